What follows belongs to an exercise in optimizing a design on an open flow for small area, a short achievable clock period and few clock cycles per item; a production flow would make more cautious choices. Where RTL was checked, it was by simulation tests only, not by an equivalence proof against the original. Order is by start time. A run may have started before the one above it ended, and the first run may already hold edits. The series may have gaps, and a smaller design here may also do less where the tests do not look. Only the layout flow was run in runs 3 to 6, 9 to 13, 18 and 23; the RTL was not checked for function there. Power figures rest on the tool's default switching activity, not on a simulated workload.

[design/flow/run.sh]
#!/bin/bash
# synth_recipe.tcl (not shown) runs the flow's synth.tcl, then flattens the netlist and writes it again
# the make line also repeats each setting of config.mk as NAME=value (left out here)
make -C /OpenROAD-flow-scripts/flow DESIGN_CONFIG=/design/flow/config.mk WORK_HOME=/design/flow/orfs CLKGATE_MAP_FILE= SYNTH_SCRIPT=/design/flow/synth_recipe.tcl finish
[design/flow/config.mk]
export PLATFORM = sky130hd
export DESIGN_NAME = Final
export DESIGN_NICKNAME = Final
export VERILOG_FILES = /design/flow/design.v
export SDC_FILE = /design/flow/constraint.sdc
export NUM_CORES = 4
export LEC_CHECK = 0
export CAP_MARGIN = 20
export CORE_MARGIN = 2
export CORE_UTILIZATION = 40
export SLEW_MARGIN = 20
[design/flow/design.v]
module Final(
    rst_n,
    clk,
    in_valid,
    weight_valid,
    I,
    W,
	out_valid,
	OUT
);
    input rst_n;
    input clk;
    input in_valid;
    input weight_valid;
    input [127:0] I;
    input [127:0] W;
    output reg  out_valid;
    output reg [12:0] OUT;
    wire clk_gate_invalid;
  reg [9:0] cnt;
  reg [3:0] inputs [0:31];
  reg [3:0] weight [0:31];
   reg [7:0] mul_ans [0:3];
   reg [7:0] mul_ans1 [0:3];
   reg [7:0] mul_ans2 [0:3];
   reg [7:0] mul_ans3 [0:3];
   reg [7:0] mul_ans4 [0:3];
   reg [7:0] mul_ans5 [0:3];
   reg [7:0] mul_ans6 [0:3];
   reg [7:0] mul_ans7 [0:3];
   reg [8:0] add_ans1 [0:3];
   reg [8:0] add_ans2 [0:3];
   reg [8:0] add_ans3 [0:3];
   reg [8:0] add_ans4 [0:3];
   reg [9:0] add_ans5 [0:7];
   reg [10:0] add_ans6 [0:3];
   reg [11:0] add_ans7 [0:1];
   wire enable;
   reg flag;
always @(posedge clk or negedge rst_n) 
begin
  if(~rst_n)
    flag <= 0;
  else if(in_valid)
   flag <= 1;
  else if(out_valid)
   flag <= 0;
  else 
   flag <= flag; 
end
always @(posedge clk or negedge rst_n)  
  begin
    if(~rst_n)
      cnt <= 0;
    else if(in_valid)
      cnt <= 1;  
    else if (flag)
     cnt  <= cnt + 1;   
    else if(out_valid)
     cnt <= 0; 
    else 
     cnt <= cnt;
  end
  integer i,j;
  always @(posedge clk or negedge rst_n)  
  begin
    if (~rst_n)
    begin
     for ( i=0 ;i<32 ;i=i+1 ) 
      begin
        inputs [i] <= 0;  
      end
    end 
   else if (in_valid)
    begin
      inputs[0] <= I[127:124] ;  
      inputs[1] <= I[123:120] ;  
      inputs[2] <= I[119:116] ;  
      inputs[3] <= I[115:112] ;  
      inputs[4] <= I[111:108] ;  
      inputs[5] <= I[107:104] ;  
      inputs[6] <= I[103:100] ;  
      inputs[7] <= I[99:96] ;  
      inputs[8] <= I[95:92] ;  
      inputs[9] <= I[91:88] ;  
      inputs[10] <= I[87:84];  
      inputs[11] <= I[83:80];  
      inputs[12] <= I[79:76];  
      inputs[13] <= I[75:72];  
      inputs[14] <= I[71:68];  
      inputs[15] <= I[67:64];  
      inputs[16] <= I[63:60];  
      inputs[17] <= I[59:56];  
      inputs[18] <= I[55:52];  
      inputs[19] <= I[51:48];  
      inputs[20] <= I[47:44];  
      inputs[21] <= I[43:40];  
      inputs[22] <= I[39:36];  
      inputs[23] <= I[35:32];  
      inputs[24] <= I[31:28];  
      inputs[25] <= I[27:24];  
      inputs[26] <= I[23:20];  
      inputs[27] <= I[19:16];  
      inputs[28] <= I[15:12];  
      inputs[29] <= I[11:8];  
      inputs[30] <= I[7:4];  
      inputs[31] <= I[3:0];  
    end 
   else if (out_valid)
    begin
      for ( i=0 ;i<32 ;i=i+1 ) 
      begin
        inputs[i] <= 0;  
      end
    end 
   else 
   begin
    for ( i=0 ;i<32 ;i=i+1 ) 
    begin
      inputs[i] <= inputs[i] ; 
    end 
  end
   end
  always @(posedge clk or negedge rst_n)  
  begin
    if (~rst_n)
    begin
     for ( j=0 ;j<32 ;j=j+1 ) 
      begin
        weight[j] <= 0;  
      end
    end 
   else if(weight_valid)
    begin
      weight[0] <= W[127:124] ;  
      weight[1] <= W[123:120] ;  
      weight[2] <= W[119:116] ;  
      weight[3] <= W[115:112] ;  
      weight[4] <= W[111:108] ;  
      weight[5] <= W[107:104] ;  
      weight[6] <= W[103:100] ;  
      weight[7] <= W[99:96] ;  
      weight[8] <= W[95:92] ;  
      weight[9] <= W[91:88] ;  
      weight[10] <= W[87:84];  
      weight[11] <= W[83:80];  
      weight[12] <= W[79:76];  
      weight[13] <= W[75:72];  
      weight[14] <= W[71:68];  
      weight[15] <= W[67:64];  
      weight[16] <= W[63:60];  
      weight[17] <= W[59:56];  
      weight[18] <= W[55:52];  
      weight[19] <= W[51:48];  
      weight[20] <= W[47:44];  
      weight[21] <= W[43:40];  
      weight[22] <= W[39:36];  
      weight[23] <= W[35:32];  
      weight[24] <= W[31:28];  
      weight[25] <= W[27:24];  
      weight[26] <= W[23:20];  
      weight[27] <= W[19:16];  
      weight[28] <= W[15:12];  
      weight[29] <= W[11:8];  
      weight[30] <= W[7:4];  
      weight[31] <= W[3:0];  
    end 
  end
 always @(posedge clk or negedge rst_n) 
 begin
 if (~rst_n) 
  begin
  for ( i=0 ;i<3 ; i=i+1) 
   begin
      add_ans1[i]<=0;
      add_ans2[i]<=0;
      add_ans3[i]<=0;
      add_ans4[i]<=0;
   end
  end 
 else if (cnt==1) begin
  add_ans1[0] <= (inputs[0] *weight[0]) + (inputs[4] *weight[4]) ;
  add_ans1[1] <= (inputs[1] *weight[1]) + (inputs[5] *weight[5]) ;
  add_ans1[2] <= (inputs[2] *weight[2]) + (inputs[6] *weight[6]) ;
  add_ans1[3] <= (inputs[3] *weight[3]) + (inputs[7] *weight[7]) ;
  add_ans2[0] <= (inputs[8] *weight[8] ) + (inputs[12]*weight[12]) ;
  add_ans2[1] <= (inputs[9] *weight[9] ) + (inputs[13]*weight[13]) ;
  add_ans2[2] <= (inputs[10]*weight[10]) + (inputs[14]*weight[14]) ;
  add_ans2[3] <= (inputs[11]*weight[11]) + (inputs[15]*weight[15]) ;
  add_ans3[0] <= (inputs[16]*weight[16]) + (inputs[20]*weight[20]) ;
  add_ans3[1] <= (inputs[17]*weight[17]) + (inputs[21]*weight[21]) ;
  add_ans3[2] <= (inputs[18]*weight[18]) + (inputs[22]*weight[22]) ;
  add_ans3[3] <= (inputs[19]*weight[19]) + (inputs[23]*weight[23]) ;
  add_ans4[0] <= (inputs[24]*weight[24]) + (inputs[28]*weight[28]) ;
  add_ans4[1] <= (inputs[25]*weight[25]) + (inputs[29]*weight[29]) ;
  add_ans4[2] <= (inputs[26]*weight[26]) + (inputs[30]*weight[30]) ;
  add_ans4[3] <= (inputs[27]*weight[27]) + (inputs[31]*weight[31]) ;
  end
  else 
  begin
    for ( i=0 ;i<3 ;i=i+1 ) 
    begin
      add_ans1[i] <= add_ans1[i];
      add_ans2[i] <= add_ans2[i];
      add_ans3[i] <= add_ans3[i];
      add_ans4[i] <= add_ans4[i];
    end
  end
end
always @(posedge clk or negedge rst_n)  
 begin
  if (~rst_n) 
    begin
    for ( i=0 ;i<7 ; i=i+1) 
     begin
      add_ans5[i] <= 0;
     end
    end 
    else if (cnt==2) begin
      add_ans5[0] <= add_ans1[0] + add_ans2[0] ;
      add_ans5[1] <= add_ans1[1] + add_ans2[1] ;
      add_ans5[2] <= add_ans1[2] + add_ans2[2] ;
      add_ans5[3] <= add_ans1[3] + add_ans2[3] ;
      add_ans5[4] <= add_ans3[0] + add_ans4[0] ;
      add_ans5[5] <= add_ans3[1] + add_ans4[1] ;
      add_ans5[6] <= add_ans3[2] + add_ans4[2] ;
      add_ans5[7] <= add_ans3[3] + add_ans4[3] ;
    end
  else 
  begin
   for ( i=0 ;i<7 ;i=i+1 ) 
   begin
      add_ans5[i] <= add_ans5[i];
   end 
  end
 end
always @(posedge clk or negedge rst_n)  
 begin
  if (~rst_n) 
    begin
    for ( i=0 ;i<3 ; i=i+1) 
     begin
      add_ans6[i]<=0;
     end
    end 
   else if (cnt==3) begin
      add_ans6[0] <= add_ans5[0] + add_ans5[2] ;
      add_ans6[1] <= add_ans5[1] + add_ans5[3] ;
      add_ans6[2] <= add_ans5[4] + add_ans5[6] ;
      add_ans6[3] <= add_ans5[5] + add_ans5[7] ;
    end
 else 
  begin
   for ( i=0 ;i<3 ;i=i+1 ) 
   begin
      add_ans6[i]  <= add_ans6[i] ;
   end
  end
 end
always @(posedge clk or negedge rst_n)  
 begin
  if (~rst_n) 
    begin
    for ( i=0 ;i<2 ; i=i+1) 
     begin
      add_ans7[i]<=0;
     end
    end 
   else if (cnt==4) begin
      add_ans7[0] <= add_ans6[0] + add_ans6[1] ;
      add_ans7[1] <= add_ans6[2] + add_ans6[3] ;
    end
 else 
  begin
   for ( i=0 ;i<2 ;i=i+1 ) 
   begin
      add_ans7[i]  <= 0 ;
   end
  end
 end
  always @(posedge clk or negedge rst_n)
  begin
    if (~rst_n)
      out_valid <= 0;
    else if (cnt==5) 
      out_valid <=1;
    else
         out_valid <= 0;
  end
always @(posedge clk or negedge rst_n)
  begin
    if (~rst_n)
      OUT <= 0;
    else if(cnt==5)
       OUT <= add_ans7[0] + add_ans7[1]; 
    else 
        OUT <= 0;
  end
endmodule
[design/flow/constraint.sdc]
create_clock -name core_clock -period 10.0 [get_ports {clk}]
set_input_delay 2.0000 -clock core_clock [delete_from_list [all_inputs] [get_ports {clk}]]
set_output_delay 2.0000 -clock core_clock [all_outputs]
set_load 0.01 [all_outputs]
==> results of run 1 <==
[per-stage QoR]
stage	power, mW	std cells
finish	12.2	6013
global route	13.4	6013
CTS	12.4	6012
detailed placement	9.58	5883
global placement	9.48	5883
floorplan	7.91	4299
[registers in the layout, summed over array words and instances, names as in the netlist, 10 cells and up]
name and cells:
add_ans5 80, add_ans3 36, OUT 13, add_ans2 36, add_ans6 44, add_ans7 24, add_ans1 36, weight 128
cnt 10, inputs 128, add_ans4 36
[cell families after synthesis]
group | after synthesis | synth area share, %
AOI/OAI and AO/OA | 692 | 9.24
xor gates and xnor gates | 161 | 3.26
muxes | 181 | 5.06
buffers and inverters | 687 | 6.09
DFF | 573 | 33.9
adders and majority gates | 789 | 28.1
and+or+nand+nor | 1216 | 14.4
[layer usage]
layer	vias up	global-route usage, %	wire [um]
met3	102	2.30	3420
met2	378	29.7	45300
met5	-	0	0
met1	14158	26.1	48200
li1	14502	-	-
met4	0	4.48	1870
[worst max-delay path, stage by stage (launching register included)]
cell,delay [ns]
dfrtp_1,0.42
and2_1,0.19
fa_1,0.55
inv_1,0.05
fa_1,0.47
inv_1,0.05
fa_1,0.53
inv_1,0.06
fa_1,0.53
inv_1,0.07
fa_1,0.45
a21o_1,0.17
a21oi_1,0.22
o21bai_1,0.09
a21oi_1,0.17
xor2_1,0.15
o21ai_0,0.08
[cell usage after synthesis (3+ instances only)]
cell      number  area share [%]
buf_2          8           0.093
dfrtp_1      516              30
o21bai_1      41            0.71
a211oi_1      22            0.38
a21boi_0       6            0.10
mux2_4        40             1.4
clkbuf_1      86            0.75
nand2b_1     154             2.2
xor2_1        75             1.5
o31ai_1       13            0.23
a21o_1        47            0.82
o21ai_1       35            0.41
nand3_1       13            0.15
o22ai_1        4           0.058
a31o_2         3           0.061
or2_2          3           0.043
nor3_1        31            0.36
edfxtp_1      57             4.0
nand4_1        5           0.072
and3_1         3           0.043
o21ai_0      340             3.9
a21oi_1      114             1.3
xnor2_1       86             1.7
inv_1        583             5.1
a31oi_1       12            0.17
mux2_2       140             3.6
buf_6          5            0.13
and2_1       405             5.9
buf_1          4           0.035
a41oi_1        4           0.081
o31a_1        10            0.20
fa_1         303              14
nand2_1      442             3.8
or3_1          4           0.058
nor2b_1       39            0.56
o21a_1        26            0.45
ha_1         486              14
nor2_1       107            0.93
[power groups by stage]
stage | clock network (mW) | registers [mW] | logic, mW
floorplan | 0 | 3.31 | 4.60
global placement | 0 | 3.55 | 5.93
detailed placement | 0 | 3.56 | 6.02
CTS | 2.79 | 3.52 | 6.09
global route | 2.88 | 3.60 | 6.92
finish | 2.71 | 3.52 | 6.00
[final cells by class]
cell class | instances | area, um2 | area share [%]
diodes | 1 | 2.50 | 0.00502
clock buffers | 94 | 1990 | 3.99
clock inverters | 35 | 450 | 0.903
inverters | 583 | 2190 | 4.39
multi-input cells | 3039 | 26000 | 52.1
flip-flops and latches | 573 | 14600 | 29.3
well taps | 1403 | 1760 | 3.52
repair buffers | 285 | 2870 | 5.75
[worst paths after layout]
kind,startpoint,to,slack (ns)
setup / recovery,inputs[22][3],add_ans3[2][8],5.63
hold / removal,add_ans5[6][2],add_ans5[6][2],0.48
setup reg to reg,inputs[22][3],add_ans3[2][8],5.63
hold reg to reg,add_ans5[6][2],add_ans5[6][2],0.48
max in group asynchronous,rst_n,add_ans2[1][6],6.40
min in group asynchronous,rst_n,weight[18][1],1.37
==> notes.md, run 1 <==
hold_ws a little under 0.5 ns; core area 107000 um2; P_int around 7.3 mW; post-cts sizing count 0; Hold/Removal Path Class register to register; Fmax 229 MHz; postcts setup bufs 0; setup repair after global routing missed its margin false; initial core utilization a little over 40%; worst-case reg-to-reg path depth 16; Final nets 5602; Comb pwr share around half; Area after DPL ~47000 um2; Remaining DRCs 0; Slew Limit Fails 0; final hold violation count 0; largest fanout on the critical path 5; pre-CTS setup slack 5.60 ns; Worst VDD drop 0.130 mV; total gr overflow 0; period utilization around 44%; Sw Share 39.9%; IO Pins 274; Layout fillers 10137; first-pass GRT wire length 162 mm; Mapped Area 43200 um2; WP data arrival 4.85 ns; PwrDens 245 nW/um2; Util after Layout a little under half; area grow syn2layout 15.4%; Detail Route Antenna Nets 0; commonest non-fill, non-tap cell in the layout inv_1; Final setup viols 0; commonest non-fill, non-tap cells in the layout inv_1, dfrtp_1, ha_1; sw power 4.88 mW; Clk pwr share approximately 22%; Core Rows 120; Die Ht 333 um; number of vias per cell 4.85; Crit. End Element register; status timing/DRC/antenna clean; max_slew headroom about a third; Max H-tree Level 3; sequential power share around 29%; Final Cell Area 49900 um2; largest net degree at the start of global routing 175; CTS tree yes; vias in the first global route 30131; final worst setup slack ~5.6 ns; min cycle time layout 4.37 ns; Leak Pwr 24.0 nW; routed vias 29140; Post-synth ARST share 90.1%; syn_area_per_cell around 10 um2; critical path launch point type register; WS Path Type register to register; CTS root buf clkbuf_16; Clock Tree Buf Depth 3; total track usage between 15 and 20%; Synth cell types 60; IO Port Bufs 273; Hold Path Stages 2; DP Wirelength 76.9 mm; dominant synthesized flop cell dfrtp_1; cts hold-fix bufs 0; Maximum Capacitance Violations 0; Synth Warn # 10; Post-Syn Instances roughly 4300; Fin Clk Skew 0.0191 ns; TNS Setup 0 ns; Synth Register Bits 573; die extent in x 333 um; worst-skew pair later-pin latency 0.62 ns; die area 111000 um2; Initial DRT Pass Iterations 7; TritonCTS Buffers 71; Seq/Total Area, Yosys 33.9%; EDFF count, synth 57; clock sinks 573; layout cell share with drive strength beyond 1 7.07%; DR iter-0 viols 1335; total wire length 98.8 mm; initial antenna violation count 5; Reg clk slew, reported paths 0.06 ns; per-cell routed wire length ~16 um; routability congestion estimate 0.847; Critical Path RT 10.48 ns; Worst Max-Slew Pin Slew 0.998 ns
Testbench counts, summed over its fixed seeds: cycles 19,200, items 3,200.
==> run 2: too many edits to list; what changed since run 1 <==
design/flow/design.v: 299 -> 2592 lines; modules unchanged: 0
  Final: edited, 299 -> 2592 lines, shown in part
==> module Final as of run 2, first 80 of 2592 lines <==
module Final(
    rst_n,
    clk,
    in_valid,
    weight_valid,
    I,
    W,
    out_valid,
    OUT
);
    input rst_n;
    input clk;
    input in_valid;
    input weight_valid;
    input [127:0] I;
    input [127:0] W;
    output reg out_valid;
    output [12:0] OUT;
  reg  [127:0] weight;
  wire [127:0] wn = weight_valid ? W : weight;
  always @(posedge clk or negedge rst_n)
    if (~rst_n) weight <= 128'd0;
    else        weight <= wn;
  always @(posedge clk or negedge rst_n)
    if (~rst_n) out_valid <= 1'b0;
    else        out_valid <= in_valid;
  wire [511:0] pp;
  reg [61:0] cs;
  wire s0;
  wire c1;
  wire s2;
  wire c3;
  wire s4;
  wire c5;
  wire s6;
  wire c7;
  wire s8;
  wire c9;
  wire s10;
  wire c11;
  wire s12;
  wire c13;
  wire s14;
  wire c15;
  wire s16;
  wire c17;
  wire s18;
  wire c19;
  wire s20;
  wire c21;
  wire s22;
  wire c23;
  wire s24;
  wire c25;
  wire s26;
  wire c27;
  wire s28;
  wire c29;
  wire s30;
  wire c31;
  wire s32;
  wire c33;
  wire s34;
  wire c35;
  wire s36;
  wire c37;
  wire s38;
  wire c39;
  wire s40;
  wire c41;
  wire s42;
  wire c43;
  wire s44;
  wire c45;
  wire s46;
  wire c47;
  wire s48;
  wire c49;
  wire s50;
  wire c51;
==> notes.md, run 2 <==
area grow syn2layout 19.5%; most frequent cell after synthesis inv_1; Fmax around 150 MHz; total gr overflow 0; Crit path largest cell delay 0.61 ns; EDFF count, synth 0; Mapped Area roughly 21000 um2; Final setup viols 0; period utilization 68.9%; Reg clk slew, reported paths approximately 0.08 ns; critical path's slowest cell buf_4; area of the multi-input gates 14500 um2; die extent in x 235 um; min cycle time layout a little under 7 ns; CTS root buf clkbuf_16; DP Wirelength 57.9 mm; vias in the first global route 15793; Synth Warn # 1; worst-skew pair later-pin latency around 0.52 ns; initial antenna violation count 0; layout cell share with drive strength beyond 1 6.53%; IO Port Bufs 273; final non-filler cell total 2972; hold_ws 0.541 ns; core area 52600 um2; Post-synth ARST share between 60% and 70%; area leader, netlist fa_1; total wire length 64.3 mm; WS Path Type input port to register; Initial DRT Pass Iterations 5; Synth cell types 36; worst-path cell chain buf_4 > buf_12 > mux2_2 > and2_1 > fa_1 > fa_1 > fa_1 > inv_1 > fa_1 > inv_1 > fa_1 > inv_1 > fa_1 > fa_1; Slew Limit Fails 0; status timing/DRC/antenna clean; Maximum Capacitance Violations 0; per-cell routed wire length 21.6 um; WP data arrival 7.28 ns; placed insts about 3000; Crit. End Element register; top flop regs weight x128, cs x62, out_valid x1; Max H-tree Level 4; largest fanout on the critical path 66; postcts setup bufs 0; Hold/Removal Path Class register to register; cts hold-fix bufs 0; largest net degree at the start of global routing 68; Die Ht 235 um; Core Rows 84; Remaining DRCs 0; TritonCTS Buffers 17; commonest non-fill, non-tap cells in the layout inv_1, fa_1, clkdlybuf4s50_1; post-cts sizing count 0; routed vias approximately 14000; setup repair after global routing missed its margin false; syn_area_per_cell 10.7 um2; dominant synthesized flop cell dfrtp_1; Critical Path RT between 10 and 15 ns; Seq/Total Area, Yosys 21.0%; Clock Tree Buf Depth 2; most frequent CP cell fa_1; largest reg by FF count weight; sequential cell area approximately 4500 um2; Worst R2R Setup Slack 5.40 ns; total track usage 25.0%; Largest register FFs 128; commonest non-fill, non-tap cell in the layout inv_1; Worst Max-Slew Pin Slew 0.896 ns; Layout fillers 4923; max_slew headroom approximately two fifths; Detail Route Antenna Nets 0; critical path launch point type input port; Final Cell Area 25400 um2; CTS tree yes; Synth Register Bits 191; first-pass GRT wire length approximately 100 mm; clock sinks 191; Area after DPL 24800 um2; final hold violation count 0; Fin Clk Skew 0.0212 ns; top cell type's share of synthesized area 46.0%; top cells by area, synth fa_1, dfrtp_1, inv_1; Post-synth top cells inv_1, fa_1, and2_1; IO Pins 274; number of vias per cell 4.65; initial core utilization 40.4%; Post-Syn Instances roughly 2000; DR iter-0 viols 863; die area 55000 um2; TNS Setup 0 ns; routability congestion estimate 0.934; Final nets between 3000 and 4000
run 2: critical path: cells and delay by family:
family / cells / cell delay [ns]
muxes: 1 / 0.43
adders and majority gates: 7 / 3.37
buffers and inverters: 5 / 1.18
and+or+nand+nor: 1 / 0.18
run 2: path summary, 6_finish.rpt:
| kind | start | to | depth (start not counted) |
|---|---|---|---|
| worst max-delay path | weight_valid | cs[47] | 14 |
| worst min-delay path | weight[52] | weight[52] | 1 |
| worst max register to register | weight[121] | cs[47] | 10 |
| worst min register to register | weight[52] | weight[52] | 1 |
| max in group asynchronous | rst_n | weight[30] | 2 |
| min in group asynchronous | rst_n | out_valid | 1 |
run 2: cell families (layout without fill, tap and decap cells):
group / after synthesis / in the layout / share of synthesized area (%)
fa+ha+maj: 509 / 509 / 47.2
simple gates: 533 / 533 / 13.3
buf+inv: 592 / 887 / 10.5
flops: 191 / 191 / 21.0
xor+xnor: 8 / 8 / 0.330
mux: 129 / 129 / 6.70
other cells: 0 / 1 / 0
compound gates: 26 / 26 / 0.930
run 2: metal layers:
metal | global-route usage, % | vias up | routed length [um]
met5 | 0 | - | 0
met4 | 7.57 | 0 | 1550
met3 | 3.82 | 64 | 3080
met2 | 42.0 | 371 | 31900
met1 | 33.5 | 7201 | 27700
li1 | - | 6181 | -
run 2: final cells by class:
cell class | count | share of cell area (%)
Multi-Input combinational cell | 1205 | 57.3
Sequential cell | 191 | 17.6
Timing Repair Buffer | 277 | 10.9
Inverter | 578 | 8.54
Tap cell | 688 | 3.39
Clock buffer | 19 | 1.87
Clock inverter | 13 | 0.443
Antenna cell | 1 | 0.00985
run 2: stage by stage:
| step | setup slack [ns] | util, % |
|---|---|---|
| global placement | 2.54 | 47.2 |
| finish | 3.11 | 48.3 |
| detailed placement | 2.52 | 47.2 |
| global route | 2.84 | 48.3 |
| floorplan | 3.47 | - |
| CTS | 3.09 | 48.3 |
Testbench counts for the RTL of run 2, summed over its fixed seeds: cycles 3,200, items 3,200.
Power of run 2 is not shown: the default activity estimate is doubtful for this run.
--- run 3: outline of the changes from run 2 ---
design/flow/design.v: 2592 -> 2138 lines; modules unchanged: 0
  Final: edited, 2592 -> 2130 lines, shown in part
  Final_fa: new, 4 lines
  Final_hai: new, 4 lines
==> module Final, changes in run 3, first 29 of 1674 lines <==
@@ -25,7 +25,7 @@
     if (~rst_n) out_valid <= 1'b0;
     else        out_valid <= in_valid;
   wire [511:0] pp;
-  reg [61:0] cs;
+  reg [86:0] cs;
   wire s0;
   wire c1;
   wire s2;
@@ -1018,6 +1018,12 @@
   wire c989;
   wire s990;
   wire c991;
+  wire s992;
+  wire c993;
+  wire s994;
+  wire c995;
+  wire s996;
+  wire c997;
   assign pp[0] = ~(I[0] & wn[0]);
   assign pp[1] = ~(I[0] & wn[1]);
   assign pp[2] = ~(I[0] & wn[2]);
@@ -1530,1063 +1536,595 @@
   assign pp[509] = ~(I[127] & wn[125]);
   assign pp[510] = ~(I[127] & wn[126]);
   assign pp[511] = ~(I[127] & wn[127]);
-  assign s0 = pp[0] ^ pp[112] ^ pp[128];
-  assign c1 = (pp[0] & pp[112]) | (pp[0] & pp[128]) | (pp[112] & pp[128]);
-  assign s2 = pp[144] ^ pp[160] ^ pp[16];
==> module Final_fa as of run 3 <==
module Final_fa(input a, input b, input c, output s, output co);
  assign s = a ^ b ^ c;
  assign co = (a & b) | (a & c) | (b & c);
endmodule
==> module Final_hai as of run 3 <==
module Final_hai(input a, input b, output s, output co);
  assign s = ~(a ^ b);
  assign co = a | b;
endmodule
--- a/design/flow/config.mk
+++ b/design/flow/config.mk
@@ -9,3 +9,4 @@
 export CORE_MARGIN = 2
 export CORE_UTILIZATION = 40
 export SLEW_MARGIN = 20
+export SYNTH_HIERARCHICAL = 1
==> notes.md, run 3 <==
cts hold-fix bufs 0; die area 49600 um2; Clock Tree Buf Depth 3; initial core utilization 40.3%; worst-skew pair later-pin latency 0.58 ns; critical path launch point type register; final hold violation count 0; CTS root buf clkbuf_16; TritonCTS Buffers 28; Core Rows 80; Maximum Capacitance Violations 0; dominant synthesized flop cell dfrtp_1; status timing/DRC/antenna clean; routability congestion estimate 0.969; placed insts 2389; initial antenna violation count 0; final non-filler cell total 2441; WS Path Type register to primary output; vias in the first global route 14643; Layout fillers roughly 4300; IO Port Bufs 273; total gr overflow 0; critical path's slowest cell clkdlybuf4s50_1; commonest non-fill, non-tap cell in the layout nand2_1; syn_area_per_cell between 10 and 15 um2; IO Pins approximately 270; Slew Limit Fails 0; Synth cell types 34; period utilization 68.5%; clock sinks around 220; critical path launch point cs[63]; Synth Warn # 7; area leader, netlist fa_1; area grow syn2layout 23.0%; routed vias around 13000; postcts setup bufs 0; setup repair after global routing missed its margin false; Critical Path RT 8.00 ns; commonest non-fill, non-tap cells in the layout nand2_1, fa_1, clkdlybuf4s50_1; per-cell routed wire length between 20 and 30 um; Fin Clk Skew 0.0163 ns; Final nets 2576; CTS tree yes; worst-path cell chain fa_1 > fa_1 > fa_1 > fa_1 > fa_1 > inv_1 > ha_1 > nand3_1 > o311ai_2 > xor2_1 > clkdlybuf4s50_1; DR iter-0 viols 1022; Mapped Area 19100 um2; Fmax 146 MHz; top cells by area, synth fa_1, dfrtp_1, nand2_1; Remaining DRCs 0; TNS Setup 0 ns; WP data arrival around 4.9 ns; Post-Syn Instances roughly 1500; die extent in x roughly 220 um; Util after Layout between 40 and 50%; most frequent CP cell fa_1; Crit. End Element primary output; ant diodes 0; max_slew headroom 47.7%; core area 47400 um2; first-pass GRT wire length 94.0 mm; Synth Register Bits 216; top cell type's share of synthesized area 51.1%; DP Wirelength roughly 56 mm; largest net degree at the start of global routing 78; Reg clk slew, reported paths 0.06 ns; Die Ht approximately 220 um; Detail Route Antenna Nets 0; R2R Path Start weight[3]; min cycle time layout 6.85 ns; largest reg by FF count weight; total wire length 63.4 mm; Final setup viols 0; Largest register FFs 128; hold_sp weight[64]; top flop regs weight x128, cs x87, out_valid x1; total track usage 26.6%; Max H-tree Level 1; post-cts sizing count 0; Post-synth top cells nand2_1, fa_1, dfrtp_1; Post-synth ARST share 59.7%; Initial DRT Pass Iterations 7; largest fanout on the critical path 5; most frequent cell after synthesis nand2_1; EDFF count, synth 0; Worst R2R Setup Slack 5.94 ns; Seq/Total Area, Yosys 26.0%; Crit path largest cell delay 0.57 ns; Worst Max-Slew Pin Slew between 0.7 and 0.8 ns; number of vias per cell 5.16; layout cell share with drive strength beyond 1 10.4%; Hold/Removal Path Class register to register
-- run 3: cell count changes after synthesis, sizes merged, moves of 3 or more --
cell,previous run,this run
inv,578,70
nand2,204,517
and2,224,0
nor2b,90,1
dfxtp,62,87
mux2i,23,0
mux2,106,128
nor2,5,11
o21ai,2,7
xnor2,8,4
nand3,0,3
xor2,0,3
-- run 3: cell type report --
cell class	count	area [um2]	area share, %
Multi-Input combinational cell	1212	13800	58.8
Inverter	70	263	1.12
Clock inverter	15	163	0.691
Timing Repair Buffer	276	2750	11.7
Clock buffer	37	796	3.38
Tap cell	615	769	3.27
Sequential cell	216	4970	21.1
-- run 3: critical path: cells and delay by family (launching register included) --
| family | cells | cell delay (ns) |
|---|---|---|
| compound gates | 1 | 0.33 |
| simple gates | 1 | 0.16 |
| flops | 1 | 0.35 |
| buf+inv | 2 | 0.62 |
| xor+xnor | 1 | 0.18 |
| fa+ha+maj | 6 | 2.65 |
-- run 3: final timing paths --
check,cells after the start,end
max reg2reg,8,cs[62]
min reg2reg,1,weight[64]
min in group asynchronous,1,weight[69]
max in group asynchronous,2,weight[3]
min,1,weight[64]
max,11,OUT[11]
-- run 3: metal layers --
layer  vias up  global-route usage, %  part of all wire [%]
met5         -                      0                     0
met4         0                   9.29                   4.1
met3       112                   5.90                   7.4
met2       573                   44.1                    49
met1      6640                   34.7                    40
li1       5274                      -                     -
-- run 3: per-module statistics from Yosys (local to each module, per instance) --
module / copies in the design / flops+latches / cells inside / area [um2]
Final_hai: 11 / 0 / 5 / 27.5
Final: 1 / 216 / 969 / 9070
Final_fa: 488 / 0 / 1 / 20.0
-- run 3: logic make-up (layout without fill, tap and decap cells) --
group | count (synthesis) | count (layout) | share of synthesized area (%)
xor+xnor | 7 | 7 | 0.320
mux | 128 | 128 | 7.53
flops | 216 | 216 | 26.0
simple gates | 538 | 538 | 10.8
compound gates | 27 | 27 | 0.974
fa+ha+maj | 512 | 512 | 52.6
buf+inv | 84 | 398 | 1.74
-- run 3: per-stage QoR --
stage | instance area [um2] | hold WS [ns] | setup slack (ns)
after floorplan | 19100 | 0.512 | 4.21
final | 23600 | 0.547 | 3.15
after global placement | 22600 | 0.527 | 3.23
after global routing | 23600 | 0.565 | 2.94
after detailed placement | 22600 | 0.534 | 3.16
after CTS | 23600 | 0.548 | 3.06
Power of run 3 is left out: the tool's default activity adds up to more than one toggle a clock period on the data nets, which glitch-free logic cannot reach.
==> run 4, diff against run 3 <==
==> design/flow/design.v (replaced) <==
module Final(
    rst_n,
    clk,
    in_valid,
    weight_valid,
    I,
    W,
    out_valid,
    OUT
);
    input rst_n;
    input clk;
    input in_valid;
    input weight_valid;
    input [127:0] I;
    input [127:0] W;
    output reg out_valid;
    output [12:0] OUT;
  reg  [127:0] weight;
  wire [127:0] wn = weight_valid ? W : weight;
  always @(posedge clk or negedge rst_n)
    if (~rst_n) weight <= 128'd0;
    else        weight <= wn;
  always @(posedge clk or negedge rst_n)
    if (~rst_n) out_valid <= 1'b0;
    else        out_valid <= in_valid;
  wire [511:0] pp;
  reg [61:0] cs;
  wire s0;
  wire c1;
  wire s2;
  wire c3;
  wire s4;
  wire c5;
  wire s6;
  wire c7;
  wire s8;
  wire c9;
  wire s10;
  wire c11;
  wire s12;
  wire c13;
  wire s14;
  wire c15;
  wire s16;
  wire c17;
  wire s18;
  wire c19;
  wire s20;
  wire c21;
  wire s22;
  wire c23;
  wire s24;
  wire c25;
  wire s26;
  wire c27;
  wire s28;
  wire c29;
  wire s30;
  wire c31;
  wire s32;
  wire c33;
  wire s34;
  wire c35;
  wire s36;
  wire c37;
  wire s38;
  wire c39;
  wire s40;
  wire c41;
  wire s42;
  wire c43;
  wire s44;
  wire c45;
  wire s46;
  wire c47;
  wire s48;
  wire c49;
  wire s50;
  wire c51;
  wire s52;
  wire c53;
  wire s54;
  wire c55;
  wire s56;
  wire c57;
  wire s58;
  wire c59;
  wire s60;
  wire c61;
  wire s62;
  wire c63;
  wire s64;
  wire c65;
  wire s66;
  wire c67;
  wire s68;
  wire c69;
  wire s70;
  wire c71;
  wire s72;
  wire c73;
  wire s74;
  wire c75;
  wire s76;
  wire c77;
  wire s78;
  wire c79;
  wire s80;
  wire c81;
  wire s82;
  wire c83;
  wire s84;
  wire c85;
  wire s86;
  wire c87;
  wire s88;
  wire c89;
  wire s90;
  wire c91;
  wire s92;
  wire c93;
  wire s94;
  wire c95;
  wire s96;
  wire c97;
  wire s98;
  wire c99;
  wire s100;
  wire c101;
  wire s102;
  wire c103;
  wire s104;
  wire c105;
  wire s106;
  wire c107;
  wire s108;
  wire c109;
  wire s110;
  wire c111;
  wire s112;
  wire c113;
  wire s114;
  wire c115;
  wire s116;
  wire c117;
  wire s118;
  wire c119;
  wire s120;
  wire c121;
  wire s122;
  wire c123;
  wire s124;
  wire c125;
  wire s126;
  wire c127;
  wire s128;
  wire c129;
  wire s130;
  wire c131;
  wire s132;
  wire c133;
  wire s134;
  wire c135;
  wire s136;
  wire c137;
  wire s138;
  wire c139;
  wire s140;
  wire c141;
  wire s142;
  wire c143;
  wire s144;
  wire c145;
  wire s146;
  wire c147;
  wire s148;
  wire c149;
  wire s150;
  wire c151;
  wire s152;
  wire c153;
  wire s154;
  wire c155;
  wire s156;
  wire c157;
  wire s158;
  wire c159;
  wire s160;
  wire c161;
  wire s162;
  wire c163;
  wire s164;
  wire c165;
  wire s166;
  wire c167;
  wire s168;
  wire c169;
  wire s170;
  wire c171;
  wire s172;
  wire c173;
  wire s174;
  wire c175;
  wire s176;
  wire c177;
  wire s178;
  wire c179;
  wire s180;
  wire c181;
  wire s182;
  wire c183;
  wire s184;
  wire c185;
  wire s186;
  wire c187;
  wire s188;
  wire c189;
  wire s190;
  wire c191;
  wire s192;
  wire c193;
  wire s194;
  wire c195;
  wire s196;
  wire c197;
  wire s198;
  wire c199;
  wire s200;
  wire c201;
  wire s202;
  wire c203;
  wire s204;
  wire c205;
  wire s206;
  wire c207;
  wire s208;
  wire c209;
  wire s210;
  wire c211;
  wire s212;
  wire c213;
  wire s214;
  wire c215;
  wire s216;
  wire c217;
  wire s218;
  wire c219;
  wire s220;
  wire c221;
  wire s222;
  wire c223;
  wire s224;
  wire c225;
  wire s226;
  wire c227;
  wire s228;
  wire c229;
  wire s230;
  wire c231;
  wire s232;
  wire c233;
  wire s234;
  wire c235;
  wire s236;
  wire c237;
  wire s238;
  wire c239;
  wire s240;
  wire c241;
  wire s242;
  wire c243;
  wire s244;
  wire c245;
  wire s246;
  wire c247;
  wire s248;
  wire c249;
  wire s250;
  wire c251;
  wire s252;
  wire c253;
  wire s254;
  wire c255;
  wire s256;
  wire c257;
  wire s258;
  wire c259;
  wire s260;
  wire c261;
  wire s262;
  wire c263;
  wire s264;
  wire c265;
  wire s266;
  wire c267;
  wire s268;
  wire c269;
  wire s270;
  wire c271;
  wire s272;
  wire c273;
  wire s274;
  wire c275;
  wire s276;
  wire c277;
  wire s278;
  wire c279;
  wire s280;
  wire c281;
  wire s282;
  wire c283;
  wire s284;
  wire c285;
  wire s286;
  wire c287;
  wire s288;
  wire c289;
  wire s290;
  wire c291;
  wire s292;
  wire c293;
  wire s294;
  wire c295;
  wire s296;
  wire c297;
  wire s298;
  wire c299;
  wire s300;
  wire c301;
  wire s302;
  wire c303;
  wire s304;
  wire c305;
  wire s306;
  wire c307;
  wire s308;
  wire c309;
  wire s310;
  wire c311;
  wire s312;
  wire c313;
  wire s314;
  wire c315;
  wire s316;
  wire c317;
  wire s318;
  wire c319;
  wire s320;
  wire c321;
  wire s322;
  wire c323;
  wire s324;
  wire c325;
  wire s326;
  wire c327;
  wire s328;
  wire c329;
  wire s330;
  wire c331;
  wire s332;
  wire c333;
  wire s334;
  wire c335;
  wire s336;
  wire c337;
  wire s338;
  wire c339;
  wire s340;
  wire c341;
  wire s342;
  wire c343;
  wire s344;
  wire c345;
  wire s346;
  wire c347;
  wire s348;
  wire c349;
  wire s350;
  wire c351;
  wire s352;
  wire c353;
  wire s354;
  wire c355;
  wire s356;
  wire c357;
  wire s358;
  wire c359;
  wire s360;
  wire c361;
  wire s362;
  wire c363;
  wire s364;
  wire c365;
  wire s366;
  wire c367;
  wire s368;
  wire c369;
  wire s370;
  wire c371;
  wire s372;
  wire c373;
  wire s374;
  wire c375;
  wire s376;
  wire c377;
  wire s378;
  wire c379;
  wire s380;
  wire c381;
  wire s382;
  wire c383;
  wire s384;
  wire c385;
  wire s386;
  wire c387;
  wire s388;
  wire c389;
  wire s390;
  wire c391;
  wire s392;
  wire c393;
  wire s394;
  wire c395;
  wire s396;
  wire c397;
  wire s398;
  wire c399;
  wire s400;
  wire c401;
  wire s402;
  wire c403;
  wire s404;
  wire c405;
  wire s406;
  wire c407;
  wire s408;
  wire c409;
  wire s410;
  wire c411;
  wire s412;
  wire c413;
  wire s414;
  wire c415;
  wire s416;
  wire c417;
  wire s418;
  wire c419;
  wire s420;
  wire c421;
  wire s422;
  wire c423;
  wire s424;
  wire c425;
  wire s426;
  wire c427;
  wire s428;
  wire c429;
  wire s430;
  wire c431;
  wire s432;
  wire c433;
  wire s434;
  wire c435;
  wire s436;
  wire c437;
  wire s438;
  wire c439;
  wire s440;
  wire c441;
  wire s442;
  wire c443;
  wire s444;
  wire c445;
  wire s446;
  wire c447;
  wire s448;
  wire c449;
  wire s450;
  wire c451;
  wire s452;
  wire c453;
  wire s454;
  wire c455;
  wire s456;
  wire c457;
  wire s458;
  wire c459;
  wire s460;
  wire c461;
  wire s462;
  wire c463;
  wire s464;
  wire c465;
  wire s466;
  wire c467;
  wire s468;
  wire c469;
  wire s470;
  wire c471;
  wire s472;
  wire c473;
  wire s474;
  wire c475;
  wire s476;
  wire c477;
  wire s478;
  wire c479;
  wire s480;
  wire c481;
  wire s482;
  wire c483;
  wire s484;
  wire c485;
  wire s486;
  wire c487;
  wire s488;
  wire c489;
  wire s490;
  wire c491;
  wire s492;
  wire c493;
  wire s494;
  wire c495;
  wire s496;
  wire c497;
  wire s498;
  wire c499;
  wire s500;
  wire c501;
  wire s502;
  wire c503;
  wire s504;
  wire c505;
  wire s506;
  wire c507;
  wire s508;
  wire c509;
  wire s510;
  wire c511;
  wire s512;
  wire c513;
  wire s514;
  wire c515;
  wire s516;
  wire c517;
  wire s518;
  wire c519;
  wire s520;
  wire c521;
  wire s522;
  wire c523;
  wire s524;
  wire c525;
  wire s526;
  wire c527;
  wire s528;
  wire c529;
  wire s530;
  wire c531;
  wire s532;
  wire c533;
  wire s534;
  wire c535;
  wire s536;
  wire c537;
  wire s538;
  wire c539;
  wire s540;
  wire c541;
  wire s542;
  wire c543;
  wire s544;
  wire c545;
  wire s546;
  wire c547;
  wire s548;
  wire c549;
  wire s550;
  wire c551;
  wire s552;
  wire c553;
  wire s554;
  wire c555;
  wire s556;
  wire c557;
  wire s558;
  wire c559;
  wire s560;
  wire c561;
  wire s562;
  wire c563;
  wire s564;
  wire c565;
  wire s566;
  wire c567;
  wire s568;
  wire c569;
  wire s570;
  wire c571;
  wire s572;
  wire c573;
  wire s574;
  wire c575;
  wire s576;
  wire c577;
  wire s578;
  wire c579;
  wire s580;
  wire c581;
  wire s582;
  wire c583;
  wire s584;
  wire c585;
  wire s586;
  wire c587;
  wire s588;
  wire c589;
  wire s590;
  wire c591;
  wire s592;
  wire c593;
  wire s594;
  wire c595;
  wire s596;
  wire c597;
  wire s598;
  wire c599;
  wire s600;
  wire c601;
  wire s602;
  wire c603;
  wire s604;
  wire c605;
  wire s606;
  wire c607;
  wire s608;
  wire c609;
  wire s610;
  wire c611;
  wire s612;
  wire c613;
  wire s614;
  wire c615;
  wire s616;
  wire c617;
  wire s618;
  wire c619;
  wire s620;
  wire c621;
  wire s622;
  wire c623;
  wire s624;
  wire c625;
  wire s626;
  wire c627;
  wire s628;
  wire c629;
  wire s630;
  wire c631;
  wire s632;
  wire c633;
  wire s634;
  wire c635;
  wire s636;
  wire c637;
  wire s638;
  wire c639;
  wire s640;
  wire c641;
  wire s642;
  wire c643;
  wire s644;
  wire c645;
  wire s646;
  wire c647;
  wire s648;
  wire c649;
  wire s650;
  wire c651;
  wire s652;
  wire c653;
  wire s654;
  wire c655;
  wire s656;
  wire c657;
  wire s658;
  wire c659;
  wire s660;
  wire c661;
  wire s662;
  wire c663;
  wire s664;
  wire c665;
  wire s666;
  wire c667;
  wire s668;
  wire c669;
  wire s670;
  wire c671;
  wire s672;
  wire c673;
  wire s674;
  wire c675;
  wire s676;
  wire c677;
  wire s678;
  wire c679;
  wire s680;
  wire c681;
  wire s682;
  wire c683;
  wire s684;
  wire c685;
  wire s686;
  wire c687;
  wire s688;
  wire c689;
  wire s690;
  wire c691;
  wire s692;
  wire c693;
  wire s694;
  wire c695;
  wire s696;
  wire c697;
  wire s698;
  wire c699;
  wire s700;
  wire c701;
  wire s702;
  wire c703;
  wire s704;
  wire c705;
  wire s706;
  wire c707;
  wire s708;
  wire c709;
  wire s710;
  wire c711;
  wire s712;
  wire c713;
  wire s714;
  wire c715;
  wire s716;
  wire c717;
  wire s718;
  wire c719;
  wire s720;
  wire c721;
  wire s722;
  wire c723;
  wire s724;
  wire c725;
  wire s726;
  wire c727;
  wire s728;
  wire c729;
  wire s730;
  wire c731;
  wire s732;
  wire c733;
  wire s734;
  wire c735;
  wire s736;
  wire c737;
  wire s738;
  wire c739;
  wire s740;
  wire c741;
  wire s742;
  wire c743;
  wire s744;
  wire c745;
  wire s746;
  wire c747;
  wire s748;
  wire c749;
  wire s750;
  wire c751;
  wire s752;
  wire c753;
  wire s754;
  wire c755;
  wire s756;
  wire c757;
  wire s758;
  wire c759;
  wire s760;
  wire c761;
  wire s762;
  wire c763;
  wire s764;
  wire c765;
  wire s766;
  wire c767;
  wire s768;
  wire c769;
  wire s770;
  wire c771;
  wire s772;
  wire c773;
  wire s774;
  wire c775;
  wire s776;
  wire c777;
  wire s778;
  wire c779;
  wire s780;
  wire c781;
  wire s782;
  wire c783;
  wire s784;
  wire c785;
  wire s786;
  wire c787;
  wire s788;
  wire c789;
  wire s790;
  wire c791;
  wire s792;
  wire c793;
  wire s794;
  wire c795;
  wire s796;
  wire c797;
  wire s798;
  wire c799;
  wire s800;
  wire c801;
  wire s802;
  wire c803;
  wire s804;
  wire c805;
  wire s806;
  wire c807;
  wire s808;
  wire c809;
  wire s810;
  wire c811;
  wire s812;
  wire c813;
  wire s814;
  wire c815;
  wire s816;
  wire c817;
  wire s818;
  wire c819;
  wire s820;
  wire c821;
  wire s822;
  wire c823;
  wire s824;
  wire c825;
  wire s826;
  wire c827;
  wire s828;
  wire c829;
  wire s830;
  wire c831;
  wire s832;
  wire c833;
  wire s834;
  wire c835;
  wire s836;
  wire c837;
  wire s838;
  wire c839;
  wire s840;
  wire c841;
  wire s842;
  wire c843;
  wire s844;
  wire c845;
  wire s846;
  wire c847;
  wire s848;
  wire c849;
  wire s850;
  wire c851;
  wire s852;
  wire c853;
  wire s854;
  wire c855;
  wire s856;
  wire c857;
  wire s858;
  wire c859;
  wire s860;
  wire c861;
  wire s862;
  wire c863;
  wire s864;
  wire c865;
  wire s866;
  wire c867;
  wire s868;
  wire c869;
  wire s870;
  wire c871;
  wire s872;
  wire c873;
  wire s874;
  wire c875;
  wire s876;
  wire c877;
  wire s878;
  wire c879;
  wire s880;
  wire c881;
  wire s882;
  wire c883;
  wire s884;
  wire c885;
  wire s886;
  wire c887;
  wire s888;
  wire c889;
  wire s890;
  wire c891;
  wire s892;
  wire c893;
  wire s894;
  wire c895;
  wire s896;
  wire c897;
  wire s898;
  wire c899;
  wire s900;
  wire c901;
  wire s902;
  wire c903;
  wire s904;
  wire c905;
  wire s906;
  wire c907;
  wire s908;
  wire c909;
  wire s910;
  wire c911;
  wire s912;
  wire c913;
  wire s914;
  wire c915;
  wire s916;
  wire c917;
  wire s918;
  wire c919;
  wire s920;
  wire c921;
  wire s922;
  wire c923;
  wire s924;
  wire c925;
  wire s926;
  wire c927;
  wire s928;
  wire c929;
  wire s930;
  wire c931;
  wire s932;
  wire c933;
  wire s934;
  wire c935;
  wire s936;
  wire c937;
  wire s938;
  wire c939;
  wire s940;
  wire c941;
  wire s942;
  wire c943;
  wire s944;
  wire c945;
  wire s946;
  wire c947;
  wire s948;
  wire c949;
  wire s950;
  wire c951;
  wire s952;
  wire c953;
  wire s954;
  wire c955;
  wire s956;
  wire c957;
  wire s958;
  wire c959;
  wire s960;
  wire c961;
  wire s962;
  wire c963;
  wire s964;
  wire c965;
  wire s966;
  wire c967;
  wire s968;
  wire c969;
  wire s970;
  wire c971;
  wire s972;
  wire c973;
  wire s974;
  wire c975;
  wire s976;
  wire c977;
  wire s978;
  wire c979;
  wire s980;
  wire c981;
  wire s982;
  wire c983;
  wire s984;
  wire c985;
  wire s986;
  wire c987;
  wire s988;
  wire c989;
  wire s990;
  wire c991;
  assign pp[0] = ~(I[0] & wn[0]);
  assign pp[1] = ~(I[0] & wn[1]);
  assign pp[2] = ~(I[0] & wn[2]);
  assign pp[3] = ~(I[0] & wn[3]);
  assign pp[4] = ~(I[1] & wn[0]);
  assign pp[5] = ~(I[1] & wn[1]);
  assign pp[6] = ~(I[1] & wn[2]);
  assign pp[7] = ~(I[1] & wn[3]);
  assign pp[8] = ~(I[2] & wn[0]);
  assign pp[9] = ~(I[2] & wn[1]);
  assign pp[10] = ~(I[2] & wn[2]);
  assign pp[11] = ~(I[2] & wn[3]);
  assign pp[12] = ~(I[3] & wn[0]);
  assign pp[13] = ~(I[3] & wn[1]);
  assign pp[14] = ~(I[3] & wn[2]);
  assign pp[15] = ~(I[3] & wn[3]);
  assign pp[16] = ~(I[4] & wn[4]);
  assign pp[17] = ~(I[4] & wn[5]);
  assign pp[18] = ~(I[4] & wn[6]);
  assign pp[19] = ~(I[4] & wn[7]);
  assign pp[20] = ~(I[5] & wn[4]);
  assign pp[21] = ~(I[5] & wn[5]);
  assign pp[22] = ~(I[5] & wn[6]);
  assign pp[23] = ~(I[5] & wn[7]);
  assign pp[24] = ~(I[6] & wn[4]);
  assign pp[25] = ~(I[6] & wn[5]);
  assign pp[26] = ~(I[6] & wn[6]);
  assign pp[27] = ~(I[6] & wn[7]);
  assign pp[28] = ~(I[7] & wn[4]);
  assign pp[29] = ~(I[7] & wn[5]);
  assign pp[30] = ~(I[7] & wn[6]);
  assign pp[31] = ~(I[7] & wn[7]);
  assign pp[32] = ~(I[8] & wn[8]);
  assign pp[33] = ~(I[8] & wn[9]);
  assign pp[34] = ~(I[8] & wn[10]);
  assign pp[35] = ~(I[8] & wn[11]);
  assign pp[36] = ~(I[9] & wn[8]);
  assign pp[37] = ~(I[9] & wn[9]);
  assign pp[38] = ~(I[9] & wn[10]);
  assign pp[39] = ~(I[9] & wn[11]);
  assign pp[40] = ~(I[10] & wn[8]);
  assign pp[41] = ~(I[10] & wn[9]);
  assign pp[42] = ~(I[10] & wn[10]);
  assign pp[43] = ~(I[10] & wn[11]);
  assign pp[44] = ~(I[11] & wn[8]);
  assign pp[45] = ~(I[11] & wn[9]);
  assign pp[46] = ~(I[11] & wn[10]);
  assign pp[47] = ~(I[11] & wn[11]);
  assign pp[48] = ~(I[12] & wn[12]);
  assign pp[49] = ~(I[12] & wn[13]);
  assign pp[50] = ~(I[12] & wn[14]);
  assign pp[51] = ~(I[12] & wn[15]);
  assign pp[52] = ~(I[13] & wn[12]);
  assign pp[53] = ~(I[13] & wn[13]);
  assign pp[54] = ~(I[13] & wn[14]);
  assign pp[55] = ~(I[13] & wn[15]);
  assign pp[56] = ~(I[14] & wn[12]);
  assign pp[57] = ~(I[14] & wn[13]);
  assign pp[58] = ~(I[14] & wn[14]);
  assign pp[59] = ~(I[14] & wn[15]);
  assign pp[60] = ~(I[15] & wn[12]);
  assign pp[61] = ~(I[15] & wn[13]);
  assign pp[62] = ~(I[15] & wn[14]);
  assign pp[63] = ~(I[15] & wn[15]);
  assign pp[64] = ~(I[16] & wn[16]);
  assign pp[65] = ~(I[16] & wn[17]);
  assign pp[66] = ~(I[16] & wn[18]);
  assign pp[67] = ~(I[16] & wn[19]);
  assign pp[68] = ~(I[17] & wn[16]);
  assign pp[69] = ~(I[17] & wn[17]);
  assign pp[70] = ~(I[17] & wn[18]);
  assign pp[71] = ~(I[17] & wn[19]);
  assign pp[72] = ~(I[18] & wn[16]);
  assign pp[73] = ~(I[18] & wn[17]);
  assign pp[74] = ~(I[18] & wn[18]);
  assign pp[75] = ~(I[18] & wn[19]);
  assign pp[76] = ~(I[19] & wn[16]);
  assign pp[77] = ~(I[19] & wn[17]);
  assign pp[78] = ~(I[19] & wn[18]);
  assign pp[79] = ~(I[19] & wn[19]);
  assign pp[80] = ~(I[20] & wn[20]);
  assign pp[81] = ~(I[20] & wn[21]);
  assign pp[82] = ~(I[20] & wn[22]);
  assign pp[83] = ~(I[20] & wn[23]);
  assign pp[84] = ~(I[21] & wn[20]);
  assign pp[85] = ~(I[21] & wn[21]);
  assign pp[86] = ~(I[21] & wn[22]);
  assign pp[87] = ~(I[21] & wn[23]);
  assign pp[88] = ~(I[22] & wn[20]);
  assign pp[89] = ~(I[22] & wn[21]);
  assign pp[90] = ~(I[22] & wn[22]);
  assign pp[91] = ~(I[22] & wn[23]);
  assign pp[92] = ~(I[23] & wn[20]);
  assign pp[93] = ~(I[23] & wn[21]);
  assign pp[94] = ~(I[23] & wn[22]);
  assign pp[95] = ~(I[23] & wn[23]);
  assign pp[96] = ~(I[24] & wn[24]);
  assign pp[97] = ~(I[24] & wn[25]);
  assign pp[98] = ~(I[24] & wn[26]);
  assign pp[99] = ~(I[24] & wn[27]);
  assign pp[100] = ~(I[25] & wn[24]);
  assign pp[101] = ~(I[25] & wn[25]);
  assign pp[102] = ~(I[25] & wn[26]);
  assign pp[103] = ~(I[25] & wn[27]);
  assign pp[104] = ~(I[26] & wn[24]);
  assign pp[105] = ~(I[26] & wn[25]);
  assign pp[106] = ~(I[26] & wn[26]);
  assign pp[107] = ~(I[26] & wn[27]);
  assign pp[108] = ~(I[27] & wn[24]);
  assign pp[109] = ~(I[27] & wn[25]);
  assign pp[110] = ~(I[27] & wn[26]);
  assign pp[111] = ~(I[27] & wn[27]);
  assign pp[112] = ~(I[28] & wn[28]);
  assign pp[113] = ~(I[28] & wn[29]);
  assign pp[114] = ~(I[28] & wn[30]);
  assign pp[115] = ~(I[28] & wn[31]);
  assign pp[116] = ~(I[29] & wn[28]);
  assign pp[117] = ~(I[29] & wn[29]);
  assign pp[118] = ~(I[29] & wn[30]);
  assign pp[119] = ~(I[29] & wn[31]);
  assign pp[120] = ~(I[30] & wn[28]);
  assign pp[121] = ~(I[30] & wn[29]);
  assign pp[122] = ~(I[30] & wn[30]);
  assign pp[123] = ~(I[30] & wn[31]);
  assign pp[124] = ~(I[31] & wn[28]);
  assign pp[125] = ~(I[31] & wn[29]);
  assign pp[126] = ~(I[31] & wn[30]);
  assign pp[127] = ~(I[31] & wn[31]);
  assign pp[128] = ~(I[32] & wn[32]);
  assign pp[129] = ~(I[32] & wn[33]);
  assign pp[130] = ~(I[32] & wn[34]);
  assign pp[131] = ~(I[32] & wn[35]);
  assign pp[132] = ~(I[33] & wn[32]);
  assign pp[133] = ~(I[33] & wn[33]);
  assign pp[134] = ~(I[33] & wn[34]);
  assign pp[135] = ~(I[33] & wn[35]);
  assign pp[136] = ~(I[34] & wn[32]);
  assign pp[137] = ~(I[34] & wn[33]);
  assign pp[138] = ~(I[34] & wn[34]);
  assign pp[139] = ~(I[34] & wn[35]);
  assign pp[140] = ~(I[35] & wn[32]);
  assign pp[141] = ~(I[35] & wn[33]);
  assign pp[142] = ~(I[35] & wn[34]);
  assign pp[143] = ~(I[35] & wn[35]);
  assign pp[144] = ~(I[36] & wn[36]);
  assign pp[145] = ~(I[36] & wn[37]);
  assign pp[146] = ~(I[36] & wn[38]);
  assign pp[147] = ~(I[36] & wn[39]);
  assign pp[148] = ~(I[37] & wn[36]);
  assign pp[149] = ~(I[37] & wn[37]);
  assign pp[150] = ~(I[37] & wn[38]);
  assign pp[151] = ~(I[37] & wn[39]);
  assign pp[152] = ~(I[38] & wn[36]);
  assign pp[153] = ~(I[38] & wn[37]);
  assign pp[154] = ~(I[38] & wn[38]);
  assign pp[155] = ~(I[38] & wn[39]);
  assign pp[156] = ~(I[39] & wn[36]);
  assign pp[157] = ~(I[39] & wn[37]);
  assign pp[158] = ~(I[39] & wn[38]);
  assign pp[159] = ~(I[39] & wn[39]);
  assign pp[160] = ~(I[40] & wn[40]);
  assign pp[161] = ~(I[40] & wn[41]);
  assign pp[162] = ~(I[40] & wn[42]);
  assign pp[163] = ~(I[40] & wn[43]);
  assign pp[164] = ~(I[41] & wn[40]);
  assign pp[165] = ~(I[41] & wn[41]);
  assign pp[166] = ~(I[41] & wn[42]);
  assign pp[167] = ~(I[41] & wn[43]);
  assign pp[168] = ~(I[42] & wn[40]);
  assign pp[169] = ~(I[42] & wn[41]);
  assign pp[170] = ~(I[42] & wn[42]);
  assign pp[171] = ~(I[42] & wn[43]);
  assign pp[172] = ~(I[43] & wn[40]);
  assign pp[173] = ~(I[43] & wn[41]);
  assign pp[174] = ~(I[43] & wn[42]);
  assign pp[175] = ~(I[43] & wn[43]);
  assign pp[176] = ~(I[44] & wn[44]);
  assign pp[177] = ~(I[44] & wn[45]);
  assign pp[178] = ~(I[44] & wn[46]);
  assign pp[179] = ~(I[44] & wn[47]);
  assign pp[180] = ~(I[45] & wn[44]);
  assign pp[181] = ~(I[45] & wn[45]);
  assign pp[182] = ~(I[45] & wn[46]);
  assign pp[183] = ~(I[45] & wn[47]);
  assign pp[184] = ~(I[46] & wn[44]);
  assign pp[185] = ~(I[46] & wn[45]);
  assign pp[186] = ~(I[46] & wn[46]);
  assign pp[187] = ~(I[46] & wn[47]);
  assign pp[188] = ~(I[47] & wn[44]);
  assign pp[189] = ~(I[47] & wn[45]);
  assign pp[190] = ~(I[47] & wn[46]);
  assign pp[191] = ~(I[47] & wn[47]);
  assign pp[192] = ~(I[48] & wn[48]);
  assign pp[193] = ~(I[48] & wn[49]);
  assign pp[194] = ~(I[48] & wn[50]);
  assign pp[195] = ~(I[48] & wn[51]);
  assign pp[196] = ~(I[49] & wn[48]);
  assign pp[197] = ~(I[49] & wn[49]);
  assign pp[198] = ~(I[49] & wn[50]);
  assign pp[199] = ~(I[49] & wn[51]);
  assign pp[200] = ~(I[50] & wn[48]);
  assign pp[201] = ~(I[50] & wn[49]);
  assign pp[202] = ~(I[50] & wn[50]);
  assign pp[203] = ~(I[50] & wn[51]);
  assign pp[204] = ~(I[51] & wn[48]);
  assign pp[205] = ~(I[51] & wn[49]);
  assign pp[206] = ~(I[51] & wn[50]);
  assign pp[207] = ~(I[51] & wn[51]);
  assign pp[208] = ~(I[52] & wn[52]);
  assign pp[209] = ~(I[52] & wn[53]);
  assign pp[210] = ~(I[52] & wn[54]);
  assign pp[211] = ~(I[52] & wn[55]);
  assign pp[212] = ~(I[53] & wn[52]);
  assign pp[213] = ~(I[53] & wn[53]);
  assign pp[214] = ~(I[53] & wn[54]);
  assign pp[215] = ~(I[53] & wn[55]);
  assign pp[216] = ~(I[54] & wn[52]);
  assign pp[217] = ~(I[54] & wn[53]);
  assign pp[218] = ~(I[54] & wn[54]);
  assign pp[219] = ~(I[54] & wn[55]);
  assign pp[220] = ~(I[55] & wn[52]);
  assign pp[221] = ~(I[55] & wn[53]);
  assign pp[222] = ~(I[55] & wn[54]);
  assign pp[223] = ~(I[55] & wn[55]);
  assign pp[224] = ~(I[56] & wn[56]);
  assign pp[225] = ~(I[56] & wn[57]);
  assign pp[226] = ~(I[56] & wn[58]);
  assign pp[227] = ~(I[56] & wn[59]);
  assign pp[228] = ~(I[57] & wn[56]);
  assign pp[229] = ~(I[57] & wn[57]);
  assign pp[230] = ~(I[57] & wn[58]);
  assign pp[231] = ~(I[57] & wn[59]);
  assign pp[232] = ~(I[58] & wn[56]);
  assign pp[233] = ~(I[58] & wn[57]);
  assign pp[234] = ~(I[58] & wn[58]);
  assign pp[235] = ~(I[58] & wn[59]);
  assign pp[236] = ~(I[59] & wn[56]);
  assign pp[237] = ~(I[59] & wn[57]);
  assign pp[238] = ~(I[59] & wn[58]);
  assign pp[239] = ~(I[59] & wn[59]);
  assign pp[240] = ~(I[60] & wn[60]);
  assign pp[241] = ~(I[60] & wn[61]);
  assign pp[242] = ~(I[60] & wn[62]);
  assign pp[243] = ~(I[60] & wn[63]);
  assign pp[244] = ~(I[61] & wn[60]);
  assign pp[245] = ~(I[61] & wn[61]);
  assign pp[246] = ~(I[61] & wn[62]);
  assign pp[247] = ~(I[61] & wn[63]);
  assign pp[248] = ~(I[62] & wn[60]);
  assign pp[249] = ~(I[62] & wn[61]);
  assign pp[250] = ~(I[62] & wn[62]);
  assign pp[251] = ~(I[62] & wn[63]);
  assign pp[252] = ~(I[63] & wn[60]);
  assign pp[253] = ~(I[63] & wn[61]);
  assign pp[254] = ~(I[63] & wn[62]);
  assign pp[255] = ~(I[63] & wn[63]);
  assign pp[256] = ~(I[64] & wn[64]);
  assign pp[257] = ~(I[64] & wn[65]);
  assign pp[258] = ~(I[64] & wn[66]);
  assign pp[259] = ~(I[64] & wn[67]);
  assign pp[260] = ~(I[65] & wn[64]);
  assign pp[261] = ~(I[65] & wn[65]);
  assign pp[262] = ~(I[65] & wn[66]);
  assign pp[263] = ~(I[65] & wn[67]);
  assign pp[264] = ~(I[66] & wn[64]);
  assign pp[265] = ~(I[66] & wn[65]);
  assign pp[266] = ~(I[66] & wn[66]);
  assign pp[267] = ~(I[66] & wn[67]);
  assign pp[268] = ~(I[67] & wn[64]);
  assign pp[269] = ~(I[67] & wn[65]);
  assign pp[270] = ~(I[67] & wn[66]);
  assign pp[271] = ~(I[67] & wn[67]);
  assign pp[272] = ~(I[68] & wn[68]);
  assign pp[273] = ~(I[68] & wn[69]);
  assign pp[274] = ~(I[68] & wn[70]);
  assign pp[275] = ~(I[68] & wn[71]);
  assign pp[276] = ~(I[69] & wn[68]);
  assign pp[277] = ~(I[69] & wn[69]);
  assign pp[278] = ~(I[69] & wn[70]);
  assign pp[279] = ~(I[69] & wn[71]);
  assign pp[280] = ~(I[70] & wn[68]);
  assign pp[281] = ~(I[70] & wn[69]);
  assign pp[282] = ~(I[70] & wn[70]);
  assign pp[283] = ~(I[70] & wn[71]);
  assign pp[284] = ~(I[71] & wn[68]);
  assign pp[285] = ~(I[71] & wn[69]);
  assign pp[286] = ~(I[71] & wn[70]);
  assign pp[287] = ~(I[71] & wn[71]);
  assign pp[288] = ~(I[72] & wn[72]);
  assign pp[289] = ~(I[72] & wn[73]);
  assign pp[290] = ~(I[72] & wn[74]);
  assign pp[291] = ~(I[72] & wn[75]);
  assign pp[292] = ~(I[73] & wn[72]);
  assign pp[293] = ~(I[73] & wn[73]);
  assign pp[294] = ~(I[73] & wn[74]);
  assign pp[295] = ~(I[73] & wn[75]);
  assign pp[296] = ~(I[74] & wn[72]);
  assign pp[297] = ~(I[74] & wn[73]);
  assign pp[298] = ~(I[74] & wn[74]);
  assign pp[299] = ~(I[74] & wn[75]);
  assign pp[300] = ~(I[75] & wn[72]);
  assign pp[301] = ~(I[75] & wn[73]);
  assign pp[302] = ~(I[75] & wn[74]);
  assign pp[303] = ~(I[75] & wn[75]);
  assign pp[304] = ~(I[76] & wn[76]);
  assign pp[305] = ~(I[76] & wn[77]);
  assign pp[306] = ~(I[76] & wn[78]);
  assign pp[307] = ~(I[76] & wn[79]);
  assign pp[308] = ~(I[77] & wn[76]);
  assign pp[309] = ~(I[77] & wn[77]);
  assign pp[310] = ~(I[77] & wn[78]);
  assign pp[311] = ~(I[77] & wn[79]);
  assign pp[312] = ~(I[78] & wn[76]);
  assign pp[313] = ~(I[78] & wn[77]);
  assign pp[314] = ~(I[78] & wn[78]);
  assign pp[315] = ~(I[78] & wn[79]);
  assign pp[316] = ~(I[79] & wn[76]);
  assign pp[317] = ~(I[79] & wn[77]);
  assign pp[318] = ~(I[79] & wn[78]);
  assign pp[319] = ~(I[79] & wn[79]);
  assign pp[320] = ~(I[80] & wn[80]);
  assign pp[321] = ~(I[80] & wn[81]);
  assign pp[322] = ~(I[80] & wn[82]);
  assign pp[323] = ~(I[80] & wn[83]);
  assign pp[324] = ~(I[81] & wn[80]);
  assign pp[325] = ~(I[81] & wn[81]);
  assign pp[326] = ~(I[81] & wn[82]);
  assign pp[327] = ~(I[81] & wn[83]);
  assign pp[328] = ~(I[82] & wn[80]);
  assign pp[329] = ~(I[82] & wn[81]);
  assign pp[330] = ~(I[82] & wn[82]);
  assign pp[331] = ~(I[82] & wn[83]);
  assign pp[332] = ~(I[83] & wn[80]);
  assign pp[333] = ~(I[83] & wn[81]);
  assign pp[334] = ~(I[83] & wn[82]);
  assign pp[335] = ~(I[83] & wn[83]);
  assign pp[336] = ~(I[84] & wn[84]);
  assign pp[337] = ~(I[84] & wn[85]);
  assign pp[338] = ~(I[84] & wn[86]);
  assign pp[339] = ~(I[84] & wn[87]);
  assign pp[340] = ~(I[85] & wn[84]);
  assign pp[341] = ~(I[85] & wn[85]);
  assign pp[342] = ~(I[85] & wn[86]);
  assign pp[343] = ~(I[85] & wn[87]);
  assign pp[344] = ~(I[86] & wn[84]);
  assign pp[345] = ~(I[86] & wn[85]);
  assign pp[346] = ~(I[86] & wn[86]);
  assign pp[347] = ~(I[86] & wn[87]);
  assign pp[348] = ~(I[87] & wn[84]);
  assign pp[349] = ~(I[87] & wn[85]);
  assign pp[350] = ~(I[87] & wn[86]);
  assign pp[351] = ~(I[87] & wn[87]);
  assign pp[352] = ~(I[88] & wn[88]);
  assign pp[353] = ~(I[88] & wn[89]);
  assign pp[354] = ~(I[88] & wn[90]);
  assign pp[355] = ~(I[88] & wn[91]);
  assign pp[356] = ~(I[89] & wn[88]);
  assign pp[357] = ~(I[89] & wn[89]);
  assign pp[358] = ~(I[89] & wn[90]);
  assign pp[359] = ~(I[89] & wn[91]);
  assign pp[360] = ~(I[90] & wn[88]);
  assign pp[361] = ~(I[90] & wn[89]);
  assign pp[362] = ~(I[90] & wn[90]);
  assign pp[363] = ~(I[90] & wn[91]);
  assign pp[364] = ~(I[91] & wn[88]);
  assign pp[365] = ~(I[91] & wn[89]);
  assign pp[366] = ~(I[91] & wn[90]);
  assign pp[367] = ~(I[91] & wn[91]);
  assign pp[368] = ~(I[92] & wn[92]);
  assign pp[369] = ~(I[92] & wn[93]);
  assign pp[370] = ~(I[92] & wn[94]);
  assign pp[371] = ~(I[92] & wn[95]);
  assign pp[372] = ~(I[93] & wn[92]);
  assign pp[373] = ~(I[93] & wn[93]);
  assign pp[374] = ~(I[93] & wn[94]);
  assign pp[375] = ~(I[93] & wn[95]);
  assign pp[376] = ~(I[94] & wn[92]);
  assign pp[377] = ~(I[94] & wn[93]);
  assign pp[378] = ~(I[94] & wn[94]);
  assign pp[379] = ~(I[94] & wn[95]);
  assign pp[380] = ~(I[95] & wn[92]);
  assign pp[381] = ~(I[95] & wn[93]);
  assign pp[382] = ~(I[95] & wn[94]);
  assign pp[383] = ~(I[95] & wn[95]);
  assign pp[384] = ~(I[96] & wn[96]);
  assign pp[385] = ~(I[96] & wn[97]);
  assign pp[386] = ~(I[96] & wn[98]);
  assign pp[387] = ~(I[96] & wn[99]);
  assign pp[388] = ~(I[97] & wn[96]);
  assign pp[389] = ~(I[97] & wn[97]);
  assign pp[390] = ~(I[97] & wn[98]);
  assign pp[391] = ~(I[97] & wn[99]);
  assign pp[392] = ~(I[98] & wn[96]);
  assign pp[393] = ~(I[98] & wn[97]);
  assign pp[394] = ~(I[98] & wn[98]);
  assign pp[395] = ~(I[98] & wn[99]);
  assign pp[396] = ~(I[99] & wn[96]);
  assign pp[397] = ~(I[99] & wn[97]);
  assign pp[398] = ~(I[99] & wn[98]);
  assign pp[399] = ~(I[99] & wn[99]);
  assign pp[400] = ~(I[100] & wn[100]);
  assign pp[401] = ~(I[100] & wn[101]);
  assign pp[402] = ~(I[100] & wn[102]);
  assign pp[403] = ~(I[100] & wn[103]);
  assign pp[404] = ~(I[101] & wn[100]);
  assign pp[405] = ~(I[101] & wn[101]);
  assign pp[406] = ~(I[101] & wn[102]);
  assign pp[407] = ~(I[101] & wn[103]);
  assign pp[408] = ~(I[102] & wn[100]);
  assign pp[409] = ~(I[102] & wn[101]);
  assign pp[410] = ~(I[102] & wn[102]);
  assign pp[411] = ~(I[102] & wn[103]);
  assign pp[412] = ~(I[103] & wn[100]);
  assign pp[413] = ~(I[103] & wn[101]);
  assign pp[414] = ~(I[103] & wn[102]);
  assign pp[415] = ~(I[103] & wn[103]);
  assign pp[416] = ~(I[104] & wn[104]);
  assign pp[417] = ~(I[104] & wn[105]);
  assign pp[418] = ~(I[104] & wn[106]);
  assign pp[419] = ~(I[104] & wn[107]);
  assign pp[420] = ~(I[105] & wn[104]);
  assign pp[421] = ~(I[105] & wn[105]);
  assign pp[422] = ~(I[105] & wn[106]);
  assign pp[423] = ~(I[105] & wn[107]);
  assign pp[424] = ~(I[106] & wn[104]);
  assign pp[425] = ~(I[106] & wn[105]);
  assign pp[426] = ~(I[106] & wn[106]);
  assign pp[427] = ~(I[106] & wn[107]);
  assign pp[428] = ~(I[107] & wn[104]);
  assign pp[429] = ~(I[107] & wn[105]);
  assign pp[430] = ~(I[107] & wn[106]);
  assign pp[431] = ~(I[107] & wn[107]);
  assign pp[432] = ~(I[108] & wn[108]);
  assign pp[433] = ~(I[108] & wn[109]);
  assign pp[434] = ~(I[108] & wn[110]);
  assign pp[435] = ~(I[108] & wn[111]);
  assign pp[436] = ~(I[109] & wn[108]);
  assign pp[437] = ~(I[109] & wn[109]);
  assign pp[438] = ~(I[109] & wn[110]);
  assign pp[439] = ~(I[109] & wn[111]);
  assign pp[440] = ~(I[110] & wn[108]);
  assign pp[441] = ~(I[110] & wn[109]);
  assign pp[442] = ~(I[110] & wn[110]);
  assign pp[443] = ~(I[110] & wn[111]);
  assign pp[444] = ~(I[111] & wn[108]);
  assign pp[445] = ~(I[111] & wn[109]);
  assign pp[446] = ~(I[111] & wn[110]);
  assign pp[447] = ~(I[111] & wn[111]);
  assign pp[448] = ~(I[112] & wn[112]);
  assign pp[449] = ~(I[112] & wn[113]);
  assign pp[450] = ~(I[112] & wn[114]);
  assign pp[451] = ~(I[112] & wn[115]);
  assign pp[452] = ~(I[113] & wn[112]);
  assign pp[453] = ~(I[113] & wn[113]);
  assign pp[454] = ~(I[113] & wn[114]);
  assign pp[455] = ~(I[113] & wn[115]);
  assign pp[456] = ~(I[114] & wn[112]);
  assign pp[457] = ~(I[114] & wn[113]);
  assign pp[458] = ~(I[114] & wn[114]);
  assign pp[459] = ~(I[114] & wn[115]);
  assign pp[460] = ~(I[115] & wn[112]);
  assign pp[461] = ~(I[115] & wn[113]);
  assign pp[462] = ~(I[115] & wn[114]);
  assign pp[463] = ~(I[115] & wn[115]);
  assign pp[464] = ~(I[116] & wn[116]);
  assign pp[465] = ~(I[116] & wn[117]);
  assign pp[466] = ~(I[116] & wn[118]);
  assign pp[467] = ~(I[116] & wn[119]);
  assign pp[468] = ~(I[117] & wn[116]);
  assign pp[469] = ~(I[117] & wn[117]);
  assign pp[470] = ~(I[117] & wn[118]);
  assign pp[471] = ~(I[117] & wn[119]);
  assign pp[472] = ~(I[118] & wn[116]);
  assign pp[473] = ~(I[118] & wn[117]);
  assign pp[474] = ~(I[118] & wn[118]);
  assign pp[475] = ~(I[118] & wn[119]);
  assign pp[476] = ~(I[119] & wn[116]);
  assign pp[477] = ~(I[119] & wn[117]);
  assign pp[478] = ~(I[119] & wn[118]);
  assign pp[479] = ~(I[119] & wn[119]);
  assign pp[480] = ~(I[120] & wn[120]);
  assign pp[481] = ~(I[120] & wn[121]);
  assign pp[482] = ~(I[120] & wn[122]);
  assign pp[483] = ~(I[120] & wn[123]);
  assign pp[484] = ~(I[121] & wn[120]);
  assign pp[485] = ~(I[121] & wn[121]);
  assign pp[486] = ~(I[121] & wn[122]);
  assign pp[487] = ~(I[121] & wn[123]);
  assign pp[488] = ~(I[122] & wn[120]);
  assign pp[489] = ~(I[122] & wn[121]);
  assign pp[490] = ~(I[122] & wn[122]);
  assign pp[491] = ~(I[122] & wn[123]);
  assign pp[492] = ~(I[123] & wn[120]);
  assign pp[493] = ~(I[123] & wn[121]);
  assign pp[494] = ~(I[123] & wn[122]);
  assign pp[495] = ~(I[123] & wn[123]);
  assign pp[496] = ~(I[124] & wn[124]);
  assign pp[497] = ~(I[124] & wn[125]);
  assign pp[498] = ~(I[124] & wn[126]);
  assign pp[499] = ~(I[124] & wn[127]);
  assign pp[500] = ~(I[125] & wn[124]);
  assign pp[501] = ~(I[125] & wn[125]);
  assign pp[502] = ~(I[125] & wn[126]);
  assign pp[503] = ~(I[125] & wn[127]);
  assign pp[504] = ~(I[126] & wn[124]);
  assign pp[505] = ~(I[126] & wn[125]);
  assign pp[506] = ~(I[126] & wn[126]);
  assign pp[507] = ~(I[126] & wn[127]);
  assign pp[508] = ~(I[127] & wn[124]);
  assign pp[509] = ~(I[127] & wn[125]);
  assign pp[510] = ~(I[127] & wn[126]);
  assign pp[511] = ~(I[127] & wn[127]);
  Final_fa us0 (.a(pp[0]), .b(pp[112]), .c(pp[128]), .s(s0), .co(c1));
  Final_fa us2 (.a(pp[144]), .b(pp[160]), .c(pp[16]), .s(s2), .co(c3));
  Final_fa us4 (.a(pp[176]), .b(pp[192]), .c(pp[208]), .s(s4), .co(c5));
  Final_fa us6 (.a(pp[224]), .b(pp[240]), .c(pp[256]), .s(s6), .co(c7));
  Final_fa us8 (.a(pp[272]), .b(pp[288]), .c(pp[304]), .s(s8), .co(c9));
  Final_fa us10 (.a(pp[320]), .b(pp[32]), .c(pp[336]), .s(s10), .co(c11));
  Final_fa us12 (.a(pp[352]), .b(pp[368]), .c(pp[384]), .s(s12), .co(c13));
  Final_fa us14 (.a(pp[400]), .b(pp[416]), .c(pp[432]), .s(s14), .co(c15));
  Final_fa us16 (.a(pp[448]), .b(pp[464]), .c(pp[480]), .s(s16), .co(c17));
  Final_fa us18 (.a(pp[48]), .b(pp[496]), .c(pp[64]), .s(s18), .co(c19));
  Final_fa us20 (.a(pp[80]), .b(pp[96]), .c(s0), .s(s20), .co(c21));
  Final_fa us22 (.a(s10), .b(s12), .c(s14), .s(s22), .co(c23));
  Final_fa us24 (.a(s16), .b(s18), .c(s2), .s(s24), .co(c25));
  Final_fa us26 (.a(pp[100]), .b(pp[113]), .c(pp[116]), .s(s26), .co(c27));
  Final_fa us28 (.a(pp[129]), .b(pp[132]), .c(pp[145]), .s(s28), .co(c29));
  Final_fa us30 (.a(pp[148]), .b(pp[161]), .c(pp[164]), .s(s30), .co(c31));
  Final_fa us32 (.a(pp[177]), .b(pp[17]), .c(pp[180]), .s(s32), .co(c33));
  Final_fa us34 (.a(pp[193]), .b(pp[196]), .c(pp[1]), .s(s34), .co(c35));
  Final_fa us36 (.a(pp[209]), .b(pp[20]), .c(pp[212]), .s(s36), .co(c37));
  Final_fa us38 (.a(pp[225]), .b(pp[228]), .c(pp[241]), .s(s38), .co(c39));
  Final_fa us40 (.a(pp[244]), .b(pp[257]), .c(pp[260]), .s(s40), .co(c41));
  Final_fa us42 (.a(pp[273]), .b(pp[276]), .c(pp[289]), .s(s42), .co(c43));
  Final_fa us44 (.a(pp[292]), .b(pp[305]), .c(pp[308]), .s(s44), .co(c45));
  Final_fa us46 (.a(pp[321]), .b(pp[324]), .c(pp[337]), .s(s46), .co(c47));
  Final_fa us48 (.a(pp[33]), .b(pp[340]), .c(pp[353]), .s(s48), .co(c49));
  Final_fa us50 (.a(pp[356]), .b(pp[369]), .c(pp[36]), .s(s50), .co(c51));
  Final_fa us52 (.a(pp[372]), .b(pp[385]), .c(pp[388]), .s(s52), .co(c53));
  Final_fa us54 (.a(pp[401]), .b(pp[404]), .c(pp[417]), .s(s54), .co(c55));
  Final_fa us56 (.a(pp[420]), .b(pp[433]), .c(pp[436]), .s(s56), .co(c57));
  Final_fa us58 (.a(pp[449]), .b(pp[452]), .c(pp[465]), .s(s58), .co(c59));
  Final_fa us60 (.a(pp[468]), .b(pp[481]), .c(pp[484]), .s(s60), .co(c61));
  Final_fa us62 (.a(pp[497]), .b(pp[49]), .c(pp[4]), .s(s62), .co(c63));
  Final_fa us64 (.a(pp[500]), .b(pp[52]), .c(pp[65]), .s(s64), .co(c65));
  Final_fa us66 (.a(pp[68]), .b(pp[81]), .c(pp[84]), .s(s66), .co(c67));
  Final_fa us68 (.a(pp[97]), .b(c1), .c(c11), .s(s68), .co(c69));
  Final_fa us70 (.a(c13), .b(c15), .c(c17), .s(s70), .co(c71));
  Final_fa us72 (.a(c19), .b(c3), .c(c5), .s(s72), .co(c73));
  Final_fa us74 (.a(c7), .b(c9), .c(s26), .s(s74), .co(c75));
  Final_fa us76 (.a(s28), .b(s30), .c(s32), .s(s76), .co(c77));
  Final_fa us78 (.a(s34), .b(s36), .c(s38), .s(s78), .co(c79));
  Final_fa us80 (.a(s40), .b(s42), .c(s44), .s(s80), .co(c81));
  Final_fa us82 (.a(s46), .b(s48), .c(s50), .s(s82), .co(c83));
  Final_fa us84 (.a(s52), .b(s54), .c(s56), .s(s84), .co(c85));
  Final_fa us86 (.a(s58), .b(s60), .c(s62), .s(s86), .co(c87));
  Final_fa us88 (.a(s64), .b(s66), .c(c21), .s(s88), .co(c89));
  Final_fa us90 (.a(c23), .b(c25), .c(s68), .s(s90), .co(c91));
  Final_fa us92 (.a(s70), .b(s72), .c(s74), .s(s92), .co(c93));
  Final_fa us94 (.a(s76), .b(s78), .c(s80), .s(s94), .co(c95));
  Final_hai us96 (.a(s82), .b(s84), .s(s96), .co(c97));
  Final_fa us98 (.a(pp[101]), .b(pp[104]), .c(pp[114]), .s(s98), .co(c99));
  Final_fa us100 (.a(pp[117]), .b(pp[120]), .c(pp[130]), .s(s100), .co(c101));
  Final_fa us102 (.a(pp[133]), .b(pp[136]), .c(pp[146]), .s(s102), .co(c103));
  Final_fa us104 (.a(pp[149]), .b(pp[152]), .c(pp[162]), .s(s104), .co(c105));
  Final_fa us106 (.a(pp[165]), .b(pp[168]), .c(pp[178]), .s(s106), .co(c107));
  Final_fa us108 (.a(pp[181]), .b(pp[184]), .c(pp[18]), .s(s108), .co(c109));
  Final_fa us110 (.a(pp[194]), .b(pp[197]), .c(pp[200]), .s(s110), .co(c111));
  Final_fa us112 (.a(pp[210]), .b(pp[213]), .c(pp[216]), .s(s112), .co(c113));
  Final_fa us114 (.a(pp[21]), .b(pp[226]), .c(pp[229]), .s(s114), .co(c115));
  Final_fa us116 (.a(pp[232]), .b(pp[242]), .c(pp[245]), .s(s116), .co(c117));
  Final_fa us118 (.a(pp[248]), .b(pp[24]), .c(pp[258]), .s(s118), .co(c119));
  Final_fa us120 (.a(pp[261]), .b(pp[264]), .c(pp[274]), .s(s120), .co(c121));
  Final_fa us122 (.a(pp[277]), .b(pp[280]), .c(pp[290]), .s(s122), .co(c123));
  Final_fa us124 (.a(pp[293]), .b(pp[296]), .c(pp[2]), .s(s124), .co(c125));
  Final_fa us126 (.a(pp[306]), .b(pp[309]), .c(pp[312]), .s(s126), .co(c127));
  Final_fa us128 (.a(pp[322]), .b(pp[325]), .c(pp[328]), .s(s128), .co(c129));
  Final_fa us130 (.a(pp[338]), .b(pp[341]), .c(pp[344]), .s(s130), .co(c131));
  Final_fa us132 (.a(pp[34]), .b(pp[354]), .c(pp[357]), .s(s132), .co(c133));
  Final_fa us134 (.a(pp[360]), .b(pp[370]), .c(pp[373]), .s(s134), .co(c135));
  Final_fa us136 (.a(pp[376]), .b(pp[37]), .c(pp[386]), .s(s136), .co(c137));
  Final_fa us138 (.a(pp[389]), .b(pp[392]), .c(pp[402]), .s(s138), .co(c139));
  Final_fa us140 (.a(pp[405]), .b(pp[408]), .c(pp[40]), .s(s140), .co(c141));
  Final_fa us142 (.a(pp[418]), .b(pp[421]), .c(pp[424]), .s(s142), .co(c143));
  Final_fa us144 (.a(pp[434]), .b(pp[437]), .c(pp[440]), .s(s144), .co(c145));
  Final_fa us146 (.a(pp[450]), .b(pp[453]), .c(pp[456]), .s(s146), .co(c147));
  Final_fa us148 (.a(pp[466]), .b(pp[469]), .c(pp[472]), .s(s148), .co(c149));
  Final_fa us150 (.a(pp[482]), .b(pp[485]), .c(pp[488]), .s(s150), .co(c151));
  Final_fa us152 (.a(pp[498]), .b(pp[501]), .c(pp[504]), .s(s152), .co(c153));
  Final_fa us154 (.a(pp[50]), .b(pp[53]), .c(pp[56]), .s(s154), .co(c155));
  Final_fa us156 (.a(pp[5]), .b(pp[66]), .c(pp[69]), .s(s156), .co(c157));
  Final_fa us158 (.a(pp[72]), .b(pp[82]), .c(pp[85]), .s(s158), .co(c159));
  Final_fa us160 (.a(pp[88]), .b(pp[8]), .c(pp[98]), .s(s160), .co(c161));
  Final_fa us162 (.a(c27), .b(c29), .c(c31), .s(s162), .co(c163));
  Final_fa us164 (.a(c33), .b(c35), .c(c37), .s(s164), .co(c165));
  Final_fa us166 (.a(c39), .b(c41), .c(c43), .s(s166), .co(c167));
  Final_fa us168 (.a(c45), .b(c47), .c(c49), .s(s168), .co(c169));
  Final_fa us170 (.a(c51), .b(c53), .c(c55), .s(s170), .co(c171));
  Final_fa us172 (.a(c57), .b(c59), .c(c61), .s(s172), .co(c173));
  Final_fa us174 (.a(c63), .b(c65), .c(c67), .s(s174), .co(c175));
  Final_fa us176 (.a(s100), .b(s102), .c(s104), .s(s176), .co(c177));
  Final_fa us178 (.a(s106), .b(s108), .c(s110), .s(s178), .co(c179));
  Final_fa us180 (.a(s112), .b(s114), .c(s116), .s(s180), .co(c181));
  Final_fa us182 (.a(s118), .b(s120), .c(s122), .s(s182), .co(c183));
  Final_fa us184 (.a(s124), .b(s126), .c(s128), .s(s184), .co(c185));
  Final_fa us186 (.a(s130), .b(s132), .c(s134), .s(s186), .co(c187));
  Final_fa us188 (.a(s136), .b(s138), .c(s140), .s(s188), .co(c189));
  Final_fa us190 (.a(s142), .b(s144), .c(s146), .s(s190), .co(c191));
  Final_fa us192 (.a(s148), .b(s150), .c(s152), .s(s192), .co(c193));
  Final_fa us194 (.a(s154), .b(s156), .c(s158), .s(s194), .co(c195));
  Final_fa us196 (.a(s160), .b(s98), .c(c69), .s(s196), .co(c197));
  Final_fa us198 (.a(c71), .b(c73), .c(c75), .s(s198), .co(c199));
  Final_fa us200 (.a(c77), .b(c79), .c(c81), .s(s200), .co(c201));
  Final_fa us202 (.a(c83), .b(c85), .c(c87), .s(s202), .co(c203));
  Final_fa us204 (.a(s162), .b(s164), .c(s166), .s(s204), .co(c205));
  Final_fa us206 (.a(s168), .b(s170), .c(s172), .s(s206), .co(c207));
  Final_fa us208 (.a(s174), .b(s176), .c(s178), .s(s208), .co(c209));
  Final_fa us210 (.a(s180), .b(s182), .c(s184), .s(s210), .co(c211));
  Final_fa us212 (.a(s186), .b(s188), .c(s190), .s(s212), .co(c213));
  Final_fa us214 (.a(s192), .b(s194), .c(c97), .s(s214), .co(c215));
  Final_fa us216 (.a(c89), .b(c91), .c(s196), .s(s216), .co(c217));
  Final_fa us218 (.a(c93), .b(c95), .c(s198), .s(s218), .co(c219));
  Final_fa us220 (.a(s200), .b(s202), .c(s204), .s(s220), .co(c221));
  Final_fa us222 (.a(s206), .b(s208), .c(s210), .s(s222), .co(c223));
  Final_fa us224 (.a(pp[102]), .b(pp[105]), .c(pp[108]), .s(s224), .co(c225));
  Final_fa us226 (.a(pp[115]), .b(pp[118]), .c(pp[121]), .s(s226), .co(c227));
  Final_fa us228 (.a(pp[124]), .b(pp[12]), .c(pp[131]), .s(s228), .co(c229));
  Final_fa us230 (.a(pp[134]), .b(pp[137]), .c(pp[140]), .s(s230), .co(c231));
  Final_fa us232 (.a(pp[147]), .b(pp[150]), .c(pp[153]), .s(s232), .co(c233));
  Final_fa us234 (.a(pp[156]), .b(pp[163]), .c(pp[166]), .s(s234), .co(c235));
  Final_fa us236 (.a(pp[169]), .b(pp[172]), .c(pp[179]), .s(s236), .co(c237));
  Final_fa us238 (.a(pp[182]), .b(pp[185]), .c(pp[188]), .s(s238), .co(c239));
  Final_fa us240 (.a(pp[195]), .b(pp[198]), .c(pp[19]), .s(s240), .co(c241));
  Final_fa us242 (.a(pp[201]), .b(pp[204]), .c(pp[211]), .s(s242), .co(c243));
  Final_fa us244 (.a(pp[214]), .b(pp[217]), .c(pp[220]), .s(s244), .co(c245));
  Final_fa us246 (.a(pp[227]), .b(pp[22]), .c(pp[230]), .s(s246), .co(c247));
  Final_fa us248 (.a(pp[233]), .b(pp[236]), .c(pp[243]), .s(s248), .co(c249));
  Final_fa us250 (.a(pp[246]), .b(pp[249]), .c(pp[252]), .s(s250), .co(c251));
  Final_fa us252 (.a(pp[259]), .b(pp[25]), .c(pp[262]), .s(s252), .co(c253));
  Final_fa us254 (.a(pp[265]), .b(pp[268]), .c(pp[275]), .s(s254), .co(c255));
  Final_fa us256 (.a(pp[278]), .b(pp[281]), .c(pp[284]), .s(s256), .co(c257));
  Final_fa us258 (.a(pp[28]), .b(pp[291]), .c(pp[294]), .s(s258), .co(c259));
  Final_fa us260 (.a(pp[297]), .b(pp[300]), .c(pp[307]), .s(s260), .co(c261));
  Final_fa us262 (.a(pp[310]), .b(pp[313]), .c(pp[316]), .s(s262), .co(c263));
  Final_fa us264 (.a(pp[323]), .b(pp[326]), .c(pp[329]), .s(s264), .co(c265));
  Final_fa us266 (.a(pp[332]), .b(pp[339]), .c(pp[342]), .s(s266), .co(c267));
  Final_fa us268 (.a(pp[345]), .b(pp[348]), .c(pp[355]), .s(s268), .co(c269));
  Final_fa us270 (.a(pp[358]), .b(pp[35]), .c(pp[361]), .s(s270), .co(c271));
  Final_fa us272 (.a(pp[364]), .b(pp[371]), .c(pp[374]), .s(s272), .co(c273));
  Final_fa us274 (.a(pp[377]), .b(pp[380]), .c(pp[387]), .s(s274), .co(c275));
  Final_fa us276 (.a(pp[38]), .b(pp[390]), .c(pp[393]), .s(s276), .co(c277));
  Final_fa us278 (.a(pp[396]), .b(pp[3]), .c(pp[403]), .s(s278), .co(c279));
  Final_fa us280 (.a(pp[406]), .b(pp[409]), .c(pp[412]), .s(s280), .co(c281));
  Final_fa us282 (.a(pp[419]), .b(pp[41]), .c(pp[422]), .s(s282), .co(c283));
  Final_fa us284 (.a(pp[425]), .b(pp[428]), .c(pp[435]), .s(s284), .co(c285));
  Final_fa us286 (.a(pp[438]), .b(pp[441]), .c(pp[444]), .s(s286), .co(c287));
  Final_fa us288 (.a(pp[44]), .b(pp[451]), .c(pp[454]), .s(s288), .co(c289));
  Final_fa us290 (.a(pp[457]), .b(pp[460]), .c(pp[467]), .s(s290), .co(c291));
  Final_fa us292 (.a(pp[470]), .b(pp[473]), .c(pp[476]), .s(s292), .co(c293));
  Final_fa us294 (.a(pp[483]), .b(pp[486]), .c(pp[489]), .s(s294), .co(c295));
  Final_fa us296 (.a(pp[492]), .b(pp[499]), .c(pp[502]), .s(s296), .co(c297));
  Final_fa us298 (.a(pp[505]), .b(pp[508]), .c(pp[51]), .s(s298), .co(c299));
  Final_fa us300 (.a(pp[54]), .b(pp[57]), .c(pp[60]), .s(s300), .co(c301));
  Final_fa us302 (.a(pp[67]), .b(pp[6]), .c(pp[70]), .s(s302), .co(c303));
  Final_fa us304 (.a(pp[73]), .b(pp[76]), .c(pp[83]), .s(s304), .co(c305));
  Final_fa us306 (.a(pp[86]), .b(pp[89]), .c(pp[92]), .s(s306), .co(c307));
  Final_fa us308 (.a(pp[99]), .b(pp[9]), .c(c101), .s(s308), .co(c309));
  Final_fa us310 (.a(c103), .b(c105), .c(c107), .s(s310), .co(c311));
  Final_fa us312 (.a(c109), .b(c111), .c(c113), .s(s312), .co(c313));
  Final_fa us314 (.a(c115), .b(c117), .c(c119), .s(s314), .co(c315));
  Final_fa us316 (.a(c121), .b(c123), .c(c125), .s(s316), .co(c317));
  Final_fa us318 (.a(c127), .b(c129), .c(c131), .s(s318), .co(c319));
  Final_fa us320 (.a(c133), .b(c135), .c(c137), .s(s320), .co(c321));
  Final_fa us322 (.a(c139), .b(c141), .c(c143), .s(s322), .co(c323));
  Final_fa us324 (.a(c145), .b(c147), .c(c149), .s(s324), .co(c325));
  Final_fa us326 (.a(c151), .b(c153), .c(c155), .s(s326), .co(c327));
  Final_fa us328 (.a(c157), .b(c159), .c(c161), .s(s328), .co(c329));
  Final_fa us330 (.a(c99), .b(s224), .c(s226), .s(s330), .co(c331));
  Final_fa us332 (.a(s228), .b(s230), .c(s232), .s(s332), .co(c333));
  Final_fa us334 (.a(s234), .b(s236), .c(s238), .s(s334), .co(c335));
  Final_fa us336 (.a(s240), .b(s242), .c(s244), .s(s336), .co(c337));
  Final_fa us338 (.a(s246), .b(s248), .c(s250), .s(s338), .co(c339));
  Final_fa us340 (.a(s252), .b(s254), .c(s256), .s(s340), .co(c341));
  Final_fa us342 (.a(s258), .b(s260), .c(s262), .s(s342), .co(c343));
  Final_fa us344 (.a(s264), .b(s266), .c(s268), .s(s344), .co(c345));
  Final_fa us346 (.a(s270), .b(s272), .c(s274), .s(s346), .co(c347));
  Final_fa us348 (.a(s276), .b(s278), .c(s280), .s(s348), .co(c349));
  Final_fa us350 (.a(s282), .b(s284), .c(s286), .s(s350), .co(c351));
  Final_fa us352 (.a(s288), .b(s290), .c(s292), .s(s352), .co(c353));
  Final_fa us354 (.a(s294), .b(s296), .c(s298), .s(s354), .co(c355));
  Final_fa us356 (.a(s300), .b(s302), .c(s304), .s(s356), .co(c357));
  Final_fa us358 (.a(s306), .b(c163), .c(c165), .s(s358), .co(c359));
  Final_fa us360 (.a(c167), .b(c169), .c(c171), .s(s360), .co(c361));
  Final_fa us362 (.a(c173), .b(c175), .c(c177), .s(s362), .co(c363));
  Final_fa us364 (.a(c179), .b(c181), .c(c183), .s(s364), .co(c365));
  Final_fa us366 (.a(c185), .b(c187), .c(c189), .s(s366), .co(c367));
  Final_fa us368 (.a(c191), .b(c193), .c(c195), .s(s368), .co(c369));
  Final_fa us370 (.a(s308), .b(s310), .c(s312), .s(s370), .co(c371));
  Final_fa us372 (.a(s314), .b(s316), .c(s318), .s(s372), .co(c373));
  Final_fa us374 (.a(s320), .b(s322), .c(s324), .s(s374), .co(c375));
  Final_fa us376 (.a(s326), .b(s328), .c(s330), .s(s376), .co(c377));
  Final_fa us378 (.a(s332), .b(s334), .c(s336), .s(s378), .co(c379));
  Final_fa us380 (.a(s338), .b(s340), .c(s342), .s(s380), .co(c381));
  Final_fa us382 (.a(s344), .b(s346), .c(s348), .s(s382), .co(c383));
  Final_fa us384 (.a(s350), .b(s352), .c(s354), .s(s384), .co(c385));
  Final_fa us386 (.a(s356), .b(c197), .c(c199), .s(s386), .co(c387));
  Final_fa us388 (.a(c201), .b(c203), .c(c205), .s(s388), .co(c389));
  Final_fa us390 (.a(c207), .b(s358), .c(s360), .s(s390), .co(c391));
  Final_fa us392 (.a(c209), .b(c211), .c(c213), .s(s392), .co(c393));
  Final_fa us394 (.a(s362), .b(s364), .c(s366), .s(s394), .co(c395));
  Final_fa us396 (.a(s368), .b(s370), .c(s372), .s(s396), .co(c397));
  Final_fa us398 (.a(s374), .b(s376), .c(s378), .s(s398), .co(c399));
  Final_fa us400 (.a(s380), .b(s382), .c(s384), .s(s400), .co(c401));
  Final_fa us402 (.a(c215), .b(c217), .c(c219), .s(s402), .co(c403));
  Final_fa us404 (.a(c221), .b(s386), .c(s388), .s(s404), .co(c405));
  Final_fa us406 (.a(s390), .b(c223), .c(s392), .s(s406), .co(c407));
  Final_hai us408 (.a(s394), .b(s396), .s(s408), .co(c409));
  Final_fa us410 (.a(pp[103]), .b(pp[106]), .c(pp[109]), .s(s410), .co(c411));
  Final_fa us412 (.a(pp[10]), .b(pp[119]), .c(pp[122]), .s(s412), .co(c413));
  Final_fa us414 (.a(pp[125]), .b(pp[135]), .c(pp[138]), .s(s414), .co(c415));
  Final_fa us416 (.a(pp[13]), .b(pp[141]), .c(pp[151]), .s(s416), .co(c417));
  Final_fa us418 (.a(pp[154]), .b(pp[157]), .c(pp[167]), .s(s418), .co(c419));
  Final_fa us420 (.a(pp[170]), .b(pp[173]), .c(pp[183]), .s(s420), .co(c421));
  Final_fa us422 (.a(pp[186]), .b(pp[189]), .c(pp[199]), .s(s422), .co(c423));
  Final_fa us424 (.a(pp[202]), .b(pp[205]), .c(pp[215]), .s(s424), .co(c425));
  Final_fa us426 (.a(pp[218]), .b(pp[221]), .c(pp[231]), .s(s426), .co(c427));
  Final_fa us428 (.a(pp[234]), .b(pp[237]), .c(pp[23]), .s(s428), .co(c429));
  Final_fa us430 (.a(pp[247]), .b(pp[250]), .c(pp[253]), .s(s430), .co(c431));
  Final_fa us432 (.a(pp[263]), .b(pp[266]), .c(pp[269]), .s(s432), .co(c433));
  Final_fa us434 (.a(pp[26]), .b(pp[279]), .c(pp[282]), .s(s434), .co(c435));
  Final_fa us436 (.a(pp[285]), .b(pp[295]), .c(pp[298]), .s(s436), .co(c437));
  Final_fa us438 (.a(pp[29]), .b(pp[301]), .c(pp[311]), .s(s438), .co(c439));
  Final_fa us440 (.a(pp[314]), .b(pp[317]), .c(pp[327]), .s(s440), .co(c441));
  Final_fa us442 (.a(pp[330]), .b(pp[333]), .c(pp[343]), .s(s442), .co(c443));
  Final_fa us444 (.a(pp[346]), .b(pp[349]), .c(pp[359]), .s(s444), .co(c445));
  Final_fa us446 (.a(pp[362]), .b(pp[365]), .c(pp[375]), .s(s446), .co(c447));
  Final_fa us448 (.a(pp[378]), .b(pp[381]), .c(pp[391]), .s(s448), .co(c449));
  Final_fa us450 (.a(pp[394]), .b(pp[397]), .c(pp[39]), .s(s450), .co(c451));
  Final_fa us452 (.a(pp[407]), .b(pp[410]), .c(pp[413]), .s(s452), .co(c453));
  Final_fa us454 (.a(pp[423]), .b(pp[426]), .c(pp[429]), .s(s454), .co(c455));
  Final_fa us456 (.a(pp[42]), .b(pp[439]), .c(pp[442]), .s(s456), .co(c457));
  Final_fa us458 (.a(pp[445]), .b(pp[455]), .c(pp[458]), .s(s458), .co(c459));
  Final_fa us460 (.a(pp[45]), .b(pp[461]), .c(pp[471]), .s(s460), .co(c461));
  Final_fa us462 (.a(pp[474]), .b(pp[477]), .c(pp[487]), .s(s462), .co(c463));
  Final_fa us464 (.a(pp[490]), .b(pp[493]), .c(pp[503]), .s(s464), .co(c465));
  Final_fa us466 (.a(pp[506]), .b(pp[509]), .c(pp[55]), .s(s466), .co(c467));
  Final_fa us468 (.a(pp[58]), .b(pp[61]), .c(pp[71]), .s(s468), .co(c469));
  Final_fa us470 (.a(pp[74]), .b(pp[77]), .c(pp[7]), .s(s470), .co(c471));
  Final_fa us472 (.a(pp[87]), .b(pp[90]), .c(pp[93]), .s(s472), .co(c473));
  Final_fa us474 (.a(c225), .b(c227), .c(c229), .s(s474), .co(c475));
  Final_fa us476 (.a(c231), .b(c233), .c(c235), .s(s476), .co(c477));
  Final_fa us478 (.a(c237), .b(c239), .c(c241), .s(s478), .co(c479));
  Final_fa us480 (.a(c243), .b(c245), .c(c247), .s(s480), .co(c481));
  Final_fa us482 (.a(c249), .b(c251), .c(c253), .s(s482), .co(c483));
  Final_fa us484 (.a(c255), .b(c257), .c(c259), .s(s484), .co(c485));
  Final_fa us486 (.a(c261), .b(c263), .c(c265), .s(s486), .co(c487));
  Final_fa us488 (.a(c267), .b(c269), .c(c271), .s(s488), .co(c489));
  Final_fa us490 (.a(c273), .b(c275), .c(c277), .s(s490), .co(c491));
  Final_fa us492 (.a(c279), .b(c281), .c(c283), .s(s492), .co(c493));
  Final_fa us494 (.a(c285), .b(c287), .c(c289), .s(s494), .co(c495));
  Final_fa us496 (.a(c291), .b(c293), .c(c295), .s(s496), .co(c497));
  Final_fa us498 (.a(c297), .b(c299), .c(c301), .s(s498), .co(c499));
  Final_fa us500 (.a(c303), .b(c305), .c(c307), .s(s500), .co(c501));
  Final_fa us502 (.a(s410), .b(s412), .c(s414), .s(s502), .co(c503));
  Final_fa us504 (.a(s416), .b(s418), .c(s420), .s(s504), .co(c505));
  Final_fa us506 (.a(s422), .b(s424), .c(s426), .s(s506), .co(c507));
  Final_fa us508 (.a(s428), .b(s430), .c(s432), .s(s508), .co(c509));
  Final_fa us510 (.a(s434), .b(s436), .c(s438), .s(s510), .co(c511));
  Final_fa us512 (.a(s440), .b(s442), .c(s444), .s(s512), .co(c513));
  Final_fa us514 (.a(s446), .b(s448), .c(s450), .s(s514), .co(c515));
  Final_fa us516 (.a(s452), .b(s454), .c(s456), .s(s516), .co(c517));
  Final_fa us518 (.a(s458), .b(s460), .c(s462), .s(s518), .co(c519));
  Final_fa us520 (.a(s464), .b(s466), .c(s468), .s(s520), .co(c521));
  Final_fa us522 (.a(s470), .b(s472), .c(c309), .s(s522), .co(c523));
  Final_fa us524 (.a(c311), .b(c313), .c(c315), .s(s524), .co(c525));
  Final_fa us526 (.a(c317), .b(c319), .c(c321), .s(s526), .co(c527));
  Final_fa us528 (.a(c323), .b(c325), .c(c327), .s(s528), .co(c529));
  Final_fa us530 (.a(c329), .b(c331), .c(c333), .s(s530), .co(c531));
  Final_fa us532 (.a(c335), .b(c337), .c(c339), .s(s532), .co(c533));
  Final_fa us534 (.a(c341), .b(c343), .c(c345), .s(s534), .co(c535));
  Final_fa us536 (.a(c347), .b(c349), .c(c351), .s(s536), .co(c537));
  Final_fa us538 (.a(c353), .b(c355), .c(c357), .s(s538), .co(c539));
  Final_fa us540 (.a(s474), .b(s476), .c(s478), .s(s540), .co(c541));
  Final_fa us542 (.a(s480), .b(s482), .c(s484), .s(s542), .co(c543));
  Final_fa us544 (.a(s486), .b(s488), .c(s490), .s(s544), .co(c545));
  Final_fa us546 (.a(s492), .b(s494), .c(s496), .s(s546), .co(c547));
  Final_fa us548 (.a(s498), .b(s500), .c(s502), .s(s548), .co(c549));
  Final_fa us550 (.a(s504), .b(s506), .c(s508), .s(s550), .co(c551));
  Final_fa us552 (.a(s510), .b(s512), .c(s514), .s(s552), .co(c553));
  Final_fa us554 (.a(s516), .b(s518), .c(s520), .s(s554), .co(c555));
  Final_fa us556 (.a(c359), .b(c361), .c(c363), .s(s556), .co(c557));
  Final_fa us558 (.a(c365), .b(c367), .c(c369), .s(s558), .co(c559));
  Final_fa us560 (.a(c371), .b(c373), .c(c375), .s(s560), .co(c561));
  Final_fa us562 (.a(s522), .b(s524), .c(s526), .s(s562), .co(c563));
  Final_fa us564 (.a(s528), .b(c377), .c(c379), .s(s564), .co(c565));
  Final_fa us566 (.a(c381), .b(c383), .c(c385), .s(s566), .co(c567));
  Final_fa us568 (.a(s530), .b(s532), .c(s534), .s(s568), .co(c569));
  Final_fa us570 (.a(s536), .b(s538), .c(s540), .s(s570), .co(c571));
  Final_fa us572 (.a(s542), .b(s544), .c(s546), .s(s572), .co(c573));
  Final_fa us574 (.a(s548), .b(s550), .c(s552), .s(s574), .co(c575));
  Final_fa us576 (.a(s554), .b(c387), .c(c389), .s(s576), .co(c577));
  Final_fa us578 (.a(c391), .b(c393), .c(c395), .s(s578), .co(c579));
  Final_fa us580 (.a(c397), .b(s556), .c(s558), .s(s580), .co(c581));
  Final_fa us582 (.a(s560), .b(s562), .c(c399), .s(s582), .co(c583));
  Final_fa us584 (.a(c401), .b(s564), .c(s566), .s(s584), .co(c585));
  Final_fa us586 (.a(s568), .b(s570), .c(s572), .s(s586), .co(c587));
  Final_fa us588 (.a(s574), .b(c409), .c(c403), .s(s588), .co(c589));
  Final_fa us590 (.a(c405), .b(s576), .c(c407), .s(s590), .co(c591));
  Final_hai us592 (.a(s578), .b(s580), .s(s592), .co(c593));
  Final_fa us594 (.a(pp[107]), .b(pp[110]), .c(pp[11]), .s(s594), .co(c595));
  Final_fa us596 (.a(pp[123]), .b(pp[126]), .c(pp[139]), .s(s596), .co(c597));
  Final_fa us598 (.a(pp[142]), .b(pp[14]), .c(pp[155]), .s(s598), .co(c599));
  Final_fa us600 (.a(pp[158]), .b(pp[171]), .c(pp[174]), .s(s600), .co(c601));
  Final_fa us602 (.a(pp[187]), .b(pp[190]), .c(pp[203]), .s(s602), .co(c603));
  Final_fa us604 (.a(pp[206]), .b(pp[219]), .c(pp[222]), .s(s604), .co(c605));
  Final_fa us606 (.a(pp[235]), .b(pp[238]), .c(pp[251]), .s(s606), .co(c607));
  Final_fa us608 (.a(pp[254]), .b(pp[267]), .c(pp[270]), .s(s608), .co(c609));
  Final_fa us610 (.a(pp[27]), .b(pp[283]), .c(pp[286]), .s(s610), .co(c611));
  Final_fa us612 (.a(pp[299]), .b(pp[302]), .c(pp[30]), .s(s612), .co(c613));
  Final_fa us614 (.a(pp[315]), .b(pp[318]), .c(pp[331]), .s(s614), .co(c615));
  Final_fa us616 (.a(pp[334]), .b(pp[347]), .c(pp[350]), .s(s616), .co(c617));
  Final_fa us618 (.a(pp[363]), .b(pp[366]), .c(pp[379]), .s(s618), .co(c619));
  Final_fa us620 (.a(pp[382]), .b(pp[395]), .c(pp[398]), .s(s620), .co(c621));
  Final_fa us622 (.a(pp[411]), .b(pp[414]), .c(pp[427]), .s(s622), .co(c623));
  Final_fa us624 (.a(pp[430]), .b(pp[43]), .c(pp[443]), .s(s624), .co(c625));
  Final_fa us626 (.a(pp[446]), .b(pp[459]), .c(pp[462]), .s(s626), .co(c627));
  Final_fa us628 (.a(pp[46]), .b(pp[475]), .c(pp[478]), .s(s628), .co(c629));
  Final_fa us630 (.a(pp[491]), .b(pp[494]), .c(pp[507]), .s(s630), .co(c631));
  Final_fa us632 (.a(pp[510]), .b(pp[59]), .c(pp[62]), .s(s632), .co(c633));
  Final_fa us634 (.a(pp[75]), .b(pp[78]), .c(pp[91]), .s(s634), .co(c635));
  Final_fa us636 (.a(pp[94]), .b(c411), .c(c413), .s(s636), .co(c637));
  Final_fa us638 (.a(c415), .b(c417), .c(c419), .s(s638), .co(c639));
  Final_fa us640 (.a(c421), .b(c423), .c(c425), .s(s640), .co(c641));
  Final_fa us642 (.a(c427), .b(c429), .c(c431), .s(s642), .co(c643));
  Final_fa us644 (.a(c433), .b(c435), .c(c437), .s(s644), .co(c645));
  Final_fa us646 (.a(c439), .b(c441), .c(c443), .s(s646), .co(c647));
  Final_fa us648 (.a(c445), .b(c447), .c(c449), .s(s648), .co(c649));
  Final_fa us650 (.a(c451), .b(c453), .c(c455), .s(s650), .co(c651));
  Final_fa us652 (.a(c457), .b(c459), .c(c461), .s(s652), .co(c653));
  Final_fa us654 (.a(c463), .b(c465), .c(c467), .s(s654), .co(c655));
  Final_fa us656 (.a(c469), .b(c471), .c(c473), .s(s656), .co(c657));
  Final_fa us658 (.a(s594), .b(s596), .c(s598), .s(s658), .co(c659));
  Final_fa us660 (.a(s600), .b(s602), .c(s604), .s(s660), .co(c661));
  Final_fa us662 (.a(s606), .b(s608), .c(s610), .s(s662), .co(c663));
  Final_fa us664 (.a(s612), .b(s614), .c(s616), .s(s664), .co(c665));
  Final_fa us666 (.a(s618), .b(s620), .c(s622), .s(s666), .co(c667));
  Final_fa us668 (.a(s624), .b(s626), .c(s628), .s(s668), .co(c669));
  Final_fa us670 (.a(s630), .b(s632), .c(s634), .s(s670), .co(c671));
  Final_fa us672 (.a(c475), .b(c477), .c(c479), .s(s672), .co(c673));
  Final_fa us674 (.a(c481), .b(c483), .c(c485), .s(s674), .co(c675));
  Final_fa us676 (.a(c487), .b(c489), .c(c491), .s(s676), .co(c677));
  Final_fa us678 (.a(c493), .b(c495), .c(c497), .s(s678), .co(c679));
  Final_fa us680 (.a(c499), .b(c501), .c(c503), .s(s680), .co(c681));
  Final_fa us682 (.a(c505), .b(c507), .c(c509), .s(s682), .co(c683));
  Final_fa us684 (.a(c511), .b(c513), .c(c515), .s(s684), .co(c685));
  Final_fa us686 (.a(c517), .b(c519), .c(c521), .s(s686), .co(c687));
  Final_fa us688 (.a(s636), .b(s638), .c(s640), .s(s688), .co(c689));
  Final_fa us690 (.a(s642), .b(s644), .c(s646), .s(s690), .co(c691));
  Final_fa us692 (.a(s648), .b(s650), .c(s652), .s(s692), .co(c693));
  Final_fa us694 (.a(s654), .b(s656), .c(s658), .s(s694), .co(c695));
  Final_fa us696 (.a(s660), .b(s662), .c(s664), .s(s696), .co(c697));
  Final_fa us698 (.a(s666), .b(s668), .c(s670), .s(s698), .co(c699));
  Final_fa us700 (.a(c523), .b(c525), .c(c527), .s(s700), .co(c701));
  Final_fa us702 (.a(c529), .b(c531), .c(c533), .s(s702), .co(c703));
  Final_fa us704 (.a(c535), .b(c537), .c(c539), .s(s704), .co(c705));
  Final_fa us706 (.a(c541), .b(c543), .c(c545), .s(s706), .co(c707));
  Final_fa us708 (.a(c547), .b(s672), .c(s674), .s(s708), .co(c709));
  Final_fa us710 (.a(s676), .b(s678), .c(c549), .s(s710), .co(c711));
  Final_fa us712 (.a(c551), .b(c553), .c(c555), .s(s712), .co(c713));
  Final_fa us714 (.a(s680), .b(s682), .c(s684), .s(s714), .co(c715));
  Final_fa us716 (.a(s686), .b(s688), .c(s690), .s(s716), .co(c717));
  Final_fa us718 (.a(s692), .b(s694), .c(s696), .s(s718), .co(c719));
  Final_fa us720 (.a(s698), .b(c557), .c(c559), .s(s720), .co(c721));
  Final_fa us722 (.a(c561), .b(c563), .c(s700), .s(s722), .co(c723));
  Final_fa us724 (.a(c565), .b(c567), .c(c569), .s(s724), .co(c725));
  Final_fa us726 (.a(c571), .b(c573), .c(s702), .s(s726), .co(c727));
  Final_fa us728 (.a(s704), .b(s706), .c(s708), .s(s728), .co(c729));
  Final_fa us730 (.a(c575), .b(s710), .c(s712), .s(s730), .co(c731));
  Final_fa us732 (.a(s714), .b(s716), .c(s718), .s(s732), .co(c733));
  Final_fa us734 (.a(c577), .b(c579), .c(c581), .s(s734), .co(c735));
  Final_fa us736 (.a(s720), .b(s722), .c(c583), .s(s736), .co(c737));
  Final_fa us738 (.a(c585), .b(c587), .c(s724), .s(s738), .co(c739));
  Final_fa us740 (.a(s726), .b(s728), .c(s730), .s(s740), .co(c741));
  Final_fa us742 (.a(s732), .b(c593), .c(c589), .s(s742), .co(c743));
  Final_fa us744 (.a(pp[111]), .b(pp[127]), .c(pp[143]), .s(s744), .co(c745));
  Final_fa us746 (.a(pp[159]), .b(pp[15]), .c(pp[175]), .s(s746), .co(c747));
  Final_fa us748 (.a(pp[191]), .b(pp[207]), .c(pp[223]), .s(s748), .co(c749));
  Final_fa us750 (.a(pp[239]), .b(pp[255]), .c(pp[271]), .s(s750), .co(c751));
  Final_fa us752 (.a(pp[287]), .b(pp[303]), .c(pp[319]), .s(s752), .co(c753));
  Final_fa us754 (.a(pp[31]), .b(pp[335]), .c(pp[351]), .s(s754), .co(c755));
  Final_fa us756 (.a(pp[367]), .b(pp[383]), .c(pp[399]), .s(s756), .co(c757));
  Final_fa us758 (.a(pp[415]), .b(pp[431]), .c(pp[447]), .s(s758), .co(c759));
  Final_fa us760 (.a(pp[463]), .b(pp[479]), .c(pp[47]), .s(s760), .co(c761));
  Final_fa us762 (.a(pp[495]), .b(pp[511]), .c(pp[63]), .s(s762), .co(c763));
  Final_fa us764 (.a(pp[79]), .b(pp[95]), .c(c595), .s(s764), .co(c765));
  Final_fa us766 (.a(c597), .b(c599), .c(c601), .s(s766), .co(c767));
  Final_fa us768 (.a(c603), .b(c605), .c(c607), .s(s768), .co(c769));
  Final_fa us770 (.a(c609), .b(c611), .c(c613), .s(s770), .co(c771));
  Final_fa us772 (.a(c615), .b(c617), .c(c619), .s(s772), .co(c773));
  Final_fa us774 (.a(c621), .b(c623), .c(c625), .s(s774), .co(c775));
  Final_fa us776 (.a(c627), .b(c629), .c(c631), .s(s776), .co(c777));
  Final_fa us778 (.a(c633), .b(c635), .c(s744), .s(s778), .co(c779));
  Final_fa us780 (.a(s746), .b(s748), .c(s750), .s(s780), .co(c781));
  Final_fa us782 (.a(s752), .b(s754), .c(s756), .s(s782), .co(c783));
  Final_fa us784 (.a(s758), .b(s760), .c(s762), .s(s784), .co(c785));
  Final_fa us786 (.a(c637), .b(c639), .c(c641), .s(s786), .co(c787));
  Final_fa us788 (.a(c643), .b(c645), .c(c647), .s(s788), .co(c789));
  Final_fa us790 (.a(c649), .b(c651), .c(c653), .s(s790), .co(c791));
  Final_fa us792 (.a(c655), .b(c657), .c(c659), .s(s792), .co(c793));
  Final_fa us794 (.a(c661), .b(c663), .c(c665), .s(s794), .co(c795));
  Final_fa us796 (.a(c667), .b(c669), .c(c671), .s(s796), .co(c797));
  Final_fa us798 (.a(s764), .b(s766), .c(s768), .s(s798), .co(c799));
  Final_fa us800 (.a(s770), .b(s772), .c(s774), .s(s800), .co(c801));
  Final_fa us802 (.a(s776), .b(s778), .c(s780), .s(s802), .co(c803));
  Final_fa us804 (.a(s782), .b(s784), .c(c673), .s(s804), .co(c805));
  Final_fa us806 (.a(c675), .b(c677), .c(c679), .s(s806), .co(c807));
  Final_fa us808 (.a(c681), .b(c683), .c(c685), .s(s808), .co(c809));
  Final_fa us810 (.a(c687), .b(c689), .c(c691), .s(s810), .co(c811));
  Final_fa us812 (.a(c693), .b(s786), .c(s788), .s(s812), .co(c813));
  Final_fa us814 (.a(s790), .b(c695), .c(c697), .s(s814), .co(c815));
  Final_fa us816 (.a(c699), .b(s792), .c(s794), .s(s816), .co(c817));
  Final_fa us818 (.a(s796), .b(s798), .c(s800), .s(s818), .co(c819));
  Final_fa us820 (.a(s802), .b(c701), .c(c703), .s(s820), .co(c821));
  Final_fa us822 (.a(c705), .b(c707), .c(c709), .s(s822), .co(c823));
  Final_fa us824 (.a(s804), .b(s806), .c(c711), .s(s824), .co(c825));
  Final_fa us826 (.a(c713), .b(c715), .c(c717), .s(s826), .co(c827));
  Final_fa us828 (.a(s808), .b(s810), .c(s812), .s(s828), .co(c829));
  Final_fa us830 (.a(c719), .b(s814), .c(s816), .s(s830), .co(c831));
  Final_fa us832 (.a(s818), .b(c721), .c(c723), .s(s832), .co(c833));
  Final_fa us834 (.a(c725), .b(c727), .c(c729), .s(s834), .co(c835));
  Final_fa us836 (.a(s820), .b(s822), .c(c731), .s(s836), .co(c837));
  Final_fa us838 (.a(s824), .b(s826), .c(s828), .s(s838), .co(c839));
  Final_fa us840 (.a(s830), .b(c733), .c(c735), .s(s840), .co(c841));
  Final_fa us842 (.a(s832), .b(c737), .c(c739), .s(s842), .co(c843));
  Final_hai us844 (.a(s834), .b(c741), .s(s844), .co(c845));
  Final_fa us846 (.a(c745), .b(c747), .c(c749), .s(s846), .co(c847));
  Final_fa us848 (.a(c751), .b(c753), .c(c755), .s(s848), .co(c849));
  Final_fa us850 (.a(c757), .b(c759), .c(c761), .s(s850), .co(c851));
  Final_fa us852 (.a(c763), .b(c765), .c(c767), .s(s852), .co(c853));
  Final_fa us854 (.a(c769), .b(c771), .c(c773), .s(s854), .co(c855));
  Final_fa us856 (.a(c775), .b(c777), .c(c779), .s(s856), .co(c857));
  Final_fa us858 (.a(c781), .b(c783), .c(c785), .s(s858), .co(c859));
  Final_fa us860 (.a(s846), .b(s848), .c(s850), .s(s860), .co(c861));
  Final_fa us862 (.a(c787), .b(c789), .c(c791), .s(s862), .co(c863));
  Final_fa us864 (.a(c793), .b(c795), .c(c797), .s(s864), .co(c865));
  Final_fa us866 (.a(c799), .b(c801), .c(s852), .s(s866), .co(c867));
  Final_fa us868 (.a(s854), .b(c803), .c(s856), .s(s868), .co(c869));
  Final_fa us870 (.a(s858), .b(s860), .c(c805), .s(s870), .co(c871));
  Final_fa us872 (.a(c807), .b(c809), .c(c811), .s(s872), .co(c873));
  Final_fa us874 (.a(c813), .b(s862), .c(c815), .s(s874), .co(c875));
  Final_fa us876 (.a(c817), .b(c819), .c(s864), .s(s876), .co(c877));
  Final_fa us878 (.a(s866), .b(s868), .c(c821), .s(s878), .co(c879));
  Final_fa us880 (.a(c823), .b(s870), .c(c825), .s(s880), .co(c881));
  Final_fa us882 (.a(c827), .b(c829), .c(s872), .s(s882), .co(c883));
  Final_fa us884 (.a(c831), .b(s874), .c(s876), .s(s884), .co(c885));
  Final_fa us886 (.a(c833), .b(s878), .c(c835), .s(s886), .co(c887));
  Final_fa us888 (.a(c837), .b(c839), .c(s880), .s(s888), .co(c889));
  Final_hai us890 (.a(s882), .b(s884), .s(s890), .co(c891));
  Final_fa us892 (.a(c847), .b(c849), .c(c851), .s(s892), .co(c893));
  Final_fa us894 (.a(c853), .b(c855), .c(c857), .s(s894), .co(c895));
  Final_fa us896 (.a(c859), .b(c861), .c(s892), .s(s896), .co(c897));
  Final_fa us898 (.a(c863), .b(c865), .c(c867), .s(s898), .co(c899));
  Final_fa us900 (.a(c869), .b(s894), .c(s896), .s(s900), .co(c901));
  Final_fa us902 (.a(c871), .b(c873), .c(c875), .s(s902), .co(c903));
  Final_fa us904 (.a(c877), .b(s898), .c(s900), .s(s904), .co(c905));
  Final_fa us906 (.a(c879), .b(c881), .c(c883), .s(s906), .co(c907));
  Final_hai us908 (.a(c885), .b(s902), .s(s908), .co(c909));
  Final_fa us910 (.a(c893), .b(c895), .c(c897), .s(s910), .co(c911));
  Final_hai us912 (.a(c899), .b(c901), .s(s912), .co(c913));
  Final_fa us914 (.a(cs[0]), .b(cs[1]), .c(cs[2]), .s(s914), .co(c915));
  Final_fa us916 (.a(cs[3]), .b(cs[4]), .c(cs[5]), .s(s916), .co(c917));
  Final_fa us918 (.a(cs[10]), .b(cs[11]), .c(cs[6]), .s(s918), .co(c919));
  Final_fa us920 (.a(cs[7]), .b(cs[8]), .c(cs[9]), .s(s920), .co(c921));
  Final_fa us922 (.a(c915), .b(c917), .c(s918), .s(s922), .co(c923));
  Final_fa us924 (.a(cs[12]), .b(cs[13]), .c(cs[14]), .s(s924), .co(c925));
  Final_fa us926 (.a(cs[15]), .b(cs[16]), .c(cs[17]), .s(s926), .co(c927));
  Final_fa us928 (.a(c919), .b(c921), .c(s924), .s(s928), .co(c929));
  Final_hai us930 (.a(s926), .b(c923), .s(s930), .co(c931));
  Final_fa us932 (.a(cs[18]), .b(cs[19]), .c(cs[20]), .s(s932), .co(c933));
  Final_fa us934 (.a(cs[21]), .b(cs[22]), .c(cs[23]), .s(s934), .co(c935));
  Final_fa us936 (.a(c925), .b(c927), .c(s932), .s(s936), .co(c937));
  Final_fa us938 (.a(s934), .b(c929), .c(s936), .s(s938), .co(c939));
  Final_fa us940 (.a(cs[24]), .b(cs[25]), .c(cs[26]), .s(s940), .co(c941));
  Final_fa us942 (.a(cs[27]), .b(cs[28]), .c(cs[29]), .s(s942), .co(c943));
  Final_fa us944 (.a(c933), .b(c935), .c(s940), .s(s944), .co(c945));
  Final_fa us946 (.a(s942), .b(c937), .c(s944), .s(s946), .co(c947));
  Final_fa us948 (.a(cs[30]), .b(cs[31]), .c(cs[32]), .s(s948), .co(c949));
  Final_fa us950 (.a(cs[33]), .b(cs[34]), .c(cs[35]), .s(s950), .co(c951));
  Final_fa us952 (.a(c941), .b(c943), .c(s948), .s(s952), .co(c953));
  Final_fa us954 (.a(s950), .b(c945), .c(s952), .s(s954), .co(c955));
  Final_fa us956 (.a(cs[36]), .b(cs[37]), .c(cs[38]), .s(s956), .co(c957));
  Final_fa us958 (.a(cs[39]), .b(cs[40]), .c(cs[41]), .s(s958), .co(c959));
  Final_fa us960 (.a(c949), .b(c951), .c(s956), .s(s960), .co(c961));
  Final_fa us962 (.a(s958), .b(c953), .c(s960), .s(s962), .co(c963));
  Final_fa us964 (.a(cs[42]), .b(cs[43]), .c(cs[44]), .s(s964), .co(c965));
  Final_fa us966 (.a(cs[45]), .b(cs[46]), .c(cs[47]), .s(s966), .co(c967));
  Final_fa us968 (.a(c957), .b(c959), .c(s964), .s(s968), .co(c969));
  Final_fa us970 (.a(s966), .b(c961), .c(s968), .s(s970), .co(c971));
  Final_fa us972 (.a(cs[48]), .b(cs[49]), .c(cs[50]), .s(s972), .co(c973));
  Final_fa us974 (.a(cs[51]), .b(cs[52]), .c(cs[53]), .s(s974), .co(c975));
  Final_fa us976 (.a(c965), .b(c967), .c(s972), .s(s976), .co(c977));
  Final_fa us978 (.a(s974), .b(c969), .c(s976), .s(s978), .co(c979));
  Final_fa us980 (.a(cs[54]), .b(cs[55]), .c(cs[56]), .s(s980), .co(c981));
  Final_fa us982 (.a(cs[57]), .b(cs[58]), .c(cs[59]), .s(s982), .co(c983));
  Final_fa us984 (.a(c973), .b(c975), .c(s980), .s(s984), .co(c985));
  Final_fa us986 (.a(s982), .b(c977), .c(s984), .s(s986), .co(c987));
  Final_fa us988 (.a(cs[60]), .b(cs[61]), .c(c981), .s(s988), .co(c989));
  Final_fa us990 (.a(c983), .b(c985), .c(s988), .s(s990), .co(c991));
  always @(posedge clk) begin
    cs[0] <= s4;
    cs[1] <= s6;
    cs[2] <= s8;
    cs[3] <= s20;
    cs[4] <= s22;
    cs[5] <= s24;
    cs[6] <= s86;
    cs[7] <= s96;
    cs[8] <= s88;
    cs[9] <= s90;
    cs[10] <= s92;
    cs[11] <= s94;
    cs[12] <= s212;
    cs[13] <= s214;
    cs[14] <= s216;
    cs[15] <= s218;
    cs[16] <= s220;
    cs[17] <= s222;
    cs[18] <= s398;
    cs[19] <= s400;
    cs[20] <= s408;
    cs[21] <= s402;
    cs[22] <= s404;
    cs[23] <= s406;
    cs[24] <= s582;
    cs[25] <= s584;
    cs[26] <= s586;
    cs[27] <= s592;
    cs[28] <= s588;
    cs[29] <= s590;
    cs[30] <= c591;
    cs[31] <= s734;
    cs[32] <= s736;
    cs[33] <= s738;
    cs[34] <= s740;
    cs[35] <= s742;
    cs[36] <= s836;
    cs[37] <= s838;
    cs[38] <= c743;
    cs[39] <= s844;
    cs[40] <= s840;
    cs[41] <= s842;
    cs[42] <= c845;
    cs[43] <= c841;
    cs[44] <= s890;
    cs[45] <= c843;
    cs[46] <= s886;
    cs[47] <= s888;
    cs[48] <= s904;
    cs[49] <= s908;
    cs[50] <= c891;
    cs[51] <= c887;
    cs[52] <= c889;
    cs[53] <= s906;
    cs[54] <= s910;
    cs[55] <= s912;
    cs[56] <= c903;
    cs[57] <= c905;
    cs[58] <= c909;
    cs[59] <= c907;
    cs[60] <= c911;
    cs[61] <= c913;
  end
  wire [12:0] ra = {1'b0, ~c989, ~c987, ~c979, ~c971, ~c963, ~c955, ~c947, ~c939, ~c931, ~s928, ~s920, ~s914};
  wire [12:0] rb = {1'b0, ~c991, ~s990, ~s986, ~s978, ~s970, ~s962, ~s954, ~s946, ~s938, ~s930, ~s922, ~s916};
  assign OUT = ra + rb;
endmodule
module Final_fa(input a, input b, input c, output s, output co);
  assign s = a ^ b ^ c;
  assign co = (a & b) | (a & c) | (b & c);
endmodule
module Final_hai(input a, input b, output s, output co);
  assign s = ~(a ^ b);
  assign co = a | b;
endmodule
==> notes.md, run 4 <==
status timing/DRC/antenna clean; critical path launch point type input port; Critical R2R Capture cs[41]; Remaining DRCs 0; commonest non-fill, non-tap cells in the layout nand2_1, fa_1, clkdlybuf4s50_1; die area 48100 um2; Crit. End Element register; TNS Setup 0 ns; final hold violation count 0; DP Wirelength 55.9 mm; postcts setup bufs 0; routability congestion estimate 0.964; cts hold-fix bufs 0; hold_ws 0.545 ns; die extent in x 219 um; Synth Register Bits 191; total gr overflow 0; syn_area_per_cell 12.6 um2; core area 45600 um2; R2R Path Start weight[2]; placed insts roughly 2300; Detail Route Antenna Nets 0; per-cell routed wire length approximately 26 um; commonest non-fill, non-tap cell in the layout nand2_1; Post-synth ARST share 67.5%; hold_sp weight[98]; most frequent cell after synthesis nand2_1; Clock Tree Buf Depth 2; largest fanout on the critical path 65; min cycle time layout about 6.7 ns; IO Pins 274; Slew Limit Fails 0; vias in the first global route around 14000; IO Port Bufs 273; period utilization 67.3%; total wire length 62.1 mm; Synth cell types 34; number of vias per cell 5.15; sequential cell area about 4500 um2; routed vias 12185; clock sinks approximately 190; Hold Path Stages 1; area grow syn2layout 21.7%; Seq/Total Area, Yosys 24.1%; Core Rows 78; Initial DRT Pass Iterations 5; hold endpoint weight[98]; Area after DPL between 20000 and 25000 um2; Layout fillers 4024; Fin Clk Skew 0.0145 ns; Final setup viols 0; largest reg by FF count weight; Final Cell Area 22600 um2; dominant synthesized flop cell dfrtp_1; DR iter-0 viols 1052; Die Ht 219 um; worst-skew pair later-pin latency 0.48 ns; worst-case reg-to-reg path depth 9; Largest register FFs roughly 130; Worst R2R Setup Slack 5.55 ns; initial antenna violation count 1; EDFF count, synth 0; first-pass GRT wire length between 90 and 100 mm; Max H-tree Level 4; Mapped Area around 19000 um2; Hold/Removal Path Class register to register; top flop regs weight x128, cs x62, out_valid x1; WS Path Type input port to register; layout cell share with drive strength beyond 1 about a tenth; setup repair after global routing missed its margin false; top cell type's share of synthesized area ~53%; Fmax 149 MHz; final non-filler cell total approximately 2400; post-cts sizing count 0; CTS tree yes; CTS root buf clkbuf_16; initial core utilization 40.7%; area leader, netlist fa_1; area of the multi-input gates 13800 um2; Critical Path RT 10.37 ns; WP data arrival 7.09 ns; Reg clk slew, reported paths about 0.08 ns; TritonCTS Buffers 17; Post-synth top cells nand2_1, fa_1, dfrtp_1; Maximum Capacitance Violations 0; max_slew headroom 38.7%; Synth Warn # 7; Final nets 2521; Post-Syn Instances 1472; largest net degree at the start of global routing 67; Worst Max-Slew Pin Slew 0.919 ns; top cells by area, synth fa_1, dfrtp_1, nand2_1; total track usage 27.7%
-- run 4: metrics by stage --
stage | util (%) | setup WS (ns)
after floorplan | - | 3.81
after global placement | 48.3 | 2.78
after detailed placement | 48.3 | 2.75
after CTS | 49.5 | 3.27
after global routing | 49.5 | 3.08
final | 49.5 | 3.27
-- run 4: final cells by class --
cell class,count,area share (%)
clock inverter,13,0.515
inverter,58,0.964
sequential,191,19.8
clock buffer,19,2.06
multi-input combinational,1209,61.1
antenna,1,0.0111
timing repair buffer,275,12.2
tap,600,3.33
-- run 4: critical path: stages --
cell     delay, ns
buf_4         0.63
buf_12        0.36
mux2_2        0.34
nand2_1       0.13
fa_1          0.47
fa_1          0.56
fa_1          0.60
fa_1          0.56
fa_1          0.42
fa_1          0.44
fa_1          0.46
-- run 4: cell families (layout without fill, tap and decap cells) --
kind of cell	after synthesis	in the layout	share of synthesized area (%)
DFF	191	191	24.1
buffers and inverters	72	365	1.55
adders and majority gates	509	509	54.1
xor gates and xnor gates	7	7	0.330
and+or+nand+nor	538	538	11.2
muxes	128	128	7.77
other	0	1	0
AOI/OAI and AO/OA	27	27	1.00
-- run 4: worst max-delay path by stage --
stage                  from  endpoint  slack, ns  cells after the start
2_1_floorplan  weight_valid    cs[47]       3.81                     11
5_1_grt        weight_valid    cs[47]       3.08                     11
3_3_place_gp   weight_valid    cs[44]       2.78                     13
3_5_place_dp   weight_valid    cs[47]       2.75                     11
6_report       weight_valid    cs[41]       3.27                     11
4_1_cts        weight_valid    cs[47]       3.27                     11
-- run 4: Yosys stat by module, one instance, submodules excluded --
module,cells,area (um2),times used,flip-flops and latches
Final,944,8570,1,191
Final_hai,5,27.5,8,0
Final_fa,1,20.0,488,0
-- run 4: layer usage --
| metal | vias to the layer above | global-route usage (%) | part of all wire (%) |
|---|---|---|---|
| met3 | 80 | 4.48 | 5.9 |
| met4 | 0 | 9.82 | 3.3 |
| met5 | - | 0 | 0 |
| li1 | 5138 | - | - |
| met1 | 6485 | 38.1 | 42 |
| met2 | 482 | 44.6 | 48 |
Power of run 4 is not shown: the default activity estimate is doubtful for this run.
==> run 5, diff against run 4 <==
--- a/design/flow/config.mk
+++ b/design/flow/config.mk
@@ -8,5 +8,6 @@
 export CAP_MARGIN = 20
 export CORE_MARGIN = 2
 export CORE_UTILIZATION = 40
+export SETUP_SLACK_MARGIN = 4
 export SLEW_MARGIN = 20
 export SYNTH_HIERARCHICAL = 1
==> notes.md, run 5 <==
R2R Path Start weight[2]; worst-case reg-to-reg path depth 9; max_slew headroom a little under two fifths; Post-synth ARST share 67.5%; Worst R2R Setup Slack 5.67 ns; Worst Max-Slew Pin Slew between 0.9 and 1 ns; Core Rows 78; Post-Syn Instances 1472; Final nets roughly 2500; status timing/DRC/antenna clean; Synth Register Bits 191; first-pass GRT wire length between 90 and 100 mm; Seq/Total Area, Yosys 24.1%; Hold Path Stages 1; pre-CTS setup slack 2.78 ns; hold endpoint weight[82]; final non-filler cell total 2377; initial core utilization between 40% and 50%; per-cell routed wire length 26.4 um; Synth Warn # 7; EDFF count, synth 0; largest net degree at the start of global routing 66; final hold violation count 0; Synth cell types 34; top flop regs weight x128, cs x62, out_valid x1; CTS root buf clkbuf_16; routability congestion estimate 0.978; most frequent cell after synthesis nand2_1; total track usage 27.7%; Hold/Removal Path Class register to register; Maximum Capacitance Violations 0; Fin Clk Skew between 0.01 and 0.015 ns; Detail Route Antenna Nets 0; period utilization 59.2%; Initial DRT Pass Iterations 8; syn_area_per_cell 12.6 um2; dominant synthesized flop cell dfrtp_1; Largest register FFs 128; DR iter-0 viols 1119; worst-skew pair later-pin latency 0.49 ns; ant diodes 0; top cell type's share of synthesized area 52.8%; CTS tree yes; largest reg by FF count weight; total wire length between 60 and 70 mm; Remaining DRCs 0; IO Port Bufs 273; final worst setup slack 4.08 ns; setup repair after global routing missed its margin true; Slew Limit Fails 0; largest fanout on the critical path 5; critical path's slowest cell fa_1; Critical Path RT slightly above 10 ns; initial antenna violation count 1; DP Wirelength 54.9 mm; core area 45600 um2; commonest non-fill, non-tap cell in the layout nand2_1; critical path launch point type input port; WP data arrival 6.28 ns; WS Path Type input port to register; Crit path largest cell delay 0.58 ns; Die Ht 219 um; placed insts between 2000 and 2500; Critical R2R Capture cs[41]; Max H-tree Level 4; vias in the first global route 14040; most frequent CP cell fa_1; hold_sp weight[82]; Reg clk slew, reported paths 0.07 ns; Clock Tree Buf Depth 2; TritonCTS Buffers 17; Mapped Area 18600 um2; Fmax about 170 MHz; die area 48100 um2; Crit. End Element register; number of vias per cell 5.17; top cells by area, synth fa_1, dfrtp_1, nand2_1; layout cell share with drive strength beyond 1 13.2%; clock sinks 191; commonest non-fill, non-tap cells in the layout nand2_1, fa_1, clkdlybuf4s50_1; die extent in x 219 um; Final setup viols 0; area grow syn2layout 23.9%; area leader, netlist fa_1; routed vias 12299; worst-path cell chain clkdlybuf4s50_1 > mux2_2 > nand2_1 > fa_1 > fa_1 > fa_1 > fa_1 > fa_1 > fa_1 > fa_1; total gr overflow 0; TNS Setup 0 ns; Post-synth top cells nand2_1, fa_1, dfrtp_1; IO Pins 274; min cycle time layout 5.92 ns; hold_ws 0.550 ns
## run 5: cell types whose count changed in the layout (fill, tap and decap cells not counted), sizes merged, moves of 2 or more
cell / before / now
clkinv: 4 / 6
buf: 4 / 14
clkdlybuf4s50: 271 / 267
dlymetal6s2s: 0 / 2
dlygate4sd2: 0 / 2
bufbuf: 0 / 2
## run 5: worst max-delay path, delay by kind of cell
| kind | cells | cell delay [ns] |
|---|---|---|
| fa+ha+maj | 7 | 3.51 |
| mux | 1 | 0.22 |
| buf+inv | 1 | 0.47 |
| simple gates | 1 | 0.09 |
## run 5: stage by stage
stage                     area [um2]  utilization [%]
after floorplan                18700                -
after global placement         22100             48.4
after detailed placement       22100             48.4
after CTS                      22800             50.1
after global routing           23000             50.5
final                          23000             50.5
## run 5: area by class of cell
type	count	area [um2]
Tap cell	600	751
Clock buffer	18	429
Fill cell	3949	22600
Multi-Input combinational cell	1209	14000
Clock inverter	14	168
Timing Repair Buffer	287	2980
Inverter	58	218
Sequential cell	191	4470
## run 5: cell families (layout without fill, tap and decap cells)
logic type,after synthesis,count (layout),synth area share [%]
adders and majority gates,509,509,54.1
muxes,128,128,7.77
buffers and inverters,72,377,1.55
and+or+nand+nor,538,538,11.2
AOI/OAI and AO/OA,27,27,1.00
DFF,191,191,24.1
xor gates and xnor gates,7,7,0.330
## run 5: per-module statistics from Yosys (local to each module, per instance)
module,area [um2],times used
Final_fa,20.0,488
Final,8570,1
Final_hai,27.5,8
## run 5: repair_timing
action / 4_1_cts / 5_1_grt
pin swaps: 1 / 2
resized for setup: 17 / 37
endpoints found under the setup margin: 35 / 15
gates cloned: 4 / 0
setup buffers: 0 / 6
hold buffers: 0 / 0
## run 5: worst max path at each step
stage / from / end / slack, ns / cells past startpoint
floorplan: weight_valid / cs[47] / 4.00 / 11
global placement: weight_valid / cs[44] / 2.86 / 14
detailed placement: weight_valid / cs[47] / 2.78 / 12
CTS: weight_valid / cs[47] / 3.99 / 11
global route: weight_valid / cs[47] / 3.99 / 11
finish: W[49] / cs[47] / 4.08 / 10
## run 5: metal layers
metal  vias up  routed length, um  global-route usage (%)
met1      6511              26300                    37.5
met5         -                  0                       0
met3        84               4500                    6.17
met2       551              29900                    44.1
li1       5153                  -                       -
met4         0               2090                    10.0
Power of run 5 is not shown: the default activity estimate is doubtful for this run.
--- run 6: outline of the changes from run 5 ---
design/flow/design.v: 2104 -> 2121 lines; modules unchanged: 2
  Final: edited, 2096 -> 2113 lines, shown in part
==> module Final as of run 6, first 62 of 2113 lines <==
module Final(
    rst_n,
    clk,
    in_valid,
    weight_valid,
    I,
    W,
    out_valid,
    OUT
);
    input rst_n;
    input clk;
    input in_valid;
    input weight_valid;
    input [127:0] I;
    input [127:0] W;
    output reg out_valid;
    output [12:0] OUT;
  reg  [127:0] weight;
  wire [127:0] wn = weight_valid ? W : weight;
  always @(posedge clk or negedge rst_n)
    if (~rst_n) weight <= 128'd0;
    else        weight <= wn;
  always @(posedge clk or negedge rst_n)
    if (~rst_n) out_valid <= 1'b0;
    else        out_valid <= in_valid;
  wire [511:0] pp;
  reg [78:0] cs;
  wire s0;
  wire c1;
  wire s2;
  wire c3;
  wire s4;
  wire c5;
  wire s6;
  wire c7;
  wire s8;
  wire c9;
  wire s10;
  wire c11;
  wire s12;
  wire c13;
  wire s14;
  wire c15;
  wire s16;
  wire c17;
  wire s18;
  wire c19;
  wire s20;
  wire c21;
  wire s22;
  wire c23;
  wire s24;
  wire c25;
  wire s26;
  wire c27;
  wire s28;
  wire c29;
  wire s30;
  wire c31;
  wire s32;
  wire c33;
--- a/design/flow/config.mk
+++ b/design/flow/config.mk
@@ -8,6 +8,5 @@
 export CAP_MARGIN = 20
 export CORE_MARGIN = 2
 export CORE_UTILIZATION = 40
-export SETUP_SLACK_MARGIN = 4
 export SLEW_MARGIN = 20
 export SYNTH_HIERARCHICAL = 1
==> notes.md, run 6 <==
max_slew headroom 39.2%; R2R Path Start weight[2]; die extent in x 221 um; routability congestion estimate 0.973; EDFF count, synth 0; Reg clk slew, reported paths around 0.060 ns; final hold violation count 0; DR iter-0 viols 975; area grow syn2layout 22.8%; Max H-tree Level 1; Mapped Area 18900 um2; top cell type's share of synthesized area between 50 and 60%; largest fanout on the critical path 5; hold_sp weight[65]; DP Wirelength 54.9 mm; Synth Register Bits 208; Worst R2R Setup Slack 5.83 ns; first-pass GRT wire length 92.1 mm; area leader, netlist fa_1; period utilization between 60% and 70%; Slew Limit Fails 0; critical path launch point type register; final worst setup slack a little over 3 ns; initial core utilization between 40% and 50%; commonest non-fill, non-tap cells in the layout nand2_1, fa_1, clkdlybuf4s50_1; Initial DRT Pass Iterations 5; Die Ht 221 um; CTS root buf clkbuf_16; total gr overflow 0; setup repair after global routing missed its margin false; largest reg by FF count weight; Hold/Removal Path Class register to register; cts hold-fix bufs 0; pre-CTS setup slack 3.06 ns; total wire length 62.0 mm; Post-synth top cells nand2_1, fa_1, dfrtp_1; largest net degree at the start of global routing 68; Post-Syn Instances 1489; Final Cell Area 23200 um2; Fin Clk Skew 0.0141 ns; Hold Path Stages 1; min cycle time layout ~6.9 ns; Remaining DRCs 0; post-cts sizing count 0; syn_area_per_cell 12.7 um2; Maximum Capacitance Violations 0; clock sinks 208; Crit. End Element primary output; initial antenna violation count 1; WS Path Type register to primary output; WP data arrival 4.88 ns; worst-case reg-to-reg path depth 11; dominant synthesized flop cell dfrtp_1; Final setup viols 0; commonest non-fill, non-tap cell in the layout nand2_1; Clock Tree Buf Depth 3; postcts setup bufs 0; vias in the first global route 14232; Seq/Total Area, Yosys 25.5%; top flop regs weight x128, cs x79, out_valid x1; core area approximately 47000 um2; die area 49000 um2; Critical R2R Capture cs[63]; IO Pins 274; TritonCTS Buffers 27; Post-synth ARST share about 62%; worst-skew pair later-pin latency 0.56 ns; per-cell routed wire length between 20 and 30 um; Final nets 2548; total track usage 26.1%; Largest register FFs 128; IO Port Bufs 273; CTS tree yes; Fmax 145 MHz; Worst Max-Slew Pin Slew approximately 0.91 ns; layout cell share with drive strength beyond 1 10.2%; Critical Path RT approximately 8 ns; hold endpoint weight[65]; routed vias between 10000 and 15000; Area after DPL 22300 um2; Core Rows 79; Synth cell types 34; status timing/DRC/antenna clean; Detail Route Antenna Nets 0; TNS Setup 0 ns; most frequent cell after synthesis nand2_1; top cells by area, synth fa_1, dfrtp_1, nand2_1; number of vias per cell about 5; Synth Warn # 7
==> run 6: cell types whose count changed in the layout (fill, tap and decap cells not counted), sizes merged, moves of 4 or more <==
cell	previous run	this run
clkbuf	18	35
dfxtp	62	79
buf	14	4
inv	66	59
clkdlybuf4s50	267	271
clkinv	6	10
==> run 6: cell families (layout without fill, tap and decap cells) <==
logic type | count (synthesis) | count (layout) | synth area share, %
other | 0 | 1 | 0
buffers and inverters | 72 | 382 | 1.52
AO/OA/AOI/OAI | 27 | 27 | 0.987
multiplexers | 128 | 128 | 7.63
adder cells (fa/ha/maj) | 509 | 509 | 53.1
flip-flops | 208 | 208 | 25.5
XOR/XNOR | 7 | 7 | 0.324
AND/OR/NAND/NOR | 538 | 538 | 11.0
==> run 6: critical path, cell delays in order (launching register included) <==
cell and delay (ns):
dfxtp_1 0.31, fa_1 0.47, fa_1 0.46, fa_1 0.46, fa_1 0.39, fa_1 0.58
inv_1 0.08, ha_1 0.36, nand3_1 0.14, o311ai_2 0.32, xor2_1 0.20, clkdlybuf4s50_1 0.57
==> run 6: per-stage QoR <==
stage	cells	hold WS (ns)	utilization (%)
3_5_place_dp	2357	0.532	48.0
6_report	2407	0.544	49.8
4_1_cts	2406	0.545	49.8
2_1_floorplan	1489	0.512	-
5_1_grt	2407	0.552	49.8
3_3_place_gp	2357	0.525	48.0
==> run 6: cell type report <==
cell class	count	area, um2
Tap cell	607	759
Inverter	58	218
Timing Repair Buffer	275	2760
Antenna cell	1	2.50
Multi-Input combinational cell	1209	13800
Clock buffer	35	736
Sequential cell	208	4810
Fill cell	4139	23400
Clock inverter	14	123
==> run 6: Yosys stat by module (local to each module, per instance) <==
module,flops+latches,cells
Final_fa,0,1
Final,208,961
Final_hai,0,5
==> run 6: routing by layer <==
| layer | vias up | GRT usage [%] | share of wire [%] |
|---|---|---|---|
| met1 | 6456 | 34.8 | 41 |
| met4 | 0 | 8.38 | 3.4 |
| li1 | 5202 | - | - |
| met5 | - | 0 | 0 |
| met2 | 453 | 43.5 | 49 |
| met3 | 86 | 4.89 | 6.4 |
==> run 6: worst max-delay path by stage <==
stage / end / slack (ns) / cells past startpoint / startpoint
floorplan: cs[63] / 4.11 / 15 / weight_valid
global placement: cs[63] / 3.10 / 15 / weight_valid
detailed placement: cs[63] / 3.06 / 15 / weight_valid
CTS: OUT[11] / 3.12 / 11 / cs[48]
global route: OUT[11] / 2.97 / 13 / cs[48]
finish: OUT[11] / 3.12 / 11 / cs[48]
Power of run 6 is not shown: default switching activity piles up to over one toggle a cycle in this logic, so the estimate is an artifact.
==> run 7: too many edits to list; what changed since run 6 <==
design/flow/design.v: 2121 -> 2100 lines; modules unchanged: 1
  Final: edited, 2113 -> 2096 lines, shown in part
  removed: Final_hai
==> module Final as of run 7, first 62 of 2096 lines <==
module Final(
    rst_n,
    clk,
    in_valid,
    weight_valid,
    I,
    W,
    out_valid,
    OUT
);
    input rst_n;
    input clk;
    input in_valid;
    input weight_valid;
    input [127:0] I;
    input [127:0] W;
    output reg out_valid;
    output [12:0] OUT;
  reg  [127:0] weight;
  wire [127:0] wn = weight_valid ? W : weight;
  always @(posedge clk or negedge rst_n)
    if (~rst_n) weight <= 128'd0;
    else        weight <= wn;
  always @(posedge clk or negedge rst_n)
    if (~rst_n) out_valid <= 1'b0;
    else        out_valid <= in_valid;
  wire [511:0] pp;
  reg [61:0] cs;
  wire s0;
  wire c1;
  wire s2;
  wire c3;
  wire s4;
  wire c5;
  wire s6;
  wire c7;
  wire s8;
  wire c9;
  wire s10;
  wire c11;
  wire s12;
  wire c13;
  wire s14;
  wire c15;
  wire s16;
  wire c17;
  wire s18;
  wire c19;
  wire s20;
  wire c21;
  wire s22;
  wire c23;
  wire s24;
  wire c25;
  wire s26;
  wire c27;
  wire s28;
  wire c29;
  wire s30;
  wire c31;
  wire s32;
  wire c33;
--- a/design/flow/config.mk
+++ b/design/flow/config.mk
@@ -8,5 +8,6 @@
 export CAP_MARGIN = 20
 export CORE_MARGIN = 2
 export CORE_UTILIZATION = 40
+export SETUP_SLACK_MARGIN = 5
 export SLEW_MARGIN = 20
 export SYNTH_HIERARCHICAL = 1
==> notes.md, run 7 <==
area leader, netlist fa_1; total wire length 65.7 mm; initial antenna violation count 1; ant diodes 0; Crit. End Element register; status timing/DRC/antenna clean; CTS root buf clkbuf_16; Hold/Removal Path Class register to register; commonest non-fill, non-tap cell in the layout nand2_1; CTS tree yes; commonest non-fill, non-tap cells in the layout nand2_1, fa_2, clkdlybuf4s50_1; Core Rows 78; sequential cell area 4480 um2; TNS Setup 0 ns; total track usage 28.6%; Mapped Area about 19000 um2; area of the multi-input gates 15800 um2; EDFF count, synth 0; top cell type's share of synthesized area a little over half; top cells by area, synth fa_1, dfrtp_1, nand2_1; syn_area_per_cell 12.8 um2; WP data arrival 6.15 ns; period utilization 57.9%; number of vias per cell 5.16; TritonCTS Buffers 17; Clock Tree Buf Depth 2; Initial DRT Pass Iterations 7; Synth Register Bits around 190; total gr overflow 0; Remaining DRCs 0; initial core utilization roughly 40%; routability congestion estimate 0.970; Seq/Total Area, Yosys 24.2%; largest net degree at the start of global routing 60; largest fanout on the critical path 7; setup repair after global routing missed its margin true; Fmax 173 MHz; Largest register FFs 128; Final nets 2561; WS Path Type input port to register; largest reg by FF count weight; DR iter-0 viols between 900 and 1000; die area 48000 um2; layout cell share with drive strength beyond 1 between 40 and 50%; Die Ht 219 um; max_slew headroom 44.0%; Slew Limit Fails 0; most frequent cell after synthesis nand2_1; Post-synth top cells nand2_1, fa_1, dfrtp_1; IO Port Bufs 273; Fin Clk Skew 0.0163 ns; Maximum Capacitance Violations 0; final hold violation count 0; clock sinks 191; critical path launch point type input port; die extent in x about 220 um; DP Wirelength 54.5 mm; dominant synthesized flop cell dfrtp_1; Layout fillers 3747; Max H-tree Level 4; hold_ws 0.532 ns; top flop regs weight x128, cs x62, out_valid x1; Post-Syn Instances about 1400; routed vias 12403; Synth cell types 35; per-cell routed wire length 27.3 um; Synth Warn # 7; IO Pins roughly 270; Reg clk slew, reported paths approximately 0.080 ns; min cycle time layout roughly 5.8 ns; area grow syn2layout 36.7%; first-pass GRT wire length 95.4 mm; Detail Route Antenna Nets 0; Post-synth ARST share 67.5%; core area 45500 um2; Final setup viols 0; vias in the first global route roughly 14000; worst-skew pair later-pin latency 0.48 ns; Critical Path RT between 10 and 15 ns; Worst Max-Slew Pin Slew 0.840 ns
run 7: changes by cell type after synthesis:
| cell | before | now |
|---|---|---|
| conb_1 | 0 | 1 |
| inv_1 | 58 | 26 |
| ha_1 | 20 | 12 |
| dfxtp_1 | 79 | 62 |
| fa_1 | 489 | 497 |
run 7: worst max-delay path: stages:
cell and delay (ns):
buf_16 0.14, buf_12 0.13, buf_16 0.15, mux2_4 0.36
nand2_4 0.08, fa_2 0.46, fa_2 0.39, fa_2 0.43
fa_2 0.56, fa_2 0.45, fa_2 0.58, fa_2 0.42
run 7: stage by stage:
| stage | area, um2 | instances | util, % | worst slack, ns |
|---|---|---|---|---|
| 3_5_place_dp | 23200 | 2311 | 50.9 | 2.87 |
| 5_1_grt | 25300 | 2405 | 55.6 | 4.14 |
| 2_1_floorplan | 19900 | 1448 | - | 4.08 |
| 6_report | 25300 | 2405 | 55.6 | 4.21 |
| 3_3_place_gp | 23200 | 2311 | 50.9 | 2.90 |
| 4_1_cts | 24600 | 2381 | 54.1 | 4.15 |
run 7: final timing paths:
check / end / depth (start not counted) / start / slack, ns
setup / recovery: cs[44] / 12 / weight_valid / 4.21
hold / removal: weight[117] / 1 / weight[117] / 0.53
setup reg to reg: cs[44] / 9 / weight[78] / 5.78
hold reg to reg: weight[117] / 1 / weight[117] / 0.53
max in group asynchronous: weight[20] / 2 / rst_n / 7.55
min in group asynchronous: out_valid / 1 / rst_n / 1.35
run 7: cells by family after synthesis:
| logic type | after synthesis | synth area share [%] |
|---|---|---|
| compound gates | 27 | 1.01 |
| xor+xnor | 7 | 0.331 |
| fa+ha+maj | 509 | 54.6 |
| buf+inv | 40 | 0.906 |
| flops | 191 | 24.2 |
| mux | 128 | 7.79 |
| other cells | 1 | 0.0203 |
| simple gates | 538 | 11.2 |
run 7: repair_timing:
action                     4_1_cts  5_1_grt
setup buffers                   29       21
cloned                           9        3
setup endpoints to repair       60       50
pin swaps                       41      152
hold buffers                     0        0
resized for setup              160      159
run 7: final cells by class:
class / instances / area share, %
Clock inverter: 7 / 0.218
Tap cell: 600 / 2.97
Inverter: 26 / 0.386
Multi-Input combinational cell: 1217 / 62.3
Clock buffer: 25 / 2.34
Sequential cell: 191 / 17.7
Timing Repair Buffer: 339 / 14.1
run 7: modules after synthesis, one instance, submodules excluded:
| module | cells inside | times used | flops+latches |
|---|---|---|---|
| Final | 945 | 1 | 191 |
| Final_fa | 1 | 496 | 0 |
run 7: metal layers:
metal | vias up | share of wire [%] | global-route usage (%)
li1 | 5198 | - | -
met2 | 438 | 49 | 47.6
met5 | - | 0.017 | 0
met4 | 2 | 3.2 | 7.86
met3 | 94 | 5.6 | 4.67
met1 | 6671 | 42 | 39.0
Testbench counts for the RTL of run 7, summed over its fixed seeds: cycles 3,200, items 3,200.
Power of run 7 is not shown: the default activity estimate is doubtful for this run.
==> run 8, diff against run 7 <==
==> design/flow/flow/run.sh (new file) <==
#!/bin/bash
# Own layout flow: the standard flow (standard.sh, unchanged synthesis and
# steps) with the port buffers made from the small sky130_fd_sc_hd__buf_1
# instead of the default delay buffer. Each tool's output goes to a log here.
set -euo pipefail
export BUFFER_PORTS_ARGS="-buffer_cell sky130_fd_sc_hd__buf_1"
bash standard.sh > standard_flow.log 2>&1
==> design/flow/standard.sh (new file) <==
#!/bin/bash
# synth_recipe.tcl (not shown) runs the flow's synth.tcl, then flattens the netlist and writes it again
# the make line also repeats each setting of config.mk as NAME=value (left out here)
make -C /OpenROAD-flow-scripts/flow DESIGN_CONFIG=/design/flow/config.mk WORK_HOME=/design/flow/orfs CLKGATE_MAP_FILE= SYNTH_SCRIPT=/design/flow/synth_recipe.tcl "${@:-finish}"
--- a/design/flow/config.mk
+++ b/design/flow/config.mk
@@ -8,6 +8,6 @@
 export CAP_MARGIN = 20
 export CORE_MARGIN = 2
 export CORE_UTILIZATION = 40
-export SETUP_SLACK_MARGIN = 5
+export SETUP_SLACK_MARGIN = 4
 export SLEW_MARGIN = 20
 export SYNTH_HIERARCHICAL = 1
removed: design/flow/run.sh
==> notes.md, run 8 <==
status timing/DRC/antenna clean; dominant synthesized flop cell dfrtp_1; Post-Syn Instances 1441; largest fanout on the critical path 11; worst-case reg-to-reg path depth 9; top layer in use met4; Hold/Removal Path Class register to register; area of the multi-input gates 14100 um2; DR iter-0 viols around 950; Remaining DRCs 0; CP bufs+invs 2; Layout fillers 4258; Die Ht 219 um; area grow syn2layout 15.3%; largest net degree at the start of global routing 62; WS Path Type input port to register; worst-skew pair later-pin latency 0.49 ns; Seq/Total Area, Yosys between 20 and 25%; Slew Limit Fails 0; total track usage around 27%; area leader, netlist fa_1; Synth Warn # 7; total gr overflow 0; CTS root buf clkbuf_16; commonest non-fill, non-tap cell in the layout nand2_1; max_slew headroom ~44%; initial antenna violation count 3; final hold violation count 0; Detail Route Antenna Nets 0; min cycle time layout 5.94 ns; IO Port Bufs approximately 270; Maximum Capacitance Violations 0; EDFF count, synth 0; Largest register FFs 128; sequential cell area 4470 um2; most frequent cell after synthesis nand2_1; IO Pins 274; met1 WL 24.9 mm; Mapped Area ~19000 um2; die area 48000 um2; TNS Setup 0 ns; Post-synth top cells nand2_1, fa_1, dfrtp_1; worst-path cell chain clkbuf_16 > clkbuf_16 > mux2_2 > nand2_1 > fa_1 > fa_1 > fa_2 > fa_1 > fa_1 > fa_1 > fa_1; CP top delay family adder cells; Synth cell types 35; WP data arrival 6.30 ns; most frequent CP cell fa_1; commonest non-fill, non-tap cells in the layout nand2_1, fa_1, buf_1; core area around 45000 um2; Core Rows 78; Initial DRT Pass Iterations 5; per-cell routed wire length about 26 um; critical path's slowest cell fa_2; Fmax about 170 MHz; Worst Max-Slew Pin Slew 0.833 ns; die extent in x approximately 220 um; routed vias 12372; Fin Clk Skew 0.0172 ns; Crit. End Element register; first-pass GRT wire length 90.5 mm; largest reg by FF count weight; Hold Path Stages 1; Clock Tree Buf Depth 2; CTS tree yes; Post-synth ARST share 67.5%; setup repair after global routing missed its margin false; Critical Path RT 10.36 ns; DP Wirelength 53.3 mm; initial core utilization around two fifths; total wire length 61.7 mm; period utilization 59.4%; syn_area_per_cell between 10 and 15 um2; top cells by area, synth fa_1, dfrtp_1, nand2_1; Reg clk slew, reported paths 0.08 ns; Crit path largest cell delay slightly above 0.6 ns; number of vias per cell ~5.3; critical path launch point type input port; routability congestion estimate 0.940; top cell type's share of synthesized area between 50% and 60%; top flop regs weight x128, cs x62, out_valid x1; layout cell share with drive strength beyond 1 14.1%; Final nets 2508; met2 WL 30.1 mm; Levels on crit path 11; TritonCTS Buffers 17; vias in the first global route 14048; cts hold-fix bufs 0; Synth Register Bits about 190; clock sinks 191; metal3 WL 4.61 mm; Max H-tree Level 4; Final setup viols 0
run 8: cell counts after synthesis:
No cell type changed its count.
run 8: cell type report:
type                    instances  share of cell area [%]
well taps                     600                    3.52
flip-flops and latches        191                    20.9
clock buffers                  17                    1.99
multi-input cells            1217                    66.1
diodes                          3                  0.0352
inverters                      26                   0.457
clock inverters                15                   0.886
repair buffers                286                    6.06
run 8: final timing paths:
kind                          endpoint  slack (ns)         start
max in group asynchronous   weight[49]        7.52         rst_n
min                        weight[114]        0.54   weight[114]
min reg2reg                weight[114]        0.54   weight[114]
max reg2reg                     cs[44]        5.72    weight[10]
max                             cs[35]        4.06  weight_valid
min in group asynchronous    out_valid        1.39         rst_n
run 8: kinds of logic after synthesis:
family	Yosys count	share of synthesized area [%]
muxes	128	7.79
xor gates and xnor gates	7	0.331
adders and majority gates	509	54.6
DFF	191	24.2
and+or+nand+nor	538	11.2
other	1	0.0203
buffers and inverters	40	0.906
AOI/OAI and AO/OA	27	1.01
run 8: Yosys stat by module (local to each module, per instance):
module,flops+latches,cell area (um2),times used
Final_fa,0,20.0,496
Final,191,8570,1
run 8: worst register-to-register path: stages, from the launching register on:
cell and delay, ns:
dfrtp_1 0.36, mux2_2 0.34, nand2_1 0.17, fa_1 0.44, fa_1 0.53, fa_2 0.43
fa_2 0.41, fa_1 0.59, fa_1 0.45, fa_1 0.46
run 8: through the flow:
step	instances	setup WS [ns]	cell area, um2	utilization, %	hold slack [ns]
after floorplan	1448	3.98	18800	-	0.492
after global placement	2312	2.97	20500	45.0	0.514
after detailed placement	2312	2.89	20500	45.0	0.515
after CTS	2348	4.01	21200	46.6	0.537
after global routing	2355	4.01	21300	46.9	0.550
final	2355	4.06	21300	46.9	0.539
run 8: what timing repair did:
| item | in CTS | in global routing |
|---|---|---|
| gates resized for setup | 10 | 14 |
| cloned | 4 | 4 |
| endpoints found under the setup margin | 30 | 8 |
| buffers inserted | 0 | 0 |
| hold endpoints to repair | 0 | 0 |
| pin swaps | 1 | 1 |
run 8: routing by layer:
metal / global-route usage [%] / vias to the layer above
li1: - / 5100
met1: 35.7 / 6609
met2: 43.8 / 569
met3: 5.16 / 94
met4: 10.2 / 0
met5: 0 / -
Power of run 8 is not shown: the default activity estimate is doubtful for this run.
==> run 9, diff against run 8 <==
--- a/design/flow/design.v
+++ b/design/flow/design.v
@@ -16,11 +16,14 @@
     input [127:0] W;
     output reg out_valid;
     output [12:0] OUT;
+  reg          wz;
   reg  [127:0] weight;
-  wire [127:0] wn = weight_valid ? W : weight;
+  wire [127:0] wn = ({128{weight_valid}} & W) | ({128{~weight_valid & ~wz}} & weight);
   always @(posedge clk or negedge rst_n)
-    if (~rst_n) weight <= 128'd0;
-    else        weight <= wn;
+    if (~rst_n)            wz <= 1'b1;
+    else if (weight_valid) wz <= 1'b0;
+  always @(posedge clk)
+    weight <= wn;
   always @(posedge clk or negedge rst_n)
     if (~rst_n) out_valid <= 1'b0;
     else        out_valid <= in_valid;
@@ -1638,8 +1641,8 @@
   Final_fa us210 (.a(s180), .b(s182), .c(s184), .s(s210), .co(c211));
   Final_fa us212 (.a(s186), .b(s188), .c(s190), .s(s212), .co(c213));
   Final_fa us214 (.a(s192), .b(s194), .c(c97), .s(s214), .co(c215));
-  Final_fa us216 (.a(c89), .b(c91), .c(s196), .s(s216), .co(c217));
-  Final_fa us218 (.a(c93), .b(c95), .c(s198), .s(s218), .co(c219));
+  Final_fa us216 (.a(s196), .b(c89), .c(c91), .s(s216), .co(c217));
+  Final_fa us218 (.a(c93), .b(s198), .c(c95), .s(s218), .co(c219));
   Final_fa us220 (.a(s200), .b(s202), .c(s204), .s(s220), .co(c221));
   Final_fa us222 (.a(s206), .b(s208), .c(s210), .s(s222), .co(c223));
   Final_fa us224 (.a(pp[102]), .b(pp[105]), .c(pp[108]), .s(s224), .co(c225));
@@ -1711,11 +1714,11 @@
   Final_fa us356 (.a(s300), .b(s302), .c(s304), .s(s356), .co(c357));
   Final_fa us358 (.a(s306), .b(c163), .c(c165), .s(s358), .co(c359));
   Final_fa us360 (.a(c167), .b(c169), .c(c171), .s(s360), .co(c361));
-  Final_fa us362 (.a(c173), .b(c175), .c(c177), .s(s362), .co(c363));
-  Final_fa us364 (.a(c179), .b(c181), .c(c183), .s(s364), .co(c365));
-  Final_fa us366 (.a(c185), .b(c187), .c(c189), .s(s366), .co(c367));
-  Final_fa us368 (.a(c191), .b(c193), .c(c195), .s(s368), .co(c369));
-  Final_fa us370 (.a(s308), .b(s310), .c(s312), .s(s370), .co(c371));
+  Final_fa us362 (.a(c173), .b(c175), .c(s308), .s(s362), .co(c363));
+  Final_fa us364 (.a(c177), .b(c179), .c(c181), .s(s364), .co(c365));
+  Final_fa us366 (.a(c183), .b(c185), .c(c187), .s(s366), .co(c367));
+  Final_fa us368 (.a(c189), .b(c191), .c(c193), .s(s368), .co(c369));
+  Final_fa us370 (.a(c195), .b(s310), .c(s312), .s(s370), .co(c371));
   Final_fa us372 (.a(s314), .b(s316), .c(s318), .s(s372), .co(c373));
   Final_fa us374 (.a(s320), .b(s322), .c(s324), .s(s374), .co(c375));
   Final_fa us376 (.a(s326), .b(s328), .c(s330), .s(s376), .co(c377));
@@ -1726,13 +1729,13 @@
   Final_fa us386 (.a(s356), .b(c197), .c(c199), .s(s386), .co(c387));
   Final_fa us388 (.a(c201), .b(c203), .c(c205), .s(s388), .co(c389));
   Final_fa us390 (.a(c207), .b(s358), .c(s360), .s(s390), .co(c391));
-  Final_fa us392 (.a(c209), .b(c211), .c(c213), .s(s392), .co(c393));
-  Final_fa us394 (.a(s362), .b(s364), .c(s366), .s(s394), .co(c395));
+  Final_fa us392 (.a(s362), .b(c209), .c(c211), .s(s392), .co(c393));
+  Final_fa us394 (.a(c213), .b(s364), .c(s366), .s(s394), .co(c395));
   Final_fa us396 (.a(s368), .b(s370), .c(s372), .s(s396), .co(c397));
   Final_fa us398 (.a(s374), .b(s376), .c(s378), .s(s398), .co(c399));
   Final_fa us400 (.a(s380), .b(s382), .c(s384), .s(s400), .co(c401));
-  Final_fa us402 (.a(c215), .b(c217), .c(c219), .s(s402), .co(c403));
-  Final_fa us404 (.a(c221), .b(s386), .c(s388), .s(s404), .co(c405));
+  Final_fa us402 (.a(c215), .b(c217), .c(s386), .s(s402), .co(c403));
+  Final_fa us404 (.a(c219), .b(c221), .c(s388), .s(s404), .co(c405));
   Final_fa us406 (.a(s390), .b(c223), .c(s392), .s(s406), .co(c407));
   Final_fa us408 (.a(s394), .b(s396), .c(1'b1), .s(s408), .co(c409));
   Final_fa us410 (.a(pp[103]), .b(pp[106]), .c(pp[109]), .s(s410), .co(c411));
@@ -1808,10 +1811,10 @@
   Final_fa us550 (.a(s504), .b(s506), .c(s508), .s(s550), .co(c551));
   Final_fa us552 (.a(s510), .b(s512), .c(s514), .s(s552), .co(c553));
   Final_fa us554 (.a(s516), .b(s518), .c(s520), .s(s554), .co(c555));
-  Final_fa us556 (.a(c359), .b(c361), .c(c363), .s(s556), .co(c557));
-  Final_fa us558 (.a(c365), .b(c367), .c(c369), .s(s558), .co(c559));
-  Final_fa us560 (.a(c371), .b(c373), .c(c375), .s(s560), .co(c561));
-  Final_fa us562 (.a(s522), .b(s524), .c(s526), .s(s562), .co(c563));
+  Final_fa us556 (.a(s522), .b(c359), .c(c361), .s(s556), .co(c557));
+  Final_fa us558 (.a(c363), .b(c365), .c(c367), .s(s558), .co(c559));
+  Final_fa us560 (.a(c369), .b(c371), .c(c373), .s(s560), .co(c561));
+  Final_fa us562 (.a(c375), .b(s524), .c(s526), .s(s562), .co(c563));
   Final_fa us564 (.a(s528), .b(c377), .c(c379), .s(s564), .co(c565));
   Final_fa us566 (.a(c381), .b(c383), .c(c385), .s(s566), .co(c567));
   Final_fa us568 (.a(s530), .b(s532), .c(s534), .s(s568), .co(c569));
@@ -1819,14 +1822,14 @@
   Final_fa us572 (.a(s542), .b(s544), .c(s546), .s(s572), .co(c573));
   Final_fa us574 (.a(s548), .b(s550), .c(s552), .s(s574), .co(c575));
   Final_fa us576 (.a(s554), .b(c387), .c(c389), .s(s576), .co(c577));
-  Final_fa us578 (.a(c391), .b(c393), .c(c395), .s(s578), .co(c579));
-  Final_fa us580 (.a(c397), .b(s556), .c(s558), .s(s580), .co(c581));
+  Final_fa us578 (.a(s556), .b(c391), .c(c393), .s(s578), .co(c579));
+  Final_fa us580 (.a(c395), .b(c397), .c(s558), .s(s580), .co(c581));
   Final_fa us582 (.a(s560), .b(s562), .c(c399), .s(s582), .co(c583));
-  Final_fa us584 (.a(c401), .b(s564), .c(s566), .s(s584), .co(c585));
+  Final_fa us584 (.a(s564), .b(c401), .c(s566), .s(s584), .co(c585));
   Final_fa us586 (.a(s568), .b(s570), .c(s572), .s(s586), .co(c587));
-  Final_fa us588 (.a(s574), .b(c409), .c(c403), .s(s588), .co(c589));
-  Final_fa us590 (.a(c405), .b(s576), .c(c407), .s(s590), .co(c591));
-  Final_fa us592 (.a(s578), .b(s580), .c(1'b1), .s(s592), .co(c593));
+  Final_fa us588 (.a(s574), .b(c403), .c(c409), .s(s588), .co(c589));
+  Final_fa us590 (.a(s576), .b(c405), .c(s578), .s(s590), .co(c591));
+  Final_fa us592 (.a(c407), .b(s580), .c(1'b1), .s(s592), .co(c593));
   Final_fa us594 (.a(pp[107]), .b(pp[110]), .c(pp[11]), .s(s594), .co(c595));
   Final_fa us596 (.a(pp[123]), .b(pp[126]), .c(pp[139]), .s(s596), .co(c597));
   Final_fa us598 (.a(pp[142]), .b(pp[14]), .c(pp[155]), .s(s598), .co(c599));
@@ -1885,23 +1888,23 @@
   Final_fa us704 (.a(c535), .b(c537), .c(c539), .s(s704), .co(c705));
   Final_fa us706 (.a(c541), .b(c543), .c(c545), .s(s706), .co(c707));
   Final_fa us708 (.a(c547), .b(s672), .c(s674), .s(s708), .co(c709));
-  Final_fa us710 (.a(s676), .b(s678), .c(c549), .s(s710), .co(c711));
-  Final_fa us712 (.a(c551), .b(c553), .c(c555), .s(s712), .co(c713));
-  Final_fa us714 (.a(s680), .b(s682), .c(s684), .s(s714), .co(c715));
+  Final_fa us710 (.a(s676), .b(s678), .c(s680), .s(s710), .co(c711));
+  Final_fa us712 (.a(c549), .b(c551), .c(c553), .s(s712), .co(c713));
+  Final_fa us714 (.a(c555), .b(s682), .c(s684), .s(s714), .co(c715));
   Final_fa us716 (.a(s686), .b(s688), .c(s690), .s(s716), .co(c717));
   Final_fa us718 (.a(s692), .b(s694), .c(s696), .s(s718), .co(c719));
   Final_fa us720 (.a(s698), .b(c557), .c(c559), .s(s720), .co(c721));
-  Final_fa us722 (.a(c561), .b(c563), .c(s700), .s(s722), .co(c723));
+  Final_fa us722 (.a(c561), .b(s700), .c(c563), .s(s722), .co(c723));
   Final_fa us724 (.a(c565), .b(c567), .c(c569), .s(s724), .co(c725));
   Final_fa us726 (.a(c571), .b(c573), .c(s702), .s(s726), .co(c727));
   Final_fa us728 (.a(s704), .b(s706), .c(s708), .s(s728), .co(c729));
-  Final_fa us730 (.a(c575), .b(s710), .c(s712), .s(s730), .co(c731));
+  Final_fa us730 (.a(s710), .b(c575), .c(s712), .s(s730), .co(c731));
   Final_fa us732 (.a(s714), .b(s716), .c(s718), .s(s732), .co(c733));
-  Final_fa us734 (.a(c577), .b(c579), .c(c581), .s(s734), .co(c735));
-  Final_fa us736 (.a(s720), .b(s722), .c(c583), .s(s736), .co(c737));
+  Final_fa us734 (.a(c577), .b(s720), .c(c579), .s(s734), .co(c735));
+  Final_fa us736 (.a(c581), .b(s722), .c(c583), .s(s736), .co(c737));
   Final_fa us738 (.a(c585), .b(c587), .c(s724), .s(s738), .co(c739));
   Final_fa us740 (.a(s726), .b(s728), .c(s730), .s(s740), .co(c741));
-  Final_fa us742 (.a(s732), .b(c593), .c(c589), .s(s742), .co(c743));
+  Final_fa us742 (.a(s732), .b(c589), .c(c593), .s(s742), .co(c743));
   Final_fa us744 (.a(pp[111]), .b(pp[127]), .c(pp[143]), .s(s744), .co(c745));
   Final_fa us746 (.a(pp[159]), .b(pp[15]), .c(pp[175]), .s(s746), .co(c747));
   Final_fa us748 (.a(pp[191]), .b(pp[207]), .c(pp[223]), .s(s748), .co(c749));
@@ -1926,10 +1929,10 @@
   Final_fa us786 (.a(c637), .b(c639), .c(c641), .s(s786), .co(c787));
   Final_fa us788 (.a(c643), .b(c645), .c(c647), .s(s788), .co(c789));
   Final_fa us790 (.a(c649), .b(c651), .c(c653), .s(s790), .co(c791));
-  Final_fa us792 (.a(c655), .b(c657), .c(c659), .s(s792), .co(c793));
-  Final_fa us794 (.a(c661), .b(c663), .c(c665), .s(s794), .co(c795));
-  Final_fa us796 (.a(c667), .b(c669), .c(c671), .s(s796), .co(c797));
-  Final_fa us798 (.a(s764), .b(s766), .c(s768), .s(s798), .co(c799));
+  Final_fa us792 (.a(c655), .b(c657), .c(s764), .s(s792), .co(c793));
+  Final_fa us794 (.a(c659), .b(c661), .c(c663), .s(s794), .co(c795));
+  Final_fa us796 (.a(c665), .b(c667), .c(c669), .s(s796), .co(c797));
+  Final_fa us798 (.a(c671), .b(s766), .c(s768), .s(s798), .co(c799));
   Final_fa us800 (.a(s770), .b(s772), .c(s774), .s(s800), .co(c801));
   Final_fa us802 (.a(s776), .b(s778), .c(s780), .s(s802), .co(c803));
   Final_fa us804 (.a(s782), .b(s784), .c(c673), .s(s804), .co(c805));
@@ -1937,22 +1940,22 @@
   Final_fa us808 (.a(c681), .b(c683), .c(c685), .s(s808), .co(c809));
   Final_fa us810 (.a(c687), .b(c689), .c(c691), .s(s810), .co(c811));
   Final_fa us812 (.a(c693), .b(s786), .c(s788), .s(s812), .co(c813));
-  Final_fa us814 (.a(s790), .b(c695), .c(c697), .s(s814), .co(c815));
-  Final_fa us816 (.a(c699), .b(s792), .c(s794), .s(s816), .co(c817));
+  Final_fa us814 (.a(s790), .b(s792), .c(c695), .s(s814), .co(c815));
+  Final_fa us816 (.a(c697), .b(c699), .c(s794), .s(s816), .co(c817));
   Final_fa us818 (.a(s796), .b(s798), .c(s800), .s(s818), .co(c819));
-  Final_fa us820 (.a(s802), .b(c701), .c(c703), .s(s820), .co(c821));
-  Final_fa us822 (.a(c705), .b(c707), .c(c709), .s(s822), .co(c823));
-  Final_fa us824 (.a(s804), .b(s806), .c(c711), .s(s824), .co(c825));
+  Final_fa us820 (.a(s802), .b(c701), .c(s804), .s(s820), .co(c821));
+  Final_fa us822 (.a(c703), .b(c705), .c(c707), .s(s822), .co(c823));
+  Final_fa us824 (.a(s806), .b(c709), .c(c711), .s(s824), .co(c825));
   Final_fa us826 (.a(c713), .b(c715), .c(c717), .s(s826), .co(c827));
   Final_fa us828 (.a(s808), .b(s810), .c(s812), .s(s828), .co(c829));
-  Final_fa us830 (.a(c719), .b(s814), .c(s816), .s(s830), .co(c831));
+  Final_fa us830 (.a(s814), .b(c719), .c(s816), .s(s830), .co(c831));
   Final_fa us832 (.a(s818), .b(c721), .c(c723), .s(s832), .co(c833));
-  Final_fa us834 (.a(c725), .b(c727), .c(c729), .s(s834), .co(c835));
-  Final_fa us836 (.a(s820), .b(s822), .c(c731), .s(s836), .co(c837));
-  Final_fa us838 (.a(s824), .b(s826), .c(s828), .s(s838), .co(c839));
-  Final_fa us840 (.a(s830), .b(c733), .c(c735), .s(s840), .co(c841));
+  Final_fa us834 (.a(s820), .b(c725), .c(c727), .s(s834), .co(c835));
+  Final_fa us836 (.a(c729), .b(s822), .c(s824), .s(s836), .co(c837));
+  Final_fa us838 (.a(c731), .b(c733), .c(s826), .s(s838), .co(c839));
+  Final_fa us840 (.a(s828), .b(s830), .c(c735), .s(s840), .co(c841));
   Final_fa us842 (.a(s832), .b(c737), .c(c739), .s(s842), .co(c843));
-  Final_fa us844 (.a(s834), .b(c741), .c(1'b1), .s(s844), .co(c845));
+  Final_fa us844 (.a(s834), .b(s836), .c(1'b1), .s(s844), .co(c845));
   Final_fa us846 (.a(c745), .b(c747), .c(c749), .s(s846), .co(c847));
   Final_fa us848 (.a(c751), .b(c753), .c(c755), .s(s848), .co(c849));
   Final_fa us850 (.a(c757), .b(c759), .c(c761), .s(s850), .co(c851));
@@ -1962,31 +1965,31 @@
   Final_fa us858 (.a(c781), .b(c783), .c(c785), .s(s858), .co(c859));
   Final_fa us860 (.a(s846), .b(s848), .c(s850), .s(s860), .co(c861));
   Final_fa us862 (.a(c787), .b(c789), .c(c791), .s(s862), .co(c863));
-  Final_fa us864 (.a(c793), .b(c795), .c(c797), .s(s864), .co(c865));
-  Final_fa us866 (.a(c799), .b(c801), .c(s852), .s(s866), .co(c867));
-  Final_fa us868 (.a(s854), .b(c803), .c(s856), .s(s868), .co(c869));
+  Final_fa us864 (.a(c793), .b(s852), .c(c795), .s(s864), .co(c865));
+  Final_fa us866 (.a(c797), .b(c799), .c(c801), .s(s866), .co(c867));
+  Final_fa us868 (.a(s854), .b(s856), .c(c803), .s(s868), .co(c869));
   Final_fa us870 (.a(s858), .b(s860), .c(c805), .s(s870), .co(c871));
   Final_fa us872 (.a(c807), .b(c809), .c(c811), .s(s872), .co(c873));
-  Final_fa us874 (.a(c813), .b(s862), .c(c815), .s(s874), .co(c875));
-  Final_fa us876 (.a(c817), .b(c819), .c(s864), .s(s876), .co(c877));
-  Final_fa us878 (.a(s866), .b(s868), .c(c821), .s(s878), .co(c879));
-  Final_fa us880 (.a(c823), .b(s870), .c(c825), .s(s880), .co(c881));
+  Final_fa us874 (.a(s862), .b(c813), .c(c815), .s(s874), .co(c875));
+  Final_fa us876 (.a(s864), .b(c817), .c(c819), .s(s876), .co(c877));
+  Final_fa us878 (.a(s866), .b(s868), .c(s870), .s(s878), .co(c879));
+  Final_fa us880 (.a(c821), .b(c823), .c(c825), .s(s880), .co(c881));
   Final_fa us882 (.a(c827), .b(c829), .c(s872), .s(s882), .co(c883));
-  Final_fa us884 (.a(c831), .b(s874), .c(s876), .s(s884), .co(c885));
-  Final_fa us886 (.a(c833), .b(s878), .c(c835), .s(s886), .co(c887));
-  Final_fa us888 (.a(c837), .b(c839), .c(s880), .s(s888), .co(c889));
+  Final_fa us884 (.a(s874), .b(c831), .c(s876), .s(s884), .co(c885));
+  Final_fa us886 (.a(s878), .b(c833), .c(c835), .s(s886), .co(c887));
+  Final_fa us888 (.a(c837), .b(s880), .c(c839), .s(s888), .co(c889));
   Final_fa us890 (.a(s882), .b(s884), .c(1'b1), .s(s890), .co(c891));
   Final_fa us892 (.a(c847), .b(c849), .c(c851), .s(s892), .co(c893));
   Final_fa us894 (.a(c853), .b(c855), .c(c857), .s(s894), .co(c895));
   Final_fa us896 (.a(c859), .b(c861), .c(s892), .s(s896), .co(c897));
   Final_fa us898 (.a(c863), .b(c865), .c(c867), .s(s898), .co(c899));
-  Final_fa us900 (.a(c869), .b(s894), .c(s896), .s(s900), .co(c901));
+  Final_fa us900 (.a(s894), .b(c869), .c(s896), .s(s900), .co(c901));
   Final_fa us902 (.a(c871), .b(c873), .c(c875), .s(s902), .co(c903));
-  Final_fa us904 (.a(c877), .b(s898), .c(s900), .s(s904), .co(c905));
+  Final_fa us904 (.a(s898), .b(c877), .c(s900), .s(s904), .co(c905));
   Final_fa us906 (.a(c879), .b(c881), .c(c883), .s(s906), .co(c907));
-  Final_fa us908 (.a(c885), .b(s902), .c(1'b1), .s(s908), .co(c909));
+  Final_fa us908 (.a(s902), .b(c885), .c(1'b1), .s(s908), .co(c909));
   Final_fa us910 (.a(c893), .b(c895), .c(c897), .s(s910), .co(c911));
-  Final_fa us912 (.a(c899), .b(c901), .c(1'b1), .s(s912), .co(c913));
+  Final_fa us912 (.a(c899), .b(s910), .c(1'b1), .s(s912), .co(c913));
   Final_fa us914 (.a(cs[0]), .b(cs[1]), .c(cs[2]), .s(s914), .co(c915));
   Final_fa us916 (.a(cs[3]), .b(cs[4]), .c(cs[5]), .s(s916), .co(c917));
   Final_fa us918 (.a(cs[10]), .b(cs[11]), .c(cs[6]), .s(s918), .co(c919));
@@ -2025,7 +2028,7 @@
   Final_fa us984 (.a(c973), .b(c975), .c(s980), .s(s984), .co(c985));
   Final_fa us986 (.a(s982), .b(c977), .c(s984), .s(s986), .co(c987));
   Final_fa us988 (.a(cs[60]), .b(cs[61]), .c(c981), .s(s988), .co(c989));
-  Final_fa us990 (.a(c983), .b(c985), .c(s988), .s(s990), .co(c991));
+  Final_fa us990 (.a(c983), .b(s988), .c(c985), .s(s990), .co(c991));
   always @(posedge clk) begin
     cs[0] <= s4;
     cs[1] <= s6;
@@ -2063,25 +2066,25 @@
     cs[33] <= s738;
     cs[34] <= s740;
     cs[35] <= s742;
-    cs[36] <= s836;
+    cs[36] <= c741;
     cs[37] <= s838;
     cs[38] <= c743;
-    cs[39] <= s844;
-    cs[40] <= s840;
+    cs[39] <= s840;
+    cs[40] <= s844;
     cs[41] <= s842;
-    cs[42] <= c845;
-    cs[43] <= c841;
-    cs[44] <= s890;
-    cs[45] <= c843;
-    cs[46] <= s886;
+    cs[42] <= c841;
+    cs[43] <= c845;
+    cs[44] <= s886;
+    cs[45] <= s890;
+    cs[46] <= c843;
     cs[47] <= s888;
     cs[48] <= s904;
     cs[49] <= s908;
-    cs[50] <= c891;
-    cs[51] <= c887;
-    cs[52] <= c889;
-    cs[53] <= s906;
-    cs[54] <= s910;
+    cs[50] <= c887;
+    cs[51] <= c891;
+    cs[52] <= s906;
+    cs[53] <= c889;
+    cs[54] <= c901;
     cs[55] <= s912;
     cs[56] <= c903;
     cs[57] <= c905;
--- a/design/flow/config.mk
+++ b/design/flow/config.mk
@@ -8,6 +8,6 @@
 export CAP_MARGIN = 20
 export CORE_MARGIN = 2
 export CORE_UTILIZATION = 40
-export SETUP_SLACK_MARGIN = 4
+export SETUP_SLACK_MARGIN = 4.5
 export SLEW_MARGIN = 20
 export SYNTH_HIERARCHICAL = 1
==> notes.md, run 9 <==
initial core utilization 40.8%; Post-Syn Instances 1458; commonest non-fill, non-tap cells in the layout nand2_1, fa_2, buf_1; CP top delay family adder cells; DP Wirelength 53.4 mm; largest net degree at the start of global routing 49; Synth Warn # 7; worst-case reg-to-reg path depth 14; CTS tree yes; top layer in use met4; per-cell routed wire length about 29 um; Critical R2R Capture cs[40]; Initial DRT Pass Iterations 5; syn_area_per_cell 12.1 um2; met2 WL about 33 mm; most frequent cell after synthesis nand2_1; critical path launch point weight_valid; Post-synth ARST share under 10%; die extent in x ~210 um; WP data arrival roughly 6.4 ns; crit path to cs[40]; top cells by area, synth fa_1, dfxtp_1, nand2_1; Remaining DRCs 0; area leader, netlist fa_1; initial antenna violation count 2; TritonCTS Buffers 17; TNS Setup 0 ns; Area after DPL slightly below 20000 um2; dominant synthesized flop cell dfxtp_1; worst-path cell chain clkbuf_16 > nor2_4 > buf_12 > buf_16 > buf_16 > buf_4 > a22o_4 > nand2_1 > fa_2 > fa_2 > fa_2 > fa_1 > fa_2 > fa_2 > fa_2; Seq/Total Area, Yosys 21.8%; total wire length 68.2 mm; Worst R2R Setup Slack 5.03 ns; EDFF count, synth 0; Util after Layout 52.7%; Largest register FFs 128; Post-synth top cells nand2_1, fa_1, dfxtp_1; vias in the first global route around 14000; worst-skew pair later-pin latency about 0.48 ns; Levels on crit path 15; largest fanout on the critical path 8; IO Port Bufs 273; Fin Clk Skew 0.0169 ns; routability congestion estimate between 0.9 and 1; R2R Path Start wz; sequential cell area 3860 um2; Clock Tree Buf Depth 2; status timing/DRC/antenna clean; CTS root buf clkbuf_16; Final nets 2542; CP bufs+invs 5; layout cell share with drive strength beyond 1 about a third; critical path launch point type input port; largest reg by FF count weight; Die Ht 214 um; DR iter-0 viols about 1200; die area 45800 um2; final hold violation count 0; Synth Register Bits 192; Reg clk slew, reported paths about 0.07 ns; Mapped Area 17600 um2; Crit path largest cell delay about 0.58 ns; Hold/Removal Path Class register to register; metal3 WL about 5.6 mm; top cell type's share of synthesized area 56.4%; critical path's slowest cell fa_2; Detail Route Antenna Nets 0; most frequent CP cell fa_2; Core Rows 76; Layout fillers 3805; area grow syn2layout 29.3%; top flop regs weight x128, cs x62; Slew Limit Fails 0; routed vias 12893; first-pass GRT wire length 98.6 mm; IO Pins roughly 270; core area between 40000 and 50000 um2; Synth cell types 37; met1 WL 27.1 mm; number of vias per cell 5.44; Max H-tree Level 4; Maximum Capacitance Violations 0; Crit. End Element register; Final setup viols 0; min cycle time layout 6.08 ns; area of the multi-input gates approximately 16000 um2; commonest non-fill, non-tap cell in the layout nand2_1; setup repair after global routing missed its margin true; Critical Path RT around 10 ns; cts hold-fix bufs 0; period utilization 60.8%; Final Cell Area ~23000 um2; clock sinks 192; total track usage 30.5%; Fmax 165 MHz; total gr overflow 0; WS Path Type input port to register
## run 9: cell types whose count changed after synthesis
cell,delta
a22o_1,+128
buf_2,+12
clkbuf_1,+2
dfrtp_1,-128
dfstp_2,+1
dfxtp_1,+128
mux2_2,-128
nor2_1,+1
nor2b_1,+1
o21ai_0,+1
o21ai_1,-1
## run 9: logic make-up (layout without fill, tap and decap cells)
kind of cell               Yosys count  after routing  synth area share, %
xor gates and xnor gates             7              7                0.347
other                                1             10               0.0213
adders and majority gates          509            509                 57.2
and+or+nand+nor                    540            540                 11.8
buffers and inverters               54            374                 1.33
DFF                                192            192                 21.8
AOI/OAI and AO/OA                  155            155                 7.41
## run 9: layout make-up
| class | count | area share (%) |
|---|---|---|
| Multi-Input combinational cell | 1219 | 69.1 |
| Sequential cell | 192 | 16.9 |
| Timing Repair Buffer | 317 | 7.86 |
| Tap cell | 585 | 3.21 |
| Clock buffer | 21 | 2.02 |
| Inverter | 26 | 0.428 |
| Clock inverter | 10 | 0.389 |
| Antenna cell | 2 | 0.0219 |
## run 9: routing by layer
layer	vias up	track usage (%)
met5	-	0
li1	5302	-
met1	6773	40.6
met4	0	11.1
met2	703	49.6
met3	115	6.18
## run 9: metrics by stage
step	hold slack [ns]	worst slack (ns)	cells
after floorplan	0.485	4.04	1465
after global placement	0.497	2.83	2298
after detailed placement	0.496	2.76	2298
after CTS	0.485	3.96	2358
after global routing	0.504	3.87	2371
final	0.492	3.92	2372
## run 9: worst min path at each step
stage / start / to / cells past startpoint
6_report: weight[74] / weight[74] / 1
5_1_grt: weight[121] / weight[121] / 1
4_1_cts: weight[84] / weight[84] / 1
3_5_place_dp: wz / wz / 1
3_3_place_gp: wz / wz / 1
2_1_floorplan: wz / wz / 1
## run 9: modules after synthesis, one instance, submodules excluded
module | times used | cells | area (um2) | flops+latches
Final | 1 | 962 | 7710 | 192
Final_fa | 496 | 1 | 20.0 | 0
## run 9: repair_timing
| item | 4_1_cts | 5_1_grt |
|---|---|---|
| endpoints found under the hold margin | 0 | 0 |
| pin swaps | 168 | 113 |
| setup endpoints to repair | 51 | 38 |
| cloned | 13 | 2 |
| buffers inserted | 16 | 10 |
| resized for setup | 288 | 75 |
Power of run 9 is not shown: the default activity estimate is doubtful for this run.
==> run 10, diff against run 9 <==
--- a/design/flow/config.mk
+++ b/design/flow/config.mk
@@ -8,6 +8,6 @@
 export CAP_MARGIN = 20
 export CORE_MARGIN = 2
 export CORE_UTILIZATION = 40
-export SETUP_SLACK_MARGIN = 4.5
+export SETUP_SLACK_MARGIN = 4
 export SLEW_MARGIN = 20
 export SYNTH_HIERARCHICAL = 1
==> notes.md, run 10 <==
IO Pins 274; DP Wirelength between 50 and 60 mm; WP data arrival between 6 and 7 ns; Crit path largest cell delay 0.60 ns; Levels on crit path 14; DR iter-0 viols 1105; Critical R2R Capture cs[45]; dominant synthesized flop cell dfxtp_1; commonest non-fill, non-tap cell in the layout nand2_1; Max H-tree Level 4; cts hold-fix bufs 0; most frequent cell after synthesis nand2_1; Worst Max-Slew Pin Slew 0.511 ns; number of vias per cell 5.29; area grow syn2layout 24.3%; clock sinks around 190; critical path launch point type input port; Core Rows 76; Seq/Total Area, Yosys 21.8%; worst-path cell chain clkbuf_16 > nor2_4 > buf_12 > buf_12 > buf_16 > a22o_4 > nand2_1 > fa_1 > fa_2 > fa_2 > fa_2 > fa_2 > fa_2 > fa_1; worst-case reg-to-reg path depth 13; EDFF count, synth 0; status timing/DRC/antenna clean; Post-synth ARST share under 10%; pre-CTS setup slack 2.81 ns; TritonCTS Buffers 17; most frequent CP cell fa_2; area leader, netlist fa_1; die area 45800 um2; CP bufs+invs 4; Largest register FFs 128; largest reg by FF count weight; Crit. End Element register; Critical Path RT approximately 10 ns; Synth Warn # 7; core area roughly 43000 um2; Remaining DRCs 0; per-cell routed wire length 27.5 um; top cells by area, synth fa_1, dfxtp_1, nand2_1; largest fanout on the critical path 8; routability congestion estimate 0.983; Final setup viols 0; top cell type's share of synthesized area 56.4%; critical path launch point weight_valid; R2R Path Start wz; top flop regs weight x128, cs x62; Synth Register Bits 192; final hold violation count 0; syn_area_per_cell 12.1 um2; max_slew headroom approximately 66%; Post-synth top cells nand2_1, fa_1, dfxtp_1; CTS root buf clkbuf_16; Layout fillers 3850; vias in the first global route 13952; critical path's slowest cell fa_2; Reg clk slew, reported paths 0.08 ns; first-pass GRT wire length 92.6 mm; setup repair after global routing missed its margin true; die extent in x 214 um; Fmax 166 MHz; initial core utilization about two fifths; Post-Syn Instances 1458; total track usage 28.4%; CTS tree yes; worst-skew pair later-pin latency ~0.5 ns; period utilization 60.2%; total wire length 64.9 mm; IO Port Bufs 273; Fin Clk Skew 0.0125 ns; Detail Route Antenna Nets 0; Worst R2R Setup Slack just over 5 ns; WS Path Type input port to register; Synth cell types 37; final worst setup slack 3.98 ns; Mapped Area 17600 um2; Clock Tree Buf Depth 2; commonest non-fill, non-tap cells in the layout nand2_1, fa_1, buf_1; Hold/Removal Path Class register to register; min cycle time layout 6.02 ns; Initial DRT Pass Iterations 5; total gr overflow 0; Maximum Capacitance Violations 0; crit path to cs[45]; Slew Limit Fails 0; Final nets between 2000 and 3000; routed vias approximately 12000; largest net degree at the start of global routing 74; Die Ht 214 um; initial antenna violation count 1; TNS Setup 0 ns; CP top delay family adder cells; layout cell share with drive strength beyond 1 19.9%
-- run 10: cell counts after synthesis --
No cell type changed its count.
-- run 10: cell type report --
class	instances	area (um2)	share of cell area (%)
Tap cell	585	732	3.34
Multi-Input combinational cell	1219	14900	68.2
Inverter	26	97.6	0.445
Sequential cell	192	3850	17.6
Antenna cell	1	2.50	0.0114
Timing Repair Buffer	301	1650	7.51
Clock inverter	11	175	0.799
Clock buffer	21	470	2.15
-- run 10: per-stage QoR --
step | util, % | area (um2) | hold WS [ns] | cells
after CTS | 49.5 | 21400 | 0.487 | 2344
after floorplan | - | 18000 | 0.485 | 1465
after global placement | 45.2 | 19500 | 0.499 | 2299
final | 50.7 | 21900 | 0.489 | 2356
after global routing | 50.7 | 21900 | 0.503 | 2356
after detailed placement | 45.2 | 19500 | 0.497 | 2299
-- run 10: worst min path at each step --
stage                    start    endpoint  slack [ns]  cells past startpoint
global route        weight[76]  weight[76]        0.50                      1
finish              weight[95]  weight[95]        0.49                      1
detailed placement          wz          wz        0.50                      1
floorplan                   wz          wz        0.49                      1
CTS                 weight[99]  weight[99]        0.49                      1
global placement            wz          wz        0.50                      1
-- run 10: timing repair --
item,4_1_cts,5_1_grt
setup endpoints to repair,32,18
hold endpoints to repair,0,0
pin swaps,31,21
buffers inserted,7,3
cloned,6,8
gates resized for setup,165,77
-- run 10: per-module statistics from Yosys, one instance, submodules excluded --
module    cells inside  flops+latches
Final              962            192
Final_fa             1              0
-- run 10: metal layers --
layer	routed length [um]	part of all wire, %	vias up	GRT usage, %
li1	-	-	5274	-
met1	27500	42	6576	38.9
met2	30900	48	516	46.1
met3	4470	6.9	90	5.04
met4	1980	3.1	0	9.02
met5	0	0	-	0
-- run 10: cell families after synthesis --
logic type / share of synthesized area [%]
compound gates: 7.41
xor+xnor: 0.347
fa+ha+maj: 57.2
buf+inv: 1.33
flops: 21.8
other cells: 0.0213
simple gates: 11.8
Power of run 10 is not shown: the default activity estimate is doubtful for this run.
==> run 11, diff against run 10 <==
--- a/design/flow/config.mk
+++ b/design/flow/config.mk
@@ -8,6 +8,6 @@
 export CAP_MARGIN = 20
 export CORE_MARGIN = 2
 export CORE_UTILIZATION = 40
-export SETUP_SLACK_MARGIN = 4
+export SETUP_SLACK_MARGIN = 3.5
 export SLEW_MARGIN = 20
 export SYNTH_HIERARCHICAL = 1
==> notes.md, run 11 <==
status timing/DRC/antenna clean; total wire length 60.1 mm; Util after Layout a little under half; Slew Limit Fails 0; Final Cell Area 20100 um2; core area 43300 um2; DR iter-0 viols 994; routability congestion estimate roughly 0.96; min cycle time layout 6.34 ns; Final nets 2509; Post-Syn Instances 1458; EDFF count, synth 0; Post-synth ARST share 1.04%; Reg clk slew, reported paths around 0.080 ns; Crit. End Element register; Seq/Total Area, Yosys 21.8%; placed insts 2300; Core Rows 76; Worst Max-Slew Pin Slew 0.567 ns; Synth cell types 37; Fmax 158 MHz; area grow syn2layout 13.9%; critical path launch point type input port; Remaining DRCs 0; worst-skew pair later-pin latency 0.47 ns; TNS Setup 0 ns; initial antenna violation count 1; Area after DPL 19300 um2; period utilization 63.4%; Final setup viols 0; DP Wirelength ~53 mm; setup repair after global routing missed its margin true; CTS tree yes; die extent in x 214 um; layout cell share with drive strength beyond 1 4.56%; CTS root buf clkbuf_16; IO Pins 274; Layout fillers 4022; Detail Route Antenna Nets 0; Largest register FFs 128; top cells by area, synth fa_1, dfxtp_1, nand2_1; top flop regs weight x128, cs x62; total track usage a little over a quarter; largest net degree at the start of global routing between 70 and 80; largest fanout on the critical path 60; number of vias per cell 5.16; Synth Register Bits 192; per-cell routed wire length ~26 um; Initial DRT Pass Iterations 5; first-pass GRT wire length 88.6 mm; area of the multi-input gates roughly 14000 um2; sequential cell area 3850 um2; TritonCTS Buffers 17; dominant synthesized flop cell dfxtp_1; Maximum Capacitance Violations 0; area leader, netlist fa_1; Fin Clk Skew roughly 0.014 ns; vias in the first global route ~14000; Synth Warn # 7; top cell type's share of synthesized area 56.4%; Critical Path RT 10.36 ns; Hold/Removal Path Class register to register; R2R Path Start wz; IO Port Bufs 273; ant diodes 0; commonest non-fill, non-tap cells in the layout nand2_1, fa_1, buf_1; Post-synth top cells nand2_1, fa_1, dfxtp_1; clock sinks 192; initial core utilization 40.8%; final non-filler cell total between 2000 and 2500; max_slew headroom approximately 62%; critical path launch point weight_valid; commonest non-fill, non-tap cell in the layout nand2_1; Die Ht 214 um; die area around 46000 um2; largest reg by FF count weight; Max H-tree Level 4; final hold violation count 0; routed vias 12059; WS Path Type input port to register; syn_area_per_cell 12.1 um2; hold_sp weight[91]; Mapped Area roughly 18000 um2; most frequent cell after synthesis nand2_1; cts hold-fix bufs 0; total gr overflow 0; WP data arrival 6.70 ns; Clock Tree Buf Depth 2
[run 11: cell types whose count changed in the layout (fill, tap and decap cells not counted), moves of 6 or more]
cell | before | now
a22o_4 | 107 | 5
buf_16 | 9 | 1
clkbuf_16 | 25 | 19
fa_1 | 337 | 492
a22o_1 | 10 | 106
fa_2 | 160 | 5
a22o_2 | 11 | 17
[run 11: worst paths after layout]
| check | cells past startpoint | slack, ns | to |
|---|---|---|---|
| max in group asynchronous | 1 | 8.49 | wz |
| min reg2reg | 1 | 0.49 | weight[91] |
| max reg2reg | 13 | 4.95 | cs[35] |
| max | 14 | 3.66 | cs[45] |
| min in group asynchronous | 1 | 1.30 | out_valid |
| min | 1 | 0.49 | weight[91] |
[run 11: per-stage QoR]
stage                     hold WS, ns  worst slack [ns]
after global placement          0.495              1.97
after CTS                       0.546              3.54
final                           0.486              3.66
after detailed placement        0.493              1.92
after floorplan                 0.466              3.80
after global routing            0.502              3.50
[run 11: layer usage]
metal	track usage, %	wire [um]
met1	34.9	24300
met5	0	0
met2	44.0	29100
met3	6.37	4250
met4	11.8	2450
[run 11: worst max-delay path: stages]
cell and delay (ns):
clkbuf_16 0.23, nor2_4 0.13, buf_4 0.19, buf_4 0.17, buf_4 0.19, a22o_1 0.25
nand2_1 0.11, fa_1 0.48, fa_1 0.48, fa_1 0.50, fa_1 0.53, fa_1 0.46
fa_1 0.52, fa_1 0.48
[run 11: cell type report]
| type | instances | share of cell area [%] |
|---|---|---|
| tap | 585 | 3.64 |
| inverter | 26 | 0.486 |
| clock buffer | 20 | 2.22 |
| sequential | 192 | 19.2 |
| timing repair buffer | 283 | 5.88 |
| clock inverter | 12 | 0.548 |
| multi-input combinational | 1220 | 68.0 |
[run 11: kinds of logic after synthesis]
family,count (synthesis),share of synthesized area (%)
adders and majority gates,509,57.2
buffers and inverters,54,1.33
AOI/OAI and AO/OA,155,7.41
xor gates and xnor gates,7,0.347
other,1,0.0213
DFF,192,21.8
and+or+nand+nor,540,11.8
[run 11: repair_timing]
| item | in CTS | in global routing |
|---|---|---|
| endpoints found under the setup margin | 39 | 13 |
| setup buffers | 4 | 0 |
| gates cloned | 1 | 1 |
| pin swaps | 1 | 0 |
| gates resized for setup | 9 | 31 |
[run 11: per-module statistics from Yosys (local to each module, per instance)]
module | cells inside | copies in the design | flip-flops and latches | area [um2]
Final_fa | 1 | 496 | 0 | 20.0
Final | 962 | 1 | 192 | 7710
Power of run 11 is not shown: the default activity estimate is doubtful for this run.
==> run 12: too many edits to list; what changed since run 11 <==
design/flow/design.v: 2103 -> 2115 lines; modules unchanged: 1
  Final: edited, 2099 -> 2111 lines, shown in part
==> module Final, changes in run 12, first 31 of 1075 lines <==
@@ -28,7 +28,7 @@
     if (~rst_n) out_valid <= 1'b0;
     else        out_valid <= in_valid;
   wire [511:0] pp;
-  reg [61:0] cs;
+  reg [70:0] cs;
   wire s0;
   wire c1;
   wire s2;
@@ -1021,6 +1021,8 @@
   wire c989;
   wire s990;
   wire c991;
+  wire s992;
+  wire c993;
   assign pp[0] = ~(I[0] & wn[0]);
   assign pp[1] = ~(I[0] & wn[1]);
   assign pp[2] = ~(I[0] & wn[2]);
@@ -1545,7 +1547,7 @@
   Final_fa us18 (.a(pp[48]), .b(pp[496]), .c(pp[64]), .s(s18), .co(c19));
   Final_fa us20 (.a(pp[80]), .b(pp[96]), .c(s0), .s(s20), .co(c21));
   Final_fa us22 (.a(s10), .b(s12), .c(s14), .s(s22), .co(c23));
-  Final_fa us24 (.a(s16), .b(s18), .c(s2), .s(s24), .co(c25));
+  Final_fa us24 (.a(s16), .b(s18), .c(1'b1), .s(s24), .co(c25));
   Final_fa us26 (.a(pp[100]), .b(pp[113]), .c(pp[116]), .s(s26), .co(c27));
   Final_fa us28 (.a(pp[129]), .b(pp[132]), .c(pp[145]), .s(s28), .co(c29));
   Final_fa us30 (.a(pp[148]), .b(pp[161]), .c(pp[164]), .s(s30), .co(c31));
@@ -1577,523 +1579,533 @@
   Final_fa us82 (.a(s46), .b(s48), .c(s50), .s(s82), .co(c83));
   Final_fa us84 (.a(s52), .b(s54), .c(s56), .s(s84), .co(c85));
   Final_fa us86 (.a(s58), .b(s60), .c(s62), .s(s86), .co(c87));
==> notes.md, run 12 <==
status timing/DRC/antenna clean; dominant synthesized flop cell dfxtp_1; Remaining DRCs 0; Post-Syn Instances 1468; EDFF count, synth 0; Final nets between 2000 and 3000; Layout fillers 4207; Synth cell types 37; Reg clk slew, reported paths about 0.07 ns; IO Port Bufs ~270; Slew Limit Fails 0; Fmax roughly 160 MHz; Post-synth top cells nand2_1, fa_1, dfxtp_1; top flop regs weight x128, cs x71; clock sinks 201; total wire length 61.6 mm; TNS Setup 0 ns; layout cell share with drive strength beyond 1 4.00%; vias in the first global route 13811; Hold Path Stages 1; setup repair after global routing missed its margin false; area leader, netlist fa_1; TritonCTS Buffers 26; syn_area_per_cell 12.2 um2; Seq/Total Area, Yosys a little under a quarter; Fin Clk Skew 0.0150 ns; min cycle time layout 6.36 ns; Detail Route Antenna Nets 0; cts hold-fix bufs 0; Mapped Area between 15000 and 20000 um2; WS Path Type register to primary output; area grow syn2layout 15.4%; sequential cell area approximately 4000 um2; worst-skew pair later-pin latency roughly 0.58 ns; Largest register FFs 128; core area 44100 um2; IO Pins 274; most frequent cell after synthesis nand2_1; Die Ht 215 um; critical path launch point type register; WP data arrival 4.36 ns; Maximum Capacitance Violations 0; final hold violation count 0; DR iter-0 viols a little under 1000; total gr overflow 0; largest net degree at the start of global routing 65; number of vias per cell 5.22; Hold/Removal Path Class register to register; die extent in x about 220 um; Initial DRT Pass Iterations 5; Post-synth ARST share 0.995%; top cell type's share of synthesized area 55.9%; commonest non-fill, non-tap cells in the layout nand2_1, fa_1, buf_1; largest reg by FF count weight; top cells by area, synth fa_1, dfxtp_1, nand2_1; area of the multi-input gates 13600 um2; Final Cell Area 20600 um2; period utilization 63.6%; largest fanout on the critical path 6; Max H-tree Level 1; first-pass GRT wire length 89.7 mm; commonest non-fill, non-tap cell in the layout nand2_1; die area 46300 um2; Area after DPL 19500 um2; routed vias 12376; Clock Tree Buf Depth 3; DP Wirelength approximately 53 mm; Crit. End Element primary output; routability congestion estimate 0.967; Critical Path RT approximately 8.0 ns; Util after Layout between 40% and 50%; total track usage 26.8%; Synth Register Bits 201; worst-case reg-to-reg path depth 12; CTS tree yes; Core Rows 77; Synth Warn # 7; hold_ws 0.505 ns; Final setup viols 0; per-cell routed wire length ~26 um; initial core utilization 40.4%; initial antenna violation count 2; CTS root buf clkbuf_16
run 12: changes by cell type in the layout (fill, tap and decap cells not counted), sizes merged:
cell | previous run | this run
clkinv | 5 | 6
clkinvlp | 3 | 4
diode | 0 | 2
conb | 8 | 9
buf | 281 | 279
nor2 | 13 | 12
dfxtp | 190 | 199
fa | 497 | 498
inv | 29 | 26
bufinv | 1 | 3
clkbuf | 22 | 35
run 12: cell type report:
cell class | instances | share of cell area [%]
Multi-Input combinational cell | 1221 | 66.2
Sequential cell | 201 | 19.6
Timing Repair Buffer | 281 | 5.79
Tap cell | 592 | 3.60
Clock buffer | 33 | 3.59
Clock inverter | 13 | 0.748
Inverter | 26 | 0.474
Antenna cell | 2 | 0.0243
run 12: metal layers:
layer  up-vias  part of all wire [%]  global-route usage (%)
met5         -                 0.018                       0
met4         2                   3.3                    8.76
met3        86                   7.8                    5.10
met2       565                    48                    43.9
met1      6453                    41                    36.0
li1       5270                     -                       -
run 12: kinds of logic after synthesis:
group / count (synthesis) / synth area share [%]
AOI/OAI and AO/OA: 155 / 7.33
adders and majority gates: 510 / 56.7
xor gates and xnor gates: 7 / 0.344
buffers and inverters: 54 / 1.32
and+or+nand+nor: 540 / 11.7
other: 1 / 0.0210
DFF: 201 / 22.6
run 12: worst paths after layout:
path,startpoint,endpoint,slack [ns]
max in group asynchronous,rst_n,wz,8.60
max,cs[35],OUT[11],3.64
min in group asynchronous,rst_n,out_valid,1.20
min,wz,wz,0.50
min reg2reg,wz,wz,0.50
max reg2reg,wz,cs[53],5.07
run 12: stage by stage:
| stage | instances | worst slack (ns) |
|---|---|---|
| floorplan | 1476 | 3.82 |
| global placement | 2316 | 2.85 |
| detailed placement | 2316 | 2.81 |
| CTS | 2364 | 3.54 |
| global route | 2367 | 3.52 |
| finish | 2369 | 3.64 |
run 12: per-module statistics from Yosys, one instance, submodules excluded:
module    area (um2)  flops+latches  cells inside
Final_fa        20.0              0             1
Final           7900            201           971
run 12: timing repair:
action | CTS | global route
pin swaps | 1 | 1
endpoints found under the setup margin | 4 | 5
gates resized for setup | 4 | 14
cloned | 1 | 2
hold endpoints to repair | 0 | 0
buffers inserted | 1 | 1
run 12: critical path: stages (launching register included):
cell and delay (ns):
dfxtp_1 0.35, fa_1 0.47, fa_1 0.43, fa_1 0.51, fa_1 0.54, inv_1 0.05
ha_1 0.40, a21oi_2 0.09, nand2b_4 0.14, a211o_1 0.27, o311ai_2 0.09, xor2_1 0.25
buf_1 0.18
Power of run 12 is not shown: the default activity estimate is doubtful for this run.
--- run 13: outline of the changes from run 12 ---
design/flow/design.v: 2115 -> 2120 lines; modules unchanged: 1
  Final: edited, 2111 -> 2116 lines, shown in part
==> module Final as of run 13, first 74 of 2116 lines <==
module Final(
    rst_n,
    clk,
    in_valid,
    weight_valid,
    I,
    W,
    out_valid,
    OUT
);
    input rst_n;
    input clk;
    input in_valid;
    input weight_valid;
    input [127:0] I;
    input [127:0] W;
    output reg out_valid;
    output [12:0] OUT;
  reg          wz;
  reg  [127:0] weight;
  wire [127:0] wn = ({128{weight_valid}} & W) | ({128{~weight_valid & ~wz}} & weight);
  always @(posedge clk or negedge rst_n)
    if (~rst_n)            wz <= 1'b1;
    else if (weight_valid) wz <= 1'b0;
  always @(posedge clk)
    weight <= wn;
  always @(posedge clk or negedge rst_n)
    if (~rst_n) out_valid <= 1'b0;
    else        out_valid <= in_valid;
  wire [511:0] pp;
  reg [78:0] cs;
  wire s0;
  wire c1;
  wire s2;
  wire c3;
  wire s4;
  wire c5;
  wire s6;
  wire c7;
  wire s8;
  wire c9;
  wire s10;
  wire c11;
  wire s12;
  wire c13;
  wire s14;
  wire c15;
  wire s16;
  wire c17;
  wire s18;
  wire c19;
  wire s20;
  wire c21;
  wire s22;
  wire c23;
  wire s24;
  wire c25;
  wire s26;
  wire c27;
  wire s28;
  wire c29;
  wire s30;
  wire c31;
  wire s32;
  wire c33;
  wire s34;
  wire c35;
  wire s36;
  wire c37;
  wire s38;
  wire c39;
  wire s40;
  wire c41;
  wire s42;
==> notes.md, run 13 <==
most frequent cell after synthesis nand2_1; worst-skew pair later-pin latency 0.55 ns; initial antenna violation count 1; WP data arrival 4.44 ns; CP top delay family adder cells; worst-path cell chain fa_1 > fa_1 > fa_1 > fa_2 > fa_1 > inv_1 > ha_4 > nor2_1 > a211o_1 > o311ai_4 > xor2_1 > buf_2; Synth Area in Simple Gates around 12%; top layer in use met4; commonest non-fill, non-tap cells in the layout nand2_1, fa_1, buf_1; IO Port Bufs 273; critical path's slowest cell fa_1; CP bufs+invs 2; met1 WL 25.2 mm; CTS root buf clkbuf_16; die area ~47000 um2; core area 44300 um2; die extent in x 216 um; top cells by area, synth fa_1, dfxtp_1, nand2_1; Fmax 155 MHz; metal3 WL 4.41 mm; post-synthesis mux area share 0%; min cycle time layout 6.44 ns; max_slew headroom between 50% and 60%; met2 WL 30.5 mm; Post-Syn Instances 1475; commonest non-fill, non-tap cell in the layout nand2_1; Synth Warn # 7; area leader, netlist fa_1; top flop regs weight x128, cs x79; IO Pins 274; status timing/DRC/antenna clean; Remaining DRCs 0; dominant synthesized flop cell dfxtp_1; critical path launch point type register; Synth cell types 37; DP Wirelength 53.7 mm; Final setup viols 0; total wire length 61.9 mm; Synth Register Bits 209; largest family of logic cells by synthesized area adder cells; area of the multi-input gates 13700 um2; Core Rows 77; CTS tree yes; Slew Limit Fails 0; top cell type's share of synthesized area 55.3%; most frequent CP cell fa_1; Synth Area in Compound Gates 7.27%; syn_area_per_cell 12.2 um2; Reg clk slew, reported paths 0.06 ns; routability congestion estimate 0.952; ant diodes 0; Layout fillers roughly 4200; Hold/Removal Path Class register to register; Initial DRT Pass Iterations 5; final hold violation count 0; Maximum Capacitance Violations 0; period utilization 64.4%; Post-synth top cells nand2_1, fa_1, dfxtp_1; xor and xnor area share after synthesis less than 1%; Mapped Area 18000 um2; TritonCTS Buffers 26; total gr overflow 0; sequential cell area between 4000 and 5000 um2; Crit path largest cell delay ~0.53 ns; TNS Setup 0 ns; Largest register FFs 128; DR iter-0 viols between 1000 and 1500; WS Path Type register to primary output; Crit. End Element primary output; Seq/Total Area, Yosys 23.3%; routed vias around 12000; Post-synth ARST share less than 1%; per-cell routed wire length approximately 26 um; Fin Clk Skew 0.0108 ns; largest reg by FF count weight; Worst Max-Slew Pin Slew 0.664 ns; setup repair after global routing missed its margin true; cts hold-fix bufs 0; area grow syn2layout 15.0%; Clock Tree Buf Depth 3; Critical Path RT 8.00 ns; largest net degree at the start of global routing 129; Detail Route Antenna Nets 0; Die Ht 216 um; layout cell share with drive strength beyond 1 3.99%; Max H-tree Level 1; initial core utilization 40.6%; Worst R2R Setup Slack 4.96 ns; first-pass GRT wire length ~90 mm; EDFF count, synth 0; number of vias per cell about 5.2; Final nets 2530; Adder-Cell Fraction of Synth Area 56.2%; vias in the first global route approximately 14000; clock sinks between 200 and 250; total track usage 26.9%; largest fanout on the critical path 6
==> run 13: changes by cell type in the layout (fill, tap and decap cells not counted), moves of 5 or more <==
cell,delta
a22o_1,+6
fa_1,-7
dfxtp_1,+7
a22o_2,-6
clkinv_2,-5
fa_2,+6
clkbuf_8,+6
==> run 13: per-layer routing <==
metal  up-vias  GRT usage (%)
met5         -              0
met1      6542           36.8
met4         0           7.15
met2       545           45.3
li1       5277              -
met3        82           3.57
==> run 13: logic make-up (layout without fill, tap and decap cells) <==
kind of cell    Yosys count  count (layout)
xor+xnor                  7               7
compound gates          155             155
other cells               1               8
flops                   209             209
buf+inv                  54             351
simple gates            540             540
fa+ha+maj               509             509
==> run 13: per-stage QoR <==
stage          std cells  worst slack (ns)  utilization [%]  cell area, um2  hold WS (ns)
3_5_place_dp        2322              3.07             44.4           19700         0.507
3_3_place_gp        2322              3.14             44.4           19700         0.507
6_report            2371              3.56             46.7           20700         0.508
5_1_grt             2371              3.44             46.7           20700         0.516
2_1_floorplan       1482              3.98                -           18000         0.466
4_1_cts             2368              3.52             46.5           20600         0.515
==> run 13: what timing repair did <==
item	4_1_cts	5_1_grt
hold endpoints to repair	0	0
endpoints found under the setup margin	7	2
gates resized for setup	9	11
setup buffers	0	2
pin swaps	5	11
gates cloned	0	1
==> run 13: worst paths after layout <==
path,startpoint,endpoint,cells after the start
min in group asynchronous,rst_n,out_valid,1
setup / recovery,cs[56],OUT[11],12
hold / removal,wz,wz,1
setup reg to reg,wz,cs[46],11
max in group asynchronous,rst_n,wz,1
hold reg to reg,wz,wz,1
==> run 13: worst reg2reg max path, cell delays in order (launching register included) <==
cell and delay, ns:
dfstp_2 0.38, nor2_4 0.19, buf_6 0.56, a22o_1 0.36
nand2_1 0.10, fa_1 0.54, fa_1 0.49, fa_1 0.55
fa_1 0.43, fa_1 0.46, fa_1 0.42, fa_1 0.44
==> run 13: area by class of cell <==
type | instances | area share [%]
Clock buffer | 42 | 4.02
Timing Repair Buffer | 279 | 5.34
Clock inverter | 4 | 0.254
Tap cell | 592 | 3.58
Inverter | 26 | 0.472
Sequential cell | 209 | 20.3
Multi-Input combinational cell | 1219 | 66.0
==> run 13: per-module statistics from Yosys (local to each module, per instance) <==
module,area [um2],flops+latches
Final,8060,209
Final_fa,20.0,0
Power of run 13 is not shown: default switching activity piles up to over one toggle a cycle in this logic, so the estimate is an artifact.
==> run 14, diff against run 13 <==
==> design/flow/design.v: back to that of run 7 <==
==> notes.md, run 14 <==
crit path to cs[35]; top cells by area, synth fa_1, dfrtp_1, nand2_1; WP data arrival 6.72 ns; total wire length 60.4 mm; dominant synthesized flop cell dfrtp_1; most frequent cell after synthesis nand2_1; syn_area_per_cell 12.8 um2; area leader, netlist fa_1; Initial DRT Pass Iterations 5; Synth Warn # 7; status timing/DRC/antenna clean; initial antenna violation count 1; core area 45500 um2; largest reg by FF count weight; Synth cell types 35; routability congestion estimate 0.968; critical path launch point weight_valid; Fmax between 150 and 200 MHz; CTS tree yes; TritonCTS Buffers 17; initial core utilization 40.7%; most frequent CP cell fa_1; first-pass GRT wire length between 80 and 90 mm; Synth Register Bits 191; period utilization ~64%; Fin Clk Skew 0.0173 ns; Crit path largest cell delay 0.54 ns; Final setup viols 0; max_slew headroom 34.0%; Maximum Capacitance Violations 0; Mapped Area 18500 um2; Layout fillers 4296; CP bufs+invs 2; die extent in x ~220 um; Detail Route Antenna Nets 0; EDFF count, synth 0; clock sinks 191; critical path launch point type input port; Levels on crit path 11; routed vias 12047; layout cell share with drive strength beyond 1 9.87%; commonest non-fill, non-tap cell in the layout nand2_1; final hold violation count 0; Largest register FFs 128; Final nets 2498; CP top delay family adder cells; per-cell routed wire length 25.8 um; Remaining DRCs 0; cts hold-fix bufs 0; vias in the first global route about 14000; Critical R2R Capture cs[44]; Max H-tree Level 4; Die Ht 219 um; DR iter-0 viols around 860; Reg clk slew, reported paths 0.07 ns; post-cts sizing count 3; worst-case reg-to-reg path depth 9; sequential cell area 4470 um2; WS Path Type input port to register; area of the multi-input gates 13900 um2; top cell type's share of synthesized area 53.8%; die area around 48000 um2; total track usage between 20% and 30%; top flop regs weight x128, cs x62, out_valid x1; Crit. End Element register; IO Port Bufs 273; Clock Tree Buf Depth 2; Seq/Total Area, Yosys about a quarter; worst-path cell chain clkbuf_16 > bufbuf_16 > mux2_2 > nand2_1 > fa_1 > fa_1 > fa_1 > fa_1 > fa_1 > fa_1 > fa_1; Post-Syn Instances 1441; R2R Path Start weight[43]; IO Pins approximately 270; Hold/Removal Path Class register to register; area grow syn2layout 13.0%; min cycle time layout 6.36 ns; number of vias per cell roughly 5.1; largest net degree at the start of global routing 68; Post-synth ARST share about two thirds; Worst Max-Slew Pin Slew just under 1 ns; TNS Setup 0 ns; critical path's slowest cell fa_1; Critical Path RT 10.35 ns; Core Rows 78; CTS root buf clkbuf_16; postcts setup bufs 0; Worst R2R Setup Slack 5.55 ns; Post-synth top cells nand2_1, fa_1, dfrtp_1; setup repair after global routing missed its margin false; commonest non-fill, non-tap cells in the layout nand2_1, fa_1, buf_1; largest fanout on the critical path 57; worst-skew pair later-pin latency about 0.48 ns; Slew Limit Fails 0; DP Wirelength 54.1 mm; total gr overflow 0; hold_ws between 0.5 and 0.6 ns
run 14: cell count changes after synthesis:
cell	before	now
buf_2	26	14
clkbuf_1	2	0
nor2b_1	2	1
nor2_1	12	11
a22o_1	128	0
o21ai_1	3	4
o21ai_0	3	2
dfrtp_1	1	129
dfxtp_1	207	62
dfstp_2	1	0
mux2_2	0	128
run 14: worst min path at each step:
| stage | start | end | slack (ns) | cells past startpoint |
|---|---|---|---|---|
| floorplan | weight[0] | weight[0] | 0.51 | 1 |
| detailed placement | weight[41] | weight[41] | 0.53 | 1 |
| finish | weight[80] | weight[80] | 0.54 | 1 |
| CTS | weight[80] | weight[80] | 0.55 | 1 |
| global route | weight[41] | weight[41] | 0.57 | 1 |
| global placement | weight[117] | weight[117] | 0.52 | 1 |
run 14: kinds of logic (layout without fill, tap and decap cells):
family	after synthesis	count (layout)	synth area share, %
compound gates	27	27	1.01
xor+xnor	7	7	0.331
fa+ha+maj	509	509	54.6
buf+inv	40	334	0.906
flops	191	191	24.2
mux	128	128	7.79
other cells	1	9	0.0203
simple gates	538	538	11.2
run 14: stage by stage:
step	cells	cell area (um2)	utilization, %	setup slack (ns)
5_1_grt	2343	20900	46.0	3.53
3_3_place_gp	2309	20300	44.6	2.71
4_1_cts	2342	20900	46.0	3.65
6_report	2343	20900	46.0	3.64
3_5_place_dp	2309	20300	44.6	2.65
2_1_floorplan	1448	18500	-	3.75
run 14: area by class of cell:
type                    count  area share [%]
diodes                      1          0.0120
clock buffers              18            2.05
multi-input cells        1217            66.4
clock inverters            14           0.742
well taps                 600            3.59
inverters                  26           0.467
repair buffers            276            5.34
flip-flops and latches    191            21.4
run 14: modules after synthesis, one instance, submodules excluded:
| module | cells | cell area (um2) | copies in the design |
|---|---|---|---|
| Final | 945 | 8570 | 1 |
| Final_fa | 1 | 20.0 | 496 |
run 14: routing by layer:
| layer | track usage (%) | up-vias | share of wire (%) |
|---|---|---|---|
| met2 | 43.7 | 464 | 49 |
| met4 | 11.3 | 0 | 4.2 |
| li1 | - | 5076 | - |
| met3 | 4.95 | 96 | 6.2 |
| met5 | 0 | - | 0 |
| met1 | 35.0 | 6411 | 41 |
Testbench counts for the RTL of run 14, summed over its fixed seeds: cycles 3,200, items 3,200.
Power of run 14 is not shown: the default activity estimate is doubtful for this run.
==> run 15, diff against run 14 <==
--- a/design/flow/config.mk
+++ b/design/flow/config.mk
@@ -8,6 +8,6 @@
 export CAP_MARGIN = 20
 export CORE_MARGIN = 2
 export CORE_UTILIZATION = 40
-export SETUP_SLACK_MARGIN = 3.5
+export SETUP_SLACK_MARGIN = 3.0
 export SLEW_MARGIN = 20
 export SYNTH_HIERARCHICAL = 1
==> notes.md, run 15 <==
status timing/DRC/antenna clean; xor and xnor area share after synthesis 0.331%; die area 48000 um2; Synth Area in Simple Gates between 10% and 20%; top flop regs weight x128, cs x62, out_valid x1; DR iter-0 viols 915; Detail Route Antenna Nets 0; commonest non-fill, non-tap cell in the layout nand2_1; Adder-Cell Fraction of Synth Area 54.6%; largest fanout on the critical path 73; clock sinks roughly 190; core area 45500 um2; Critical R2R Capture cs[44]; Reg clk slew, reported paths about 0.07 ns; Synth Register Bits 191; critical path's slowest cell clkbuf_4; final non-filler cell total 2342; initial antenna violation count 1; CTS tree yes; die extent in x ~220 um; top cell type's share of synthesized area 53.8%; worst-skew pair later-pin latency 0.48 ns; Initial DRT Pass Iterations 5; Post-synth ARST share 67.5%; most frequent CP cell fa_1; Synth cell types 35; commonest non-fill, non-tap cells in the layout nand2_1, fa_1, buf_1; Post-Syn Instances between 1000 and 1500; Crit. End Element register; total gr overflow 0; number of vias per cell about 5.2; top cells by area, synth fa_1, dfrtp_1, nand2_1; total wire length 59.8 mm; max_slew headroom 34.0%; hold endpoint weight[80]; Final setup viols 0; Post-synth top cells nand2_1, fa_1, dfrtp_1; postcts setup bufs 0; Remaining DRCs 0; hold_sp weight[80]; Hold Path Stages 1; routed vias approximately 12000; routability congestion estimate 0.968; WS Path Type input port to register; area grow syn2layout 12.7%; CTS root buf clkbuf_16; Mapped Area 18500 um2; Worst R2R Setup Slack 5.53 ns; cts hold-fix bufs 0; Largest register FFs 128; R2R Path Start weight[43]; Final nets between 2000 and 2500; Worst Max-Slew Pin Slew 0.990 ns; IO Port Bufs roughly 270; WP data arrival 7.12 ns; Slew Limit Fails 0; first-pass GRT wire length 89.0 mm; Clock Tree Buf Depth 2; post-synthesis mux area share slightly below 8%; TritonCTS Buffers 17; Synth Area in Compound Gates roughly 1%; worst-path cell chain clkbuf_4 > buf_12 > mux2_2 > nand2_1 > fa_1 > fa_1 > fa_1 > fa_1 > fa_1 > fa_1 > fa_1; critical path launch point type input port; Fin Clk Skew 0.0139 ns; min cycle time layout 6.76 ns; TNS Setup 0 ns; IO Pins 274; Crit path largest cell delay 0.60 ns; worst-case reg-to-reg path depth 9; Maximum Capacitance Violations 0; setup repair after global routing missed its margin false; final hold violation count 0; area leader, netlist fa_1; Hold/Removal Path Class register to register; Synth Warn # 7; Critical Path RT between 10 and 15 ns; layout cell share with drive strength beyond 1 9.82%; largest family of logic cells by synthesized area adder cells; post-cts sizing count 0; per-cell routed wire length roughly 26 um; Max H-tree Level 4; Core Rows 78; syn_area_per_cell 12.8 um2; initial core utilization 40.7%; DP Wirelength 54.1 mm; most frequent cell after synthesis nand2_1; Seq/Total Area, Yosys 24.2%; largest reg by FF count weight; dominant synthesized flop cell dfrtp_1; total track usage 26.5%; Fmax 148 MHz; vias in the first global route 13616; largest net degree at the start of global routing 74; EDFF count, synth 0; Die Ht approximately 220 um; placed insts 2309; period utilization 67.6%
==> run 15: cell counts after synthesis <==
No cell type changed its count.
==> run 15: worst max path at each step <==
stage               depth (start not counted)          from      to
finish                                     11  weight_valid  cs[35]
global route                               11  weight_valid  cs[44]
detailed placement                         11  weight_valid  cs[44]
global placement                           11  weight_valid  cs[44]
floorplan                                  11  weight_valid  cs[44]
CTS                                        11  weight_valid  cs[44]
==> run 15: per-stage QoR <==
step	setup WS, ns	hold WS [ns]	cell area (um2)	utilization [%]
after CTS	3.17	0.550	20900	45.9
after detailed placement	2.65	0.533	20300	44.6
after global routing	3.04	0.572	20900	45.9
final	3.24	0.548	20900	45.9
after global placement	2.71	0.525	20300	44.6
after floorplan	3.75	0.512	18500	-
==> run 15: per-module statistics from Yosys (local to each module, per instance) <==
module / cells / flip-flops and latches / cell area [um2]
Final_fa: 1 / 0 / 20.0
Final: 945 / 191 / 8570
==> run 15: routing by layer <==
layer  GRT usage [%]  vias to the layer above  wire [um]
met5               0                        -          0
met4            11.3                        0       2480
met3            4.91                      106       3880
met2            43.4                      513      29300
met1            34.8                     6382      24200
li1                -                     5076          -
==> run 15: cell families (layout without fill, tap and decap cells) <==
| family | after synthesis | count (layout) |
|---|---|---|
| other | 1 | 9 |
| AOI/OAI and AO/OA | 27 | 27 |
| adders and majority gates | 509 | 509 |
| buffers and inverters | 40 | 333 |
| DFF | 191 | 191 |
| xor gates and xnor gates | 7 | 7 |
| muxes | 128 | 128 |
| and+or+nand+nor | 538 | 538 |
==> run 15: worst max-delay path, delay by kind of cell <==
kind	cells	cell delay, ns
mux	1	0.44
buf+inv	2	1.00
simple gates	1	0.11
fa+ha+maj	7	3.45
==> run 15: cell type report <==
type                       count  area [um2]
multi-input combinational   1217       13900
sequential                   191        4470
clock buffer                  18         429
clock inverter                14         155
fill                        4298       24600
inverter                      26        97.6
antenna                        1        2.50
timing repair buffer         275        1060
tap                          600         751
Power of run 15 is not shown: the default activity estimate is doubtful for this run.
==> run 16, diff against run 15 <==
--- a/design/flow/config.mk
+++ b/design/flow/config.mk
@@ -8,6 +8,6 @@
 export CAP_MARGIN = 20
 export CORE_MARGIN = 2
 export CORE_UTILIZATION = 40
-export SETUP_SLACK_MARGIN = 3.0
+export SETUP_SLACK_MARGIN = 4.5
 export SLEW_MARGIN = 20
 export SYNTH_HIERARCHICAL = 1
==> notes.md, run 16 <==
Maximum Capacitance Violations 0; top cell type's share of synthesized area 53.8%; Crit. End Element register; worst-skew pair later-pin latency 0.51 ns; Synth Area in Simple Gates 11.2%; Util after Layout 50.6%; max_slew headroom around 43%; largest fanout on the critical path 7; largest family of logic cells by synthesized area adder cells; critical path launch point type input port; initial core utilization 40.7%; clock sinks between 150 and 200; Seq/Total Area, Yosys about a quarter; xor and xnor area share after synthesis 0.331%; per-cell routed wire length between 20 and 30 um; initial antenna violation count 1; WS Path Type input port to register; first-pass GRT wire length 96.6 mm; total track usage 29.2%; total gr overflow 0; layout cell share with drive strength beyond 1 33.7%; IO Port Bufs 273; final non-filler cell total 2371; core area 45500 um2; commonest non-fill, non-tap cell in the layout nand2_1; number of vias per cell 5.17; CTS tree yes; DR iter-0 viols 1039; Adder-Cell Fraction of Synth Area 54.6%; Clock Tree Buf Depth 2; routed vias 12268; syn_area_per_cell 12.8 um2; ant diodes 0; Final nets 2527; total wire length 65.0 mm; Reg clk slew, reported paths 0.09 ns; Initial DRT Pass Iterations 5; commonest non-fill, non-tap cells in the layout nand2_1, fa_2, buf_1; routability congestion estimate a little over 0.9; Max H-tree Level 4; post-synthesis mux area share roughly 7.8%; Post-Syn Instances between 1000 and 1500; hold_ws 0.532 ns; status timing/DRC/antenna clean; Detail Route Antenna Nets 0; Largest register FFs approximately 130; Fin Clk Skew 0.0144 ns; Core Rows 78; Worst Max-Slew Pin Slew 0.857 ns; min cycle time layout 5.83 ns; DP Wirelength 54.7 mm; die extent in x 219 um; Mapped Area 18500 um2; die area between 40000 and 50000 um2; TNS Setup 0 ns; area grow syn2layout 24.4%; Post-synth top cells nand2_1, fa_1, dfrtp_1; largest net degree at the start of global routing 64; IO Pins 274; top flop regs weight x128, cs x62, out_valid x1; Hold/Removal Path Class register to register; Synth Register Bits roughly 190; CTS root buf clkbuf_16; most frequent cell after synthesis nand2_1; Post-synth ARST share 67.5%; Synth cell types 35; area leader, netlist fa_1; Fmax ~170 MHz; top cells by area, synth fa_1, dfrtp_1, nand2_1; Final setup viols 0; Synth Warn # 7; period utilization 58.3%; WP data arrival 6.23 ns; setup repair after global routing missed its margin true; EDFF count, synth 0; dominant synthesized flop cell dfrtp_1; TritonCTS Buffers 17; largest reg by FF count weight; Synth Area in Compound Gates around 1%; Slew Limit Fails 0; final hold violation count 0; Remaining DRCs 0; Die Ht about 220 um; placed insts roughly 2300; vias in the first global route 14389; Critical Path RT between 10 and 15 ns
## run 16: path summary, 6_finish.rpt
kind	from	endpoint	slack (ns)	cells after the start
setup / recovery	weight_valid	cs[44]	4.17	12
hold / removal	weight[64]	weight[64]	0.53	1
setup reg to reg	weight[2]	cs[35]	5.72	9
hold reg to reg	weight[64]	weight[64]	0.53	1
max in group asynchronous	rst_n	weight[64]	7.56	2
min in group asynchronous	rst_n	weight[126]	1.34	1
## run 16: routing by layer
metal | share of wire, % | up-vias | track usage (%)
met3 | 5.5 | 86 | 4.77
met2 | 50 | 441 | 48.6
met4 | 3.1 | 0 | 9.73
met1 | 42 | 6591 | 39.3
li1 | - | 5150 | -
met5 | 0 | - | 0
## run 16: Yosys stat by module (local to each module, per instance)
module	cell area [um2]	copies in the design	cells	flops+latches
Final_fa	20.0	496	1	0
Final	8570	1	945	191
## run 16: cell families after synthesis
logic type      after synthesis
compound gates               27
xor+xnor                      7
fa+ha+maj                   509
buf+inv                      40
flops                       191
mux                         128
other cells                   1
simple gates                538
## run 16: cell type report
| type | instances | area [um2] |
|---|---|---|
| Clock buffer | 17 | 425 |
| Clock inverter | 15 | 209 |
| Fill cell | 4039 | 22500 |
| Inverter | 26 | 97.6 |
| Multi-Input combinational cell | 1217 | 15400 |
| Sequential cell | 191 | 4480 |
| Tap cell | 600 | 751 |
| Timing Repair Buffer | 305 | 1610 |
## run 16: through the flow
step	area, um2	setup slack (ns)
floorplan	19700	4.08
global placement	21300	2.64
detailed placement	21300	2.60
CTS	22800	4.21
global route	23000	4.17
finish	23000	4.17
## run 16: worst max-delay path, stage by stage
cell and delay [ns]:
clkbuf_16 0.16, buf_12 0.16, buf_16 0.15, mux2_4 0.25, nand2_2 0.07, fa_2 0.61, fa_2 0.51, fa_2 0.44
fa_2 0.49, fa_2 0.40, fa_2 0.55, fa_2 0.42
## run 16: what timing repair did
action	4_1_cts	5_1_grt
pin swaps	102	67
endpoints found under the setup margin	53	26
buffers inserted	17	0
cloned	11	0
resized for setup	150	53
hold buffers	0	0
Power of run 16 is left out: the tool's default activity adds up to more than one toggle a clock period on the data nets, which glitch-free logic cannot reach.
==> run 17, diff against run 16 <==
==> design/flow/flow/run.sh (replaced) <==
#!/bin/bash
# Own layout flow: the standard flow (standard.sh, unchanged synthesis and
# steps) with
#  - port buffers made from the small sky130_fd_sc_hd__buf_1 instead of the
#    default delay buffer;
#  - clock tree synthesis without dummy loads and with smaller clock buffers.
# The make output goes to standard_flow.log here; ORFS keeps each step's log
# under orfs/logs.
set -euo pipefail
export BUFFER_PORTS_ARGS="-buffer_cell sky130_fd_sc_hd__buf_1"
export CTS_ARGS="-sink_clustering_enable -sink_clustering_size 14 -repair_clock_nets -dont_use_dummy_load -buf_list {sky130_fd_sc_hd__clkbuf_4 sky130_fd_sc_hd__clkbuf_8} -root_buf sky130_fd_sc_hd__clkbuf_8"
bash standard.sh > standard_flow.log 2>&1
--- a/design/flow/config.mk
+++ b/design/flow/config.mk
@@ -8,6 +8,6 @@
 export CAP_MARGIN = 20
 export CORE_MARGIN = 2
 export CORE_UTILIZATION = 40
-export SETUP_SLACK_MARGIN = 4.5
+export SETUP_SLACK_MARGIN = 4
 export SLEW_MARGIN = 20
 export SYNTH_HIERARCHICAL = 1
==> notes.md, run 17 <==
Crit path largest cell delay 0.64 ns; DP Wirelength 53.3 mm; Layout fillers 4314; Detail Route Antenna Nets 0; largest net degree at the start of global routing 62; total wire length 60.7 mm; max_slew headroom 44.6%; routability congestion estimate 0.940; pre-CTS setup slack between 2 and 3 ns; GR Util met3 5.05%; min cycle time layout 5.96 ns; commonest non-fill, non-tap cells in the layout nand2_1, fa_1, buf_1; IO Pins 274; GR Util met2 42.9%; WS Path Type input port to register; IO Port Bufs between 200 and 300; number of vias per cell 5.22; routed vias 12194; final non-filler cell total 2335; setup repair after global routing missed its margin true; total track usage about a quarter; largest reg by FF count weight; Fmax 168 MHz; Final setup viols 0; critical path launch point type input port; die area 48000 um2; postcts setup bufs 0; TNS Setup 0 ns; Clock Tree Buf Depth 2; per-cell routed wire length 26.0 um; layout cell share with drive strength beyond 1 roughly an eighth; critical path's slowest cell fa_2; dominant synthesized flop cell dfrtp_1; Critical Path RT 10.43 ns; CTS tree yes; Initial DRT Pass Iterations 5; first-pass GRT wire length 89.2 mm; placed insts approximately 2300; EDFF count, synth 0; most frequent CP cell fa_1; largest fanout on the critical path 21; most frequent cell after synthesis nand2_1; Post-Syn Instances 1441; sequential cell area 4470 um2; Post-synth top cells nand2_1, fa_1, dfrtp_1; die extent in x 219 um; top flop regs weight x128, cs x62, out_valid x1; initial core utilization 40.7%; Core Rows 78; Maximum Capacitance Violations 0; status timing/DRC/antenna clean; area grow syn2layout 12.6%; M1 GR Usage 35.6%; Fin Clk Skew approximately 0.040 ns; final hold violation count 0; CP bufs+invs 2; Largest register FFs 128; Die Ht 219 um; Hold/Removal Path Class register to register; top cell type's share of synthesized area a little over half; Mapped Area roughly 19000 um2; Crit. End Element register; area of the multi-input gates 14100 um2; Remaining DRCs 0; total gr overflow 0; TritonCTS Buffers 17; final worst setup slack between 4 and 5 ns; Reg clk slew, reported paths 0.11 ns; worst-path cell chain clkbuf_16 > buf_16 > mux2_2 > nand2_1 > fa_1 > fa_1 > fa_2 > fa_1 > fa_1 > fa_1 > fa_1; CP top delay family adder cells; top cells by area, synth fa_1, dfrtp_1, nand2_1; cts hold-fix bufs 0; area leader, netlist fa_1; vias in the first global route 13868; core area 45500 um2; clock sinks 191; WP data arrival 6.38 ns; Synth Register Bits about 190; CTS root buf clkbuf_8; initial antenna violation count 4; commonest non-fill, non-tap cell in the layout nand2_1; Post-synth ARST share 67.5%; Slew Limit Fails 0; DR iter-0 viols roughly 980; Synth cell types 35; period utilization 59.6%; Synth Warn # 7; Most Used Layer, Global Route met2; syn_area_per_cell 12.8 um2; Seq/Total Area, Yosys between 20% and 30%; Max H-tree Level 4; Final nets about 2500; worst-skew pair later-pin latency 0.54 ns; Worst Max-Slew Pin Slew 0.830 ns
-- run 17: cell counts after synthesis --
Identical to the previous run, type by type.
-- run 17: cell families after synthesis --
| group | share of synthesized area (%) |
|---|---|
| mux | 7.79 |
| compound gates | 1.01 |
| xor+xnor | 0.331 |
| other cells | 0.0203 |
| flops | 24.2 |
| buf+inv | 0.906 |
| simple gates | 11.2 |
| fa+ha+maj | 54.6 |
-- run 17: path summary, 6_finish.rpt --
path                         startpoint     endpoint  slack, ns  cells past startpoint
max in group asynchronous         rst_n   weight[48]       7.55                      2
hold reg to reg             weight[114]  weight[114]       0.54                      1
setup reg to reg              weight[0]       cs[39]       5.67                      9
min in group asynchronous         rst_n    out_valid       1.35                      1
hold / removal              weight[114]  weight[114]       0.54                      1
setup / recovery           weight_valid       cs[35]       4.04                     11
-- run 17: worst register-to-register path: cells and delay by family (launching register included) --
| kind | cells | cell delay [ns] |
|---|---|---|
| fa+ha+maj | 7 | 3.44 |
| flops | 1 | 0.38 |
| mux | 1 | 0.32 |
| simple gates | 1 | 0.13 |
-- run 17: timing repair --
action,CTS,global route
setup endpoints to repair,29,20
resized for setup,6,6
gates cloned,2,2
-- run 17: Yosys stat by module (local to each module, per instance) --
module	cells inside	area (um2)	flip-flops and latches	copies in the design
Final	945	8570	191	1
Final_fa	1	20.0	0	496
-- run 17: metrics by stage --
stage	util (%)	hold slack [ns]	area [um2]
after floorplan	-	0.492	18800
after global placement	45.0	0.514	20500
after detailed placement	45.0	0.515	20500
after CTS	45.7	0.541	20800
after global routing	45.8	0.551	20800
final	45.8	0.537	20800
-- run 17: cell type report --
class / count / area share, %
antenna: 2 / 0.0240
clock buffer: 17 / 1.12
inverter: 26 / 0.469
multi-input combinational: 1217 / 67.6
sequential: 191 / 21.5
tap: 600 / 3.60
timing repair buffer: 282 / 5.76
-- run 17: layer usage --
metal / part of all wire [%] / up-vias
met4: 3.7 / 2
met3: 7.2 / 92
li1: - / 5059
met5: 0.020 / -
met2: 48 / 527
met1: 41 / 6514
Power of run 17 is not shown: the default activity estimate is doubtful for this run.
==> run 18, diff against run 17 <==
==> design/flow/design.v: back to that of run 9 <==
==> notes.md, run 18 <==
status timing/DRC/antenna clean; period utilization 60.0%; Initial DRT Pass Iterations 5; Post-Syn Instances roughly 1500; Synth Warn # 7; total wire length 63.6 mm; Worst R2R Setup Slack 5.10 ns; routed vias about 12000; total track usage between 20% and 30%; Final nets 2518; area leader, netlist fa_1; Crit. End Element register; CTS root buf clkbuf_8; IO Port Bufs 273; Die Ht ~210 um; Crit path largest cell delay 0.62 ns; die area roughly 46000 um2; syn_area_per_cell 12.1 um2; final hold violation count 0; Fin Clk Skew 0.0314 ns; clock sinks around 190; Final setup viols 0; Critical Path RT 10.46 ns; sequential cell area 3850 um2; number of vias per cell 5.30; most frequent CP cell fa_1; largest reg by FF count weight; initial antenna violation count 0; Seq/Total Area, Yosys 21.8%; WS Path Type input port to register; top cells by area, synth fa_1, dfxtp_1, nand2_1; layout cell share with drive strength beyond 1 between 10 and 15%; Mapped Area 17600 um2; ant diodes 0; Util after Layout 48.5%; TritonCTS Buffers 17; Most Used Layer, Global Route met2; largest fanout on the critical path 21; Area after DPL about 20000 um2; most frequent cell after synthesis nand2_1; dominant synthesized flop cell dfxtp_1; TNS Setup 0 ns; commonest non-fill, non-tap cell in the layout nand2_1; critical path launch point type input port; Detail Route Antenna Nets 0; Layout fillers 3956; core area 43300 um2; top flop regs weight x128, cs x62; CP bufs+invs 4; critical path's slowest cell fa_1; die extent in x 214 um; per-cell routed wire length about 27 um; final worst setup slack 4.00 ns; Core Rows 76; Clock Tree Buf Depth 2; Reg clk slew, reported paths approximately 0.10 ns; DR iter-0 viols 1126; cts hold-fix bufs 0; commonest non-fill, non-tap cells in the layout nand2_1, fa_1, buf_1; M1 GR Usage 39.0%; vias in the first global route around 14000; Post-synth top cells nand2_1, fa_1, dfxtp_1; Post-synth ARST share 1.04%; CP top delay family adder cells; initial core utilization 40.8%; Maximum Capacitance Violations 0; total gr overflow 0; Remaining DRCs 0; WP data arrival 6.46 ns; setup repair after global routing missed its margin true; Slew Limit Fails 0; first-pass GRT wire length 91.7 mm; IO Pins 274; largest net degree at the start of global routing 74; min cycle time layout roughly 6 ns; GR Util met2 between 40% and 50%; worst-skew pair later-pin latency 0.58 ns; routability congestion estimate 0.983; EDFF count, synth 0; pre-CTS setup slack 2.81 ns; DP Wirelength 53.3 mm; area of the multi-input gates approximately 15000 um2; Synth cell types 37; Max H-tree Level 4; GR Util met3 roughly 4.8%; Largest register FFs ~130; Fmax between 150 and 200 MHz; worst-path cell chain buf_12 > nor2_4 > buf_12 > buf_12 > buf_16 > a22o_4 > nand2_1 > fa_1 > fa_1 > fa_1 > fa_1 > fa_2 > fa_1 > fa_1; area grow syn2layout 18.9%; top cell type's share of synthesized area 56.4%; Final Cell Area roughly 21000 um2; Hold/Removal Path Class register to register; Synth Register Bits 192; CTS tree yes
## run 18: cell types whose count changed in the layout (fill, tap and decap cells not counted), sizes merged
cell | before | now
nor2 | 11 | 12
buf | 278 | 288
a22o | 0 | 128
mux2 | 128 | 0
dfstp | 0 | 1
clkbuf | 21 | 22
nor2b | 1 | 2
dfxtp | 62 | 190
dfrtp | 129 | 1
diode | 2 | 0
## run 18: routing by layer
layer  routed length [um]  up-vias
met2                30500      554
met5                    0        -
met3                 4380       69
met1                27100     6511
met4                 1580        0
li1                     -     5228
## run 18: final cells by class
class / instances / share of cell area (%)
Multi-Input combinational cell: 1219 / 69.4
Sequential cell: 192 / 18.4
Timing Repair Buffer: 293 / 7.11
Tap cell: 585 / 3.49
Clock buffer: 17 / 1.12
Inverter: 26 / 0.465
## run 18: worst paths after layout
kind | startpoint | end | cells after the start
setup / recovery | weight_valid | cs[35] | 14
hold / removal | weight[95] | weight[95] | 1
setup reg to reg | wz | cs[45] | 13
hold reg to reg | weight[95] | weight[95] | 1
max in group asynchronous | rst_n | wz | 1
min in group asynchronous | rst_n | out_valid | 1
## run 18: metrics by stage
| stage | hold slack (ns) | std cells |
|---|---|---|
| floorplan | 0.485 | 1465 |
| global placement | 0.499 | 2299 |
| detailed placement | 0.497 | 2299 |
| CTS | 0.489 | 2326 |
| global route | 0.512 | 2332 |
| finish | 0.493 | 2332 |
## run 18: cells by family (layout without fill, tap and decap cells)
family,after synthesis,after routing,synth area share (%)
and+or+nand+nor,540,540,11.8
adders and majority gates,509,509,57.2
DFF,192,192,21.8
AOI/OAI and AO/OA,155,155,7.41
buffers and inverters,54,336,1.33
xor gates and xnor gates,7,7,0.347
other,1,8,0.0213
## run 18: modules after synthesis, one instance, submodules excluded
module	times used	cells inside	flops+latches
Final_fa	496	1	0
Final	1	962	192
## run 18: timing repair
item,in CTS,in global routing
pin swaps,10,21
endpoints found under the setup margin,30,19
gates resized for setup,116,46
cloned,5,5
buffers inserted,5,1
Power of run 18 is not shown: the default activity estimate is doubtful for this run.
==> run 19, diff against run 18 <==
==> design/flow/design.v: back to that of run 7 <==
--- a/design/flow/flow/run.sh
+++ b/design/flow/flow/run.sh
@@ -8,5 +8,5 @@
 # under orfs/logs.
 set -euo pipefail
 export BUFFER_PORTS_ARGS="-buffer_cell sky130_fd_sc_hd__buf_1"
-export CTS_ARGS="-sink_clustering_enable -sink_clustering_size 14 -repair_clock_nets -dont_use_dummy_load -buf_list {sky130_fd_sc_hd__clkbuf_4 sky130_fd_sc_hd__clkbuf_8} -root_buf sky130_fd_sc_hd__clkbuf_8"
+export CTS_ARGS="-sink_clustering_enable -repair_clock_nets -dont_use_dummy_load -buf_list {sky130_fd_sc_hd__clkbuf_4 sky130_fd_sc_hd__clkbuf_8} -root_buf sky130_fd_sc_hd__clkbuf_8"
 bash standard.sh > standard_flow.log 2>&1
==> notes.md, run 19 <==
Layout fillers 4314; Synth cell types 35; Reg clk slew, reported paths 0.11 ns; Worst Max-Slew Pin Slew 0.830 ns; top flop regs weight x128, cs x62, out_valid x1; Clock Tree Buf Depth 2; Fin Clk Skew 0.0399 ns; Mapped Area 18500 um2; crit path to cs[35]; total gr overflow 0; min cycle time layout 5.96 ns; Post-synth ARST share 67.5%; Area after DPL around 20000 um2; IO Port Bufs 273; number of vias per cell 5.22; Hold/Removal Path Class register to register; Detail Route Antenna Nets 0; TritonCTS Buffers 17; DP Wirelength roughly 53 mm; largest net degree at the start of global routing a little over 60; worst-case reg-to-reg path depth 9; largest fanout on the critical path 21; top cells by area, synth fa_1, dfrtp_1, nand2_1; CTS tree yes; largest reg by FF count weight; Critical R2R Capture cs[39]; Synth Warn # 7; critical path launch point weight_valid; final hold violation count 0; commonest non-fill, non-tap cell in the layout nand2_1; die area 48000 um2; total track usage 26.5%; routability congestion estimate roughly 0.94; WS Path Type input port to register; Fmax 168 MHz; Initial DRT Pass Iterations 5; layout cell share with drive strength beyond 1 roughly an eighth; syn_area_per_cell 12.8 um2; area grow syn2layout 12.6%; Post-Syn Instances 1441; critical path launch point type input port; Die Ht ~220 um; first-pass GRT wire length 89.2 mm; area leader, netlist fa_1; commonest non-fill, non-tap cells in the layout nand2_1, fa_1, buf_1; Critical Path RT 10.43 ns; max_slew headroom 44.6%; per-cell routed wire length approximately 26 um; Final nets 2504; Crit. End Element register; dominant synthesized flop cell dfrtp_1; Max H-tree Level 4; IO Pins 274; Post-synth top cells nand2_1, fa_1, dfrtp_1; Final Cell Area 20800 um2; DR iter-0 viols 981; clock sinks 191; Core Rows a little under 80; core area 45500 um2; Maximum Capacitance Violations 0; Slew Limit Fails 0; die extent in x between 200 and 250 um; R2R Path Start weight[0]; Final setup viols 0; setup repair after global routing missed its margin true; routed vias 12194; period utilization 59.6%; Seq/Total Area, Yosys between 20% and 30%; status timing/DRC/antenna clean; TNS Setup 0 ns; Largest register FFs 128; Worst R2R Setup Slack 5.67 ns; worst-skew pair later-pin latency 0.54 ns; top cell type's share of synthesized area 53.8%; initial antenna violation count 4; CTS root buf clkbuf_8; Util after Layout a little under half; EDFF count, synth 0; total wire length 60.7 mm; Synth Register Bits about 190; initial core utilization 40.7%; vias in the first global route 13868; WP data arrival 6.38 ns; Remaining DRCs 0; most frequent cell after synthesis nand2_1
## run 19: how the worst min path moves through the flow
stage / from / endpoint / slack, ns / cells past startpoint
after floorplan: weight[107] / weight[107] / 0.49 / 1
after global placement: weight[63] / weight[63] / 0.51 / 1
after detailed placement: weight[107] / weight[107] / 0.52 / 1
after CTS: weight[114] / weight[114] / 0.54 / 1
after global routing: weight[63] / weight[63] / 0.55 / 1
final: weight[114] / weight[114] / 0.54 / 1
## run 19: per-module statistics from Yosys, one instance, submodules excluded
| module | flops+latches | cells inside | copies in the design | area (um2) |
|---|---|---|---|---|
| Final_fa | 0 | 1 | 496 | 20.0 |
| Final | 191 | 945 | 1 | 8570 |
## run 19: metrics by stage
stage | worst slack, ns | hold slack (ns) | instances
after floorplan | 3.98 | 0.492 | 1448
after global placement | 2.97 | 0.514 | 2312
after detailed placement | 2.89 | 0.515 | 2312
after CTS | 3.99 | 0.541 | 2331
after global routing | 3.99 | 0.551 | 2335
final | 4.04 | 0.537 | 2335
## run 19: cells by family (layout without fill, tap and decap cells)
| family | after synthesis | in the layout | synth area share, % |
|---|---|---|---|
| xor gates and xnor gates | 7 | 7 | 0.331 |
| buffers and inverters | 40 | 325 | 0.906 |
| and+or+nand+nor | 538 | 538 | 11.2 |
| muxes | 128 | 128 | 7.79 |
| other | 1 | 10 | 0.0203 |
| DFF | 191 | 191 | 24.2 |
| AOI/OAI and AO/OA | 27 | 27 | 1.01 |
| adders and majority gates | 509 | 509 | 54.6 |
## run 19: per-layer routing
metal / part of all wire [%] / routed length [um] / track usage [%] / vias to the layer above
met5: 0.020 / 12 / 0 / -
met4: 3.7 / 2220 / 10.1 / 2
met3: 7.2 / 4400 / 5.05 / 92
met2: 48 / 29200 / 42.9 / 527
met1: 41 / 24800 / 35.6 / 6514
li1: - / - / - / 5059
## run 19: timing repair
action                                  4_1_cts  5_1_grt
endpoints found under the hold margin         0        0
gates resized for setup                       6        6
endpoints found under the setup margin       29       20
hold buffers                                  0        0
gates cloned                                  2        2
setup buffers                                 0        0
## run 19: cell type report
class	count	area [um2]	area share [%]
flip-flops and latches	191	4470	21.5
diodes	2	5.00	0.0240
repair buffers	282	1200	5.76
inverters	26	97.6	0.469
multi-input cells	1217	14100	67.6
well taps	600	751	3.60
clock buffers	17	234	1.12
## run 19: worst max-delay path, stage by stage
cell       delay, ns
clkbuf_16       0.21
buf_16          0.21
mux2_2          0.43
nand2_1         0.11
fa_1            0.46
fa_1            0.51
fa_2            0.64
fa_1            0.47
fa_1            0.45
fa_1            0.42
fa_1            0.44
Testbench counts for the RTL of run 19, summed over its fixed seeds: cycles 3,200, items 3,200.
Power of run 19 is not shown: the default activity estimate is doubtful for this run.
==> run 20, diff against run 19 <==
--- a/design/flow/flow/run.sh
+++ b/design/flow/flow/run.sh
@@ -8,5 +8,5 @@
 # under orfs/logs.
 set -euo pipefail
 export BUFFER_PORTS_ARGS="-buffer_cell sky130_fd_sc_hd__buf_1"
-export CTS_ARGS="-sink_clustering_enable -repair_clock_nets -dont_use_dummy_load -buf_list {sky130_fd_sc_hd__clkbuf_4 sky130_fd_sc_hd__clkbuf_8} -root_buf sky130_fd_sc_hd__clkbuf_8"
+export CTS_ARGS="-sink_clustering_enable -repair_clock_nets -dont_use_dummy_load -buf_list {sky130_fd_sc_hd__clkbuf_8 sky130_fd_sc_hd__clkbuf_16} -root_buf sky130_fd_sc_hd__clkbuf_16"
 bash standard.sh > standard_flow.log 2>&1
==> notes.md, run 20 <==
Initial DRT Pass Iterations 5; Synth cell types 35; Final nets 2509; Seq/Total Area, Yosys approximately 24%; area leader, netlist fa_1; Remaining DRCs 0; top flop regs weight x128, cs x62, out_valid x1; Synth Warn # 7; TNS Setup 0 ns; status timing/DRC/antenna clean; top cells by area, synth fa_1, dfrtp_1, nand2_1; Max H-tree Level 4; Crit path largest cell delay 0.59 ns; largest fanout on the critical path 12; Fin Clk Skew about 0.026 ns; per-cell routed wire length ~26 um; syn_area_per_cell about 13 um2; max_slew headroom 43.9%; CP top delay family adder cells; die area 48000 um2; CP bufs+invs 2; top cell type's share of synthesized area between 50% and 60%; Slew Limit Fails 0; layout cell share with drive strength beyond 1 about an eighth; critical path launch point type input port; routability congestion estimate 0.940; total track usage 26.7%; EDFF count, synth 0; Mapped Area 18500 um2; Post-Syn Instances 1441; Crit. End Element register; Post-synth top cells nand2_1, fa_1, dfrtp_1; first-pass GRT wire length 90.1 mm; Layout fillers roughly 4300; Die Ht approximately 220 um; worst-skew pair later-pin latency 0.48 ns; CTS tree yes; sequential cell area about 4500 um2; setup repair after global routing missed its margin true; total wire length 61.8 mm; dominant synthesized flop cell dfrtp_1; Largest register FFs 128; Critical Path RT around 10 ns; DR iter-0 viols ~950; most frequent CP cell fa_1; GR Util met2 roughly 43%; area of the multi-input gates between 10000 and 15000 um2; IO Pins 274; Worst Max-Slew Pin Slew 0.842 ns; total gr overflow 0; Core Rows between 70 and 80; commonest non-fill, non-tap cell in the layout nand2_1; Hold/Removal Path Class register to register; Final setup viols 0; most frequent cell after synthesis nand2_1; M1 GR Usage 35.9%; routed vias 12362; WP data arrival 6.32 ns; GR Util met3 4.80%; period utilization between 50% and 60%; Detail Route Antenna Nets 0; min cycle time layout 5.96 ns; Clock Tree Buf Depth 2; initial core utilization ~41%; Fmax 168 MHz; largest reg by FF count weight; cts hold-fix bufs 0; vias in the first global route between 10000 and 15000; area grow syn2layout 14.4%; number of vias per cell 5.28; WS Path Type input port to register; core area 45500 um2; initial antenna violation count 3; final hold violation count 0; Synth Register Bits 191; Maximum Capacitance Violations 0; critical path's slowest cell fa_1; die extent in x 219 um; Post-synth ARST share between 60% and 70%; largest net degree at the start of global routing 62; DP Wirelength 53.3 mm; IO Port Bufs 273; worst-path cell chain clkbuf_16 > clkbuf_16 > mux2_2 > nand2_1 > fa_1 > fa_1 > fa_1 > fa_1 > fa_1 > fa_1 > fa_1; CTS root buf clkbuf_16; Reg clk slew, reported paths 0.08 ns; TritonCTS Buffers 17; Most Used Layer, Global Route met2; clock sinks 191; commonest non-fill, non-tap cells in the layout nand2_1, fa_1, buf_1
[run 20: path summary, 6_finish.rpt]
kind / startpoint / to / slack [ns] / cells past startpoint
setup / recovery: weight_valid / cs[35] / 4.04 / 11
hold / removal: weight[114] / weight[114] / 0.53 / 1
setup reg to reg: weight[107] / cs[44] / 5.70 / 9
hold reg to reg: weight[114] / weight[114] / 0.53 / 1
max in group asynchronous: rst_n / weight[49] / 7.48 / 2
min in group asynchronous: rst_n / out_valid / 1.41 / 1
[run 20: modules after synthesis, one instance, submodules excluded]
module    cell area [um2]  cells  times used  flip-flops and latches
Final_fa             20.0      1         496                       0
Final                8570    945           1                     191
[run 20: layer usage]
layer  part of all wire, %  wire (um)
met1                    41      25400
met2                    48      29800
met3                   6.9       4280
met5                 0.019         12
met4                   3.8       2350
[run 20: stage by stage]
stage	util [%]	hold WS, ns	setup slack, ns	std cells	instance area [um2]
finish	46.5	0.534	4.04	2340	21200
global route	46.5	0.544	3.99	2340	21200
CTS	46.2	0.535	4.01	2333	21000
detailed placement	45.0	0.515	2.89	2312	20500
global placement	45.0	0.514	2.97	2312	20500
floorplan	-	0.492	3.98	1448	18800
[run 20: area by class of cell]
cell class,count,share of cell area (%)
Multi-Input combinational cell,1217,66.6
Sequential cell,191,21.1
Timing Repair Buffer,287,6.23
Tap cell,600,3.55
Clock buffer,17,2.01
Inverter,26,0.461
Antenna cell,2,0.0236
[run 20: cells by family after synthesis]
logic type,after synthesis,share of synthesized area [%]
AO/OA/AOI/OAI,27,1.01
adder cells (fa/ha/maj),509,54.6
multiplexers,128,7.79
flip-flops,191,24.2
AND/OR/NAND/NOR,538,11.2
other,1,0.0203
buffers and inverters,40,0.906
XOR/XNOR,7,0.331
[run 20: timing repair]
item	4_1_cts	5_1_grt
setup endpoints to repair	31	13
setup buffers	0	0
gates resized for setup	8	16
gates cloned	4	5
pin swaps	1	3
endpoints found under the hold margin	0	0
Power of run 20 is not shown: the default activity estimate is doubtful for this run.
==> run 21, diff against run 20 <==
--- a/design/flow/config.mk
+++ b/design/flow/config.mk
@@ -5,6 +5,7 @@
 export SDC_FILE = /design/flow/constraint.sdc
 export NUM_CORES = 4
 export LEC_CHECK = 0
+export ABC_CLOCK_PERIOD_IN_PS = 2000
 export CAP_MARGIN = 20
 export CORE_MARGIN = 2
 export CORE_UTILIZATION = 40
==> notes.md, run 21 <==
top flop regs weight x128, cs x62, out_valid x1; total wire length 61.8 mm; Post-synth top cells nand2_1, fa_1, dfrtp_1; Critical R2R Capture cs[44]; total gr overflow 0; Fin Clk Skew 0.0264 ns; Worst R2R Setup Slack 5.70 ns; top cells by area, synth fa_1, dfrtp_1, nand2_1; WS Path Type input port to register; status timing/DRC/antenna clean; Seq/Total Area, Yosys between 20 and 25%; DR iter-0 viols 953; IO Pins 274; commonest non-fill, non-tap cell in the layout nand2_1; routed vias 12362; Remaining DRCs 0; Initial DRT Pass Iterations 5; largest fanout on the critical path 12; syn_area_per_cell 12.8 um2; Maximum Capacitance Violations 0; Reg clk slew, reported paths roughly 0.080 ns; Worst Max-Slew Pin Slew between 0.8 and 0.9 ns; EDFF count, synth 0; Slew Limit Fails 0; Detail Route Antenna Nets 0; period utilization 59.6%; placed insts 2312; crit path to cs[35]; core area 45500 um2; max_slew headroom between 40% and 50%; postcts setup bufs 0; worst-case reg-to-reg path depth 9; Hold/Removal Path Class register to register; CTS root buf clkbuf_16; vias in the first global route around 14000; Clock Tree Buf Depth 2; Mapped Area approximately 19000 um2; Crit. End Element register; final hold violation count 0; initial antenna violation count 3; first-pass GRT wire length about 90 mm; Final setup viols 0; dominant synthesized flop cell dfrtp_1; critical path launch point type input port; setup repair after global routing missed its margin true; largest reg by FF count weight; IO Port Bufs ~270; clock sinks 191; commonest non-fill, non-tap cells in the layout nand2_1, fa_1, buf_1; Fmax 168 MHz; Util after Layout ~47%; final non-filler cell total about 2300; total track usage 26.7%; critical path launch point weight_valid; area grow syn2layout 14.4%; per-cell routed wire length 26.4 um; die extent in x 219 um; Post-synth ARST share 67.5%; largest net degree at the start of global routing 62; Final nets 2509; CTS tree yes; top cell type's share of synthesized area 53.8%; worst-skew pair later-pin latency 0.48 ns; Synth Warn # 7; DP Wirelength 53.3 mm; TNS Setup 0 ns; TritonCTS Buffers 17; initial core utilization 40.7%; Critical Path RT 10.35 ns; area leader, netlist fa_1; min cycle time layout 5.96 ns; most frequent cell after synthesis nand2_1; Die Ht 219 um; routability congestion estimate 0.940; Synth Register Bits 191; R2R Path Start weight[107]; Core Rows just under 80; Max H-tree Level 4; number of vias per cell 5.28; WP data arrival approximately 6.3 ns; Synth cell types 35; layout cell share with drive strength beyond 1 13.3%; Post-Syn Instances 1441; Layout fillers 4257; die area 48000 um2; Largest register FFs 128
-- run 21: worst min-delay path by stage --
stage,startpoint,endpoint,depth (start not counted)
final,weight[114],weight[114],1
after global placement,weight[63],weight[63],1
after detailed placement,weight[107],weight[107],1
after global routing,weight[63],weight[63],1
after CTS,weight[107],weight[107],1
after floorplan,weight[107],weight[107],1
-- run 21: layout make-up --
cell class / instances / area, um2 / area share (%)
Sequential cell: 191 / 4470 / 21.1
Tap cell: 600 / 751 / 3.55
Timing Repair Buffer: 287 / 1320 / 6.23
Inverter: 26 / 97.6 / 0.461
Multi-Input combinational cell: 1217 / 14100 / 66.6
Clock buffer: 17 / 425 / 2.01
Antenna cell: 2 / 5.00 / 0.0236
-- run 21: cell families (layout without fill, tap and decap cells) --
family,Yosys count,in the layout,share of synthesized area (%)
buf+inv,40,330,0.906
xor+xnor,7,7,0.331
other cells,1,10,0.0203
compound gates,27,27,1.01
simple gates,538,538,11.2
mux,128,128,7.79
fa+ha+maj,509,509,54.6
flops,191,191,24.2
-- run 21: Yosys stat by module (local to each module, per instance) --
module | flops+latches | area, um2
Final_fa | 0 | 20.0
Final | 191 | 8570
-- run 21: worst max-delay path, cell delays in order --
cell and delay [ns]:
clkbuf_16 0.22, clkbuf_16 0.22, mux2_2 0.39, nand2_1 0.10
fa_1 0.46, fa_1 0.59, fa_1 0.54, fa_1 0.43
fa_1 0.47, fa_1 0.42, fa_1 0.44
-- run 21: per-layer routing --
metal / up-vias / share of wire [%] / global-route usage (%)
met2: 559 / 48 / 43.4
li1: 5078 / - / -
met5: - / 0.019 / 0
met1: 6624 / 41 / 35.9
met4: 2 / 3.8 / 10.5
met3: 99 / 6.9 / 4.80
-- run 21: timing repair --
action,4_1_cts,5_1_grt
pin swaps,1,3
hold buffers,0,0
gates resized for setup,8,16
setup endpoints to repair,31,13
cloned,4,5
-- run 21: per-stage QoR --
step	hold WS (ns)	cell area, um2	setup WS (ns)
after floorplan	0.492	18800	3.98
after global placement	0.514	20500	2.97
after detailed placement	0.515	20500	2.89
after CTS	0.535	21000	4.01
after global routing	0.544	21200	3.99
final	0.534	21200	4.04
Power of run 21 is not shown: the default activity estimate is doubtful for this run.
==> run 22, diff against run 21 <==
--- a/design/flow/flow/run.sh
+++ b/design/flow/flow/run.sh
@@ -8,5 +8,5 @@
 # under orfs/logs.
 set -euo pipefail
 export BUFFER_PORTS_ARGS="-buffer_cell sky130_fd_sc_hd__buf_1"
-export CTS_ARGS="-sink_clustering_enable -repair_clock_nets -dont_use_dummy_load -buf_list {sky130_fd_sc_hd__clkbuf_8 sky130_fd_sc_hd__clkbuf_16} -root_buf sky130_fd_sc_hd__clkbuf_16"
+export CTS_ARGS="-sink_clustering_enable -repair_clock_nets -dont_use_dummy_load -buf_list {sky130_fd_sc_hd__clkbuf_4 sky130_fd_sc_hd__clkbuf_8} -root_buf sky130_fd_sc_hd__clkbuf_8"
 bash standard.sh > standard_flow.log 2>&1
==> design/flow/config.mk (replaced) <==
export PLATFORM = sky130hd
export DESIGN_NAME = Final
export DESIGN_NICKNAME = Final
export VERILOG_FILES = /design/flow/design.v
export SDC_FILE = /design/flow/constraint.sdc
export NUM_CORES = 4
export LEC_CHECK = 0
export CAP_MARGIN = 20
export CORE_MARGIN = 2
export CORE_UTILIZATION = 40
export SETUP_SLACK_MARGIN = 4.2
export SLEW_MARGIN = 20
export SYNTH_HIERARCHICAL = 1
==> notes.md, run 22 <==
setup repair after global routing missed its margin true; min cycle time layout 5.86 ns; status timing/DRC/antenna clean; ant diodes 0; Fmax 171 MHz; vias in the first global route between 10000 and 15000; Crit path largest cell delay around 0.56 ns; Mapped Area roughly 19000 um2; top cell type's share of synthesized area roughly 54%; Remaining DRCs 0; DR iter-0 viols 883; core area 45500 um2; Seq/Total Area, Yosys 24.2%; max_slew headroom 33.9%; per-cell routed wire length 27.1 um; syn_area_per_cell around 13 um2; top cells by area, synth fa_1, dfrtp_1, nand2_1; Post-synth top cells nand2_1, fa_1, dfrtp_1; EDFF count, synth 0; dominant synthesized flop cell dfrtp_1; area grow syn2layout 18.5%; most frequent cell after synthesis nand2_1; routability congestion estimate 0.997; Critical Path RT slightly above 10 ns; routed vias roughly 12000; total track usage 27.6%; Final setup viols 0; commonest non-fill, non-tap cells in the layout nand2_1, fa_1, buf_1; Synth cell types 35; cts hold-fix bufs 0; Post-synth ARST share 67.5%; worst-skew pair later-pin latency 0.52 ns; Clock Tree Buf Depth 2; Max H-tree Level 4; Reg clk slew, reported paths 0.08 ns; critical path's slowest cell fa_2; Crit. End Element register; Die Ht 219 um; die extent in x between 200 and 250 um; Slew Limit Fails 0; Core Rows 78; Fin Clk Skew about 0.04 ns; CTS root buf clkbuf_8; clock sinks 191; CTS tree yes; worst-path cell chain clkbuf_16 > buf_12 > buf_16 > mux2_4 > nand2_2 > fa_2 > fa_2 > fa_2 > fa_2 > fa_1 > fa_2 > fa_2; number of vias per cell 5.17; total wire length between 60 and 70 mm; most frequent CP cell fa_2; Post-Syn Instances approximately 1400; DP Wirelength ~54 mm; final hold violation count 0; TritonCTS Buffers 17; total gr overflow 0; WP data arrival 6.25 ns; WS Path Type input port to register; initial core utilization between 40% and 50%; Hold/Removal Path Class register to register; critical path launch point type input port; Maximum Capacitance Violations 0; initial antenna violation count 1; IO Port Bufs 273; commonest non-fill, non-tap cell in the layout nand2_1; first-pass GRT wire length between 90 and 100 mm; Worst Max-Slew Pin Slew 0.992 ns; Largest register FFs 128; largest fanout on the critical path 8; IO Pins 274; period utilization between 50% and 60%; Final nets between 2000 and 3000; Detail Route Antenna Nets 0; largest net degree at the start of global routing about 70; Synth Register Bits about 190; largest reg by FF count weight; TNS Setup 0 ns; Initial DRT Pass Iterations 5; area leader, netlist fa_1; layout cell share with drive strength beyond 1 22.5%; CP top delay family adder cells; CP bufs+invs 3; die area 48000 um2; top flop regs weight x128, cs x62, out_valid x1; Synth Warn # 7
-- run 22: worst reg2reg max path, cell delays in order (launching register included) --
cell and delay, ns:
dfrtp_1 0.38, mux2_2 0.31, nand2_1 0.11, fa_2 0.48, fa_2 0.44, fa_2 0.53, fa_2 0.41, fa_1 0.49
fa_2 0.56, fa_2 0.42
-- run 22: path summary, 6_finish.rpt --
kind | from | endpoint | slack [ns] | cells past startpoint
max in group asynchronous | rst_n | weight[76] | 6.93 | 3
setup / recovery | weight_valid | cs[44] | 4.14 | 12
min in group asynchronous | rst_n | weight[15] | 1.70 | 2
setup reg to reg | weight[18] | cs[44] | 5.72 | 9
hold reg to reg | weight[97] | weight[97] | 0.53 | 1
hold / removal | weight[97] | weight[97] | 0.53 | 1
-- run 22: per-layer routing --
| layer | vias to the layer above | global-route usage [%] | share of wire (%) |
|---|---|---|---|
| li1 | 5091 | - | - |
| met1 | 6486 | 35.6 | 40 |
| met2 | 478 | 46.3 | 49 |
| met3 | 81 | 6.79 | 7.2 |
| met4 | 2 | 8.36 | 3.2 |
| met5 | - | 0 | 0.020 |
-- run 22: cell families after synthesis --
kind of cell | Yosys count | share of synthesized area [%]
multiplexers | 128 | 7.79
other | 1 | 0.0203
AND/OR/NAND/NOR | 538 | 11.2
adder cells (fa/ha/maj) | 509 | 54.6
XOR/XNOR | 7 | 0.331
flip-flops | 191 | 24.2
buffers and inverters | 40 | 0.906
AO/OA/AOI/OAI | 27 | 1.01
-- run 22: layout make-up --
cell class,count,area (um2)
Sequential cell,191,4470
Multi-Input combinational cell,1217,14800
Inverter,26,97.6
Timing Repair Buffer,299,1520
Fill cell,4140,23600
Clock buffer,17,234
Tap cell,600,751
-- run 22: through the flow --
stage	hold WS [ns]	instance area, um2	cells	utilization, %	worst slack [ns]
2_1_floorplan	0.492	19300	1448	-	4.05
3_3_place_gp	0.509	20900	2311	45.9	2.88
3_5_place_dp	0.510	20900	2311	45.9	2.80
4_1_cts	0.528	21600	2342	47.4	4.15
5_1_grt	0.544	21900	2350	48.2	4.10
6_report	0.525	21900	2350	48.2	4.14
-- run 22: repair_timing --
item / 4_1_cts / 5_1_grt
endpoints found under the setup margin: 38 / 21
cloned: 8 / 4
pin swaps: 31 / 63
resized for setup: 60 / 81
buffers inserted: 6 / 4
-- run 22: modules after synthesis (local to each module, per instance) --
module | flops+latches | times used | cells inside | cell area, um2
Final | 191 | 1 | 945 | 8570
Final_fa | 0 | 496 | 1 | 20.0
Power of run 22 is not shown: the default activity estimate is doubtful for this run.
==> run 23, diff against run 22 <==
==> design/flow/design.v: back to that of run 9 <==
--- a/design/flow/config.mk
+++ b/design/flow/config.mk
@@ -8,6 +8,6 @@
 export CAP_MARGIN = 20
 export CORE_MARGIN = 2
 export CORE_UTILIZATION = 40
-export SETUP_SLACK_MARGIN = 4.2
+export SETUP_SLACK_MARGIN = 3.8
 export SLEW_MARGIN = 20
 export SYNTH_HIERARCHICAL = 1
==> notes.md, run 23 <==
Most Used Layer, Global Route met2; clock sinks around 190; worst-path cell chain clkbuf_4 > nor2_4 > buf_12 > buf_16 > a22o_2 > nand2_1 > fa_1 > fa_1 > fa_1 > fa_1 > fa_1 > fa_1 > fa_1; die area roughly 46000 um2; Maximum Capacitance Violations 0; Synth Area in Simple Gates a little under an eighth; status timing/DRC/antenna clean; initial antenna violation count 1; worst-skew pair later-pin latency 0.52 ns; total gr overflow 0; post-synthesis mux area share 0%; hold endpoint weight[50]; Layout fillers 4012; CP bufs+invs 3; syn_area_per_cell 12.1 um2; EDFF count, synth 0; Crit path largest cell delay 0.58 ns; Synth Area in Compound Gates 7.41%; Synth Register Bits about 190; Hold/Removal Path Class register to register; xor and xnor area share after synthesis 0.347%; WP data arrival 6.55 ns; Critical R2R Capture cs[40]; Hold Path Stages 1; Synth Warn # 7; number of vias per cell ~5.3; WS Path Type input port to register; core area 43300 um2; Core Rows 76; Crit. End Element register; M1 GR Usage 36.5%; Initial DRT Pass Iterations 5; Fmax around 160 MHz; placed insts 2299; setup repair after global routing missed its margin true; die extent in x 214 um; min cycle time layout 6.16 ns; Max H-tree Level 4; GR Util met2 45.5%; CTS tree yes; critical path's slowest cell fa_1; area leader, netlist fa_1; GR Util met3 4.58%; commonest non-fill, non-tap cell in the layout nand2_1; commonest non-fill, non-tap cells in the layout nand2_1, fa_1, buf_1; Slew Limit Fails 0; Fin Clk Skew around 0.033 ns; critical path launch point type input port; final hold violation count 0; Clock Tree Buf Depth 2; most frequent CP cell fa_1; dominant synthesized flop cell dfxtp_1; Mapped Area 17600 um2; initial core utilization 40.8%; largest net degree at the start of global routing 74; DR iter-0 viols 1071; IO Port Bufs 273; period utilization 61.6%; TNS Setup 0 ns; Post-synth top cells nand2_1, fa_1, dfxtp_1; hold_sp weight[50]; Remaining DRCs 0; Seq/Total Area, Yosys 21.8%; most frequent cell after synthesis nand2_1; top cells by area, synth fa_1, dfxtp_1, nand2_1; largest fanout on the critical path 18; final non-filler cell total around 2300; R2R Path Start wz; Util after Layout a little under half; Worst R2R Setup Slack between 5 and 6 ns; total wire length 62.0 mm; area grow syn2layout 16.0%; total track usage 27.3%; Largest register FFs 128; Final nets 2510; largest reg by FF count weight; Post-synth ARST share 1.04%; Detail Route Antenna Nets 0; Post-Syn Instances 1458; Critical Path RT 10.39 ns; worst-case reg-to-reg path depth 12; layout cell share with drive strength beyond 1 9.66%; TritonCTS Buffers 17; CP top delay family adder cells; Die Ht 214 um; Adder-Cell Fraction of Synth Area a little under three fifths; per-cell routed wire length 26.7 um; IO Pins 274; routed vias 12309; top flop regs weight x128, cs x62; DP Wirelength 53.2 mm; routability congestion estimate 0.981; Synth cell types 37; top cell type's share of synthesized area a little under three fifths; first-pass GRT wire length roughly 90 mm; Final setup viols 0; Reg clk slew, reported paths about 0.080 ns; largest family of logic cells by synthesized area adder cells; vias in the first global route 13854; CTS root buf clkbuf_8
[run 23: kinds of logic after synthesis]
group,after synthesis
AND/OR/NAND/NOR,540
flip-flops,192
XOR/XNOR,7
buffers and inverters,54
AO/OA/AOI/OAI,155
adder cells (fa/ha/maj),509
other,1
[run 23: timing repair]
action	in CTS	in global routing
setup endpoints to repair	18	16
cloned	2	5
hold buffers	0	0
resized for setup	20	129
buffers inserted	1	0
pin swaps	1	0
[run 23: worst max-delay path by stage]
stage,endpoint,depth (start not counted),start
2_1_floorplan,cs[45],12,weight_valid
3_3_place_gp,cs[45],12,weight_valid
3_5_place_dp,cs[45],12,weight_valid
4_1_cts,cs[40],13,weight_valid
5_1_grt,cs[40],13,weight_valid
6_report,cs[40],13,weight_valid
[run 23: metrics by stage]
stage	worst slack, ns	hold slack [ns]	area (um2)
3_3_place_gp	2.88	0.495	19300
5_1_grt	3.77	0.504	20500
2_1_floorplan	3.81	0.466	17700
3_5_place_dp	2.87	0.497	19300
6_report	3.84	0.493	20500
4_1_cts	3.79	0.500	19700
[run 23: per-layer routing]
layer  share of wire, %  vias up
met1                 41     6502
li1                   -     5211
met2                 49      505
met4                3.2        0
met5                  0        -
met3                6.4       91
[run 23: worst reg2reg max path: stages (launching register included)]
cell     delay [ns]
dfstp_2        0.55
nor2_4         0.05
buf_12         0.17
buf_16         0.18
a22o_2         0.32
nand2_1        0.14
fa_1           0.46
fa_2           0.44
fa_1           0.48
fa_1           0.53
fa_1           0.48
fa_1           0.58
fa_1           0.43
[run 23: cell type report]
type | count | area (um2) | area share, %
Antenna cell | 2 | 5.00 | 0.0244
Clock buffer | 17 | 234 | 1.14
Inverter | 26 | 97.6 | 0.477
Multi-Input combinational cell | 1219 | 14200 | 69.6
Sequential cell | 192 | 3850 | 18.8
Tap cell | 585 | 732 | 3.57
Timing Repair Buffer | 285 | 1310 | 6.40
[run 23: modules after synthesis, one instance, submodules excluded]
module    area [um2]  flip-flops and latches  cells  times used
Final           7710                     192    962           1
Final_fa        20.0                       0      1         496
Power of run 23 is not shown: the default activity estimate is doubtful for this run.
==> run 24, diff against run 23 <==
--- a/design/flow/design.v
+++ b/design/flow/design.v
@@ -18,7 +18,7 @@
     output [12:0] OUT;
   reg          wz;
   reg  [127:0] weight;
-  wire [127:0] wn = ({128{weight_valid}} & W) | ({128{~weight_valid & ~wz}} & weight);
+  wire [127:0] wn = weight_valid ? W : weight;
   always @(posedge clk or negedge rst_n)
     if (~rst_n)            wz <= 1'b1;
     else if (weight_valid) wz <= 1'b0;
@@ -2095,7 +2095,7 @@
   end
   wire [12:0] ra = {1'b0, ~c989, ~c987, ~c979, ~c971, ~c963, ~c955, ~c947, ~c939, ~c931, ~s928, ~s920, ~s914};
   wire [12:0] rb = {1'b0, ~c991, ~s990, ~s986, ~s978, ~s970, ~s962, ~s954, ~s946, ~s938, ~s930, ~s922, ~s916};
-  assign OUT = ra + rb;
+  assign OUT = (ra + rb) & {13{~wz}};
 endmodule
 module Final_fa(input a, input b, input c, output s, output co);
   assign s = a ^ b ^ c;
--- a/design/flow/flow/run.sh
+++ b/design/flow/flow/run.sh
@@ -8,5 +8,5 @@
 # under orfs/logs.
 set -euo pipefail
 export BUFFER_PORTS_ARGS="-buffer_cell sky130_fd_sc_hd__buf_1"
-export CTS_ARGS="-sink_clustering_enable -repair_clock_nets -dont_use_dummy_load -buf_list {sky130_fd_sc_hd__clkbuf_4 sky130_fd_sc_hd__clkbuf_8} -root_buf sky130_fd_sc_hd__clkbuf_8"
+export CTS_ARGS="-sink_clustering_enable -repair_clock_nets -dont_use_dummy_load -buf_list {sky130_fd_sc_hd__clkbuf_8} -root_buf sky130_fd_sc_hd__clkbuf_16"
 bash standard.sh > standard_flow.log 2>&1
--- a/design/flow/config.mk
+++ b/design/flow/config.mk
@@ -8,6 +8,6 @@
 export CAP_MARGIN = 20
 export CORE_MARGIN = 2
 export CORE_UTILIZATION = 40
-export SETUP_SLACK_MARGIN = 3.8
+export SETUP_SLACK_MARGIN = 4
 export SLEW_MARGIN = 20
 export SYNTH_HIERARCHICAL = 1
==> notes.md, run 24 <==
status timing/DRC/antenna clean; largest reg by FF count weight; min cycle time layout between 5 and 6 ns; Final setup viols 0; area grow syn2layout 13.8%; hold endpoint weight[35]; worst-path cell chain clkbuf_16 > mux2_2 > nand2_1 > fa_1 > fa_2 > fa_1 > fa_1 > fa_1 > fa_1 > fa_1; IO Pins 274; CTS tree yes; Post-synth top cells nand2_1, fa_1, dfxtp_1; TritonCTS Buffers 17; TNS Setup 0 ns; initial antenna violation count 0; first-pass GRT wire length 88.1 mm; Clock Tree Buf Depth 2; clock sinks 192; DR iter-0 viols 965; dominant synthesized flop cell dfxtp_1; Detail Route Antenna Nets 0; Hold Path Stages 1; Die Ht 216 um; per-cell routed wire length 26.1 um; Synth Warn # 7; Hold/Removal Path Class register to register; Mapped Area around 18000 um2; Final nets 2513; top flop regs weight x128, cs x62; Seq/Total Area, Yosys 21.5%; ant diodes 0; vias in the first global route ~13000; total track usage 27.2%; EDFF count, synth 0; setup repair after global routing missed its margin true; number of vias per cell around 5.1; worst-skew pair later-pin latency 0.48 ns; total gr overflow 0; area leader, netlist fa_1; Reg clk slew, reported paths roughly 0.12 ns; Critical R2R Capture cs[40]; final hold violation count 0; Maximum Capacitance Violations 0; Util after Layout approximately 46%; WS Path Type input port to register; core area 44200 um2; critical path launch point type input port; CTS root buf clkbuf_16; total wire length 61.0 mm; Fmax 168 MHz; commonest non-fill, non-tap cell in the layout nand2_1; Remaining DRCs 0; IO Port Bufs 273; worst-case reg-to-reg path depth 9; Initial DRT Pass Iterations 5; top cell type's share of synthesized area 55.5%; most frequent CP cell fa_1; critical path's slowest cell fa_1; Max H-tree Level 4; Core Rows between 70 and 80; Crit. End Element register; DP Wirelength 52.8 mm; Synth Register Bits approximately 190; Crit path largest cell delay 0.58 ns; Worst R2R Setup Slack approximately 5.6 ns; Synth cell types 40; WP data arrival 6.32 ns; Critical Path RT approximately 10 ns; commonest non-fill, non-tap cells in the layout nand2_1, fa_1, buf_1; top cells by area, synth fa_1, dfxtp_1, nand2_1; most frequent cell after synthesis nand2_1; Post-synth ARST share 1.04%; initial core utilization 40.6%; largest net degree at the start of global routing 35; Post-Syn Instances 1448; R2R Path Start weight[3]; routability congestion estimate 0.991; hold_sp weight[35]; Fin Clk Skew 0.0563 ns; placed insts 2304; die area about 47000 um2; syn_area_per_cell approximately 12 um2; die extent in x 216 um; period utilization 59.6%; routed vias 11950; layout cell share with drive strength beyond 1 14.9%; Largest register FFs 128; final non-filler cell total ~2300; largest fanout on the critical path 9; Slew Limit Fails 0
[run 24: logic make-up (layout without fill, tap and decap cells)]
group	count (synthesis)	after routing	share of synthesized area [%]
AOI/OAI and AO/OA	27	27	1.19
xor gates and xnor gates	5	5	0.244
adders and majority gates	509	509	56.3
buffers and inverters	43	330	1.04
DFF	192	192	21.5
muxes	130	130	8.16
other	1	8	0.0209
and+or+nand+nor	541	541	11.5
[run 24: layer usage]
layer  up-vias  track usage (%)  part of all wire [%]
li1       5088                -                     -
met3        87             7.10                   7.9
met4         0             10.9                   3.8
met2       535             44.2                    48
met1      6240             34.8                    40
met5         -                0                     0
[run 24: final cells by class]
type | count | area [um2]
Inverter | 26 | 97.6
Tap cell | 592 | 741
Multi-Input combinational cell | 1220 | 14200
Fill cell | 4103 | 23800
Timing Repair Buffer | 287 | 1270
Sequential cell | 192 | 3860
Clock buffer | 17 | 245
[run 24: worst max-delay path, delay by kind of cell]
kind	cells	cell delay (ns)
fa+ha+maj	7	3.61
buf+inv	1	0.18
mux	1	0.31
simple gates	1	0.22
[run 24: worst max-delay path by stage]
stage	endpoint	slack (ns)	from
global route	OUT[11]	3.99	cs[18]
finish	cs[40]	4.04	weight_valid
detailed placement	cs[51]	2.63	weight_valid
global placement	cs[51]	2.68	weight_valid
CTS	OUT[11]	4.00	cs[36]
floorplan	cs[40]	3.97	weight_valid
[run 24: per-module statistics from Yosys, one instance, submodules excluded]
| module | flops+latches | cells inside |
|---|---|---|
| Final_fa | 0 | 1 |
| Final | 192 | 952 |
[run 24: what timing repair did]
item / in CTS / in global routing
endpoints found under the setup margin: 38 / 12
hold buffers: 0 / 0
pin swaps: 2 / 5
endpoints found under the hold margin: 0 / 0
resized for setup: 17 / 21
gates cloned: 4 / 4
setup buffers: 0 / 5
[run 24: through the flow]
| step | area (um2) | worst slack (ns) | hold slack [ns] |
|---|---|---|---|
| floorplan | 18300 | 3.97 | 0.472 |
| global placement | 19900 | 2.68 | 0.489 |
| detailed placement | 19900 | 2.63 | 0.488 |
| CTS | 20300 | 4.00 | 0.515 |
| global route | 20400 | 3.99 | 0.528 |
| finish | 20400 | 4.04 | 0.513 |
Testbench counts for the RTL of run 24, summed over its fixed seeds: cycles 3,200, items 3,200.
Power of run 24 is not shown: the default activity estimate is doubtful for this run.
==> run 25, diff against run 24 <==
--- a/design/flow/flow/run.sh
+++ b/design/flow/flow/run.sh
@@ -8,5 +8,5 @@
 # under orfs/logs.
 set -euo pipefail
 export BUFFER_PORTS_ARGS="-buffer_cell sky130_fd_sc_hd__buf_1"
-export CTS_ARGS="-sink_clustering_enable -repair_clock_nets -dont_use_dummy_load -buf_list {sky130_fd_sc_hd__clkbuf_8} -root_buf sky130_fd_sc_hd__clkbuf_16"
+export CTS_ARGS="-sink_clustering_enable -sink_clustering_size 10 -sink_clustering_max_diameter 40 -repair_clock_nets -dont_use_dummy_load -buf_list {sky130_fd_sc_hd__clkbuf_4 sky130_fd_sc_hd__clkbuf_8} -root_buf sky130_fd_sc_hd__clkbuf_8"
 bash standard.sh > standard_flow.log 2>&1
==> notes.md, run 25 <==
status timing/DRC/antenna clean; Detail Route Antenna Nets 0; dominant synthesized flop cell dfxtp_1; Util after Layout a little under half; EDFF count, synth 0; Crit. End Element primary output; CTS tree yes; initial core utilization about two fifths; initial antenna violation count 0; Fmax 168 MHz; Final setup viols 0; Reg clk slew, reported paths 0.09 ns; most frequent cell after synthesis nand2_1; setup repair after global routing missed its margin true; clock sinks ~190; Synth Register Bits 192; first-pass GRT wire length about 88 mm; Initial DRT Pass Iterations 6; Final nets 2508; total track usage 27.2%; Clock Tree Buf Depth 2; area grow syn2layout 13.6%; commonest non-fill, non-tap cell in the layout nand2_1; commonest non-fill, non-tap cells in the layout nand2_1, fa_1, buf_1; top cells by area, synth fa_1, dfxtp_1, nand2_1; Largest register FFs 128; ant diodes 0; Slew Limit Fails 0; Post-synth ARST share 1.04%; IO Port Bufs approximately 270; total wire length 60.2 mm; area leader, netlist fa_1; Max H-tree Level 4; worst-skew pair later-pin latency 0.60 ns; total gr overflow 0; TritonCTS Buffers 17; core area 44200 um2; top cell type's share of synthesized area 55.5%; largest net degree at the start of global routing 35; period utilization about three fifths; vias in the first global route 13562; Critical Path RT 8.00 ns; CTS root buf clkbuf_8; WS Path Type register to primary output; die area ~47000 um2; Die Ht 216 um; critical path launch point type register; largest reg by FF count weight; Post-Syn Instances 1448; cts hold-fix bufs 0; Post-synth top cells nand2_1, fa_1, dfxtp_1; routed vias roughly 12000; number of vias per cell 5.11; WP data arrival 3.95 ns; layout cell share with drive strength beyond 1 14.5%; per-cell routed wire length 25.9 um; routability congestion estimate 0.991; Synth Warn # 7; DR iter-0 viols 961; Synth cell types 40; Fin Clk Skew 0.0560 ns; DP Wirelength 52.8 mm; Remaining DRCs 0; Hold/Removal Path Class register to register; Mapped Area 17900 um2; final hold violation count 0; TNS Setup 0 ns; top flop regs weight x128, cs x62; IO Pins about 270; largest fanout on the critical path 3; Core Rows 77; Maximum Capacitance Violations 0; syn_area_per_cell roughly 12 um2; min cycle time layout 5.95 ns; Seq/Total Area, Yosys 21.5%; die extent in x 216 um
-- run 25: changes by cell type in the layout (fill, tap and decap cells not counted), moves of 2 or more --
| cell | before | now |
|---|---|---|
| fa_1 | 422 | 429 |
| ha_1 | 9 | 6 |
| ha_4 | 1 | 6 |
| ha_2 | 2 | 0 |
| fa_2 | 75 | 68 |
| clkbuf_16 | 4 | 1 |
-- run 25: final timing paths --
path	slack, ns	to	startpoint	cells after the start
worst max-delay path	4.05	OUT[11]	cs[38]	11
worst min-delay path	0.52	weight[83]	weight[83]	1
worst max register to register	5.47	cs[40]	weight[3]	9
worst min register to register	0.52	weight[83]	weight[83]	1
max in group asynchronous	8.57	wz	rst_n	1
min in group asynchronous	1.21	out_valid	rst_n	1
-- run 25: area by class of cell --
cell class                      instances  area (um2)
Timing Repair Buffer                  282        1190
Tap cell                              592         741
Inverter                               26        97.6
Sequential cell                       192        3860
Clock buffer                           17         234
Multi-Input combinational cell       1220       14200
Fill cell                            4103       23800
-- run 25: per-module statistics from Yosys, one instance, submodules excluded --
module    flops+latches  times used
Final_fa              0         496
Final               192           1
-- run 25: layer usage --
metal / global-route usage, % / part of all wire [%]
met1: 34.4 / 40
met2: 44.4 / 49
met3: 7.34 / 7.6
met4: 10.8 / 3.6
met5: 0 / 0
-- run 25: logic make-up (layout without fill, tap and decap cells) --
family	after synthesis	after routing	share of synthesized area (%)
AO/OA/AOI/OAI	27	27	1.19
XOR/XNOR	5	5	0.244
adder cells (fa/ha/maj)	509	509	56.3
buffers and inverters	43	325	1.04
flip-flops	192	192	21.5
multiplexers	130	130	8.16
other	1	8	0.0209
AND/OR/NAND/NOR	541	541	11.5
-- run 25: stage by stage --
step / std cells / hold slack [ns] / area, um2 / worst slack [ns]
detailed placement: 2304 / 0.488 / 19900 / 2.63
finish: 2329 / 0.516 / 20400 / 4.05
CTS: 2328 / 0.516 / 20300 / 4.00
global route: 2329 / 0.528 / 20400 / 3.92
global placement: 2304 / 0.489 / 19900 / 2.68
floorplan: 1455 / 0.472 / 18300 / 3.97
-- run 25: worst max-delay path: stages, from the launching register on --
cell	delay (ns)
dfxtp_2	0.33
fa_2	0.59
fa_1	0.45
fa_1	0.52
inv_2	0.05
ha_4	0.22
a211o_1	0.29
a211oi_2	0.18
o21bai_1	0.10
a41oi_2	0.18
mux2_4	0.35
buf_6	0.13
-- run 25: what timing repair did --
item                                    in CTS  in global routing
pin swaps                                    7                  1
setup buffers                                4                  0
endpoints found under the setup margin      37                 11
gates resized for setup                     28                 12
cloned                                       3                  1
Power of run 25 is left out: the tool's default activity adds up to more than one toggle a clock period on the data nets, which glitch-free logic cannot reach.
==> run 26, diff against run 25 <==
--- a/design/flow/flow/run.sh
+++ b/design/flow/flow/run.sh
@@ -8,5 +8,5 @@
 # under orfs/logs.
 set -euo pipefail
 export BUFFER_PORTS_ARGS="-buffer_cell sky130_fd_sc_hd__buf_1"
-export CTS_ARGS="-sink_clustering_enable -sink_clustering_size 10 -sink_clustering_max_diameter 40 -repair_clock_nets -dont_use_dummy_load -buf_list {sky130_fd_sc_hd__clkbuf_4 sky130_fd_sc_hd__clkbuf_8} -root_buf sky130_fd_sc_hd__clkbuf_8"
+export CTS_ARGS="-sink_clustering_enable -sink_buffer_max_cap_derate 0.8 -repair_clock_nets -dont_use_dummy_load -buf_list {sky130_fd_sc_hd__clkbuf_4 sky130_fd_sc_hd__clkbuf_8} -root_buf sky130_fd_sc_hd__clkbuf_8"
 bash standard.sh > standard_flow.log 2>&1
==> notes.md, run 26 <==
DR iter-0 viols just under 1000; CP bufs+invs 2; WP data arrival 3.95 ns; top cell type's share of synthesized area a little under three fifths; initial core utilization 40.6%; Area after DPL 19900 um2; core area 44200 um2; die extent in x 216 um; Synth Warn # 7; clock sinks 192; min cycle time layout 5.95 ns; Post-synth ARST share 1.04%; Crit. End Element primary output; CTS root buf clkbuf_8; TNS Setup 0 ns; sequential cell area between 3000 and 4000 um2; Initial DRT Pass Iterations 6; total wire length 60.2 mm; most frequent cell after synthesis nand2_1; Critical Path RT 8.00 ns; initial antenna violation count 0; Layout fillers between 4000 and 5000; CP top delay family adder cells; Fmax 168 MHz; EDFF count, synth 0; top cells by area, synth fa_1, dfxtp_1, nand2_1; routability congestion estimate 0.991; per-cell routed wire length 25.9 um; IO Port Bufs ~270; Fin Clk Skew 0.0560 ns; area leader, netlist fa_1; largest fanout on the critical path 3; Final nets between 2000 and 3000; setup repair after global routing missed its margin true; Die Ht 216 um; Hold/Removal Path Class register to register; Post-Syn Instances 1448; most frequent CP cell fa_1; layout cell share with drive strength beyond 1 between 10% and 20%; Final setup viols 0; commonest non-fill, non-tap cells in the layout nand2_1, fa_1, buf_1; Maximum Capacitance Violations 0; Reg clk slew, reported paths 0.09 ns; CTS tree yes; worst-skew pair later-pin latency 0.60 ns; Synth Register Bits 192; IO Pins ~270; top layer in use met4; largest reg by FF count weight; Detail Route Antenna Nets 0; DP Wirelength ~53 mm; number of vias per cell ~5; Seq/Total Area, Yosys 21.5%; critical path launch point type register; total track usage a little over a quarter; cts hold-fix bufs 0; Synth cell types 40; area of the multi-input gates roughly 14000 um2; dominant synthesized flop cell dfxtp_1; Largest register FFs around 130; final hold violation count 0; total gr overflow 0; Remaining DRCs 0; routed vias 11891; metal3 WL between 4 and 5 mm; period utilization 59.5%; syn_area_per_cell 12.4 um2; Crit path largest cell delay 0.59 ns; first-pass GRT wire length 88.2 mm; TritonCTS Buffers 17; commonest non-fill, non-tap cell in the layout nand2_1; critical path's slowest cell fa_2; Slew Limit Fails 0; ant diodes 0; Max H-tree Level 4; top flop regs weight x128, cs x62; met1 WL 24.2 mm; Final Cell Area approximately 20000 um2; status timing/DRC/antenna clean; vias in the first global route 13562; Clock Tree Buf Depth 2; WS Path Type register to primary output; Mapped Area 17900 um2; worst-path cell chain fa_2 > fa_1 > fa_1 > inv_2 > ha_4 > a211o_1 > a211oi_2 > o21bai_1 > a41oi_2 > mux2_4 > buf_6; die area 46500 um2; Post-synth top cells nand2_1, fa_1, dfxtp_1; met2 WL 29.3 mm; area grow syn2layout 13.6%; largest net degree at the start of global routing 35; Core Rows between 70 and 80
-- run 26: kinds of logic (layout without fill, tap and decap cells) --
family	Yosys count	after routing	share of synthesized area (%)
AOI/OAI and AO/OA	27	27	1.19
other	1	8	0.0209
muxes	130	130	8.16
buffers and inverters	43	325	1.04
xor gates and xnor gates	5	5	0.244
adders and majority gates	509	509	56.3
DFF	192	192	21.5
and+or+nand+nor	541	541	11.5
-- run 26: area by class of cell --
cell class                 instances  share of cell area (%)
multi-input combinational       1220                    69.9
sequential                       192                    19.0
timing repair buffer             282                    5.86
tap                              592                    3.64
clock buffer                      17                    1.15
inverter                          26                   0.479
-- run 26: per-module statistics from Yosys (local to each module, per instance) --
module | cells | cell area, um2 | flops+latches
Final_fa | 1 | 20.0 | 0
Final | 952 | 8010 | 192
-- run 26: final timing paths --
check                           start    endpoint  slack [ns]  cells after the start
setup / recovery               cs[38]     OUT[11]        4.05                     11
hold / removal             weight[83]  weight[83]        0.52                      1
setup reg to reg            weight[3]      cs[40]        5.47                      9
hold reg to reg            weight[83]  weight[83]        0.52                      1
max in group asynchronous       rst_n          wz        8.57                      1
min in group asynchronous       rst_n   out_valid        1.21                      1
-- run 26: metrics by stage --
stage | instances | worst slack, ns | hold slack (ns) | util [%]
after detailed placement | 2304 | 2.63 | 0.488 | 44.9
after global placement | 2304 | 2.68 | 0.489 | 44.9
final | 2329 | 4.05 | 0.516 | 46.1
after global routing | 2329 | 3.92 | 0.528 | 46.1
after CTS | 2328 | 4.00 | 0.516 | 46.0
after floorplan | 1455 | 3.97 | 0.472 | -
-- run 26: per-layer routing --
layer / GRT usage [%] / up-vias
li1: - / 5076
met1: 34.4 / 6221
met2: 44.4 / 511
met3: 7.34 / 83
met4: 10.8 / 0
met5: 0 / -
-- run 26: timing repair --
item	in CTS	in global routing
resized for setup	28	12
setup endpoints to repair	37	11
pin swaps	7	1
hold endpoints to repair	0	0
buffers inserted	4	0
cloned	3	1
Power of run 26 is left out for the same reason.
==> run 27, diff against run 26 <==
--- a/design/flow/flow/run.sh
+++ b/design/flow/flow/run.sh
@@ -8,5 +8,5 @@
 # under orfs/logs.
 set -euo pipefail
 export BUFFER_PORTS_ARGS="-buffer_cell sky130_fd_sc_hd__buf_1"
-export CTS_ARGS="-sink_clustering_enable -sink_buffer_max_cap_derate 0.8 -repair_clock_nets -dont_use_dummy_load -buf_list {sky130_fd_sc_hd__clkbuf_4 sky130_fd_sc_hd__clkbuf_8} -root_buf sky130_fd_sc_hd__clkbuf_8"
+export CTS_ARGS="-sink_clustering_enable -sink_buffer_max_cap_derate 0.6 -repair_clock_nets -dont_use_dummy_load -buf_list {sky130_fd_sc_hd__clkbuf_4 sky130_fd_sc_hd__clkbuf_8} -root_buf sky130_fd_sc_hd__clkbuf_8"
 bash standard.sh > standard_flow.log 2>&1
==> notes.md, run 27 <==
Crit. End Element primary output; met1 WL 24.2 mm; number of vias per cell a little over 5; Synth Register Bits 192; setup repair after global routing missed its margin true; initial core utilization 40.6%; per-cell routed wire length about 26 um; Maximum Capacitance Violations 0; Synth cell types 40; CTS tree yes; Fmax around 170 MHz; total wire length approximately 60 mm; Post-Syn Instances around 1400; top cell type's share of synthesized area roughly 55%; EDFF count, synth 0; Core Rows 77; Final Cell Area 20400 um2; Hold Path Stages 1; Hold/Removal Path Class register to register; Layout fillers 4103; TritonCTS Buffers 17; commonest non-fill, non-tap cell in the layout nand2_1; core area 44200 um2; Post-synth ARST share 1.04%; IO Port Bufs 273; vias in the first global route 13562; total gr overflow 0; Critical Path RT around 8 ns; Slew Limit Fails 0; largest net degree at the start of global routing 35; Remaining DRCs 0; layout cell share with drive strength beyond 1 14.5%; Area after DPL 19900 um2; period utilization 59.5%; Largest register FFs 128; Seq/Total Area, Yosys 21.5%; total track usage 27.2%; min cycle time layout roughly 5.9 ns; dominant synthesized flop cell dfxtp_1; Post-synth top cells nand2_1, fa_1, dfxtp_1; most frequent cell after synthesis nand2_1; Reg clk slew, reported paths 0.09 ns; worst-skew pair later-pin latency 0.60 ns; syn_area_per_cell between 10 and 15 um2; commonest non-fill, non-tap cells in the layout nand2_1, fa_1, buf_1; status timing/DRC/antenna clean; Final setup viols 0; hold_sp weight[83]; metal3 WL 4.58 mm; top flop regs weight x128, cs x62; top layer in use met4; CTS root buf clkbuf_8; Worst R2R Setup Slack 5.47 ns; Critical R2R Capture cs[40]; DP Wirelength 52.8 mm; met2 WL about 30 mm; Clock Tree Buf Depth 2; Final nets 2508; IO Pins 274; sequential cell area 3860 um2; Synth Warn # 7; largest fanout on the critical path 3; ant diodes 0; area of the multi-input gates 14200 um2; Mapped Area roughly 18000 um2; Max H-tree Level 4; worst-case reg-to-reg path depth 9; first-pass GRT wire length roughly 88 mm; die extent in x 216 um; die area around 47000 um2; critical path launch point type register; WS Path Type register to primary output; area grow syn2layout 13.6%; TNS Setup 0 ns; largest reg by FF count weight; Initial DRT Pass Iterations 6; Detail Route Antenna Nets 0; routability congestion estimate 0.991; clock sinks 192; Die Ht 216 um; R2R Path Start weight[3]; top cells by area, synth fa_1, dfxtp_1, nand2_1; final hold violation count 0; initial antenna violation count 0; area leader, netlist fa_1; hold endpoint weight[83]; WP data arrival roughly 4.0 ns; Fin Clk Skew between 0.05 and 0.06 ns; DR iter-0 viols 961; routed vias ~12000
run 27: cell counts in the layout (fill, tap and decap cells not counted):
Identical to the previous run, type by type.
run 27: cells by family (layout without fill, tap and decap cells):
group,after synthesis,in the layout,share of synthesized area (%)
DFF,192,192,21.5
buffers and inverters,43,325,1.04
other,1,8,0.0209
AOI/OAI and AO/OA,27,27,1.19
xor gates and xnor gates,5,5,0.244
muxes,130,130,8.16
and+or+nand+nor,541,541,11.5
adders and majority gates,509,509,56.3
run 27: modules after synthesis (local to each module, per instance):
module | cell area, um2 | cells inside
Final | 8010 | 952
Final_fa | 20.0 | 1
run 27: worst max-delay path by stage:
stage / from / to / cells past startpoint
after floorplan: weight_valid / cs[40] / 11
after global placement: weight_valid / cs[51] / 11
after detailed placement: weight_valid / cs[51] / 11
after CTS: cs[54] / OUT[12] / 10
after global routing: cs[36] / OUT[11] / 11
final: cs[38] / OUT[11] / 11
run 27: per-layer routing:
layer | GRT usage [%] | up-vias
li1 | - | 5076
met1 | 34.4 | 6221
met2 | 44.4 | 511
met3 | 7.34 | 83
met4 | 10.8 | 0
met5 | 0 | -
run 27: final cells by class:
cell class	instances	area share, %
Sequential cell	192	19.0
Clock buffer	17	1.15
Timing Repair Buffer	282	5.86
Tap cell	592	3.64
Inverter	26	0.479
Multi-Input combinational cell	1220	69.9
run 27: metrics by stage:
step                      cells  utilization [%]  hold WS, ns  setup slack (ns)
after floorplan            1455                -        0.472              3.97
final                      2329             46.1        0.516              4.05
after global placement     2304             44.9        0.489              2.68
after global routing       2329             46.1        0.528              3.92
after CTS                  2328             46.0        0.516              4.00
after detailed placement   2304             44.9        0.488              2.63
run 27: critical path: stages (launching register included):
cell	delay, ns
dfxtp_2	0.33
fa_2	0.59
fa_1	0.45
fa_1	0.52
inv_2	0.05
ha_4	0.22
a211o_1	0.29
a211oi_2	0.18
o21bai_1	0.10
a41oi_2	0.18
mux2_4	0.35
buf_6	0.13
run 27: repair_timing:
item / in CTS / in global routing
buffers inserted: 4 / 0
setup endpoints to repair: 37 / 11
cloned: 3 / 1
gates resized for setup: 28 / 12
hold buffers: 0 / 0
pin swaps: 7 / 1
Power of run 27 is left out for the same reason.
==> run 28, diff against run 27 <==
--- a/design/flow/flow/run.sh
+++ b/design/flow/flow/run.sh
@@ -8,5 +8,5 @@
 # under orfs/logs.
 set -euo pipefail
 export BUFFER_PORTS_ARGS="-buffer_cell sky130_fd_sc_hd__buf_1"
-export CTS_ARGS="-sink_clustering_enable -sink_buffer_max_cap_derate 0.6 -repair_clock_nets -dont_use_dummy_load -buf_list {sky130_fd_sc_hd__clkbuf_4 sky130_fd_sc_hd__clkbuf_8} -root_buf sky130_fd_sc_hd__clkbuf_8"
+export CTS_ARGS="-sink_clustering_enable -repair_clock_nets -dont_use_dummy_load -buf_list {sky130_fd_sc_hd__clkbuf_4 sky130_fd_sc_hd__clkbuf_8} -root_buf sky130_fd_sc_hd__clkbuf_8"
 bash standard.sh > standard_flow.log 2>&1
==> notes.md, run 28 <==
status timing/DRC/antenna clean; Slew Limit Fails 0; Post-synth ARST share 1.04%; total track usage a little over a quarter; IO Port Bufs between 200 and 300; Critical Path RT around 8.0 ns; placed insts 2304; WP data arrival 3.95 ns; Post-synth top cells nand2_1, fa_1, dfxtp_1; CTS tree yes; Initial DRT Pass Iterations 6; final non-filler cell total 2329; Synth cell types 40; ant diodes 0; layout cell share with drive strength beyond 1 14.5%; critical path launch point cs[38]; Detail Route Antenna Nets 0; worst-path cell chain fa_2 > fa_1 > fa_1 > inv_2 > ha_4 > a211o_1 > a211oi_2 > o21bai_1 > a41oi_2 > mux2_4 > buf_6; TNS Setup 0 ns; most frequent cell after synthesis nand2_1; crit path to OUT[11]; commonest non-fill, non-tap cell in the layout nand2_1; R2R Path Start weight[3]; commonest non-fill, non-tap cells in the layout nand2_1, fa_1, buf_1; DR iter-0 viols 961; dominant synthesized flop cell dfxtp_1; routability congestion estimate 0.991; largest net degree at the start of global routing 35; Synth Warn # 7; EDFF count, synth 0; area grow syn2layout 13.6%; Reg clk slew, reported paths 0.09 ns; Worst R2R Setup Slack roughly 5.5 ns; Synth Register Bits around 190; Maximum Capacitance Violations 0; final hold violation count 0; routed vias approximately 12000; vias in the first global route 13562; top flop regs weight x128, cs x62; CTS root buf clkbuf_8; die area between 40000 and 50000 um2; top cells by area, synth fa_1, dfxtp_1, nand2_1; initial antenna violation count 0; critical path's slowest cell fa_2; IO Pins 274; Final nets 2508; TritonCTS Buffers 17; period utilization 59.5%; initial core utilization between 40% and 50%; Die Ht 216 um; Fin Clk Skew 0.0560 ns; Clock Tree Buf Depth 2; total wire length 60.2 mm; Seq/Total Area, Yosys 21.5%; core area 44200 um2; top cell type's share of synthesized area between 50% and 60%; Critical R2R Capture cs[40]; Mapped Area 17900 um2; die extent in x ~220 um; first-pass GRT wire length 88.2 mm; Post-Syn Instances about 1400; worst-skew pair later-pin latency 0.60 ns; per-cell routed wire length approximately 26 um; Util after Layout a little under half; min cycle time layout 5.95 ns; Fmax 168 MHz; WS Path Type register to primary output; syn_area_per_cell 12.4 um2; largest fanout on the critical path 3; Crit path largest cell delay 0.59 ns; Core Rows between 70 and 80; largest reg by FF count weight; DP Wirelength 52.8 mm; setup repair after global routing missed its margin true; Remaining DRCs 0; Final setup viols 0; area leader, netlist fa_1; Max H-tree Level 4; critical path launch point type register; Largest register FFs 128; Hold/Removal Path Class register to register; number of vias per cell a little over 5; clock sinks 192; most frequent CP cell fa_1; Crit. End Element primary output; worst-case reg-to-reg path depth 9; total gr overflow 0
## run 28: cell counts in the layout (fill, tap and decap cells not counted)
Identical to the previous run, type by type.
## run 28: per-layer routing
| layer | GRT usage, % | part of all wire [%] | up-vias |
|---|---|---|---|
| li1 | - | - | 5076 |
| met1 | 34.4 | 40 | 6221 |
| met2 | 44.4 | 49 | 511 |
| met3 | 7.34 | 7.6 | 83 |
| met4 | 10.8 | 3.6 | 0 |
| met5 | 0 | 0 | - |
## run 28: cell families (layout without fill, tap and decap cells)
logic type | count (synthesis) | count (layout) | share of synthesized area, %
AND/OR/NAND/NOR | 541 | 541 | 11.5
adder cells (fa/ha/maj) | 509 | 509 | 56.3
flip-flops | 192 | 192 | 21.5
multiplexers | 130 | 130 | 8.16
buffers and inverters | 43 | 325 | 1.04
AO/OA/AOI/OAI | 27 | 27 | 1.19
XOR/XNOR | 5 | 5 | 0.244
other | 1 | 8 | 0.0209
## run 28: per-stage QoR
stage / hold slack (ns) / worst slack [ns] / area, um2
3_5_place_dp: 0.488 / 2.63 / 19900
4_1_cts: 0.516 / 4.00 / 20300
5_1_grt: 0.528 / 3.92 / 20400
6_report: 0.516 / 4.05 / 20400
3_3_place_gp: 0.489 / 2.68 / 19900
2_1_floorplan: 0.472 / 3.97 / 18300
## run 28: Yosys stat by module (local to each module, per instance)
module	flip-flops and latches	cell area, um2	times used
Final	192	8010	1
Final_fa	0	20.0	496
## run 28: cell type report
type                       instances  area [um2]
clock buffer                      17         234
fill                            4103       23800
inverter                          26        97.6
multi-input combinational       1220       14200
sequential                       192        3860
tap                              592         741
timing repair buffer             282        1190
## run 28: repair_timing
action	in CTS	in global routing
endpoints found under the setup margin	37	11
pin swaps	7	1
buffers inserted	4	0
gates cloned	3	1
hold buffers	0	0
gates resized for setup	28	12
## run 28: how the worst min path moves through the flow
stage            endpoint       start  cells past startpoint
2_1_floorplan  weight[26]  weight[26]                      1
3_3_place_gp   weight[26]  weight[26]                      1
3_5_place_dp   weight[26]  weight[26]                      1
4_1_cts        weight[54]  weight[54]                      1
5_1_grt        weight[71]  weight[71]                      1
6_report       weight[83]  weight[83]                      1
## run 28: critical path, delay by kind of cell (launching register included)
family / cells / cell delay [ns]
adders and majority gates: 4 / 1.78
muxes: 1 / 0.35
AOI/OAI and AO/OA: 4 / 0.75
buffers and inverters: 2 / 0.18
DFF: 1 / 0.33
Power of run 28 is left out for the same reason.
==> run 29, diff against run 28 <==
--- a/design/flow/flow/run.sh
+++ b/design/flow/flow/run.sh
@@ -8,5 +8,5 @@
 # under orfs/logs.
 set -euo pipefail
 export BUFFER_PORTS_ARGS="-buffer_cell sky130_fd_sc_hd__buf_1"
-export CTS_ARGS="-sink_clustering_enable -repair_clock_nets -dont_use_dummy_load -buf_list {sky130_fd_sc_hd__clkbuf_4 sky130_fd_sc_hd__clkbuf_8} -root_buf sky130_fd_sc_hd__clkbuf_8"
+export CTS_ARGS="-sink_clustering_enable -repair_clock_nets -dont_use_dummy_load -buf_list {sky130_fd_sc_hd__clkbuf_8 sky130_fd_sc_hd__clkbuf_16} -root_buf sky130_fd_sc_hd__clkbuf_16"
 bash standard.sh > standard_flow.log 2>&1
==> notes.md, run 29 <==
status timing/DRC/antenna clean; dominant synthesized flop cell dfxtp_1; EDFF count, synth 0; worst-path cell chain clkbuf_16 > mux2_2 > nand2_1 > fa_1 > fa_2 > fa_1 > fa_1 > fa_1 > fa_1 > fa_1; final hold violation count 0; Clock Tree Buf Depth 2; first-pass GRT wire length about 88 mm; Fin Clk Skew between 0.03 and 0.04 ns; largest reg by FF count weight; Maximum Capacitance Violations 0; IO Port Bufs around 270; Initial DRT Pass Iterations 6; IO Pins 274; TritonCTS Buffers 17; clock sinks between 150 and 200; Crit. End Element register; area leader, netlist fa_1; R2R Path Start weight[3]; Post-synth ARST share 1.04%; CTS tree yes; worst-case reg-to-reg path depth 9; top flop regs weight x128, cs x62; Detail Route Antenna Nets 0; die area approximately 47000 um2; DR iter-0 viols 951; hold endpoint weight[35]; critical path launch point type input port; routed vias 11913; most frequent cell after synthesis nand2_1; Final setup viols 0; initial antenna violation count 0; CP bufs+invs 1; Synth Register Bits 192; Final nets 2509; Largest register FFs 128; largest net degree at the start of global routing 35; initial core utilization 40.6%; Max H-tree Level 4; Worst R2R Setup Slack 5.54 ns; period utilization 59.8%; top cells by area, synth fa_1, dfxtp_1, nand2_1; min cycle time layout 5.98 ns; worst-skew pair later-pin latency about 0.51 ns; Core Rows 77; top cell type's share of synthesized area 55.5%; Post-synth top cells nand2_1, fa_1, dfxtp_1; Post-Syn Instances 1448; Die Ht roughly 220 um; TNS Setup 0 ns; syn_area_per_cell roughly 12 um2; Seq/Total Area, Yosys between 20 and 25%; Mapped Area 17900 um2; Reg clk slew, reported paths 0.08 ns; commonest non-fill, non-tap cell in the layout nand2_1; Critical R2R Capture cs[40]; per-cell routed wire length 26.1 um; critical path's slowest cell fa_2; die extent in x 216 um; Hold Path Stages 1; total wire length 60.8 mm; DP Wirelength 52.8 mm; WS Path Type input port to register; Slew Limit Fails 0; Synth cell types 40; WP data arrival 6.37 ns; Fmax 167 MHz; ant diodes 0; Critical Path RT 10.39 ns; routability congestion estimate 0.991; Levels on crit path 10; area grow syn2layout 14.8%; number of vias per cell 5.11; layout cell share with drive strength beyond 1 14.6%; CP top delay family adder cells; most frequent CP cell fa_1; Hold/Removal Path Class register to register; Remaining DRCs 0; vias in the first global route approximately 14000; setup repair after global routing missed its margin true; Synth Warn # 7; total track usage about 27%; hold_sp weight[35]; CTS root buf clkbuf_16; largest fanout on the critical path 18; commonest non-fill, non-tap cells in the layout nand2_1, fa_1, buf_1; core area roughly 44000 um2; Crit path largest cell delay around 0.55 ns; total gr overflow 0
==> run 29: kinds of logic (layout without fill, tap and decap cells) <==
logic type / count (synthesis) / after routing / synth area share, %
compound gates: 27 / 27 / 1.19
simple gates: 541 / 541 / 11.5
flops: 192 / 192 / 21.5
fa+ha+maj: 509 / 509 / 56.3
other cells: 1 / 8 / 0.0209
xor+xnor: 5 / 5 / 0.244
buf+inv: 43 / 326 / 1.04
mux: 130 / 130 / 8.16
==> run 29: worst max path at each step <==
stage                 startpoint  endpoint  slack, ns
floorplan           weight_valid    cs[40]       3.97
global placement    weight_valid    cs[51]       2.68
detailed placement  weight_valid    cs[51]       2.63
CTS                 weight_valid    cs[40]       4.02
global route              cs[30]    OUT[9]       3.83
finish              weight_valid    cs[40]       4.02
==> run 29: Yosys stat by module, one instance, submodules excluded <==
module / area [um2] / copies in the design
Final_fa: 20.0 / 496
Final: 8010 / 1
==> run 29: worst reg2reg max path: stages, from the launching register on <==
cell and delay [ns]:
dfxtp_1 0.31, mux2_2 0.21, nand2_1 0.22, fa_1 0.53
fa_2 0.55, fa_1 0.55, fa_1 0.49, fa_1 0.54
fa_1 0.46, fa_1 0.49
==> run 29: what timing repair did <==
action / in CTS / in global routing
buffers inserted: 0 / 3
pin swaps: 3 / 7
gates resized for setup: 17 / 23
gates cloned: 4 / 2
setup endpoints to repair: 38 / 9
endpoints found under the hold margin: 0 / 0
hold buffers: 0 / 0
==> run 29: per-stage QoR <==
stage	setup WS (ns)	std cells	cell area (um2)	hold WS (ns)	util (%)
global placement	2.68	2304	19900	0.489	44.9
finish	4.02	2330	20600	0.510	46.6
detailed placement	2.63	2304	19900	0.488	44.9
CTS	4.02	2325	20400	0.509	46.2
floorplan	3.97	1455	18300	0.472	-
global route	3.83	2330	20600	0.523	46.6
==> run 29: area by class of cell <==
type	count	area (um2)
clock buffer	17	425
fill	4064	23600
timing repair buffer	283	1240
multi-input combinational	1220	14200
tap	592	741
sequential	192	3860
inverter	26	97.6
==> run 29: layer usage <==
| metal | vias to the layer above | routed length (um) | GRT usage (%) |
|---|---|---|---|
| met5 | - | 0 | 0 |
| met4 | 0 | 2090 | 9.03 |
| met3 | 81 | 4700 | 8.60 |
| met2 | 534 | 29600 | 44.6 |
| met1 | 6220 | 24400 | 34.5 |
| li1 | 5078 | - | - |
Power of run 29 is left out for the same reason.
==> run 30, diff against run 29 <==
--- a/design/flow/design.v
+++ b/design/flow/design.v
@@ -1533,44 +1533,44 @@
   assign pp[509] = ~(I[127] & wn[125]);
   assign pp[510] = ~(I[127] & wn[126]);
   assign pp[511] = ~(I[127] & wn[127]);
-  Final_fa us0 (.a(pp[0]), .b(pp[112]), .c(pp[128]), .s(s0), .co(c1));
-  Final_fa us2 (.a(pp[144]), .b(pp[160]), .c(pp[16]), .s(s2), .co(c3));
-  Final_fa us4 (.a(pp[176]), .b(pp[192]), .c(pp[208]), .s(s4), .co(c5));
-  Final_fa us6 (.a(pp[224]), .b(pp[240]), .c(pp[256]), .s(s6), .co(c7));
-  Final_fa us8 (.a(pp[272]), .b(pp[288]), .c(pp[304]), .s(s8), .co(c9));
-  Final_fa us10 (.a(pp[320]), .b(pp[32]), .c(pp[336]), .s(s10), .co(c11));
-  Final_fa us12 (.a(pp[352]), .b(pp[368]), .c(pp[384]), .s(s12), .co(c13));
-  Final_fa us14 (.a(pp[400]), .b(pp[416]), .c(pp[432]), .s(s14), .co(c15));
-  Final_fa us16 (.a(pp[448]), .b(pp[464]), .c(pp[480]), .s(s16), .co(c17));
-  Final_fa us18 (.a(pp[48]), .b(pp[496]), .c(pp[64]), .s(s18), .co(c19));
-  Final_fa us20 (.a(pp[80]), .b(pp[96]), .c(s0), .s(s20), .co(c21));
-  Final_fa us22 (.a(s10), .b(s12), .c(s14), .s(s22), .co(c23));
-  Final_fa us24 (.a(s16), .b(s18), .c(s2), .s(s24), .co(c25));
-  Final_fa us26 (.a(pp[100]), .b(pp[113]), .c(pp[116]), .s(s26), .co(c27));
-  Final_fa us28 (.a(pp[129]), .b(pp[132]), .c(pp[145]), .s(s28), .co(c29));
-  Final_fa us30 (.a(pp[148]), .b(pp[161]), .c(pp[164]), .s(s30), .co(c31));
-  Final_fa us32 (.a(pp[177]), .b(pp[17]), .c(pp[180]), .s(s32), .co(c33));
-  Final_fa us34 (.a(pp[193]), .b(pp[196]), .c(pp[1]), .s(s34), .co(c35));
-  Final_fa us36 (.a(pp[209]), .b(pp[20]), .c(pp[212]), .s(s36), .co(c37));
-  Final_fa us38 (.a(pp[225]), .b(pp[228]), .c(pp[241]), .s(s38), .co(c39));
-  Final_fa us40 (.a(pp[244]), .b(pp[257]), .c(pp[260]), .s(s40), .co(c41));
-  Final_fa us42 (.a(pp[273]), .b(pp[276]), .c(pp[289]), .s(s42), .co(c43));
-  Final_fa us44 (.a(pp[292]), .b(pp[305]), .c(pp[308]), .s(s44), .co(c45));
-  Final_fa us46 (.a(pp[321]), .b(pp[324]), .c(pp[337]), .s(s46), .co(c47));
-  Final_fa us48 (.a(pp[33]), .b(pp[340]), .c(pp[353]), .s(s48), .co(c49));
-  Final_fa us50 (.a(pp[356]), .b(pp[369]), .c(pp[36]), .s(s50), .co(c51));
-  Final_fa us52 (.a(pp[372]), .b(pp[385]), .c(pp[388]), .s(s52), .co(c53));
-  Final_fa us54 (.a(pp[401]), .b(pp[404]), .c(pp[417]), .s(s54), .co(c55));
-  Final_fa us56 (.a(pp[420]), .b(pp[433]), .c(pp[436]), .s(s56), .co(c57));
-  Final_fa us58 (.a(pp[449]), .b(pp[452]), .c(pp[465]), .s(s58), .co(c59));
-  Final_fa us60 (.a(pp[468]), .b(pp[481]), .c(pp[484]), .s(s60), .co(c61));
-  Final_fa us62 (.a(pp[497]), .b(pp[49]), .c(pp[4]), .s(s62), .co(c63));
-  Final_fa us64 (.a(pp[500]), .b(pp[52]), .c(pp[65]), .s(s64), .co(c65));
-  Final_fa us66 (.a(pp[68]), .b(pp[81]), .c(pp[84]), .s(s66), .co(c67));
-  Final_fa us68 (.a(pp[97]), .b(c1), .c(c11), .s(s68), .co(c69));
-  Final_fa us70 (.a(c13), .b(c15), .c(c17), .s(s70), .co(c71));
-  Final_fa us72 (.a(c19), .b(c3), .c(c5), .s(s72), .co(c73));
-  Final_fa us74 (.a(c7), .b(c9), .c(s26), .s(s74), .co(c75));
+  Final_fa us0 (.a(pp[0]), .b(pp[16]), .c(pp[32]), .s(s0), .co(c1));
+  Final_fa us2 (.a(pp[48]), .b(pp[64]), .c(pp[80]), .s(s2), .co(c3));
+  Final_fa us4 (.a(pp[96]), .b(pp[112]), .c(pp[128]), .s(s4), .co(c5));
+  Final_fa us6 (.a(pp[144]), .b(pp[160]), .c(pp[176]), .s(s6), .co(c7));
+  Final_fa us8 (.a(pp[192]), .b(pp[208]), .c(pp[224]), .s(s8), .co(c9));
+  Final_fa us10 (.a(pp[240]), .b(pp[256]), .c(pp[272]), .s(s10), .co(c11));
+  Final_fa us12 (.a(pp[288]), .b(pp[304]), .c(pp[320]), .s(s12), .co(c13));
+  Final_fa us14 (.a(pp[336]), .b(pp[352]), .c(pp[368]), .s(s14), .co(c15));
+  Final_fa us16 (.a(pp[384]), .b(pp[400]), .c(pp[416]), .s(s16), .co(c17));
+  Final_fa us18 (.a(pp[432]), .b(pp[448]), .c(pp[464]), .s(s18), .co(c19));
+  Final_fa us20 (.a(pp[480]), .b(pp[496]), .c(s0), .s(s20), .co(c21));
+  Final_fa us22 (.a(s2), .b(s4), .c(s6), .s(s22), .co(c23));
+  Final_fa us24 (.a(s8), .b(s10), .c(s12), .s(s24), .co(c25));
+  Final_fa us26 (.a(pp[1]), .b(pp[4]), .c(pp[17]), .s(s26), .co(c27));
+  Final_fa us28 (.a(pp[20]), .b(pp[33]), .c(pp[36]), .s(s28), .co(c29));
+  Final_fa us30 (.a(pp[49]), .b(pp[52]), .c(pp[65]), .s(s30), .co(c31));
+  Final_fa us32 (.a(pp[68]), .b(pp[81]), .c(pp[84]), .s(s32), .co(c33));
+  Final_fa us34 (.a(pp[100]), .b(pp[97]), .c(pp[113]), .s(s34), .co(c35));
+  Final_fa us36 (.a(pp[116]), .b(pp[129]), .c(pp[132]), .s(s36), .co(c37));
+  Final_fa us38 (.a(pp[145]), .b(pp[148]), .c(pp[161]), .s(s38), .co(c39));
+  Final_fa us40 (.a(pp[164]), .b(pp[177]), .c(pp[180]), .s(s40), .co(c41));
+  Final_fa us42 (.a(pp[193]), .b(pp[196]), .c(pp[209]), .s(s42), .co(c43));
+  Final_fa us44 (.a(pp[212]), .b(pp[225]), .c(pp[228]), .s(s44), .co(c45));
+  Final_fa us46 (.a(pp[241]), .b(pp[244]), .c(pp[257]), .s(s46), .co(c47));
+  Final_fa us48 (.a(pp[260]), .b(pp[273]), .c(pp[276]), .s(s48), .co(c49));
+  Final_fa us50 (.a(pp[289]), .b(pp[292]), .c(pp[305]), .s(s50), .co(c51));
+  Final_fa us52 (.a(pp[308]), .b(pp[321]), .c(pp[324]), .s(s52), .co(c53));
+  Final_fa us54 (.a(pp[337]), .b(pp[340]), .c(pp[353]), .s(s54), .co(c55));
+  Final_fa us56 (.a(pp[356]), .b(pp[369]), .c(pp[372]), .s(s56), .co(c57));
+  Final_fa us58 (.a(pp[385]), .b(pp[388]), .c(pp[401]), .s(s58), .co(c59));
+  Final_fa us60 (.a(pp[404]), .b(pp[417]), .c(pp[420]), .s(s60), .co(c61));
+  Final_fa us62 (.a(pp[433]), .b(pp[436]), .c(pp[449]), .s(s62), .co(c63));
+  Final_fa us64 (.a(pp[452]), .b(pp[465]), .c(pp[468]), .s(s64), .co(c65));
+  Final_fa us66 (.a(pp[481]), .b(pp[484]), .c(pp[497]), .s(s66), .co(c67));
+  Final_fa us68 (.a(pp[500]), .b(c1), .c(c3), .s(s68), .co(c69));
+  Final_fa us70 (.a(c5), .b(c7), .c(c9), .s(s70), .co(c71));
+  Final_fa us72 (.a(c11), .b(c13), .c(c15), .s(s72), .co(c73));
+  Final_fa us74 (.a(c17), .b(c19), .c(s26), .s(s74), .co(c75));
   Final_fa us76 (.a(s28), .b(s30), .c(s32), .s(s76), .co(c77));
   Final_fa us78 (.a(s34), .b(s36), .c(s38), .s(s78), .co(c79));
   Final_fa us80 (.a(s40), .b(s42), .c(s44), .s(s80), .co(c81));
@@ -1578,42 +1578,42 @@
   Final_fa us84 (.a(s52), .b(s54), .c(s56), .s(s84), .co(c85));
   Final_fa us86 (.a(s58), .b(s60), .c(s62), .s(s86), .co(c87));
   Final_fa us88 (.a(s64), .b(s66), .c(c21), .s(s88), .co(c89));
-  Final_fa us90 (.a(c23), .b(c25), .c(s68), .s(s90), .co(c91));
-  Final_fa us92 (.a(s70), .b(s72), .c(s74), .s(s92), .co(c93));
+  Final_fa us90 (.a(c23), .b(s70), .c(s68), .s(s90), .co(c91));
+  Final_fa us92 (.a(c25), .b(s72), .c(s74), .s(s92), .co(c93));
   Final_fa us94 (.a(s76), .b(s78), .c(s80), .s(s94), .co(c95));
   Final_fa us96 (.a(s82), .b(s84), .c(1'b1), .s(s96), .co(c97));
-  Final_fa us98 (.a(pp[101]), .b(pp[104]), .c(pp[114]), .s(s98), .co(c99));
-  Final_fa us100 (.a(pp[117]), .b(pp[120]), .c(pp[130]), .s(s100), .co(c101));
-  Final_fa us102 (.a(pp[133]), .b(pp[136]), .c(pp[146]), .s(s102), .co(c103));
-  Final_fa us104 (.a(pp[149]), .b(pp[152]), .c(pp[162]), .s(s104), .co(c105));
-  Final_fa us106 (.a(pp[165]), .b(pp[168]), .c(pp[178]), .s(s106), .co(c107));
-  Final_fa us108 (.a(pp[181]), .b(pp[184]), .c(pp[18]), .s(s108), .co(c109));
-  Final_fa us110 (.a(pp[194]), .b(pp[197]), .c(pp[200]), .s(s110), .co(c111));
-  Final_fa us112 (.a(pp[210]), .b(pp[213]), .c(pp[216]), .s(s112), .co(c113));
-  Final_fa us114 (.a(pp[21]), .b(pp[226]), .c(pp[229]), .s(s114), .co(c115));
-  Final_fa us116 (.a(pp[232]), .b(pp[242]), .c(pp[245]), .s(s116), .co(c117));
-  Final_fa us118 (.a(pp[248]), .b(pp[24]), .c(pp[258]), .s(s118), .co(c119));
-  Final_fa us120 (.a(pp[261]), .b(pp[264]), .c(pp[274]), .s(s120), .co(c121));
-  Final_fa us122 (.a(pp[277]), .b(pp[280]), .c(pp[290]), .s(s122), .co(c123));
-  Final_fa us124 (.a(pp[293]), .b(pp[296]), .c(pp[2]), .s(s124), .co(c125));
-  Final_fa us126 (.a(pp[306]), .b(pp[309]), .c(pp[312]), .s(s126), .co(c127));
-  Final_fa us128 (.a(pp[322]), .b(pp[325]), .c(pp[328]), .s(s128), .co(c129));
-  Final_fa us130 (.a(pp[338]), .b(pp[341]), .c(pp[344]), .s(s130), .co(c131));
-  Final_fa us132 (.a(pp[34]), .b(pp[354]), .c(pp[357]), .s(s132), .co(c133));
-  Final_fa us134 (.a(pp[360]), .b(pp[370]), .c(pp[373]), .s(s134), .co(c135));
-  Final_fa us136 (.a(pp[376]), .b(pp[37]), .c(pp[386]), .s(s136), .co(c137));
-  Final_fa us138 (.a(pp[389]), .b(pp[392]), .c(pp[402]), .s(s138), .co(c139));
-  Final_fa us140 (.a(pp[405]), .b(pp[408]), .c(pp[40]), .s(s140), .co(c141));
-  Final_fa us142 (.a(pp[418]), .b(pp[421]), .c(pp[424]), .s(s142), .co(c143));
-  Final_fa us144 (.a(pp[434]), .b(pp[437]), .c(pp[440]), .s(s144), .co(c145));
-  Final_fa us146 (.a(pp[450]), .b(pp[453]), .c(pp[456]), .s(s146), .co(c147));
-  Final_fa us148 (.a(pp[466]), .b(pp[469]), .c(pp[472]), .s(s148), .co(c149));
-  Final_fa us150 (.a(pp[482]), .b(pp[485]), .c(pp[488]), .s(s150), .co(c151));
-  Final_fa us152 (.a(pp[498]), .b(pp[501]), .c(pp[504]), .s(s152), .co(c153));
-  Final_fa us154 (.a(pp[50]), .b(pp[53]), .c(pp[56]), .s(s154), .co(c155));
-  Final_fa us156 (.a(pp[5]), .b(pp[66]), .c(pp[69]), .s(s156), .co(c157));
-  Final_fa us158 (.a(pp[72]), .b(pp[82]), .c(pp[85]), .s(s158), .co(c159));
-  Final_fa us160 (.a(pp[88]), .b(pp[8]), .c(pp[98]), .s(s160), .co(c161));
+  Final_fa us98 (.a(pp[2]), .b(pp[5]), .c(pp[8]), .s(s98), .co(c99));
+  Final_fa us100 (.a(pp[18]), .b(pp[21]), .c(pp[24]), .s(s100), .co(c101));
+  Final_fa us102 (.a(pp[34]), .b(pp[37]), .c(pp[40]), .s(s102), .co(c103));
+  Final_fa us104 (.a(pp[50]), .b(pp[53]), .c(pp[56]), .s(s104), .co(c105));
+  Final_fa us106 (.a(pp[66]), .b(pp[69]), .c(pp[72]), .s(s106), .co(c107));
+  Final_fa us108 (.a(pp[82]), .b(pp[85]), .c(pp[88]), .s(s108), .co(c109));
+  Final_fa us110 (.a(pp[101]), .b(pp[104]), .c(pp[98]), .s(s110), .co(c111));
+  Final_fa us112 (.a(pp[114]), .b(pp[117]), .c(pp[120]), .s(s112), .co(c113));
+  Final_fa us114 (.a(pp[130]), .b(pp[133]), .c(pp[136]), .s(s114), .co(c115));
+  Final_fa us116 (.a(pp[146]), .b(pp[149]), .c(pp[152]), .s(s116), .co(c117));
+  Final_fa us118 (.a(pp[162]), .b(pp[165]), .c(pp[168]), .s(s118), .co(c119));
+  Final_fa us120 (.a(pp[178]), .b(pp[181]), .c(pp[184]), .s(s120), .co(c121));
+  Final_fa us122 (.a(pp[194]), .b(pp[197]), .c(pp[200]), .s(s122), .co(c123));
+  Final_fa us124 (.a(pp[210]), .b(pp[213]), .c(pp[216]), .s(s124), .co(c125));
+  Final_fa us126 (.a(pp[226]), .b(pp[229]), .c(pp[232]), .s(s126), .co(c127));
+  Final_fa us128 (.a(pp[242]), .b(pp[245]), .c(pp[248]), .s(s128), .co(c129));
+  Final_fa us130 (.a(pp[258]), .b(pp[261]), .c(pp[264]), .s(s130), .co(c131));
+  Final_fa us132 (.a(pp[274]), .b(pp[277]), .c(pp[280]), .s(s132), .co(c133));
+  Final_fa us134 (.a(pp[290]), .b(pp[293]), .c(pp[296]), .s(s134), .co(c135));
+  Final_fa us136 (.a(pp[306]), .b(pp[309]), .c(pp[312]), .s(s136), .co(c137));
+  Final_fa us138 (.a(pp[322]), .b(pp[325]), .c(pp[328]), .s(s138), .co(c139));
+  Final_fa us140 (.a(pp[338]), .b(pp[341]), .c(pp[344]), .s(s140), .co(c141));
+  Final_fa us142 (.a(pp[354]), .b(pp[357]), .c(pp[360]), .s(s142), .co(c143));
+  Final_fa us144 (.a(pp[370]), .b(pp[373]), .c(pp[376]), .s(s144), .co(c145));
+  Final_fa us146 (.a(pp[386]), .b(pp[389]), .c(pp[392]), .s(s146), .co(c147));
+  Final_fa us148 (.a(pp[402]), .b(pp[405]), .c(pp[408]), .s(s148), .co(c149));
+  Final_fa us150 (.a(pp[418]), .b(pp[421]), .c(pp[424]), .s(s150), .co(c151));
+  Final_fa us152 (.a(pp[434]), .b(pp[437]), .c(pp[440]), .s(s152), .co(c153));
+  Final_fa us154 (.a(pp[450]), .b(pp[453]), .c(pp[456]), .s(s154), .co(c155));
+  Final_fa us156 (.a(pp[466]), .b(pp[469]), .c(pp[472]), .s(s156), .co(c157));
+  Final_fa us158 (.a(pp[482]), .b(pp[485]), .c(pp[488]), .s(s158), .co(c159));
+  Final_fa us160 (.a(pp[498]), .b(pp[501]), .c(pp[504]), .s(s160), .co(c161));
   Final_fa us162 (.a(c27), .b(c29), .c(c31), .s(s162), .co(c163));
   Final_fa us164 (.a(c33), .b(c35), .c(c37), .s(s164), .co(c165));
   Final_fa us166 (.a(c39), .b(c41), .c(c43), .s(s166), .co(c167));
@@ -1621,84 +1621,84 @@
   Final_fa us170 (.a(c51), .b(c53), .c(c55), .s(s170), .co(c171));
   Final_fa us172 (.a(c57), .b(c59), .c(c61), .s(s172), .co(c173));
   Final_fa us174 (.a(c63), .b(c65), .c(c67), .s(s174), .co(c175));
-  Final_fa us176 (.a(s100), .b(s102), .c(s104), .s(s176), .co(c177));
-  Final_fa us178 (.a(s106), .b(s108), .c(s110), .s(s178), .co(c179));
-  Final_fa us180 (.a(s112), .b(s114), .c(s116), .s(s180), .co(c181));
-  Final_fa us182 (.a(s118), .b(s120), .c(s122), .s(s182), .co(c183));
-  Final_fa us184 (.a(s124), .b(s126), .c(s128), .s(s184), .co(c185));
-  Final_fa us186 (.a(s130), .b(s132), .c(s134), .s(s186), .co(c187));
-  Final_fa us188 (.a(s136), .b(s138), .c(s140), .s(s188), .co(c189));
-  Final_fa us190 (.a(s142), .b(s144), .c(s146), .s(s190), .co(c191));
-  Final_fa us192 (.a(s148), .b(s150), .c(s152), .s(s192), .co(c193));
-  Final_fa us194 (.a(s154), .b(s156), .c(s158), .s(s194), .co(c195));
-  Final_fa us196 (.a(s160), .b(s98), .c(c69), .s(s196), .co(c197));
-  Final_fa us198 (.a(c71), .b(c73), .c(c75), .s(s198), .co(c199));
-  Final_fa us200 (.a(c77), .b(c79), .c(c81), .s(s200), .co(c201));
-  Final_fa us202 (.a(c83), .b(c85), .c(c87), .s(s202), .co(c203));
-  Final_fa us204 (.a(s162), .b(s164), .c(s166), .s(s204), .co(c205));
-  Final_fa us206 (.a(s168), .b(s170), .c(s172), .s(s206), .co(c207));
+  Final_fa us176 (.a(s98), .b(s100), .c(s102), .s(s176), .co(c177));
+  Final_fa us178 (.a(s104), .b(s106), .c(s108), .s(s178), .co(c179));
+  Final_fa us180 (.a(s110), .b(s112), .c(s114), .s(s180), .co(c181));
+  Final_fa us182 (.a(s116), .b(s118), .c(s120), .s(s182), .co(c183));
+  Final_fa us184 (.a(s122), .b(s124), .c(s126), .s(s184), .co(c185));
+  Final_fa us186 (.a(s128), .b(s130), .c(s132), .s(s186), .co(c187));
+  Final_fa us188 (.a(s134), .b(s136), .c(s138), .s(s188), .co(c189));
+  Final_fa us190 (.a(s140), .b(s142), .c(s144), .s(s190), .co(c191));
+  Final_fa us192 (.a(s146), .b(s148), .c(s150), .s(s192), .co(c193));
+  Final_fa us194 (.a(s152), .b(s154), .c(s156), .s(s194), .co(c195));
+  Final_fa us196 (.a(s158), .b(s160), .c(c71), .s(s196), .co(c197));
+  Final_fa us198 (.a(c69), .b(c73), .c(c75), .s(s198), .co(c199));
+  Final_fa us200 (.a(s162), .b(c77), .c(s164), .s(s200), .co(c201));
+  Final_fa us202 (.a(c79), .b(s166), .c(c81), .s(s202), .co(c203));
+  Final_fa us204 (.a(s168), .b(c83), .c(s170), .s(s204), .co(c205));
+  Final_fa us206 (.a(c85), .b(s172), .c(c87), .s(s206), .co(c207));
   Final_fa us208 (.a(s174), .b(s176), .c(s178), .s(s208), .co(c209));
   Final_fa us210 (.a(s180), .b(s182), .c(s184), .s(s210), .co(c211));
   Final_fa us212 (.a(s186), .b(s188), .c(s190), .s(s212), .co(c213));
   Final_fa us214 (.a(s192), .b(s194), .c(c97), .s(s214), .co(c215));
   Final_fa us216 (.a(s196), .b(c89), .c(c91), .s(s216), .co(c217));
-  Final_fa us218 (.a(c93), .b(s198), .c(c95), .s(s218), .co(c219));
-  Final_fa us220 (.a(s200), .b(s202), .c(s204), .s(s220), .co(c221));
-  Final_fa us222 (.a(s206), .b(s208), .c(s210), .s(s222), .co(c223));
-  Final_fa us224 (.a(pp[102]), .b(pp[105]), .c(pp[108]), .s(s224), .co(c225));
-  Final_fa us226 (.a(pp[115]), .b(pp[118]), .c(pp[121]), .s(s226), .co(c227));
-  Final_fa us228 (.a(pp[124]), .b(pp[12]), .c(pp[131]), .s(s228), .co(c229));
-  Final_fa us230 (.a(pp[134]), .b(pp[137]), .c(pp[140]), .s(s230), .co(c231));
-  Final_fa us232 (.a(pp[147]), .b(pp[150]), .c(pp[153]), .s(s232), .co(c233));
-  Final_fa us234 (.a(pp[156]), .b(pp[163]), .c(pp[166]), .s(s234), .co(c235));
-  Final_fa us236 (.a(pp[169]), .b(pp[172]), .c(pp[179]), .s(s236), .co(c237));
-  Final_fa us238 (.a(pp[182]), .b(pp[185]), .c(pp[188]), .s(s238), .co(c239));
-  Final_fa us240 (.a(pp[195]), .b(pp[198]), .c(pp[19]), .s(s240), .co(c241));
-  Final_fa us242 (.a(pp[201]), .b(pp[204]), .c(pp[211]), .s(s242), .co(c243));
-  Final_fa us244 (.a(pp[214]), .b(pp[217]), .c(pp[220]), .s(s244), .co(c245));
-  Final_fa us246 (.a(pp[227]), .b(pp[22]), .c(pp[230]), .s(s246), .co(c247));
-  Final_fa us248 (.a(pp[233]), .b(pp[236]), .c(pp[243]), .s(s248), .co(c249));
-  Final_fa us250 (.a(pp[246]), .b(pp[249]), .c(pp[252]), .s(s250), .co(c251));
-  Final_fa us252 (.a(pp[259]), .b(pp[25]), .c(pp[262]), .s(s252), .co(c253));
-  Final_fa us254 (.a(pp[265]), .b(pp[268]), .c(pp[275]), .s(s254), .co(c255));
-  Final_fa us256 (.a(pp[278]), .b(pp[281]), .c(pp[284]), .s(s256), .co(c257));
-  Final_fa us258 (.a(pp[28]), .b(pp[291]), .c(pp[294]), .s(s258), .co(c259));
-  Final_fa us260 (.a(pp[297]), .b(pp[300]), .c(pp[307]), .s(s260), .co(c261));
-  Final_fa us262 (.a(pp[310]), .b(pp[313]), .c(pp[316]), .s(s262), .co(c263));
-  Final_fa us264 (.a(pp[323]), .b(pp[326]), .c(pp[329]), .s(s264), .co(c265));
-  Final_fa us266 (.a(pp[332]), .b(pp[339]), .c(pp[342]), .s(s266), .co(c267));
-  Final_fa us268 (.a(pp[345]), .b(pp[348]), .c(pp[355]), .s(s268), .co(c269));
-  Final_fa us270 (.a(pp[358]), .b(pp[35]), .c(pp[361]), .s(s270), .co(c271));
-  Final_fa us272 (.a(pp[364]), .b(pp[371]), .c(pp[374]), .s(s272), .co(c273));
-  Final_fa us274 (.a(pp[377]), .b(pp[380]), .c(pp[387]), .s(s274), .co(c275));
-  Final_fa us276 (.a(pp[38]), .b(pp[390]), .c(pp[393]), .s(s276), .co(c277));
-  Final_fa us278 (.a(pp[396]), .b(pp[3]), .c(pp[403]), .s(s278), .co(c279));
-  Final_fa us280 (.a(pp[406]), .b(pp[409]), .c(pp[412]), .s(s280), .co(c281));
-  Final_fa us282 (.a(pp[419]), .b(pp[41]), .c(pp[422]), .s(s282), .co(c283));
-  Final_fa us284 (.a(pp[425]), .b(pp[428]), .c(pp[435]), .s(s284), .co(c285));
-  Final_fa us286 (.a(pp[438]), .b(pp[441]), .c(pp[444]), .s(s286), .co(c287));
-  Final_fa us288 (.a(pp[44]), .b(pp[451]), .c(pp[454]), .s(s288), .co(c289));
-  Final_fa us290 (.a(pp[457]), .b(pp[460]), .c(pp[467]), .s(s290), .co(c291));
-  Final_fa us292 (.a(pp[470]), .b(pp[473]), .c(pp[476]), .s(s292), .co(c293));
-  Final_fa us294 (.a(pp[483]), .b(pp[486]), .c(pp[489]), .s(s294), .co(c295));
-  Final_fa us296 (.a(pp[492]), .b(pp[499]), .c(pp[502]), .s(s296), .co(c297));
-  Final_fa us298 (.a(pp[505]), .b(pp[508]), .c(pp[51]), .s(s298), .co(c299));
-  Final_fa us300 (.a(pp[54]), .b(pp[57]), .c(pp[60]), .s(s300), .co(c301));
-  Final_fa us302 (.a(pp[67]), .b(pp[6]), .c(pp[70]), .s(s302), .co(c303));
-  Final_fa us304 (.a(pp[73]), .b(pp[76]), .c(pp[83]), .s(s304), .co(c305));
-  Final_fa us306 (.a(pp[86]), .b(pp[89]), .c(pp[92]), .s(s306), .co(c307));
-  Final_fa us308 (.a(pp[99]), .b(pp[9]), .c(c101), .s(s308), .co(c309));
-  Final_fa us310 (.a(c103), .b(c105), .c(c107), .s(s310), .co(c311));
-  Final_fa us312 (.a(c109), .b(c111), .c(c113), .s(s312), .co(c313));
-  Final_fa us314 (.a(c115), .b(c117), .c(c119), .s(s314), .co(c315));
-  Final_fa us316 (.a(c121), .b(c123), .c(c125), .s(s316), .co(c317));
-  Final_fa us318 (.a(c127), .b(c129), .c(c131), .s(s318), .co(c319));
-  Final_fa us320 (.a(c133), .b(c135), .c(c137), .s(s320), .co(c321));
-  Final_fa us322 (.a(c139), .b(c141), .c(c143), .s(s322), .co(c323));
-  Final_fa us324 (.a(c145), .b(c147), .c(c149), .s(s324), .co(c325));
-  Final_fa us326 (.a(c151), .b(c153), .c(c155), .s(s326), .co(c327));
-  Final_fa us328 (.a(c157), .b(c159), .c(c161), .s(s328), .co(c329));
-  Final_fa us330 (.a(c99), .b(s224), .c(s226), .s(s330), .co(c331));
+  Final_fa us218 (.a(c93), .b(s198), .c(s200), .s(s218), .co(c219));
+  Final_fa us220 (.a(c95), .b(s202), .c(s204), .s(s220), .co(c221));
+  Final_fa us222 (.a(s206), .b(s210), .c(s208), .s(s222), .co(c223));
+  Final_fa us224 (.a(pp[12]), .b(pp[3]), .c(pp[6]), .s(s224), .co(c225));
+  Final_fa us226 (.a(pp[9]), .b(pp[19]), .c(pp[22]), .s(s226), .co(c227));
+  Final_fa us228 (.a(pp[25]), .b(pp[28]), .c(pp[35]), .s(s228), .co(c229));
+  Final_fa us230 (.a(pp[38]), .b(pp[41]), .c(pp[44]), .s(s230), .co(c231));
+  Final_fa us232 (.a(pp[51]), .b(pp[54]), .c(pp[57]), .s(s232), .co(c233));
+  Final_fa us234 (.a(pp[60]), .b(pp[67]), .c(pp[70]), .s(s234), .co(c235));
+  Final_fa us236 (.a(pp[73]), .b(pp[76]), .c(pp[83]), .s(s236), .co(c237));
+  Final_fa us238 (.a(pp[86]), .b(pp[89]), .c(pp[92]), .s(s238), .co(c239));
+  Final_fa us240 (.a(pp[102]), .b(pp[105]), .c(pp[108]), .s(s240), .co(c241));
+  Final_fa us242 (.a(pp[99]), .b(pp[115]), .c(pp[118]), .s(s242), .co(c243));
+  Final_fa us244 (.a(pp[121]), .b(pp[124]), .c(pp[131]), .s(s244), .co(c245));
+  Final_fa us246 (.a(pp[134]), .b(pp[137]), .c(pp[140]), .s(s246), .co(c247));
+  Final_fa us248 (.a(pp[147]), .b(pp[150]), .c(pp[153]), .s(s248), .co(c249));
+  Final_fa us250 (.a(pp[156]), .b(pp[163]), .c(pp[166]), .s(s250), .co(c251));
+  Final_fa us252 (.a(pp[169]), .b(pp[172]), .c(pp[179]), .s(s252), .co(c253));
+  Final_fa us254 (.a(pp[182]), .b(pp[185]), .c(pp[188]), .s(s254), .co(c255));
+  Final_fa us256 (.a(pp[195]), .b(pp[198]), .c(pp[201]), .s(s256), .co(c257));
+  Final_fa us258 (.a(pp[204]), .b(pp[211]), .c(pp[214]), .s(s258), .co(c259));
+  Final_fa us260 (.a(pp[217]), .b(pp[220]), .c(pp[227]), .s(s260), .co(c261));
+  Final_fa us262 (.a(pp[230]), .b(pp[233]), .c(pp[236]), .s(s262), .co(c263));
+  Final_fa us264 (.a(pp[243]), .b(pp[246]), .c(pp[249]), .s(s264), .co(c265));
+  Final_fa us266 (.a(pp[252]), .b(pp[259]), .c(pp[262]), .s(s266), .co(c267));
+  Final_fa us268 (.a(pp[265]), .b(pp[268]), .c(pp[275]), .s(s268), .co(c269));
+  Final_fa us270 (.a(pp[278]), .b(pp[281]), .c(pp[284]), .s(s270), .co(c271));
+  Final_fa us272 (.a(pp[291]), .b(pp[294]), .c(pp[297]), .s(s272), .co(c273));
+  Final_fa us274 (.a(pp[300]), .b(pp[307]), .c(pp[310]), .s(s274), .co(c275));
+  Final_fa us276 (.a(pp[313]), .b(pp[316]), .c(pp[323]), .s(s276), .co(c277));
+  Final_fa us278 (.a(pp[326]), .b(pp[329]), .c(pp[332]), .s(s278), .co(c279));
+  Final_fa us280 (.a(pp[339]), .b(pp[342]), .c(pp[345]), .s(s280), .co(c281));
+  Final_fa us282 (.a(pp[348]), .b(pp[355]), .c(pp[358]), .s(s282), .co(c283));
+  Final_fa us284 (.a(pp[361]), .b(pp[364]), .c(pp[371]), .s(s284), .co(c285));
+  Final_fa us286 (.a(pp[374]), .b(pp[377]), .c(pp[380]), .s(s286), .co(c287));
+  Final_fa us288 (.a(pp[387]), .b(pp[390]), .c(pp[393]), .s(s288), .co(c289));
+  Final_fa us290 (.a(pp[396]), .b(pp[403]), .c(pp[406]), .s(s290), .co(c291));
+  Final_fa us292 (.a(pp[409]), .b(pp[412]), .c(pp[419]), .s(s292), .co(c293));
+  Final_fa us294 (.a(pp[422]), .b(pp[425]), .c(pp[428]), .s(s294), .co(c295));
+  Final_fa us296 (.a(pp[435]), .b(pp[438]), .c(pp[441]), .s(s296), .co(c297));
+  Final_fa us298 (.a(pp[444]), .b(pp[451]), .c(pp[454]), .s(s298), .co(c299));
+  Final_fa us300 (.a(pp[457]), .b(pp[460]), .c(pp[467]), .s(s300), .co(c301));
+  Final_fa us302 (.a(pp[470]), .b(pp[473]), .c(pp[476]), .s(s302), .co(c303));
+  Final_fa us304 (.a(pp[483]), .b(pp[486]), .c(pp[489]), .s(s304), .co(c305));
+  Final_fa us306 (.a(pp[492]), .b(pp[499]), .c(pp[502]), .s(s306), .co(c307));
+  Final_fa us308 (.a(pp[505]), .b(pp[508]), .c(c99), .s(s308), .co(c309));
+  Final_fa us310 (.a(c101), .b(c103), .c(c105), .s(s310), .co(c311));
+  Final_fa us312 (.a(c107), .b(c109), .c(c111), .s(s312), .co(c313));
+  Final_fa us314 (.a(c113), .b(c115), .c(c117), .s(s314), .co(c315));
+  Final_fa us316 (.a(c119), .b(c121), .c(c123), .s(s316), .co(c317));
+  Final_fa us318 (.a(c125), .b(c127), .c(c129), .s(s318), .co(c319));
+  Final_fa us320 (.a(c131), .b(c133), .c(c135), .s(s320), .co(c321));
+  Final_fa us322 (.a(c137), .b(c139), .c(c141), .s(s322), .co(c323));
+  Final_fa us324 (.a(c143), .b(c145), .c(c147), .s(s324), .co(c325));
+  Final_fa us326 (.a(c149), .b(c151), .c(c153), .s(s326), .co(c327));
+  Final_fa us328 (.a(c155), .b(c157), .c(c159), .s(s328), .co(c329));
+  Final_fa us330 (.a(c161), .b(s224), .c(s226), .s(s330), .co(c331));
   Final_fa us332 (.a(s228), .b(s230), .c(s232), .s(s332), .co(c333));
   Final_fa us334 (.a(s234), .b(s236), .c(s238), .s(s334), .co(c335));
   Final_fa us336 (.a(s240), .b(s242), .c(s244), .s(s336), .co(c337));
@@ -1715,61 +1715,61 @@
   Final_fa us358 (.a(s306), .b(c163), .c(c165), .s(s358), .co(c359));
   Final_fa us360 (.a(c167), .b(c169), .c(c171), .s(s360), .co(c361));
   Final_fa us362 (.a(c173), .b(c175), .c(s308), .s(s362), .co(c363));
-  Final_fa us364 (.a(c177), .b(c179), .c(c181), .s(s364), .co(c365));
-  Final_fa us366 (.a(c183), .b(c185), .c(c187), .s(s366), .co(c367));
-  Final_fa us368 (.a(c189), .b(c191), .c(c193), .s(s368), .co(c369));
-  Final_fa us370 (.a(c195), .b(s310), .c(s312), .s(s370), .co(c371));
-  Final_fa us372 (.a(s314), .b(s316), .c(s318), .s(s372), .co(c373));
-  Final_fa us374 (.a(s320), .b(s322), .c(s324), .s(s374), .co(c375));
-  Final_fa us376 (.a(s326), .b(s328), .c(s330), .s(s376), .co(c377));
-  Final_fa us378 (.a(s332), .b(s334), .c(s336), .s(s378), .co(c379));
-  Final_fa us380 (.a(s338), .b(s340), .c(s342), .s(s380), .co(c381));
+  Final_fa us364 (.a(c177), .b(s310), .c(c179), .s(s364), .co(c365));
+  Final_fa us366 (.a(s312), .b(c181), .c(s314), .s(s366), .co(c367));
+  Final_fa us368 (.a(c183), .b(s316), .c(c185), .s(s368), .co(c369));
+  Final_fa us370 (.a(s318), .b(c187), .c(s320), .s(s370), .co(c371));
+  Final_fa us372 (.a(c189), .b(s322), .c(c191), .s(s372), .co(c373));
+  Final_fa us374 (.a(s324), .b(c193), .c(s326), .s(s374), .co(c375));
+  Final_fa us376 (.a(c195), .b(s328), .c(s332), .s(s376), .co(c377));
+  Final_fa us378 (.a(s334), .b(s336), .c(s338), .s(s378), .co(c379));
+  Final_fa us380 (.a(s330), .b(s340), .c(s342), .s(s380), .co(c381));
   Final_fa us382 (.a(s344), .b(s346), .c(s348), .s(s382), .co(c383));
   Final_fa us384 (.a(s350), .b(s352), .c(s354), .s(s384), .co(c385));
   Final_fa us386 (.a(s356), .b(c197), .c(c199), .s(s386), .co(c387));
   Final_fa us388 (.a(c201), .b(c203), .c(c205), .s(s388), .co(c389));
   Final_fa us390 (.a(c207), .b(s358), .c(s360), .s(s390), .co(c391));
-  Final_fa us392 (.a(s362), .b(c209), .c(c211), .s(s392), .co(c393));
-  Final_fa us394 (.a(c213), .b(s364), .c(s366), .s(s394), .co(c395));
-  Final_fa us396 (.a(s368), .b(s370), .c(s372), .s(s396), .co(c397));
+  Final_fa us392 (.a(s362), .b(s364), .c(s366), .s(s392), .co(c393));
+  Final_fa us394 (.a(c211), .b(c209), .c(s368), .s(s394), .co(c395));
+  Final_fa us396 (.a(s370), .b(c213), .c(s372), .s(s396), .co(c397));
   Final_fa us398 (.a(s374), .b(s376), .c(s378), .s(s398), .co(c399));
   Final_fa us400 (.a(s380), .b(s382), .c(s384), .s(s400), .co(c401));
   Final_fa us402 (.a(c215), .b(c217), .c(s386), .s(s402), .co(c403));
-  Final_fa us404 (.a(c219), .b(c221), .c(s388), .s(s404), .co(c405));
-  Final_fa us406 (.a(s390), .b(c223), .c(s392), .s(s406), .co(c407));
-  Final_fa us408 (.a(s394), .b(s396), .c(1'b1), .s(s408), .co(c409));
-  Final_fa us410 (.a(pp[103]), .b(pp[106]), .c(pp[109]), .s(s410), .co(c411));
-  Final_fa us412 (.a(pp[10]), .b(pp[119]), .c(pp[122]), .s(s412), .co(c413));
-  Final_fa us414 (.a(pp[125]), .b(pp[135]), .c(pp[138]), .s(s414), .co(c415));
-  Final_fa us416 (.a(pp[13]), .b(pp[141]), .c(pp[151]), .s(s416), .co(c417));
-  Final_fa us418 (.a(pp[154]), .b(pp[157]), .c(pp[167]), .s(s418), .co(c419));
-  Final_fa us420 (.a(pp[170]), .b(pp[173]), .c(pp[183]), .s(s420), .co(c421));
-  Final_fa us422 (.a(pp[186]), .b(pp[189]), .c(pp[199]), .s(s422), .co(c423));
-  Final_fa us424 (.a(pp[202]), .b(pp[205]), .c(pp[215]), .s(s424), .co(c425));
-  Final_fa us426 (.a(pp[218]), .b(pp[221]), .c(pp[231]), .s(s426), .co(c427));
-  Final_fa us428 (.a(pp[234]), .b(pp[237]), .c(pp[23]), .s(s428), .co(c429));
-  Final_fa us430 (.a(pp[247]), .b(pp[250]), .c(pp[253]), .s(s430), .co(c431));
-  Final_fa us432 (.a(pp[263]), .b(pp[266]), .c(pp[269]), .s(s432), .co(c433));
-  Final_fa us434 (.a(pp[26]), .b(pp[279]), .c(pp[282]), .s(s434), .co(c435));
-  Final_fa us436 (.a(pp[285]), .b(pp[295]), .c(pp[298]), .s(s436), .co(c437));
-  Final_fa us438 (.a(pp[29]), .b(pp[301]), .c(pp[311]), .s(s438), .co(c439));
-  Final_fa us440 (.a(pp[314]), .b(pp[317]), .c(pp[327]), .s(s440), .co(c441));
-  Final_fa us442 (.a(pp[330]), .b(pp[333]), .c(pp[343]), .s(s442), .co(c443));
-  Final_fa us444 (.a(pp[346]), .b(pp[349]), .c(pp[359]), .s(s444), .co(c445));
-  Final_fa us446 (.a(pp[362]), .b(pp[365]), .c(pp[375]), .s(s446), .co(c447));
-  Final_fa us448 (.a(pp[378]), .b(pp[381]), .c(pp[391]), .s(s448), .co(c449));
-  Final_fa us450 (.a(pp[394]), .b(pp[397]), .c(pp[39]), .s(s450), .co(c451));
-  Final_fa us452 (.a(pp[407]), .b(pp[410]), .c(pp[413]), .s(s452), .co(c453));
-  Final_fa us454 (.a(pp[423]), .b(pp[426]), .c(pp[429]), .s(s454), .co(c455));
-  Final_fa us456 (.a(pp[42]), .b(pp[439]), .c(pp[442]), .s(s456), .co(c457));
-  Final_fa us458 (.a(pp[445]), .b(pp[455]), .c(pp[458]), .s(s458), .co(c459));
-  Final_fa us460 (.a(pp[45]), .b(pp[461]), .c(pp[471]), .s(s460), .co(c461));
-  Final_fa us462 (.a(pp[474]), .b(pp[477]), .c(pp[487]), .s(s462), .co(c463));
-  Final_fa us464 (.a(pp[490]), .b(pp[493]), .c(pp[503]), .s(s464), .co(c465));
-  Final_fa us466 (.a(pp[506]), .b(pp[509]), .c(pp[55]), .s(s466), .co(c467));
-  Final_fa us468 (.a(pp[58]), .b(pp[61]), .c(pp[71]), .s(s468), .co(c469));
-  Final_fa us470 (.a(pp[74]), .b(pp[77]), .c(pp[7]), .s(s470), .co(c471));
-  Final_fa us472 (.a(pp[87]), .b(pp[90]), .c(pp[93]), .s(s472), .co(c473));
+  Final_fa us404 (.a(c219), .b(s388), .c(c221), .s(s404), .co(c405));
+  Final_fa us406 (.a(s390), .b(s394), .c(s392), .s(s406), .co(c407));
+  Final_fa us408 (.a(c223), .b(s396), .c(1'b1), .s(s408), .co(c409));
+  Final_fa us410 (.a(pp[10]), .b(pp[13]), .c(pp[7]), .s(s410), .co(c411));
+  Final_fa us412 (.a(pp[23]), .b(pp[26]), .c(pp[29]), .s(s412), .co(c413));
+  Final_fa us414 (.a(pp[39]), .b(pp[42]), .c(pp[45]), .s(s414), .co(c415));
+  Final_fa us416 (.a(pp[55]), .b(pp[58]), .c(pp[61]), .s(s416), .co(c417));
+  Final_fa us418 (.a(pp[71]), .b(pp[74]), .c(pp[77]), .s(s418), .co(c419));
+  Final_fa us420 (.a(pp[87]), .b(pp[90]), .c(pp[93]), .s(s420), .co(c421));
+  Final_fa us422 (.a(pp[103]), .b(pp[106]), .c(pp[109]), .s(s422), .co(c423));
+  Final_fa us424 (.a(pp[119]), .b(pp[122]), .c(pp[125]), .s(s424), .co(c425));
+  Final_fa us426 (.a(pp[135]), .b(pp[138]), .c(pp[141]), .s(s426), .co(c427));
+  Final_fa us428 (.a(pp[151]), .b(pp[154]), .c(pp[157]), .s(s428), .co(c429));
+  Final_fa us430 (.a(pp[167]), .b(pp[170]), .c(pp[173]), .s(s430), .co(c431));
+  Final_fa us432 (.a(pp[183]), .b(pp[186]), .c(pp[189]), .s(s432), .co(c433));
+  Final_fa us434 (.a(pp[199]), .b(pp[202]), .c(pp[205]), .s(s434), .co(c435));
+  Final_fa us436 (.a(pp[215]), .b(pp[218]), .c(pp[221]), .s(s436), .co(c437));
+  Final_fa us438 (.a(pp[231]), .b(pp[234]), .c(pp[237]), .s(s438), .co(c439));
+  Final_fa us440 (.a(pp[247]), .b(pp[250]), .c(pp[253]), .s(s440), .co(c441));
+  Final_fa us442 (.a(pp[263]), .b(pp[266]), .c(pp[269]), .s(s442), .co(c443));
+  Final_fa us444 (.a(pp[279]), .b(pp[282]), .c(pp[285]), .s(s444), .co(c445));
+  Final_fa us446 (.a(pp[295]), .b(pp[298]), .c(pp[301]), .s(s446), .co(c447));
+  Final_fa us448 (.a(pp[311]), .b(pp[314]), .c(pp[317]), .s(s448), .co(c449));
+  Final_fa us450 (.a(pp[327]), .b(pp[330]), .c(pp[333]), .s(s450), .co(c451));
+  Final_fa us452 (.a(pp[343]), .b(pp[346]), .c(pp[349]), .s(s452), .co(c453));
+  Final_fa us454 (.a(pp[359]), .b(pp[362]), .c(pp[365]), .s(s454), .co(c455));
+  Final_fa us456 (.a(pp[375]), .b(pp[378]), .c(pp[381]), .s(s456), .co(c457));
+  Final_fa us458 (.a(pp[391]), .b(pp[394]), .c(pp[397]), .s(s458), .co(c459));
+  Final_fa us460 (.a(pp[407]), .b(pp[410]), .c(pp[413]), .s(s460), .co(c461));
+  Final_fa us462 (.a(pp[423]), .b(pp[426]), .c(pp[429]), .s(s462), .co(c463));
+  Final_fa us464 (.a(pp[439]), .b(pp[442]), .c(pp[445]), .s(s464), .co(c465));
+  Final_fa us466 (.a(pp[455]), .b(pp[458]), .c(pp[461]), .s(s466), .co(c467));
+  Final_fa us468 (.a(pp[471]), .b(pp[474]), .c(pp[477]), .s(s468), .co(c469));
+  Final_fa us470 (.a(pp[487]), .b(pp[490]), .c(pp[493]), .s(s470), .co(c471));
+  Final_fa us472 (.a(pp[503]), .b(pp[506]), .c(pp[509]), .s(s472), .co(c473));
   Final_fa us474 (.a(c225), .b(c227), .c(c229), .s(s474), .co(c475));
   Final_fa us476 (.a(c231), .b(c233), .c(c235), .s(s476), .co(c477));
   Final_fa us478 (.a(c237), .b(c239), .c(c241), .s(s478), .co(c479));
@@ -1798,16 +1798,16 @@
   Final_fa us524 (.a(c311), .b(c313), .c(c315), .s(s524), .co(c525));
   Final_fa us526 (.a(c317), .b(c319), .c(c321), .s(s526), .co(c527));
   Final_fa us528 (.a(c323), .b(c325), .c(c327), .s(s528), .co(c529));
-  Final_fa us530 (.a(c329), .b(c331), .c(c333), .s(s530), .co(c531));
-  Final_fa us532 (.a(c335), .b(c337), .c(c339), .s(s532), .co(c533));
-  Final_fa us534 (.a(c341), .b(c343), .c(c345), .s(s534), .co(c535));
-  Final_fa us536 (.a(c347), .b(c349), .c(c351), .s(s536), .co(c537));
-  Final_fa us538 (.a(c353), .b(c355), .c(c357), .s(s538), .co(c539));
-  Final_fa us540 (.a(s474), .b(s476), .c(s478), .s(s540), .co(c541));
-  Final_fa us542 (.a(s480), .b(s482), .c(s484), .s(s542), .co(c543));
-  Final_fa us544 (.a(s486), .b(s488), .c(s490), .s(s544), .co(c545));
-  Final_fa us546 (.a(s492), .b(s494), .c(s496), .s(s546), .co(c547));
-  Final_fa us548 (.a(s498), .b(s500), .c(s502), .s(s548), .co(c549));
+  Final_fa us530 (.a(c329), .b(s474), .c(c333), .s(s530), .co(c531));
+  Final_fa us532 (.a(s476), .b(c335), .c(s478), .s(s532), .co(c533));
+  Final_fa us534 (.a(c337), .b(s480), .c(c339), .s(s534), .co(c535));
+  Final_fa us536 (.a(s482), .b(c331), .c(c341), .s(s536), .co(c537));
+  Final_fa us538 (.a(s484), .b(c343), .c(s486), .s(s538), .co(c539));
+  Final_fa us540 (.a(c345), .b(s488), .c(c347), .s(s540), .co(c541));
+  Final_fa us542 (.a(s490), .b(c349), .c(s492), .s(s542), .co(c543));
+  Final_fa us544 (.a(c351), .b(s494), .c(c353), .s(s544), .co(c545));
+  Final_fa us546 (.a(s496), .b(c355), .c(s498), .s(s546), .co(c547));
+  Final_fa us548 (.a(c357), .b(s500), .c(s502), .s(s548), .co(c549));
   Final_fa us550 (.a(s504), .b(s506), .c(s508), .s(s550), .co(c551));
   Final_fa us552 (.a(s510), .b(s512), .c(s514), .s(s552), .co(c553));
   Final_fa us554 (.a(s516), .b(s518), .c(s520), .s(s554), .co(c555));
@@ -1815,43 +1815,43 @@
   Final_fa us558 (.a(c363), .b(c365), .c(c367), .s(s558), .co(c559));
   Final_fa us560 (.a(c369), .b(c371), .c(c373), .s(s560), .co(c561));
   Final_fa us562 (.a(c375), .b(s524), .c(s526), .s(s562), .co(c563));
-  Final_fa us564 (.a(s528), .b(c377), .c(c379), .s(s564), .co(c565));
-  Final_fa us566 (.a(c381), .b(c383), .c(c385), .s(s566), .co(c567));
-  Final_fa us568 (.a(s530), .b(s532), .c(s534), .s(s568), .co(c569));
-  Final_fa us570 (.a(s536), .b(s538), .c(s540), .s(s570), .co(c571));
-  Final_fa us572 (.a(s542), .b(s544), .c(s546), .s(s572), .co(c573));
+  Final_fa us564 (.a(s528), .b(c377), .c(s532), .s(s564), .co(c565));
+  Final_fa us566 (.a(c379), .b(s534), .c(s536), .s(s566), .co(c567));
+  Final_fa us568 (.a(s530), .b(c381), .c(s538), .s(s568), .co(c569));
+  Final_fa us570 (.a(s540), .b(c383), .c(s542), .s(s570), .co(c571));
+  Final_fa us572 (.a(s544), .b(c385), .c(s546), .s(s572), .co(c573));
   Final_fa us574 (.a(s548), .b(s550), .c(s552), .s(s574), .co(c575));
   Final_fa us576 (.a(s554), .b(c387), .c(c389), .s(s576), .co(c577));
-  Final_fa us578 (.a(s556), .b(c391), .c(c393), .s(s578), .co(c579));
-  Final_fa us580 (.a(c395), .b(c397), .c(s558), .s(s580), .co(c581));
-  Final_fa us582 (.a(s560), .b(s562), .c(c399), .s(s582), .co(c583));
-  Final_fa us584 (.a(s564), .b(c401), .c(s566), .s(s584), .co(c585));
-  Final_fa us586 (.a(s568), .b(s570), .c(s572), .s(s586), .co(c587));
+  Final_fa us578 (.a(s556), .b(c391), .c(c395), .s(s578), .co(c579));
+  Final_fa us580 (.a(c393), .b(s558), .c(s560), .s(s580), .co(c581));
+  Final_fa us582 (.a(c397), .b(s562), .c(s564), .s(s582), .co(c583));
+  Final_fa us584 (.a(c399), .b(s566), .c(s568), .s(s584), .co(c585));
+  Final_fa us586 (.a(c401), .b(s570), .c(s572), .s(s586), .co(c587));
   Final_fa us588 (.a(s574), .b(c403), .c(c409), .s(s588), .co(c589));
   Final_fa us590 (.a(s576), .b(c405), .c(s578), .s(s590), .co(c591));
-  Final_fa us592 (.a(c407), .b(s580), .c(1'b1), .s(s592), .co(c593));
-  Final_fa us594 (.a(pp[107]), .b(pp[110]), .c(pp[11]), .s(s594), .co(c595));
-  Final_fa us596 (.a(pp[123]), .b(pp[126]), .c(pp[139]), .s(s596), .co(c597));
-  Final_fa us598 (.a(pp[142]), .b(pp[14]), .c(pp[155]), .s(s598), .co(c599));
-  Final_fa us600 (.a(pp[158]), .b(pp[171]), .c(pp[174]), .s(s600), .co(c601));
-  Final_fa us602 (.a(pp[187]), .b(pp[190]), .c(pp[203]), .s(s602), .co(c603));
-  Final_fa us604 (.a(pp[206]), .b(pp[219]), .c(pp[222]), .s(s604), .co(c605));
-  Final_fa us606 (.a(pp[235]), .b(pp[238]), .c(pp[251]), .s(s606), .co(c607));
-  Final_fa us608 (.a(pp[254]), .b(pp[267]), .c(pp[270]), .s(s608), .co(c609));
-  Final_fa us610 (.a(pp[27]), .b(pp[283]), .c(pp[286]), .s(s610), .co(c611));
-  Final_fa us612 (.a(pp[299]), .b(pp[302]), .c(pp[30]), .s(s612), .co(c613));
-  Final_fa us614 (.a(pp[315]), .b(pp[318]), .c(pp[331]), .s(s614), .co(c615));
-  Final_fa us616 (.a(pp[334]), .b(pp[347]), .c(pp[350]), .s(s616), .co(c617));
-  Final_fa us618 (.a(pp[363]), .b(pp[366]), .c(pp[379]), .s(s618), .co(c619));
-  Final_fa us620 (.a(pp[382]), .b(pp[395]), .c(pp[398]), .s(s620), .co(c621));
-  Final_fa us622 (.a(pp[411]), .b(pp[414]), .c(pp[427]), .s(s622), .co(c623));
-  Final_fa us624 (.a(pp[430]), .b(pp[43]), .c(pp[443]), .s(s624), .co(c625));
-  Final_fa us626 (.a(pp[446]), .b(pp[459]), .c(pp[462]), .s(s626), .co(c627));
-  Final_fa us628 (.a(pp[46]), .b(pp[475]), .c(pp[478]), .s(s628), .co(c629));
-  Final_fa us630 (.a(pp[491]), .b(pp[494]), .c(pp[507]), .s(s630), .co(c631));
-  Final_fa us632 (.a(pp[510]), .b(pp[59]), .c(pp[62]), .s(s632), .co(c633));
-  Final_fa us634 (.a(pp[75]), .b(pp[78]), .c(pp[91]), .s(s634), .co(c635));
-  Final_fa us636 (.a(pp[94]), .b(c411), .c(c413), .s(s636), .co(c637));
+  Final_fa us592 (.a(s580), .b(c407), .c(1'b1), .s(s592), .co(c593));
+  Final_fa us594 (.a(pp[11]), .b(pp[14]), .c(pp[27]), .s(s594), .co(c595));
+  Final_fa us596 (.a(pp[30]), .b(pp[43]), .c(pp[46]), .s(s596), .co(c597));
+  Final_fa us598 (.a(pp[59]), .b(pp[62]), .c(pp[75]), .s(s598), .co(c599));
+  Final_fa us600 (.a(pp[78]), .b(pp[91]), .c(pp[94]), .s(s600), .co(c601));
+  Final_fa us602 (.a(pp[107]), .b(pp[110]), .c(pp[123]), .s(s602), .co(c603));
+  Final_fa us604 (.a(pp[126]), .b(pp[139]), .c(pp[142]), .s(s604), .co(c605));
+  Final_fa us606 (.a(pp[155]), .b(pp[158]), .c(pp[171]), .s(s606), .co(c607));
+  Final_fa us608 (.a(pp[174]), .b(pp[187]), .c(pp[190]), .s(s608), .co(c609));
+  Final_fa us610 (.a(pp[203]), .b(pp[206]), .c(pp[219]), .s(s610), .co(c611));
+  Final_fa us612 (.a(pp[222]), .b(pp[235]), .c(pp[238]), .s(s612), .co(c613));
+  Final_fa us614 (.a(pp[251]), .b(pp[254]), .c(pp[267]), .s(s614), .co(c615));
+  Final_fa us616 (.a(pp[270]), .b(pp[283]), .c(pp[286]), .s(s616), .co(c617));
+  Final_fa us618 (.a(pp[299]), .b(pp[302]), .c(pp[315]), .s(s618), .co(c619));
+  Final_fa us620 (.a(pp[318]), .b(pp[331]), .c(pp[334]), .s(s620), .co(c621));
+  Final_fa us622 (.a(pp[347]), .b(pp[350]), .c(pp[363]), .s(s622), .co(c623));
+  Final_fa us624 (.a(pp[366]), .b(pp[379]), .c(pp[382]), .s(s624), .co(c625));
+  Final_fa us626 (.a(pp[395]), .b(pp[398]), .c(pp[411]), .s(s626), .co(c627));
+  Final_fa us628 (.a(pp[414]), .b(pp[427]), .c(pp[430]), .s(s628), .co(c629));
+  Final_fa us630 (.a(pp[443]), .b(pp[446]), .c(pp[459]), .s(s630), .co(c631));
+  Final_fa us632 (.a(pp[462]), .b(pp[475]), .c(pp[478]), .s(s632), .co(c633));
+  Final_fa us634 (.a(pp[491]), .b(pp[494]), .c(pp[507]), .s(s634), .co(c635));
+  Final_fa us636 (.a(pp[510]), .b(c411), .c(c413), .s(s636), .co(c637));
   Final_fa us638 (.a(c415), .b(c417), .c(c419), .s(s638), .co(c639));
   Final_fa us640 (.a(c421), .b(c423), .c(c425), .s(s640), .co(c641));
   Final_fa us642 (.a(c427), .b(c429), .c(c431), .s(s642), .co(c643));
@@ -1874,48 +1874,48 @@
   Final_fa us676 (.a(c487), .b(c489), .c(c491), .s(s676), .co(c677));
   Final_fa us678 (.a(c493), .b(c495), .c(c497), .s(s678), .co(c679));
   Final_fa us680 (.a(c499), .b(c501), .c(c503), .s(s680), .co(c681));
-  Final_fa us682 (.a(c505), .b(c507), .c(c509), .s(s682), .co(c683));
-  Final_fa us684 (.a(c511), .b(c513), .c(c515), .s(s684), .co(c685));
-  Final_fa us686 (.a(c517), .b(c519), .c(c521), .s(s686), .co(c687));
-  Final_fa us688 (.a(s636), .b(s638), .c(s640), .s(s688), .co(c689));
-  Final_fa us690 (.a(s642), .b(s644), .c(s646), .s(s690), .co(c691));
-  Final_fa us692 (.a(s648), .b(s650), .c(s652), .s(s692), .co(c693));
-  Final_fa us694 (.a(s654), .b(s656), .c(s658), .s(s694), .co(c695));
+  Final_fa us682 (.a(s638), .b(c505), .c(s640), .s(s682), .co(c683));
+  Final_fa us684 (.a(c507), .b(s642), .c(c509), .s(s684), .co(c685));
+  Final_fa us686 (.a(s636), .b(s644), .c(c511), .s(s686), .co(c687));
+  Final_fa us688 (.a(s646), .b(c513), .c(s648), .s(s688), .co(c689));
+  Final_fa us690 (.a(c515), .b(s650), .c(c517), .s(s690), .co(c691));
+  Final_fa us692 (.a(s652), .b(c519), .c(s654), .s(s692), .co(c693));
+  Final_fa us694 (.a(c521), .b(s656), .c(s658), .s(s694), .co(c695));
   Final_fa us696 (.a(s660), .b(s662), .c(s664), .s(s696), .co(c697));
   Final_fa us698 (.a(s666), .b(s668), .c(s670), .s(s698), .co(c699));
   Final_fa us700 (.a(c523), .b(c525), .c(c527), .s(s700), .co(c701));
-  Final_fa us702 (.a(c529), .b(c531), .c(c533), .s(s702), .co(c703));
-  Final_fa us704 (.a(c535), .b(c537), .c(c539), .s(s704), .co(c705));
+  Final_fa us702 (.a(c529), .b(c533), .c(c535), .s(s702), .co(c703));
+  Final_fa us704 (.a(c537), .b(c531), .c(c539), .s(s704), .co(c705));
   Final_fa us706 (.a(c541), .b(c543), .c(c545), .s(s706), .co(c707));
   Final_fa us708 (.a(c547), .b(s672), .c(s674), .s(s708), .co(c709));
   Final_fa us710 (.a(s676), .b(s678), .c(s680), .s(s710), .co(c711));
-  Final_fa us712 (.a(c549), .b(c551), .c(c553), .s(s712), .co(c713));
-  Final_fa us714 (.a(c555), .b(s682), .c(s684), .s(s714), .co(c715));
-  Final_fa us716 (.a(s686), .b(s688), .c(s690), .s(s716), .co(c717));
+  Final_fa us712 (.a(c549), .b(s682), .c(c551), .s(s712), .co(c713));
+  Final_fa us714 (.a(s684), .b(s686), .c(c553), .s(s714), .co(c715));
+  Final_fa us716 (.a(s688), .b(s690), .c(c555), .s(s716), .co(c717));
   Final_fa us718 (.a(s692), .b(s694), .c(s696), .s(s718), .co(c719));
   Final_fa us720 (.a(s698), .b(c557), .c(c559), .s(s720), .co(c721));
-  Final_fa us722 (.a(c561), .b(s700), .c(c563), .s(s722), .co(c723));
-  Final_fa us724 (.a(c565), .b(c567), .c(c569), .s(s724), .co(c725));
-  Final_fa us726 (.a(c571), .b(c573), .c(s702), .s(s726), .co(c727));
-  Final_fa us728 (.a(s704), .b(s706), .c(s708), .s(s728), .co(c729));
-  Final_fa us730 (.a(s710), .b(c575), .c(s712), .s(s730), .co(c731));
-  Final_fa us732 (.a(s714), .b(s716), .c(s718), .s(s732), .co(c733));
+  Final_fa us722 (.a(s700), .b(c561), .c(c563), .s(s722), .co(c723));
+  Final_fa us724 (.a(c565), .b(c567), .c(s704), .s(s724), .co(c725));
+  Final_fa us726 (.a(s702), .b(c569), .c(c571), .s(s726), .co(c727));
+  Final_fa us728 (.a(s706), .b(c573), .c(s708), .s(s728), .co(c729));
+  Final_fa us730 (.a(s710), .b(s712), .c(s714), .s(s730), .co(c731));
+  Final_fa us732 (.a(c575), .b(s716), .c(s718), .s(s732), .co(c733));
   Final_fa us734 (.a(c577), .b(s720), .c(c579), .s(s734), .co(c735));
   Final_fa us736 (.a(c581), .b(s722), .c(c583), .s(s736), .co(c737));
-  Final_fa us738 (.a(c585), .b(c587), .c(s724), .s(s738), .co(c739));
-  Final_fa us740 (.a(s726), .b(s728), .c(s730), .s(s740), .co(c741));
+  Final_fa us738 (.a(s724), .b(c585), .c(s726), .s(s738), .co(c739));
+  Final_fa us740 (.a(s728), .b(c587), .c(s730), .s(s740), .co(c741));
   Final_fa us742 (.a(s732), .b(c589), .c(c593), .s(s742), .co(c743));
-  Final_fa us744 (.a(pp[111]), .b(pp[127]), .c(pp[143]), .s(s744), .co(c745));
-  Final_fa us746 (.a(pp[159]), .b(pp[15]), .c(pp[175]), .s(s746), .co(c747));
-  Final_fa us748 (.a(pp[191]), .b(pp[207]), .c(pp[223]), .s(s748), .co(c749));
-  Final_fa us750 (.a(pp[239]), .b(pp[255]), .c(pp[271]), .s(s750), .co(c751));
-  Final_fa us752 (.a(pp[287]), .b(pp[303]), .c(pp[319]), .s(s752), .co(c753));
-  Final_fa us754 (.a(pp[31]), .b(pp[335]), .c(pp[351]), .s(s754), .co(c755));
-  Final_fa us756 (.a(pp[367]), .b(pp[383]), .c(pp[399]), .s(s756), .co(c757));
-  Final_fa us758 (.a(pp[415]), .b(pp[431]), .c(pp[447]), .s(s758), .co(c759));
-  Final_fa us760 (.a(pp[463]), .b(pp[479]), .c(pp[47]), .s(s760), .co(c761));
-  Final_fa us762 (.a(pp[495]), .b(pp[511]), .c(pp[63]), .s(s762), .co(c763));
-  Final_fa us764 (.a(pp[79]), .b(pp[95]), .c(c595), .s(s764), .co(c765));
+  Final_fa us744 (.a(pp[15]), .b(pp[31]), .c(pp[47]), .s(s744), .co(c745));
+  Final_fa us746 (.a(pp[63]), .b(pp[79]), .c(pp[95]), .s(s746), .co(c747));
+  Final_fa us748 (.a(pp[111]), .b(pp[127]), .c(pp[143]), .s(s748), .co(c749));
+  Final_fa us750 (.a(pp[159]), .b(pp[175]), .c(pp[191]), .s(s750), .co(c751));
+  Final_fa us752 (.a(pp[207]), .b(pp[223]), .c(pp[239]), .s(s752), .co(c753));
+  Final_fa us754 (.a(pp[255]), .b(pp[271]), .c(pp[287]), .s(s754), .co(c755));
+  Final_fa us756 (.a(pp[303]), .b(pp[319]), .c(pp[335]), .s(s756), .co(c757));
+  Final_fa us758 (.a(pp[351]), .b(pp[367]), .c(pp[383]), .s(s758), .co(c759));
+  Final_fa us760 (.a(pp[399]), .b(pp[415]), .c(pp[431]), .s(s760), .co(c761));
+  Final_fa us762 (.a(pp[447]), .b(pp[463]), .c(pp[479]), .s(s762), .co(c763));
+  Final_fa us764 (.a(pp[495]), .b(pp[511]), .c(c595), .s(s764), .co(c765));
   Final_fa us766 (.a(c597), .b(c599), .c(c601), .s(s766), .co(c767));
   Final_fa us768 (.a(c603), .b(c605), .c(c607), .s(s768), .co(c769));
   Final_fa us770 (.a(c609), .b(c611), .c(c613), .s(s770), .co(c771));
@@ -1926,34 +1926,34 @@
   Final_fa us780 (.a(s746), .b(s748), .c(s750), .s(s780), .co(c781));
   Final_fa us782 (.a(s752), .b(s754), .c(s756), .s(s782), .co(c783));
   Final_fa us784 (.a(s758), .b(s760), .c(s762), .s(s784), .co(c785));
-  Final_fa us786 (.a(c637), .b(c639), .c(c641), .s(s786), .co(c787));
-  Final_fa us788 (.a(c643), .b(c645), .c(c647), .s(s788), .co(c789));
+  Final_fa us786 (.a(c639), .b(c641), .c(c643), .s(s786), .co(c787));
+  Final_fa us788 (.a(c637), .b(c645), .c(c647), .s(s788), .co(c789));
   Final_fa us790 (.a(c649), .b(c651), .c(c653), .s(s790), .co(c791));
   Final_fa us792 (.a(c655), .b(c657), .c(s764), .s(s792), .co(c793));
-  Final_fa us794 (.a(c659), .b(c661), .c(c663), .s(s794), .co(c795));
-  Final_fa us796 (.a(c665), .b(c667), .c(c669), .s(s796), .co(c797));
-  Final_fa us798 (.a(c671), .b(s766), .c(s768), .s(s798), .co(c799));
-  Final_fa us800 (.a(s770), .b(s772), .c(s774), .s(s800), .co(c801));
-  Final_fa us802 (.a(s776), .b(s778), .c(s780), .s(s802), .co(c803));
+  Final_fa us794 (.a(c659), .b(s766), .c(c661), .s(s794), .co(c795));
+  Final_fa us796 (.a(s768), .b(c663), .c(s770), .s(s796), .co(c797));
+  Final_fa us798 (.a(c665), .b(s772), .c(c667), .s(s798), .co(c799));
+  Final_fa us800 (.a(s774), .b(c669), .c(s776), .s(s800), .co(c801));
+  Final_fa us802 (.a(c671), .b(s778), .c(s780), .s(s802), .co(c803));
   Final_fa us804 (.a(s782), .b(s784), .c(c673), .s(s804), .co(c805));
   Final_fa us806 (.a(c675), .b(c677), .c(c679), .s(s806), .co(c807));
   Final_fa us808 (.a(c681), .b(c683), .c(c685), .s(s808), .co(c809));
   Final_fa us810 (.a(c687), .b(c689), .c(c691), .s(s810), .co(c811));
   Final_fa us812 (.a(c693), .b(s786), .c(s788), .s(s812), .co(c813));
   Final_fa us814 (.a(s790), .b(s792), .c(c695), .s(s814), .co(c815));
-  Final_fa us816 (.a(c697), .b(c699), .c(s794), .s(s816), .co(c817));
-  Final_fa us818 (.a(s796), .b(s798), .c(s800), .s(s818), .co(c819));
+  Final_fa us816 (.a(s794), .b(s796), .c(c697), .s(s816), .co(c817));
+  Final_fa us818 (.a(s798), .b(s800), .c(c699), .s(s818), .co(c819));
   Final_fa us820 (.a(s802), .b(c701), .c(s804), .s(s820), .co(c821));
-  Final_fa us822 (.a(c703), .b(c705), .c(c707), .s(s822), .co(c823));
-  Final_fa us824 (.a(s806), .b(c709), .c(c711), .s(s824), .co(c825));
-  Final_fa us826 (.a(c713), .b(c715), .c(c717), .s(s826), .co(c827));
-  Final_fa us828 (.a(s808), .b(s810), .c(s812), .s(s828), .co(c829));
+  Final_fa us822 (.a(c705), .b(c703), .c(s806), .s(s822), .co(c823));
+  Final_fa us824 (.a(c707), .b(c709), .c(c711), .s(s824), .co(c825));
+  Final_fa us826 (.a(c713), .b(s808), .c(c715), .s(s826), .co(c827));
+  Final_fa us828 (.a(s810), .b(c717), .c(s812), .s(s828), .co(c829));
   Final_fa us830 (.a(s814), .b(c719), .c(s816), .s(s830), .co(c831));
   Final_fa us832 (.a(s818), .b(c721), .c(c723), .s(s832), .co(c833));
   Final_fa us834 (.a(s820), .b(c725), .c(c727), .s(s834), .co(c835));
   Final_fa us836 (.a(c729), .b(s822), .c(s824), .s(s836), .co(c837));
-  Final_fa us838 (.a(c731), .b(c733), .c(s826), .s(s838), .co(c839));
-  Final_fa us840 (.a(s828), .b(s830), .c(c735), .s(s840), .co(c841));
+  Final_fa us838 (.a(s826), .b(c731), .c(s828), .s(s838), .co(c839));
+  Final_fa us840 (.a(c733), .b(s830), .c(c735), .s(s840), .co(c841));
   Final_fa us842 (.a(s832), .b(c737), .c(c739), .s(s842), .co(c843));
   Final_fa us844 (.a(s834), .b(s836), .c(1'b1), .s(s844), .co(c845));
   Final_fa us846 (.a(c745), .b(c747), .c(c749), .s(s846), .co(c847));
@@ -1962,23 +1962,23 @@
   Final_fa us852 (.a(c763), .b(c765), .c(c767), .s(s852), .co(c853));
   Final_fa us854 (.a(c769), .b(c771), .c(c773), .s(s854), .co(c855));
   Final_fa us856 (.a(c775), .b(c777), .c(c779), .s(s856), .co(c857));
-  Final_fa us858 (.a(c781), .b(c783), .c(c785), .s(s858), .co(c859));
-  Final_fa us860 (.a(s846), .b(s848), .c(s850), .s(s860), .co(c861));
+  Final_fa us858 (.a(s846), .b(c781), .c(s848), .s(s858), .co(c859));
+  Final_fa us860 (.a(c783), .b(s850), .c(c785), .s(s860), .co(c861));
   Final_fa us862 (.a(c787), .b(c789), .c(c791), .s(s862), .co(c863));
   Final_fa us864 (.a(c793), .b(s852), .c(c795), .s(s864), .co(c865));
   Final_fa us866 (.a(c797), .b(c799), .c(c801), .s(s866), .co(c867));
   Final_fa us868 (.a(s854), .b(s856), .c(c803), .s(s868), .co(c869));
   Final_fa us870 (.a(s858), .b(s860), .c(c805), .s(s870), .co(c871));
-  Final_fa us872 (.a(c807), .b(c809), .c(c811), .s(s872), .co(c873));
-  Final_fa us874 (.a(s862), .b(c813), .c(c815), .s(s874), .co(c875));
-  Final_fa us876 (.a(s864), .b(c817), .c(c819), .s(s876), .co(c877));
-  Final_fa us878 (.a(s866), .b(s868), .c(s870), .s(s878), .co(c879));
+  Final_fa us872 (.a(c807), .b(c809), .c(s862), .s(s872), .co(c873));
+  Final_fa us874 (.a(c811), .b(c813), .c(c815), .s(s874), .co(c875));
+  Final_fa us876 (.a(s864), .b(c817), .c(s866), .s(s876), .co(c877));
+  Final_fa us878 (.a(c819), .b(s868), .c(s870), .s(s878), .co(c879));
   Final_fa us880 (.a(c821), .b(c823), .c(c825), .s(s880), .co(c881));
   Final_fa us882 (.a(c827), .b(c829), .c(s872), .s(s882), .co(c883));
   Final_fa us884 (.a(s874), .b(c831), .c(s876), .s(s884), .co(c885));
   Final_fa us886 (.a(s878), .b(c833), .c(c835), .s(s886), .co(c887));
-  Final_fa us888 (.a(c837), .b(s880), .c(c839), .s(s888), .co(c889));
-  Final_fa us890 (.a(s882), .b(s884), .c(1'b1), .s(s890), .co(c891));
+  Final_fa us888 (.a(s880), .b(c837), .c(s882), .s(s888), .co(c889));
+  Final_fa us890 (.a(c839), .b(s884), .c(1'b1), .s(s890), .co(c891));
   Final_fa us892 (.a(c847), .b(c849), .c(c851), .s(s892), .co(c893));
   Final_fa us894 (.a(c853), .b(c855), .c(c857), .s(s894), .co(c895));
   Final_fa us896 (.a(c859), .b(c861), .c(s892), .s(s896), .co(c897));
@@ -1990,49 +1990,49 @@
   Final_fa us908 (.a(s902), .b(c885), .c(1'b1), .s(s908), .co(c909));
   Final_fa us910 (.a(c893), .b(c895), .c(c897), .s(s910), .co(c911));
   Final_fa us912 (.a(c899), .b(s910), .c(1'b1), .s(s912), .co(c913));
-  Final_fa us914 (.a(cs[0]), .b(cs[1]), .c(cs[2]), .s(s914), .co(c915));
-  Final_fa us916 (.a(cs[3]), .b(cs[4]), .c(cs[5]), .s(s916), .co(c917));
-  Final_fa us918 (.a(cs[10]), .b(cs[11]), .c(cs[6]), .s(s918), .co(c919));
-  Final_fa us920 (.a(cs[7]), .b(cs[8]), .c(cs[9]), .s(s920), .co(c921));
+  Final_fa us914 (.a(cs[4]), .b(cs[5]), .c(cs[3]), .s(s914), .co(c915));
+  Final_fa us916 (.a(cs[0]), .b(cs[1]), .c(cs[2]), .s(s916), .co(c917));
+  Final_fa us918 (.a(cs[11]), .b(cs[9]), .c(cs[10]), .s(s918), .co(c919));
+  Final_fa us920 (.a(cs[7]), .b(cs[6]), .c(cs[8]), .s(s920), .co(c921));
   Final_fa us922 (.a(c915), .b(c917), .c(s918), .s(s922), .co(c923));
-  Final_fa us924 (.a(cs[12]), .b(cs[13]), .c(cs[14]), .s(s924), .co(c925));
-  Final_fa us926 (.a(cs[15]), .b(cs[16]), .c(cs[17]), .s(s926), .co(c927));
+  Final_fa us924 (.a(cs[16]), .b(cs[15]), .c(cs[17]), .s(s924), .co(c925));
+  Final_fa us926 (.a(cs[12]), .b(cs[14]), .c(cs[13]), .s(s926), .co(c927));
   Final_fa us928 (.a(c919), .b(c921), .c(s924), .s(s928), .co(c929));
   Final_fa us930 (.a(s926), .b(c923), .c(1'b1), .s(s930), .co(c931));
-  Final_fa us932 (.a(cs[18]), .b(cs[19]), .c(cs[20]), .s(s932), .co(c933));
-  Final_fa us934 (.a(cs[21]), .b(cs[22]), .c(cs[23]), .s(s934), .co(c935));
+  Final_fa us932 (.a(cs[22]), .b(cs[23]), .c(cs[20]), .s(s932), .co(c933));
+  Final_fa us934 (.a(cs[18]), .b(cs[19]), .c(cs[21]), .s(s934), .co(c935));
   Final_fa us936 (.a(c925), .b(c927), .c(s932), .s(s936), .co(c937));
   Final_fa us938 (.a(s934), .b(c929), .c(s936), .s(s938), .co(c939));
-  Final_fa us940 (.a(cs[24]), .b(cs[25]), .c(cs[26]), .s(s940), .co(c941));
-  Final_fa us942 (.a(cs[27]), .b(cs[28]), .c(cs[29]), .s(s942), .co(c943));
+  Final_fa us940 (.a(cs[25]), .b(cs[27]), .c(cs[29]), .s(s940), .co(c941));
+  Final_fa us942 (.a(cs[24]), .b(cs[28]), .c(cs[26]), .s(s942), .co(c943));
   Final_fa us944 (.a(c933), .b(c935), .c(s940), .s(s944), .co(c945));
   Final_fa us946 (.a(s942), .b(c937), .c(s944), .s(s946), .co(c947));
-  Final_fa us948 (.a(cs[30]), .b(cs[31]), .c(cs[32]), .s(s948), .co(c949));
-  Final_fa us950 (.a(cs[33]), .b(cs[34]), .c(cs[35]), .s(s950), .co(c951));
+  Final_fa us948 (.a(cs[33]), .b(cs[32]), .c(cs[30]), .s(s948), .co(c949));
+  Final_fa us950 (.a(cs[35]), .b(cs[31]), .c(cs[34]), .s(s950), .co(c951));
   Final_fa us952 (.a(c941), .b(c943), .c(s948), .s(s952), .co(c953));
   Final_fa us954 (.a(s950), .b(c945), .c(s952), .s(s954), .co(c955));
-  Final_fa us956 (.a(cs[36]), .b(cs[37]), .c(cs[38]), .s(s956), .co(c957));
-  Final_fa us958 (.a(cs[39]), .b(cs[40]), .c(cs[41]), .s(s958), .co(c959));
+  Final_fa us956 (.a(cs[37]), .b(cs[41]), .c(cs[40]), .s(s956), .co(c957));
+  Final_fa us958 (.a(cs[38]), .b(cs[39]), .c(cs[36]), .s(s958), .co(c959));
   Final_fa us960 (.a(c949), .b(c951), .c(s956), .s(s960), .co(c961));
   Final_fa us962 (.a(s958), .b(c953), .c(s960), .s(s962), .co(c963));
-  Final_fa us964 (.a(cs[42]), .b(cs[43]), .c(cs[44]), .s(s964), .co(c965));
-  Final_fa us966 (.a(cs[45]), .b(cs[46]), .c(cs[47]), .s(s966), .co(c967));
+  Final_fa us964 (.a(cs[45]), .b(cs[46]), .c(cs[43]), .s(s964), .co(c965));
+  Final_fa us966 (.a(cs[47]), .b(cs[44]), .c(cs[42]), .s(s966), .co(c967));
   Final_fa us968 (.a(c957), .b(c959), .c(s964), .s(s968), .co(c969));
   Final_fa us970 (.a(s966), .b(c961), .c(s968), .s(s970), .co(c971));
-  Final_fa us972 (.a(cs[48]), .b(cs[49]), .c(cs[50]), .s(s972), .co(c973));
-  Final_fa us974 (.a(cs[51]), .b(cs[52]), .c(cs[53]), .s(s974), .co(c975));
+  Final_fa us972 (.a(cs[51]), .b(cs[48]), .c(cs[53]), .s(s972), .co(c973));
+  Final_fa us974 (.a(cs[49]), .b(cs[52]), .c(cs[50]), .s(s974), .co(c975));
   Final_fa us976 (.a(c965), .b(c967), .c(s972), .s(s976), .co(c977));
   Final_fa us978 (.a(s974), .b(c969), .c(s976), .s(s978), .co(c979));
-  Final_fa us980 (.a(cs[54]), .b(cs[55]), .c(cs[56]), .s(s980), .co(c981));
-  Final_fa us982 (.a(cs[57]), .b(cs[58]), .c(cs[59]), .s(s982), .co(c983));
+  Final_fa us980 (.a(cs[55]), .b(cs[57]), .c(cs[56]), .s(s980), .co(c981));
+  Final_fa us982 (.a(cs[58]), .b(cs[59]), .c(cs[54]), .s(s982), .co(c983));
   Final_fa us984 (.a(c973), .b(c975), .c(s980), .s(s984), .co(c985));
   Final_fa us986 (.a(s982), .b(c977), .c(s984), .s(s986), .co(c987));
   Final_fa us988 (.a(cs[60]), .b(cs[61]), .c(c981), .s(s988), .co(c989));
   Final_fa us990 (.a(c983), .b(s988), .c(c985), .s(s990), .co(c991));
   always @(posedge clk) begin
-    cs[0] <= s4;
-    cs[1] <= s6;
-    cs[2] <= s8;
+    cs[0] <= s14;
+    cs[1] <= s16;
+    cs[2] <= s18;
     cs[3] <= s20;
     cs[4] <= s22;
     cs[5] <= s24;
--- a/design/flow/flow/run.sh
+++ b/design/flow/flow/run.sh
@@ -8,5 +8,5 @@
 # under orfs/logs.
 set -euo pipefail
 export BUFFER_PORTS_ARGS="-buffer_cell sky130_fd_sc_hd__buf_1"
-export CTS_ARGS="-sink_clustering_enable -repair_clock_nets -dont_use_dummy_load -buf_list {sky130_fd_sc_hd__clkbuf_8 sky130_fd_sc_hd__clkbuf_16} -root_buf sky130_fd_sc_hd__clkbuf_16"
+export CTS_ARGS="-sink_clustering_enable -repair_clock_nets -dont_use_dummy_load -buf_list {sky130_fd_sc_hd__clkbuf_4 sky130_fd_sc_hd__clkbuf_8} -root_buf sky130_fd_sc_hd__clkbuf_8"
 bash standard.sh > standard_flow.log 2>&1
==> notes.md, run 30 <==
status timing/DRC/antenna clean; Crit path largest cell delay 0.56 ns; commonest non-fill, non-tap cells in the layout nand2_1, fa_1, buf_1; period utilization 59.5%; Critical Path RT 10.47 ns; final hold violation count 0; Seq/Total Area, Yosys 21.5%; top cell type's share of synthesized area a little under three fifths; largest net degree at the start of global routing 62; worst-skew pair later-pin latency 0.58 ns; total gr overflow 0; min cycle time layout 5.95 ns; Synth Warn # 7; critical path's slowest cell fa_1; Hold Path Stages 1; total track usage 24.5%; core area 44200 um2; pre-CTS setup slack 2.73 ns; per-cell routed wire length ~23 um; area grow syn2layout 13.2%; dominant synthesized flop cell dfxtp_1; IO Pins 274; Reg clk slew, reported paths approximately 0.11 ns; Remaining DRCs 0; Post-synth ARST share 1.04%; critical path launch point type input port; total wire length 54.4 mm; first-pass GRT wire length between 80 and 90 mm; Fin Clk Skew between 0.04 and 0.05 ns; DR iter-0 viols 880; largest reg by FF count weight; die extent in x 216 um; Slew Limit Fails 0; Largest register FFs 128; setup repair after global routing missed its margin true; Initial DRT Pass Iterations 5; vias in the first global route 13235; area leader, netlist fa_1; IO Port Bufs 273; WS Path Type input port to register; Clock Tree Buf Depth 2; cts hold-fix bufs 0; final worst setup slack 4.05 ns; TNS Setup 0 ns; Die Ht 216 um; Post-synth top cells nand2_1, fa_1, dfxtp_1; Hold/Removal Path Class register to register; initial core utilization 40.6%; EDFF count, synth 0; commonest non-fill, non-tap cell in the layout nand2_1; TritonCTS Buffers 17; Synth Register Bits about 190; clock sinks around 190; worst-path cell chain clkbuf_16 > buf_16 > mux2_2 > nand2_1 > fa_1 > fa_1 > fa_1 > fa_1 > fa_1 > fa_1 > fa_1; CTS tree yes; Core Rows 77; DP Wirelength between 40 and 50 mm; syn_area_per_cell 12.4 um2; Crit. End Element register; largest fanout on the critical path 35; worst-case reg-to-reg path depth 9; number of vias per cell about 5; Mapped Area 17900 um2; most frequent CP cell fa_1; ant diodes 0; routability congestion estimate 0.970; Max H-tree Level 4; Final nets 2505; Detail Route Antenna Nets 0; Fmax 168 MHz; layout cell share with drive strength beyond 1 13.8%; Levels on crit path 11; die area 46500 um2; WP data arrival 6.42 ns; initial antenna violation count 0; CTS root buf clkbuf_8; most frequent cell after synthesis nand2_1; routed vias about 12000; top flop regs weight x128, cs x62; Post-Syn Instances 1448; Synth cell types 40; CP top delay family adder cells; Maximum Capacitance Violations 0; top cells by area, synth fa_1, dfxtp_1, nand2_1; CP bufs+invs 2; Final setup viols 0
## run 30: cell counts after synthesis
No cell type changed its count.
## run 30: per-module statistics from Yosys, one instance, submodules excluded
module / cell area, um2 / flip-flops and latches
Final: 8010 / 192
Final_fa: 20.0 / 0
## run 30: area by class of cell
cell class | count | area (um2)
Clock buffer | 17 | 234
Timing Repair Buffer | 279 | 1140
Multi-Input combinational cell | 1220 | 14200
Sequential cell | 192 | 3860
Inverter | 26 | 97.6
Fill cell | 4133 | 23900
Tap cell | 592 | 741
## run 30: worst register-to-register path, cell delays in order (launching register included)
cell and delay [ns]:
dfxtp_1 0.31, mux2_2 0.20, nand2_1 0.09, fa_1 0.46, fa_1 0.52, fa_1 0.58
fa_1 0.61, fa_2 0.46, fa_2 0.43, fa_1 0.48
## run 30: cell families after synthesis
group	synth area share (%)
flops	21.5
other cells	0.0209
simple gates	11.5
xor+xnor	0.244
fa+ha+maj	56.3
buf+inv	1.04
compound gates	1.19
mux	8.16
## run 30: stage by stage
| stage | instances | hold slack, ns | instance area [um2] | util [%] |
|---|---|---|---|---|
| floorplan | 1455 | 0.472 | 18300 | - |
| global placement | 2304 | 0.488 | 19900 | 44.9 |
| detailed placement | 2304 | 0.489 | 19900 | 44.9 |
| CTS | 2325 | 0.513 | 20200 | 45.8 |
| global route | 2326 | 0.529 | 20300 | 45.9 |
| finish | 2326 | 0.513 | 20300 | 45.9 |
## run 30: worst paths after layout
check	start	to	slack, ns
max in group asynchronous	rst_n	wz	8.57
worst min-delay path	weight[18]	weight[18]	0.51
worst min register to register	weight[18]	weight[18]	0.51
worst max-delay path	weight_valid	cs[45]	4.05
min in group asynchronous	rst_n	out_valid	1.21
worst max register to register	weight[111]	cs[45]	5.76
## run 30: routing by layer
layer  share of wire, %  up-vias  global-route usage [%]
met4                2.8        0                    8.37
met5                  0        -                       0
met2                 50      439                    40.5
met3                6.0       55                    5.19
li1                   -     5069                       -
met1                 41     6101                    32.3
## run 30: repair_timing
item | CTS | global route
gates cloned | 1 | 1
gates resized for setup | 23 | 11
pin swaps | 7 | 7
buffers inserted | 3 | 0
endpoints found under the setup margin | 37 | 19
Testbench counts for the RTL of run 30, summed over its fixed seeds: cycles 3,200, items 3,200.
Power of run 30 is left out for the same reason.
==> run 31, diff against run 30 <==
--- a/design/flow/config.mk
+++ b/design/flow/config.mk
@@ -8,6 +8,6 @@
 export CAP_MARGIN = 20
 export CORE_MARGIN = 2
 export CORE_UTILIZATION = 40
-export SETUP_SLACK_MARGIN = 4
+export SETUP_SLACK_MARGIN = 4.1
 export SLEW_MARGIN = 20
 export SYNTH_HIERARCHICAL = 1
==> notes.md, run 31 <==
DP Wirelength 48.6 mm; min cycle time layout 6.06 ns; syn_area_per_cell around 12 um2; worst-skew pair later-pin latency roughly 0.58 ns; cts hold-fix bufs 0; TNS Setup 0 ns; routed vias 11868; Synth Warn # 7; Max H-tree Level 4; routability congestion estimate ~0.9; DR iter-0 viols 784; Post-Syn Instances 1448; WP data arrival 4.06 ns; WS Path Type register to primary output; TritonCTS Buffers 17; period utilization a little over 60%; final hold violation count 0; ant diodes 0; Initial DRT Pass Iterations 7; Largest register FFs roughly 130; layout cell share with drive strength beyond 1 17.5%; top flop regs weight x128, cs x62; top cell type's share of synthesized area 55.5%; vias in the first global route 13315; Util after Layout 46.9%; dominant synthesized flop cell dfxtp_1; largest net degree at the start of global routing 36; area grow syn2layout 15.6%; initial antenna violation count 0; Maximum Capacitance Violations 0; core area 44200 um2; Fin Clk Skew 0.0411 ns; Layout fillers 4108; largest reg by FF count weight; Clock Tree Buf Depth 2; Reg clk slew, reported paths about 0.11 ns; Mapped Area around 18000 um2; die extent in x 216 um; top cells by area, synth fa_1, dfxtp_1, nand2_1; Slew Limit Fails 0; status timing/DRC/antenna clean; Final setup viols 0; area leader, netlist fa_1; EDFF count, synth 0; first-pass GRT wire length roughly 83 mm; total wire length ~56 mm; total track usage 24.9%; commonest non-fill, non-tap cells in the layout nand2_1, fa_1, buf_1; setup repair after global routing missed its margin true; Core Rows 77; Crit. End Element primary output; most frequent cell after synthesis nand2_1; Detail Route Antenna Nets 0; Die Ht 216 um; per-cell routed wire length 24.2 um; initial core utilization 40.6%; Post-synth top cells nand2_1, fa_1, dfxtp_1; critical path launch point type register; total gr overflow 0; clock sinks 192; Hold/Removal Path Class register to register; number of vias per cell 5.09; largest fanout on the critical path 3; IO Port Bufs 273; Fmax approximately 170 MHz; Final nets 2512; Synth cell types 40; IO Pins 274; die area 46500 um2; Remaining DRCs 0; Seq/Total Area, Yosys ~21%; Critical Path RT roughly 8.0 ns; commonest non-fill, non-tap cell in the layout nand2_1; CTS root buf clkbuf_8; CTS tree yes; hold_ws 0.510 ns; Post-synth ARST share 1.04%; Synth Register Bits between 150 and 200
[run 31: final timing paths]
kind / from / endpoint / slack, ns / cells after the start
max: cs[41] / OUT[11] / 3.94 / 11
min: weight[87] / weight[87] / 0.51 / 1
max reg2reg: weight[1] / cs[40] / 5.77 / 9
min reg2reg: weight[87] / weight[87] / 0.51 / 1
max in group asynchronous: rst_n / wz / 8.58 / 1
min in group asynchronous: rst_n / out_valid / 1.21 / 1
[run 31: cell families (layout without fill, tap and decap cells)]
logic type / Yosys count / count (layout) / synth area share [%]
simple gates: 541 / 541 / 11.5
compound gates: 27 / 27 / 1.19
fa+ha+maj: 509 / 509 / 56.3
other cells: 1 / 8 / 0.0209
flops: 192 / 192 / 21.5
buf+inv: 43 / 329 / 1.04
xor+xnor: 5 / 5 / 0.244
mux: 130 / 130 / 8.16
[run 31: critical path: stages (launching register included)]
cell      delay [ns]
dfxtp_1         0.33
fa_1            0.61
fa_1            0.46
fa_1            0.51
inv_2           0.05
ha_4            0.24
a211o_1         0.31
a211oi_2        0.21
o21bai_1        0.11
a41oi_2         0.19
mux2_4          0.33
buf_6           0.12
[run 31: what timing repair did]
item                                    CTS  global route
gates resized for setup                  33            18
pin swaps                                11            13
endpoints found under the setup margin   39            16
setup buffers                             2             3
cloned                                    2             5
[run 31: metal layers]
layer  part of all wire, %  global-route usage (%)  vias up
met2                    50                    41.5      439
met4                   3.0                    8.85        0
met5                     0                       0        -
li1                      -                       -     5088
met3                   5.3                    3.89       75
met1                    42                    33.3     6266
[run 31: cell type report]
class                   count  area, um2  area share (%)
clock buffers              17        234            1.13
flip-flops and latches    192       3860            18.6
inverters                  26       97.6           0.471
repair buffers            286       1270            6.12
multi-input cells        1220      14500            70.1
well taps                 592        741            3.57
[run 31: Yosys stat by module, one instance, submodules excluded]
module | area (um2) | flops+latches | copies in the design | cells
Final | 8010 | 192 | 1 | 952
Final_fa | 20.0 | 0 | 496 | 1
[run 31: per-stage QoR]
| step | std cells | setup slack (ns) | cell area, um2 |
|---|---|---|---|
| floorplan | 1455 | 4.06 | 18600 |
| global placement | 2304 | 2.80 | 20100 |
| detailed placement | 2304 | 2.71 | 20100 |
| CTS | 2325 | 3.96 | 20500 |
| global route | 2333 | 3.87 | 20700 |
| finish | 2333 | 3.94 | 20700 |
Power of run 31 is left out for the same reason.
==> run 32, diff against run 31 <==
--- a/design/flow/config.mk
+++ b/design/flow/config.mk
@@ -8,6 +8,6 @@
 export CAP_MARGIN = 20
 export CORE_MARGIN = 2
 export CORE_UTILIZATION = 40
-export SETUP_SLACK_MARGIN = 4.1
+export SETUP_SLACK_MARGIN = 3.9
 export SLEW_MARGIN = 20
 export SYNTH_HIERARCHICAL = 1
==> notes.md, run 32 <==
status timing/DRC/antenna clean; Hold Path Stages 1; clock sinks 192; area leader, netlist fa_1; total gr overflow 0; WP data arrival 4.00 ns; Post-Syn Instances 1448; DR iter-0 viols 750; Remaining DRCs 0; Worst R2R Setup Slack approximately 5.6 ns; TritonCTS Buffers 17; area of the multi-input gates about 14000 um2; critical path launch point cs[37]; CTS tree yes; CP bufs+invs 2; layout cell share with drive strength beyond 1 10.4%; dominant synthesized flop cell dfxtp_1; total wire length 54.9 mm; critical path's slowest cell fa_1; DP Wirelength 48.4 mm; critical path launch point type register; Detail Route Antenna Nets 0; number of vias per cell 5.03; routability congestion estimate around 0.9; commonest non-fill, non-tap cell in the layout nand2_1; WS Path Type register to primary output; sequential cell area 3860 um2; Maximum Capacitance Violations 0; Critical R2R Capture cs[47]; Clock Tree Buf Depth 2; R2R Path Start weight[112]; Seq/Total Area, Yosys 21.5%; Synth Warn # 7; CTS root buf clkbuf_8; largest reg by FF count weight; die extent in x 216 um; Synth cell types 40; die area 46500 um2; Mapped Area ~18000 um2; syn_area_per_cell 12.4 um2; commonest non-fill, non-tap cells in the layout nand2_1, fa_1, buf_1; worst-skew pair later-pin latency 0.59 ns; Post-synth top cells nand2_1, fa_1, dfxtp_1; Slew Limit Fails 0; setup repair after global routing missed its margin true; Final nets roughly 2500; largest fanout on the critical path 6; Fin Clk Skew 0.0387 ns; EDFF count, synth 0; most frequent cell after synthesis nand2_1; hold_sp weight[57]; routed vias 11701; IO Pins ~270; Crit. End Element primary output; period utilization 60.0%; final hold violation count 0; total track usage approximately a quarter; top flop regs weight x128, cs x62; IO Port Bufs around 270; Reg clk slew, reported paths 0.12 ns; most frequent CP cell fa_1; first-pass GRT wire length 82.8 mm; Synth Register Bits between 150 and 200; Die Ht between 200 and 250 um; per-cell routed wire length 23.6 um; Max H-tree Level 4; hold endpoint weight[57]; vias in the first global route around 13000; Initial DRT Pass Iterations 5; core area 44200 um2; worst-path cell chain fa_1 > fa_1 > fa_1 > inv_2 > ha_4 > a211o_1 > a211oi_2 > o21bai_1 > a41oi_2 > mux2_4 > clkbuf_2; largest net degree at the start of global routing 36; top cell type's share of synthesized area 55.5%; worst-case reg-to-reg path depth 9; Final setup viols 0; Fmax 167 MHz; Levels on crit path 11; min cycle time layout about 6.0 ns; Crit path largest cell delay 0.57 ns; Layout fillers 4132; Largest register FFs ~130; CP top delay family adder cells; Post-synth ARST share 1.04%; initial antenna violation count 1; ant diodes 0; TNS Setup 0 ns; Hold/Removal Path Class register to register; initial core utilization between 40 and 50%; Critical Path RT 8.00 ns; Core Rows 77; top cells by area, synth fa_1, dfxtp_1, nand2_1; area grow syn2layout 12.0%
## run 32: cell counts after synthesis
No cell type changed its count.
## run 32: repair_timing
item | 4_1_cts | 5_1_grt
buffers inserted | 0 | 3
endpoints found under the setup margin | 34 | 13
gates cloned | 3 | 0
pin swaps | 0 | 4
hold buffers | 0 | 0
resized for setup | 12 | 12
## run 32: layout make-up
type,count,share of cell area [%]
repair buffers,280,5.81
well taps,592,3.69
multi-input cells,1220,69.7
clock buffers,17,1.16
inverters,26,0.486
flip-flops and latches,192,19.2
## run 32: kinds of logic (layout without fill, tap and decap cells)
family                   Yosys count  after routing  share of synthesized area [%]
AND/OR/NAND/NOR                  541            541                           11.5
adder cells (fa/ha/maj)          509            509                           56.3
flip-flops                       192            192                           21.5
multiplexers                     130            130                           8.16
buffers and inverters             43            323                           1.04
AO/OA/AOI/OAI                     27             27                           1.19
XOR/XNOR                           5              5                          0.244
other                              1              8                         0.0209
## run 32: per-layer routing
metal,up-vias,part of all wire [%],wire (um),track usage (%)
li1,5072,-,-,-
met1,6200,42,23100,33.0
met2,389,51,28000,42.6
met3,38,5.3,2930,4.67
met4,2,1.5,836,5.54
met5,-,0.027,15,0
## run 32: how the worst max path moves through the flow
stage	endpoint	slack [ns]
final	OUT[11]	4.00
after global routing	OUT[9]	3.88
after CTS	OUT[11]	3.91
after detailed placement	cs[35]	2.67
after global placement	cs[35]	2.71
after floorplan	cs[45]	3.91
## run 32: modules after synthesis (local to each module, per instance)
module    cells  copies in the design  flops+latches
Final       952                     1            192
Final_fa      1                   496              0
## run 32: through the flow
step                      instances  worst slack (ns)  area, um2  hold WS [ns]  utilization, %
after CTS                      2324              3.91      20000         0.533            45.3
final                          2327              4.00      20100         0.530            45.4
after global placement         2304              2.71      19700         0.501            44.5
after detailed placement       2304              2.67      19700         0.511            44.5
after floorplan                1455              3.91      18100         0.491               -
after global routing           2327              3.88      20100         0.546            45.4
## run 32: worst register-to-register path: stages, from the launching register on
cell	delay, ns
dfxtp_1	0.30
mux2_2	0.30
nand2_1	0.10
fa_1	0.47
fa_1	0.49
fa_1	0.57
fa_1	0.51
fa_1	0.48
fa_1	0.59
fa_1	0.46
Power of run 32 is left out for the same reason.
==> run 33, diff against run 32 <==
--- a/design/flow/config.mk
+++ b/design/flow/config.mk
@@ -8,6 +8,7 @@
 export CAP_MARGIN = 20
 export CORE_MARGIN = 2
 export CORE_UTILIZATION = 40
+export PLACE_DENSITY = 0.75
 export SETUP_SLACK_MARGIN = 3.9
 export SLEW_MARGIN = 20
 export SYNTH_HIERARCHICAL = 1
==> notes.md, run 33 <==
DR iter-0 viols 1005; die area 46500 um2; die extent in x 216 um; core area 44200 um2; largest fanout on the critical path 2; EDFF count, synth 0; Synth cell types 40; Initial DRT Pass Iterations 5; worst-case reg-to-reg path depth 9; commonest non-fill, non-tap cells in the layout nand2_1, fa_1, buf_1; per-cell routed wire length 23.5 um; largest reg by FF count weight; Post-Syn Instances 1448; top flop regs weight x128, cs x62; most frequent cell after synthesis nand2_1; CTS tree yes; syn_area_per_cell between 10 and 15 um2; total track usage 24.5%; Critical Path RT around 8.0 ns; Die Ht ~220 um; Largest register FFs 128; worst-path cell chain fa_1 > fa_1 > fa_1 > inv_1 > ha_4 > a211o_1 > a211oi_2 > o21bai_1 > a41oi_2 > mux2_4 > buf_1; top cell type's share of synthesized area 55.5%; Worst R2R Setup Slack 5.67 ns; WS Path Type register to primary output; initial antenna violation count 1; Post-synth top cells nand2_1, fa_1, dfxtp_1; largest net degree at the start of global routing 59; Fin Clk Skew 0.0323 ns; CP top delay family adder cells; hold endpoint weight[27]; total gr overflow 0; dominant synthesized flop cell dfxtp_1; final hold violation count 0; DP Wirelength between 40 and 50 mm; Final nets between 2000 and 3000; ant diodes 0; CTS root buf clkbuf_8; Slew Limit Fails 0; Fmax 165 MHz; commonest non-fill, non-tap cell in the layout nand2_1; CP bufs+invs 2; most frequent CP cell fa_1; Remaining DRCs 0; Final setup viols 0; critical path's slowest cell fa_1; Seq/Total Area, Yosys 21.5%; layout cell share with drive strength beyond 1 around a tenth; TNS Setup 0 ns; hold_sp weight[27]; IO Pins 274; Crit. End Element primary output; R2R Path Start weight[95]; number of vias per cell ~5.1; worst-skew pair later-pin latency between 0.5 and 0.6 ns; routed vias 11939; Mapped Area 17900 um2; Crit path largest cell delay 0.60 ns; Clock Tree Buf Depth 2; Detail Route Antenna Nets 0; Synth Register Bits 192; routability congestion estimate 0.966; period utilization 60.4%; area grow syn2layout 12.0%; WP data arrival a little over 4 ns; first-pass GRT wire length 81.3 mm; clock sinks around 190; initial core utilization about two fifths; Post-synth ARST share 1.04%; area leader, netlist fa_1; setup repair after global routing missed its margin true; IO Port Bufs approximately 270; vias in the first global route between 10000 and 15000; TritonCTS Buffers 17; critical path launch point cs[41]; min cycle time layout 6.04 ns; Maximum Capacitance Violations 0; top cells by area, synth fa_1, dfxtp_1, nand2_1; Max H-tree Level 4; Hold Path Stages 1; total wire length 54.8 mm; Core Rows 77; Reg clk slew, reported paths 0.11 ns; status timing/DRC/antenna clean; critical path launch point type register; Synth Warn # 7; Hold/Removal Path Class register to register; Critical R2R Capture cs[45]
## run 33: Yosys stat by module, one instance, submodules excluded
module | times used | cells inside | area, um2
Final_fa | 496 | 1 | 20.0
Final | 1 | 952 | 8010
## run 33: how the worst max path moves through the flow
stage	depth (start not counted)	slack [ns]	to
final	11	3.96	OUT[11]
after global routing	11	3.82	OUT[9]
after CTS	11	3.89	cs[40]
after detailed placement	11	2.69	cs[40]
after global placement	11	2.71	cs[45]
after floorplan	11	3.91	cs[45]
## run 33: cell families after synthesis
group | share of synthesized area (%)
and+or+nand+nor | 11.5
adders and majority gates | 56.3
DFF | 21.5
muxes | 8.16
buffers and inverters | 1.04
AOI/OAI and AO/OA | 1.19
xor gates and xnor gates | 0.244
other | 0.0209
## run 33: metrics by stage
step                      hold slack (ns)  instances  setup slack (ns)  util, %  instance area (um2)
final                               0.534       2327              3.96     45.4                20100
after global routing                0.548       2327              3.82     45.4                20100
after CTS                           0.533       2322              3.89     45.2                20000
after detailed placement            0.511       2304              2.69     44.5                19700
after global placement              0.501       2304              2.71     44.5                19700
after floorplan                     0.491       1455              3.91        -                18100
## run 33: layer usage
layer  GRT usage [%]  part of all wire (%)  up-vias
li1                -                     -     5073
met1            32.0                    40     6211
met2            39.3                    48      558
met3            5.88                   7.1       95
met4            10.1                   4.2        2
met5               0                 0.024        -
## run 33: worst reg2reg max path: stages, from the launching register on
cell,delay (ns)
dfxtp_1,0.31
mux2_2,0.20
nand2_1,0.09
fa_1,0.46
fa_1,0.58
fa_1,0.58
fa_1,0.51
fa_1,0.48
fa_1,0.59
fa_1,0.43
## run 33: cell type report
class                      count  area (um2)
fill                        4128       24100
multi-input combinational   1220       14000
inverter                      26        97.6
sequential                   192        3850
timing repair buffer         280        1170
clock buffer                  17         234
tap                          592         741
## run 33: repair_timing
item                                    4_1_cts  5_1_grt
cloned                                        1        2
resized for setup                            11        8
pin swaps                                     0        6
endpoints found under the setup margin       33       20
hold buffers                                  0        0
buffers inserted                              0        3
Power of run 33 is left out for the same reason.
==> run 34, diff against run 33 <==
--- a/design/flow/config.mk
+++ b/design/flow/config.mk
@@ -7,8 +7,7 @@
 export LEC_CHECK = 0
 export CAP_MARGIN = 20
 export CORE_MARGIN = 2
-export CORE_UTILIZATION = 40
-export PLACE_DENSITY = 0.75
+export CORE_UTILIZATION = 50
 export SETUP_SLACK_MARGIN = 3.9
 export SLEW_MARGIN = 20
 export SYNTH_HIERARCHICAL = 1
==> notes.md, run 34 <==
syn_area_per_cell 12.4 um2; commonest non-fill, non-tap cells in the layout nand2_1, fa_1, buf_1; Detail Route Antenna Nets 0; ant diodes 0; Fin Clk Skew 0.0363 ns; Post-synth ARST share 1.04%; Largest register FFs between 100 and 150; Max H-tree Level 4; final hold violation count 0; critical path launch point type input port; Maximum Capacitance Violations 0; Clock Tree Buf Depth 2; per-cell routed wire length 23.5 um; Mapped Area 17900 um2; critical path's slowest cell fa_1; CTS root buf clkbuf_8; WS Path Type input port to register; dominant synthesized flop cell dfxtp_1; min cycle time layout between 6 and 7 ns; largest net degree at the start of global routing 35; area grow syn2layout 11.0%; largest fanout on the critical path 18; Worst R2R Setup Slack 5.71 ns; Die Ht 193 um; most frequent cell after synthesis nand2_1; vias in the first global route ~13000; Final setup viols 0; IO Port Bufs 273; Post-synth top cells nand2_1, fa_1, dfxtp_1; Synth cell types 40; CTS tree yes; EDFF count, synth 0; worst-case reg-to-reg path depth 9; Util after Layout 56.1%; total track usage around 28%; layout cell share with drive strength beyond 1 roughly a tenth; top flop regs weight x128, cs x62; WP data arrival 6.48 ns; initial core utilization 50.5%; Core Rows 69; Slew Limit Fails 0; DP Wirelength 44.9 mm; crit path to cs[40]; TNS Setup 0 ns; placed insts around 2200; core area 35500 um2; period utilization around three fifths; commonest non-fill, non-tap cell in the layout nand2_1; total wire length a little over 50 mm; Fmax 166 MHz; final non-filler cell total approximately 2200; Critical R2R Capture cs[45]; IO Pins 274; TritonCTS Buffers 17; clock sinks 192; worst-skew pair later-pin latency 0.52 ns; Layout fillers 3127; initial antenna violation count 0; Synth Register Bits 192; routability congestion estimate 0.978; Initial DRT Pass Iterations 8; first-pass GRT wire length 76.5 mm; top cells by area, synth fa_1, dfxtp_1, nand2_1; Critical Path RT 10.47 ns; postcts setup bufs 0; R2R Path Start weight[71]; total gr overflow 0; routed vias 11683; Final nets 2506; Seq/Total Area, Yosys 21.5%; worst-path cell chain clkbuf_16 > clkbuf_16 > mux2_2 > nand2_1 > fa_1 > fa_1 > fa_1 > fa_1 > fa_1 > fa_1 > fa_1; Remaining DRCs 0; DR iter-0 viols 804; number of vias per cell 5.32; largest reg by FF count weight; status timing/DRC/antenna clean; setup repair after global routing missed its margin false; Synth Warn # 7; top cell type's share of synthesized area between 50% and 60%; Hold/Removal Path Class register to register; pre-CTS setup slack 2.70 ns; area leader, netlist fa_1; Post-Syn Instances between 1000 and 1500; die area 37400 um2; final worst setup slack 3.99 ns; Crit. End Element register; die extent in x 193 um; cts hold-fix bufs 0; critical path launch point weight_valid; Crit path largest cell delay 0.55 ns; most frequent CP cell fa_1; Reg clk slew, reported paths between 0.1 and 0.15 ns
## run 34: critical path, delay by kind of cell
family	cells	cell delay (ns)
fa+ha+maj	7	3.51
buf+inv	2	0.43
mux	1	0.39
simple gates	1	0.10
## run 34: area by class of cell
type | instances | area, um2 | share of cell area (%)
Tap cell | 461 | 577 | 2.90
Timing Repair Buffer | 280 | 1190 | 5.96
Clock buffer | 17 | 234 | 1.18
Multi-Input combinational cell | 1220 | 14000 | 70.1
Sequential cell | 192 | 3850 | 19.4
Inverter | 26 | 97.6 | 0.490
## run 34: worst min path at each step
| stage | depth (start not counted) | start | slack [ns] | end |
|---|---|---|---|---|
| 3_3_place_gp | 1 | weight[23] | 0.50 | weight[23] |
| 6_report | 1 | weight[52] | 0.53 | weight[52] |
| 5_1_grt | 1 | weight[35] | 0.54 | weight[35] |
| 2_1_floorplan | 1 | weight[100] | 0.49 | weight[100] |
| 4_1_cts | 1 | weight[44] | 0.53 | weight[44] |
| 3_5_place_dp | 1 | weight[23] | 0.51 | weight[23] |
## run 34: stage by stage
| stage | area, um2 | hold slack, ns |
|---|---|---|
| 6_report | 19900 | 0.528 |
| 5_1_grt | 19900 | 0.542 |
| 4_1_cts | 19800 | 0.528 |
| 3_5_place_dp | 19500 | 0.510 |
| 3_3_place_gp | 19500 | 0.502 |
| 2_1_floorplan | 18100 | 0.491 |
## run 34: what timing repair did
item	CTS	global route
gates cloned	2	4
resized for setup	5	5
endpoints found under the setup margin	32	13
## run 34: logic make-up (layout without fill, tap and decap cells)
logic type / Yosys count / after routing / share of synthesized area (%)
AOI/OAI and AO/OA: 27 / 27 / 1.19
xor gates and xnor gates: 5 / 5 / 0.244
adders and majority gates: 509 / 509 / 56.3
buffers and inverters: 43 / 323 / 1.04
DFF: 192 / 192 / 21.5
muxes: 130 / 130 / 8.16
other: 1 / 8 / 0.0209
and+or+nand+nor: 541 / 541 / 11.5
## run 34: per-module statistics from Yosys, one instance, submodules excluded
| module | flip-flops and latches | area (um2) |
|---|---|---|
| Final_fa | 0 | 20.0 |
| Final | 192 | 8010 |
## run 34: layer usage
layer	track usage, %	part of all wire [%]
met5	0	0
met1	38.4	41
met2	47.3	50
met4	8.14	2.4
met3	5.00	6.1
Power of run 34 is left out for the same reason.

separate check: timing with driven ports:
Ports are ideal in the flow. The routed layouts listed here were re-timed in OpenROAD.
Step 1 sets driving cells, clkbuf_16 on the clock port and buf_2 on the other inputs (assumed; they add their load-dependent delay and slew).
Step 2 also shifts input and output timing later by t, the mid clock arrival at the registers, as if the neighbouring blocks saw the same clock.
Three values: ideal, step 1, step 2; two values: the first two.
run	t (ns)	slack for setup (ns)	hold WS [ns]	worst data-port slew with drivers (ns)
run 1	0.689	5.626 / 5.626 / 5.626	0.482 / 0.482 / 0.482	0.13
run 2	0.560	3.114 / 3.138 / 2.578	0.541 / 0.541 / 0.541	0.07
run 3	0.633	3.147 / 3.089 / 3.124	0.547 / 0.547 / 0.547	0.07
run 4	0.528	3.274 / 3.302 / 2.774	0.545 / 0.545 / 0.545	0.07
run 5	0.534	4.079 / 3.898 / 3.364	0.550 / 0.550 / 0.550	0.26
run 6	0.613	3.118 / 3.062 / 3.078	0.544 / 0.544 / 0.544	0.16
run 7	0.534	4.214 / 3.931 / 3.396	0.532 / 0.532 / 0.532	0.40
run 8	0.532	4.063 / 3.870 / 3.339	0.539 / 0.539 / 0.539	0.24
run 9	0.522	3.925 / 3.787 / 3.266	0.492 / 0.492 / 0.492	0.19
run 10	0.551	3.985 / 3.975 / 3.424	0.489 / 0.489 / 0.489	0.09
run 11	0.520	3.658 / 3.669 / 3.150	0.486 / 0.486 / 0.486	0.07
run 12	0.625	3.643 / 3.586 / 3.119	0.505 / 0.505 / 0.505	0.07
run 13	0.601	3.565 / 3.512 / 3.038	0.508 / 0.508 / 0.508	0.07
run 14	0.530	3.637 / 3.637 / 3.108	0.545 / 0.545 / 0.545	0.08
run 15	0.532	3.235 / 3.267 / 2.735	0.548 / 0.548 / 0.548	0.08
run 16	0.565	4.170 / 4.040 / 3.475	0.532 / 0.532 / 0.532	0.21
run 17	0.574	4.044 / 3.918 / 3.344	0.537 / 0.537 / 0.537	0.17
run 18	0.617	3.995 / 4.005 / 3.388	0.493 / 0.493 / 0.493	0.06
run 19	0.574	4.044 / 3.918 / 3.344	0.537 / 0.537 / 0.537	0.17
run 20	0.516	4.036 / 3.843 / 3.327	0.534 / 0.534 / 0.534	0.24
run 21	0.516	4.036 / 3.843 / 3.327	0.534 / 0.534 / 0.534	0.24
run 22	0.556	4.137 / 3.960 / 3.404	0.525 / 0.525 / 0.525	0.22
run 23	0.563	3.839 / 3.873 / 3.310	0.493 / 0.493 / 0.493	0.07
run 24	0.512	4.044 / 3.864 / 3.351	0.513 / 0.513 / 0.513	0.26
run 25	0.625	4.051 / 3.909 / 3.284	0.516 / 0.516 / 0.516	0.23
run 26	0.625	4.051 / 3.909 / 3.284	0.516 / 0.516 / 0.516	0.23
run 27	0.625	4.051 / 3.909 / 3.284	0.516 / 0.516 / 0.516	0.23
run 28	0.625	4.051 / 3.909 / 3.284	0.516 / 0.516 / 0.516	0.23
run 29	0.549	4.022 / 3.892 / 3.342	0.510 / 0.510 / 0.510	0.22
run 30	0.615	4.047 / 3.945 / 3.330	0.513 / 0.513 / 0.513	0.15
run 31	0.609	3.944 / 3.893 / 3.357	0.510 / 0.510 / 0.510	0.26
run 32	0.615	4.004 / 3.846 / 3.231	0.530 / 0.530 / 0.530	0.21
run 33	0.604	3.955 / 3.853 / 3.249	0.534 / 0.534 / 0.534	0.16
run 34	0.551	3.989 / 3.808 / 3.257	0.528 / 0.528 / 0.528	0.22
After both steps setup and hold are still met in every run listed. For run 7, which loses most, drivers alone change the setup slack by -0.283 ns; drivers and shift together by -0.818 ns.
